Context: an optimization exercise on an open-source flow, tuned for small area. The choices shown serve that exercise and are no tape-out recipe.
RTL that was checked went through simulation tests only; none was proved equivalent to the original.
Order is by start time. A run may have started before the one above it ended, and the first run may already hold edits.
The series may have gaps, and a smaller design here may also do less where the tests do not look.
Function not checked in runs 5 to 9, 20, 33 and 34: the RTL went through the layout flow alone.

<file path="flow/config.mk">
export PLATFORM = sky130hd
export DESIGN_NAME = ddmtd
export DESIGN_NICKNAME = ddmtd
export VERILOG_FILES = /design/flow/design.v
export SDC_FILE = /design/flow/constraint.sdc
export NUM_CORES = 4
export LEC_CHECK = 0
export CAP_MARGIN = 20
export CORE_MARGIN = 2
export CORE_UTILIZATION = 40
export SLEW_MARGIN = 20
</file>
<file path="flow/constraint.sdc">
create_clock -name core_clock -period 4.0 [get_ports {clk_ddmtd_i}]
set_input_delay 0.8000 -clock core_clock [delete_from_list [all_inputs] [get_ports {clk_ddmtd_i}]]
set_output_delay 0.8000 -clock core_clock [all_outputs]
set_load 0.01 [all_outputs]
</file>
<file path="flow/design.v">
module sampler
(
  input  wire       clk_in_i,            
  input  wire       rst_n_ddmtdclk_i,    
  input  wire       clk_ddmtd_i,         
  output reg       clk_sampled_o         
);
  reg  clk_i_d0;
  reg  clk_i_d1;
  reg  clk_i_d2;
  always @(posedge clk_ddmtd_i) begin
    if (!rst_n_ddmtdclk_i) begin
    clk_i_d0 <= 1'b0;
    clk_i_d1 <= 1'b1;
    clk_i_d2 <= 1'b1;
    clk_sampled_o <= 1'b1;
    end
    else begin
    clk_i_d0      <= clk_in_i;
    clk_i_d1      <= ~clk_i_d0;  
    clk_i_d2      <= clk_i_d1;
    clk_sampled_o <= clk_i_d2;
    end
  end
endmodule
module deglitcher
#(
  parameter integer COUNTER_BIT_WIDTH = 16
)
(
  input  wire                         rst_n_ddmtdclk_i,
  input  wire                         clk_in_i,
  input  wire                         clk_ddmtd_i,
  input  wire [15:0]                  deglitch_threshold_i,
  output reg  [COUNTER_BIT_WIDTH-1:0] tag_o,
  output reg                          tag_p_o
);
  localparam [1:0] WAIT_STABLE_0 = 2'd0;           
  localparam [1:0] WAIT_EDGE     = 2'd1;           
  localparam [1:0] GOT_EDGE      = 2'd2;           
  reg [1:0] state;
  reg [15:0] stab_cntr;                            
  reg [COUNTER_BIT_WIDTH-1:0] free_cntr;              
  reg [COUNTER_BIT_WIDTH-1:0] tag_int;               
  wire clk_sampled;                                
  sampler sampler_inst (
    .clk_in_i                   (clk_in_i),
    .rst_n_ddmtdclk_i           (rst_n_ddmtdclk_i),
    .clk_ddmtd_i                (clk_ddmtd_i),
    .clk_sampled_o              (clk_sampled)
  );
  always @(posedge clk_ddmtd_i) begin
    if (!rst_n_ddmtdclk_i) begin
      free_cntr <= {COUNTER_BIT_WIDTH{1'b0}};
    end else begin
      free_cntr <= free_cntr + {{(COUNTER_BIT_WIDTH-1){1'b0}},1'b1};
    end
  end
  always @(posedge clk_ddmtd_i) begin
    if (!rst_n_ddmtdclk_i) begin
      stab_cntr         <= 16'd0;
      state             <= WAIT_STABLE_0;
      tag_p_o           <= 1'b0;
      tag_int           <= {COUNTER_BIT_WIDTH{1'b0}};
      tag_o             <= {COUNTER_BIT_WIDTH{1'b0}};
    end
    else begin
      case (state)
        WAIT_STABLE_0: begin
          tag_p_o <= 1'b0;
          if (clk_sampled != 1'b0)
            stab_cntr   <= 16'd0;
          else
            stab_cntr   <= stab_cntr + 16'd1;
          if (stab_cntr == deglitch_threshold_i)
            state       <= WAIT_EDGE;
        end
        WAIT_EDGE: begin
          tag_p_o <= 1'b0;
          if (clk_sampled != 1'b0) begin
            state       <= GOT_EDGE;
            tag_int     <= free_cntr;
            stab_cntr   <= 16'd0;
          end
        end
        GOT_EDGE: begin
          if (clk_sampled == 1'b0)
            tag_int     <= tag_int + {{(COUNTER_BIT_WIDTH-1){1'b0}},1'b1};
          if (stab_cntr == deglitch_threshold_i) begin
            state       <= WAIT_STABLE_0;
            tag_p_o     <= 1'b1;      
            tag_o       <= tag_int;   
            stab_cntr   <= 16'd0;
          end else if (clk_sampled == 1'b0) begin
            stab_cntr   <= 16'd0;
          end else begin
            stab_cntr   <= stab_cntr + 16'd1;
          end
        end
        default: begin
          state <= WAIT_STABLE_0;
        end
      endcase
    end
  end
endmodule
module ddmtd
#(
  parameter integer COUNTER_BIT_WIDTH = 16                 
)
(
  input  wire rst_n_ddmtdclk_i,
  input  wire clk_a_i,                                     
  input  wire clk_b_i,                                     
  input  wire clk_ddmtd_i,                                 
  input  wire [15:0]  deglitch_threshold_i,                
  output reg signed [COUNTER_BIT_WIDTH-1:0] phase_diff_o,
  output reg                                phase_diff_p_o   
);
  localparam [1:0] PD_WAIT_TAG = 2'd0;
  localparam [1:0] PD_WAIT_A   = 2'd1;
  localparam [1:0] PD_WAIT_B   = 2'd2;
  reg [1:0] pd_state;
  wire [COUNTER_BIT_WIDTH-1:0] tag_a;
  wire [COUNTER_BIT_WIDTH-1:0] tag_b;
  wire tag_a_p;
  wire tag_b_p;
  reg  [COUNTER_BIT_WIDTH-1:0] temp;
  deglitcher #(
    .COUNTER_BIT_WIDTH(COUNTER_BIT_WIDTH)
  ) deglitcher_inst_a (
    .rst_n_ddmtdclk_i        (rst_n_ddmtdclk_i),
    .clk_in_i                (clk_a_i),
    .clk_ddmtd_i             (clk_ddmtd_i),
    .deglitch_threshold_i    (deglitch_threshold_i),
    .tag_o                   (tag_a),
    .tag_p_o                 (tag_a_p)
  );
  deglitcher #(
    .COUNTER_BIT_WIDTH(COUNTER_BIT_WIDTH)
  ) deglitcher_inst_b (
    .rst_n_ddmtdclk_i        (rst_n_ddmtdclk_i),
    .clk_in_i                (clk_b_i),
    .clk_ddmtd_i             (clk_ddmtd_i),
    .deglitch_threshold_i    (deglitch_threshold_i),
    .tag_o                   (tag_b),
    .tag_p_o                 (tag_b_p)
  );
always @(posedge clk_ddmtd_i) begin
    if (!rst_n_ddmtdclk_i) begin
      phase_diff_o    <= {COUNTER_BIT_WIDTH{1'b0}};
      temp            <= {COUNTER_BIT_WIDTH{1'b0}};
      phase_diff_p_o  <= 1'b0;
      pd_state        <= PD_WAIT_TAG;
    end else begin
      case (pd_state)
        PD_WAIT_TAG: begin
          if (tag_a_p && tag_b_p) begin
            phase_diff_o    <= (tag_a - tag_b);
            phase_diff_p_o  <= 1'b1;
          end else if (tag_a_p) begin
            temp            <= tag_a;
            phase_diff_p_o  <= 1'b0;
            pd_state        <= PD_WAIT_B;
          end else if (tag_b_p) begin
            temp            <= (~tag_b) + {{(COUNTER_BIT_WIDTH-1){1'b0}},1'b1};
            phase_diff_p_o  <= 1'b0;
            pd_state        <= PD_WAIT_A;
          end else begin
            phase_diff_p_o  <= 1'b0;
          end
        end
        PD_WAIT_A: begin
          if (tag_a_p) begin
            phase_diff_o    <= temp + tag_a;
            phase_diff_p_o  <= 1'b1;
            pd_state        <= PD_WAIT_TAG;
          end else begin
            phase_diff_p_o  <= 1'b0;
          end
        end
        PD_WAIT_B: begin
          if (tag_b_p) begin
            phase_diff_o    <= temp - tag_b;
            phase_diff_p_o  <= 1'b1;
            pd_state        <= PD_WAIT_TAG;
          end else begin
            phase_diff_p_o  <= 1'b0;
          end
        end
        default: begin
          pd_state          <= PD_WAIT_TAG;
          phase_diff_p_o    <= 1'b0;
        end
      endcase
    end
  end
endmodule
</file>
<file path="flow/run.sh">
#!/bin/bash
# synth_recipe.tcl (not shown) runs the flow's synth.tcl, then flattens the netlist and writes it again
# the make line also repeats each setting of config.mk as NAME=value (left out here)
make -C /OpenROAD-flow-scripts/flow DESIGN_CONFIG=/design/flow/config.mk WORK_HOME=/design/flow/orfs CLKGATE_MAP_FILE= SYNTH_SCRIPT=/design/flow/synth_recipe.tcl finish
</file>
==> results of run 1 <==
logic make-up (layout without fill, tap and decap cells):
kind of cell / count (synthesis) / in the layout
AO/OA/AOI/OAI: 318 / 318
XOR/XNOR: 131 / 131
adder cells (fa/ha/maj): 54 / 54
buffers and inverters: 114 / 131
flip-flops: 177 / 177
multiplexers: 20 / 20
AND/OR/NAND/NOR: 512 / 512
worst max-delay path by stage:
stage / slack (ns) / to / startpoint
finish: 0.56 / phase_diff_o[15] / deglitcher_inst_a.tag_o[1]
global route: 0.14 / phase_diff_o[15] / deglitcher_inst_a.tag_o[1]
CTS: 0.61 / phase_diff_o[15] / deglitcher_inst_a.tag_o[1]
detailed placement: 0.65 / phase_diff_o[15] / deglitcher_inst_a.tag_o[1]
global placement: 0.58 / phase_diff_o[15] / deglitcher_inst_a.tag_o[1]
floorplan: 0.89 / phase_diff_o[14] / deglitcher_inst_a.tag_o[0]
sequential cells by signal (all words and copies together) (netlist names):
signal and cells:
phase_diff_o 16, deglitcher_inst_b.stab_cntr 16, deglitcher_inst_a.sampler_inst.clk_i_d2 1, deglitcher_inst_b.tag_p_o 1
deglitcher_inst_b.state 2, deglitcher_inst_b.sampler_inst.clk_i_d1 1, deglitcher_inst_a.tag_o 16, deglitcher_inst_b.sampler_inst.clk_i_d2 1
deglitcher_inst_a.state 2, phase_diff_p_o 1, deglitcher_inst_a.sampler_inst.clk_i_d1 1, temp 16
deglitcher_inst_a.tag_p_o 1, deglitcher_inst_b.sampler_inst.clk_sampled_o 1, deglitcher_inst_a.free_cntr 16, pd_state 2
deglitcher_inst_b.tag_o 16, deglitcher_inst_a.stab_cntr 16, deglitcher_inst_b.free_cntr 16, deglitcher_inst_b.tag_int 16
deglitcher_inst_a.sampler_inst.clk_sampled_o 1, deglitcher_inst_a.sampler_inst.clk_i_d0 1, deglitcher_inst_b.sampler_inst.clk_i_d0 1, deglitcher_inst_a.tag_int 16
stage by stage:
step           hold WS, ns  utilization, %
3_3_place_gp        0.3573           42.79
6_report            0.3781           45.07
3_5_place_dp        0.3546           42.79
4_1_cts             0.3816           45.05
2_1_floorplan       0.3434               -
5_1_grt             0.3919           45.07
critical path, cell delays in order (launching register included):
cell      delay [ns]
dfxtp_1         0.36
inv_1           0.12
ha_1            0.21
nand3b_1        0.17
or3_1           0.48
nor4_1          0.25
xor2_1          0.18
nor2_1          0.05
a21oi_1         0.13
ha_1            0.34
a21o_1          0.21
a21oi_1         0.13
o21ai_0         0.09
a21oi_1         0.17
o31ai_1         0.11
xnor2_1         0.22
o21ai_1         0.08
layer usage:
layer,share of wire [%],track usage (%)
met2,45,32.42
met1,48,27.08
met5,0,0
met3,3.9,3.097
met4,2.3,6.466
layout by cell type, fill, tap and decap left out, types with 6 or more instances in the layout:
cell             count
nand3b_1             6
nor2_1             152
nor3_1              16
dfxtp_1            177
and4_1               7
a21oi_1            121
nand4_1             30
and3_1              24
xnor2_1             67
mux2i_1             15
nand3_1             79
clkdlybuf4s50_1     35
nor4_1               9
a211oi_1            18
nor2b_1             15
ha_1                52
clkbuf_16           17
or3_1                8
nand2b_1            14
a31oi_1              8
o21ai_0             81
o22ai_1             13
o211ai_1            15
xor2_1              64
nand2_1            122
inv_1               43
a21o_1              18
and2_1              14
buf_4               17
layout make-up:
type	count	area [um2]	share of cell area, %
clock buffer	19	432.9	3.718
clock inverter	13	150.1	1.289
inverter	45	170.2	1.461
multi-input combinational	1035	6425	55.18
sequential	177	3543	30.43
tap	335	419.2	3.600
timing repair buffer	54	503.0	4.320
==> key figures, run 1 <==
STA
  • Final worst path period share: 86.11%
  • Post-route setup TNS: 0 ns
  • Final Hold Viols: 0
  • Final setup viols: 0
  • Period minus WS final: 3.444 ns
  • Worst slew pin tran: 0.9038 ns
  • RSZ-0062 raised after global routing: false
  • Setup ws final: 0.5557 ns
  • Layout Skew: 0.01140 ns
  • Slew Limit Fails: 0
  • Slew headroom: 39.71%
  • Fmax: 290.3 MHz

Placement
  • Placed Area: 0.01106 mm2
  • RePlAce Congestion: 0.8810
  • Cell count after placement: 1646
  • IO buf count: 36
  • HPWL Detailed: 18930 um
  • Pre-CTS WS: 0.6532 ns

Global route
  • Initial antenna violation count: 0
  • Largest net degree at the start of global routing: 62
  • First-pass GRT wire length: 43780 um
  • Gr ovfl total: 0
  • Overall Global Routing Usage: 19.94%
  • Vias in the first global route: 8637

Synthesis
  • Commonest register cell after synthesis: dfxtp_1
  • Mapped Cells: 1326
  • Ys Warns: 3
  • Adder-cell share of the synthesized area: 6.630%
  • Synth Register Bits: 177
  • Largest family of logic cells by synthesized area: simple AND/OR/NAND/NOR gates
  • Syn Area/Cell: 7.856 um2
  • Post-synth top area share: 34.01%
  • Post-synth EDFFs: 0
  • Top-count cell post-synth: dfxtp_1
  • Netlist Area Pre-Place: 0.01042 mm2
  • Post-synthesis sequential area ratio: 34.01%
  • XOR/XNOR Fraction of Synth Area: 11.01%
  • Asr flop ratio synth: 0%
  • Largest area contributor in the netlist: dfxtp_1
  • Top cells by area, synth: dfxtp_1 (34%), ha_1 (6.2%), a21oi_1 (5.9%), xnor2_1 (5.6%), nor2_1 (5.5%)
  • Post-Synth Simple-Gate Area: 23.67%
  • Syn Nets: 1400
  • Netlist cell types: 67
  • Most frequent cells after synthesis: dfxtp_1 (177), nor2_1 (152), a21oi_1 (122), nand2_1 (122), o21ai_0 (81)
  • Compound-cell area share of the yosys netlist: 18.22%
  • Post-synthesis mux area share: 1.982%

Final layout
  • Non-Filler Instances: 1678
  • Antenna diodes: 0
  • # fillers: 2630
  • # nets final: 1404
  • Share of layout cells above drive strength 1: 4.989%
  • Area grow syn2layout: 11.77%
  • Design Area, Final: 0.01164 mm2

Clocking
  • Cts hold-fix bufs: 0
  • Post-cts resize count: 0
  • CTS sink count: 177
  • Num CTS Buffers: 17
  • Setup bufs post-CTS: 0
  • CTS H-tree lvls: 4
  • Worst-Skew Late Latency: 0.43 ns
  • Worst-path clk slew: 0.07 ns
  • TritonCTS clock tree: done
  • Root Driver: clkbuf_16
  • Clk buf depth: 2

Drt
  • Antenna-violating nets left: 0
  • Vias/cell: 5.495
  • DRC errors left: 0
  • Drt first-iter violations: 719
  • Via Count: 9221
  • TritonRoute pass-1 iters: 5
  • DR WL/cell: 15.70 um
  • Routed WL: 26340 um

Worst setup path
  • R2R cell count: 16
  • Crit Path Category: reg2reg
  • Flop2flop setup slack: 0.56 ns
  • Required time worst endpoint: 4.31 ns
  • Worst setup SP type: register
  • Crit path max fanout: 7
  • Reg-to-Reg Start: deglitcher_inst_a.tag_o[1]
  • Crit path arrival time: 3.76 ns
  • RR Endpoint: phase_diff_o[15]
  • Worst setup EP type: register

Floorplanning
  • Ports: 37
  • Die width: 165.4 um
  • Starting Density: 40.32%
  • Die Span Y: 165.4 um
  • Die ar.: 0.02735 mm2
  • Row count: 59
  • Core area: 0.02584 mm2

Min path
  • Hold endpoint: deglitcher_inst_a.sampler_inst.clk_i_d1
  • Hold depth: 1
  • Worst hold path type: reg2reg
  • Worst Hold Launch: deglitcher_inst_a.sampler_inst.clk_i_d0

Status
  • Outcome: no timing/DRC/antenna violations

Run
  • Max-cap violations: 0
Power of run 1 is not shown: the default activity estimate is doubtful for this run.
==> inputs of run 2 (changes only) <==
==> flow/design.v (replaced) <==
module sampler
(
  input  wire       clk_in_i,            
  input  wire       rst_n_ddmtdclk_i,    
  input  wire       clk_ddmtd_i,         
  output reg       clk_sampled_o         
);
  reg  clk_i_d0;
  reg  clk_i_d1;
  reg  clk_i_d2;
  always @(posedge clk_ddmtd_i) begin
    if (!rst_n_ddmtdclk_i) begin
    clk_i_d0 <= 1'b0;
    clk_i_d1 <= 1'b1;
    clk_i_d2 <= 1'b1;
    clk_sampled_o <= 1'b1;
    end
    else begin
    clk_i_d0      <= clk_in_i;
    clk_i_d1      <= ~clk_i_d0;  
    clk_i_d2      <= clk_i_d1;
    clk_sampled_o <= clk_i_d2;
    end
  end
endmodule
module deglitcher
(
  input  wire        rst_n_ddmtdclk_i,
  input  wire        clk_in_i,
  input  wire        clk_ddmtd_i,
  input  wire [15:0] deglitch_threshold_i,
  input  wire [15:0] free_cntr_i,            
  output reg  [15:0] tag_o,                  
  output wire        tag_p_o
);
  reg  [1:0]  state;
  reg  [15:0] stab_cntr;
  wire clk_sampled;
  sampler sampler_inst (
    .clk_in_i         (clk_in_i),
    .rst_n_ddmtdclk_i (rst_n_ddmtdclk_i),
    .clk_ddmtd_i      (clk_ddmtd_i),
    .clk_sampled_o    (clk_sampled)
  );
  wire got_edge  = state[1] &  state[0];
  wire wait_edge = state[1] & ~state[0];
  wire eq        = (stab_cntr == deglitch_threshold_i);
  wire clr       = got_edge ? (eq | ~clk_sampled) : clk_sampled;
  assign tag_p_o = ~state[1] & state[0];
  always @(posedge clk_ddmtd_i) begin
    if (!rst_n_ddmtdclk_i) begin
      state     <= 2'b00;
      stab_cntr <= 16'd0;
    end else begin
      state[1]  <= state[1] ? ~(got_edge & eq) : eq;
      state[0]  <= state[1] & (state[0] | clk_sampled);
      stab_cntr <= clr ? 16'd0 : stab_cntr + 16'd1;
    end
  end
  always @(posedge clk_ddmtd_i) begin
    if (wait_edge & clk_sampled)
      tag_o <= free_cntr_i;
    else if (got_edge & ~clk_sampled & ~eq)
      tag_o <= tag_o + 16'd1;
  end
endmodule
module ddmtd
#(
  parameter integer COUNTER_BIT_WIDTH = 16
)
(
  input  wire rst_n_ddmtdclk_i,
  input  wire clk_a_i,
  input  wire clk_b_i,
  input  wire clk_ddmtd_i,
  input  wire [15:0]  deglitch_threshold_i,
  output wire signed [COUNTER_BIT_WIDTH-1:0] phase_diff_o,
  output reg                                 phase_diff_p_o
);
  reg  [15:0] free_cntr;
  always @(posedge clk_ddmtd_i)
    free_cntr <= free_cntr + 16'd1;
  wire [15:0] tag_a, tag_b;
  wire        tag_a_p, tag_b_p;
  deglitcher deglitcher_inst_a (
    .rst_n_ddmtdclk_i     (rst_n_ddmtdclk_i),
    .clk_in_i             (clk_a_i),
    .clk_ddmtd_i          (clk_ddmtd_i),
    .deglitch_threshold_i (deglitch_threshold_i),
    .free_cntr_i          (free_cntr),
    .tag_o                (tag_a),
    .tag_p_o              (tag_a_p)
  );
  deglitcher deglitcher_inst_b (
    .rst_n_ddmtdclk_i     (rst_n_ddmtdclk_i),
    .clk_in_i             (clk_b_i),
    .clk_ddmtd_i          (clk_ddmtd_i),
    .deglitch_threshold_i (deglitch_threshold_i),
    .free_cntr_i          (free_cntr),
    .tag_o                (tag_b),
    .tag_p_o              (tag_b_p)
  );
  reg         wait_a, wait_b;
  reg  [15:0] temp;
  wire        wait_tag = phase_diff_p_o | ~(wait_a | wait_b);
  always @(posedge clk_ddmtd_i) begin
    if (!rst_n_ddmtdclk_i) begin
      phase_diff_p_o <= 1'b0;
      wait_a         <= 1'b0;
      wait_b         <= 1'b0;
    end else if (wait_tag) begin
      phase_diff_p_o <= tag_a_p & tag_b_p;
      wait_a         <= tag_b_p & ~tag_a_p;
      wait_b         <= tag_a_p & ~tag_b_p;
    end else begin
      phase_diff_p_o <= wait_a ? tag_a_p : tag_b_p;
    end
  end
  always @(posedge clk_ddmtd_i)
    if (wait_tag & (tag_a_p ^ tag_b_p))
      temp <= tag_a_p ? tag_a : tag_b;
  assign phase_diff_o = (wait_b ? temp : tag_a) - (wait_a ? temp : tag_b);
endmodule
==> run 2 against run 1 <==
Net effect: register-to-register slack better by 1.3 ns; synthesized area decreased by 36%; synthesized cell count decreased by 48%; sequential cell count down 66; critical path depth decreased by 8; die area down 35%; wire length is 48% lower; via count fell by 47%; first-iteration DRC count shrank 61%; maximum frequency fell by 11%; sequential share of layout area up 5.1 points; clock skew increased by 0.0060 ns; critical endpoint is now phase_diff_o[15]; highest routed layer unchanged.
==> key figures, run 2 <==
Clocking
  • CTS sink count: 111
  • TritonCTS clock tree: done
  • Num CTS Buffers: 9
  • Cts hold-fix bufs: 0
  • Worst-path clk slew: 0.09 ns
  • Worst-Skew Late Latency: 0.37 ns
  • Clk buf depth: 2
  • Root Driver: clkbuf_16
  • CTS H-tree lvls: 3

Synthesis
  • Netlist cell types: 53
  • Top-count cell post-synth: nor2_1
  • Commonest register cell after synthesis: dfxtp_1
  • Netlist Area Pre-Place: 0.006656 mm2
  • Asr flop ratio synth: 0%
  • Syn Area/Cell: 9.689 um2
  • Post-synth top area share: 21.65%
  • Top cells by area, synth: edfxtp_1 (22%), dfxtp_1 (19%), xor2_1 (9.5%), xnor2_1 (5.9%), mux2_2 (5.6%)
  • Most frequent cells after synthesis: nor2_1 (77), xor2_1 (72), dfxtp_1 (63), nand2_1 (59), a21oi_1 (49)
  • Mapped Cells: 687
  • Synth Register Bits: 111
  • Largest area contributor in the netlist: edfxtp_1
  • Ys Warns: 3
  • Syn Nets: 731
  • Post-synthesis sequential area ratio: 40.60%
  • Post-synth EDFFs: 48

Worst setup path
  • RR Endpoint: temp[5]
  • Reg-to-Reg Start: deglitcher_inst_a.state[1]
  • R2R cell count: 5
  • Worst path max stage delay: 0.55 ns
  • Crit path max fanout: 7
  • WP depth: 8
  • Worst Path Buf+Inv: 1
  • Cell Chain, Critical Path: mux2_2 > ha_1 > nand2_1 > a211oi_4 > o211ai_1 > a31oi_1 > xnor2_1 > clkdlybuf4s50_1
  • Crit Path Category: reg2out
  • Crit path arrival time: 3.06 ns
  • CP Capture Point: phase_diff_o[15]
  • Required time worst endpoint: 3.20 ns
  • Flop2flop setup slack: 1.83 ns
  • Worst setup SP type: register
  • CP max-delay cell: clkdlybuf4s50_1
  • Top delay family on crit path: compound AO/OA/AOI/OAI gates
  • Worst setup EP type: output port
  • Worst Setup SP: deglitcher_inst_a.tag_o[3]

STA
  • Period minus WS final: 3.860 ns
  • RSZ-0062 raised after global routing: true
  • Final setup viols: 0
  • Fmax: 259.1 MHz
  • Slew headroom: 33.24%
  • Post-route setup TNS: 0 ns
  • Final worst path period share: 96.49%
  • Layout Skew: 0.01738 ns
  • Worst slew pin tran: 0.9982 ns
  • Slew Limit Fails: 0
  • Final Hold Viols: 0

Final layout
  • # nets final: 765
  • Non-Filler Instances: 946
  • Antenna diodes: 0
  • Commonest non-fill, non-tap cell in the layout: nor2_1
  • Layout Utilization: 46.46%
  • Register area: 0.002708 mm2
  • Share of layout cells above drive strength 1: 12.53%
  • Multi-input logic area: 0.003794 mm2
  • # fillers: 1530
  • Most frequent cells in the layout: nor2_1 (75), xor2_1 (72), dfxtp_1 (61)
  • Area grow syn2layout: 14.51%
  • Design Area, Final: 0.007622 mm2

Drt
  • Via Count: 4879
  • Routed WL: 13730 um
  • Vias/cell: 5.158
  • TritonRoute pass-1 iters: 5
  • DRC errors left: 0
  • Antenna-violating nets left: 0
  • DR WL/cell: 14.51 um
  • Drt first-iter violations: 277

Floorplanning
  • Die Span Y: 133 um
  • Starting Density: 40.57%
  • Die width: 133 um
  • Ports: 37
  • Row count: 47
  • Die ar.: 0.01769 mm2
  • Core area: 0.01641 mm2

Global route
  • Initial antenna violation count: 1
  • Largest net degree at the start of global routing: 32
  • Vias in the first global route: 4691
  • First-pass GRT wire length: 22850 um
  • Gr ovfl total: 0
  • Overall Global Routing Usage: 15.89%

Placement
  • RePlAce Congestion: 0.8292
  • IO buf count: 36
  • HPWL Detailed: 10410 um
  • Placed Area: 0.007227 mm2
  • Cell count after placement: 926

Status
  • Outcome: no timing/DRC/antenna violations

Min path
  • Worst hold path type: reg2reg

Run
  • Max-cap violations: 0
## run 2: layer usage
| metal | GRT usage [%] | share of wire (%) |
|---|---|---|
| met1 | 22.53 | 51 |
| met2 | 24.01 | 44 |
| met3 | 2.989 | 2.8 |
| met4 | 6.033 | 2.1 |
| met5 | 0 | 0 |
## run 2: cell families after synthesis
kind of cell	synth area share [%]
simple gates	20.06
xor+xnor	15.39
flops	40.60
compound gates	8.271
mux	7.989
buf+inv	3.064
fa+ha+maj	4.624
## run 2: per-stage QoR
stage | hold slack [ns] | setup slack (ns)
after global placement | 0.3550 | 0.2974
after detailed placement | 0.3568 | 0.2265
after CTS | 0.3770 | 0.001730
after global routing | 0.3819 | 0.004919
final | 0.3765 | 0.1402
after floorplan | 0.3517 | 0.4517
## run 2: how the worst min path moves through the flow
stage                                                  startpoint                                      end  slack (ns)  cells past startpoint
after floorplan           deglitcher_inst_a.sampler_inst.clk_i_d0  deglitcher_inst_a.sampler_inst.clk_i_d1        0.35                      1
after global placement    deglitcher_inst_b.sampler_inst.clk_i_d0  deglitcher_inst_b.sampler_inst.clk_i_d1        0.36                      1
after detailed placement  deglitcher_inst_a.sampler_inst.clk_i_d0  deglitcher_inst_a.sampler_inst.clk_i_d1        0.36                      1
after CTS                 deglitcher_inst_a.sampler_inst.clk_i_d0  deglitcher_inst_a.sampler_inst.clk_i_d1        0.38                      1
after global routing      deglitcher_inst_a.sampler_inst.clk_i_d0  deglitcher_inst_a.sampler_inst.clk_i_d1        0.38                      1
final                     deglitcher_inst_a.sampler_inst.clk_i_d0  deglitcher_inst_a.sampler_inst.clk_i_d1        0.38                      1
## run 2: cell type report
class	instances	share of cell area [%]
Clock inverter	7	0.9521
Sequential cell	111	35.52
Timing Repair Buffer	50	6.353
Multi-Input combinational cell	532	49.77
Inverter	17	0.8372
Clock buffer	9	2.955
Tap cell	220	3.611
## run 2: what timing repair did
item | CTS | global route
endpoints found under the setup margin | 6 | 8
cloned | 0 | 0
resized for setup | 7 | 15
pin swaps | 0 | 3
endpoints found under the hold margin | 0 | 0
buffers inserted | 0 | 4
Power of run 2 is not shown: the default activity estimate is doubtful for this run.
==> inputs of run 3 (changes only) <==
--- a/flow/design.v
+++ b/flow/design.v
@@ -29,8 +29,7 @@
   input  wire        clk_in_i,
   input  wire        clk_ddmtd_i,
   input  wire [15:0] deglitch_threshold_i,
-  input  wire [15:0] free_cntr_i,            
-  output reg  [15:0] tag_o,                  
+  output reg  [15:0] tag_o,
   output wire        tag_p_o
 );
   reg  [1:0]  state;
@@ -59,8 +58,8 @@
   end
   always @(posedge clk_ddmtd_i) begin
     if (wait_edge & clk_sampled)
-      tag_o <= free_cntr_i;
-    else if (got_edge & ~clk_sampled & ~eq)
+      tag_o <= 16'd0;
+    else if (~(got_edge & ~clk_sampled & ~eq))
       tag_o <= tag_o + 16'd1;
   end
 endmodule
@@ -77,18 +76,14 @@
   output wire signed [COUNTER_BIT_WIDTH-1:0] phase_diff_o,
   output reg                                 phase_diff_p_o
 );
-  reg  [15:0] free_cntr;
-  always @(posedge clk_ddmtd_i)
-    free_cntr <= free_cntr + 16'd1;
-  wire [15:0] tag_a, tag_b;
+  wire [15:0] rel_a, rel_b;
   wire        tag_a_p, tag_b_p;
   deglitcher deglitcher_inst_a (
     .rst_n_ddmtdclk_i     (rst_n_ddmtdclk_i),
     .clk_in_i             (clk_a_i),
     .clk_ddmtd_i          (clk_ddmtd_i),
     .deglitch_threshold_i (deglitch_threshold_i),
-    .free_cntr_i          (free_cntr),
-    .tag_o                (tag_a),
+    .tag_o                (rel_a),
     .tag_p_o              (tag_a_p)
   );
   deglitcher deglitcher_inst_b (
@@ -96,13 +91,13 @@
     .clk_in_i             (clk_b_i),
     .clk_ddmtd_i          (clk_ddmtd_i),
     .deglitch_threshold_i (deglitch_threshold_i),
-    .free_cntr_i          (free_cntr),
-    .tag_o                (tag_b),
+    .tag_o                (rel_b),
     .tag_p_o              (tag_b_p)
   );
   reg         wait_a, wait_b;
-  reg  [15:0] temp;
+  reg  [15:0] temp;             
   wire        wait_tag = phase_diff_p_o | ~(wait_a | wait_b);
+  wire        load     = wait_tag & (tag_a_p ^ tag_b_p);
   always @(posedge clk_ddmtd_i) begin
     if (!rst_n_ddmtdclk_i) begin
       phase_diff_p_o <= 1'b0;
@@ -117,7 +112,6 @@
     end
   end
   always @(posedge clk_ddmtd_i)
-    if (wait_tag & (tag_a_p ^ tag_b_p))
-      temp <= tag_a_p ? tag_a : tag_b;
-  assign phase_diff_o = (wait_b ? temp : tag_a) - (wait_a ? temp : tag_b);
+    temp <= (load ? (tag_a_p ? rel_a : rel_b) : temp) + 16'd1;
+  assign phase_diff_o = (wait_a ? temp : rel_b) - (wait_b ? temp : rel_a);
 endmodule
==> run 3 against run 2 <==
Net effect: still clean on timing, DRC and antenna; core utilization up 1.9 points; count of clock-buffer cells in the layout unchanged; hold slack worse by 0.0035 ns; worst setup slack better by 0.0036 ns; sequential share of layout area down 9.6 points; clock skew down 0.011 ns; synthesized area down 7.0%; critical path depth up 3; first-iteration DRC count down 2.2%; via count up 12%; final area down 3.8%; maximum frequency about the same; critical path type unchanged; largest cell class unchanged.
==> key figures, run 3 <==
STA
  • Final Hold Viols: 0
  • Slew Limit Fails: 0
  • Layout Skew: 0.006762 ns
  • Fmax: 259.3 MHz
  • RSZ-0062 raised after global routing: true
  • Fin Hold WS: 0.3731 ns
  • Setup ws final: 0.1438 ns
  • Final setup viols: 0
  • Worst slew pin tran: 0.7585 ns
  • Slew headroom: 49.09%
  • Period minus WS final: 3.856 ns
  • Final worst path period share: 96.40%

Worst setup path
  • CP max-delay cell: clkdlybuf4s50_1
  • Cell Chain, Critical Path: buf_4 > mux2_2 > ha_1 > buf_4 > o21a_1 > o31a_1 > buf_4 > o21a_1 > nor2_1 > xnor2_1 > clkdlybuf4s50_1
  • Worst path max stage delay: 0.56 ns
  • Crit path max fanout: 4
  • Required time worst endpoint: 3.20 ns
  • Worst setup EP type: output port
  • Worst setup SP type: register
  • Cell mode on critical path: buf_4
  • Crit Path Category: reg2out
  • Crit path arrival time: 3.06 ns

Clocking
  • Worst-path clk slew: 0.07 ns
  • Num CTS Buffers: 9
  • Root Driver: clkbuf_16
  • Worst-Skew Late Latency: 0.36 ns
  • Clk buf depth: 2
  • Cts hold-fix bufs: 0
  • CTS H-tree lvls: 3
  • CTS sink count: 95
  • TritonCTS clock tree: done

Synthesis
  • Syn Nets: 778
  • Post-synth top area share: 30.71%
  • Post-synth EDFFs: 0
  • Top cells by area, synth: dfxtp_1 (31%), xnor2_1 (9.1%), xor2_1 (6.5%), nor2_1 (5.9%), mux2i_1 (5.0%)
  • Synth Register Bits: 95
  • Netlist cell types: 66
  • Ys Warns: 3
  • Most frequent cells after synthesis: nor2_1 (97), dfxtp_1 (95), xnor2_1 (64), nand2_1 (53), xor2_1 (46)
  • Syn Area/Cell: 8.436 um2
  • Post-synthesis sequential area ratio: 30.71%
  • Netlist Area Pre-Place: 0.006192 mm2
  • Largest area contributor in the netlist: dfxtp_1
  • Asr flop ratio synth: 0%
  • Top-count cell post-synth: nor2_1
  • Mapped Cells: 734
  • Commonest register cell after synthesis: dfxtp_1

Placement
  • Cell count after placement: 972
  • RePlAce Congestion: 0.9205
  • Pre-CTS WS: -0.08367 ns
  • HPWL Detailed: 12430 um
  • IO buf count: 36

Final layout
  • # fillers: 1442
  • Antenna diodes: 0
  • # nets final: 840
  • Share of layout cells above drive strength 1: 14.23%
  • Area grow syn2layout: 18.37%
  • Most frequent cells in the layout: nor2_1 (95), dfxtp_1 (94), xnor2_1 (64)
  • Layout Utilization: 48.39%
  • Non-Filler Instances: 989
  • Commonest non-fill, non-tap cell in the layout: nor2_1

Floorplanning
  • Die Span Y: 128.4 um
  • Die width: 128.4 um
  • Core area: 0.01515 mm2
  • Row count: 45
  • Ports: 37
  • Starting Density: 40.88%
  • Die ar.: 0.01649 mm2

Global route
  • Largest net degree at the start of global routing: 25
  • Overall Global Routing Usage: 19.95%
  • Initial antenna violation count: 0
  • First-pass GRT wire length: 26390 um
  • Vias in the first global route: 5370
  • Gr ovfl total: 0

Min path
  • Worst hold path type: reg2reg

Run
  • Max-cap violations: 0

Drt
  • Drt first-iter violations: 271
  • Vias/cell: 5.521
  • DRC errors left: 0
  • Via Count: 5460
  • DR WL/cell: 16.09 um
  • Routed WL: 15910 um
  • TritonRoute pass-1 iters: 5
  • Antenna-violating nets left: 0

Status
  • Outcome: no timing/DRC/antenna violations
-- run 3: changes by cell type in the layout (fill, tap and decap cells not counted), sizes merged, moves of 21 or more --
cell,previous run,this run
a21oi,51,30
buf,14,48
dfxtp,63,95
edfxtp,48,0
nor2,77,98
xor2,72,46
-- run 3: cell families after synthesis --
kind of cell | share of synthesized area [%]
buffers and inverters | 3.273
AOI/OAI and AO/OA | 14.33
DFF | 30.71
muxes | 8.891
xor gates and xnor gates | 15.56
adders and majority gates | 4.971
and+or+nand+nor | 22.27
-- run 3: area by class of cell --
type,instances,area [um2],share of cell area [%]
Sequential cell,95,1903,25.96
Clock inverter,7,63.81,0.8706
Multi-Input combinational cell,589,4126,56.30
Inverter,18,67.56,0.9218
Clock buffer,9,225.2,3.073
Timing Repair Buffer,83,708.2,9.662
Tap cell,188,235.2,3.209
-- run 3: through the flow --
step | TNS, ns | cell area [um2]
floorplan | 0 | 6195
finish | 0 | 7330
detailed placement | -0.08367 | 6999
global placement | -0.05835 | 6999
CTS | -0.07437 | 7297
global route | -0.006547 | 7330
-- run 3: timing repair --
item	in CTS	in global routing
pin swaps	0	6
endpoints found under the setup margin	7	8
gates resized for setup	13	17
setup buffers	0	1
-- run 3: metal layers --
| metal | vias to the layer above | track usage, % | part of all wire, % |
|---|---|---|---|
| met4 | 0 | 9.438 | 3.1 |
| met1 | 2586 | 26.65 | 48 |
| met3 | 32 | 2.412 | 3.4 |
| li1 | 2719 | - | - |
| met2 | 123 | 32.17 | 46 |
| met5 | - | 0 | 0 |
-- run 3: final timing paths --
path	start	end	slack, ns	depth (start not counted)
max	wait_a	phase_diff_o[5]	0.14	11
min	deglitcher_inst_a.sampler_inst.clk_i_d0	deglitcher_inst_a.sampler_inst.clk_i_d1	0.37	1
max reg2reg	deglitcher_inst_a.state[1]	temp[6]	0.91	14
min reg2reg	deglitcher_inst_a.sampler_inst.clk_i_d0	deglitcher_inst_a.sampler_inst.clk_i_d1	0.37	1
-- run 3: worst max-delay path: cells and delay by family, from the launching register on --
kind / cells / cell delay (ns)
fa+ha+maj: 1 / 0.32
buf+inv: 4 / 1.02
compound gates: 3 / 0.44
flops: 1 / 0.35
simple gates: 1 / 0.11
mux: 1 / 0.33
xor+xnor: 1 / 0.15
Power of run 3 is not shown: the default activity estimate is doubtful for this run.
==> inputs of run 4 (changes only) <==
--- a/flow/config.mk
+++ b/flow/config.mk
@@ -5,6 +5,7 @@
 export SDC_FILE = /design/flow/constraint.sdc
 export NUM_CORES = 4
 export LEC_CHECK = 0
+export ABC_AREA = 1
 export CAP_MARGIN = 20
 export CORE_MARGIN = 2
 export CORE_UTILIZATION = 40
==> run 4 against run 3 <==
Net effect: highest routed layer unchanged; maximum frequency grew 3.8%; final cell count grew 25%; global-route usage shrank 0.29 points; worst setup slack gained 0.14 ns; sequential share of layout area shrank 0.44 points; sequential cell count is the same; clock skew is essentially flat; core utilization shrank 2.9 points; first-iteration DRC count grew 77%; still clean.
==> key figures, run 4 <==
Synthesis
  • Largest area contributor in the netlist: dfxtp_1
  • Synth Register Bits: 95
  • Post-synth top area share: 28.56%
  • Asr flop ratio synth: 0%
  • Ys Warns: 3
  • Syn Area/Cell: 6.734 um2
  • Post-synth EDFFs: 0
  • Commonest register cell after synthesis: dfxtp_1
  • Post-synthesis sequential area ratio: 28.56%
  • Netlist cell types: 42
  • Top-count cell post-synth: nand2_1
  • Syn Nets: 1033
  • Top cells by area, synth: dfxtp_1 (29%), nand2_1 (15%), xor2_1 (11%), nor2_1 (6.2%), nand3_1 (5.6%)
  • Mapped Cells: 989
  • Most frequent cells after synthesis: nand2_1 (272), nor2_1 (110), dfxtp_1 (95), xor2_1 (85), inv_1 (81)
  • Netlist Area Pre-Place: 0.006660 mm2

Final layout
  • Most frequent cells in the layout: nand2_1 (272), nor2_1 (110), dfxtp_1 (93)
  • Commonest non-fill, non-tap cell in the layout: nand2_1
  • # nets final: 1059
  • Antenna diodes: 0
  • # fillers: 1682
  • Area grow syn2layout: 12.02%
  • Share of layout cells above drive strength 1: 7.549%

Placement
  • RePlAce Congestion: 0.9237
  • HPWL Detailed: 13070 um
  • IO buf count: 36

Worst setup path
  • Worst Path Buf+Inv: 3
  • Crit path max fanout: 33
  • CP max-delay cell: clkdlybuf4s50_1
  • Flop2flop setup slack: 1.30 ns
  • Required time worst endpoint: 3.20 ns
  • Cell Chain, Critical Path: buf_12 > nand2_1 > o21ai_0 > ha_1 > inv_1 > fa_1 > nand3_1 > nand2_1 > nand3_1 > nand2_1 > a21oi_1 > xnor2_1 > clkdlybuf4s50_1
  • Cell mode on critical path: nand2_1
  • Worst setup SP type: register
  • Crit Path Category: reg2out
  • Worst setup EP type: output port
  • Top delay family on crit path: buffers and inverters
  • Crit path arrival time: 2.91 ns
  • Worst path max stage delay: 0.56 ns

Drt
  • Via Count: 6116
  • Antenna-violating nets left: 0
  • Drt first-iter violations: 481
  • Vias/cell: 4.932
  • Routed WL: 16850 um
  • TritonRoute pass-1 iters: 5
  • DRC errors left: 0
  • DR WL/cell: 13.59 um

Clocking
  • Setup bufs post-CTS: 0
  • Num CTS Buffers: 9
  • Clk buf depth: 2
  • Root Driver: clkbuf_16
  • Worst-path clk slew: 0.07 ns
  • CTS H-tree lvls: 3
  • TritonCTS clock tree: done
  • Worst-Skew Late Latency: 0.35 ns
  • CTS sink count: 95
  • Post-cts resize count: 0
  • Cts hold-fix bufs: 0

STA
  • Period minus WS final: 3.714 ns
  • Worst slew pin tran: 0.5667 ns
  • RSZ-0062 raised after global routing: false
  • Layout Skew: 0.006950 ns
  • Final worst path period share: 92.84%
  • Slew Limit Fails: 0
  • Final setup viols: 0
  • Fin Hold WS: 0.3725 ns
  • Post-route setup TNS: 0 ns
  • Fmax: 269.3 MHz
  • Slew headroom: 62.13%
  • Final Hold Viols: 0

Min path
  • Worst hold path type: reg2reg

Floorplanning
  • Die ar.: 0.01770 mm2
  • Row count: 47
  • Core area: 0.01641 mm2
  • Die Span Y: 133.0 um
  • Starting Density: 40.59%
  • Ports: 37
  • Die width: 133.0 um

Global route
  • Largest net degree at the start of global routing: 34
  • First-pass GRT wire length: 28170 um
  • Gr ovfl total: 0
  • Overall Global Routing Usage: 19.66%
  • Initial antenna violation count: 0
  • Vias in the first global route: 5707

Status
  • Outcome: no timing/DRC/antenna violations

Run
  • Max-cap violations: 0
[run 4: cell count changes in the layout (fill, tap and decap cells not counted), sizes merged, moves of 14 or more]
cell,previous run,this run
xnor2,64,18
mux2,19,1
o21ai,27,49
nor2,98,119
a21oi,30,59
and3,15,1
buf,48,7
xor2,46,85
inv,22,88
nand3,26,76
mux2i,32,0
nand2,54,294
[run 4: logic make-up after synthesis]
family	share of synthesized area (%)
AO/OA/AOI/OAI	9.318
XOR/XNOR	13.54
adder cells (fa/ha/maj)	4.622
buffers and inverters	8.003
flip-flops	28.56
multiplexers	0.1691
AND/OR/NAND/NOR	35.79
[run 4: path summary, 6_finish.rpt]
kind,start,to,cells past startpoint
max,wait_b,phase_diff_o[10],13
min,deglitcher_inst_a.sampler_inst.clk_i_d0,deglitcher_inst_a.sampler_inst.clk_i_d1,1
max reg2reg,deglitcher_inst_a.state[0],temp[14],11
min reg2reg,deglitcher_inst_a.sampler_inst.clk_i_d0,deglitcher_inst_a.sampler_inst.clk_i_d1,1
[run 4: final cells by class]
class / count / area, um2 / share of cell area, %
well taps: 220 / 275.3 / 3.689
repair buffers: 43 / 429.2 / 5.752
multi-input cells: 780 / 4225 / 56.63
clock inverters: 5 / 46.29 / 0.6205
inverters: 86 / 327.8 / 4.394
flip-flops and latches: 95 / 1904 / 25.52
clock buffers: 11 / 252.7 / 3.388
[run 4: layer usage]
metal / up-vias / GRT usage (%) / wire length (um)
li1: 3218 / - / -
met1: 2744 / 27.87 / 8554
met2: 127 / 30.63 / 7262
met3: 27 / 2.414 / 639
met4: 0 / 7.288 / 393
met5: - / 0 / 0
[run 4: through the flow]
step	cell area (um2)	utilization, %	instances	setup WS (ns)
after floorplan	6660	-	989	1.131
after global placement	7143	43.54	1224	0.5562
after detailed placement	7143	43.54	1224	0.5149
after CTS	7442	45.36	1240	0.1320
after global routing	7461	45.47	1240	0.006777
final	7461	45.47	1240	0.2864
Power of run 4 is not shown: the default activity estimate is doubtful for this run.
==> inputs of run 5 (changes only) <==
--- a/flow/design.v
+++ b/flow/design.v
@@ -46,6 +46,9 @@
   wire eq        = (stab_cntr == deglitch_threshold_i);
   wire clr       = got_edge ? (eq | ~clk_sampled) : clk_sampled;
   assign tag_p_o = ~state[1] & state[0];
+  wire [16:0] stab_c, tag_c;
+  assign stab_c[0] = 1'b1;
+  assign stab_c[16:1] = stab_c[15:0] & stab_cntr;
   always @(posedge clk_ddmtd_i) begin
     if (!rst_n_ddmtdclk_i) begin
       state     <= 2'b00;
@@ -53,15 +56,14 @@
     end else begin
       state[1]  <= state[1] ? ~(got_edge & eq) : eq;
       state[0]  <= state[1] & (state[0] | clk_sampled);
-      stab_cntr <= clr ? 16'd0 : stab_cntr + 16'd1;
+      stab_cntr <= clr ? 16'd0 : stab_cntr ^ stab_c[15:0];
     end
   end
-  always @(posedge clk_ddmtd_i) begin
-    if (wait_edge & clk_sampled)
-      tag_o <= 16'd0;
-    else if (~(got_edge & ~clk_sampled & ~eq))
-      tag_o <= tag_o + 16'd1;
-  end
+  wire tag_inc = ~(got_edge & ~clk_sampled & ~eq);
+  always @(posedge clk_ddmtd_i)
+    tag_o <= (wait_edge & clk_sampled) ? 16'd0 : tag_o ^ tag_c[15:0];
+  assign tag_c[0] = tag_inc;
+  assign tag_c[16:1] = tag_c[15:0] & tag_o;
 endmodule
 module ddmtd
 #(
@@ -111,7 +113,16 @@
       phase_diff_p_o <= wait_a ? tag_a_p : tag_b_p;
     end
   end
+  wire [15:0] temp_base = load ? (tag_a_p ? rel_a : rel_b) : temp;
+  wire [16:0] temp_c;
+  assign temp_c[0] = 1'b1;
+  assign temp_c[16:1] = temp_c[15:0] & temp_base;
   always @(posedge clk_ddmtd_i)
-    temp <= (load ? (tag_a_p ? rel_a : rel_b) : temp) + 16'd1;
-  assign phase_diff_o = (wait_a ? temp : rel_b) - (wait_b ? temp : rel_a);
+    temp <= temp_base ^ temp_c[15:0];
+  wire [15:0] x  = wait_a ? temp : rel_b;
+  wire [15:0] yn = ~(wait_b ? temp : rel_a);
+  wire [16:0] c;
+  assign c[0] = 1'b1;
+  assign c[16:1] = (x & yn) | (c[15:0] & (x ^ yn));
+  assign phase_diff_o = x ^ yn ^ c[15:0];
 endmodule
--- a/flow/config.mk
+++ b/flow/config.mk
@@ -5,8 +5,9 @@
 export SDC_FILE = /design/flow/constraint.sdc
 export NUM_CORES = 4
 export LEC_CHECK = 0
-export ABC_AREA = 1
 export CAP_MARGIN = 20
 export CORE_MARGIN = 2
-export CORE_UTILIZATION = 40
+export CORE_UTILIZATION = 60
+export CTS_BUF_LIST = sky130_fd_sc_hd__clkbuf_4 sky130_fd_sc_hd__clkbuf_8
+export GPL_TIMING_DRIVEN = 0
 export SLEW_MARGIN = 20
==> run 5 against run 4 <==
Net effect: now fails the layout checks on negative setup slack; via count shrank 39%; clock skew rose by 0.0082 ns; core utilization rose by 34 points; register-to-register slack worse by 1.2 ns; non-clock buffer count rose by 24; critical path depth rose by 8; first-iteration DRC count down 88%; sequential cell count stayed put; maximum frequency shrank 51%; wire length shrank 35%; global-route usage up 4.0 points; synthesized cell count fell by 46%; critical endpoint is now phase_diff_o[14]; largest cell class unchanged.
==> key figures, run 5 <==
Placement
  • HPWL Detailed: 7849 um
  • IO buf count: 36
  • Cell count after placement: 674
  • RePlAce Congestion: 0.7779

STA
  • Setup ws final: -3.655 ns
  • Final worst path period share: 191.4%
  • Slew Limit Fails: 0
  • Period minus WS final: 7.655 ns
  • Final Hold Viols: 0
  • RSZ-0062 raised after global routing: true
  • Fmax: 130.6 MHz
  • Layout Skew: 0.01519 ns
  • Worst slew pin tran: 0.5209 ns
  • Final setup viols: 12
  • Slew headroom: 65.27%

Worst setup path
  • Worst setup EP type: output port
  • CP max-delay cell: fa_2
  • Crit Path Category: reg2out
  • Crit path max fanout: 4
  • RR Endpoint: temp[15]
  • Top delay family on crit path: adder cells
  • Required time worst endpoint: 3.20 ns
  • Cell Chain, Critical Path: buf_8 > mux2_4 > ha_4 > fa_2 > fa_2 > fa_2 > fa_2 > fa_2 > fa_2 > fa_2 > fa_2 > fa_2 > fa_2 > fa_2 > inv_2 > fa_1 > inv_2 > fa_2 > fa_2 > inv_2 > buf_2
  • Worst Path Buf+Inv: 5
  • Flop2flop setup slack: 0.11 ns
  • Worst setup SP type: register
  • Worst path max stage delay: 0.57 ns
  • R2R cell count: 22
  • Cell mode on critical path: fa_2
  • Crit path arrival time: 6.86 ns
  • Reg-to-Reg Start: deglitcher_inst_a.state[1]

Clocking
  • CTS sink count: 95
  • Clk buf depth: 2
  • Worst-path clk slew: 0.10 ns
  • TritonCTS clock tree: done
  • Num CTS Buffers: 9
  • Root Driver: clkbuf_8
  • CTS H-tree lvls: 3
  • Cts hold-fix bufs: 0
  • Worst-Skew Late Latency: 0.36 ns

Synthesis
  • XOR/XNOR Fraction of Synth Area: 6.640%
  • Post-synth EDFFs: 0
  • Asr flop ratio synth: 0%
  • Syn Nets: 640
  • Post-synthesis sequential area ratio: 36.04%
  • Compound-cell area share of the yosys netlist: 5.596%
  • Top cells by area, synth: dfxtp_1 (36%), ha_1 (18%), mux2i_1 (6.5%), nand2_1 (6.0%), xnor2_1 (5.6%)
  • Largest area contributor in the netlist: dfxtp_1
  • Netlist cell types: 36
  • Post-synthesis mux area share: 9.865%
  • Top-count cell post-synth: dfxtp_1
  • Post-synth top area share: 36.04%
  • Commonest register cell after synthesis: dfxtp_1
  • Netlist Area Pre-Place: 0.005276 mm2
  • Largest family of logic cells by synthesized area: adder cells
  • Post-Synth Simple-Gate Area: 15.18%
  • Adder-cell share of the synthesized area: 23.33%
  • Ys Warns: 3
  • Mapped Cells: 530
  • Most frequent cells after synthesis: dfxtp_1 (95), nand2_1 (84), ha_1 (76), o21ai_0 (41), and2_1 (35)
  • Syn Area/Cell: 9.955 um2
  • Synth Register Bits: 95

Run
  • Max-cap violations: 0

Final layout
  • # nets final: 697
  • Non-Filler Instances: 700
  • Area grow syn2layout: 29.71%
  • Commonest non-fill, non-tap cell in the layout: dfxtp_1
  • Antenna diodes: 0
  • Most frequent cells in the layout: dfxtp_1 (92), nand2_1 (84), o21ai_0 (40)
  • Share of layout cells above drive strength 1: 29.73%

Floorplanning
  • Core area: 0.008636 mm2
  • Die width: 97.78 um
  • Ports: 37
  • Row count: 34
  • Die ar.: 0.009560 mm2
  • Die Span Y: 97.78 um
  • Starting Density: 61.10%

Status
  • Failed Checks: negative setup slack
  • Outcome: failed layout checks

Drt
  • Routed WL: 10880 um
  • Drt first-iter violations: 59
  • Vias/cell: 5.333
  • TritonRoute pass-1 iters: 4
  • DRC errors left: 0
  • Via Count: 3733
  • Antenna-violating nets left: 0
  • DR WL/cell: 15.55 um

Global route
  • First-pass GRT wire length: 18000 um
  • Overall Global Routing Usage: 23.64%
  • Initial antenna violation count: 0
  • Largest net degree at the start of global routing: 19
  • Vias in the first global route: 3872
  • Gr ovfl total: 0

Min path
  • Worst hold path type: reg2reg
  • Hold depth: 1
  • Worst Hold Launch: deglitcher_inst_a.sampler_inst.clk_i_d0
  • Hold endpoint: deglitcher_inst_a.sampler_inst.clk_i_d1
## run 5: changes by cell type after synthesis, sizes merged, moves of 35 or more
cell,previous run,this run
nand2,294,84
nor2,119,9
xor2,85,6
nand3,76,1
inv,85,20
a21oi,59,2
ha,23,76
and2,0,35
## run 5: per-layer routing
| metal | wire length, um | vias up | GRT usage, % |
|---|---|---|---|
| met5 | 0 | - | 0 |
| met4 | 129 | 0 | 7.692 |
| met3 | 246 | 10 | 2.720 |
| met2 | 5500 | 44 | 41.70 |
| met1 | 5006 | 1767 | 30.40 |
| li1 | - | 1912 | - |
## run 5: how the worst max path moves through the flow
stage	start	cells past startpoint	end	slack, ns
2_1_floorplan	wait_b	20	phase_diff_o[14]	-2.94
3_3_place_gp	wait_a	22	phase_diff_o[15]	-3.78
3_5_place_dp	wait_a	22	phase_diff_o[15]	-3.78
4_1_cts	wait_b	21	phase_diff_o[14]	-3.70
5_1_grt	wait_b	21	phase_diff_o[14]	-3.84
6_report	wait_b	21	phase_diff_o[14]	-3.66
## run 5: kinds of logic after synthesis
family / Yosys count
buffers and inverters: 41
AND/OR/NAND/NOR: 158
XOR/XNOR: 40
adder cells (fa/ha/maj): 90
flip-flops: 95
AO/OA/AOI/OAI: 56
multiplexers: 50
## run 5: what timing repair did
action	4_1_cts	5_1_grt
gates cloned	0	0
setup endpoints to repair	25	16
gates resized for setup	160	22
setup buffers	8	3
pin swaps	17	2
## run 5: layout make-up
| type | instances | area, um2 |
|---|---|---|
| clock inverter | 7 | 101.3 |
| inverter | 20 | 75.07 |
| sequential | 95 | 1906 |
| timing repair buffer | 47 | 447.9 |
| multi-input combinational | 394 | 3891 |
| clock buffer | 9 | 123.9 |
| fill | 565 | 1792 |
| buffer | 20 | 163.9 |
| tap | 108 | 135.1 |
## run 5: per-stage QoR
step	TNS [ns]	hold WS, ns	util, %	area, um2	setup slack (ns)
6_report	-23.64	0.3813	79.25	6844	-3.655
5_1_grt	-25.32	0.4062	79.25	6844	-3.840
4_1_cts	-24.11	0.3881	77.12	6660	-3.703
3_5_place_dp	-31.85	0.3634	72.92	6297	-3.776
3_3_place_gp	-31.39	0.3582	72.92	6297	-3.782
2_1_floorplan	-17.14	0.3517	-	5802	-2.941
Power of run 5 is not shown: the default activity estimate is doubtful for this run.
==> inputs of run 6 (changes only) <==
==> flow/config.mk (replaced) <==
export PLATFORM = sky130hd
export DESIGN_NAME = ddmtd
export DESIGN_NICKNAME = ddmtd
export VERILOG_FILES = /design/flow/design.v
export SDC_FILE = /design/flow/constraint.sdc
export NUM_CORES = 4
export LEC_CHECK = 0
export CAP_MARGIN = 20
export CORE_MARGIN = 2
export CORE_UTILIZATION = 40
export SLEW_MARGIN = 20
==> run 6 against run 5 <==
Net effect: the layout still fails its checks (negative setup slack); clock skew down 0.010 ns; count of clock-buffer cells in the layout up 4; core utilization down 25 points; first-iteration DRC count rose to 2.6 times the previous value; via count up 0.24%; worst setup slack better by 0.058 ns; critical path type unchanged.
==> key figures, run 6 <==
Status
  • Failed Checks: negative setup slack
  • Outcome: failed layout checks

Synthesis
  • Top cells by area, synth: dfxtp_1 (36%), ha_1 (18%), mux2i_1 (6.5%), nand2_1 (6.0%), xnor2_1 (5.6%)
  • Mapped Cells: 530
  • Syn Nets: 640
  • Netlist Area Pre-Place: 0.005276 mm2
  • Most frequent cells after synthesis: dfxtp_1 (95), nand2_1 (84), ha_1 (76), o21ai_0 (41), and2_1 (35)
  • Post-synth EDFFs: 0
  • Commonest register cell after synthesis: dfxtp_1
  • Post-synthesis sequential area ratio: 36.04%
  • Post-synth top area share: 36.04%
  • Largest area contributor in the netlist: dfxtp_1
  • Synth Register Bits: 95
  • Netlist cell types: 36
  • Asr flop ratio synth: 0%
  • Top-count cell post-synth: dfxtp_1
  • Ys Warns: 3
  • Syn Area/Cell: 9.955 um2

Clocking
  • CTS sink count: 95
  • Clk buf depth: 2
  • Cts hold-fix bufs: 0
  • Root Driver: clkbuf_16
  • TritonCTS clock tree: done
  • Worst-Skew Late Latency: 0.34 ns
  • CTS H-tree lvls: 3
  • Worst-path clk slew: 0.06 ns
  • Num CTS Buffers: 9

Worst setup path
  • Crit Path Category: reg2out
  • Worst setup SP type: register
  • Required time worst endpoint: 3.20 ns
  • Worst setup EP type: output port
  • Crit path max fanout: 4
  • Crit path arrival time: 6.80 ns

Final layout
  • Area grow syn2layout: 31.37%
  • Share of layout cells above drive strength 1: 31.78%
  • Antenna diodes: 0
  • # nets final: 706
  • Commonest non-fill, non-tap cell in the layout: dfxtp_1
  • Non-Filler Instances: 773
  • Most frequent cells in the layout: dfxtp_1 (91), nand2_1 (84), o21ai_0 (40)

STA
  • RSZ-0062 raised after global routing: true
  • Slew Limit Fails: 0
  • Setup ws final: -3.598 ns
  • Final Hold Viols: 0
  • Final setup viols: 13
  • Period minus WS final: 7.598 ns
  • Fmax: 131.6 MHz
  • Final worst path period share: 189.9%
  • Worst slew pin tran: 0.9108 ns
  • Slew headroom: 39.01%
  • Layout Skew: 0.005061 ns
  • Fin Hold WS: 0.3728 ns

Global route
  • Initial antenna violation count: 0
  • Overall Global Routing Usage: 16.88%
  • Vias in the first global route: 3881
  • Gr ovfl total: 0
  • Largest net degree at the start of global routing: 18
  • First-pass GRT wire length: 18890 um

Drt
  • Vias/cell: 4.841
  • Drt first-iter violations: 156
  • DRC errors left: 0
  • Antenna-violating nets left: 0
  • DR WL/cell: 13.94 um
  • Via Count: 3742
  • TritonRoute pass-1 iters: 4
  • Routed WL: 10770 um

Floorplanning
  • Die ar.: 0.01413 mm2
  • Die Span Y: 118.9 um
  • Row count: 41
  • Core area: 0.01277 mm2
  • Starting Density: 41.31%
  • Die width: 118.9 um
  • Ports: 37

Min path
  • Worst hold path type: reg2reg

Placement
  • RePlAce Congestion: 0.7619
  • Cell count after placement: 753
  • HPWL Detailed: 8219 um
  • IO buf count: 36

Run
  • Max-cap violations: 0
[run 6: cell counts after synthesis]
No cell type changed its count.
[run 6: worst paths after layout]
path,start,end,slack [ns],cells after the start
worst max register to register,deglitcher_inst_b.stab_cntr[12],deglitcher_inst_b.tag_o[15],0.10,21
worst max-delay path,wait_b,phase_diff_o[14],-3.60,20
worst min-delay path,deglitcher_inst_b.sampler_inst.clk_i_d0,deglitcher_inst_b.sampler_inst.clk_i_d1,0.37,1
worst min register to register,deglitcher_inst_b.sampler_inst.clk_i_d0,deglitcher_inst_b.sampler_inst.clk_i_d1,0.37,1
[run 6: metrics by stage]
stage / setup TNS (ns) / worst slack, ns / area [um2] / utilization, %
detailed placement: -27.98 / -3.497 / 6502 / 50.91
CTS: -22.90 / -3.644 / 6852 / 53.64
finish: -22.34 / -3.598 / 6932 / 54.27
global route: -24.34 / -3.822 / 6932 / 54.27
floorplan: -17.14 / -2.941 / 5802 / -
global placement: -27.60 / -3.494 / 6502 / 50.91
[run 6: layout make-up]
type | count | area [um2]
flip-flops and latches | 95 | 1909
clock inverters | 3 | 40.04
inverters | 20 | 75.07
repair buffers | 76 | 639.4
well taps | 172 | 215.2
multi-input cells | 394 | 3782
clock buffers | 13 | 270.3
fillers | 1111 | 5842
[run 6: logic make-up after synthesis]
group                      Yosys count  synth area share [%]
muxes                               50                 9.865
buffers and inverters               41                 3.344
AOI/OAI and AO/OA                   56                 5.597
and+or+nand+nor                    158                 15.18
xor gates and xnor gates            40                 6.640
DFF                                 95                 36.04
adders and majority gates           90                 23.33
[run 6: worst max-delay path: stages (launching register included)]
cell and delay (ns):
dfxtp_4 0.37, mux2_4 0.32, ha_4 0.17, fa_2 0.36, fa_2 0.38, fa_2 0.39, fa_2 0.38, fa_2 0.37
fa_2 0.37, fa_2 0.38, fa_2 0.38, fa_2 0.38, fa_2 0.38, fa_2 0.37, inv_2 0.07, fa_1 0.17
inv_1 0.06, fa_2 0.38, fa_2 0.55, inv_2 0.03, clkdlybuf4s15_2 0.21
[run 6: routing by layer]
layer / vias to the layer above / track usage, % / share of wire, %
li1: 1924 / - / -
met1: 1761 / 22.62 / 49
met2: 42 / 27.05 / 47
met3: 15 / 2.874 / 2.6
met4: 0 / 6.771 / 1.9
met5: - / 0 / 0
[run 6: repair_timing]
action                     4_1_cts  5_1_grt
pin swaps                       26       19
setup endpoints to repair       21       18
gates resized for setup        137       16
setup buffers                    0        4
Power of run 6 is not shown: the default activity estimate is doubtful for this run.
==> inputs of run 7 (changes only) <==
--- a/flow/design.v
+++ b/flow/design.v
@@ -119,10 +119,5 @@
   assign temp_c[16:1] = temp_c[15:0] & temp_base;
   always @(posedge clk_ddmtd_i)
     temp <= temp_base ^ temp_c[15:0];
-  wire [15:0] x  = wait_a ? temp : rel_b;
-  wire [15:0] yn = ~(wait_b ? temp : rel_a);
-  wire [16:0] c;
-  assign c[0] = 1'b1;
-  assign c[16:1] = (x & yn) | (c[15:0] & (x ^ yn));
-  assign phase_diff_o = x ^ yn ^ c[15:0];
+  assign phase_diff_o = (wait_a ? temp : rel_b) - (wait_b ? temp : rel_a);
 endmodule
--- a/flow/config.mk
+++ b/flow/config.mk
@@ -7,5 +7,7 @@
 export LEC_CHECK = 0
 export CAP_MARGIN = 20
 export CORE_MARGIN = 2
-export CORE_UTILIZATION = 40
+export CORE_UTILIZATION = 60
+export CTS_BUF_LIST = sky130_fd_sc_hd__clkbuf_4 sky130_fd_sc_hd__clkbuf_8
+export GPL_TIMING_DRIVEN = 0
 export SLEW_MARGIN = 20
==> run 7 against run 6 <==
Net effect: now clean on timing, DRC and antenna; global-route usage rose by 7.7 points; critical path depth rose by 2; worst setup slack improved by 3.7 ns; count of clock-buffer cells in the layout fell by 3; final area rose by 2.1%; final cell count fell by 1.8%; hold slack improved by 0.0082 ns; wire length rose by 12%; core utilization rose by 26 points; sequential cell count did not move; die area fell by 30%; non-clock buffer count rose by 5; highest routed layer unchanged.
==> key figures, run 7 <==
Drt
  • Met3 wire length: 344 um
  • DRC errors left: 0
  • DR WL/cell: 15.96 um
  • TritonRoute pass-1 iters: 4
  • Drt first-iter violations: 114
  • Via Count: 4275
  • Wl on met1: 5318 um
  • Routed WL: 12120 um
  • Met2 wire len: 6256 um
  • Antenna-violating nets left: 0
  • Vias/cell: 5.632
  • Highest routed layer: met4

Min path
  • Hold depth: 1
  • Worst hold path type: reg2reg

Final layout
  • Non-Filler Instances: 759
  • Antenna diodes: 0
  • # nets final: 757
  • Register area: 0.001908 mm2
  • # fillers: 553
  • Share of layout cells above drive strength 1: 25.35%
  • Area grow syn2layout: 29.16%
  • Multi-input logic area: 0.004156 mm2
  • Most frequent cells in the layout: dfxtp_1 (92), nand2_1 (61), nor2_1 (45)
  • Commonest non-fill, non-tap cell in the layout: dfxtp_1

Placement
  • HPWL Detailed: 8599 um
  • IO buf count: 35
  • Cell count after placement: 717
  • RePlAce Congestion: 0.8639

Worst setup path
  • Crit path arrival time: 4.18 ns
  • R2R cell count: 22
  • Worst setup SP type: register
  • Worst setup EP type: register
  • Crit Path Category: reg2reg
  • Required time worst endpoint: 4.25 ns
  • Crit path max fanout: 7

STA
  • Slew headroom: 67.70%
  • Final setup viols: 0
  • Fmax: 254.8 MHz
  • Post-route setup TNS: 0 ns
  • Worst slew pin tran: 0.4846 ns
  • Period minus WS final: 3.924 ns
  • Final worst path period share: 98.10%
  • Fin Hold WS: 0.3810 ns
  • Slew Limit Fails: 0
  • Final Hold Viols: 0
  • Layout Skew: 0.01637 ns

Synthesis
  • Netlist Area Pre-Place: 0.005479 mm2
  • Ys Warns: 3
  • Largest area contributor in the netlist: dfxtp_1
  • Asr flop ratio synth: 0%
  • Mapped Cells: 574
  • Commonest register cell after synthesis: dfxtp_1
  • Top cells by area, synth: dfxtp_1 (35%), ha_1 (21%), xor2_1 (6.4%), mux2i_1 (6.0%), nand2_1 (4.3%)
  • Top-count cell post-synth: dfxtp_1
  • Syn Area/Cell: 9.545 um2
  • Post-synth top area share: 34.71%
  • Most frequent cells after synthesis: dfxtp_1 (95), ha_1 (90), nand2_1 (63), nor2_1 (45), xor2_1 (40)
  • Synth Register Bits: 95
  • Post-synthesis sequential area ratio: 34.71%
  • Netlist cell types: 47
  • Syn Nets: 685
  • Post-synth EDFFs: 0

Floorplanning
  • Ports: 37
  • Die width: 99.56 um
  • Die ar.: 0.009912 mm2
  • Die Span Y: 99.56 um
  • Core area: 0.008806 mm2
  • Row count: 34
  • Starting Density: 62.22%

Global route
  • Largest net degree at the start of global routing: 17
  • Gr ovfl total: 0
  • Initial antenna violation count: 0
  • Vias in the first global route: 4236
  • Overall Global Routing Usage: 24.60%
  • First-pass GRT wire length: 19670 um

Clocking
  • Worst-Skew Late Latency: 0.36 ns
  • CTS sink count: 95
  • Cts hold-fix bufs: 0
  • Worst-path clk slew: 0.10 ns
  • Num CTS Buffers: 9
  • TritonCTS clock tree: done
  • Root Driver: clkbuf_8
  • Clk buf depth: 2
  • CTS H-tree lvls: 3

Run
  • Max-cap violations: 0

Status
  • Outcome: no timing/DRC/antenna violations
run 7: stage by stage:
stage | worst slack [ns] | area [um2] | utilization [%]
after CTS | 0.00008393 | 6967 | 79.11
after floorplan | 0.00005373 | 5937 | -
final | 0.07589 | 7077 | 80.36
after detailed placement | -0.8928 | 6422 | 72.93
after global routing | -0.02589 | 7077 | 80.36
after global placement | -0.8326 | 6422 | 72.93
run 7: cells by family after synthesis:
logic type,count (synthesis),synth area share [%]
AOI/OAI and AO/OA,71,8.313
buffers and inverters,33,2.717
DFF,95,34.71
xor gates and xnor gates,51,8.153
adders and majority gates,91,20.92
and+or+nand+nor,186,16.28
muxes,47,8.906
run 7: critical path, stage by stage (launching register included):
cell and delay (ns):
dfxtp_4 0.40, nor2b_4 0.05, buf_6 0.11, buf_12 0.12, ha_4 0.22, o21bai_4 0.19
buf_8 0.14, a21o_1 0.17, ha_2 0.21, ha_4 0.17, ha_4 0.16, ha_4 0.16
ha_4 0.16, ha_4 0.16, ha_4 0.16, ha_4 0.16, ha_4 0.16, ha_4 0.16
ha_4 0.16, ha_4 0.16, ha_4 0.16, ha_4 0.16, xnor2_2 0.12
run 7: final cells by class:
type,instances,area share [%]
Buffer,18,2.245
Clock buffer,10,1.856
Clock inverter,6,0.6188
Inverter,13,0.6895
Multi-Input combinational cell,446,58.73
Sequential cell,95,26.96
Tap cell,108,1.909
Timing Repair Buffer,63,6.984
run 7: repair_timing:
item / in CTS / in global routing
setup buffers: 13 / 15
pin swaps: 33 / 15
gates resized for setup: 103 / 30
endpoints found under the hold margin: 0 / 0
setup endpoints to repair: 26 / 11
run 7: final timing paths:
kind	from	end	slack, ns
max	deglitcher_inst_a.state[1]	temp[15]	0.08
min	deglitcher_inst_b.sampler_inst.clk_i_d0	deglitcher_inst_b.sampler_inst.clk_i_d1	0.38
max reg2reg	deglitcher_inst_a.state[1]	temp[15]	0.08
min reg2reg	deglitcher_inst_b.sampler_inst.clk_i_d0	deglitcher_inst_b.sampler_inst.clk_i_d1	0.38
run 7: per-layer routing:
metal | vias to the layer above | GRT usage (%)
met5 | - | 0
met4 | 0 | 7.798
met3 | 20 | 3.654
met2 | 87 | 43.81
met1 | 2059 | 30.58
li1 | 2109 | -
Power of run 7 is not shown: the default activity estimate is doubtful for this run.
==> inputs of run 8 (changes only) <==
--- a/flow/design.v
+++ b/flow/design.v
@@ -75,8 +75,8 @@
   input  wire clk_b_i,
   input  wire clk_ddmtd_i,
   input  wire [15:0]  deglitch_threshold_i,
-  output wire signed [COUNTER_BIT_WIDTH-1:0] phase_diff_o,
-  output reg                                 phase_diff_p_o
+  output reg signed [COUNTER_BIT_WIDTH-1:0] phase_diff_o,
+  output reg                                phase_diff_p_o
 );
   wire [15:0] rel_a, rel_b;
   wire        tag_a_p, tag_b_p;
@@ -98,7 +98,7 @@
   );
   reg         wait_a, wait_b;
   reg  [15:0] temp;             
-  wire        wait_tag = phase_diff_p_o | ~(wait_a | wait_b);
+  wire        wait_tag = ~(wait_a | wait_b);
   wire        load     = wait_tag & (tag_a_p ^ tag_b_p);
   always @(posedge clk_ddmtd_i) begin
     if (!rst_n_ddmtdclk_i) begin
@@ -111,6 +111,8 @@
       wait_b         <= tag_a_p & ~tag_b_p;
     end else begin
       phase_diff_p_o <= wait_a ? tag_a_p : tag_b_p;
+      wait_a         <= wait_a & ~tag_a_p;
+      wait_b         <= wait_b & ~tag_b_p;
     end
   end
   wire [15:0] temp_base = load ? (tag_a_p ? rel_a : rel_b) : temp;
@@ -119,5 +121,24 @@
   assign temp_c[16:1] = temp_c[15:0] & temp_base;
   always @(posedge clk_ddmtd_i)
     temp <= temp_base ^ temp_c[15:0];
-  assign phase_diff_o = (wait_a ? temp : rel_b) - (wait_b ? temp : rel_a);
+  wire [15:0] x  = wait_a ? temp : rel_b;
+  wire [15:0] yn = ~(wait_b ? temp : rel_a);
+  wire [15:0] g  = x & yn;
+  wire [15:0] p  = x ^ yn;
+  wire [16:0] c;
+  assign c[0] = 1'b1;
+  genvar k;
+  generate
+    for (k = 0; k < 16; k = k + 4) begin : cla
+      assign c[k+1] = g[k]   | (p[k]   & c[k]);
+      assign c[k+2] = g[k+1] | (p[k+1] & g[k]) | (p[k+1] & p[k] & c[k]);
+      assign c[k+3] = g[k+2] | (p[k+2] & g[k+1]) | (p[k+2] & p[k+1] & g[k])
+                    | (p[k+2] & p[k+1] & p[k] & c[k]);
+      assign c[k+4] = g[k+3] | (p[k+3] & g[k+2]) | (p[k+3] & p[k+2] & g[k+1])
+                    | (p[k+3] & p[k+2] & p[k+1] & g[k])
+                    | (p[k+3] & p[k+2] & p[k+1] & p[k] & c[k]);
+    end
+  endgenerate
+  always @(posedge clk_ddmtd_i)
+    phase_diff_o <= p ^ c[15:0];
 endmodule
==> run 8 against run 7 <==
Net effect: first-iteration DRC count decreased by 23%; maximum frequency decreased by 1.0%; global-route usage decreased by 1.4 points; highest routed layer unchanged; synthesized area increased by 0.69%; sequential cell count increased by 16; critical path depth unchanged; final cell count decreased by 9.0%; core utilization decreased by 1.1 points; sequential share of layout area increased by 5.0 points; clock skew decreased by 0.0032 ns; synthesized cell count decreased by 8.9%.
==> key figures, run 8 <==
Status
  • Outcome: no timing/DRC/antenna violations

Synthesis
  • Syn Area/Cell: 10.55 um2
  • Syn Nets: 635
  • Mapped Cells: 523
  • Commonest register cell after synthesis: dfxtp_1
  • Top-count cell post-synth: dfxtp_1
  • Post-synthesis sequential area ratio: 40.28%
  • Netlist cell types: 43
  • Largest area contributor in the netlist: dfxtp_1
  • Post-synth top area share: 40.28%
  • Post-synth EDFFs: 0
  • Ys Warns: 3
  • Netlist Area Pre-Place: 0.005517 mm2
  • Asr flop ratio synth: 0%
  • Most frequent cells after synthesis: dfxtp_1 (111), ha_1 (89), and2_1 (65), xnor2_1 (39), nand2_1 (38)
  • Synth Register Bits: 111
  • Top cells by area, synth: dfxtp_1 (40%), ha_1 (20%), and2_1 (7.4%), xnor2_1 (6.2%), mux2i_1 (3.8%)

Worst setup path
  • Worst Path Buf+Inv: 1
  • Cell Chain, Critical Path: buf_8 > xnor2_4 > nand4_1 > nor4_4 > or3_4 > ha_4 > ha_4 > ha_4 > ha_4 > ha_4 > ha_4 > ha_4 > ha_4 > ha_4 > ha_4 > ha_4 > ha_4 > ha_4 > ha_4 > ha_4 > xor2_1 > and2_1
  • Worst setup SP type: input pin
  • Required time worst endpoint: 4.29 ns
  • Worst path max stage delay: 0.36 ns
  • Crit path max fanout: 2
  • Top delay family on crit path: adder cells
  • Cell mode on critical path: ha_4
  • Crit Path Category: in2reg
  • Worst setup EP type: register
  • Crit path arrival time: 4.25 ns
  • CP max-delay cell: or3_4

STA
  • Worst slew pin tran: 0.7376 ns
  • Fin Hold WS: 0.3886 ns
  • Layout Skew: 0.01313 ns
  • Final worst path period share: 99.09%
  • Final Hold Viols: 0
  • Fmax: 252.3 MHz
  • Period minus WS final: 3.964 ns
  • Slew headroom: 50.83%
  • Slew Limit Fails: 0
  • RSZ-0062 raised after global routing: true
  • Final setup viols: 0

Global route
  • Gr ovfl total: 0
  • Initial antenna violation count: 0
  • Vias in the first global route: 3826
  • First-pass GRT wire length: 18110 um
  • Largest net degree at the start of global routing: 20
  • Overall Global Routing Usage: 23.24%

Drt
  • TritonRoute pass-1 iters: 4
  • Antenna-violating nets left: 0
  • DR WL/cell: 15.57 um
  • Vias/cell: 5.495
  • Drt first-iter violations: 88
  • Routed WL: 10760 um
  • DRC errors left: 0
  • Via Count: 3797

Floorplanning
  • Die width: 99.89 um
  • Ports: 37
  • Core area: 0.008806 mm2
  • Die Span Y: 99.89 um
  • Starting Density: 62.65%
  • Die ar.: 0.009977 mm2
  • Row count: 34

Final layout
  • # fillers: 551
  • Commonest non-fill, non-tap cell in the layout: dfxtp_1
  • Area grow syn2layout: 26.47%
  • Design Area, Final: 0.006977 mm2
  • # nets final: 690
  • Multi-input logic area: 0.003822 mm2
  • Register area: 0.002230 mm2
  • Antenna diodes: 0
  • Most frequent cells in the layout: dfxtp_1 (107), and2_1 (65), ha_1 (44)
  • Share of layout cells above drive strength 1: 24.01%

Clocking
  • Clk buf depth: 2
  • Num CTS Buffers: 9
  • Worst-path clk slew: 0.11 ns
  • CTS H-tree lvls: 3
  • CTS sink count: 111
  • TritonCTS clock tree: done
  • Root Driver: clkbuf_8
  • Worst-Skew Late Latency: 0.38 ns

Min path
  • Worst hold path type: reg2reg

Run
  • Max-cap violations: 0

Placement
  • HPWL Detailed: 8086 um
  • RePlAce Congestion: 0.7952
  • IO buf count: 36
  • Placed Area: 0.006585 mm2
run 8: path summary, 6_finish.rpt:
kind	from	slack [ns]	cells after the start	endpoint
worst max-delay path	deglitch_threshold_i[2]	0.04	22	deglitcher_inst_b.tag_o[15]
worst min-delay path	deglitcher_inst_b.sampler_inst.clk_i_d0	0.39	1	deglitcher_inst_b.sampler_inst.clk_i_d1
worst max register to register	deglitcher_inst_a.state[1]	0.08	21	temp[15]
worst min register to register	deglitcher_inst_b.sampler_inst.clk_i_d0	0.39	1	deglitcher_inst_b.sampler_inst.clk_i_d1
run 8: worst reg2reg max path: cells and delay by family (launching register included):
family          cells  cell delay [ns]
fa+ha+maj          15             2.52
simple gates        2             0.43
flops               1             0.34
buf+inv             2             0.28
xor+xnor            1             0.15
compound gates      1             0.08
run 8: metrics by stage:
| stage | std cells | setup slack (ns) | utilization (%) | setup TNS, ns |
|---|---|---|---|---|
| after floorplan | 523 | -0.09105 | - | -0.2173 |
| after global placement | 667 | -0.8556 | 74.78 | -7.346 |
| after detailed placement | 667 | -0.8940 | 74.78 | -7.996 |
| after CTS | 688 | 0.0008660 | 78.18 | 0 |
| after global routing | 691 | -0.02235 | 79.23 | -0.04987 |
| final | 691 | 0.03634 | 79.23 | 0 |
run 8: final cells by class:
type / count / share of cell area (%)
clock buffers: 9 / 1.775
multi-input cells: 380 / 54.79
repair buffers: 48 / 5.900
well taps: 108 / 1.937
clock inverters: 7 / 1.471
plain buffers: 11 / 1.040
inverters: 17 / 1.130
flip-flops and latches: 111 / 31.96
run 8: cells by family after synthesis:
logic type,after synthesis,share of synthesized area [%]
simple gates,157,15.45
flops,111,40.28
fa+ha+maj,92,21.27
compound gates,49,6.578
xor+xnor,49,7.780
mux,33,6.260
buf+inv,32,2.381
run 8: metal layers:
metal  vias to the layer above  track usage (%)  share of wire [%]  wire [um]
met5                         -                0                  0          0
met3                        23            4.039                3.5        373
met4                         0            6.428                1.7        187
li1                       1912                -                  -          -
met1                      1782            27.41                 43       4675
met2                        80            43.30                 51       5519
run 8: repair_timing:
item                                    CTS  global route
pin swaps                                19            11
endpoints found under the setup margin   12             4
hold buffers                              0             0
setup buffers                             7             5
gates resized for setup                  85            18
Power of run 8 is not shown: the default activity estimate is doubtful for this run.
==> inputs of run 9 (changes only) <==
--- a/flow/design.v
+++ b/flow/design.v
@@ -46,9 +46,9 @@
   wire eq        = (stab_cntr == deglitch_threshold_i);
   wire clr       = got_edge ? (eq | ~clk_sampled) : clk_sampled;
   assign tag_p_o = ~state[1] & state[0];
-  wire [16:0] stab_c, tag_c;
-  assign stab_c[0] = 1'b1;
-  assign stab_c[16:1] = stab_c[15:0] & stab_cntr;
+  wire [15:0] stab_carry, tag_carry;
+  inc_carry stab_inc (.q(stab_cntr), .c(stab_carry));
+  inc_carry tag_inc  (.q(tag_o),     .c(tag_carry));
   always @(posedge clk_ddmtd_i) begin
     if (!rst_n_ddmtdclk_i) begin
       state     <= 2'b00;
@@ -56,14 +56,29 @@
     end else begin
       state[1]  <= state[1] ? ~(got_edge & eq) : eq;
       state[0]  <= state[1] & (state[0] | clk_sampled);
-      stab_cntr <= clr ? 16'd0 : stab_cntr ^ stab_c[15:0];
+      stab_cntr <= clr ? 16'd0 : stab_cntr ^ stab_carry;
     end
   end
-  wire tag_inc = ~(got_edge & ~clk_sampled & ~eq);
+  wire tag_step = ~(got_edge & ~clk_sampled & ~eq);
   always @(posedge clk_ddmtd_i)
-    tag_o <= (wait_edge & clk_sampled) ? 16'd0 : tag_o ^ tag_c[15:0];
-  assign tag_c[0] = tag_inc;
-  assign tag_c[16:1] = tag_c[15:0] & tag_o;
+    tag_o <= (wait_edge & clk_sampled) ? 16'd0 : tag_o ^ (tag_carry & {16{tag_step}});
+endmodule
+module inc_carry
+(
+  input  wire [15:0] q,
+  output wire [15:0] c
+);
+  wire [3:0] blk = {&q[15:12], &q[11:8], &q[7:4], &q[3:0]};
+  wire [3:0] pre = {&blk[2:0], &blk[1:0], blk[0], 1'b1};
+  genvar k;
+  generate
+    for (k = 0; k < 4; k = k + 1) begin : b
+      assign c[4*k]   = pre[k];
+      assign c[4*k+1] = pre[k] & q[4*k];
+      assign c[4*k+2] = pre[k] & (&q[4*k+1:4*k]);
+      assign c[4*k+3] = pre[k] & (&q[4*k+2:4*k]);
+    end
+  endgenerate
 endmodule
 module ddmtd
 #(
@@ -116,11 +131,10 @@
     end
   end
   wire [15:0] temp_base = load ? (tag_a_p ? rel_a : rel_b) : temp;
-  wire [16:0] temp_c;
-  assign temp_c[0] = 1'b1;
-  assign temp_c[16:1] = temp_c[15:0] & temp_base;
+  wire [15:0] temp_carry;
+  inc_carry temp_inc (.q(temp_base), .c(temp_carry));
   always @(posedge clk_ddmtd_i)
-    temp <= temp_base ^ temp_c[15:0];
+    temp <= temp_base ^ temp_carry;
   wire [15:0] x  = wait_a ? temp : rel_b;
   wire [15:0] yn = ~(wait_b ? temp : rel_a);
   wire [15:0] g  = x & yn;
==> run 9 against run 8 <==
Net effect: clock skew hardly changed; synthesized area is 8.8% higher; still clean; core utilization is 9.8 points lower.
==> key figures, run 9 <==
Worst setup path
  • Top delay family on crit path: compound AO/OA/AOI/OAI gates
  • Crit Path Category: reg2reg
  • Flop2flop setup slack: 0.25 ns
  • Cell Chain, Critical Path: clkbuf_1 > buf_2 > mux2i_1 > inv_1 > ha_1 > o21a_1 > o221ai_2 > o221ai_1 > o41a_1 > a21oi_1 > fa_1 > inv_1
  • Worst setup SP type: register
  • Required time worst endpoint: 4.33 ns
  • Worst path max stage delay: 0.43 ns
  • Cell mode on critical path: inv_1
  • Worst Path Buf+Inv: 4
  • CP max-delay cell: o41a_1
  • Crit path arrival time: 4.08 ns
  • Worst setup EP type: register
  • Crit path max fanout: 10

Drt
  • Antenna-violating nets left: 0
  • Vias/cell: 5.647
  • Routed WL: 13310 um
  • Drt first-iter violations: 253
  • DRC errors left: 0
  • DR WL/cell: 15.37 um
  • TritonRoute pass-1 iters: 5
  • Via Count: 4890

Clocking
  • Worst-Skew Late Latency: 0.39 ns
  • Root Driver: clkbuf_8
  • TritonCTS clock tree: done
  • Clk buf depth: 2
  • CTS H-tree lvls: 3
  • CTS sink count: 111
  • Worst-path clk slew: 0.11 ns
  • Cts hold-fix bufs: 0
  • Num CTS Buffers: 9

Final layout
  • Antenna diodes: 0
  • Register area: 0.002222 mm2
  • Commonest non-fill, non-tap cell in the layout: dfxtp_1
  • # fillers: 826
  • # nets final: 785
  • Most frequent cells in the layout: dfxtp_1 (111), nor2_1 (83), nand2_1 (61)
  • Area grow syn2layout: 12.57%
  • Non-Filler Instances: 866
  • Multi-input logic area: 0.003547 mm2
  • Share of layout cells above drive strength 1: 7.094%
  • Design Area, Final: 0.006758 mm2

Synthesis
  • Netlist cell types: 58
  • Top cells by area, synth: dfxtp_1 (37%), xnor2_1 (8.8%), ha_1 (7.1%), nor2_1 (5.2%), mux2i_1 (4.3%)
  • Netlist Area Pre-Place: 0.006003 mm2
  • Synth Register Bits: 111
  • Post-synth EDFFs: 0
  • Syn Area/Cell: 8.790 um2
  • Most frequent cells after synthesis: dfxtp_1 (111), nor2_1 (83), nand2_1 (61), xnor2_1 (60), inv_1 (38)
  • Post-synthesis sequential area ratio: 37.02%
  • Asr flop ratio synth: 0%
  • Top-count cell post-synth: dfxtp_1
  • Mapped Cells: 683
  • Largest area contributor in the netlist: dfxtp_1
  • Commonest register cell after synthesis: dfxtp_1
  • Ys Warns: 3
  • Post-synth top area share: 37.02%
  • Syn Nets: 740

STA
  • Worst slew pin tran: 0.5778 ns
  • Period minus WS final: 3.752 ns
  • Final Hold Viols: 0
  • Final setup viols: 0
  • RSZ-0062 raised after global routing: false
  • Slew headroom: 61.48%
  • Slew Limit Fails: 0
  • Layout Skew: 0.01288 ns
  • Final worst path period share: 93.79%
  • Fmax: 266.6 MHz

Floorplanning
  • Die ar.: 0.01082 mm2
  • Core area: 0.009729 mm2
  • Starting Density: 61.70%
  • Die width: 104.0 um
  • Ports: 37
  • Row count: 36
  • Die Span Y: 104.0 um

Global route
  • First-pass GRT wire length: 22010 um
  • Gr ovfl total: 0
  • Vias in the first global route: 4732
  • Initial antenna violation count: 0
  • Overall Global Routing Usage: 25.28%
  • Largest net degree at the start of global routing: 20

Min path
  • Worst hold path type: reg2reg

Placement
  • Cell count after placement: 852
  • RePlAce Congestion: 0.8986
  • HPWL Detailed: 10240 um
  • IO buf count: 36
  • Placed Area: 0.006530 mm2

Run
  • Max-cap violations: 0

Status
  • Outcome: no timing/DRC/antenna violations
run 9: logic make-up (layout without fill, tap and decap cells):
logic type,after synthesis,in the layout,share of synthesized area (%)
mux,35,35,6.023
buf+inv,65,115,4.189
fa+ha+maj,37,37,8.087
flops,111,111,37.02
compound gates,108,108,12.59
xor+xnor,89,89,12.98
simple gates,238,238,19.11
run 9: metal layers:
metal | up-vias | wire length (um) | global-route usage [%]
met3 | 22 | 630 | 5.639
met5 | - | 0 | 0
met2 | 139 | 6843 | 46.57
met4 | 0 | 225 | 7.625
met1 | 2288 | 5611 | 29.08
li1 | 2441 | - | -
run 9: final timing paths:
path                                                 from                                       to  cells after the start
setup reg to reg                                   wait_a                         phase_diff_o[12]                     12
setup / recovery                                   wait_a                         phase_diff_o[12]                     12
hold reg to reg   deglitcher_inst_a.sampler_inst.clk_i_d0  deglitcher_inst_a.sampler_inst.clk_i_d1                      1
hold / removal    deglitcher_inst_a.sampler_inst.clk_i_d0  deglitcher_inst_a.sampler_inst.clk_i_d1                      1
run 9: area by class of cell:
| type | count | area share, % |
|---|---|---|
| clock buffers | 10 | 2.037 |
| clock inverters | 6 | 1.074 |
| multi-input cells | 507 | 52.49 |
| repair buffers | 36 | 5.332 |
| inverters | 39 | 2.166 |
| flip-flops and latches | 111 | 32.88 |
| well taps | 133 | 2.463 |
| plain buffers | 24 | 1.555 |
run 9: worst register-to-register path: cells and delay by family (launching register included):
family	cells	cell delay [ns]
flip-flops	1	0.32
buffers and inverters	4	0.90
adder cells (fa/ha/maj)	2	0.73
AO/OA/AOI/OAI	5	1.41
multiplexers	1	0.33
run 9: what timing repair did:
action	4_1_cts	5_1_grt
gates resized for setup	5	6
endpoints found under the setup margin	11	6
setup buffers	0	0
run 9: metrics by stage:
stage               util [%]  setup TNS, ns  setup slack [ns]  hold WS (ns)
finish                 69.46              0            0.2484        0.3841
global route           69.46              0           0.01705        0.3972
CTS                    69.32              0           0.08980        0.3859
detailed placement     67.12         -3.170           -0.5791        0.3594
global placement       67.12         -2.710           -0.5621        0.3554
floorplan                  -              0            0.4627        0.3517
Power of run 9 is not shown: the default activity estimate is doubtful for this run.
==> inputs of run 10 (changes only) <==
--- a/flow/design.v
+++ b/flow/design.v
@@ -90,8 +90,8 @@
   input  wire clk_b_i,
   input  wire clk_ddmtd_i,
   input  wire [15:0]  deglitch_threshold_i,
-  output reg signed [COUNTER_BIT_WIDTH-1:0] phase_diff_o,
-  output reg                                phase_diff_p_o
+  output wire signed [COUNTER_BIT_WIDTH-1:0] phase_diff_o,
+  output reg                                 phase_diff_p_o
 );
   wire [15:0] rel_a, rel_b;
   wire        tag_a_p, tag_b_p;
@@ -111,34 +111,29 @@
     .tag_o                (rel_b),
     .tag_p_o              (tag_b_p)
   );
-  reg         wait_a, wait_b;
-  reg  [15:0] temp;             
-  wire        wait_tag = ~(wait_a | wait_b);
-  wire        load     = wait_tag & (tag_a_p ^ tag_b_p);
+  reg  wait_a, wait_b;
+  wire wait_tag = ~(wait_a | wait_b);
+  wire done_a   = wait_a & tag_a_p;                  
+  wire done_b   = wait_b & tag_b_p;                  
+  wire both     = wait_tag & tag_a_p & tag_b_p;      
+  wire only_a   = wait_tag & tag_a_p & ~tag_b_p;     
+  wire only_b   = wait_tag & tag_b_p & ~tag_a_p;     
   always @(posedge clk_ddmtd_i) begin
     if (!rst_n_ddmtdclk_i) begin
       phase_diff_p_o <= 1'b0;
       wait_a         <= 1'b0;
       wait_b         <= 1'b0;
-    end else if (wait_tag) begin
-      phase_diff_p_o <= tag_a_p & tag_b_p;
-      wait_a         <= tag_b_p & ~tag_a_p;
-      wait_b         <= tag_a_p & ~tag_b_p;
     end else begin
-      phase_diff_p_o <= wait_a ? tag_a_p : tag_b_p;
-      wait_a         <= wait_a & ~tag_a_p;
-      wait_b         <= wait_b & ~tag_b_p;
+      phase_diff_p_o <= both | done_a | done_b;
+      wait_a         <= only_b | (wait_a & ~tag_a_p);
+      wait_b         <= only_a | (wait_b & ~tag_b_p);
     end
   end
-  wire [15:0] temp_base = load ? (tag_a_p ? rel_a : rel_b) : temp;
-  wire [15:0] temp_carry;
-  inc_carry temp_inc (.q(temp_base), .c(temp_carry));
-  always @(posedge clk_ddmtd_i)
-    temp <= temp_base ^ temp_carry;
-  wire [15:0] x  = wait_a ? temp : rel_b;
-  wire [15:0] yn = ~(wait_b ? temp : rel_a);
-  wire [15:0] g  = x & yn;
-  wire [15:0] p  = x ^ yn;
+  reg  [15:0] temp;
+  wire [15:0] a = only_a ? rel_a : ((only_b | both | done_b) ? rel_b : temp);
+  wire [15:0] b = ~(({16{~(both | done_a)}} | rel_a) & ({16{~done_b}} | temp));
+  wire [15:0] g = a & b;
+  wire [15:0] p = a ^ b;
   wire [16:0] c;
   assign c[0] = 1'b1;
   genvar k;
@@ -154,5 +149,6 @@
     end
   endgenerate
   always @(posedge clk_ddmtd_i)
-    phase_diff_o <= p ^ c[15:0];
+    temp <= p ^ c[15:0];
+  assign phase_diff_o = temp;
 endmodule
==> run 10 against run 9 <==
Net effect: still clean on timing, DRC and antenna; sequential cell count is 16 lower; maximum frequency grew 2.3%; wire length decreased by 25%; worst setup slack better by 0.084 ns; largest cell class unchanged.
==> key figures, run 10 <==
Status
  • Outcome: no timing/DRC/antenna violations

Clocking
  • CTS sink count: 95
  • Root Driver: clkbuf_8
  • CTS H-tree lvls: 3
  • Clk buf depth: 2
  • TritonCTS clock tree: done
  • Num CTS Buffers: 9
  • Worst-path clk slew: 0.10 ns
  • Cts hold-fix bufs: 0
  • Worst-Skew Late Latency: 0.36 ns

Synthesis
  • Top-count cell post-synth: dfxtp_1
  • Post-synth EDFFs: 0
  • Largest area contributor in the netlist: dfxtp_1
  • Post-synth top area share: 39.28%
  • Ys Warns: 3
  • Syn Nets: 588
  • Most frequent cells after synthesis: dfxtp_1 (95), nor2_1 (83), xor2_1 (62)
  • Netlist cell types: 43
  • Commonest register cell after synthesis: dfxtp_1
  • Post-synthesis sequential area ratio: 39.28%
  • Top cells by area, synth: dfxtp_1 (39%), xor2_1 (11%), ha_1 (7.2%), nor2_1 (6.4%), xnor2_1 (5.1%)
  • Asr flop ratio synth: 0%
  • Netlist Area Pre-Place: 0.004842 mm2
  • Mapped Cells: 537
  • Syn Area/Cell: 9.017 um2
  • Synth Register Bits: 95

Final layout
  • Design Area, Final: 0.005545 mm2
  • Antenna diodes: 0
  • Most frequent cells in the layout: dfxtp_1 (94), nor2_1 (83), xor2_1 (62)
  • Share of layout cells above drive strength 1: 5.442%
  • Commonest non-fill, non-tap cell in the layout: dfxtp_1
  • # nets final: 634
  • Non-Filler Instances: 690
  • Area grow syn2layout: 14.52%

Drt
  • Routed WL: 9958 um
  • Antenna-violating nets left: 0
  • TritonRoute pass-1 iters: 4
  • Drt first-iter violations: 95
  • Vias/cell: 5.419
  • DR WL/cell: 14.43 um
  • DRC errors left: 0
  • Via Count: 3739

STA
  • Layout Skew: 0.01190 ns
  • Slew headroom: 39.04%
  • Period minus WS final: 3.668 ns
  • Slew Limit Fails: 0
  • Fin Hold WS: 0.3770 ns
  • Setup ws final: 0.3324 ns
  • Fmax: 272.7 MHz
  • Final Hold Viols: 0
  • Final setup viols: 0
  • RSZ-0062 raised after global routing: false
  • Final worst path period share: 91.69%
  • Worst slew pin tran: 0.9075 ns

Global route
  • Initial antenna violation count: 0
  • Largest net degree at the start of global routing: 18
  • Gr ovfl total: 0
  • Overall Global Routing Usage: 24.44%
  • Vias in the first global route: 3668
  • First-pass GRT wire length: 16910 um

Worst setup path
  • Required time worst endpoint: 4.26 ns
  • Crit path max fanout: 10
  • CP max-delay cell: fa_1
  • Worst Path Buf+Inv: 2
  • Cell mode on critical path: a21oi_1
  • Crit Path Category: reg2reg
  • Top delay family on crit path: compound AO/OA/AOI/OAI gates
  • Crit path arrival time: 3.93 ns
  • Worst setup EP type: register
  • Worst path max stage delay: 0.44 ns
  • Worst setup SP type: register
  • Cell Chain, Critical Path: nor2b_1 > or4_1 > clkbuf_1 > clkbuf_2 > nor2_1 > a21oi_1 > ha_1 > o21a_1 > o2bb2ai_2 > o311a_1 > nor3_2 > a21oi_1 > o21bai_1 > fa_1 > xor2_1

Floorplanning
  • Die ar.: 0.008805 mm2
  • Row count: 32
  • Die Span Y: 93.84 um
  • Starting Density: 62.34%
  • Core area: 0.007767 mm2
  • Die width: 93.84 um
  • Ports: 37

Placement
  • IO buf count: 36
  • HPWL Detailed: 7695 um
  • Placed Area: 0.005330 mm2
  • Pre-CTS WS: -0.1459 ns
  • RePlAce Congestion: 0.8577
  • Cell count after placement: 675

Min path
  • Worst hold path type: reg2reg

Run
  • Max-cap violations: 0
run 10: cell types whose count changed after synthesis, sizes merged, moves of 7 or more:
cell | before | now
buf | 9 | 2
o21ai | 19 | 8
o22ai | 0 | 16
mux2 | 9 | 2
inv | 39 | 23
a211oi | 9 | 0
dfxtp | 111 | 95
nand2 | 62 | 28
xnor2 | 60 | 28
mux2i | 26 | 15
xor2 | 29 | 62
run 10: timing repair:
item	in CTS	in global routing
setup buffers	0	0
endpoints found under the hold margin	0	0
gates resized for setup	1	11
endpoints found under the setup margin	2	2
run 10: final cells by class:
type                    count  area, um2
plain buffers              12      51.30
clock buffers              11      138.9
clock inverters             5      57.56
fillers                   626       2222
inverters                  23      86.33
multi-input cells         406       2820
flip-flops and latches     95       1903
well taps                 102      127.6
repair buffers             36      360.3
run 10: per-layer routing:
layer  vias up  track usage [%]  routed length [um]
met5         -                0                   0
met4         0            7.971                 152
met3        14            3.451                 323
met2        55            43.69                4932
met1      1740            30.13                4549
li1       1930                -                   -
run 10: worst register-to-register path, delay by kind of cell, from the launching register on:
kind | cells | cell delay [ns]
xor+xnor | 1 | 0.16
flops | 1 | 0.40
fa+ha+maj | 2 | 0.77
simple gates | 4 | 0.78
compound gates | 6 | 1.06
buf+inv | 2 | 0.39
run 10: cells by family (layout without fill, tap and decap cells):
group	count (synthesis)	count (layout)	share of synthesized area, %
adder cells (fa/ha/maj)	31	31	8.476
XOR/XNOR	90	90	16.28
AO/OA/AOI/OAI	69	69	9.406
flip-flops	95	95	39.28
AND/OR/NAND/NOR	199	199	20.10
multiplexers	17	17	3.643
buffers and inverters	36	87	2.816
run 10: final timing paths:
| check | startpoint | end | slack [ns] | depth (start not counted) |
|---|---|---|---|---|
| worst max-delay path | deglitcher_inst_b.state[0] | temp[13] | 0.33 | 15 |
| worst min-delay path | deglitcher_inst_a.sampler_inst.clk_i_d0 | deglitcher_inst_a.sampler_inst.clk_i_d1 | 0.38 | 1 |
| worst max register to register | deglitcher_inst_b.state[0] | temp[13] | 0.33 | 15 |
| worst min register to register | deglitcher_inst_a.sampler_inst.clk_i_d0 | deglitcher_inst_a.sampler_inst.clk_i_d1 | 0.38 | 1 |
run 10: through the flow:
| step | utilization [%] | setup TNS [ns] |
|---|---|---|
| after CTS | 71.12 | 0 |
| after global routing | 71.39 | 0 |
| after global placement | 68.62 | -0.1705 |
| after floorplan | - | 0 |
| after detailed placement | 68.62 | -0.1637 |
| final | 71.39 | 0 |
Power of run 10 is not shown: the default activity estimate is doubtful for this run.
==> inputs of run 11 (changes only) <==
==> flow/flow/run.sh (new file) <==
#!/bin/bash
# The standard layout, with two changes:
#  - the port buffers are the smallest buffer (buf_1) rather than the one
#    buffer_ports picks by default;
#  - clock tree synthesis adds no dummy loads.
set -e
export BUFFER_PORTS_ARGS="-buffer_cell sky130_fd_sc_hd__buf_1"
export CTS_ARGS="-sink_clustering_enable -repair_clock_nets -dont_use_dummy_load -buf_list {sky130_fd_sc_hd__clkbuf_4 sky130_fd_sc_hd__clkbuf_8}"
bash standard.sh > standard.log 2>&1
==> flow/standard.sh (new file) <==
#!/bin/bash
# synth_recipe.tcl (not shown) runs the flow's synth.tcl, then flattens the netlist and writes it again
# the make line also repeats each setting of config.mk as NAME=value (left out here)
make -C /OpenROAD-flow-scripts/flow DESIGN_CONFIG=/design/flow/config.mk WORK_HOME=/design/flow/orfs CLKGATE_MAP_FILE= SYNTH_SCRIPT=/design/flow/synth_recipe.tcl "${@:-finish}"
removed: flow/run.sh
==> run 11 against run 10 <==
Net effect: still clean; worst setup slack worse by 0.13 ns; critical path depth is 1 lower; synthesized cell count unchanged; critical path type unchanged.
==> key figures, run 11 <==
Synthesis
  • Post-synthesis sequential area ratio: 39.28%
  • Top cells by area, synth: dfxtp_1 (39%), xor2_1 (11%), ha_1 (7.2%), nor2_1 (6.4%), xnor2_1 (5.1%)
  • Netlist cell types: 43
  • Post-synth top area share: 39.28%
  • Synth Register Bits: 95
  • Top-count cell post-synth: dfxtp_1
  • Post-synth EDFFs: 0
  • Syn Nets: 588
  • Asr flop ratio synth: 0%
  • Syn Area/Cell: 9.017 um2
  • Most frequent cells after synthesis: dfxtp_1 (95), nor2_1 (83), xor2_1 (62)
  • Ys Warns: 3
  • Netlist Area Pre-Place: 0.004842 mm2
  • Largest area contributor in the netlist: dfxtp_1
  • Commonest register cell after synthesis: dfxtp_1
  • Mapped Cells: 537

STA
  • Final setup viols: 0
  • Worst slew pin tran: 0.8847 ns
  • Layout Skew: 0.02521 ns
  • Post-route setup TNS: 0 ns
  • Period minus WS final: 3.795 ns
  • Fmax: 263.5 MHz
  • Final Hold Viols: 0
  • Slew Limit Fails: 0
  • Fin Hold WS: 0.3740 ns
  • Setup ws final: 0.2047 ns
  • Final worst path period share: 94.88%
  • Slew headroom: 40.57%

Worst setup path
  • Crit path arrival time: 4.04 ns
  • Crit Path Category: reg2reg
  • Worst setup EP type: register
  • Crit path max fanout: 10
  • Required time worst endpoint: 4.25 ns
  • Worst setup SP type: register

Placement
  • RePlAce Congestion: 0.8806
  • IO buf count: 36
  • HPWL Detailed: 7451 um
  • Cell count after placement: 675
  • Pre-CTS WS: -0.2423 ns

Floorplanning
  • Die ar.: 0.008805 mm2
  • Core area: 0.007767 mm2
  • Die width: 93.84 um
  • Starting Density: 62.34%
  • Row count: 32
  • Die Span Y: 93.84 um
  • Ports: 37

Clocking
  • Worst-Skew Late Latency: 0.36 ns
  • Num CTS Buffers: 9
  • Cts hold-fix bufs: 0
  • Worst-path clk slew: 0.08 ns
  • CTS H-tree lvls: 3
  • CTS sink count: 95
  • Clk buf depth: 2
  • Root Driver: clkbuf_8
  • TritonCTS clock tree: done

Drt
  • Antenna-violating nets left: 0
  • Drt first-iter violations: 113
  • TritonRoute pass-1 iters: 4
  • Routed WL: 9858 um
  • DR WL/cell: 14.43 um
  • DRC errors left: 0
  • Via Count: 3698
  • Vias/cell: 5.414

Global route
  • Overall Global Routing Usage: 24.09%
  • Initial antenna violation count: 0
  • First-pass GRT wire length: 16480 um
  • Largest net degree at the start of global routing: 18
  • Gr ovfl total: 0
  • Vias in the first global route: 3569

Run
  • Max-cap violations: 0

Final layout
  • Antenna diodes: 0
  • # fillers: 680
  • Commonest non-fill, non-tap cell in the layout: dfxtp_1
  • Area grow syn2layout: 8.243%
  • Most frequent cells in the layout: dfxtp_1 (93), nor2_1 (83), xor2_1 (62)
  • # nets final: 634
  • Non-Filler Instances: 683
  • Share of layout cells above drive strength 1: 4.303%

Status
  • Outcome: no timing/DRC/antenna violations

Min path
  • Worst hold path type: reg2reg
==> run 11: cell count changes in the layout (fill, tap and decap cells not counted), sizes merged <==
cell and delta:
inv -1, bufinv -1, clkinv -3, buf +36
clkdlybuf4s50 -36, clkbuf -2
==> run 11: logic make-up (layout without fill, tap and decap cells) <==
kind of cell | Yosys count | after routing | share of synthesized area, %
xor+xnor | 90 | 90 | 16.28
compound gates | 69 | 69 | 9.406
simple gates | 199 | 199 | 20.10
mux | 17 | 17 | 3.643
flops | 95 | 95 | 39.28
buf+inv | 36 | 80 | 2.816
fa+ha+maj | 31 | 31 | 8.476
==> run 11: metal layers <==
metal | vias up | global-route usage, % | wire length, um | share of wire [%]
met4 | 0 | 7.246 | 130 | 1.3
met1 | 1712 | 30.08 | 4624 | 47
met5 | - | 0 | 0 | 0
li1 | 1918 | - | - | -
met3 | 12 | 3.852 | 257 | 2.6
met2 | 56 | 42.62 | 4845 | 49
==> run 11: repair_timing <==
action,CTS,global route
resized for setup,2,8
hold endpoints to repair,0,0
cloned,0,0
setup buffers,0,0
setup endpoints to repair,2,2
==> run 11: per-stage QoR <==
step / utilization [%] / area [um2]
CTS: 67.30 / 5228
finish: 67.48 / 5241
global route: 67.48 / 5241
floorplan: - / 4842
detailed placement: 65.72 / 5105
global placement: 65.72 / 5105
==> run 11: layout make-up <==
class	count	area [um2]	area share (%)
plain buffers	12	51.30	0.9788
clock buffers	9	123.9	2.363
inverters	23	86.33	1.647
multi-input cells	406	2813	53.66
flip-flops and latches	95	1904	36.33
well taps	102	127.6	2.435
repair buffers	36	135.1	2.578
==> run 11: worst paths after layout <==
kind	cells after the start	start	endpoint	slack, ns
max	14	deglitcher_inst_a.state[0]	temp[13]	0.20
min	1	deglitcher_inst_a.sampler_inst.clk_i_d0	deglitcher_inst_a.sampler_inst.clk_i_d1	0.37
max reg2reg	14	deglitcher_inst_a.state[0]	temp[13]	0.20
min reg2reg	1	deglitcher_inst_a.sampler_inst.clk_i_d0	deglitcher_inst_a.sampler_inst.clk_i_d1	0.37
==> run 11: critical path, stage by stage (launching register included) <==
cell and delay [ns]:
dfxtp_1 0.44, nand2b_1 0.10, or4_1 0.46, clkbuf_1 0.17, clkbuf_2 0.23, a21oi_1 0.22
ha_1 0.28, o21ai_0 0.26, o2bb2ai_1 0.25, o311a_1 0.25, nor3_1 0.08, a21oi_1 0.26
o21bai_2 0.11, fa_1 0.43, xor2_1 0.16
Power of run 11 is not shown: the default activity estimate is doubtful for this run.
==> inputs of run 12 (changes only) <==
==> flow/flow/run.sh (replaced) <==
#!/bin/bash
set -e
export BUFFER_PORTS_ARGS="-buffer_cell sky130_fd_sc_hd__buf_1"
export CTS_ARGS="-sink_clustering_enable -repair_clock_nets -dont_use_dummy_load -buf_list {sky130_fd_sc_hd__clkbuf_2 sky130_fd_sc_hd__clkbuf_4 sky130_fd_sc_hd__clkbuf_8}"
bash standard.sh > standard.log 2>&1
==> run 12 against run 11 <==
Net effect: still clean on timing, DRC and antenna; first-iteration DRC count stayed put; non-clock buffer count stayed put; sequential cell count stayed put; core utilization stayed put; count of clock-buffer cells in the layout stayed put; final area stayed put; sequential share of layout area stayed put; hold slack stayed put; synthesized cell count stayed put; clock skew stayed put; die area stayed put; critical path type unchanged.
==> key figures, run 12 <==
Status
  • Outcome: no timing/DRC/antenna violations

Clocking
  • TritonCTS clock tree: done
  • Worst-path clk slew: 0.08 ns
  • Num CTS Buffers: 9
  • Setup bufs post-CTS: 0
  • Root Driver: clkbuf_8
  • CTS H-tree lvls: 3
  • Clk buf depth: 2
  • CTS sink count: 95
  • Worst-Skew Late Latency: 0.36 ns

Floorplanning
  • Ports: 37
  • Core area: 0.007767 mm2
  • Starting Density: 62.34%
  • Row count: 32
  • Die Span Y: 93.84 um
  • Die ar.: 0.008805 mm2
  • Die width: 93.84 um

Synthesis
  • Top cells by area, synth: dfxtp_1 (39%), xor2_1 (11%), ha_1 (7.2%), nor2_1 (6.4%), xnor2_1 (5.1%)
  • Synth Register Bits: 95
  • Netlist Area Pre-Place: 0.004842 mm2
  • Syn Nets: 588
  • Post-synth EDFFs: 0
  • Post-synth top area share: 39.28%
  • Ys Warns: 3
  • Most frequent cells after synthesis: dfxtp_1 (95), nor2_1 (83), xor2_1 (62)
  • Commonest register cell after synthesis: dfxtp_1
  • Post-synthesis sequential area ratio: 39.28%
  • Asr flop ratio synth: 0%
  • Netlist cell types: 43
  • Syn Area/Cell: 9.017 um2
  • Top-count cell post-synth: dfxtp_1
  • Mapped Cells: 537
  • Largest area contributor in the netlist: dfxtp_1

Final layout
  • # nets final: 634
  • Commonest non-fill, non-tap cell in the layout: dfxtp_1
  • Area grow syn2layout: 8.243%
  • Share of layout cells above drive strength 1: 4.303%
  • Antenna diodes: 0
  • Design Area, Final: 0.005241 mm2
  • Non-Filler Instances: 683
  • Most frequent cells in the layout: dfxtp_1 (93), nor2_1 (83), xor2_1 (62)

Placement
  • HPWL Detailed: 7451 um
  • IO buf count: 36
  • Cell count after placement: 675
  • Placed Area: 0.005105 mm2
  • RePlAce Congestion: 0.8806
  • Pre-CTS WS: -0.2423 ns

Worst setup path
  • Worst setup EP type: register
  • Crit path arrival time: 4.04 ns
  • Crit path max fanout: 10
  • Required time worst endpoint: 4.25 ns
  • Flop2flop setup slack: 0.20 ns
  • Reg-to-Reg Start: deglitcher_inst_a.state[0]
  • Crit Path Category: reg2reg
  • RR Endpoint: temp[13]
  • R2R cell count: 14
  • Worst setup SP type: register

STA
  • Final Hold Viols: 0
  • Final worst path period share: 94.88%
  • Final setup viols: 0
  • Post-route setup TNS: 0 ns
  • Setup ws final: 0.2047 ns
  • Fmax: 263.5 MHz
  • Slew headroom: 40.57%
  • Period minus WS final: 3.795 ns
  • Slew Limit Fails: 0
  • Worst slew pin tran: 0.8847 ns
  • Layout Skew: 0.02521 ns

Drt
  • Highest routed layer: met4
  • Met3 wire length: 257 um
  • DR WL/cell: 14.43 um
  • TritonRoute pass-1 iters: 4
  • Via Count: 3698
  • Drt first-iter violations: 113
  • Met2 wire len: 4845 um
  • Vias/cell: 5.414
  • DRC errors left: 0
  • Wl on met1: 4624 um
  • Antenna-violating nets left: 0
  • Routed WL: 9858 um

Global route
  • Initial antenna violation count: 0
  • Largest net degree at the start of global routing: 18
  • Gr ovfl total: 0
  • Vias in the first global route: 3569
  • Overall Global Routing Usage: 24.09%
  • First-pass GRT wire length: 16480 um

Run
  • Max-cap violations: 0

Min path
  • Worst Hold Launch: deglitcher_inst_a.sampler_inst.clk_i_d0
  • Worst hold path type: reg2reg
  • Hold depth: 1
  • Hold endpoint: deglitcher_inst_a.sampler_inst.clk_i_d1
## run 12: cell counts after synthesis
Identical to the previous run, type by type.
## run 12: kinds of logic (layout without fill, tap and decap cells)
kind of cell,Yosys count,in the layout,share of synthesized area (%)
flip-flops,95,95,39.28
AND/OR/NAND/NOR,199,199,20.10
adder cells (fa/ha/maj),31,31,8.476
buffers and inverters,36,80,2.816
multiplexers,17,17,3.643
XOR/XNOR,90,90,16.28
AO/OA/AOI/OAI,69,69,9.406
## run 12: timing repair
| action | in CTS | in global routing |
|---|---|---|
| hold buffers | 0 | 0 |
| setup endpoints to repair | 2 | 2 |
| gates resized for setup | 2 | 8 |
## run 12: layer usage
layer | vias to the layer above | GRT usage [%]
met1 | 1712 | 30.08
met3 | 12 | 3.852
met4 | 0 | 7.246
li1 | 1918 | -
met2 | 56 | 42.62
met5 | - | 0
## run 12: how the worst max path moves through the flow
stage                                          start        to
after detailed placement  deglitcher_inst_b.state[1]  temp[12]
after floorplan           deglitcher_inst_b.state[1]  temp[12]
after CTS                 deglitcher_inst_b.state[0]  temp[12]
after global routing      deglitcher_inst_a.state[0]  temp[12]
after global placement    deglitcher_inst_b.state[1]  temp[12]
final                     deglitcher_inst_a.state[0]  temp[13]
## run 12: final cells by class
class                           count  area (um2)
Multi-Input combinational cell    406        2813
Fill cell                         680        2526
Sequential cell                    95        1904
Timing Repair Buffer               36       135.1
Tap cell                          102       127.6
Clock buffer                        9       123.9
Inverter                           23       86.33
Buffer                             12       51.30
## run 12: critical path, stage by stage, from the launching register on
cell	delay (ns)
dfxtp_1	0.44
nand2b_1	0.10
or4_1	0.46
clkbuf_1	0.17
clkbuf_2	0.23
a21oi_1	0.22
ha_1	0.28
o21ai_0	0.26
o2bb2ai_1	0.25
o311a_1	0.25
nor3_1	0.08
a21oi_1	0.26
o21bai_2	0.11
fa_1	0.43
xor2_1	0.16
## run 12: stage by stage
step	utilization (%)	hold WS (ns)
after floorplan	-	0.3517
after global placement	65.72	0.3528
after detailed placement	65.72	0.3568
after CTS	67.30	0.3767
after global routing	67.48	0.3862
final	67.48	0.3740
Power of run 12 is not shown: the default activity estimate is doubtful for this run.
==> inputs of run 13 (changes only) <==
==> flow/flow/run.sh (replaced) <==
#!/bin/bash
# The standard layout (standard.sh), with three changes:
#  - synthesis maps the logic with an area-oriented ABC script (flow/area.abc)
#    instead of ORFS's speed script; everything else in synthesis, and so every
#    register, is as in the standard synthesis;
#  - the port buffers are the smallest buffer (buf_1);
#  - clock tree synthesis adds no dummy loads.
set -e
W=$(pwd)
export BUFFER_PORTS_ARGS="-buffer_cell sky130_fd_sc_hd__buf_1"
export CTS_ARGS="-sink_clustering_enable -repair_clock_nets -dont_use_dummy_load -buf_list {sky130_fd_sc_hd__clkbuf_4 sky130_fd_sc_hd__clkbuf_8}"
cat > "$W/flow_synth.tcl" <<EOT
proc abc {args} {
  set i [lsearch -exact \$args -script]
  if { \$i >= 0 } { lset args [expr { \$i + 1 }] $W/flow/area.abc }
  yosys abc {*}\$args
}
source $W/synth_recipe.tcl
EOT
bash standard.sh SYNTH_SCRIPT="$W/flow_synth.tcl" finish > standard.log 2>&1
==> flow/flow/area.abc (new file) <==
strash
dc2
&get -n
&syn2
&dch -f
&nf -a -R 1000
&put
==> run 13 against run 12 <==
Net effect: clock skew down 0.0056 ns; register-to-register slack got worse by 0.36 ns; wire length down 2.3%; hold slack gained 0.0046 ns; worst setup slack worse by 0.36 ns; critical path depth grew 8; highest routed layer unchanged; the layout now fails its checks (negative setup slack); sequential share of layout area up 0.19 points; critical path type unchanged.
==> key figures, run 13 <==
Clocking
  • Clk buf depth: 2
  • CTS H-tree lvls: 3
  • TritonCTS clock tree: done
  • Root Driver: clkbuf_8
  • Cts hold-fix bufs: 0
  • Num CTS Buffers: 9
  • CTS sink count: 95
  • Worst-path clk slew: 0.09 ns
  • Worst-Skew Late Latency: 0.35 ns

Synthesis
  • Most frequent cells after synthesis: dfxtp_1 (95), nor2_1 (77), nand2_1 (44), xnor2_1 (35), ha_1 (28)
  • Largest family of logic cells by synthesized area: simple AND/OR/NAND/NOR gates
  • Commonest register cell after synthesis: dfxtp_1
  • Syn Nets: 546
  • XOR/XNOR Fraction of Synth Area: 11.42%
  • Post-synth top area share: 43.50%
  • Netlist Area Pre-Place: 0.004372 mm2
  • Top cells by area, synth: dfxtp_1 (44%), ha_1 (8.0%), xnor2_1 (7.0%), nor2_1 (6.6%), xor2_1 (4.4%)
  • Top-count cell post-synth: dfxtp_1
  • Largest area contributor in the netlist: dfxtp_1
  • Post-synthesis mux area share: 0%
  • Post-synth EDFFs: 0
  • Post-synthesis sequential area ratio: 43.50%
  • Synth Register Bits: 95
  • Netlist cell types: 30
  • Asr flop ratio synth: 0%
  • Syn Area/Cell: 8.832 um2
  • Mapped Cells: 495
  • Ys Warns: 3
  • Post-Synth Simple-Gate Area: 23.24%
  • Compound-cell area share of the yosys netlist: 10.99%
  • Adder-cell share of the synthesized area: 9.388%

Drt
  • DR WL/cell: 14.21 um
  • Via Count: 3689
  • Drt first-iter violations: 131
  • DRC errors left: 0
  • Vias/cell: 5.441
  • Antenna-violating nets left: 0
  • Routed WL: 9632 um
  • TritonRoute pass-1 iters: 4

STA
  • RSZ-0062 raised after global routing: true
  • Setup ws final: -0.1588 ns
  • Final worst path period share: 104.0%
  • Final setup viols: 4
  • Slew headroom: 50.19%
  • Final Hold Viols: 0
  • Fmax: 240.5 MHz
  • Layout Skew: 0.01959 ns
  • Worst slew pin tran: 0.7463 ns
  • Slew Limit Fails: 0
  • Period minus WS final: 4.159 ns

Global route
  • Gr ovfl total: 0
  • Overall Global Routing Usage: 25.33%
  • First-pass GRT wire length: 15730 um
  • Largest net degree at the start of global routing: 20
  • Vias in the first global route: 3548
  • Initial antenna violation count: 0

Final layout
  • Share of layout cells above drive strength 1: 14.85%
  • Area grow syn2layout: 19.98%
  • Non-Filler Instances: 678
  • # nets final: 632
  • Commonest non-fill, non-tap cell in the layout: dfxtp_1
  • Most frequent cells in the layout: dfxtp_1 (90), nor2_1 (74), nand2_1 (42)
  • Antenna diodes: 0

Floorplanning
  • Ports: 37
  • Die ar.: 0.007985 mm2
  • Starting Density: 61.26%
  • Row count: 31
  • Die width: 89.36 um
  • Die Span Y: 89.36 um
  • Core area: 0.007137 mm2

Worst setup path
  • Crit path arrival time: 4.39 ns
  • Crit path max fanout: 5
  • Crit Path Category: reg2reg
  • Worst setup SP type: register
  • Required time worst endpoint: 4.23 ns
  • Worst setup EP type: register

Run
  • Max-cap violations: 0

Status
  • Failed Checks: negative setup slack
  • Outcome: failed layout checks

Placement
  • HPWL Detailed: 6140 um
  • IO buf count: 36
  • Cell count after placement: 632
  • Pre-CTS WS: -0.7621 ns
  • RePlAce Congestion: 0.7500

Min path
  • Worst hold path type: reg2reg
run 13: cell count changes in the layout (fill, tap and decap cells not counted), sizes merged, moves of 8 or more:
cell	previous run	this run
a211oi	0	8
a21oi	28	20
a31oi	1	16
and3	11	22
buf	37	74
clkbuf	20	9
clkinv	0	16
inv	23	1
mux2i	15	0
nand2	28	44
nor3	7	26
xor2	62	22
run 13: routing by layer:
metal	share of wire [%]	up-vias	GRT usage, %	routed length, um
met1	44	1734	29.81	4272
met2	52	61	46.60	4972
li1	-	1883	-	-
met5	0	-	0	0
met4	1.2	0	8.548	115
met3	2.8	11	3.970	271
run 13: kinds of logic (layout without fill, tap and decap cells):
| family | count (synthesis) | count (layout) |
|---|---|---|
| xor gates and xnor gates | 57 | 57 |
| and+or+nand+nor | 216 | 217 |
| adders and majority gates | 31 | 31 |
| AOI/OAI and AO/OA | 79 | 79 |
| buffers and inverters | 17 | 100 |
| DFF | 95 | 95 |
run 13: final cells by class:
class                      count  area (um2)
clock buffer                   9       123.9
inverter                      17       68.82
sequential                    95        1916
timing repair buffer          74       427.9
multi-input combinational    384        2585
tap                           99       123.9
fill                         566        1892
run 13: final timing paths:
path,startpoint,to,slack [ns],depth (start not counted)
min reg2reg,deglitcher_inst_b.sampler_inst.clk_i_d0,deglitcher_inst_b.sampler_inst.clk_i_d1,0.38,1
max,deglitcher_inst_b.state[0],temp[13],-0.16,22
min,deglitcher_inst_b.sampler_inst.clk_i_d0,deglitcher_inst_b.sampler_inst.clk_i_d1,0.38,1
max reg2reg,deglitcher_inst_b.state[0],temp[13],-0.16,22
run 13: worst max-delay path: stages (launching register included):
cell and delay [ns]:
dfxtp_4 0.36, nor2b_4 0.12, or4_4 0.58, nand3_2 0.10, o21a_1 0.20, ha_4 0.23, o21a_1 0.23, o21a_1 0.23
o21ai_2 0.12, nand2b_1 0.09, a21o_1 0.20, a21oi_4 0.16, nor2b_2 0.06, o21ai_1 0.12, nand2b_1 0.09, nand3_1 0.09
nand2_1 0.08, and2_4 0.15, o21ai_2 0.10, nand2b_1 0.09, buf_4 0.15, fa_2 0.33, xor2_1 0.14
run 13: repair_timing:
| item | in CTS | in global routing |
|---|---|---|
| pin swaps | 24 | 18 |
| cloned | 1 | 0 |
| resized for setup | 23 | 19 |
| setup endpoints to repair | 7 | 12 |
| setup buffers | 32 | 7 |
run 13: through the flow:
step                setup TNS (ns)  cell area [um2]  util (%)  hold WS (ns)
floorplan                 -0.02378             4405         -        0.3504
global placement            -3.389             4664     65.36        0.3530
detailed placement          -4.337             4682     65.60        0.3607
CTS                        -0.2784             5159     72.28        0.3821
global route                -1.498             5245     73.49        0.4023
finish                     -0.5015             5245     73.49        0.3786
Power of run 13 is not shown: the default activity estimate is doubtful for this run.
==> inputs of run 14 (changes only) <==
==> flow/flow/area.abc (replaced) <==
&get -n
&st
&dch
&nf -R 1000
&put
==> run 14 against run 13 <==
Net effect: the run now finishes clean; clock skew rose by 0.0072 ns; count of clock-buffer cells in the layout did not move; worst setup slack improved by 0.45 ns; core utilization fell by 4.8 points; via count fell by 2.2%; final cell count fell by 3.2%; largest cell class unchanged.
==> key figures, run 14 <==
STA
  • Final worst path period share: 92.70%
  • RSZ-0062 raised after global routing: true
  • Final setup viols: 0
  • Worst slew pin tran: 1.036 ns
  • Slew Limit Fails: 0
  • Period minus WS final: 3.708 ns
  • Final Hold Viols: 0
  • Post-route setup TNS: 0 ns
  • Layout Skew: 0.02679 ns
  • Fmax: 269.7 MHz
  • Slew headroom: 30.71%
  • Fin Hold WS: 0.3758 ns

Clocking
  • CTS H-tree lvls: 3
  • Worst-path clk slew: 0.10 ns
  • Root Driver: clkbuf_8
  • Num CTS Buffers: 9
  • Worst-Skew Late Latency: 0.36 ns
  • CTS sink count: 95
  • Cts hold-fix bufs: 0
  • Clk buf depth: 2
  • TritonCTS clock tree: done

Global route
  • Gr ovfl total: 0
  • Vias in the first global route: 3480
  • Largest net degree at the start of global routing: 34
  • Initial antenna violation count: 0
  • Overall Global Routing Usage: 22.25%
  • First-pass GRT wire length: 14950 um

Synthesis
  • Top-count cell post-synth: dfxtp_1
  • Post-synth top area share: 42.70%
  • Syn Nets: 558
  • Largest area contributor in the netlist: dfxtp_1
  • Commonest register cell after synthesis: dfxtp_1
  • Post-synth EDFFs: 0
  • Netlist cell types: 28
  • Most frequent cells after synthesis: dfxtp_1 (95), nor2_1 (73), nand2_1 (51), xnor2_1 (34), xor2_1 (29)
  • Mapped Cells: 507
  • Top cells by area, synth: dfxtp_1 (43%), ha_1 (7.9%), xnor2_1 (6.7%), nor2_1 (6.2%), xor2_1 (5.7%)
  • Post-synthesis sequential area ratio: 42.70%
  • Asr flop ratio synth: 0%
  • Netlist Area Pre-Place: 0.004454 mm2
  • Ys Warns: 3
  • Synth Register Bits: 95
  • Syn Area/Cell: 8.786 um2

Placement
  • IO buf count: 36
  • Placed Area: 0.004737 mm2
  • HPWL Detailed: 6278 um
  • RePlAce Congestion: 0.7956

Drt
  • Antenna-violating nets left: 0
  • TritonRoute pass-1 iters: 4
  • Vias/cell: 5.498
  • Drt first-iter violations: 89
  • Via Count: 3607
  • DR WL/cell: 13.08 um
  • Routed WL: 8583 um
  • DRC errors left: 0

Worst setup path
  • Crit path max fanout: 16
  • Cell Chain, Critical Path: nor2_2 > nand2_1 > nand2_8 > nor2_1 > o21ai_0 > o21a_1 > ha_1 > o21ai_0 > o21ai_0 > nand3_1 > nor2_1 > a211oi_2 > o21ai_1 > fa_1 > xor2_1
  • Crit path arrival time: 3.96 ns
  • Crit Path Category: reg2reg
  • R2R cell count: 15
  • Cell mode on critical path: o21ai_0
  • Worst setup EP type: register
  • Worst setup SP type: register
  • Required time worst endpoint: 4.26 ns
  • Worst path max stage delay: 0.46 ns
  • CP max-delay cell: fa_1

Floorplanning
  • Die width: 90.16 um
  • Row count: 31
  • Die ar.: 0.008129 mm2
  • Die Span Y: 90.16 um
  • Starting Density: 61.74%
  • Ports: 37
  • Core area: 0.007214 mm2

Run
  • Max-cap violations: 0

Final layout
  • Commonest non-fill, non-tap cell in the layout: dfxtp_1
  • Layout Utilization: 68.64%
  • Design Area, Final: 0.004952 mm2
  • Most frequent cells in the layout: dfxtp_1 (95), nor2_1 (71), nand2_1 (49)
  • Area grow syn2layout: 11.18%
  • Antenna diodes: 0
  • # nets final: 610
  • Share of layout cells above drive strength 1: 4.488%

Min path
  • Worst hold path type: reg2reg
  • Hold depth: 1

Status
  • Outcome: no timing/DRC/antenna violations
-- run 14: changes by cell type after synthesis, moves of 5 or more --
cell     previous run  this run
nand2_1            44        51
a31oi_1            16        21
xor2_1             22        29
nand4_1             4        12
and3_1             22        17
-- run 14: final cells by class --
cell class,instances,area [um2]
Clock buffer,9,123.9
Timing Repair Buffer,40,168.9
Inverter,17,63.81
Sequential cell,95,1902
Multi-Input combinational cell,396,2570
Tap cell,99,123.9
Fill cell,639,2262
-- run 14: what timing repair did --
| action | CTS | global route |
|---|---|---|
| setup endpoints to repair | 8 | 8 |
| buffers inserted | 0 | 3 |
| pin swaps | 0 | 2 |
| cloned | 0 | 1 |
| resized for setup | 7 | 6 |
-- run 14: final timing paths --
path                                                           endpoint                                    start  slack (ns)
worst max register to register                                 temp[13]                                   wait_b        0.29
worst min register to register  deglitcher_inst_b.sampler_inst.clk_i_d1  deglitcher_inst_b.sampler_inst.clk_i_d0        0.38
worst max-delay path                                           temp[13]                                   wait_b        0.29
worst min-delay path            deglitcher_inst_b.sampler_inst.clk_i_d1  deglitcher_inst_b.sampler_inst.clk_i_d0        0.38
-- run 14: logic make-up (layout without fill, tap and decap cells) --
| logic type | after synthesis | after routing | synth area share, % |
|---|---|---|---|
| compound gates | 80 | 80 | 10.98 |
| buf+inv | 17 | 66 | 1.433 |
| xor+xnor | 63 | 63 | 12.39 |
| fa+ha+maj | 31 | 31 | 9.214 |
| flops | 95 | 95 | 42.70 |
| simple gates | 221 | 222 | 23.29 |
-- run 14: critical path: cells and delay by family, from the launching register on --
kind,cells,cell delay (ns)
adders and majority gates,2,0.70
AOI/OAI and AO/OA,6,1.35
xor gates and xnor gates,1,0.17
and+or+nand+nor,6,1.00
DFF,1,0.39
-- run 14: through the flow --
stage	instances	setup slack (ns)
after CTS	652	0.01720
after detailed placement	643	-0.8231
after global routing	656	-0.008736
after global placement	642	-1.145
final	656	0.2918
after floorplan	507	0.1905
-- run 14: per-layer routing --
metal	track usage (%)	share of wire (%)
met3	3.353	2.7
met1	26.47	47
met2	39.85	49
met5	0	0
met4	9.487	1.3
Power of run 14 is not shown: the default activity estimate is doubtful for this run.
==> inputs of run 15 (changes only) <==
==> flow/flow/area.abc (replaced) <==
&get -n
&st
&syn2
&dch -f
&nf -a -R 1000
&put
==> run 15 against run 14 <==
Net effect: still clean; global-route usage decreased by 0.50 points; hold slack improved by 0.0049 ns; first-iteration DRC count increased by 26%; core utilization decreased by 0.68 points; synthesized area decreased by 0.81%; non-clock buffer count decreased by 1.
==> key figures, run 15 <==
Final layout
  • Most frequent cells in the layout: dfxtp_1 (95), nor2_1 (69), nand2_1 (47)
  • Area grow syn2layout: 10.39%
  • Share of layout cells above drive strength 1: 4.037%
  • Antenna diodes: 0
  • # nets final: 598
  • Commonest non-fill, non-tap cell in the layout: dfxtp_1

Clocking
  • CTS H-tree lvls: 3
  • Cts hold-fix bufs: 0
  • CTS sink count: 95
  • Clk buf depth: 2
  • Num CTS Buffers: 9
  • Worst-Skew Late Latency: 0.35 ns
  • Worst-path clk slew: 0.09 ns
  • TritonCTS clock tree: done
  • Root Driver: clkbuf_8
  • Setup bufs post-CTS: 0

STA
  • Final setup viols: 0
  • RSZ-0062 raised after global routing: false
  • Period minus WS final: 3.771 ns
  • Slew Limit Fails: 0
  • Slew headroom: 36.68%
  • Final worst path period share: 94.27%
  • Fmax: 265.2 MHz
  • Worst slew pin tran: 0.9464 ns
  • Setup ws final: 0.2290 ns
  • Layout Skew: 0.01914 ns
  • Fin Hold WS: 0.3807 ns
  • Post-route setup TNS: 0 ns
  • Final Hold Viols: 0

Global route
  • Gr ovfl total: 0
  • Overall Global Routing Usage: 21.75%
  • First-pass GRT wire length: 14370 um
  • Initial antenna violation count: 0
  • Vias in the first global route: 3314
  • Largest net degree at the start of global routing: 34

Status
  • Outcome: no timing/DRC/antenna violations

Synthesis
  • Syn Area/Cell: 8.889 um2
  • Most frequent cells after synthesis: dfxtp_1 (95), nor2_1 (70), nand2_1 (48), xnor2_1 (37), ha_1 (28)
  • Netlist cell types: 35
  • Asr flop ratio synth: 0%
  • Top cells by area, synth: dfxtp_1 (43%), ha_1 (7.9%), xnor2_1 (7.3%), nor2_1 (5.9%), xor2_1 (4.2%)
  • Netlist Area Pre-Place: 0.004418 mm2
  • Post-synthesis sequential area ratio: 43.05%
  • Commonest register cell after synthesis: dfxtp_1
  • Post-synth EDFFs: 0
  • Ys Warns: 3
  • Mapped Cells: 497
  • Synth Register Bits: 95
  • Top-count cell post-synth: dfxtp_1
  • Post-synth top area share: 43.05%
  • Largest area contributor in the netlist: dfxtp_1
  • Syn Nets: 548

Worst setup path
  • Worst setup SP type: input pin
  • Required time worst endpoint: 4.20 ns
  • Crit Path Category: in2reg
  • Crit path max fanout: 5
  • Worst path max stage delay: 0.29 ns
  • Cell mode on critical path: and3_1
  • Cell Chain, Critical Path: buf_1 > xor2_1 > nor4_1 > nand2_1 > nor3_4 > or3_1 > and3_1 > and3_1 > and3_1 > and3_2 > and3_1 > and2_1 > and3_1 > and2_2 > and3_1 > nor3_1
  • Crit path arrival time: 3.97 ns
  • Worst setup EP type: register
  • Worst Path Buf+Inv: 1
  • CP max-delay cell: nor4_1
  • Top delay family on crit path: simple AND/OR/NAND/NOR gates

Drt
  • DR WL/cell: 13.00 um
  • Antenna-violating nets left: 0
  • Via Count: 3532
  • Drt first-iter violations: 112
  • TritonRoute pass-1 iters: 7
  • Routed WL: 8373 um
  • DRC errors left: 0
  • Vias/cell: 5.484

Floorplanning
  • Ports: 37
  • Row count: 31
  • Die Span Y: 89.81 um
  • Core area: 0.007176 mm2
  • Starting Density: 61.57%
  • Die ar.: 0.008066 mm2
  • Die width: 89.81 um

Placement
  • IO buf count: 36
  • HPWL Detailed: 6148 um
  • Pre-CTS WS: -0.4423 ns
  • RePlAce Congestion: 0.7690

Run
  • Max-cap violations: 0

Min path
  • Worst hold path type: reg2reg
## run 15: worst paths after layout
check | from | to | slack, ns | cells past startpoint
min reg2reg | deglitcher_inst_b.sampler_inst.clk_i_d0 | deglitcher_inst_b.sampler_inst.clk_i_d1 | 0.38 | 1
max reg2reg | deglitcher_inst_a.state[0] | temp[13] | 0.27 | 15
min | deglitcher_inst_b.sampler_inst.clk_i_d0 | deglitcher_inst_b.sampler_inst.clk_i_d1 | 0.38 | 1
max | deglitch_threshold_i[5] | deglitcher_inst_b.tag_o[15] | 0.23 | 16
## run 15: layout make-up
type / count / area, um2
Sequential cell: 95 / 1902
Inverter: 15 / 56.30
Fill cell: 624 / 2298
Multi-Input combinational cell: 387 / 2514
Timing Repair Buffer: 39 / 157.7
Clock buffer: 9 / 123.9
Tap cell: 99 / 123.9
## run 15: timing repair
action / CTS / global route
endpoints found under the setup margin: 5 / 7
pin swaps: 0 / 0
gates resized for setup: 6 / 10
## run 15: cells by family after synthesis
logic type	Yosys count	share of synthesized area (%)
compound gates	84	12.01
flops	95	43.05
xor+xnor	58	11.50
fa+ha+maj	31	9.289
simple gates	214	22.88
buf+inv	15	1.274
## run 15: per-layer routing
layer	vias to the layer above	routed length, um	global-route usage (%)
li1	1839	-	-
met1	1622	3773	25.17
met2	61	4117	39.33
met3	10	348	5.281
met4	0	134	7.436
met5	-	0	0
## run 15: per-stage QoR
stage / utilization, % / std cells / area, um2
global route: 67.97 / 644 / 4877
CTS: 67.50 / 644 / 4843
global placement: 65.18 / 632 / 4677
floorplan: - / 497 / 4418
detailed placement: 65.53 / 635 / 4702
finish: 67.97 / 644 / 4877
Power of run 15 is not shown: the default activity estimate is doubtful for this run.
==> inputs of run 16 (changes only) <==
--- a/flow/flow/run.sh
+++ b/flow/flow/run.sh
@@ -8,7 +8,7 @@
 set -e
 W=$(pwd)
 export BUFFER_PORTS_ARGS="-buffer_cell sky130_fd_sc_hd__buf_1"
-export CTS_ARGS="-sink_clustering_enable -repair_clock_nets -dont_use_dummy_load -buf_list {sky130_fd_sc_hd__clkbuf_4 sky130_fd_sc_hd__clkbuf_8}"
+export CTS_ARGS="-sink_clustering_enable -repair_clock_nets -dont_use_dummy_load -buf_list {sky130_fd_sc_hd__clkbuf_8} -sink_clustering_size 30 -sink_clustering_max_diameter 60"
 cat > "$W/flow_synth.tcl" <<EOT
 proc abc {args} {
   set i [lsearch -exact \$args -script]
==> run 16 against run 15 <==
Net effect: worst setup slack did not move; synthesized cell count did not move; critical path depth did not move; global-route usage did not move; maximum frequency did not move; first-iteration DRC count did not move; die area did not move; hold slack did not move; critical path type unchanged; largest cell class unchanged.
==> key figures, run 16 <==
Status
  • Outcome: no timing/DRC/antenna violations

STA
  • Final worst path period share: 94.27%
  • Slew headroom: 36.68%
  • Post-route setup TNS: 0 ns
  • Layout Skew: 0.01914 ns
  • Fmax: 265.2 MHz
  • Setup ws final: 0.2290 ns
  • Worst slew pin tran: 0.9464 ns
  • Period minus WS final: 3.771 ns
  • Slew Limit Fails: 0
  • Final Hold Viols: 0
  • Final setup viols: 0
  • RSZ-0062 raised after global routing: false

Clocking
  • Root Driver: clkbuf_8
  • TritonCTS clock tree: done
  • CTS sink count: 95
  • Clk buf depth: 2
  • Worst-Skew Late Latency: 0.35 ns
  • CTS H-tree lvls: 3
  • Worst-path clk slew: 0.09 ns
  • Num CTS Buffers: 9
  • Setup bufs post-CTS: 0

Drt
  • Routed WL: 8373 um
  • Vias/cell: 5.484
  • Via Count: 3532
  • DR WL/cell: 13.00 um
  • Drt first-iter violations: 112
  • TritonRoute pass-1 iters: 7
  • Antenna-violating nets left: 0
  • DRC errors left: 0

Synthesis
  • Post-synthesis sequential area ratio: 43.05%
  • Largest area contributor in the netlist: dfxtp_1
  • Ys Warns: 3
  • Asr flop ratio synth: 0%
  • Synth Register Bits: 95
  • Netlist Area Pre-Place: 0.004418 mm2
  • Syn Nets: 548
  • Post-synth EDFFs: 0
  • Mapped Cells: 497
  • Most frequent cells after synthesis: dfxtp_1 (95), nor2_1 (70), nand2_1 (48), xnor2_1 (37), ha_1 (28)
  • Commonest register cell after synthesis: dfxtp_1
  • Top cells by area, synth: dfxtp_1 (43%), ha_1 (7.9%), xnor2_1 (7.3%), nor2_1 (5.9%), xor2_1 (4.2%)
  • Syn Area/Cell: 8.889 um2
  • Netlist cell types: 35
  • Top-count cell post-synth: dfxtp_1
  • Post-synth top area share: 43.05%

Worst setup path
  • CP max-delay cell: nor4_1
  • Reg-to-Reg Start: deglitcher_inst_a.state[0]
  • Worst Setup SP: deglitch_threshold_i[5]
  • Crit path arrival time: 3.97 ns
  • Crit path max fanout: 5
  • Flop2flop setup slack: 0.27 ns
  • Crit Path Category: in2reg
  • R2R cell count: 15
  • Worst setup EP type: register
  • Cell Chain, Critical Path: buf_1 > xor2_1 > nor4_1 > nand2_1 > nor3_4 > or3_1 > and3_1 > and3_1 > and3_1 > and3_2 > and3_1 > and2_1 > and3_1 > and2_2 > and3_1 > nor3_1
  • Cell mode on critical path: and3_1
  • Required time worst endpoint: 4.20 ns
  • Worst setup SP type: input pin
  • RR Endpoint: temp[13]
  • Worst path max stage delay: 0.29 ns

Min path
  • Worst Hold Launch: deglitcher_inst_b.sampler_inst.clk_i_d0
  • Hold endpoint: deglitcher_inst_b.sampler_inst.clk_i_d1
  • Worst hold path type: reg2reg
  • Hold depth: 1

Global route
  • Global routing usage on met1: 25.17%
  • Largest net degree at the start of global routing: 34
  • First-pass GRT wire length: 14370 um
  • Overall Global Routing Usage: 21.75%
  • Gr ovfl total: 0
  • GRT busiest layer: met2
  • Vias in the first global route: 3314
  • Met3 usage: 5.281%
  • Initial antenna violation count: 0
  • Global Route met2 Usage: 39.33%

Final layout
  • Antenna diodes: 0
  • Commonest non-fill, non-tap cell in the layout: dfxtp_1
  • Share of layout cells above drive strength 1: 4.037%
  • Most frequent cells in the layout: dfxtp_1 (95), nor2_1 (69), nand2_1 (47)
  • Register area: 0.001902 mm2
  • Area grow syn2layout: 10.39%
  • # fillers: 624
  • Non-Filler Instances: 644
  • Layout Utilization: 67.97%
  • # nets final: 598
  • Multi-input logic area: 0.002514 mm2

Floorplanning
  • Die ar.: 0.008066 mm2
  • Die width: 89.81 um
  • Starting Density: 61.57%
  • Row count: 31
  • Core area: 0.007176 mm2
  • Ports: 37
  • Die Span Y: 89.81 um

Placement
  • IO buf count: 36
  • RePlAce Congestion: 0.7690
  • Pre-CTS WS: -0.4423 ns
  • HPWL Detailed: 6148 um
  • Cell count after placement: 635

Run
  • Max-cap violations: 0
run 16: cell counts after synthesis:
Identical to the previous run, type by type.
run 16: worst max-delay path by stage:
stage / end / slack (ns) / cells after the start
3_5_place_dp: deglitcher_inst_b.tag_o[15] / -0.44 / 16
3_3_place_gp: temp[13] / -0.76 / 18
2_1_floorplan: temp[13] / 0.23 / 18
6_report: deglitcher_inst_b.tag_o[15] / 0.23 / 16
5_1_grt: temp[13] / 0.005 / 15
4_1_cts: temp[13] / 0.04 / 15
run 16: routing by layer:
layer / part of all wire (%) / vias to the layer above / wire [um]
met5: 0 / - / 0
met4: 1.6 / 0 / 134
met3: 4.2 / 10 / 348
met2: 49 / 61 / 4117
met1: 45 / 1622 / 3773
li1: - / 1839 / -
run 16: through the flow:
stage / area, um2 / hold WS [ns]
after global routing: 4877 / 0.4028
final: 4877 / 0.3807
after CTS: 4843 / 0.3803
after detailed placement: 4702 / 0.3578
after floorplan: 4418 / 0.3504
after global placement: 4677 / 0.3537
run 16: kinds of logic (layout without fill, tap and decap cells):
group,after synthesis,after routing,share of synthesized area [%]
buffers and inverters,15,63,1.274
XOR/XNOR,58,58,11.50
adder cells (fa/ha/maj),31,31,9.289
flip-flops,95,95,43.05
AND/OR/NAND/NOR,214,214,22.88
AO/OA/AOI/OAI,84,84,12.01
run 16: layout make-up:
type	instances	share of cell area [%]
flip-flops and latches	95	38.99
clock buffers	9	2.540
well taps	99	2.540
inverters	15	1.154
repair buffers	39	3.232
multi-input cells	387	51.54
run 16: what timing repair did:
item	in CTS	in global routing
pin swaps	0	0
gates resized for setup	6	10
setup endpoints to repair	5	7
hold buffers	0	0
run 16: critical path, delay by kind of cell:
kind                   cells  cell delay, ns
XOR/XNOR                   1            0.17
AND/OR/NAND/NOR           14            2.89
buffers and inverters      1            0.11
Power of run 16 is not shown: the default activity estimate is doubtful for this run.
==> inputs of run 17 (changes only) <==
--- a/flow/flow/run.sh
+++ b/flow/flow/run.sh
@@ -8,7 +8,7 @@
 set -e
 W=$(pwd)
 export BUFFER_PORTS_ARGS="-buffer_cell sky130_fd_sc_hd__buf_1"
-export CTS_ARGS="-sink_clustering_enable -repair_clock_nets -dont_use_dummy_load -buf_list {sky130_fd_sc_hd__clkbuf_8} -sink_clustering_size 30 -sink_clustering_max_diameter 60"
+export CTS_ARGS="-sink_clustering_enable -repair_clock_nets -dont_use_dummy_load -buf_list {sky130_fd_sc_hd__clkbuf_4 sky130_fd_sc_hd__clkbuf_8}"
 cat > "$W/flow_synth.tcl" <<EOT
 proc abc {args} {
   set i [lsearch -exact \$args -script]
==> flow/flow/area.abc (replaced) <==
&get -n
&st
&syn2
&dch -f
&nf -a -R 1000
&st
&syn2
&dch -f
&nf -a -R 1000
&put
==> run 17 against run 16 <==
Net effect: still clean on timing, DRC and antenna; count of clock-buffer cells in the layout did not move; critical path depth rose by 1; wire length rose by 11%; sequential cell count did not move; die area fell by 0.49%; first-iteration DRC count rose by 28%; synthesized cell count rose by 0.40%; hold slack improved by 0.0040 ns; final cell count rose by 2.6%; sequential share of layout area fell by 1.4 points; critical endpoint is now deglitcher_inst_a.tag_o[15].
==> key figures, run 17 <==
STA
  • Period minus WS final: 3.757 ns
  • RSZ-0062 raised after global routing: false
  • Final setup viols: 0
  • Final worst path period share: 93.92%
  • Slew Limit Fails: 0
  • Worst slew pin tran: 0.9797 ns
  • Fmax: 266.2 MHz
  • Final Hold Viols: 0
  • Slew headroom: 34.45%
  • Layout Skew: 0.02423 ns

Worst setup path
  • Required time worst endpoint: 4.29 ns
  • Cell mode on critical path: and3_1
  • Crit path arrival time: 4.05 ns
  • Worst path max stage delay: 0.25 ns
  • Cell Chain, Critical Path: buf_1 > xor2_1 > nor4_1 > nand3_1 > nand3_1 > or2_0 > and3_1 > and2_1 > and3_1 > and2_2 > and3_1 > and2_2 > and3_1 > and2_2 > and3_1 > and3_1 > nor3_1
  • Worst Path Buf+Inv: 1
  • Worst setup EP type: register
  • Crit Path Category: in2reg
  • CP max-delay cell: or2_0
  • Crit path max fanout: 5
  • Top delay family on crit path: simple AND/OR/NAND/NOR gates
  • Worst setup SP type: input pin

Floorplanning
  • Core area: 0.007176 mm2
  • Ports: 37
  • Die width: 89.59 um
  • Row count: 31
  • Die ar.: 0.008026 mm2
  • Die Span Y: 89.59 um
  • Starting Density: 61.26%

Global route
  • First-pass GRT wire length: 15470 um
  • Largest net degree at the start of global routing: 17
  • Global Route met2 Usage: 48.26%
  • Initial antenna violation count: 0
  • Global routing usage on met1: 27.19%
  • GRT busiest layer: met2
  • Overall Global Routing Usage: 25.11%
  • Met3 usage: 4.753%
  • Gr ovfl total: 0
  • Vias in the first global route: 3488

Synthesis
  • Post-synth EDFFs: 0
  • Syn Area/Cell: 8.809 um2
  • Post-synthesis sequential area ratio: 43.27%
  • Netlist cell types: 30
  • Netlist Area Pre-Place: 0.004395 mm2
  • Post-synth top area share: 43.27%
  • Top-count cell post-synth: dfxtp_1
  • Largest area contributor in the netlist: dfxtp_1
  • Mapped Cells: 499
  • Most frequent cells after synthesis: dfxtp_1 (95), nor2_1 (78), nand2_1 (45), xnor2_1 (34), nor3_1 (29)
  • Synth Register Bits: 95
  • Commonest register cell after synthesis: dfxtp_1
  • Ys Warns: 3
  • Asr flop ratio synth: 0%
  • Syn Nets: 550
  • Top cells by area, synth: dfxtp_1 (43%), ha_1 (8.0%), xnor2_1 (6.8%), nor2_1 (6.7%), xor2_1 (4.4%)

Clocking
  • Root Driver: clkbuf_8
  • Worst-path clk slew: 0.09 ns
  • Clk buf depth: 2
  • CTS H-tree lvls: 3
  • TritonCTS clock tree: done
  • CTS sink count: 95
  • Cts hold-fix bufs: 0
  • Num CTS Buffers: 9
  • Worst-Skew Late Latency: 0.36 ns

Drt
  • DRC errors left: 0
  • Routed WL: 9321 um
  • Vias/cell: 5.519
  • DR WL/cell: 14.10 um
  • Antenna-violating nets left: 0
  • Drt first-iter violations: 143
  • TritonRoute pass-1 iters: 5
  • Via Count: 3648

Placement
  • Placed Area: 0.004682 mm2
  • HPWL Detailed: 6556 um
  • RePlAce Congestion: 0.8715
  • IO buf count: 36

Final layout
  • Area grow syn2layout: 15.51%
  • Share of layout cells above drive strength 1: 10.68%
  • Antenna diodes: 0
  • Most frequent cells in the layout: dfxtp_1 (92), nor2_1 (75), nand2_1 (40)
  • # nets final: 615
  • Commonest non-fill, non-tap cell in the layout: dfxtp_1
  • Design Area, Final: 0.005077 mm2

Status
  • Outcome: no timing/DRC/antenna violations

Min path
  • Worst hold path type: reg2reg

Run
  • Max-cap violations: 0
==> run 17: cell types whose count changed in the layout (fill, tap and decap cells not counted), sizes merged, moves of 3 or more <==
cell and change:
buf +14, and2 +3, a21boi -3, nor2 +8
xnor2 -3, a21o +3
==> run 17: final timing paths <==
| check | start | to | slack [ns] | cells past startpoint |
|---|---|---|---|---|
| min reg2reg | deglitcher_inst_a.sampler_inst.clk_i_d0 | deglitcher_inst_a.sampler_inst.clk_i_d1 | 0.38 | 1 |
| max reg2reg | deglitcher_inst_a.state[1] | temp[15] | 0.34 | 24 |
| min | deglitcher_inst_a.sampler_inst.clk_i_d0 | deglitcher_inst_a.sampler_inst.clk_i_d1 | 0.38 | 1 |
| max | deglitch_threshold_i[10] | deglitcher_inst_a.tag_o[15] | 0.24 | 17 |
==> run 17: kinds of logic (layout without fill, tap and decap cells) <==
family / Yosys count / in the layout / share of synthesized area [%]
adders and majority gates: 31 / 31 / 9.337
xor gates and xnor gates: 56 / 56 / 11.16
and+or+nand+nor: 218 / 219 / 23.20
DFF: 95 / 95 / 43.27
muxes: 1 / 1 / 0.2277
buffers and inverters: 17 / 79 / 1.452
AOI/OAI and AO/OA: 81 / 81 / 11.36
==> run 17: per-stage QoR <==
stage / setup slack (ns) / hold slack, ns / cells / setup TNS [ns] / util, %
after floorplan: 0.05290 / 0.3504 / 499 / 0 / -
after global placement: -0.6515 / 0.3533 / 634 / -3.936 / 65.00
after detailed placement: -0.7118 / 0.3688 / 636 / -5.061 / 65.25
after CTS: 0.004125 / 0.3912 / 659 / 0 / 69.50
after global routing: 0.004693 / 0.3941 / 661 / 0 / 70.76
final: 0.2432 / 0.3846 / 661 / 0 / 70.76
==> run 17: routing by layer <==
layer,vias up,wire length [um]
met1,1697,3770
met2,65,5052
li1,1870,-
met3,16,329
met4,0,167
met5,-,0
==> run 17: what timing repair did <==
action	in CTS	in global routing
endpoints found under the setup margin	9	10
gates resized for setup	20	27
buffers inserted	13	2
pin swaps	5	6
cloned	1	0
==> run 17: layout make-up <==
class,count,area [um2]
clock buffer,9,123.9
fill,588,2098
inverter,17,63.81
multi-input combinational,388,2595
sequential,95,1908
tap,99,123.9
timing repair buffer,53,262.8
Power of run 17 is not shown: the default activity estimate is doubtful for this run.
==> inputs of run 18 (changes only) <==
==> flow/flow/area.abc (replaced) <==
&get -n
&st
&dc2
&syn2
&dch -f
&nf -R 1000
&put
==> run 18 against run 17 <==
Net effect: the layout now fails its checks (negative setup slack); sequential share of layout area down 0.41 points; hold slack got worse by 0.0019 ns; count of clock-buffer cells in the layout is the same; clock skew down 0.0026 ns; non-clock buffer count grew 7; critical path depth grew 8; register-to-register slack lost 0.43 ns; maximum frequency down 8.2%; die area decreased by 0.57%; synthesized area shrank 0.60%; wire length fell by 0.23%; largest cell class unchanged.
==> key figures, run 18 <==
Worst setup path
  • Required time worst endpoint: 4.27 ns
  • Crit path max fanout: 5
  • Worst setup EP type: register
  • Worst setup SP type: register
  • Crit Path Category: reg2reg
  • Crit path arrival time: 4.36 ns

Synthesis
  • Top-count cell post-synth: dfxtp_1
  • Netlist Area Pre-Place: 0.004369 mm2
  • Top cells by area, synth: dfxtp_1 (44%), ha_1 (8.0%), xnor2_1 (7.4%), nor2_1 (6.4%), xor2_1 (4.4%)
  • Post-synthesis sequential area ratio: 43.53%
  • Ys Warns: 3
  • Netlist cell types: 30
  • Syn Area/Cell: 8.845 um2
  • Most frequent cells after synthesis: dfxtp_1 (95), nor2_1 (75), nand2_1 (47), xnor2_1 (37), ha_1 (28)
  • Syn Nets: 545
  • Post-synth EDFFs: 0
  • Post-synth top area share: 43.53%
  • Synth Register Bits: 95
  • Asr flop ratio synth: 0%
  • Mapped Cells: 494
  • Largest area contributor in the netlist: dfxtp_1
  • Commonest register cell after synthesis: dfxtp_1

STA
  • Fmax: 244.5 MHz
  • Slew headroom: 25.64%
  • Final Hold Viols: 0
  • RSZ-0062 raised after global routing: true
  • Worst slew pin tran: 1.111 ns
  • Final setup viols: 3
  • Period minus WS final: 4.091 ns
  • Final worst path period share: 102.3%
  • Slew Limit Fails: 0
  • Setup ws final: -0.09073 ns
  • Layout Skew: 0.02165 ns

Final layout
  • Share of layout cells above drive strength 1: 12.77%
  • Commonest non-fill, non-tap cell in the layout: dfxtp_1
  • Most frequent cells in the layout: dfxtp_1 (90), nor2_1 (73), nand2_1 (45)
  • Antenna diodes: 0
  • Design Area, Final: 0.005154 mm2
  • # fillers: 584
  • # nets final: 617
  • Area grow syn2layout: 17.96%

Floorplanning
  • Core area: 0.007137 mm2
  • Die ar.: 0.007981 mm2
  • Die width: 89.34 um
  • Starting Density: 61.22%
  • Row count: 31
  • Die Span Y: 89.34 um
  • Ports: 37

Global route
  • Overall Global Routing Usage: 23.72%
  • Met3 usage: 4.063%
  • Initial antenna violation count: 0
  • First-pass GRT wire length: 14510 um
  • GRT busiest layer: met2
  • Global Route met2 Usage: 44.38%
  • Largest net degree at the start of global routing: 20
  • Gr ovfl total: 0
  • Vias in the first global route: 3322
  • Global routing usage on met1: 26.68%

Drt
  • Routed WL: 9300 um
  • Drt first-iter violations: 117
  • DRC errors left: 0
  • Via Count: 3662
  • TritonRoute pass-1 iters: 4
  • Antenna-violating nets left: 0
  • Vias/cell: 5.523
  • DR WL/cell: 14.03 um

Placement
  • HPWL Detailed: 6205 um
  • Placed Area: 0.004679 mm2
  • IO buf count: 36
  • RePlAce Congestion: 0.8011

Run
  • Max-cap violations: 0

Clocking
  • CTS H-tree lvls: 3
  • Worst-Skew Late Latency: 0.35 ns
  • CTS sink count: 95
  • Num CTS Buffers: 9
  • Root Driver: clkbuf_8
  • TritonCTS clock tree: done
  • Clk buf depth: 2
  • Cts hold-fix bufs: 0
  • Worst-path clk slew: 0.09 ns

Status
  • Failed Checks: negative setup slack
  • Outcome: failed layout checks

Min path
  • Worst hold path type: reg2reg
-- run 18: repair_timing --
action	CTS	global route
setup endpoints to repair	8	10
gates cloned	1	0
buffers inserted	18	4
pin swaps	19	19
gates resized for setup	20	25
-- run 18: kinds of logic (layout without fill, tap and decap cells) --
kind of cell	count (synthesis)	count (layout)	synth area share, %
and+or+nand+nor	218	219	23.45
DFF	95	95	43.53
AOI/OAI and AO/OA	75	75	10.42
xor gates and xnor gates	59	59	11.83
adders and majority gates	31	31	9.393
buffers and inverters	16	85	1.375
-- run 18: critical path, stage by stage, from the launching register on --
cell      delay, ns
dfxtp_4        0.37
inv_4          0.07
nand2_4        0.05
or4_4          0.56
buf_6          0.16
a31oi_4        0.19
ha_4           0.22
o21a_1         0.12
o21a_1         0.19
o21ai_1        0.12
nand2b_1       0.09
a21o_1         0.18
a21oi_2        0.16
nor2b_1        0.08
o21ai_1        0.12
nand2b_1       0.12
nand3_1        0.10
nand2_1        0.08
and2_4         0.17
o21ai_2        0.12
nand2b_1       0.08
a21o_1         0.17
a21oi_2        0.18
inv_2          0.05
a21oi_2        0.13
xnor2_1        0.12
-- run 18: worst paths after layout --
path              slack, ns  cells after the start                                 endpoint                                     from
hold reg to reg        0.38                      1  deglitcher_inst_a.sampler_inst.clk_i_d1  deglitcher_inst_a.sampler_inst.clk_i_d0
setup / recovery      -0.09                     25                                 temp[15]               deglitcher_inst_a.state[1]
setup reg to reg      -0.09                     25                                 temp[15]               deglitcher_inst_a.state[1]
hold / removal         0.38                      1  deglitcher_inst_a.sampler_inst.clk_i_d1  deglitcher_inst_a.sampler_inst.clk_i_d0
-- run 18: metal layers --
metal  routed length (um)  share of wire (%)
met1                 4067                 44
met2                 4763                 51
met3                  304                3.3
met4                  164                1.8
met5                    0                  0
-- run 18: area by class of cell --
class,instances,area (um2),area share [%]
clock buffers,9,123.9,2.404
inverters,16,62.56,1.214
multi-input cells,384,2601,50.47
flip-flops and latches,95,1916,37.17
well taps,99,123.9,2.404
repair buffers,60,326.6,6.336
-- run 18: per-stage QoR --
stage          setup WS (ns)  util, %  instances  hold WS (ns)  setup TNS [ns]
4_1_cts              -0.1848    70.55        659        0.3874         -0.3054
3_3_place_gp         -0.6685    65.32        629        0.3560          -3.442
5_1_grt              -0.3237    72.21        663        0.4095          -1.030
3_5_place_dp         -0.7822    65.57        631        0.3645          -4.644
6_report            -0.09073    72.21        663        0.3827         -0.2288
2_1_floorplan       -0.01916        -        494        0.3504        -0.02758
Power of run 18 is not shown: the default activity estimate is doubtful for this run.
==> inputs of run 19 (changes only) <==
--- a/flow/flow/run.sh
+++ b/flow/flow/run.sh
@@ -8,7 +8,7 @@
 set -e
 W=$(pwd)
 export BUFFER_PORTS_ARGS="-buffer_cell sky130_fd_sc_hd__buf_1"
-export CTS_ARGS="-sink_clustering_enable -repair_clock_nets -dont_use_dummy_load -buf_list {sky130_fd_sc_hd__clkbuf_4 sky130_fd_sc_hd__clkbuf_8}"
+export CTS_ARGS="-sink_clustering_enable -repair_clock_nets -dont_use_dummy_load -buf_list {sky130_fd_sc_hd__clkbuf_16}"
 cat > "$W/flow_synth.tcl" <<EOT
 proc abc {args} {
   set i [lsearch -exact \$args -script]
==> flow/flow/area.abc (replaced) <==
&get -n
&st
&syn2
&dch -f
&nf -a -R 1000
&put
==> run 19 against run 18 <==
Net effect: the run now finishes clean; synthesized cell count up 0.61%; count of clock-buffer cells in the layout unchanged; hold slack worse by 0.0080 ns; clock skew fell by 0.0089 ns; sequential cell count did not move; final cell count fell by 2.9%; highest routed layer unchanged.
==> key figures, run 19 <==
STA
  • Worst slew pin tran: 0.9394 ns
  • Slew Limit Fails: 0
  • Setup ws final: 0.2584 ns
  • Period minus WS final: 3.742 ns
  • Final setup viols: 0
  • Slew headroom: 37.14%
  • RSZ-0062 raised after global routing: false
  • Fmax: 267.3 MHz
  • Final Hold Viols: 0
  • Final worst path period share: 93.54%
  • Post-route setup TNS: 0 ns
  • Layout Skew: 0.01275 ns

Drt
  • Antenna-violating nets left: 0
  • Met3 wire length: 310 um
  • Drt first-iter violations: 119
  • Via Count: 3552
  • Highest routed layer: met4
  • Wl on met1: 3724 um
  • Met2 wire len: 4189 um
  • TritonRoute pass-1 iters: 5
  • DR WL/cell: 12.90 um
  • Routed WL: 8306 um
  • DRC errors left: 0
  • Vias/cell: 5.516

Worst setup path
  • CP max-delay cell: or4_4
  • Worst setup SP type: register
  • Worst setup EP type: register
  • Flop2flop setup slack: 0.26 ns
  • Worst path max stage delay: 0.68 ns
  • Crit path max fanout: 33
  • Reg-to-Reg Start: deglitcher_inst_a.state[0]
  • Cell Chain, Critical Path: nand2_1 > or4_4 > o21a_1 > ha_1 > o21a_1 > o21a_1 > nand2_1 > nand2_1 > nand3_1 > nand2_1 > and2_0 > nand4_1 > nand2_1 > fa_1 > xor2_1
  • Worst Setup SP: deglitcher_inst_a.state[0]
  • Crit Path Category: reg2reg
  • Required time worst endpoint: 4.22 ns
  • Cell mode on critical path: nand2_1
  • Crit path arrival time: 3.96 ns

Run
  • Max-cap violations: 0

Final layout
  • # nets final: 598
  • Area grow syn2layout: 12.83%
  • Commonest non-fill, non-tap cell in the layout: dfxtp_1
  • Layout Utilization: 69.47%
  • Non-Filler Instances: 644
  • Share of layout cells above drive strength 1: 4.220%
  • Antenna diodes: 0
  • Most frequent cells in the layout: dfxtp_1 (95), nor2_1 (69), nand2_1 (47)

Floorplanning
  • Starting Density: 61.57%
  • Core area: 0.007176 mm2
  • Die ar.: 0.008066 mm2
  • Die Span Y: 89.81 um
  • Ports: 37
  • Die width: 89.81 um
  • Row count: 31

Synthesis
  • Most frequent cells after synthesis: dfxtp_1 (95), nor2_1 (70), nand2_1 (48), xnor2_1 (37), ha_1 (28)
  • Top cells by area, synth: dfxtp_1 (43%), ha_1 (7.9%), xnor2_1 (7.3%), nor2_1 (5.9%), xor2_1 (4.2%)
  • Syn Area/Cell: 8.889 um2
  • Commonest register cell after synthesis: dfxtp_1
  • Syn Nets: 548
  • Top-count cell post-synth: dfxtp_1
  • Post-synth top area share: 43.05%
  • Post-synthesis sequential area ratio: 43.05%
  • Mapped Cells: 497
  • Netlist cell types: 35
  • Asr flop ratio synth: 0%
  • Synth Register Bits: 95
  • Ys Warns: 3
  • Largest area contributor in the netlist: dfxtp_1
  • Post-synth EDFFs: 0
  • Netlist Area Pre-Place: 0.004418 mm2

Min path
  • Worst hold path type: reg2reg
  • Worst Hold Launch: deglitcher_inst_b.sampler_inst.clk_i_d0

Global route
  • Gr ovfl total: 0
  • Largest net degree at the start of global routing: 34
  • Initial antenna violation count: 0
  • Overall Global Routing Usage: 21.56%
  • First-pass GRT wire length: 14300 um
  • Vias in the first global route: 3303

Clocking
  • CTS sink count: 95
  • Num CTS Buffers: 9
  • Root Driver: clkbuf_16
  • Clk buf depth: 2
  • Setup bufs post-CTS: 0
  • Cts hold-fix bufs: 0
  • TritonCTS clock tree: done
  • CTS H-tree lvls: 3
  • Worst-Skew Late Latency: 0.33 ns
  • Worst-path clk slew: 0.07 ns

Placement
  • Pre-CTS WS: -0.4423 ns
  • RePlAce Congestion: 0.7690
  • Cell count after placement: 635
  • IO buf count: 36
  • HPWL Detailed: 6148 um

Status
  • Outcome: no timing/DRC/antenna violations
[run 19: cell count changes after synthesis, sizes merged, moves of 3 or more]
cell / change
nor2: -5
a21boi: +3
o21ai: -4
a21oi: +3
nand2b: -3
[run 19: cell type report]
type	instances	area, um2
Fill cell	614	2191
Timing Repair Buffer	39	157.7
Tap cell	99	123.9
Inverter	15	56.30
Multi-Input combinational cell	387	2520
Clock buffer	9	225.2
Sequential cell	95	1902
[run 19: worst max-delay path: cells and delay by family (launching register included)]
| kind | cells | cell delay (ns) |
|---|---|---|
| xor gates and xnor gates | 1 | 0.17 |
| adders and majority gates | 2 | 0.75 |
| AOI/OAI and AO/OA | 3 | 0.67 |
| and+or+nand+nor | 9 | 1.60 |
| DFF | 1 | 0.44 |
[run 19: per-stage QoR]
step / hold WS [ns] / instance area, um2
after floorplan: 0.3504 / 4418
after global placement: 0.3537 / 4677
after detailed placement: 0.3578 / 4702
after CTS: 0.3738 / 4945
after global routing: 0.3948 / 4985
final: 0.3747 / 4985
[run 19: layer usage]
layer / track usage, % / vias to the layer above
li1: - / 1848
met1: 24.75 / 1629
met2: 39.84 / 67
met3: 5.281 / 8
met4: 6.026 / 0
met5: 0 / -
[run 19: what timing repair did]
action | CTS | global route
setup endpoints to repair | 6 | 7
pin swaps | 0 | 1
resized for setup | 7 | 10
[run 19: path summary, 6_finish.rpt]
check	endpoint	cells past startpoint
max	temp[13]	15
min	deglitcher_inst_b.sampler_inst.clk_i_d1	1
max reg2reg	temp[13]	15
min reg2reg	deglitcher_inst_b.sampler_inst.clk_i_d1	1
[run 19: kinds of logic after synthesis]
kind of cell	after synthesis	synth area share (%)
xor gates and xnor gates	58	11.50
buffers and inverters	15	1.274
DFF	95	43.05
AOI/OAI and AO/OA	84	12.01
adders and majority gates	31	9.289
and+or+nand+nor	214	22.88
Power of run 19 is not shown: the default activity estimate is doubtful for this run.
==> inputs of run 20 (changes only) <==
--- a/flow/design.v
+++ b/flow/design.v
@@ -47,8 +47,8 @@
   wire clr       = got_edge ? (eq | ~clk_sampled) : clk_sampled;
   assign tag_p_o = ~state[1] & state[0];
   wire [15:0] stab_carry, tag_carry;
-  inc_carry stab_inc (.q(stab_cntr), .c(stab_carry));
-  inc_carry tag_inc  (.q(tag_o),     .c(tag_carry));
+  inc_carry stab_inc (.q(stab_cntr), .ci(1'b1), .c(stab_carry));
+  inc_carry tag_inc  (.q(tag_o),     .ci(clk_sampled | eq), .c(tag_carry));
   always @(posedge clk_ddmtd_i) begin
     if (!rst_n_ddmtdclk_i) begin
       state     <= 2'b00;
@@ -59,17 +59,17 @@
       stab_cntr <= clr ? 16'd0 : stab_cntr ^ stab_carry;
     end
   end
-  wire tag_step = ~(got_edge & ~clk_sampled & ~eq);
   always @(posedge clk_ddmtd_i)
-    tag_o <= (wait_edge & clk_sampled) ? 16'd0 : tag_o ^ (tag_carry & {16{tag_step}});
+    tag_o <= wait_edge ? 16'd0 : tag_o ^ tag_carry;
 endmodule
 module inc_carry
 (
   input  wire [15:0] q,
+  input  wire        ci,
   output wire [15:0] c
 );
   wire [3:0] blk = {&q[15:12], &q[11:8], &q[7:4], &q[3:0]};
-  wire [3:0] pre = {&blk[2:0], &blk[1:0], blk[0], 1'b1};
+  wire [3:0] pre = {ci & (&blk[2:0]), ci & (&blk[1:0]), ci & blk[0], ci};
   genvar k;
   generate
     for (k = 0; k < 4; k = k + 1) begin : b
--- a/flow/flow/run.sh
+++ b/flow/flow/run.sh
@@ -8,7 +8,7 @@
 set -e
 W=$(pwd)
 export BUFFER_PORTS_ARGS="-buffer_cell sky130_fd_sc_hd__buf_1"
-export CTS_ARGS="-sink_clustering_enable -repair_clock_nets -dont_use_dummy_load -buf_list {sky130_fd_sc_hd__clkbuf_16}"
+export CTS_ARGS="-sink_clustering_enable -repair_clock_nets -dont_use_dummy_load -buf_list {sky130_fd_sc_hd__clkbuf_4 sky130_fd_sc_hd__clkbuf_8}"
 cat > "$W/flow_synth.tcl" <<EOT
 proc abc {args} {
   set i [lsearch -exact \$args -script]
==> run 20 against run 19 <==
Net effect: maximum frequency up 0.78%; critical endpoint unchanged; synthesized area up 2.3%; sequential share of layout area is 0.24 points lower.
==> key figures, run 20 <==
Clocking
  • Num CTS Buffers: 9
  • CTS sink count: 95
  • Clk buf depth: 2
  • CTS H-tree lvls: 3
  • Worst-Skew Late Latency: 0.35 ns
  • Worst-path clk slew: 0.09 ns
  • Root Driver: clkbuf_8
  • TritonCTS clock tree: done
  • Cts hold-fix bufs: 0

Final layout
  • Non-Filler Instances: 659
  • Share of layout cells above drive strength 1: 4.643%
  • Antenna diodes: 0
  • # fillers: 619
  • Commonest non-fill, non-tap cell in the layout: dfxtp_1
  • Area grow syn2layout: 11.10%
  • Most frequent cells in the layout: dfxtp_1 (94), nor2_1 (68), nand2_1 (46)
  • # nets final: 619

Drt
  • Antenna-violating nets left: 0
  • Vias/cell: 5.425
  • Drt first-iter violations: 120
  • Routed WL: 8738 um
  • DRC errors left: 0
  • Via Count: 3575
  • TritonRoute pass-1 iters: 4
  • DR WL/cell: 13.26 um

Placement
  • IO buf count: 36
  • RePlAce Congestion: 0.7799
  • Cell count after placement: 645
  • Pre-CTS WS: -0.4836 ns
  • HPWL Detailed: 6194 um

STA
  • Layout Skew: 0.02112 ns
  • Setup ws final: 0.2873 ns
  • Fmax: 269.3 MHz
  • Fin Hold WS: 0.3764 ns
  • Slew headroom: 51.96%
  • Final setup viols: 0
  • Worst slew pin tran: 0.7199 ns
  • Final Hold Viols: 0
  • Period minus WS final: 3.713 ns
  • Slew Limit Fails: 0
  • Final worst path period share: 92.82%
  • Post-route setup TNS: 0 ns

Synthesis
  • Post-synth EDFFs: 0
  • Syn Area/Cell: 8.876 um2
  • Most frequent cells after synthesis: dfxtp_1 (95), nor2_1 (69), nand2_1 (48), xnor2_1 (44), ha_1 (34)
  • Mapped Cells: 509
  • Compound-cell area share of the yosys netlist: 10.50%
  • Adder-cell share of the synthesized area: 10.74%
  • Netlist cell types: 30
  • Largest family of logic cells by synthesized area: simple AND/OR/NAND/NOR gates
  • Top cells by area, synth: dfxtp_1 (42%), ha_1 (9.4%), xnor2_1 (8.5%), nor2_1 (5.7%), xor2_1 (4.3%)
  • Asr flop ratio synth: 0%
  • Post-synthesis mux area share: 0%
  • Synth Register Bits: 95
  • XOR/XNOR Fraction of Synth Area: 12.79%
  • Post-synthesis sequential area ratio: 42.09%
  • Syn Nets: 566
  • Top-count cell post-synth: dfxtp_1
  • Largest area contributor in the netlist: dfxtp_1
  • Ys Warns: 3
  • Commonest register cell after synthesis: dfxtp_1
  • Post-synth top area share: 42.09%
  • Netlist Area Pre-Place: 0.004518 mm2
  • Post-Synth Simple-Gate Area: 21.63%

Min path
  • Worst hold path type: reg2reg
  • Hold depth: 1

Global route
  • Gr ovfl total: 0
  • Initial antenna violation count: 0
  • Overall Global Routing Usage: 21.94%
  • Largest net degree at the start of global routing: 34
  • First-pass GRT wire length: 14830 um
  • Vias in the first global route: 3335

Floorplanning
  • Core area: 0.007253 mm2
  • Ports: 37
  • Die ar.: 0.008240 mm2
  • Die Span Y: 90.78 um
  • Starting Density: 62.29%
  • Die width: 90.78 um
  • Row count: 31

Worst setup path
  • Top delay family on crit path: simple AND/OR/NAND/NOR gates
  • Worst path max stage delay: 0.58 ns
  • Crit Path Category: reg2reg
  • Cell Chain, Critical Path: clkinv_1 > nand2_1 > or4_4 > o21a_1 > ha_1 > o21a_1 > o21a_1 > a21oi_2 > nand2b_1 > nand3_1 > nand2_1 > nor2_1 > nand4_1 > nand2_1 > fa_1 > xor2_1
  • Crit path max fanout: 5
  • CP max-delay cell: or4_4
  • Crit path arrival time: 3.94 ns
  • Worst setup EP type: register
  • WP depth: 16
  • Required time worst endpoint: 4.22 ns
  • Worst Path Buf+Inv: 1
  • R2R cell count: 16
  • Worst setup SP type: register

Run
  • Max-cap violations: 0

Status
  • Outcome: no timing/DRC/antenna violations
run 20: cell types whose count changed in the layout (fill, tap and decap cells not counted), sizes merged, moves of 3 or more:
| cell | previous run | this run |
|---|---|---|
| clkinv | 15 | 27 |
| ha | 28 | 34 |
| nand2b | 5 | 8 |
| a21oi | 21 | 16 |
| xnor2 | 37 | 44 |
| o21ai | 5 | 9 |
| nand3 | 8 | 11 |
| a31oi | 17 | 21 |
| nor3 | 27 | 21 |
| and3 | 24 | 14 |
| a211oi | 8 | 1 |
run 20: path summary, 6_finish.rpt:
path,from,endpoint,slack (ns)
worst max-delay path,deglitcher_inst_a.state[1],temp[13],0.29
worst min-delay path,deglitcher_inst_a.sampler_inst.clk_i_d0,deglitcher_inst_a.sampler_inst.clk_i_d1,0.38
worst max register to register,deglitcher_inst_a.state[1],temp[13],0.29
worst min register to register,deglitcher_inst_a.sampler_inst.clk_i_d0,deglitcher_inst_a.sampler_inst.clk_i_d1,0.38
run 20: routing by layer:
layer	part of all wire, %	vias to the layer above	global-route usage [%]
li1	-	1863	-
met1	46	1648	27.75
met2	50	50	38.25
met3	2.7	14	3.255
met4	2.0	0	7.576
met5	0	-	0
run 20: logic make-up (layout without fill, tap and decap cells):
| logic type | count (synthesis) | in the layout |
|---|---|---|
| and+or+nand+nor | 207 | 208 |
| DFF | 95 | 95 |
| AOI/OAI and AO/OA | 77 | 77 |
| xor gates and xnor gates | 66 | 66 |
| adders and majority gates | 37 | 37 |
| buffers and inverters | 27 | 77 |
run 20: what timing repair did:
item / CTS / global route
cloned: 0 / 1
endpoints found under the setup margin: 7 / 4
setup buffers: 0 / 4
resized for setup: 7 / 10
pin swaps: 0 / 1
run 20: layout make-up:
class	count	area (um2)	share of cell area [%]
repair buffers	41	172.7	3.440
inverters	27	101.3	2.019
multi-input cells	388	2595	51.69
clock buffers	9	123.9	2.468
flip-flops and latches	95	1903	37.91
well taps	99	123.9	2.468
run 20: metrics by stage:
| step | instance area [um2] | utilization, % |
|---|---|---|
| 3_5_place_dp | 4785 | 65.97 |
| 3_3_place_gp | 4777 | 65.86 |
| 6_report | 5020 | 69.21 |
| 5_1_grt | 5020 | 69.21 |
| 2_1_floorplan | 4518 | - |
| 4_1_cts | 4931 | 67.98 |
run 20: worst register-to-register path: cells and delay by family (launching register included):
family          cells  cell delay (ns)
compound gates      4             0.84
xor+xnor            1             0.17
fa+ha+maj           2             0.74
buf+inv             1             0.12
flops               1             0.33
simple gates        8             1.39
Power of run 20 is not shown: the default activity estimate is doubtful for this run.
==> inputs of run 21 (changes only) <==
--- a/flow/design.v
+++ b/flow/design.v
@@ -47,8 +47,8 @@
   wire clr       = got_edge ? (eq | ~clk_sampled) : clk_sampled;
   assign tag_p_o = ~state[1] & state[0];
   wire [15:0] stab_carry, tag_carry;
-  inc_carry stab_inc (.q(stab_cntr), .ci(1'b1), .c(stab_carry));
-  inc_carry tag_inc  (.q(tag_o),     .ci(clk_sampled | eq), .c(tag_carry));
+  inc_carry stab_inc (.q(stab_cntr), .c(stab_carry));
+  inc_carry tag_inc  (.q(tag_o),     .c(tag_carry));
   always @(posedge clk_ddmtd_i) begin
     if (!rst_n_ddmtdclk_i) begin
       state     <= 2'b00;
@@ -59,17 +59,17 @@
       stab_cntr <= clr ? 16'd0 : stab_cntr ^ stab_carry;
     end
   end
+  wire tag_step = ~(got_edge & ~clk_sampled & ~eq);
   always @(posedge clk_ddmtd_i)
-    tag_o <= wait_edge ? 16'd0 : tag_o ^ tag_carry;
+    tag_o <= (wait_edge & clk_sampled) ? 16'd0 : tag_o ^ (tag_carry & {16{tag_step}});
 endmodule
 module inc_carry
 (
   input  wire [15:0] q,
-  input  wire        ci,
   output wire [15:0] c
 );
   wire [3:0] blk = {&q[15:12], &q[11:8], &q[7:4], &q[3:0]};
-  wire [3:0] pre = {ci & (&blk[2:0]), ci & (&blk[1:0]), ci & blk[0], ci};
+  wire [3:0] pre = {&blk[2:0], &blk[1:0], blk[0], 1'b1};
   genvar k;
   generate
     for (k = 0; k < 4; k = k + 1) begin : b
@@ -130,12 +130,17 @@
     end
   end
   reg  [15:0] temp;
-  wire [15:0] a = only_a ? rel_a : ((only_b | both | done_b) ? rel_b : temp);
-  wire [15:0] b = ~(({16{~(both | done_a)}} | rel_a) & ({16{~done_b}} | temp));
+  wire        a_rel_b  = tag_b_p & ~wait_a;                
+  wire        a_temp   = wait_a | (wait_b & ~tag_b_p);     
+  wire        b_nrel_a = only_a | both | done_a;
+  wire        b_ones   = wait_b & ~tag_b_p;
+  wire        ci       = ~(wait_b | only_a);
+  wire [15:0] a = ({16{a_rel_b}} & rel_b) | ({16{a_temp}} & temp);
+  wire [15:0] b = ({16{b_nrel_a}} & ~rel_a) | ({16{done_b}} & temp) | {16{b_ones}};
   wire [15:0] g = a & b;
   wire [15:0] p = a ^ b;
   wire [16:0] c;
-  assign c[0] = 1'b1;
+  assign c[0] = ci;
   genvar k;
   generate
     for (k = 0; k < 16; k = k + 4) begin : cla
==> run 21 against run 20 <==
Net effect: highest routed layer unchanged; die area decreased by 3.0%; wire length decreased by 2.6%; still clean on timing, DRC and antenna; final cell count decreased by 5.5%.
==> key figures, run 21 <==
Status
  • Outcome: no timing/DRC/antenna violations

Worst setup path
  • Worst setup SP type: register
  • Top delay family on crit path: simple AND/OR/NAND/NOR gates
  • Crit path max fanout: 16
  • Crit path arrival time: 4.03 ns
  • Worst path max stage delay: 0.43 ns
  • WP depth: 17
  • R2R cell count: 17
  • Required time worst endpoint: 4.24 ns
  • CP max-delay cell: fa_1
  • Crit Path Category: reg2reg
  • Cell mode on critical path: nand3_1
  • Cell Chain, Critical Path: nand2b_4 > a21o_4 > a22o_1 > ha_1 > and3_1 > nand2_1 > nand3_1 > a31oi_2 > nor2b_1 > nand4_1 > nand3_1 > and2_0 > and4_1 > a211oi_2 > inv_2 > fa_1 > xor2_1
  • Worst Path Buf+Inv: 1
  • Worst setup EP type: register

Drt
  • Routed WL: 8514 um
  • DR WL/cell: 13.67 um
  • Drt first-iter violations: 88
  • TritonRoute pass-1 iters: 4
  • Via Count: 3449
  • Antenna-violating nets left: 0
  • Vias/cell: 5.536
  • DRC errors left: 0

STA
  • Setup ws final: 0.2085 ns
  • Final setup viols: 0
  • Final worst path period share: 94.79%
  • Post-route setup TNS: 0 ns
  • Worst slew pin tran: 1.088 ns
  • Final Hold Viols: 0
  • Layout Skew: 0.01468 ns
  • Period minus WS final: 3.792 ns
  • Fmax: 263.7 MHz
  • Slew headroom: 27.17%
  • Slew Limit Fails: 0
  • RSZ-0062 raised after global routing: false

Placement
  • RePlAce Congestion: 0.7866
  • Placed Area: 0.004657 mm2
  • IO buf count: 36
  • Cell count after placement: 606
  • HPWL Detailed: 6029 um
  • Pre-CTS WS: -1.110 ns

Synthesis
  • XOR/XNOR Fraction of Synth Area: 11.40%
  • Post-synth top area share: 43.44%
  • Post-Synth Simple-Gate Area: 18.01%
  • Ys Warns: 3
  • Most frequent cells after synthesis: dfxtp_1 (95), nor2_1 (51), o21ai_0 (36), xnor2_1 (34), ha_1 (27)
  • Adder-cell share of the synthesized area: 9.546%
  • Post-synthesis sequential area ratio: 43.44%
  • Post-synthesis mux area share: 0%
  • Syn Nets: 520
  • Mapped Cells: 469
  • Netlist cell types: 34
  • Largest area contributor in the netlist: dfxtp_1
  • Syn Area/Cell: 9.335 um2
  • Netlist Area Pre-Place: 0.004378 mm2
  • Commonest register cell after synthesis: dfxtp_1
  • Largest family of logic cells by synthesized area: simple AND/OR/NAND/NOR gates
  • Synth Register Bits: 95
  • Top-count cell post-synth: dfxtp_1
  • Post-synth EDFFs: 0
  • Asr flop ratio synth: 0%
  • Compound-cell area share of the yosys netlist: 15.98%
  • Top cells by area, synth: dfxtp_1 (43%), ha_1 (7.7%), xnor2_1 (6.8%), xor2_1 (4.6%), nor2_1 (4.4%)

Clocking
  • CTS sink count: 95
  • Worst-Skew Late Latency: 0.34 ns
  • CTS H-tree lvls: 3
  • TritonCTS clock tree: done
  • Worst-path clk slew: 0.08 ns
  • Clk buf depth: 2
  • Root Driver: clkbuf_8
  • Num CTS Buffers: 9
  • Cts hold-fix bufs: 0

Final layout
  • Antenna diodes: 0
  • Design Area, Final: 0.004911 mm2
  • Most frequent cells in the layout: dfxtp_1 (92), nor2_1 (49), o21ai_0 (36), buf_1 (36), xnor2_1 (34)
  • # fillers: 637
  • Area grow syn2layout: 12.17%
  • Non-Filler Instances: 623
  • Share of layout cells above drive strength 1: 6.489%
  • # nets final: 577
  • Commonest non-fill, non-tap cell in the layout: dfxtp_1

Floorplanning
  • Die width: 89.42 um
  • Ports: 37
  • Die Span Y: 89.42 um
  • Core area: 0.007176 mm2
  • Starting Density: 61.01%
  • Row count: 31
  • Die ar.: 0.007996 mm2

Global route
  • Vias in the first global route: 3197
  • Initial antenna violation count: 0
  • Largest net degree at the start of global routing: 22
  • Overall Global Routing Usage: 22.34%
  • First-pass GRT wire length: 13790 um
  • Gr ovfl total: 0

Min path
  • Worst hold path type: reg2reg
  • Hold depth: 1

Run
  • Max-cap violations: 0
run 21: changes by cell type after synthesis, moves of 6 or more:
cell | before | now
a21oi_1 | 16 | 26
ha_1 | 34 | 27
a22o_1 | 0 | 15
xnor2_1 | 44 | 34
o21ai_0 | 9 | 36
a31oi_1 | 21 | 4
a211oi_1 | 1 | 10
nand2_1 | 48 | 15
o22ai_1 | 16 | 2
and3_1 | 14 | 20
clkinv_1 | 27 | 19
nor2_1 | 69 | 51
run 21: worst register-to-register path, stage by stage, from the launching register on:
cell	delay [ns]
dfxtp_2	0.36
nand2b_4	0.22
a21o_4	0.32
a22o_1	0.21
ha_1	0.34
and3_1	0.24
nand2_1	0.08
nand3_1	0.07
a31oi_2	0.18
nor2b_1	0.08
nand4_1	0.09
nand3_1	0.16
and2_0	0.24
and4_1	0.23
a211oi_2	0.22
inv_2	0.07
fa_1	0.43
xor2_1	0.16
run 21: area by class of cell:
class                           instances  area [um2]  share of cell area (%)
Multi-Input combinational cell        356        2466                   50.22
Sequential cell                        95        1911                   38.90
Timing Repair Buffer                   45       215.2                   4.382
Clock buffer                            9       123.9                   2.522
Tap cell                               99       123.9                   2.522
Inverter                               19       71.32                   1.452
run 21: path summary, 6_finish.rpt:
path | slack (ns) | end | startpoint
worst max register to register | 0.21 | temp[13] | deglitcher_inst_b.state[1]
worst min-delay path | 0.39 | deglitcher_inst_b.sampler_inst.clk_i_d1 | deglitcher_inst_b.sampler_inst.clk_i_d0
worst max-delay path | 0.21 | temp[13] | deglitcher_inst_b.state[1]
worst min register to register | 0.39 | deglitcher_inst_b.sampler_inst.clk_i_d1 | deglitcher_inst_b.sampler_inst.clk_i_d0
run 21: cell families after synthesis:
kind of cell             Yosys count
AO/OA/AOI/OAI                    111
XOR/XNOR                          57
adder cells (fa/ha/maj)           31
buffers and inverters             19
flip-flops                        95
AND/OR/NAND/NOR                  156
run 21: routing by layer:
layer	vias to the layer above	routed length, um	track usage [%]
met5	-	0	0
met4	0	161	8.955
met3	12	303	5.448
met2	52	4311	39.60
met1	1599	3738	25.76
li1	1786	-	-
run 21: metrics by stage:
stage,hold slack (ns),util (%)
finish,0.3866,68.44
global route,0.4091,68.44
CTS,0.3848,67.31
detailed placement,0.3594,64.90
global placement,0.3533,64.62
floorplan,0.3504,-
run 21: what timing repair did:
item,CTS,global route
endpoints found under the setup margin,10,8
buffers inserted,3,4
cloned,0,1
gates resized for setup,7,14
pin swaps,1,1
Power of run 21 is not shown: the default activity estimate is doubtful for this run.
==> inputs of run 22 (changes only) <==
--- a/flow/flow/run.sh
+++ b/flow/flow/run.sh
@@ -8,7 +8,7 @@
 set -e
 W=$(pwd)
 export BUFFER_PORTS_ARGS="-buffer_cell sky130_fd_sc_hd__buf_1"
-export CTS_ARGS="-sink_clustering_enable -repair_clock_nets -dont_use_dummy_load -buf_list {sky130_fd_sc_hd__clkbuf_4 sky130_fd_sc_hd__clkbuf_8}"
+export CTS_ARGS="-sink_clustering_enable -repair_clock_nets -dont_use_dummy_load -buf_list {sky130_fd_sc_hd__clkbuf_16} -sink_clustering_size 100 -sink_clustering_max_diameter 1000 -sink_clustering_levels 1"
 cat > "$W/flow_synth.tcl" <<EOT
 proc abc {args} {
   set i [lsearch -exact \$args -script]
==> run 22 against run 21 <==
Net effect: still clean on timing, DRC and antenna; maximum frequency up 1.2%; wire length down 0.15%; clock skew down 0.0044 ns; non-clock buffer count up 1; first-iteration DRC count up 3.4%; critical path type unchanged.
==> key figures, run 22 <==
Synthesis
  • Syn Area/Cell: 9.335 um2
  • Synth Register Bits: 95
  • Syn Nets: 520
  • Netlist cell types: 34
  • Mapped Cells: 469
  • Post-synth top area share: 43.44%
  • Post-synthesis sequential area ratio: 43.44%
  • Ys Warns: 3
  • Largest area contributor in the netlist: dfxtp_1
  • Top cells by area, synth: dfxtp_1 (43%), ha_1 (7.7%), xnor2_1 (6.8%), xor2_1 (4.6%), nor2_1 (4.4%)
  • Netlist Area Pre-Place: 0.004378 mm2
  • Commonest register cell after synthesis: dfxtp_1
  • Top-count cell post-synth: dfxtp_1
  • Post-synth EDFFs: 0
  • Asr flop ratio synth: 0%
  • Most frequent cells after synthesis: dfxtp_1 (95), nor2_1 (51), o21ai_0 (36), xnor2_1 (34), ha_1 (27)

Worst setup path
  • Crit path arrival time: 3.97 ns
  • Crit Path Category: reg2reg
  • Flop2flop setup slack: 0.25 ns
  • Required time worst endpoint: 4.22 ns
  • Worst setup EP type: register
  • Crit path max fanout: 16
  • R2R cell count: 17
  • Worst setup SP type: register

STA
  • Slew headroom: 52.34%
  • Fmax: 266.9 MHz
  • RSZ-0062 raised after global routing: false
  • Fin Hold WS: 0.3762 ns
  • Post-route setup TNS: 0 ns
  • Final setup viols: 0
  • Period minus WS final: 3.747 ns
  • Layout Skew: 0.01032 ns
  • Slew Limit Fails: 0
  • Final Hold Viols: 0
  • Final worst path period share: 93.67%
  • Worst slew pin tran: 0.7141 ns
  • Setup ws final: 0.2532 ns

Drt
  • Wl on met1: 3719 um
  • Met3 wire length: 337 um
  • DR WL/cell: 13.62 um
  • Drt first-iter violations: 91
  • DRC errors left: 0
  • Antenna-violating nets left: 0
  • Via Count: 3472
  • Routed WL: 8501 um
  • TritonRoute pass-1 iters: 4
  • Met2 wire len: 4306 um
  • Highest routed layer: met4
  • Vias/cell: 5.564

Clocking
  • Worst-Skew Late Latency: 0.33 ns
  • Root Driver: clkbuf_16
  • TritonCTS clock tree: done
  • Num CTS Buffers: 9
  • Worst-path clk slew: 0.06 ns
  • Clk buf depth: 2
  • CTS sink count: 95
  • CTS H-tree lvls: 3

Global route
  • Overall Global Routing Usage: 22.36%
  • Initial antenna violation count: 0
  • Vias in the first global route: 3191
  • First-pass GRT wire length: 13800 um
  • Gr ovfl total: 0
  • Largest net degree at the start of global routing: 22

Floorplanning
  • Die width: 89.42 um
  • Row count: 31
  • Core area: 0.007176 mm2
  • Die Span Y: 89.42 um
  • Ports: 37
  • Starting Density: 61.01%
  • Die ar.: 0.007996 mm2

Final layout
  • Most frequent cells in the layout: dfxtp_1 (92), nor2_1 (49), o21ai_0 (36), buf_1 (36), xnor2_1 (34)
  • Multi-input logic area: 0.002466 mm2
  • # fillers: 605
  • Area grow syn2layout: 14.66%
  • Commonest non-fill, non-tap cell in the layout: dfxtp_1
  • # nets final: 578
  • Register area: 0.001911 mm2
  • Share of layout cells above drive strength 1: 6.667%
  • Antenna diodes: 0

Min path
  • Worst hold path type: reg2reg
  • Hold depth: 1

Run
  • Max-cap violations: 0

Placement
  • RePlAce Congestion: 0.7866
  • IO buf count: 36
  • Pre-CTS WS: -1.110 ns
  • HPWL Detailed: 6029 um

Status
  • Outcome: no timing/DRC/antenna violations
[run 22: cell types whose count changed in the layout (fill, tap and decap cells not counted), sizes merged]
cell,before,now
buf,44,45
[run 22: kinds of logic (layout without fill, tap and decap cells)]
logic type	count (synthesis)	in the layout	synth area share, %
DFF	95	95	43.44
xor gates and xnor gates	57	57	11.40
adders and majority gates	31	31	9.546
buffers and inverters	19	74	1.629
AOI/OAI and AO/OA	111	111	15.98
and+or+nand+nor	156	157	18.01
[run 22: per-layer routing]
metal	vias up	track usage, %
met5	-	0
met4	0	8.141
met3	13	5.448
met1	1599	25.78
met2	64	40.07
li1	1796	-
[run 22: critical path, cell delays in order (launching register included)]
cell      delay (ns)
dfxtp_2         0.36
nand2b_4        0.22
a21o_4          0.32
a22o_1          0.20
ha_1            0.32
and3_1          0.22
nand2_1         0.07
nand3_1         0.07
a31oi_2         0.18
nor2b_1         0.08
nand4_1         0.09
nand3_1         0.15
and2_0          0.23
and4_1          0.22
a211oi_2        0.23
inv_2           0.07
fa_1            0.43
xor2_1          0.16
[run 22: stage by stage]
step / util, % / std cells / instance area, um2
finish: 69.96 / 624 / 5020
global placement: 64.62 / 604 / 4637
global route: 69.96 / 624 / 5020
floorplan: - / 469 / 4378
detailed placement: 64.90 / 606 / 4657
CTS: 68.72 / 618 / 4931
[run 22: repair_timing]
item                       4_1_cts  5_1_grt
pin swaps                        1        1
buffers inserted                 3        4
hold buffers                     0        0
gates resized for setup          7       14
gates cloned                     0        1
setup endpoints to repair       11        8
[run 22: worst paths after layout]
check / from / end
max reg2reg: deglitcher_inst_b.state[1] / temp[13]
min reg2reg: deglitcher_inst_b.sampler_inst.clk_i_d0 / deglitcher_inst_b.sampler_inst.clk_i_d1
max: deglitcher_inst_b.state[1] / temp[13]
min: deglitcher_inst_b.sampler_inst.clk_i_d0 / deglitcher_inst_b.sampler_inst.clk_i_d1
[run 22: layout make-up]
class	count	share of cell area, %
clock buffer	9	4.487
inverter	19	1.421
timing repair buffer	46	4.437
sequential	95	38.06
tap	99	2.468
multi-input combinational	356	49.13
Power of run 22 is not shown: the default activity estimate is doubtful for this run.
==> inputs of run 23 (changes only) <==
--- a/flow/design.v
+++ b/flow/design.v
@@ -130,17 +130,12 @@
     end
   end
   reg  [15:0] temp;
-  wire        a_rel_b  = tag_b_p & ~wait_a;                
-  wire        a_temp   = wait_a | (wait_b & ~tag_b_p);     
-  wire        b_nrel_a = only_a | both | done_a;
-  wire        b_ones   = wait_b & ~tag_b_p;
-  wire        ci       = ~(wait_b | only_a);
-  wire [15:0] a = ({16{a_rel_b}} & rel_b) | ({16{a_temp}} & temp);
-  wire [15:0] b = ({16{b_nrel_a}} & ~rel_a) | ({16{done_b}} & temp) | {16{b_ones}};
+  wire [15:0] a = only_a ? rel_a : ((only_b | both | done_b) ? rel_b : temp);
+  wire [15:0] b = ~(({16{~(both | done_a)}} | rel_a) & ({16{~done_b}} | temp));
   wire [15:0] g = a & b;
   wire [15:0] p = a ^ b;
   wire [16:0] c;
-  assign c[0] = ci;
+  assign c[0] = 1'b1;
   genvar k;
   generate
     for (k = 0; k < 16; k = k + 4) begin : cla
--- a/flow/flow/run.sh
+++ b/flow/flow/run.sh
@@ -8,7 +8,7 @@
 set -e
 W=$(pwd)
 export BUFFER_PORTS_ARGS="-buffer_cell sky130_fd_sc_hd__buf_1"
-export CTS_ARGS="-sink_clustering_enable -repair_clock_nets -dont_use_dummy_load -buf_list {sky130_fd_sc_hd__clkbuf_16} -sink_clustering_size 100 -sink_clustering_max_diameter 1000 -sink_clustering_levels 1"
+export CTS_ARGS="-sink_clustering_enable -repair_clock_nets -dont_use_dummy_load -buf_list {sky130_fd_sc_hd__clkbuf_4 sky130_fd_sc_hd__clkbuf_8}"
 cat > "$W/flow_synth.tcl" <<EOT
 proc abc {args} {
   set i [lsearch -exact \$args -script]
--- a/flow/config.mk
+++ b/flow/config.mk
@@ -7,7 +7,7 @@
 export LEC_CHECK = 0
 export CAP_MARGIN = 20
 export CORE_MARGIN = 2
-export CORE_UTILIZATION = 60
+export CORE_UTILIZATION = 70
 export CTS_BUF_LIST = sky130_fd_sc_hd__clkbuf_4 sky130_fd_sc_hd__clkbuf_8
 export GPL_TIMING_DRIVEN = 0
 export SLEW_MARGIN = 20
==> run 23 against run 22 <==
Net effect: clock skew rose by 0.0073 ns; synthesized area rose by 0.91%; highest routed layer unchanged; non-clock buffer count fell by 4; final cell count fell by 0.16%.
==> key figures, run 23 <==
Status
  • Outcome: no timing/DRC/antenna violations

Placement
  • HPWL Detailed: 6299 um
  • IO buf count: 36
  • RePlAce Congestion: 0.7950

Run
  • Max-cap violations: 0

Synthesis
  • Syn Area/Cell: 8.889 um2
  • Netlist Area Pre-Place: 0.004418 mm2
  • Top cells by area, synth: dfxtp_1 (43%), ha_1 (7.9%), xnor2_1 (7.3%), nor2_1 (5.9%), xor2_1 (4.2%)
  • Syn Nets: 548
  • Mapped Cells: 497
  • Post-synthesis sequential area ratio: 43.05%
  • Ys Warns: 3
  • Netlist cell types: 35
  • Asr flop ratio synth: 0%
  • Commonest register cell after synthesis: dfxtp_1
  • Post-synth EDFFs: 0
  • Largest area contributor in the netlist: dfxtp_1
  • Synth Register Bits: 95
  • Top-count cell post-synth: dfxtp_1
  • Post-synth top area share: 43.05%
  • Most frequent cells after synthesis: dfxtp_1 (95), nor2_1 (70), nand2_1 (48), xnor2_1 (37), ha_1 (28)

Drt
  • Via Count: 3700
  • Drt first-iter violations: 189
  • DRC errors left: 0
  • TritonRoute pass-1 iters: 6
  • Vias/cell: 5.939
  • DR WL/cell: 14.36 um
  • Routed WL: 8949 um
  • Antenna-violating nets left: 0

Worst setup path
  • Worst path max stage delay: 0.69 ns
  • Worst Setup SP: deglitcher_inst_b.state[0]
  • Cell Chain, Critical Path: nor2b_2 > or4_4 > o21a_1 > ha_1 > o21a_1 > o21a_1 > nand2_1 > nand2_1 > nand3_1 > nand2_1 > and2_0 > nand4_1 > nand2_1 > fa_1 > xor2_1
  • CP max-delay cell: or4_4
  • Cell mode on critical path: nand2_1
  • Crit path arrival time: 4.04 ns
  • Worst setup EP type: register
  • Reg-to-Reg Start: deglitcher_inst_b.state[0]
  • Crit Path Category: reg2reg
  • Crit path max fanout: 33
  • Required time worst endpoint: 4.24 ns
  • R2R cell count: 15
  • CP Capture Point: temp[13]
  • RR Endpoint: temp[13]
  • Flop2flop setup slack: 0.20 ns
  • Worst setup SP type: register

Global route
  • First-pass GRT wire length: 15530 um
  • Largest net degree at the start of global routing: 34
  • Gr ovfl total: 0
  • Initial antenna violation count: 0
  • Vias in the first global route: 3655
  • Overall Global Routing Usage: 26.93%

Floorplanning
  • Ports: 37
  • Starting Density: 73.32%
  • Core area: 0.006026 mm2
  • Die width: 83.45 um
  • Die ar.: 0.006963 mm2
  • Row count: 28
  • Die Span Y: 83.45 um

Clocking
  • Clk buf depth: 2
  • Num CTS Buffers: 9
  • Root Driver: clkbuf_8
  • CTS H-tree lvls: 3
  • Cts hold-fix bufs: 0
  • CTS sink count: 95
  • TritonCTS clock tree: done
  • Worst-path clk slew: 0.09 ns
  • Worst-Skew Late Latency: 0.35 ns

STA
  • Period minus WS final: 3.799 ns
  • Fmax: 263.2 MHz
  • Fin Hold WS: 0.3895 ns
  • Layout Skew: 0.01761 ns
  • Worst slew pin tran: 0.9863 ns
  • Slew headroom: 34.00%
  • Slew Limit Fails: 0
  • Final worst path period share: 94.99%
  • Post-route setup TNS: 0 ns
  • Final setup viols: 0
  • Final Hold Viols: 0

Final layout
  • Share of layout cells above drive strength 1: 5.292%
  • Commonest non-fill, non-tap cell in the layout: dfxtp_1
  • # fillers: 415
  • Most frequent cells in the layout: dfxtp_1 (94), nor2_1 (69), nand2_1 (47)
  • Antenna diodes: 0
  • Area grow syn2layout: 10.68%
  • # nets final: 601

Min path
  • Worst hold path type: reg2reg
[run 23: cell count changes after synthesis, sizes merged, moves of 4 or more]
cell and change:
a22o -15, o22ai +15, a21oi -5, a31oi +13, clkinv -4, o21ai -31, nand2 +33, and3 +4
nor2 +19
[run 23: critical path: cells and delay by family, from the launching register on]
kind	cells	cell delay (ns)
DFF	1	0.36
and+or+nand+nor	9	1.71
AOI/OAI and AO/OA	3	0.67
adders and majority gates	2	0.76
xor gates and xnor gates	1	0.17
[run 23: routing by layer]
metal  vias up  GRT usage, %  routed length, um
li1       1846             -                  -
met1      1731         30.91               3926
met2        99         48.61               4511
met3        24         6.064                326
met4         0         10.41                184
met5         -             0                  0
[run 23: worst min-delay path by stage]
stage / to / cells past startpoint / slack (ns) / from
after floorplan: deglitcher_inst_a.sampler_inst.clk_i_d1 / 1 / 0.35 / deglitcher_inst_a.sampler_inst.clk_i_d0
after global placement: deglitcher_inst_b.sampler_inst.clk_i_d1 / 1 / 0.35 / deglitcher_inst_b.sampler_inst.clk_i_d0
after detailed placement: deglitcher_inst_b.sampler_inst.clk_i_d1 / 1 / 0.37 / deglitcher_inst_b.sampler_inst.clk_i_d0
after CTS: deglitcher_inst_b.sampler_inst.clk_i_d1 / 1 / 0.39 / deglitcher_inst_b.sampler_inst.clk_i_d0
after global routing: deglitcher_inst_b.sampler_inst.clk_i_d1 / 1 / 0.41 / deglitcher_inst_b.sampler_inst.clk_i_d0
final: deglitcher_inst_b.sampler_inst.clk_i_d1 / 1 / 0.39 / deglitcher_inst_b.sampler_inst.clk_i_d0
[run 23: area by class of cell]
cell class                      instances  area (um2)  share of cell area [%]
Multi-Input combinational cell        387        2532                   51.79
Sequential cell                        95        1903                   38.92
Timing Repair Buffer                   42       180.2                   3.685
Clock buffer                            9       123.9                   2.533
Tap cell                               75       93.84                   1.919
Inverter                               15       56.30                   1.151
[run 23: repair_timing]
item,CTS,global route
pin swaps,0,3
cloned,0,0
gates resized for setup,8,14
setup buffers,0,3
setup endpoints to repair,7,9
[run 23: logic make-up after synthesis]
logic type	count (synthesis)	synth area share, %
AO/OA/AOI/OAI	84	12.01
XOR/XNOR	58	11.50
AND/OR/NAND/NOR	214	22.88
buffers and inverters	15	1.274
flip-flops	95	43.05
adder cells (fa/ha/maj)	31	9.289
[run 23: stage by stage]
stage	instance area [um2]	cells	utilization, %	worst slack (ns)
2_1_floorplan	4418	497	-	0.2258
3_3_place_gp	4647	608	77.12	-0.6899
3_5_place_dp	4672	611	77.53	-0.4187
4_1_cts	4822	620	80.02	0.02772
5_1_grt	4890	623	81.15	-0.001117
6_report	4890	623	81.15	0.2006
Power of run 23 is not shown: the default activity estimate is doubtful for this run.
==> inputs of run 24 (changes only) <==
--- a/flow/design.v
+++ b/flow/design.v
@@ -130,12 +130,17 @@
     end
   end
   reg  [15:0] temp;
-  wire [15:0] a = only_a ? rel_a : ((only_b | both | done_b) ? rel_b : temp);
-  wire [15:0] b = ~(({16{~(both | done_a)}} | rel_a) & ({16{~done_b}} | temp));
+  wire        a_rel_b  = tag_b_p & ~wait_a;                
+  wire        a_temp   = wait_a | (wait_b & ~tag_b_p);     
+  wire        b_nrel_a = only_a | both | done_a;
+  wire        b_ones   = wait_b & ~tag_b_p;
+  wire        ci       = ~(wait_b | only_a);
+  wire [15:0] a = ({16{a_rel_b}} & rel_b) | ({16{a_temp}} & temp);
+  wire [15:0] b = ({16{b_nrel_a}} & ~rel_a) | ({16{done_b}} & temp) | {16{b_ones}};
   wire [15:0] g = a & b;
   wire [15:0] p = a ^ b;
   wire [16:0] c;
-  assign c[0] = 1'b1;
+  assign c[0] = ci;
   genvar k;
   generate
     for (k = 0; k < 16; k = k + 4) begin : cla
==> run 24 against run 23 <==
Net effect: critical endpoint unchanged; critical path depth grew 2; clock skew rose by 0.0011 ns; final cell count fell by 3.2%; final area rose by 0.23%.
==> key figures, run 24 <==
Drt
  • Routed WL: 8955 um
  • Drt first-iter violations: 230
  • Vias/cell: 5.965
  • TritonRoute pass-1 iters: 4
  • DRC errors left: 0
  • DR WL/cell: 14.85 um
  • Antenna-violating nets left: 0
  • Via Count: 3597

Final layout
  • Layout Utilization: 81.81%
  • Share of layout cells above drive strength 1: 7.386%
  • Design Area, Final: 0.004901 mm2
  • Most frequent cells in the layout: dfxtp_1 (93), nor2_1 (48), o21ai_0 (36), buf_1 (36), xnor2_1 (34)
  • Register area: 0.001909 mm2
  • Area grow syn2layout: 11.95%
  • # nets final: 581
  • Multi-input logic area: 0.002470 mm2
  • Commonest non-fill, non-tap cell in the layout: dfxtp_1
  • # fillers: 375
  • Antenna diodes: 0

Synthesis
  • Asr flop ratio synth: 0%
  • Top cells by area, synth: dfxtp_1 (43%), ha_1 (7.7%), xnor2_1 (6.8%), xor2_1 (4.6%), nor2_1 (4.4%)
  • Syn Nets: 520
  • Post-synthesis sequential area ratio: 43.44%
  • Synth Register Bits: 95
  • Netlist cell types: 34
  • Ys Warns: 3
  • Netlist Area Pre-Place: 0.004378 mm2
  • Largest area contributor in the netlist: dfxtp_1
  • Post-synth top area share: 43.44%
  • Top-count cell post-synth: dfxtp_1
  • Post-synth EDFFs: 0
  • Most frequent cells after synthesis: dfxtp_1 (95), nor2_1 (51), o21ai_0 (36), xnor2_1 (34), ha_1 (27)
  • Mapped Cells: 469
  • Syn Area/Cell: 9.335 um2
  • Commonest register cell after synthesis: dfxtp_1

Global route
  • Vias in the first global route: 3609
  • Gr ovfl total: 0
  • Overall Global Routing Usage: 27.34%
  • Initial antenna violation count: 0
  • Largest net degree at the start of global routing: 22
  • First-pass GRT wire length: 15730 um

Clocking
  • Worst-path clk slew: 0.09 ns
  • TritonCTS clock tree: done
  • Cts hold-fix bufs: 0
  • Clk buf depth: 2
  • Root Driver: clkbuf_8
  • CTS H-tree lvls: 3
  • CTS sink count: 95
  • Num CTS Buffers: 9
  • Worst-Skew Late Latency: 0.35 ns

STA
  • Worst slew pin tran: 0.6756 ns
  • Layout Skew: 0.01872 ns
  • Slew Limit Fails: 0
  • Fin Hold WS: 0.3774 ns
  • RSZ-0062 raised after global routing: false
  • Final Hold Viols: 0
  • Final worst path period share: 93.28%
  • Final setup viols: 0
  • Fmax: 268.0 MHz
  • Period minus WS final: 3.731 ns
  • Slew headroom: 54.91%
  • Post-route setup TNS: 0 ns

Floorplanning
  • Die width: 83.09 um
  • Core area: 0.005991 mm2
  • Ports: 37
  • Die Span Y: 83.09 um
  • Die ar.: 0.006903 mm2
  • Starting Density: 73.08%
  • Row count: 28

Worst setup path
  • Worst setup EP type: register
  • Crit path arrival time: 3.97 ns
  • Crit path max fanout: 12
  • Worst setup SP type: register
  • Required time worst endpoint: 4.23 ns
  • Crit Path Category: reg2reg

Min path
  • Worst hold path type: reg2reg

Placement
  • Placed Area: 0.004624 mm2
  • IO buf count: 36
  • RePlAce Congestion: 0.8170
  • HPWL Detailed: 6173 um

Run
  • Max-cap violations: 0

Status
  • Outcome: no timing/DRC/antenna violations
==> run 24: layout make-up <==
class / count / share of cell area (%)
Timing Repair Buffer: 49 / 4.749
Inverter: 19 / 1.455
Tap cell: 75 / 1.915
Sequential cell: 95 / 38.96
Multi-Input combinational cell: 356 / 50.40
Clock buffer: 9 / 2.527
==> run 24: final timing paths <==
kind              cells after the start  slack (ns)                                       to                                    start
setup / recovery                     17        0.27                                 temp[13]               deglitcher_inst_b.state[1]
hold / removal                        1        0.38  deglitcher_inst_a.sampler_inst.clk_i_d1  deglitcher_inst_a.sampler_inst.clk_i_d0
setup reg to reg                     17        0.27                                 temp[13]               deglitcher_inst_b.state[1]
hold reg to reg                       1        0.38  deglitcher_inst_a.sampler_inst.clk_i_d1  deglitcher_inst_a.sampler_inst.clk_i_d0
==> run 24: stage by stage <==
stage,instances,setup slack [ns]
after floorplan,469,0.001646
after global placement,580,-0.9756
after detailed placement,582,-1.050
after CTS,596,0.009279
after global routing,603,0.01608
final,603,0.2687
==> run 24: logic make-up after synthesis <==
family                   after synthesis  share of synthesized area (%)
buffers and inverters                 19                          1.629
adder cells (fa/ha/maj)               31                          9.546
AO/OA/AOI/OAI                        111                          15.98
XOR/XNOR                              57                          11.40
AND/OR/NAND/NOR                      156                          18.01
flip-flops                            95                          43.44
==> run 24: routing by layer <==
layer  wire, um  GRT usage, %  vias up
li1           -             -     1794
met1       3879         32.67     1682
met2       4507         48.90      104
met3        434         3.678       17
met4        133         11.92        0
met5          0             0        -
==> run 24: repair_timing <==
action / in CTS / in global routing
gates resized for setup: 9 / 13
pin swaps: 3 / 1
setup endpoints to repair: 10 / 9
setup buffers: 5 / 6
gates cloned: 0 / 1
hold endpoints to repair: 0 / 0
==> run 24: worst max-delay path, cell delays in order, from the launching register on <==
cell and delay (ns):
dfxtp_1 0.38, nand2b_4 0.20, a21o_4 0.29, a22o_1 0.20, ha_1 0.33, and3_1 0.23, nand2_1 0.07, nand3_1 0.08
a31oi_2 0.20, nor2b_1 0.09, nand4_1 0.09, nand3_1 0.14, and2_0 0.21, and4_1 0.21, a211oi_2 0.24, inv_2 0.07
fa_1 0.43, xor2_1 0.16
Power of run 24 is not shown: the default activity estimate is doubtful for this run.
==> inputs of run 25 (changes only) <==
--- a/flow/design.v
+++ b/flow/design.v
@@ -130,17 +130,12 @@
     end
   end
   reg  [15:0] temp;
-  wire        a_rel_b  = tag_b_p & ~wait_a;                
-  wire        a_temp   = wait_a | (wait_b & ~tag_b_p);     
-  wire        b_nrel_a = only_a | both | done_a;
-  wire        b_ones   = wait_b & ~tag_b_p;
-  wire        ci       = ~(wait_b | only_a);
-  wire [15:0] a = ({16{a_rel_b}} & rel_b) | ({16{a_temp}} & temp);
-  wire [15:0] b = ({16{b_nrel_a}} & ~rel_a) | ({16{done_b}} & temp) | {16{b_ones}};
+  wire [15:0] a = only_a ? rel_a : ((only_b | both | done_b) ? rel_b : temp);
+  wire [15:0] b = ~(({16{~(both | done_a)}} | rel_a) & ({16{~done_b}} | temp));
   wire [15:0] g = a & b;
   wire [15:0] p = a ^ b;
   wire [16:0] c;
-  assign c[0] = ci;
+  assign c[0] = 1'b1;
   genvar k;
   generate
     for (k = 0; k < 16; k = k + 4) begin : cla
==> flow/config.mk (replaced) <==
export PLATFORM = sky130hd
export DESIGN_NAME = ddmtd
export DESIGN_NICKNAME = ddmtd
export VERILOG_FILES = /design/flow/design.v
export SDC_FILE = /design/flow/constraint.sdc
export NUM_CORES = 4
export LEC_CHECK = 0
export CAP_MARGIN = 0
export CORE_MARGIN = 2
export CORE_UTILIZATION = 60
export CTS_BUF_LIST = sky130_fd_sc_hd__clkbuf_4 sky130_fd_sc_hd__clkbuf_8
export GPL_TIMING_DRIVEN = 0
export SLEW_MARGIN = 0
==> run 25 against run 24 <==
Net effect: core utilization down 14 points; hold slack better by 0.0019 ns; maximum frequency fell by 0.87%; highest routed layer unchanged; critical endpoint is now deglitcher_inst_b.tag_o[15]; register-to-register slack improved by 0.02 ns; largest cell class unchanged; via count decreased by 0.36%.
==> key figures, run 25 <==
Status
  • Outcome: no timing/DRC/antenna violations

Worst setup path
  • Cell Chain, Critical Path: buf_1 > xor2_1 > nor4_1 > nand2_1 > nor3_4 > or3_1 > and3_1 > and3_1 > and3_1 > and3_2 > and3_1 > and2_1 > and3_1 > and2_4 > and3_1 > nor3_1
  • Worst setup EP type: register
  • Top delay family on crit path: simple AND/OR/NAND/NOR gates
  • Crit Path Category: in2reg
  • Worst path max stage delay: 0.29 ns
  • Cell mode on critical path: and3_1
  • CP max-delay cell: nor4_1
  • Worst setup SP type: input pin
  • Required time worst endpoint: 4.21 ns
  • Crit path max fanout: 5
  • Worst Path Buf+Inv: 1
  • Crit path arrival time: 3.97 ns

Drt
  • Drt first-iter violations: 126
  • Routed WL: 8306 um
  • Vias/cell: 5.583
  • DR WL/cell: 12.94 um
  • TritonRoute pass-1 iters: 4
  • Via Count: 3584
  • DRC errors left: 0
  • Antenna-violating nets left: 0

STA
  • Slew headroom: 15.17%
  • Final worst path period share: 94.10%
  • Layout Skew: 0.02250 ns
  • Period minus WS final: 3.764 ns
  • Final Hold Viols: 0
  • RSZ-0062 raised after global routing: true
  • Slew Limit Fails: 0
  • Fmax: 265.7 MHz
  • Post-route setup TNS: 0 ns
  • Worst slew pin tran: 1.267 ns
  • Fin Hold WS: 0.3794 ns
  • Final setup viols: 0

Synthesis
  • Post-synth top area share: 43.05%
  • Post-synthesis sequential area ratio: 43.05%
  • Netlist Area Pre-Place: 0.004418 mm2
  • Syn Nets: 548
  • Synth Register Bits: 95
  • Netlist cell types: 35
  • Asr flop ratio synth: 0%
  • Ys Warns: 3
  • Largest area contributor in the netlist: dfxtp_1
  • Syn Area/Cell: 8.889 um2
  • Top cells by area, synth: dfxtp_1 (43%), ha_1 (7.9%), xnor2_1 (7.3%), nor2_1 (5.9%), xor2_1 (4.2%)
  • Post-synth EDFFs: 0
  • Mapped Cells: 497
  • Most frequent cells after synthesis: dfxtp_1 (95), nor2_1 (70), nand2_1 (48), xnor2_1 (37), ha_1 (28)
  • Top-count cell post-synth: dfxtp_1
  • Commonest register cell after synthesis: dfxtp_1

Clocking
  • Clk buf depth: 2
  • TritonCTS clock tree: done
  • Num CTS Buffers: 9
  • Worst-Skew Late Latency: 0.36 ns
  • Worst-path clk slew: 0.09 ns
  • CTS sink count: 95
  • Root Driver: clkbuf_8
  • CTS H-tree lvls: 3

Floorplanning
  • Die Span Y: 89.81 um
  • Die ar.: 0.008066 mm2
  • Die width: 89.81 um
  • Row count: 31
  • Core area: 0.007176 mm2
  • Starting Density: 61.57%
  • Ports: 37

Global route
  • Vias in the first global route: 3317
  • First-pass GRT wire length: 14440 um
  • Overall Global Routing Usage: 21.59%
  • Initial antenna violation count: 0
  • Gr ovfl total: 0
  • Largest net degree at the start of global routing: 34

Final layout
  • Layout Utilization: 67.76%
  • # nets final: 596
  • Commonest non-fill, non-tap cell in the layout: dfxtp_1
  • Most frequent cells in the layout: dfxtp_1 (94), nor2_1 (70), nand2_1 (47)
  • Antenna diodes: 0
  • Share of layout cells above drive strength 1: 3.683%
  • Area grow syn2layout: 10.05%
  • # fillers: 636

Run
  • Max-cap violations: 0

Placement
  • HPWL Detailed: 6162 um
  • IO buf count: 36
  • RePlAce Congestion: 0.7690

Min path
  • Worst hold path type: reg2reg
run 25: final cells by class:
class | count | area (um2) | area share, %
clock buffers | 9 | 123.9 | 2.548
inverters | 15 | 56.30 | 1.158
multi-input cells | 387 | 2512 | 51.67
flip-flops and latches | 95 | 1903 | 39.14
well taps | 99 | 123.9 | 2.548
repair buffers | 37 | 142.6 | 2.934
run 25: repair_timing:
| item | in CTS | in global routing |
|---|---|---|
| hold buffers | 0 | 0 |
| gates cloned | 0 | 0 |
| setup buffers | 0 | 0 |
| resized for setup | 6 | 12 |
| endpoints found under the setup margin | 5 | 9 |
run 25: cell families (layout without fill, tap and decap cells):
group | count (synthesis) | in the layout | share of synthesized area, %
xor+xnor | 58 | 58 | 11.50
fa+ha+maj | 31 | 31 | 9.289
simple gates | 214 | 214 | 22.88
buf+inv | 15 | 61 | 1.274
compound gates | 84 | 84 | 12.01
flops | 95 | 95 | 43.05
run 25: final timing paths:
kind / slack (ns) / from / endpoint / cells past startpoint
worst max-delay path: 0.24 / deglitch_threshold_i[5] / deglitcher_inst_b.tag_o[15] / 16
worst min-delay path: 0.38 / deglitcher_inst_b.sampler_inst.clk_i_d0 / deglitcher_inst_b.sampler_inst.clk_i_d1 / 1
worst min register to register: 0.38 / deglitcher_inst_b.sampler_inst.clk_i_d0 / deglitcher_inst_b.sampler_inst.clk_i_d1 / 1
worst max register to register: 0.29 / deglitcher_inst_a.state[0] / temp[13] / 15
run 25: layer usage:
| layer | vias to the layer above | global-route usage [%] | routed length, um |
|---|---|---|---|
| li1 | 1843 | - | - |
| met1 | 1674 | 25.78 | 3883 |
| met2 | 56 | 39.71 | 4067 |
| met3 | 11 | 2.766 | 237 |
| met4 | 0 | 7.949 | 117 |
| met5 | - | 0 | 0 |
run 25: through the flow:
stage,area (um2),setup slack [ns],std cells
global route,4862,-0.01783,642
global placement,4677,-0.7567,632
detailed placement,4684,-0.4665,633
CTS,4826,0.02493,642
finish,4862,0.2358,642
floorplan,4418,0.2258,497
Power of run 25 is not shown: the default activity estimate is doubtful for this run.
==> inputs of run 26 (changes only) <==
--- a/flow/design.v
+++ b/flow/design.v
@@ -130,12 +130,17 @@
     end
   end
   reg  [15:0] temp;
-  wire [15:0] a = only_a ? rel_a : ((only_b | both | done_b) ? rel_b : temp);
-  wire [15:0] b = ~(({16{~(both | done_a)}} | rel_a) & ({16{~done_b}} | temp));
+  wire        a_rel_b  = tag_b_p & ~wait_a;                
+  wire        a_temp   = wait_a | (wait_b & ~tag_b_p);     
+  wire        b_nrel_a = only_a | both | done_a;
+  wire        b_ones   = wait_b & ~tag_b_p;
+  wire        ci       = ~(wait_b | only_a);
+  wire [15:0] a = ({16{a_rel_b}} & rel_b) | ({16{a_temp}} & temp);
+  wire [15:0] b = ({16{b_nrel_a}} & ~rel_a) | ({16{done_b}} & temp) | {16{b_ones}};
   wire [15:0] g = a & b;
   wire [15:0] p = a ^ b;
   wire [16:0] c;
-  assign c[0] = 1'b1;
+  assign c[0] = ci;
   genvar k;
   generate
     for (k = 0; k < 16; k = k + 4) begin : cla
==> flow/flow/area.abc (replaced) <==
&get -n
&st
&syn3
&syn2
&dch -f
&nf -a -R 1000
&put
==> run 26 against run 25 <==
Net effect: still clean on timing, DRC and antenna; maximum frequency is 0.68% higher; clock skew is 0.0034 ns lower; wire length is 0.95% lower; synthesized cell count is 5.6% lower; sequential share of layout area is 0.077 points lower; via count is 7.7% lower; critical endpoint is now temp[13].
==> key figures, run 26 <==
Drt
  • Antenna-violating nets left: 0
  • DR WL/cell: 13.25 um
  • DRC errors left: 0
  • TritonRoute pass-1 iters: 4
  • Routed WL: 8227 um
  • Vias/cell: 5.325
  • Drt first-iter violations: 118
  • Via Count: 3307

Synthesis
  • Largest family of logic cells by synthesized area: simple AND/OR/NAND/NOR gates
  • XOR/XNOR Fraction of Synth Area: 12.14%
  • Post-synth EDFFs: 0
  • Syn Nets: 520
  • Netlist Area Pre-Place: 0.004330 mm2
  • Commonest register cell after synthesis: dfxtp_1
  • Post-synthesis mux area share: 0%
  • Post-Synth Simple-Gate Area: 19.27%
  • Largest area contributor in the netlist: dfxtp_1
  • Post-synthesis sequential area ratio: 43.92%
  • Most frequent cells after synthesis: dfxtp_1 (95), nor2_1 (61), o21ai_0 (42), xnor2_1 (38), nor3_1 (28)
  • Post-synth top area share: 43.92%
  • Ys Warns: 3
  • Mapped Cells: 469
  • Syn Area/Cell: 9.233 um2
  • Asr flop ratio synth: 0%
  • Synth Register Bits: 95
  • Compound-cell area share of the yosys netlist: 13.38%
  • Top cells by area, synth: dfxtp_1 (44%), ha_1 (7.8%), xnor2_1 (7.7%), nor2_1 (5.3%), o21ai_0 (4.9%)
  • Adder-cell share of the synthesized area: 9.650%
  • Top-count cell post-synth: dfxtp_1
  • Netlist cell types: 30

Global route
  • Overall Global Routing Usage: 21.82%
  • Global routing usage on met1: 25.63%
  • GRT busiest layer: met2
  • First-pass GRT wire length: 13370 um
  • Largest net degree at the start of global routing: 23
  • Met3 usage: 6.187%
  • Gr ovfl total: 0
  • Vias in the first global route: 3093
  • Global Route met2 Usage: 39.55%
  • Initial antenna violation count: 0

Final layout
  • Most frequent cells in the layout: dfxtp_1 (92), nor2_1 (59), o21ai_0 (39)
  • Design Area, Final: 0.004891 mm2
  • Multi-input logic area: 0.002455 mm2
  • Commonest non-fill, non-tap cell in the layout: dfxtp_1
  • # fillers: 583
  • Area grow syn2layout: 12.94%
  • # nets final: 578
  • Share of layout cells above drive strength 1: 6.857%
  • Register area: 0.001911 mm2
  • Antenna diodes: 0

Min path
  • Worst hold path type: reg2reg
  • Hold depth: 1

STA
  • Fmax: 267.5 MHz
  • Post-route setup TNS: 0 ns
  • Period minus WS final: 3.739 ns
  • Final Hold Viols: 0
  • Final worst path period share: 93.47%
  • Final setup viols: 0
  • Slew headroom: 17.37%
  • Worst slew pin tran: 1.234 ns
  • Fin Hold WS: 0.3775 ns
  • Slew Limit Fails: 0
  • Layout Skew: 0.01907 ns

Placement
  • IO buf count: 36
  • HPWL Detailed: 5795 um
  • RePlAce Congestion: 0.8104
  • Placed Area: 0.004607 mm2

Clocking
  • CTS sink count: 95
  • Worst-path clk slew: 0.09 ns
  • CTS H-tree lvls: 3
  • Clk buf depth: 2
  • Worst-Skew Late Latency: 0.35 ns
  • TritonCTS clock tree: done
  • Num CTS Buffers: 9
  • Root Driver: clkbuf_8

Run
  • Max-cap violations: 0

Worst setup path
  • Worst setup SP type: register
  • Crit path max fanout: 7
  • Required time worst endpoint: 4.25 ns
  • Crit path arrival time: 3.99 ns
  • Crit Path Category: reg2reg
  • Worst setup EP type: register
  • R2R cell count: 18

Floorplanning
  • Die width: 88.96 um
  • Core area: 0.006907 mm2
  • Ports: 37
  • Row count: 30
  • Starting Density: 62.70%
  • Die Span Y: 88.96 um
  • Die ar.: 0.007913 mm2

Status
  • Outcome: no timing/DRC/antenna violations
==> run 26: final cells by class <==
cell class	count	share of cell area (%)
Multi-Input combinational cell	356	50.19
Sequential cell	95	39.06
Timing Repair Buffer	46	4.298
Clock buffer	9	2.533
Tap cell	96	2.456
Inverter	19	1.458
==> run 26: worst paths after layout <==
| check | slack, ns | end | from |
|---|---|---|---|
| worst max-delay path | 0.26 | temp[13] | wait_a |
| worst min-delay path | 0.38 | deglitcher_inst_a.sampler_inst.clk_i_d1 | deglitcher_inst_a.sampler_inst.clk_i_d0 |
| worst max register to register | 0.26 | temp[13] | wait_a |
| worst min register to register | 0.38 | deglitcher_inst_a.sampler_inst.clk_i_d1 | deglitcher_inst_a.sampler_inst.clk_i_d0 |
==> run 26: through the flow <==
| stage | utilization [%] | instances | setup slack, ns |
|---|---|---|---|
| floorplan | - | 469 | 0.04905 |
| global placement | 66.70 | 601 | -0.8041 |
| detailed placement | 66.70 | 601 | -0.9159 |
| CTS | 69.76 | 617 | 0.03006 |
| global route | 70.82 | 621 | -0.003742 |
| finish | 70.82 | 621 | 0.2612 |
==> run 26: layer usage <==
| layer | routed length, um | share of wire (%) | vias to the layer above |
|---|---|---|---|
| met5 | 0 | 0 | - |
| met4 | 70 | 0.85 | 0 |
| met3 | 276 | 3.4 | 7 |
| met2 | 4192 | 51 | 50 |
| met1 | 3687 | 45 | 1493 |
| li1 | - | - | 1757 |
==> run 26: cell families after synthesis <==
kind of cell,after synthesis
buffers and inverters,19
adders and majority gates,31
xor gates and xnor gates,60
DFF,95
AOI/OAI and AO/OA,96
and+or+nand+nor,168
==> run 26: worst max-delay path, stage by stage (launching register included) <==
cell      delay [ns]
dfxtp_1         0.51
nor2_4          0.07
buf_4           0.18
a22o_1          0.26
ha_1            0.29
a21o_1          0.20
a21oi_4         0.20
o21ai_1         0.12
and2_0          0.19
nand4_1         0.09
nand2_1         0.10
a21o_1          0.21
a21oi_2         0.17
nor2b_1         0.08
o21ai_0         0.14
nand2b_1        0.10
buf_4           0.15
fa_1            0.43
xor2_1          0.17
==> run 26: what timing repair did <==
item                                    in CTS  in global routing
hold endpoints to repair                     0                  0
pin swaps                                    3                  1
hold buffers                                 0                  0
gates cloned                                 1                  0
buffers inserted                             6                  4
gates resized for setup                      9                 15
endpoints found under the setup margin       5                 10
Power of run 26 is not shown: the default activity estimate is doubtful for this run.
==> inputs of run 27 (changes only) <==
==> flow/flow/area.abc (replaced) <==
strash
dc2
&get -n
&syn2
&dch -f
&nf -a -R 1000
&put
==> run 27 against run 26 <==
Net effect: sequential share of layout area fell by 0.66 points; core utilization up 1.7 points; sequential cell count is the same; first-iteration DRC count rose by 43%; maximum frequency down 3.3%; wire length grew 4.1%; global-route usage grew 1.7 points; die area is 0.34% lower; synthesized area decreased by 0.35%; final area is 1.8% higher; count of clock-buffer cells in the layout is the same.
==> key figures, run 27 <==
Synthesis
  • Top-count cell post-synth: dfxtp_1
  • Commonest register cell after synthesis: dfxtp_1
  • Largest area contributor in the netlist: dfxtp_1
  • Largest family of logic cells by synthesized area: simple AND/OR/NAND/NOR gates
  • Asr flop ratio synth: 0%
  • Adder-cell share of the synthesized area: 9.684%
  • Ys Warns: 3
  • Netlist cell types: 30
  • Most frequent cells after synthesis: dfxtp_1 (95), nor2_1 (66), o21ai_0 (44), xnor2_1 (36), ha_1 (27)
  • XOR/XNOR Fraction of Synth Area: 11.97%
  • Netlist Area Pre-Place: 0.004315 mm2
  • Top cells by area, synth: dfxtp_1 (44%), ha_1 (7.8%), xnor2_1 (7.3%), nor2_1 (5.7%), o21ai_0 (5.1%)
  • Post-synth top area share: 44.07%
  • Post-Synth Simple-Gate Area: 19.72%
  • Post-synth EDFFs: 0
  • Syn Area/Cell: 9.221 um2
  • Compound-cell area share of the yosys netlist: 12.99%
  • Post-synthesis mux area share: 0%
  • Syn Nets: 519
  • Mapped Cells: 468
  • Synth Register Bits: 95
  • Post-synthesis sequential area ratio: 44.07%

Global route
  • First-pass GRT wire length: 14280 um
  • Initial antenna violation count: 0
  • Gr ovfl total: 0
  • Overall Global Routing Usage: 23.50%
  • Largest net degree at the start of global routing: 17
  • Vias in the first global route: 3224

Clocking
  • CTS sink count: 95
  • Num CTS Buffers: 9
  • TritonCTS clock tree: done
  • CTS H-tree lvls: 3
  • Root Driver: clkbuf_8
  • Worst-Skew Late Latency: 0.36 ns
  • Clk buf depth: 2
  • Worst-path clk slew: 0.09 ns

Placement
  • RePlAce Congestion: 0.7262
  • Cell count after placement: 600
  • HPWL Detailed: 5889 um
  • IO buf count: 36
  • Pre-CTS WS: -0.9422 ns

Drt
  • Drt first-iter violations: 169
  • TritonRoute pass-1 iters: 6
  • Via Count: 3406
  • Routed WL: 8568 um
  • DR WL/cell: 13.56 um
  • DRC errors left: 0
  • Vias/cell: 5.389
  • Antenna-violating nets left: 0

Final layout
  • Commonest non-fill, non-tap cell in the layout: dfxtp_1
  • Antenna diodes: 0
  • Share of layout cells above drive strength 1: 11.01%
  • Area grow syn2layout: 15.37%
  • # nets final: 589
  • Most frequent cells in the layout: dfxtp_1 (91), nor2_1 (63), o21ai_0 (37)
  • Non-Filler Instances: 632

Worst setup path
  • Flop2flop setup slack: 0.13 ns
  • Required time worst endpoint: 4.25 ns
  • Reg-to-Reg Start: deglitcher_inst_b.state[1]
  • Crit path arrival time: 4.11 ns
  • RR Endpoint: temp[13]
  • Crit path max fanout: 3
  • Crit Path Category: reg2reg
  • Worst setup EP type: register
  • Worst Setup SP: deglitcher_inst_b.state[1]
  • Worst setup SP type: register
  • R2R cell count: 24

Min path
  • Worst hold path type: reg2reg
  • Hold endpoint: deglitcher_inst_b.sampler_inst.clk_i_d1
  • Worst Hold Launch: deglitcher_inst_b.sampler_inst.clk_i_d0
  • Hold depth: 1

Floorplanning
  • Die width: 88.81 um
  • Ports: 37
  • Core area: 0.006869 mm2
  • Row count: 30
  • Starting Density: 62.82%
  • Die ar.: 0.007886 mm2
  • Die Span Y: 88.81 um

STA
  • Fmax: 258.6 MHz
  • Final worst path period share: 96.67%
  • Setup ws final: 0.1331 ns
  • Final setup viols: 0
  • Post-route setup TNS: 0 ns
  • Slew headroom: 14.31%
  • Layout Skew: 0.02302 ns
  • Final Hold Viols: 0
  • Worst slew pin tran: 1.280 ns
  • Slew Limit Fails: 0
  • RSZ-0062 raised after global routing: true
  • Period minus WS final: 3.867 ns

Run
  • Max-cap violations: 0

Status
  • Outcome: no timing/DRC/antenna violations
[run 27: layer usage]
| metal | GRT usage [%] | routed length (um) | up-vias |
|---|---|---|---|
| li1 | - | - | 1776 |
| met2 | 43.55 | 4462 | 45 |
| met1 | 27.01 | 3710 | 1572 |
| met3 | 3.545 | 247 | 13 |
| met4 | 8.953 | 148 | 0 |
| met5 | 0 | 0 | - |
[run 27: worst max-delay path by stage]
stage / end
after global routing: temp[13]
final: temp[13]
after CTS: temp[15]
after detailed placement: temp[15]
after floorplan: temp[15]
after global placement: temp[15]
[run 27: cells by family after synthesis]
kind of cell | count (synthesis)
AO/OA/AOI/OAI | 93
XOR/XNOR | 59
adder cells (fa/ha/maj) | 31
buffers and inverters | 18
flip-flops | 95
AND/OR/NAND/NOR | 172
[run 27: metrics by stage]
stage	utilization, %	cell area, um2	hold WS, ns
global route	72.48	4979	0.3937
CTS	71.04	4880	0.3781
global placement	67.14	4612	0.3526
finish	72.48	4979	0.3766
floorplan	-	4357	0.3504
detailed placement	67.14	4612	0.3555
[run 27: worst max-delay path, cell delays in order, from the launching register on]
cell      delay (ns)
dfxtp_4         0.36
nand2b_4        0.15
nor2_4          0.15
nor2_4          0.06
a22o_1          0.20
ha_1            0.31
clkinv_1        0.07
nor2_1          0.05
o21ai_1         0.15
nand2b_1        0.10
and2_4          0.17
o21ai_2         0.12
nand2b_1        0.10
a31oi_2         0.22
nor2b_1         0.09
o21ai_1         0.14
nand2b_1        0.08
nand3_1         0.08
nand2_1         0.08
and2_4          0.18
o21ai_2         0.11
nand2b_1        0.08
buf_4           0.15
fa_2            0.38
xor2_1          0.16
[run 27: what timing repair did]
action,in CTS,in global routing
pin swaps,5,10
gates resized for setup,13,23
buffers inserted,16,6
hold buffers,0,0
endpoints found under the setup margin,8,11
[run 27: layout make-up]
class,count,area (um2)
Tap cell,96,120.1
Timing Repair Buffer,59,311.5
Clock buffer,9,123.9
Sequential cell,95,1912
Inverter,18,67.56
Multi-Input combinational cell,355,2444
Fill cell,546,1891
Power of run 27 is not shown: the default activity estimate is doubtful for this run.
==> inputs of run 28 (changes only) <==
==> flow/flow/area.abc (replaced) <==
&get -n
&st
&syn2
&dch -f
&nf -a -R 1000
&put
==> run 28 against run 27 <==
Net effect: still clean; final area shrank 2.4%; maximum frequency grew 2.2%; clock skew grew 0.0064 ns; global-route usage shrank 1.7 points; die area grew 1.4%; sequential share of layout area grew 0.84 points; register-to-register slack gained 0.08 ns; via count is essentially flat; non-clock buffer count shrank 19; critical path depth shrank 7; wire length shrank 1.3%; hold slack gained 0.0026 ns; critical path type unchanged.
==> key figures, run 28 <==
Worst setup path
  • Crit path arrival time: 4.03 ns
  • CP max-delay cell: fa_1
  • Worst path max stage delay: 0.43 ns
  • Cell mode on critical path: nand3_1
  • Crit path max fanout: 16
  • Worst setup EP type: register
  • Top delay family on crit path: simple AND/OR/NAND/NOR gates
  • Worst Path Buf+Inv: 1
  • Crit Path Category: reg2reg
  • Cell Chain, Critical Path: nand2b_4 > a21o_4 > a22o_1 > ha_1 > and3_1 > nand2_1 > nand3_1 > a31oi_2 > nor2b_1 > nand4_1 > nand3_1 > and2_0 > and4_1 > a211oi_2 > inv_2 > fa_1 > xor2_1
  • Worst setup SP type: register
  • Required time worst endpoint: 4.25 ns

Final layout
  • Commonest non-fill, non-tap cell in the layout: dfxtp_1
  • # nets final: 572
  • Antenna diodes: 0
  • Area grow syn2layout: 11.00%
  • Design Area, Final: 0.004860 mm2
  • Share of layout cells above drive strength 1: 5.202%
  • Layout Utilization: 67.72%
  • Most frequent cells in the layout: dfxtp_1 (93), nor2_1 (50), o21ai_0 (36), buf_1 (36), xnor2_1 (34)
  • # fillers: 625

Synthesis
  • Asr flop ratio synth: 0%
  • Post-synth EDFFs: 0
  • Commonest register cell after synthesis: dfxtp_1
  • Syn Nets: 520
  • Ys Warns: 3
  • Top-count cell post-synth: dfxtp_1
  • Post-synthesis sequential area ratio: 43.44%
  • Syn Area/Cell: 9.335 um2
  • Netlist cell types: 34
  • Mapped Cells: 469
  • Most frequent cells after synthesis: dfxtp_1 (95), nor2_1 (51), o21ai_0 (36), xnor2_1 (34), ha_1 (27)
  • Largest area contributor in the netlist: dfxtp_1
  • Synth Register Bits: 95
  • Netlist Area Pre-Place: 0.004378 mm2
  • Top cells by area, synth: dfxtp_1 (43%), ha_1 (7.7%), xnor2_1 (6.8%), xor2_1 (4.6%), nor2_1 (4.4%)
  • Post-synth top area share: 43.44%

Clocking
  • Worst-Skew Late Latency: 0.35 ns
  • Root Driver: clkbuf_8
  • Cts hold-fix bufs: 0
  • CTS sink count: 95
  • Num CTS Buffers: 9
  • CTS H-tree lvls: 3
  • Clk buf depth: 2
  • TritonCTS clock tree: done
  • Worst-path clk slew: 0.10 ns

STA
  • Final worst path period share: 94.58%
  • Period minus WS final: 3.783 ns
  • Layout Skew: 0.02939 ns
  • Final setup viols: 0
  • Final Hold Viols: 0
  • Worst slew pin tran: 1.258 ns
  • Slew headroom: 15.76%
  • Post-route setup TNS: 0 ns
  • Fmax: 264.3 MHz
  • Slew Limit Fails: 0

Floorplanning
  • Die width: 89.42 um
  • Core area: 0.007176 mm2
  • Die Span Y: 89.42 um
  • Ports: 37
  • Row count: 31
  • Die ar.: 0.007996 mm2
  • Starting Density: 61.01%

Drt
  • Vias/cell: 5.510
  • DR WL/cell: 13.68 um
  • Drt first-iter violations: 88
  • Antenna-violating nets left: 0
  • Routed WL: 8457 um
  • DRC errors left: 0
  • TritonRoute pass-1 iters: 6
  • Via Count: 3405

Global route
  • Vias in the first global route: 3090
  • Overall Global Routing Usage: 21.81%
  • Initial antenna violation count: 0
  • Largest net degree at the start of global routing: 22
  • Gr ovfl total: 0
  • First-pass GRT wire length: 13540 um

Run
  • Max-cap violations: 0

Placement
  • RePlAce Congestion: 0.7866
  • HPWL Detailed: 5918 um
  • IO buf count: 36
  • Placed Area: 0.004637 mm2

Status
  • Outcome: no timing/DRC/antenna violations

Min path
  • Worst hold path type: reg2reg
run 28: changes by cell type after synthesis, sizes merged, moves of 3 or more:
cell / change
a211oi: +3
a21oi: +9
and2: -4
and4: +4
nand2: +3
nand2b: -4
nand3: +3
nor2: -15
o211a: +3
o21a: +3
o21ai: -8
run 28: worst reg2reg max path: stages (launching register included):
cell      delay (ns)
dfxtp_1         0.39
nand2b_4        0.25
a21o_4          0.32
a22o_1          0.21
ha_1            0.33
and3_1          0.23
nand2_1         0.07
nand3_1         0.07
a31oi_2         0.18
nor2b_1         0.08
nand4_1         0.09
nand3_1         0.14
and2_0          0.23
and4_1          0.23
a211oi_2        0.22
inv_2           0.07
fa_1            0.43
xor2_1          0.16
run 28: what timing repair did:
item                                    CTS  global route
pin swaps                                 2             0
buffers inserted                          3             1
cloned                                    0             1
resized for setup                        10            10
endpoints found under the setup margin   10             8
run 28: cell type report:
class	instances	area (um2)	share of cell area, %
multi-input combinational	356	2469	50.80
sequential	95	1907	39.24
timing repair buffer	40	165.2	3.399
clock buffer	9	123.9	2.549
tap	99	123.9	2.549
inverter	19	71.32	1.468
run 28: cell families after synthesis:
family | synth area share (%)
adder cells (fa/ha/maj) | 9.546
flip-flops | 43.44
buffers and inverters | 1.629
XOR/XNOR | 11.40
AO/OA/AOI/OAI | 15.98
AND/OR/NAND/NOR | 18.01
run 28: layer usage:
| metal | share of wire (%) | vias to the layer above | track usage [%] |
|---|---|---|---|
| met5 | 0 | - | 0 |
| met4 | 1.8 | 0 | 8.141 |
| met1 | 46 | 1580 | 26.38 |
| li1 | - | 1774 | - |
| met2 | 50 | 41 | 39.33 |
| met3 | 2.6 | 10 | 2.862 |
run 28: path summary, 6_finish.rpt:
path / startpoint / to / slack, ns / cells after the start
worst max-delay path: deglitcher_inst_b.state[1] / temp[13] / 0.22 / 17
worst max register to register: deglitcher_inst_b.state[1] / temp[13] / 0.22 / 17
worst min register to register: deglitcher_inst_b.sampler_inst.clk_i_d0 / deglitcher_inst_b.sampler_inst.clk_i_d1 / 0.38 / 1
worst min-delay path: deglitcher_inst_b.sampler_inst.clk_i_d0 / deglitcher_inst_b.sampler_inst.clk_i_d1 / 0.38 / 1
run 28: metrics by stage:
stage | cells | setup WS, ns | hold slack, ns
6_report | 618 | 0.2167 | 0.3792
5_1_grt | 618 | -0.01371 | 0.4092
4_1_cts | 616 | 0.02026 | 0.3823
3_5_place_dp | 604 | -1.132 | 0.3597
3_3_place_gp | 604 | -0.9804 | 0.3533
2_1_floorplan | 469 | 0.001646 | 0.3504
Power of run 28 is not shown: the default activity estimate is doubtful for this run.
==> inputs of run 29 (changes only) <==
--- a/flow/config.mk
+++ b/flow/config.mk
@@ -10,4 +10,5 @@
 export CORE_UTILIZATION = 60
 export CTS_BUF_LIST = sky130_fd_sc_hd__clkbuf_4 sky130_fd_sc_hd__clkbuf_8
 export GPL_TIMING_DRIVEN = 0
+export PLACE_DENSITY = 0.8
 export SLEW_MARGIN = 0
==> run 29 against run 28 <==
Net effect: core utilization is 0.24 points higher; maximum frequency is 0.35% higher; final cell count is 0.49% higher; sequential cell count stayed put; largest cell class unchanged; critical path depth stayed put.
==> key figures, run 29 <==
Status
  • Outcome: no timing/DRC/antenna violations

Final layout
  • Area grow syn2layout: 11.40%
  • Share of layout cells above drive strength 1: 5.747%
  • Layout Utilization: 67.97%
  • Non-Filler Instances: 621
  • # nets final: 575
  • # fillers: 589
  • Antenna diodes: 0
  • Commonest non-fill, non-tap cell in the layout: dfxtp_1
  • Most frequent cells in the layout: dfxtp_1 (93), nor2_1 (50), o21ai_0 (36), buf_1 (36), xnor2_1 (34)

Synthesis
  • Mapped Cells: 469
  • Netlist Area Pre-Place: 0.004378 mm2
  • XOR/XNOR Fraction of Synth Area: 11.40%
  • Ys Warns: 3
  • Top cells by area, synth: dfxtp_1 (43%), ha_1 (7.7%), xnor2_1 (6.8%), xor2_1 (4.6%), nor2_1 (4.4%)
  • Post-Synth Simple-Gate Area: 18.01%
  • Compound-cell area share of the yosys netlist: 15.98%
  • Post-synth top area share: 43.44%
  • Post-synthesis mux area share: 0%
  • Largest family of logic cells by synthesized area: simple AND/OR/NAND/NOR gates
  • Commonest register cell after synthesis: dfxtp_1
  • Synth Register Bits: 95
  • Syn Area/Cell: 9.335 um2
  • Syn Nets: 520
  • Asr flop ratio synth: 0%
  • Top-count cell post-synth: dfxtp_1
  • Adder-cell share of the synthesized area: 9.546%
  • Post-synth EDFFs: 0
  • Netlist cell types: 34
  • Post-synthesis sequential area ratio: 43.44%
  • Largest area contributor in the netlist: dfxtp_1
  • Most frequent cells after synthesis: dfxtp_1 (95), nor2_1 (51), o21ai_0 (36), xnor2_1 (34), ha_1 (27)

Drt
  • Drt first-iter violations: 193
  • DR WL/cell: 13.87 um
  • TritonRoute pass-1 iters: 5
  • Vias/cell: 5.771
  • Routed WL: 8613 um
  • Via Count: 3584
  • Antenna-violating nets left: 0
  • DRC errors left: 0

STA
  • RSZ-0062 raised after global routing: false
  • Final setup viols: 0
  • Worst slew pin tran: 1.201 ns
  • Layout Skew: 0.02255 ns
  • Period minus WS final: 3.770 ns
  • Fin Hold WS: 0.3775 ns
  • Final worst path period share: 94.25%
  • Final Hold Viols: 0
  • Fmax: 265.2 MHz
  • Slew Limit Fails: 0
  • Slew headroom: 19.56%

Worst setup path
  • Worst setup EP type: register
  • R2R cell count: 17
  • RR Endpoint: temp[13]
  • Flop2flop setup slack: 0.23 ns
  • Required time worst endpoint: 4.25 ns
  • Crit path arrival time: 4.02 ns
  • Worst setup SP type: register
  • Crit path max fanout: 16
  • Reg-to-Reg Start: deglitcher_inst_b.state[1]
  • Crit Path Category: reg2reg

Clocking
  • Worst-Skew Late Latency: 0.35 ns
  • Num CTS Buffers: 9
  • CTS H-tree lvls: 3
  • Root Driver: clkbuf_8
  • TritonCTS clock tree: done
  • Clk buf depth: 2
  • CTS sink count: 95
  • Worst-path clk slew: 0.09 ns

Floorplanning
  • Row count: 31
  • Ports: 37
  • Starting Density: 61.01%
  • Core area: 0.007176 mm2
  • Die ar.: 0.007996 mm2
  • Die Span Y: 89.42 um
  • Die width: 89.42 um

Global route
  • Gr ovfl total: 0
  • Initial antenna violation count: 0
  • Vias in the first global route: 3197
  • Largest net degree at the start of global routing: 22
  • Overall Global Routing Usage: 22.46%
  • First-pass GRT wire length: 14060 um

Min path
  • Worst hold path type: reg2reg
  • Hold depth: 1
  • Hold endpoint: deglitcher_inst_a.sampler_inst.clk_i_d1
  • Worst Hold Launch: deglitcher_inst_a.sampler_inst.clk_i_d0

Placement
  • Cell count after placement: 604
  • RePlAce Congestion: 0.7669
  • IO buf count: 36
  • HPWL Detailed: 6012 um

Run
  • Max-cap violations: 0
[run 29: changes by cell type in the layout (fill, tap and decap cells not counted)]
cell	previous run	this run
nor4_2	1	0
nor4_1	3	4
and2_1	2	1
and2_2	0	1
buf_4	3	6
[run 29: metrics by stage]
step | area [um2] | TNS, ns | setup WS [ns]
floorplan | 4378 | 0 | 0.001646
global placement | 4637 | -4.435 | -0.9542
detailed placement | 4637 | -5.263 | -1.005
CTS | 4837 | 0 | 0.02015
global route | 4877 | 0 | 0.03679
finish | 4877 | 0 | 0.2298
[run 29: worst max-delay path: stages (launching register included)]
cell,delay [ns]
dfxtp_1,0.38
nand2b_4,0.24
a21o_4,0.32
a22o_1,0.20
ha_1,0.32
and3_1,0.22
nand2_1,0.07
nand3_1,0.07
a31oi_2,0.21
nor2b_1,0.10
nand4_1,0.10
nand3_1,0.12
and2_0,0.20
and4_1,0.22
a211oi_2,0.21
inv_2,0.08
fa_1,0.43
xor2_1,0.17
[run 29: logic make-up after synthesis]
logic type               count (synthesis)
flip-flops                              95
adder cells (fa/ha/maj)                 31
XOR/XNOR                                57
AO/OA/AOI/OAI                          111
buffers and inverters                   19
AND/OR/NAND/NOR                        156
[run 29: worst max path at each step]
stage | slack, ns | start | depth (start not counted) | to
after floorplan | 0.002 | deglitcher_inst_b.state[1] | 17 | temp[13]
after global placement | -0.95 | deglitcher_inst_b.state[1] | 17 | temp[13]
after detailed placement | -1.00 | deglitcher_inst_b.state[0] | 17 | temp[13]
after CTS | 0.02 | deglitch_threshold_i[5] | 15 | deglitcher_inst_b.tag_o[15]
after global routing | 0.04 | deglitcher_inst_b.state[1] | 17 | temp[13]
final | 0.23 | deglitcher_inst_b.state[1] | 17 | temp[13]
[run 29: what timing repair did]
item | CTS | global route
gates resized for setup | 11 | 9
pin swaps | 2 | 1
hold endpoints to repair | 0 | 0
buffers inserted | 5 | 2
hold buffers | 0 | 0
setup endpoints to repair | 10 | 7
cloned | 0 | 1
[run 29: per-layer routing]
layer  track usage (%)  vias up  part of all wire, %
met4             7.870        0                  1.6
met1             26.99     1692                   44
met2             40.61       86                   51
li1                  -     1791                    -
met3             3.416       15                  3.8
met5                 0        -                    0
[run 29: final cells by class]
class,instances,area (um2),share of cell area [%]
Sequential cell,95,1907,39.10
Tap cell,99,123.9,2.540
Timing Repair Buffer,43,187.7,3.848
Clock buffer,9,123.9,2.540
Inverter,19,71.32,1.462
Multi-Input combinational cell,356,2464,50.51
Power of run 29 is not shown: the default activity estimate is doubtful for this run.
==> inputs of run 30 (changes only) <==
--- a/flow/config.mk
+++ b/flow/config.mk
@@ -10,5 +10,5 @@
 export CORE_UTILIZATION = 60
 export CTS_BUF_LIST = sky130_fd_sc_hd__clkbuf_4 sky130_fd_sc_hd__clkbuf_8
 export GPL_TIMING_DRIVEN = 0
-export PLACE_DENSITY = 0.8
+export PLACE_DENSITY = 0.45
 export SLEW_MARGIN = 0
==> run 30 against run 29 <==
Net effect: non-clock buffer count shrank 3; critical path type unchanged; highest routed layer unchanged; synthesized cell count is the same; worst setup slack lost 0.013 ns; critical endpoint unchanged.
==> key figures, run 30 <==
Drt
  • DRC errors left: 0
  • Via Count: 3405
  • Routed WL: 8457 um
  • Vias/cell: 5.510
  • DR WL/cell: 13.68 um
  • Drt first-iter violations: 88
  • Antenna-violating nets left: 0
  • TritonRoute pass-1 iters: 6

STA
  • Final worst path period share: 94.58%
  • Period minus WS final: 3.783 ns
  • Final setup viols: 0
  • Layout Skew: 0.02939 ns
  • Fmax: 264.3 MHz
  • Slew Limit Fails: 0
  • Setup ws final: 0.2167 ns
  • Final Hold Viols: 0
  • Worst slew pin tran: 1.258 ns
  • Slew headroom: 15.76%

Final layout
  • Antenna diodes: 0
  • # nets final: 572
  • # fillers: 625
  • Commonest non-fill, non-tap cell in the layout: dfxtp_1
  • Layout Utilization: 67.72%
  • Non-Filler Instances: 618
  • Share of layout cells above drive strength 1: 5.202%
  • Most frequent cells in the layout: dfxtp_1 (93), nor2_1 (50), o21ai_0 (36), buf_1 (36), xnor2_1 (34)
  • Area grow syn2layout: 11.00%

Placement
  • Cell count after placement: 604
  • HPWL Detailed: 5918 um
  • Pre-CTS WS: -1.132 ns
  • RePlAce Congestion: 0.7866
  • IO buf count: 36

Worst setup path
  • Cell Chain, Critical Path: nand2b_4 > a21o_4 > a22o_1 > ha_1 > and3_1 > nand2_1 > nand3_1 > a31oi_2 > nor2b_1 > nand4_1 > nand3_1 > and2_0 > and4_1 > a211oi_2 > inv_2 > fa_1 > xor2_1
  • Crit path arrival time: 4.03 ns
  • Worst Path Buf+Inv: 1
  • CP max-delay cell: fa_1
  • RR Endpoint: temp[13]
  • Worst path max stage delay: 0.43 ns
  • Reg-to-Reg Start: deglitcher_inst_b.state[1]
  • Crit Path Category: reg2reg
  • Worst setup EP type: register
  • WP depth: 17
  • Required time worst endpoint: 4.25 ns
  • CP Capture Point: temp[13]
  • Flop2flop setup slack: 0.22 ns
  • Top delay family on crit path: simple AND/OR/NAND/NOR gates
  • Worst Setup SP: deglitcher_inst_b.state[1]
  • R2R cell count: 17
  • Crit path max fanout: 16
  • Worst setup SP type: register
  • Cell mode on critical path: nand3_1

Synthesis
  • Top cells by area, synth: dfxtp_1 (43%), ha_1 (7.7%), xnor2_1 (6.8%), xor2_1 (4.6%), nor2_1 (4.4%)
  • Commonest register cell after synthesis: dfxtp_1
  • Most frequent cells after synthesis: dfxtp_1 (95), nor2_1 (51), o21ai_0 (36), xnor2_1 (34), ha_1 (27)
  • Ys Warns: 3
  • Post-synth top area share: 43.44%
  • Netlist cell types: 34
  • Post-synthesis sequential area ratio: 43.44%
  • Syn Area/Cell: 9.335 um2
  • Post-synth EDFFs: 0
  • Top-count cell post-synth: dfxtp_1
  • Syn Nets: 520
  • Netlist Area Pre-Place: 0.004378 mm2
  • Largest area contributor in the netlist: dfxtp_1
  • Asr flop ratio synth: 0%
  • Synth Register Bits: 95
  • Mapped Cells: 469

Floorplanning
  • Die ar.: 0.007996 mm2
  • Die width: 89.42 um
  • Core area: 0.007176 mm2
  • Die Span Y: 89.42 um
  • Starting Density: 61.01%
  • Row count: 31
  • Ports: 37

Global route
  • Largest net degree at the start of global routing: 22
  • Initial antenna violation count: 0
  • Vias in the first global route: 3090
  • First-pass GRT wire length: 13540 um
  • Gr ovfl total: 0
  • Overall Global Routing Usage: 21.81%

Clocking
  • TritonCTS clock tree: done
  • Root Driver: clkbuf_8
  • CTS sink count: 95
  • Worst-Skew Late Latency: 0.35 ns
  • Clk buf depth: 2
  • Worst-path clk slew: 0.10 ns
  • CTS H-tree lvls: 3
  • Num CTS Buffers: 9
  • Cts hold-fix bufs: 0

Run
  • Max-cap violations: 0

Min path
  • Worst hold path type: reg2reg

Status
  • Outcome: no timing/DRC/antenna violations
-- run 30: cell counts after synthesis --
Identical to the previous run, type by type.
-- run 30: cells by family after synthesis --
kind of cell | count (synthesis) | synth area share (%)
AOI/OAI and AO/OA | 111 | 15.98
buffers and inverters | 19 | 1.629
xor gates and xnor gates | 57 | 11.40
and+or+nand+nor | 156 | 18.01
adders and majority gates | 31 | 9.546
DFF | 95 | 43.44
-- run 30: area by class of cell --
type | count | area, um2 | share of cell area (%)
well taps | 99 | 123.9 | 2.549
flip-flops and latches | 95 | 1907 | 39.24
inverters | 19 | 71.32 | 1.468
repair buffers | 40 | 165.2 | 3.399
clock buffers | 9 | 123.9 | 2.549
multi-input cells | 356 | 2469 | 50.80
-- run 30: worst register-to-register path: cells and delay by family (launching register included) --
family / cells / cell delay (ns)
DFF: 1 / 0.39
buffers and inverters: 1 / 0.07
and+or+nand+nor: 9 / 1.39
adders and majority gates: 2 / 0.76
xor gates and xnor gates: 1 / 0.16
AOI/OAI and AO/OA: 4 / 0.93
-- run 30: metal layers --
metal / vias to the layer above / global-route usage, % / wire length [um]
met5: - / 0 / 0
met1: 1580 / 26.38 / 3891
met2: 41 / 39.33 / 4187
li1: 1774 / - / -
met3: 10 / 2.862 / 222
met4: 0 / 8.141 / 155
-- run 30: worst min path at each step --
stage | from | to | cells past startpoint
floorplan | deglitcher_inst_a.sampler_inst.clk_i_d0 | deglitcher_inst_a.sampler_inst.clk_i_d1 | 1
global placement | deglitcher_inst_b.sampler_inst.clk_i_d0 | deglitcher_inst_b.sampler_inst.clk_i_d1 | 1
detailed placement | deglitcher_inst_b.sampler_inst.clk_i_d0 | deglitcher_inst_b.sampler_inst.clk_i_d1 | 1
CTS | deglitcher_inst_b.sampler_inst.clk_i_d0 | deglitcher_inst_b.sampler_inst.clk_i_d1 | 1
global route | deglitcher_inst_a.sampler_inst.clk_i_d0 | deglitcher_inst_a.sampler_inst.clk_i_d1 | 1
finish | deglitcher_inst_b.sampler_inst.clk_i_d0 | deglitcher_inst_b.sampler_inst.clk_i_d1 | 1
-- run 30: metrics by stage --
| stage | hold slack [ns] | cell area [um2] | setup TNS, ns |
|---|---|---|---|
| final | 0.3792 | 4860 | 0 |
| after global routing | 0.4092 | 4860 | -0.01371 |
| after CTS | 0.3823 | 4816 | 0 |
| after detailed placement | 0.3597 | 4637 | -6.394 |
| after global placement | 0.3533 | 4637 | -4.766 |
| after floorplan | 0.3504 | 4378 | 0 |
-- run 30: what timing repair did --
action                     4_1_cts  5_1_grt
buffers inserted                 3        1
gates resized for setup         10       10
setup endpoints to repair       10        8
pin swaps                        2        0
cloned                           0        1
Power of run 30 is not shown: the default activity estimate is doubtful for this run.
==> inputs of run 31 (changes only) <==
==> flow/flow/run.sh (replaced) <==
#!/bin/bash
# The standard layout (standard.sh), with three changes:
#  - synthesis leaves the adders to ABC (no extract_fa into ha/fa cells) and
#    maps the logic with an area-oriented ABC script (flow/area.abc) instead of
#    ORFS's speed script; everything else in synthesis, and so every register,
#    is as in the standard synthesis;
#  - the port buffers are the smallest buffer (buf_1);
#  - clock tree synthesis adds no dummy loads.
set -e
W=$(pwd)
export BUFFER_PORTS_ARGS="-buffer_cell sky130_fd_sc_hd__buf_1"
export CTS_ARGS="-sink_clustering_enable -repair_clock_nets -dont_use_dummy_load -buf_list {sky130_fd_sc_hd__clkbuf_4 sky130_fd_sc_hd__clkbuf_8}"
cat > "$W/flow_synth.tcl" <<EOT
proc extract_fa {args} {
  puts "flow: extract_fa skipped; abc maps the adders"
}
proc abc {args} {
  set i [lsearch -exact \$args -script]
  if { \$i >= 0 } { lset args [expr { \$i + 1 }] $W/flow/area.abc }
  yosys abc {*}\$args
}
source $W/synth_recipe.tcl
EOT
bash standard.sh SYNTH_SCRIPT="$W/flow_synth.tcl" finish > standard.log 2>&1
==> flow/flow/area.abc (replaced) <==
&get -n
&st
&syn3
&syn2
&dch -f
&nf -a -R 1000
&put
--- a/flow/config.mk
+++ b/flow/config.mk
@@ -10,5 +10,4 @@
 export CORE_UTILIZATION = 60
 export CTS_BUF_LIST = sky130_fd_sc_hd__clkbuf_4 sky130_fd_sc_hd__clkbuf_8
 export GPL_TIMING_DRIVEN = 0
-export PLACE_DENSITY = 0.45
 export SLEW_MARGIN = 0
==> run 31 against run 30 <==
Net effect: the layout now fails its checks (negative setup slack); first-iteration DRC count rose by 110%; synthesized area fell by 4.5%; worst setup slack got worse by 0.71 ns; sequential share of layout area fell by 1.2 points; final area rose by 4.0%; core utilization rose by 7.1 points; final cell count rose by 3.1%; clock skew fell by 0.0034 ns; sequential cell count did not move; global-route usage rose by 4.2 points; critical path depth rose by 10; hold slack got worse by 0.00063 ns; critical endpoint is now temp[15]; highest routed layer unchanged.
==> key figures, run 31 <==
Status
  • Outcome: failed layout checks
  • Failed Checks: negative setup slack

Clocking
  • Worst-Skew Late Latency: 0.36 ns
  • Clk buf depth: 2
  • Num CTS Buffers: 9
  • Root Driver: clkbuf_8
  • Worst-path clk slew: 0.09 ns
  • Cts hold-fix bufs: 0
  • CTS sink count: 95
  • TritonCTS clock tree: done
  • CTS H-tree lvls: 3

Synthesis
  • Mapped Cells: 477
  • Most frequent cells after synthesis: dfxtp_1 (95), nor2_1 (53), xnor2_1 (39), o21ai_0 (38), nor3_1 (36)
  • Top cells by area, synth: dfxtp_1 (46%), xnor2_1 (8.2%), xor2_1 (5.9%), nor2_1 (4.8%), o21ai_0 (4.6%)
  • Netlist Area Pre-Place: 0.004179 mm2
  • Syn Nets: 497
  • Ys Warns: 3
  • Netlist cell types: 28
  • Commonest register cell after synthesis: dfxtp_1
  • Largest area contributor in the netlist: dfxtp_1
  • Post-synthesis sequential area ratio: 45.51%
  • Post-synth EDFFs: 0
  • Syn Area/Cell: 8.761 um2
  • Post-synth top area share: 45.51%
  • Asr flop ratio synth: 0%
  • Top-count cell post-synth: dfxtp_1
  • Synth Register Bits: 95

Floorplanning
  • Starting Density: 61.85%
  • Die width: 87.46 um
  • Die Span Y: 87.46 um
  • Row count: 30
  • Die ar.: 0.007648 mm2
  • Core area: 0.006756 mm2
  • Ports: 37

STA
  • Slew headroom: 18.09%
  • Slew Limit Fails: 0
  • Layout Skew: 0.02598 ns
  • Final Hold Viols: 0
  • Fmax: 222.5 MHz
  • Final worst path period share: 112.4%
  • Worst slew pin tran: 1.223 ns
  • RSZ-0062 raised after global routing: true
  • Setup ws final: -0.4943 ns
  • Period minus WS final: 4.494 ns
  • Final setup viols: 4

Final layout
  • Share of layout cells above drive strength 1: 17.77%
  • Area grow syn2layout: 20.93%
  • Design Area, Final: 0.005054 mm2
  • # nets final: 579
  • Antenna diodes: 0
  • Layout Utilization: 74.80%
  • Commonest non-fill, non-tap cell in the layout: dfxtp_1
  • # fillers: 528
  • Most frequent cells in the layout: dfxtp_1 (89), nor2_1 (48), xnor2_1 (39)

Worst setup path
  • Worst setup EP type: register
  • Worst setup SP type: register
  • Crit path max fanout: 6
  • Required time worst endpoint: 4.28 ns
  • Crit Path Category: reg2reg
  • Crit path arrival time: 4.77 ns

Global route
  • First-pass GRT wire length: 15550 um
  • Gr ovfl total: 0
  • Largest net degree at the start of global routing: 17
  • Vias in the first global route: 3419
  • Initial antenna violation count: 0
  • Overall Global Routing Usage: 25.99%

Drt
  • DR WL/cell: 14.90 um
  • Routed WL: 9492 um
  • Vias/cell: 5.673
  • Drt first-iter violations: 182
  • Antenna-violating nets left: 0
  • TritonRoute pass-1 iters: 5
  • DRC errors left: 0
  • Via Count: 3614

Placement
  • RePlAce Congestion: 0.7612
  • HPWL Detailed: 6157 um
  • IO buf count: 36
  • Placed Area: 0.004527 mm2

Run
  • Max-cap violations: 0

Min path
  • Worst hold path type: reg2reg
run 31: metal layers:
metal / track usage (%) / vias to the layer above / wire length, um
li1: - / 1844 / -
met1: 31.96 / 1679 / 4028
met2: 45.59 / 75 / 4929
met3: 2.938 / 16 / 343
met4: 11.47 / 0 / 191
met5: 0 / - / 0
run 31: final timing paths:
kind | cells past startpoint | from | end | slack, ns
setup reg to reg | 27 | deglitcher_inst_b.state[1] | temp[15] | -0.49
hold reg to reg | 1 | deglitcher_inst_b.sampler_inst.clk_i_d0 | deglitcher_inst_b.sampler_inst.clk_i_d1 | 0.38
setup / recovery | 27 | deglitcher_inst_b.state[1] | temp[15] | -0.49
hold / removal | 1 | deglitcher_inst_b.sampler_inst.clk_i_d0 | deglitcher_inst_b.sampler_inst.clk_i_d1 | 0.38
run 31: layout make-up:
cell class	instances	area, um2	area share [%]
multi-input combinational	372	2449	48.45
inverter	10	41.29	0.8170
clock buffer	9	123.9	2.451
sequential	95	1922	38.03
timing repair buffer	71	417.9	8.269
tap	80	100.1	1.981
run 31: kinds of logic after synthesis:
group                    Yosys count  share of synthesized area [%]
AO/OA/AOI/OAI                    121                          17.25
XOR/XNOR                          67                          14.04
adder cells (fa/ha/maj)            6                          1.437
buffers and inverters             10                         0.8983
flip-flops                        95                          45.51
AND/OR/NAND/NOR                  178                          20.87
run 31: stage by stage:
stage / setup TNS, ns / instances / hold slack (ns) / setup WS [ns]
final: -1.144 / 637 / 0.3786 / -0.4943
after global routing: -1.830 / 637 / 0.4049 / -0.6681
after CTS: -1.084 / 631 / 0.3806 / -0.4724
after detailed placement: -10.74 / 593 / 0.3576 / -1.250
after global placement: -9.044 / 593 / 0.3573 / -1.183
after floorplan: -0.8654 / 477 / 0.3504 / -0.4545
run 31: timing repair:
item / CTS / global route
endpoints found under the hold margin: 0 / 0
gates resized for setup: 44 / 13
pin swaps: 26 / 31
gates cloned: 0 / 0
buffers inserted: 29 / 6
setup endpoints to repair: 16 / 11
run 31: worst max-delay path, stage by stage (launching register included):
cell and delay, ns:
dfxtp_4 0.35, nand2b_4 0.16, nor2_4 0.07, buf_6 0.13
nor2_4 0.16, a22oi_2 0.09, and2_4 0.15, o21bai_4 0.17
o21ai_2 0.15, maj3_2 0.23, clkinv_2 0.05, maj3_2 0.31
maj3_2 0.34, o22ai_2 0.13, nor2_1 0.08, nor2_1 0.13
nor2_2 0.05, nand2_1 0.07, nand2_2 0.07, o21bai_4 0.15
maj3_2 0.22, clkinv_2 0.05, maj3_2 0.32, nor2_2 0.10
a21oi_2 0.05, maj3_2 0.34, o21ai_2 0.16, xnor2_1 0.12
Power of run 31 is not shown: the default activity estimate is doubtful for this run.
==> inputs of run 32 (changes only) <==
==> flow/flow/area.abc (replaced) <==
&get -n
&st
&syn2
&dch -f
&nf -a -R 1000
&put
==> run 32 against run 31 <==
Net effect: via count is 4.4% lower; synthesized area is 0.63% higher; hold slack better by 0.00075 ns; critical path depth is 11 lower; count of clock-buffer cells in the layout stayed put; sequential share of layout area is 2.0 points higher; die area is 0.61% higher; critical endpoint is now deglitcher_inst_a.tag_o[15]; highest routed layer unchanged; the run now finishes clean.
==> key figures, run 32 <==
Drt
  • Drt first-iter violations: 184
  • Vias/cell: 5.526
  • Via Count: 3454
  • DR WL/cell: 13.71 um
  • Routed WL: 8568 um
  • Antenna-violating nets left: 0
  • TritonRoute pass-1 iters: 4
  • DRC errors left: 0

Synthesis
  • Post-synth EDFFs: 0
  • Synth Register Bits: 95
  • Netlist Area Pre-Place: 0.004205 mm2
  • Commonest register cell after synthesis: dfxtp_1
  • Top cells by area, synth: dfxtp_1 (45%), xnor2_1 (9.4%), nor2_1 (5.4%), nor3_1 (5.1%), xor2_1 (4.6%)
  • Post-synthesis sequential area ratio: 45.22%
  • Post-synth top area share: 45.22%
  • Mapped Cells: 476
  • Top-count cell post-synth: dfxtp_1
  • Most frequent cells after synthesis: dfxtp_1 (95), nor2_1 (60), xnor2_1 (45), nor3_1 (43), o21ai_0 (30)
  • Largest area contributor in the netlist: dfxtp_1
  • Syn Area/Cell: 8.835 um2
  • Netlist cell types: 33
  • Syn Nets: 496
  • Ys Warns: 3
  • Asr flop ratio synth: 0%

Status
  • Outcome: no timing/DRC/antenna violations

Clocking
  • Root Driver: clkbuf_8
  • TritonCTS clock tree: done
  • CTS sink count: 95
  • Clk buf depth: 2
  • Cts hold-fix bufs: 0
  • Worst-Skew Late Latency: 0.35 ns
  • Num CTS Buffers: 9
  • CTS H-tree lvls: 3
  • Worst-path clk slew: 0.09 ns

Worst setup path
  • Reg-to-Reg Start: deglitcher_inst_b.state[1]
  • Worst setup EP type: register
  • Flop2flop setup slack: 0.25 ns
  • Worst Setup SP: deglitch_threshold_i[6]
  • Crit Path Category: in2reg
  • CP Capture Point: deglitcher_inst_a.tag_o[15]
  • Crit path max fanout: 5
  • RR Endpoint: temp[14]
  • R2R cell count: 17
  • Required time worst endpoint: 4.20 ns
  • Worst setup SP type: input pin
  • Crit path arrival time: 3.97 ns

Global route
  • Initial antenna violation count: 0
  • Gr ovfl total: 0
  • Overall Global Routing Usage: 23.46%
  • First-pass GRT wire length: 14210 um
  • Largest net degree at the start of global routing: 21
  • Vias in the first global route: 3303

Final layout
  • Design Area, Final: 0.004765 mm2
  • Antenna diodes: 0
  • # fillers: 584
  • Register area: 0.001907 mm2
  • # nets final: 551
  • Commonest non-fill, non-tap cell in the layout: dfxtp_1
  • Area grow syn2layout: 13.30%
  • Share of layout cells above drive strength 1: 8.318%
  • Multi-input logic area: 0.002404 mm2
  • Most frequent cells in the layout: dfxtp_1 (93), nor2_1 (58), xnor2_1 (44)

STA
  • Fin Hold WS: 0.3793 ns
  • Period minus WS final: 3.767 ns
  • Final worst path period share: 94.18%
  • Fmax: 265.4 MHz
  • Final Hold Viols: 0
  • Worst slew pin tran: 1.242 ns
  • Layout Skew: 0.03154 ns
  • Slew Limit Fails: 0
  • Final setup viols: 0
  • Slew headroom: 16.92%

Floorplanning
  • Die Span Y: 87.72 um
  • Starting Density: 61.90%
  • Ports: 37
  • Core area: 0.006794 mm2
  • Die width: 87.72 um
  • Die ar.: 0.007695 mm2
  • Row count: 30

Min path
  • Worst hold path type: reg2reg

Placement
  • Placed Area: 0.004461 mm2
  • IO buf count: 36
  • RePlAce Congestion: 0.8059
  • HPWL Detailed: 6104 um

Run
  • Max-cap violations: 0
-- run 32: area by class of cell --
type | instances | area share, %
tap | 96 | 2.521
clock buffer | 9 | 2.600
sequential | 95 | 40.02
timing repair buffer | 44 | 4.097
inverter | 4 | 0.3151
multi-input combinational | 377 | 50.45
-- run 32: kinds of logic after synthesis --
| family | Yosys count | share of synthesized area, % |
|---|---|---|
| simple gates | 196 | 23.06 |
| flops | 95 | 45.22 |
| buf+inv | 4 | 0.3569 |
| compound gates | 110 | 16.45 |
| fa+ha+maj | 4 | 0.9521 |
| xor+xnor | 67 | 13.95 |
-- run 32: per-layer routing --
metal / GRT usage (%) / vias to the layer above / wire length [um]
met5: 0 / - / 0
met4: 10.63 / 0 / 161
met3: 3.205 / 12 / 179
met1: 26.37 / 1592 / 3812
met2: 43.66 / 50 / 4415
li1: - / 1800 / -
-- run 32: per-stage QoR --
step | cells | TNS (ns) | utilization, % | setup WS (ns)
finish | 625 | 0 | 70.13 | 0.2327
global route | 625 | -0.01227 | 70.13 | -0.01227
CTS | 619 | -0.01731 | 68.62 | -0.01731
detailed placement | 608 | -8.928 | 65.65 | -1.088
global placement | 608 | -7.348 | 65.65 | -0.9914
floorplan | 476 | 0 | - | 0.08564
-- run 32: worst min-delay path by stage --
| stage | start | end | slack [ns] | depth (start not counted) |
|---|---|---|---|---|
| 3_5_place_dp | deglitcher_inst_b.sampler_inst.clk_i_d0 | deglitcher_inst_b.sampler_inst.clk_i_d1 | 0.36 | 1 |
| 6_report | deglitcher_inst_b.sampler_inst.clk_i_d0 | deglitcher_inst_b.sampler_inst.clk_i_d1 | 0.38 | 1 |
| 3_3_place_gp | deglitcher_inst_b.sampler_inst.clk_i_d0 | deglitcher_inst_b.sampler_inst.clk_i_d1 | 0.35 | 1 |
| 5_1_grt | deglitcher_inst_a.sampler_inst.clk_i_d0 | deglitcher_inst_a.sampler_inst.clk_i_d1 | 0.40 | 1 |
| 4_1_cts | deglitcher_inst_b.sampler_inst.clk_i_d0 | deglitcher_inst_b.sampler_inst.clk_i_d1 | 0.38 | 1 |
| 2_1_floorplan | deglitcher_inst_a.sampler_inst.clk_i_d0 | deglitcher_inst_a.sampler_inst.clk_i_d1 | 0.35 | 1 |
-- run 32: repair_timing --
action | CTS | global route
gates resized for setup | 25 | 22
setup endpoints to repair | 15 | 9
gates cloned | 0 | 0
pin swaps | 1 | 7
buffers inserted | 2 | 6
-- run 32: critical path, stage by stage --
cell and delay [ns]:
buf_1 0.11, xor2_1 0.18, nor4_2 0.36, nand3_2 0.16, nand3_1 0.16, o21a_1 0.21, and3_1 0.22, and2_1 0.21
and3_2 0.25, and3_1 0.21, and2_1 0.21, and3_1 0.23, and2_1 0.22, and3_2 0.25, and3_1 0.16, nor3_1 0.05
Power of run 32 is not shown: the default activity estimate is doubtful for this run.
==> inputs of run 33 (changes only) <==
--- a/flow/design.v
+++ b/flow/design.v
@@ -47,8 +47,8 @@
   wire clr       = got_edge ? (eq | ~clk_sampled) : clk_sampled;
   assign tag_p_o = ~state[1] & state[0];
   wire [15:0] stab_carry, tag_carry;
-  inc_carry stab_inc (.q(stab_cntr), .c(stab_carry));
-  inc_carry tag_inc  (.q(tag_o),     .c(tag_carry));
+  inc_carry stab_inc (.q(stab_cntr), .ci(1'b1), .c(stab_carry));
+  inc_carry tag_inc  (.q(tag_o),     .ci(clk_sampled | eq), .c(tag_carry));
   always @(posedge clk_ddmtd_i) begin
     if (!rst_n_ddmtdclk_i) begin
       state     <= 2'b00;
@@ -59,17 +59,17 @@
       stab_cntr <= clr ? 16'd0 : stab_cntr ^ stab_carry;
     end
   end
-  wire tag_step = ~(got_edge & ~clk_sampled & ~eq);
   always @(posedge clk_ddmtd_i)
-    tag_o <= (wait_edge & clk_sampled) ? 16'd0 : tag_o ^ (tag_carry & {16{tag_step}});
+    tag_o <= wait_edge ? 16'd0 : tag_o ^ tag_carry;
 endmodule
 module inc_carry
 (
   input  wire [15:0] q,
+  input  wire        ci,
   output wire [15:0] c
 );
   wire [3:0] blk = {&q[15:12], &q[11:8], &q[7:4], &q[3:0]};
-  wire [3:0] pre = {&blk[2:0], &blk[1:0], blk[0], 1'b1};
+  wire [3:0] pre = {ci & (&blk[2:0]), ci & (&blk[1:0]), ci & blk[0], ci};
   genvar k;
   generate
     for (k = 0; k < 4; k = k + 1) begin : b
==> run 33 against run 32 <==
Net effect: wire length decreased by 1.6%; via count decreased by 0.87%; synthesized cell count unchanged; final area decreased by 0.32%; critical path type is now reg2reg.
==> key figures, run 33 <==
STA
  • Final Hold Viols: 0
  • Final worst path period share: 95.17%
  • Final setup viols: 0
  • RSZ-0062 raised after global routing: true
  • Slew Limit Fails: 0
  • Layout Skew: 0.02281 ns
  • Period minus WS final: 3.807 ns
  • Fmax: 262.7 MHz
  • Slew headroom: 13.44%
  • Worst slew pin tran: 1.294 ns

Placement
  • IO buf count: 36
  • Cell count after placement: 608
  • RePlAce Congestion: 0.8267
  • HPWL Detailed: 5684 um

Drt
  • Wl on met1: 3892 um
  • Vias/cell: 5.470
  • TritonRoute pass-1 iters: 5
  • Antenna-violating nets left: 0
  • Met3 wire length: 287 um
  • DR WL/cell: 13.47 um
  • Drt first-iter violations: 118
  • Met2 wire len: 4135 um
  • Highest routed layer: met4
  • Via Count: 3424
  • DRC errors left: 0
  • Routed WL: 8431 um

Clocking
  • Root Driver: clkbuf_8
  • Clk buf depth: 2
  • CTS H-tree lvls: 3
  • Num CTS Buffers: 9
  • TritonCTS clock tree: done
  • Worst-Skew Late Latency: 0.36 ns
  • Worst-path clk slew: 0.09 ns
  • CTS sink count: 95

Synthesis
  • Mapped Cells: 476
  • Netlist Area Pre-Place: 0.004212 mm2
  • Netlist cell types: 32
  • Synth Register Bits: 95
  • Syn Area/Cell: 8.848 um2
  • Asr flop ratio synth: 0%
  • Commonest register cell after synthesis: dfxtp_1
  • Syn Nets: 496
  • Largest area contributor in the netlist: dfxtp_1
  • Post-synthesis sequential area ratio: 45.16%
  • Post-synth EDFFs: 0
  • Top cells by area, synth: dfxtp_1 (45%), xnor2_1 (9.6%), xor2_1 (5.4%), nor2_1 (5.2%), nor3_1 (4.9%)
  • Post-synth top area share: 45.16%
  • Ys Warns: 3
  • Most frequent cells after synthesis: dfxtp_1 (95), nor2_1 (58), xnor2_1 (46), nor3_1 (41)
  • Top-count cell post-synth: dfxtp_1

Worst setup path
  • R2R cell count: 19
  • Required time worst endpoint: 4.24 ns
  • Crit path arrival time: 4.05 ns
  • Flop2flop setup slack: 0.19 ns
  • RR Endpoint: temp[14]
  • Worst setup SP type: register
  • Reg-to-Reg Start: deglitcher_inst_b.state[0]
  • Crit path max fanout: 6
  • Crit Path Category: reg2reg
  • Worst setup EP type: register

Final layout
  • Layout Utilization: 69.91%
  • Most frequent cells in the layout: dfxtp_1 (93), nor2_1 (57), xnor2_1 (45)
  • Share of layout cells above drive strength 1: 6.604%
  • # nets final: 552
  • Non-Filler Instances: 626
  • Area grow syn2layout: 12.77%
  • Antenna diodes: 0
  • Commonest non-fill, non-tap cell in the layout: dfxtp_1

Floorplanning
  • Core area: 0.006794 mm2
  • Die Span Y: 87.78 um
  • Starting Density: 61.99%
  • Ports: 37
  • Row count: 30
  • Die width: 87.78 um
  • Die ar.: 0.007705 mm2

Global route
  • Overall Global Routing Usage: 23.42%
  • Initial antenna violation count: 0
  • Gr ovfl total: 0
  • Largest net degree at the start of global routing: 21
  • First-pass GRT wire length: 14150 um
  • Vias in the first global route: 3205

Status
  • Outcome: no timing/DRC/antenna violations

Min path
  • Hold depth: 1
  • Worst Hold Launch: deglitcher_inst_a.sampler_inst.clk_i_d0
  • Hold endpoint: deglitcher_inst_a.sampler_inst.clk_i_d1
  • Worst hold path type: reg2reg

Run
  • Max-cap violations: 0
-- run 33: cell types whose count changed in the layout (fill, tap and decap cells not counted), moves of 4 or more --
cell      previous run  this run
a211oi_1            15         7
nand2_1             20        12
o21ai_0             27        33
and3_1              19        24
a21oi_1             29        33
and3_2               4         0
nand2b_1             5         9
xor2_1              22        26
-- run 33: worst max-delay path by stage --
stage / from / end / slack [ns] / depth (start not counted)
2_1_floorplan: deglitcher_inst_b.state[0] / temp[14] / 0.15 / 19
3_3_place_gp: wait_b / temp[14] / -0.95 / 18
3_5_place_dp: wait_b / temp[14] / -1.03 / 18
4_1_cts: deglitcher_inst_b.state[0] / temp[14] / 0.003 / 19
5_1_grt: deglitcher_inst_b.state[0] / temp[14] / -0.05 / 19
6_report: deglitcher_inst_b.state[0] / temp[14] / 0.19 / 19
-- run 33: cells by family (layout without fill, tap and decap cells) --
| kind of cell | count (synthesis) | count (layout) | share of synthesized area (%) |
|---|---|---|---|
| AOI/OAI and AO/OA | 107 | 107 | 15.30 |
| xor gates and xnor gates | 72 | 72 | 14.97 |
| adders and majority gates | 4 | 4 | 0.9507 |
| buffers and inverters | 7 | 61 | 0.6240 |
| DFF | 95 | 95 | 45.16 |
| and+or+nand+nor | 191 | 191 | 22.99 |
-- run 33: layout make-up --
cell class / count / area [um2]
multi-input cells: 374 / 2370
repair buffers: 45 / 202.7
fillers: 531 / 2044
clock buffers: 9 / 123.9
well taps: 96 / 120.1
inverters: 7 / 26.28
flip-flops and latches: 95 / 1907
-- run 33: per-layer routing --
layer	vias to the layer above	track usage (%)
li1	1780	-
met1	1582	28.10
met2	54	40.70
met3	8	5.938
met4	0	8.252
met5	-	0
-- run 33: worst max-delay path, cell delays in order (launching register included) --
cell and delay (ns):
dfxtp_2 0.39, nor2b_4 0.22, nor2b_4 0.08, or2_4 0.28, a22o_1 0.23, maj3_1 0.38, nor2b_1 0.16, nor2b_1 0.15
o31ai_2 0.30, clkinv_1 0.11, nand2_1 0.12, o41ai_2 0.10, nor2b_1 0.16, a21oi_2 0.15, nand3b_1 0.15, a31oi_1 0.12
nor2b_1 0.18, nor2_1 0.16, o21ai_0 0.12, xor2_1 0.15
-- run 33: through the flow --
stage	setup WS (ns)	instance area [um2]	TNS, ns	hold slack [ns]
after floorplan	0.1485	4212	0	0.3504
after global placement	-0.9523	4467	-4.059	0.3530
after detailed placement	-1.034	4467	-5.034	0.3566
after CTS	0.002683	4634	0	0.3796
after global routing	-0.04689	4750	-0.04689	0.3873
final	0.1934	4750	0	0.3770
-- run 33: timing repair --
item | CTS | global route
hold buffers | 0 | 0
resized for setup | 13 | 21
pin swaps | 1 | 3
buffers inserted | 1 | 8
setup endpoints to repair | 9 | 9
Power of run 33 is not shown: the default activity estimate is doubtful for this run.
==> inputs of run 34 (changes only) <==
--- a/flow/design.v
+++ b/flow/design.v
@@ -47,8 +47,8 @@
   wire clr       = got_edge ? (eq | ~clk_sampled) : clk_sampled;
   assign tag_p_o = ~state[1] & state[0];
   wire [15:0] stab_carry, tag_carry;
-  inc_carry stab_inc (.q(stab_cntr), .ci(1'b1), .c(stab_carry));
-  inc_carry tag_inc  (.q(tag_o),     .ci(clk_sampled | eq), .c(tag_carry));
+  inc_carry stab_inc (.q(stab_cntr), .c(stab_carry));
+  inc_carry tag_inc  (.q(tag_o),     .c(tag_carry));
   always @(posedge clk_ddmtd_i) begin
     if (!rst_n_ddmtdclk_i) begin
       state     <= 2'b00;
@@ -59,26 +59,16 @@
       stab_cntr <= clr ? 16'd0 : stab_cntr ^ stab_carry;
     end
   end
+  wire tag_step = ~(got_edge & ~clk_sampled & ~eq);
   always @(posedge clk_ddmtd_i)
-    tag_o <= wait_edge ? 16'd0 : tag_o ^ tag_carry;
+    tag_o <= (wait_edge & clk_sampled) ? 16'd0 : tag_o ^ (tag_carry & {16{tag_step}});
 endmodule
 module inc_carry
 (
   input  wire [15:0] q,
-  input  wire        ci,
   output wire [15:0] c
 );
-  wire [3:0] blk = {&q[15:12], &q[11:8], &q[7:4], &q[3:0]};
-  wire [3:0] pre = {ci & (&blk[2:0]), ci & (&blk[1:0]), ci & blk[0], ci};
-  genvar k;
-  generate
-    for (k = 0; k < 4; k = k + 1) begin : b
-      assign c[4*k]   = pre[k];
-      assign c[4*k+1] = pre[k] & q[4*k];
-      assign c[4*k+2] = pre[k] & (&q[4*k+1:4*k]);
-      assign c[4*k+3] = pre[k] & (&q[4*k+2:4*k]);
-    end
-  endgenerate
+  assign c = {c[14:0] & q[14:0], 1'b1};
 endmodule
 module ddmtd
 #(
@@ -139,20 +129,7 @@
   wire [15:0] b = ({16{b_nrel_a}} & ~rel_a) | ({16{done_b}} & temp) | {16{b_ones}};
   wire [15:0] g = a & b;
   wire [15:0] p = a ^ b;
-  wire [16:0] c;
-  assign c[0] = ci;
-  genvar k;
-  generate
-    for (k = 0; k < 16; k = k + 4) begin : cla
-      assign c[k+1] = g[k]   | (p[k]   & c[k]);
-      assign c[k+2] = g[k+1] | (p[k+1] & g[k]) | (p[k+1] & p[k] & c[k]);
-      assign c[k+3] = g[k+2] | (p[k+2] & g[k+1]) | (p[k+2] & p[k+1] & g[k])
-                    | (p[k+2] & p[k+1] & p[k] & c[k]);
-      assign c[k+4] = g[k+3] | (p[k+3] & g[k+2]) | (p[k+3] & p[k+2] & g[k+1])
-                    | (p[k+3] & p[k+2] & p[k+1] & g[k])
-                    | (p[k+3] & p[k+2] & p[k+1] & p[k] & c[k]);
-    end
-  endgenerate
+  wire [16:0] c = {g | (p & c[15:0]), ci};
   always @(posedge clk_ddmtd_i)
     temp <= p ^ c[15:0];
   assign phase_diff_o = temp;
==> run 34 against run 33 <==
Net effect: the layout now fails its checks (negative setup slack); count of clock-buffer cells in the layout unchanged; maximum frequency decreased by 18%; wire length increased by 4.4%; non-clock buffer count increased by 39; sequential cell count unchanged; largest cell class unchanged.
==> key figures, run 34 <==
Status
  • Outcome: failed layout checks
  • Failed Checks: negative setup slack

Worst setup path
  • RR Endpoint: temp[15]
  • Worst setup SP type: register
  • Crit path max fanout: 5
  • Crit Path Category: reg2reg
  • R2R cell count: 24
  • Worst setup EP type: register
  • Flop2flop setup slack: -0.63 ns
  • Required time worst endpoint: 4.24 ns
  • Crit path arrival time: 4.87 ns
  • Reg-to-Reg Start: deglitcher_inst_b.state[1]

Floorplanning
  • Die ar.: 0.007570 mm2
  • Die Span Y: 87.01 um
  • Die width: 87.01 um
  • Ports: 37
  • Core area: 0.006719 mm2
  • Row count: 30
  • Starting Density: 61.53%

Global route
  • Gr ovfl total: 0
  • First-pass GRT wire length: 14720 um
  • Vias in the first global route: 3369
  • Initial antenna violation count: 0
  • Largest net degree at the start of global routing: 18
  • Overall Global Routing Usage: 24.34%

Synthesis
  • Netlist Area Pre-Place: 0.004134 mm2
  • Asr flop ratio synth: 0%
  • Ys Warns: 3
  • Post-synth top area share: 46.00%
  • Most frequent cells after synthesis: dfxtp_1 (95), nor2_1 (62), xnor2_1 (51), nor3_1 (45), o21ai_0 (34)
  • Top-count cell post-synth: dfxtp_1
  • Largest area contributor in the netlist: dfxtp_1
  • Mapped Cells: 464
  • Syn Area/Cell: 8.909 um2
  • Commonest register cell after synthesis: dfxtp_1
  • Synth Register Bits: 95
  • Post-synth EDFFs: 0
  • Post-synthesis sequential area ratio: 46.00%
  • Netlist cell types: 24
  • Top cells by area, synth: dfxtp_1 (46%), xnor2_1 (11%), nor2_1 (5.6%), xor2_1 (5.5%), nor3_1 (5.4%)
  • Syn Nets: 484

Min path
  • Hold depth: 1
  • Worst Hold Launch: deglitcher_inst_b.sampler_inst.clk_i_d0
  • Hold endpoint: deglitcher_inst_b.sampler_inst.clk_i_d1
  • Worst hold path type: reg2reg

Placement
  • Pre-CTS WS: -1.146 ns
  • HPWL Detailed: 5643 um
  • RePlAce Congestion: 0.7538
  • IO buf count: 36

Final layout
  • # nets final: 579
  • Antenna diodes: 0
  • Commonest non-fill, non-tap cell in the layout: dfxtp_1
  • Area grow syn2layout: 21.88%
  • Most frequent cells in the layout: dfxtp_1 (89), nor2_1 (56), xnor2_1 (49)
  • Share of layout cells above drive strength 1: 17.59%

STA
  • RSZ-0062 raised after global routing: true
  • Worst slew pin tran: 1.224 ns
  • Slew headroom: 18.07%
  • Fmax: 216.0 MHz
  • Post-route setup TNS: -2.254 ns
  • Period minus WS final: 4.630 ns
  • Slew Limit Fails: 0
  • Layout Skew: 0.02355 ns
  • Final Hold Viols: 0
  • Setup ws final: -0.6302 ns
  • Fin Hold WS: 0.3837 ns
  • Final worst path period share: 115.8%
  • Final setup viols: 5

Clocking
  • CTS H-tree lvls: 3
  • Worst-Skew Late Latency: 0.36 ns
  • Clk buf depth: 2
  • Root Driver: clkbuf_8
  • CTS sink count: 95
  • Num CTS Buffers: 9
  • Worst-path clk slew: 0.09 ns
  • TritonCTS clock tree: done

Drt
  • Drt first-iter violations: 116
  • DR WL/cell: 13.81 um
  • DRC errors left: 0
  • Vias/cell: 5.485
  • TritonRoute pass-1 iters: 6
  • Antenna-violating nets left: 0
  • Routed WL: 8798 um
  • Via Count: 3494

Run
  • Max-cap violations: 0
## run 34: changes by cell type in the layout (fill, tap and decap cells not counted), moves of 5 or more
cell	change
a21oi_1	-8
buf_4	+36
maj3_2	+9
nand2b_1	-5
nor2b_1	-8
## run 34: cell families after synthesis
logic type      after synthesis  share of synthesized area (%)
fa+ha+maj                     9                          2.179
compound gates               88                          12.62
buf+inv                       9                         0.8171
xor+xnor                     77                          16.31
simple gates                186                          22.06
flops                        95                          46.00
## run 34: metrics by stage
stage | instances | area (um2) | utilization (%)
floorplan | 464 | 4239 | -
global placement | 580 | 4474 | 66.59
detailed placement | 580 | 4474 | 66.59
CTS | 623 | 4892 | 72.81
global route | 637 | 5039 | 74.99
finish | 637 | 5039 | 74.99
## run 34: final cells by class
type                    instances  area, um2
multi-input cells             360       2344
flip-flops and latches         95       1919
fillers                       520       1680
repair buffers                 84      506.7
clock buffers                   9      123.9
well taps                      80      100.1
inverters                       9      45.04
## run 34: metal layers
metal	GRT usage [%]	vias up	wire, um
met5	0	-	0
met4	10.94	0	106
met3	2.938	11	331
met2	40.60	58	4248
met1	31.54	1606	4112
li1	-	1819	-
## run 34: critical path, cell delays in order, from the launching register on
cell	delay (ns)
dfxtp_4	0.37
nor2b_4	0.17
nor2_4	0.04
or2_4	0.27
buf_6	0.13
a22oi_2	0.19
buf_4	0.14
nand2b_4	0.10
o21a_1	0.17
o21ai_2	0.07
maj3_2	0.34
nor2_2	0.13
nor2_2	0.06
inv_2	0.05
maj3_2	0.23
a21oi_4	0.06
a22o_1	0.21
maj3_2	0.31
maj3_2	0.31
maj3_2	0.33
maj3_2	0.33
clkinv_2	0.05
maj3_2	0.19
maj3_2	0.21
xnor2_2	0.06
## run 34: worst max-delay path by stage
stage	startpoint	to	cells past startpoint
floorplan	deglitcher_inst_b.state[0]	temp[15]	24
global placement	wait_b	temp[15]	24
detailed placement	wait_b	temp[15]	24
CTS	deglitcher_inst_a.state[1]	temp[15]	24
global route	deglitcher_inst_b.state[1]	temp[15]	22
finish	deglitcher_inst_b.state[1]	temp[15]	24
## run 34: repair_timing
action	in CTS	in global routing
endpoints found under the setup margin	5	9
hold buffers	0	0
setup buffers	34	14
gates resized for setup	12	14
pin swaps	23	20
Power of run 34 is not shown: the default activity estimate is doubtful for this run.
==> inputs of run 35 (changes only) <==
--- a/flow/design.v
+++ b/flow/design.v
@@ -68,7 +68,17 @@
   input  wire [15:0] q,
   output wire [15:0] c
 );
-  assign c = {c[14:0] & q[14:0], 1'b1};
+  wire [3:0] blk = {&q[15:12], &q[11:8], &q[7:4], &q[3:0]};
+  wire [3:0] pre = {&blk[2:0], &blk[1:0], blk[0], 1'b1};
+  genvar k;
+  generate
+    for (k = 0; k < 4; k = k + 1) begin : b
+      assign c[4*k]   = pre[k];
+      assign c[4*k+1] = pre[k] & q[4*k];
+      assign c[4*k+2] = pre[k] & (&q[4*k+1:4*k]);
+      assign c[4*k+3] = pre[k] & (&q[4*k+2:4*k]);
+    end
+  endgenerate
 endmodule
 module ddmtd
 #(
@@ -129,7 +139,20 @@
   wire [15:0] b = ({16{b_nrel_a}} & ~rel_a) | ({16{done_b}} & temp) | {16{b_ones}};
   wire [15:0] g = a & b;
   wire [15:0] p = a ^ b;
-  wire [16:0] c = {g | (p & c[15:0]), ci};
+  wire [16:0] c;
+  assign c[0] = ci;
+  genvar k;
+  generate
+    for (k = 0; k < 16; k = k + 4) begin : cla
+      assign c[k+1] = g[k]   | (p[k]   & c[k]);
+      assign c[k+2] = g[k+1] | (p[k+1] & g[k]) | (p[k+1] & p[k] & c[k]);
+      assign c[k+3] = g[k+2] | (p[k+2] & g[k+1]) | (p[k+2] & p[k+1] & g[k])
+                    | (p[k+2] & p[k+1] & p[k] & c[k]);
+      assign c[k+4] = g[k+3] | (p[k+3] & g[k+2]) | (p[k+3] & p[k+2] & g[k+1])
+                    | (p[k+3] & p[k+2] & p[k+1] & g[k])
+                    | (p[k+3] & p[k+2] & p[k+1] & p[k] & c[k]);
+    end
+  endgenerate
   always @(posedge clk_ddmtd_i)
     temp <= p ^ c[15:0];
   assign phase_diff_o = temp;
--- a/flow/config.mk
+++ b/flow/config.mk
@@ -9,5 +9,5 @@
 export CORE_MARGIN = 2
 export CORE_UTILIZATION = 60
 export CTS_BUF_LIST = sky130_fd_sc_hd__clkbuf_4 sky130_fd_sc_hd__clkbuf_8
-export GPL_TIMING_DRIVEN = 0
+export GPL_TIMING_DRIVEN = 1
 export SLEW_MARGIN = 0
==> run 35 against run 34 <==
Net effect: core utilization fell by 3.9 points; synthesized area rose by 1.7%; highest routed layer unchanged; now clean on timing, DRC and antenna; maximum frequency rose by 26%; final area fell by 4.1%.
==> key figures, run 35 <==
STA
  • Period minus WS final: 3.673 ns
  • Slew headroom: 14.63%
  • Slew Limit Fails: 0
  • Final worst path period share: 91.82%
  • Fmax: 272.3 MHz
  • RSZ-0062 raised after global routing: false
  • Worst slew pin tran: 1.275 ns
  • Setup ws final: 0.3273 ns
  • Final setup viols: 0
  • Layout Skew: 0.01776 ns
  • Post-route setup TNS: 0 ns
  • Final Hold Viols: 0

Final layout
  • Share of layout cells above drive strength 1: 7.581%
  • Non-Filler Instances: 650
  • Area grow syn2layout: 14.91%
  • Antenna diodes: 0
  • # nets final: 576
  • Commonest non-fill, non-tap cell in the layout: dfxtp_1
  • Most frequent cells in the layout: dfxtp_1 (95), nor2_1 (60), xnor2_1 (45)
  • # fillers: 563

Synthesis
  • Most frequent cells after synthesis: dfxtp_1 (95), nor2_1 (60), xnor2_1 (45), nor3_1 (43), o21ai_0 (30)
  • XOR/XNOR Fraction of Synth Area: 13.95%
  • Netlist cell types: 33
  • Top-count cell post-synth: dfxtp_1
  • Ys Warns: 3
  • Asr flop ratio synth: 0%
  • Post-Synth Simple-Gate Area: 23.06%
  • Top cells by area, synth: dfxtp_1 (45%), xnor2_1 (9.4%), nor2_1 (5.4%), nor3_1 (5.1%), xor2_1 (4.6%)
  • Adder-cell share of the synthesized area: 0.9521%
  • Post-synthesis mux area share: 0%
  • Mapped Cells: 476
  • Commonest register cell after synthesis: dfxtp_1
  • Post-synthesis sequential area ratio: 45.22%
  • Largest family of logic cells by synthesized area: simple AND/OR/NAND/NOR gates
  • Synth Register Bits: 95
  • Post-synth top area share: 45.22%
  • Post-synth EDFFs: 0
  • Syn Nets: 496
  • Netlist Area Pre-Place: 0.004205 mm2
  • Largest area contributor in the netlist: dfxtp_1
  • Syn Area/Cell: 8.835 um2
  • Compound-cell area share of the yosys netlist: 16.45%

Placement
  • Cell count after placement: 641
  • HPWL Detailed: 6770 um
  • RePlAce Congestion: 0.7855
  • Pre-CTS WS: 0.09700 ns
  • IO buf count: 36

Floorplanning
  • Ports: 37
  • Core area: 0.006794 mm2
  • Die width: 87.72 um
  • Row count: 30
  • Die Span Y: 87.72 um
  • Starting Density: 61.90%
  • Die ar.: 0.007695 mm2

Worst setup path
  • Required time worst endpoint: 4.23 ns
  • Crit Path Category: reg2reg
  • Crit path arrival time: 3.91 ns
  • Crit path max fanout: 4
  • Worst setup SP type: register
  • Worst setup EP type: register

Drt
  • Routed WL: 8983 um
  • Via Count: 3595
  • DR WL/cell: 13.82 um
  • TritonRoute pass-1 iters: 5
  • Drt first-iter violations: 92
  • DRC errors left: 0
  • Vias/cell: 5.531
  • Antenna-violating nets left: 0

Clocking
  • TritonCTS clock tree: done
  • Clk buf depth: 2
  • Root Driver: clkbuf_8
  • Num CTS Buffers: 9
  • CTS H-tree lvls: 3
  • Worst-path clk slew: 0.09 ns
  • Worst-Skew Late Latency: 0.35 ns
  • CTS sink count: 95

Global route
  • Overall Global Routing Usage: 24.67%
  • Initial antenna violation count: 0
  • Vias in the first global route: 3365
  • Largest net degree at the start of global routing: 18
  • First-pass GRT wire length: 14910 um
  • Gr ovfl total: 0

Min path
  • Worst hold path type: reg2reg

Status
  • Outcome: no timing/DRC/antenna violations

Run
  • Max-cap violations: 0
run 35: final timing paths:
check / slack [ns] / endpoint / start / depth (start not counted)
min reg2reg: 0.38 / deglitcher_inst_a.sampler_inst.clk_i_d1 / deglitcher_inst_a.sampler_inst.clk_i_d0 / 1
min: 0.38 / deglitcher_inst_a.sampler_inst.clk_i_d1 / deglitcher_inst_a.sampler_inst.clk_i_d0 / 1
max reg2reg: 0.33 / temp[14] / deglitcher_inst_b.state[1] / 17
max: 0.33 / temp[14] / deglitcher_inst_b.state[1] / 17
run 35: cell type report:
class                      instances  area [um2]  share of cell area, %
clock buffer                       9       123.9                  2.563
inverter                           4       15.01                 0.3107
tap                               96       120.1                  2.486
multi-input combinational        377        2288                  47.36
timing repair buffer              69       382.9                  7.923
sequential                        95        1902                  39.36
run 35: through the flow:
stage	instance area, um2	util (%)	hold slack, ns
after floorplan	4205	-	0.3504
after CTS	4832	71.12	0.3802
after global routing	4832	71.12	0.3881
after global placement	4708	69.30	0.3536
after detailed placement	4708	69.30	0.3586
final	4832	71.12	0.3774
run 35: cell families (layout without fill, tap and decap cells):
logic type	after synthesis	in the layout
simple gates	196	196
compound gates	110	110
flops	95	95
xor+xnor	67	67
fa+ha+maj	4	4
buf+inv	4	82
run 35: repair_timing:
action                     4_1_cts  5_1_grt
gates resized for setup          0        3
hold buffers                     0        0
setup buffers                    0        0
setup endpoints to repair        0        1
run 35: metal layers:
metal	wire length (um)	track usage (%)	vias to the layer above
li1	-	-	1853
met1	3961	28.90	1676
met2	4640	45.32	54
met3	243	3.110	12
met4	137	10.07	0
met5	0	0	-
run 35: worst max-delay path: stages, from the launching register on:
cell	delay, ns
dfxtp_1	0.31
nand2b_1	0.14
and2_0	0.16
or2_0	0.31
a22o_1	0.24
maj3_1	0.39
nor2b_1	0.16
nor2b_1	0.16
o311ai_1	0.33
buf_4	0.17
a31oi_1	0.10
nor2b_1	0.16
o211ai_1	0.22
a31oi_1	0.14
nor2b_1	0.17
nor2_1	0.13
o21ai_1	0.10
xor2_1	0.15
Power of run 35 is not shown: the default activity estimate is doubtful for this run.
==> inputs of run 36 (changes only) <==
==> flow/flow/area.abc (replaced) <==
&get -n
&st
&dch
&nf -R 1000
&put
--- a/flow/config.mk
+++ b/flow/config.mk
@@ -9,5 +9,5 @@
 export CORE_MARGIN = 2
 export CORE_UTILIZATION = 60
 export CTS_BUF_LIST = sky130_fd_sc_hd__clkbuf_4 sky130_fd_sc_hd__clkbuf_8
-export GPL_TIMING_DRIVEN = 1
+export GPL_TIMING_DRIVEN = 0
 export SLEW_MARGIN = 0
==> run 36 against run 35 <==
Net effect: critical path depth fell by 2; final cell count fell by 0.77%; sequential share of layout area fell by 0.12 points; global-route usage fell by 1.3 points; synthesized area rose by 1.1%; final area rose by 0.65%; clock skew barely moved; hold slack got worse by 0.0072 ns; core utilization rose by 0.067 points; sequential cell count did not move; register-to-register slack barely moved.
==> key figures, run 36 <==
Status
  • Outcome: no timing/DRC/antenna violations

Synthesis
  • Syn Area/Cell: 8.662 um2
  • Compound-cell area share of the yosys netlist: 14.62%
  • Syn Nets: 511
  • Post-synthesis mux area share: 0%
  • Top-count cell post-synth: dfxtp_1
  • Ys Warns: 3
  • Netlist cell types: 33
  • Most frequent cells after synthesis: dfxtp_1 (95), nor2_1 (65), xnor2_1 (46), nor3_1 (44), o21ai_0 (32)
  • Largest family of logic cells by synthesized area: simple AND/OR/NAND/NOR gates
  • Top cells by area, synth: dfxtp_1 (45%), xnor2_1 (9.5%), nor2_1 (5.7%), xor2_1 (5.6%), nor3_1 (5.2%)
  • Commonest register cell after synthesis: dfxtp_1
  • Post-Synth Simple-Gate Area: 24.18%
  • Mapped Cells: 491
  • Largest area contributor in the netlist: dfxtp_1
  • Post-synth top area share: 44.72%
  • Netlist Area Pre-Place: 0.004253 mm2
  • Synth Register Bits: 95
  • Asr flop ratio synth: 0%
  • XOR/XNOR Fraction of Synth Area: 15.03%
  • Adder-cell share of the synthesized area: 0.4707%
  • Post-synthesis sequential area ratio: 44.72%
  • Post-synth EDFFs: 0

Final layout
  • Most frequent cells in the layout: dfxtp_1 (92), nor2_1 (63), xnor2_1 (46)
  • # nets final: 571
  • Commonest non-fill, non-tap cell in the layout: dfxtp_1
  • Share of layout cells above drive strength 1: 8.015%
  • Area grow syn2layout: 14.36%
  • Antenna diodes: 0
  • # fillers: 573

STA
  • Final worst path period share: 92.50%
  • Slew Limit Fails: 0
  • Layout Skew: 0.01803 ns
  • Worst slew pin tran: 1.151 ns
  • Final Hold Viols: 0
  • Final setup viols: 0
  • Period minus WS final: 3.700 ns
  • Fin Hold WS: 0.3702 ns
  • Fmax: 270.3 MHz
  • Slew headroom: 22.96%

Global route
  • First-pass GRT wire length: 14360 um
  • Global routing usage on met1: 31.71%
  • Overall Global Routing Usage: 23.32%
  • Gr ovfl total: 0
  • Vias in the first global route: 3344
  • GRT busiest layer: met2
  • Largest net degree at the start of global routing: 23
  • Global Route met2 Usage: 37.18%
  • Met3 usage: 4.807%
  • Initial antenna violation count: 0

Clocking
  • Root Driver: clkbuf_8
  • Clk buf depth: 2
  • TritonCTS clock tree: done
  • CTS H-tree lvls: 3
  • Num CTS Buffers: 9
  • Worst-path clk slew: 0.09 ns
  • CTS sink count: 95
  • Worst-Skew Late Latency: 0.35 ns

Drt
  • Drt first-iter violations: 218
  • TritonRoute pass-1 iters: 4
  • Via Count: 3624
  • DR WL/cell: 13.81 um
  • Vias/cell: 5.619
  • Routed WL: 8906 um
  • Antenna-violating nets left: 0
  • DRC errors left: 0

Placement
  • HPWL Detailed: 6099 um
  • RePlAce Congestion: 0.8311
  • IO buf count: 36

Worst setup path
  • Worst setup EP type: register
  • Worst setup SP type: input pin
  • Crit path max fanout: 5
  • Crit path arrival time: 3.89 ns
  • Required time worst endpoint: 4.19 ns
  • Crit Path Category: in2reg

Floorplanning
  • Die Span Y: 88.19 um
  • Starting Density: 62.25%
  • Row count: 30
  • Die width: 88.19 um
  • Core area: 0.006832 mm2
  • Ports: 37
  • Die ar.: 0.007777 mm2

Run
  • Max-cap violations: 0

Min path
  • Worst hold path type: reg2reg
[run 36: cell types whose count changed in the layout (fill, tap and decap cells not counted), moves of 4 or more]
cell      delta
buf_4       -21
nand3_1      +4
clkinv_1     +7
a22o_1       -7
and2_0       -4
a211oi_1     -5
xor2_1       +5
a22oi_1      +6
[run 36: repair_timing]
action,CTS,global route
setup endpoints to repair,12,12
hold buffers,0,0
buffers inserted,0,12
pin swaps,0,3
gates cloned,0,1
gates resized for setup,15,19
[run 36: final timing paths]
check / end / startpoint / cells after the start / slack [ns]
setup / recovery: deglitcher_inst_a.tag_o[15] / deglitch_threshold_i[15] / 15 / 0.30
hold / removal: deglitcher_inst_b.sampler_inst.clk_i_d1 / deglitcher_inst_b.sampler_inst.clk_i_d0 / 1 / 0.37
setup reg to reg: temp[15] / deglitcher_inst_a.state[0] / 17 / 0.34
hold reg to reg: deglitcher_inst_b.sampler_inst.clk_i_d1 / deglitcher_inst_b.sampler_inst.clk_i_d0 / 1 / 0.37
[run 36: through the flow]
step                cells  instance area, um2  util (%)  setup TNS [ns]  setup WS [ns]
floorplan             491                4253         -               0         0.3477
global placement      623                4508     65.99          -5.876        -0.7414
detailed placement    623                4508     65.99          -8.055        -0.9186
CTS                   632                4692     68.68               0        0.01758
global route          645                4863     71.19        -0.02242       -0.02242
finish                645                4863     71.19               0         0.2999
[run 36: logic make-up after synthesis]
family          count (synthesis)
simple gates                  208
compound gates                102
flops                          95
xor+xnor                       73
buf+inv                        11
fa+ha+maj                       2
[run 36: worst max-delay path, cell delays in order]
cell,delay (ns)
buf_1,0.10
xor2_1,0.17
nor4_2,0.35
nand2_1,0.16
nor3_4,0.22
nor3_1,0.10
nor2_1,0.23
and3_1,0.25
and2_0,0.25
and3_1,0.28
and3_1,0.24
and3_1,0.26
and3_1,0.25
and3_1,0.17
nor3_1,0.04
[run 36: area by class of cell]
cell class / instances / area [um2] / area share (%)
Multi-Input combinational cell: 386 / 2445 / 50.27
Sequential cell: 95 / 1908 / 39.23
Timing Repair Buffer: 48 / 225.2 / 4.631
Clock buffer: 9 / 123.9 / 2.547
Tap cell: 96 / 120.1 / 2.470
Inverter: 11 / 41.29 / 0.8490
[run 36: per-layer routing]
| metal | up-vias | part of all wire, % |
|---|---|---|
| met5 | - | 0 |
| met2 | 92 | 45 |
| li1 | 1853 | - |
| met1 | 1672 | 50 |
| met3 | 7 | 4.3 |
| met4 | 0 | 1.2 |
Power of run 36 is not shown: the default activity estimate is doubtful for this run.
==> inputs of run 37 (changes only) <==
==> flow/flow/area.abc (replaced) <==
&get -n
&st
&dc2
&syn2
&dch -f
&nf -R 1000
&put
==> run 37 against run 36 <==
Net effect: the layout now fails its checks (negative setup slack); critical path depth increased by 8; count of clock-buffer cells in the layout unchanged; die area decreased by 1.8%; final cell count increased by 0.93%; clock skew increased by 0.0023 ns; highest routed layer unchanged.
==> key figures, run 37 <==
Min path
  • Worst hold path type: reg2reg

Global route
  • First-pass GRT wire length: 15510 um
  • Largest net degree at the start of global routing: 17
  • Overall Global Routing Usage: 26.11%
  • Gr ovfl total: 0
  • Initial antenna violation count: 0
  • Global Route met2 Usage: 48.62%
  • Global routing usage on met1: 29.25%
  • Met3 usage: 5.972%
  • GRT busiest layer: met2
  • Vias in the first global route: 3482

Drt
  • Antenna-violating nets left: 0
  • Vias/cell: 5.714
  • Drt first-iter violations: 169
  • DRC errors left: 0
  • Via Count: 3720
  • TritonRoute pass-1 iters: 4
  • Routed WL: 9997 um
  • DR WL/cell: 15.36 um

Final layout
  • # nets final: 593
  • Area grow syn2layout: 22.85%
  • Antenna diodes: 0
  • Commonest non-fill, non-tap cell in the layout: dfxtp_1
  • Most frequent cells in the layout: dfxtp_1 (91), nor2_1 (58), xnor2_1 (43)
  • Share of layout cells above drive strength 1: 17.16%
  • Design Area, Final: 0.005126 mm2
  • # fillers: 502

Floorplanning
  • Core area: 0.006756 mm2
  • Die width: 87.40 um
  • Die ar.: 0.007638 mm2
  • Die Span Y: 87.40 um
  • Starting Density: 61.76%
  • Ports: 37
  • Row count: 30

STA
  • Final setup viols: 8
  • Worst slew pin tran: 1.238 ns
  • Period minus WS final: 4.442 ns
  • Fmax: 225.1 MHz
  • Setup ws final: -0.4421 ns
  • RSZ-0062 raised after global routing: true
  • Layout Skew: 0.02036 ns
  • Final Hold Viols: 0
  • Final worst path period share: 111.1%
  • Slew headroom: 17.11%
  • Slew Limit Fails: 0
  • Post-route setup TNS: -2.276 ns

Synthesis
  • Most frequent cells after synthesis: dfxtp_1 (95), nor2_1 (60), xnor2_1 (45), o21ai_0 (40), nor3_1 (39)
  • Largest area contributor in the netlist: dfxtp_1
  • Syn Area/Cell: 8.785 um2
  • Netlist cell types: 29
  • Ys Warns: 3
  • Asr flop ratio synth: 0%
  • Mapped Cells: 475
  • Synth Register Bits: 95
  • Post-synthesis sequential area ratio: 45.58%
  • Netlist Area Pre-Place: 0.004173 mm2
  • Commonest register cell after synthesis: dfxtp_1
  • Syn Nets: 495
  • Post-synth top area share: 45.58%
  • Post-synth EDFFs: 0
  • Top-count cell post-synth: dfxtp_1
  • Top cells by area, synth: dfxtp_1 (46%), xnor2_1 (9.4%), xor2_1 (6.5%), nor2_1 (5.4%), o21ai_0 (4.8%)

Clocking
  • Worst-Skew Late Latency: 0.36 ns
  • Num CTS Buffers: 9
  • TritonCTS clock tree: done
  • Root Driver: clkbuf_8
  • CTS sink count: 95
  • Cts hold-fix bufs: 0
  • Worst-path clk slew: 0.09 ns
  • Clk buf depth: 2
  • CTS H-tree lvls: 3

Worst setup path
  • Crit path max fanout: 6
  • Flop2flop setup slack: -0.44 ns
  • Crit Path Category: reg2reg
  • Worst setup EP type: register
  • Worst setup SP type: register
  • Crit path arrival time: 4.73 ns
  • Required time worst endpoint: 4.29 ns

Placement
  • Placed Area: 0.004486 mm2
  • IO buf count: 36
  • HPWL Detailed: 6132 um
  • RePlAce Congestion: 0.8407

Run
  • Max-cap violations: 0

Status
  • Failed Checks: negative setup slack
  • Outcome: failed layout checks
==> run 37: cell count changes after synthesis, moves of 3 or more <==
cell,before,now
maj3_1,2,5
o211ai_1,0,3
and3_1,25,22
o21a_1,2,5
a22oi_1,16,12
xor2_1,27,31
nand2b_1,8,5
nor2b_1,8,4
nor2_1,65,60
o21ai_0,32,40
a311oi_1,3,0
nor3_1,44,39
nand3_1,8,3
a22o_1,1,4
==> run 37: worst paths after layout <==
kind / startpoint / cells after the start / endpoint
worst min register to register: deglitcher_inst_a.sampler_inst.clk_i_d0 / 1 / deglitcher_inst_a.sampler_inst.clk_i_d1
worst max-delay path: deglitcher_inst_b.state[1] / 23 / temp[15]
worst min-delay path: deglitcher_inst_a.sampler_inst.clk_i_d0 / 1 / deglitcher_inst_a.sampler_inst.clk_i_d1
worst max register to register: deglitcher_inst_b.state[1] / 23 / temp[15]
==> run 37: layout make-up <==
cell class	count	area (um2)	area share, %
multi-input cells	368	2377	46.38
flip-flops and latches	95	1914	37.34
repair buffers	86	560.5	10.93
clock buffers	9	123.9	2.416
well taps	80	100.1	1.953
inverters	13	50.05	0.9763
==> run 37: per-layer routing <==
layer / vias up / wire, um
li1: 1857 / -
met1: 1750 / 4171
met2: 88 / 5229
met3: 25 / 369
met4: 0 / 226
met5: - / 0
==> run 37: cell families (layout without fill, tap and decap cells) <==
logic type / after synthesis / after routing / share of synthesized area, %
AO/OA/AOI/OAI: 104 / 104 / 14.93
XOR/XNOR: 76 / 76 / 15.95
adder cells (fa/ha/maj): 5 / 5 / 1.199
buffers and inverters: 13 / 108 / 1.169
flip-flops: 95 / 95 / 45.58
AND/OR/NAND/NOR: 182 / 183 / 21.17
==> run 37: critical path: stages (launching register included) <==
cell	delay [ns]
dfxtp_4	0.35
nand2b_4	0.17
a21o_4	0.23
a22oi_2	0.20
xor2_1	0.22
o21ai_1	0.10
o21a_1	0.14
or4_1	0.50
o211ai_1	0.15
nor2b_2	0.21
nor2_2	0.06
inv_2	0.05
maj3_2	0.19
maj3_2	0.20
clkinv_2	0.05
maj3_2	0.31
maj3_2	0.34
o41ai_4	0.24
nand2_1	0.10
nand2_2	0.09
nand2_2	0.07
o21ai_4	0.09
maj3_2	0.20
xnor2_1	0.11
==> run 37: stage by stage <==
step                worst slack [ns]  util (%)  std cells  hold slack (ns)
floorplan                    -0.2966         -        475           0.3504
global placement             -0.6965     66.39        591           0.3527
detailed placement           -0.8585     66.39        591           0.3585
CTS                          -0.5136     73.70        643           0.3816
global route                 -0.6878     75.87        651           0.3857
finish                       -0.4421     75.87        651           0.3791
==> run 37: repair_timing <==
action / 4_1_cts / 5_1_grt
setup buffers: 42 / 10
setup endpoints to repair: 10 / 14
resized for setup: 19 / 28
pin swaps: 18 / 17
gates cloned: 1 / 0
Power of run 37 is not shown: the default activity estimate is doubtful for this run.

[static timing again, ports no longer ideal]
In the flow no input, the clock included, has a driving cell. The finished layouts below were timed again as built, in two steps. Step 1 sets driving cells, clkbuf_16 on the clock port and buf_2 on the other inputs (assumed; they add their load-dependent delay and slew). Step 2 times the ports against the registers' clock, not the clock port: input delays grow and output delays shrink by t, the midpoint of the rising clock arrivals with the driver on. a / b / c = no drivers / after step 1 / after step 2; a / b = the first two.
| run | t, ns | setup slack, ns | latest minus earliest clock arrival (ns) | worst data-port slew with drivers (ns) |
|---|---|---|---|---|
| run 1 | 0.474 | 0.556 / 0.556 / 0.556 | 0.011 / 0.011 | 0.04 |
| run 2 | 0.407 | 0.140 / 0.094 / 0.501 | 0.017 / 0.018 | 0.04 |
| run 3 | 0.398 | 0.144 / 0.099 / 0.497 | 0.007 / 0.006 | 0.03 |
| run 4 | 0.390 | 0.286 / 0.246 / 0.636 | 0.008 / 0.008 | 0.03 |
| run 5 | 0.391 | -3.655 / -3.689 / -3.298 | 0.016 / 0.016 | 0.06 |
| run 6 | 0.379 | -3.597 / -3.636 / -3.257 | 0.006 / 0.006 | 0.06 |
| run 7 | 0.388 | 0.076 / 0.076 / -0.288 | 0.017 / 0.017 | 0.04 |
| run 8 | 0.402 | 0.036 / 0.032 / -0.371 | 0.014 / 0.013 | 0.05 |
| run 9 | 0.415 | 0.248 / 0.248 / 0.248 | 0.013 / 0.013 | 0.03 |
| run 10 | 0.392 | 0.332 / 0.332 / 0.332 | 0.012 / 0.012 | 0.04 |
| run 11 | 0.384 | 0.205 / 0.205 / 0.205 | 0.026 / 0.025 | 0.03 |
| run 12 | 0.384 | 0.205 / 0.205 / 0.205 | 0.026 / 0.025 | 0.03 |
| run 13 | 0.373 | -0.159 / -0.159 / -0.159 | 0.020 / 0.020 | 0.03 |
| run 14 | 0.375 | 0.292 / 0.292 / 0.052 | 0.027 / 0.026 | 0.03 |
| run 15 | 0.374 | 0.229 / 0.241 / -0.133 | 0.020 / 0.020 | 0.03 |
| run 16 | 0.374 | 0.229 / 0.241 / -0.133 | 0.020 / 0.020 | 0.03 |
| run 17 | 0.378 | 0.243 / 0.246 / -0.132 | 0.025 / 0.024 | 0.04 |
| run 18 | 0.372 | -0.091 / -0.091 / -0.095 | 0.022 / 0.022 | 0.04 |
| run 19 | 0.357 | 0.258 / 0.258 / -0.082 | 0.013 / 0.013 | 0.03 |
| run 20 | 0.373 | 0.287 / 0.287 / 0.287 | 0.021 / 0.021 | 0.03 |
| run 21 | 0.367 | 0.208 / 0.208 / -0.031 | 0.015 / 0.015 | 0.04 |
| run 22 | 0.361 | 0.253 / 0.253 / -0.041 | 0.011 / 0.010 | 0.04 |
| run 23 | 0.372 | 0.201 / 0.201 / -0.127 | 0.018 / 0.018 | 0.04 |
| run 24 | 0.371 | 0.269 / 0.269 / -0.085 | 0.019 / 0.019 | 0.03 |
| run 25 | 0.377 | 0.236 / 0.246 / -0.131 | 0.023 / 0.023 | 0.03 |
| run 26 | 0.372 | 0.261 / 0.261 / -0.086 | 0.019 / 0.019 | 0.03 |
| run 27 | 0.378 | 0.133 / 0.133 / -0.123 | 0.023 / 0.023 | 0.03 |
| run 28 | 0.369 | 0.217 / 0.217 / -0.086 | 0.029 / 0.029 | 0.04 |
| run 29 | 0.370 | 0.230 / 0.230 / -0.100 | 0.022 / 0.022 | 0.03 |
| run 30 | 0.369 | 0.217 / 0.217 / -0.086 | 0.029 / 0.029 | 0.04 |
| run 31 | 0.377 | -0.494 / -0.494 / -0.494 | 0.027 / 0.027 | 0.03 |
| run 32 | 0.363 | 0.233 / 0.245 / -0.119 | 0.032 / 0.031 | 0.03 |
| run 33 | 0.381 | 0.193 / 0.193 / -0.015 | 0.023 / 0.023 | 0.03 |
| run 34 | 0.379 | -0.630 / -0.630 / -0.630 | 0.023 / 0.023 | 0.03 |
| run 35 | 0.370 | 0.327 / 0.327 / 0.113 | 0.018 / 0.018 | 0.03 |
| run 36 | 0.368 | 0.300 / 0.307 / -0.061 | 0.018 / 0.018 | 0.03 |
| run 37 | 0.383 | -0.442 / -0.442 / -0.442 | 0.020 / 0.020 | 0.03 |
Met with ideal ports but missed after step 2: setup timing in 19 of these runs. The setup slack of run 8, which loses most, moves by -0.004 ns with the drivers and by -0.407 ns with both steps.
